This is an optimization exercise on Yosys and OpenROAD, whose aim is small area and a short achievable clock period, not a production implementation.
RTL that was checked went through simulation tests only; none was proved equivalent to the original.
Runs are listed by start time; runs that overlapped did not see each other's results, and the first one shown may already differ from the original design.
The series may have gaps, and a smaller design here may also do less where the tests do not look.
The RTL of runs 2 to 6, 14 to 16, 26, 27 and 33 was laid out without a check of its function.

**design/flow/run.sh**
```bash
#!/bin/bash
# synth_recipe.tcl (not shown) runs the flow's synth.tcl, then flattens the netlist and writes it again
# the make line also repeats each setting of config.mk as NAME=value (left out here)
make -C /OpenROAD-flow-scripts/flow DESIGN_CONFIG=/design/flow/config.mk WORK_HOME=/design/flow/orfs CLKGATE_MAP_FILE= SYNTH_SCRIPT=/design/flow/synth_recipe.tcl finish
```
**design/flow/design.v**
```verilog
module	pwm #(parameter DATA_WIDTH = 32,
                        ADDR_WIDTH = 8)(
	input   logic	     clk_i,	 
	input   logic	     rst_ni, 
	input   logic	     w_en,rd_en,										
	input   logic [ADDR_WIDTH -1:0]  addr_i, 
	input   logic [DATA_WIDTH -1:0] wdata_i,
	output  logic [DATA_WIDTH -1:0] rdata_o,  
  	output  logic        o_pwm_1,  
 	output  logic        o_pwm_2,  
	output  logic     	 oe_pwm1,  
	output  logic     	 oe_pwm2  
);
localparam  adr_ctrl_1	 =	0,   
		   adr_divisor_1 =	4,
		   adr_period_1	 =	8,
		   adr_DC_1		 =	12;
localparam  adr_ctrl_2	 =	16,
		   adr_divisor_2 =	20,
		   adr_period_2	 =	24,
		   adr_DC_2		 =	28;
	reg [2:0] ctrl_1;    
	reg [2:0] ctrl_2;
	reg [DATA_WIDTH -1:0] period_1;
	reg [DATA_WIDTH -1:0] period_2;
	reg [DATA_WIDTH -1:0] DC_1;
	reg [DATA_WIDTH -1:0] DC_2;
	reg [DATA_WIDTH -1:0] divisor_1;
	reg [DATA_WIDTH -1:0] divisor_2;
	always @(posedge clk_i or negedge rst_ni) begin
		if (!rst_ni) begin
			ctrl_1    <= 3'd0;
			ctrl_2    <= 3'd0;
			period_1  <=  'd0;
			period_2  <=  'd0;
			divisor_1 <=  'd0;
			divisor_2 <=  'd0;
			DC_1      <=  'd0;
			DC_2      <=  'd0;
		end
		else if (w_en) begin
			case (addr_i)
				adr_ctrl_1: ctrl_1       <= wdata_i[2:0];
				adr_ctrl_2: ctrl_2       <= wdata_i[2:0];
				adr_divisor_1: divisor_1 <= wdata_i[DATA_WIDTH -1:0];
				adr_divisor_2: divisor_2 <= wdata_i[DATA_WIDTH -1:0];
				adr_period_1: period_1   <= wdata_i[DATA_WIDTH -1:0];
				adr_period_2: period_2   <= wdata_i[DATA_WIDTH -1:0];
				adr_DC_1: DC_1           <= wdata_i[DATA_WIDTH -1:0];
				adr_DC_2: DC_2           <= wdata_i[DATA_WIDTH -1:0];				
			endcase
		end
	end
	wire pwm_1,pwm_2;
	assign pwm_1   = ctrl_1[1];
	assign pwm_2   = ctrl_2[1];
	reg clock_p1;
	reg clock_p2;
	reg [DATA_WIDTH -1:0] counter_p1;
	reg [DATA_WIDTH -1:0] counter_p2;
	reg [DATA_WIDTH -1:0] period_counter1;
	reg [DATA_WIDTH -1:0] period_counter2;
	reg pts_1;
	reg pts_2;
	always @(posedge clk_i or negedge rst_ni) begin
			if (~rst_ni) begin
				clock_p1   <= 1'd0;
				clock_p2   <= 1'd0;
				counter_p1 <=  'd0;
				counter_p2 <=  'd0;
			end
			else begin
				if (pwm_1) begin
					counter_p1 <= counter_p1 + 'd1;
					if (counter_p1 == (divisor_1 - 1)) begin
						counter_p1 <=  'd0;
						clock_p1 <= ~clock_p1;
					end
				end
				if (pwm_2) begin
					counter_p2 <= counter_p2 + 'd1;
					if (counter_p2 == (divisor_2 - 1)) begin
						counter_p2 <= 'd0;
						clock_p2 <= ~clock_p2;
					end
			    end
	        end
	end	
	wire tick_1, tick_2;
	assign tick_1 = pwm_1 && (counter_p1 == (divisor_1 - 1)) && !clock_p1;
	assign tick_2 = pwm_2 && (counter_p2 == (divisor_2 - 1)) && !clock_p2;
	always @(posedge clk_i or negedge rst_ni) begin
			if (!rst_ni) begin
				pts_1           <= 1'b0;
				oe_pwm1         <= 1'b0;
				period_counter1 <=  'd0;
			end
			else if (tick_1 && ctrl_1[0]) begin
					if (pwm_1) begin
						oe_pwm1             <= 1'b1;
						if (period_counter1 >= period_1)
							period_counter1 <= 'd0;
						else
							period_counter1 <= period_counter1 + 'd1;
						if (period_counter1 < DC_1)
							pts_1 <= 1'b1;
						else
							pts_1 <= 1'b0;
					end
			end
    end
	always @(posedge clk_i or negedge rst_ni)
			if (!rst_ni) begin
				pts_2 <= 1'b0;
				oe_pwm2 <= 1'b0;
				period_counter2 <= 'd0;
			end
			else if (tick_2 && ctrl_2[0]) begin
				if (pwm_2) begin
					oe_pwm2 <= 1'b1;
					if (period_counter2 >= period_2)
						period_counter2 <= 'd0;
					else
						period_counter2 <= period_counter2 + 'd1;
					if (period_counter2 < DC_2)
						pts_2 <= 1'b1;
					else
						pts_2 <= 1'b0;
				end
			end 
	assign o_pwm_1 = (ctrl_1[2] ? pts_1 : 1'b0);
	assign o_pwm_2 = (ctrl_2[2] ? pts_2 : 1'b0);
	logic [DATA_WIDTH -1:0] rdata_d;
	always_comb
	if(rd_en ==1'b1) 
	rdata_d = (addr_i == adr_ctrl_1 ? {13'h0, ctrl_1} : (addr_i == adr_divisor_1 ? divisor_1 : (addr_i == adr_period_1 ? period_1 : (addr_i == adr_DC_1 ? DC_1 : (addr_i == adr_DC_2 ? DC_2 : (addr_i == adr_period_2 ? period_2 : (addr_i == adr_divisor_2 ? divisor_2 : (addr_i == adr_ctrl_2 ? {13'h0, ctrl_2} :32'd0))))))));
	else
	rdata_d = 'd0;
	always @(posedge clk_i or negedge rst_ni) begin
		if (!rst_ni)
			rdata_o <= 'd0;
		else
			rdata_o <= rdata_d;
	end
endmodule
module	apb_pwm #(parameter DATA_WIDTH = 32,
                        ADDR_WIDTH = 8)(
	input   logic	     PCLK_i,	 
	input   logic	     PRST_ni, 
	input   logic	     PWRITE_i,	 
	input   logic [ADDR_WIDTH -1:0]  PADDR_i, 
	input   logic [DATA_WIDTH -1:0] PWDATA_i,
	input   logic        PSEL_i,PENABLE_i, 
	output  logic [DATA_WIDTH -1:0] PRDATA_o,  
  	output  logic        o_pwm_1,  
 	output  logic        o_pwm_2,  
	output  logic     	 oe_pwm1,  
	output  logic     	 oe_pwm2,  
	output  logic        PSLVERR_o,PREADY_o  
);
logic [DATA_WIDTH -1 :0] wdata,rdata;
logic [ADDR_WIDTH -1 :0] addr;
logic write;
logic read;
pwm #(
.DATA_WIDTH(DATA_WIDTH),
.ADDR_WIDTH(ADDR_WIDTH) ) 
PWM_peripheral (
.clk_i(PCLK_i),
.rst_ni(PRST_ni),
.w_en(write),
.rd_en(read),
.wdata_i(wdata),
.addr_i(addr),
.rdata_o(rdata),
.o_pwm_1(o_pwm_1),
.o_pwm_2(o_pwm_2),
.oe_pwm1(oe_pwm1),
.oe_pwm2(oe_pwm2)
);
assign wdata = (PSEL_i && PENABLE_i)? PWDATA_i :'d0;
assign addr  = PSEL_i ? PADDR_i  :'d0;
assign write  = (PSEL_i && PENABLE_i)? PWRITE_i  :'d0;
assign read   = (PSEL_i && !PENABLE_i)? ~PWRITE_i :'d0;
assign PRDATA_o = rdata;
	assign PSLVERR_o = 1'b0;
	assign PREADY_o = 1'b1;
endmodule
```
**design/flow/constraint.sdc**
```tcl
create_clock -name core_clock -period 5.0 [get_ports {PCLK_i}]
set_input_delay 1.0000 -clock core_clock [delete_from_list [all_inputs] [get_ports {PCLK_i}]]
set_output_delay 1.0000 -clock core_clock [all_outputs]
set_load 0.01 [all_outputs]
```
**design/flow/config.mk**
```make
export PLATFORM = sky130hd
export DESIGN_NAME = apb_pwm
export DESIGN_NICKNAME = apb_pwm
export VERILOG_FILES = /design/flow/design.v
export SDC_FILE = /design/flow/constraint.sdc
export NUM_CORES = 4
export LEC_CHECK = 0
export CAP_MARGIN = 20
export CORE_MARGIN = 2
export CORE_UTILIZATION = 30
export SLEW_MARGIN = 20
```
==> summary.txt, run 1 <==
outcome complete, no violations; register area share after synthesis 41.24%; post-cts hold buffer count 0; r2r endpoint PWM_peripheral.period_counter2[29]; CTS Buf Count 41; xor/xnor share of the synthesized area 4.878%; layout cells sized above 1 9.320%; most frequent cells in the layout dfrtp_1, nand2_1, o21ai_0; vias in the first global route 17060; Async S/R FF share, synth 100.0%; DRC violations left 0; num rows 99; pins over their slew limit 0; Port-buffer cells 80; Sequential Area 0.009109 mm^2; Reg-to-Reg Start PWM_peripheral.divisor_2[21]; YS warnings 1; DIE WIDTH 275.3 um; multi-input logic area 0.01194 mm^2; Final TNS setup 0 ns; mux contribution to synthesized area 6.549%; max_slew headroom 33.05%; most common cell after layout, fill and taps aside dfrtp_1; Critical Path, Cell by Cell or4_1, nand4b_1, o31a_1, a2111oi_4, o2111ai_1, or4_1, or4_2, buf_12, or4_1, nand3_1; Worst Path Buf+Inv 1; Starting Density 30.27%; # setup viols final 0; Post-DP HPWL 52430 um; Worst Path Arrival 5.19 ns; depth of the most critical reg-to-reg path 10; worst slew pin tran 1.001 ns; Post-Syn Area 0.02209 mm^2; die area 0.07581 mm^2; Clock Latency Late Sink 0.58 ns; first-pass GRT wire length 108200 um; Synth Area per Inst 9.089 um^2; First-pass DRT Iterations 5; Syn Nets 2607; I/O pins 83; overall die height 275.3 um; Compound-Gate Fraction of Synth Area 16.13%; fillers 7436; Worst Skew 0.02686 ns; # clock sinks 364; Crit path max-delay family simple AND/OR/NAND/NOR gates; vias per cell 5.305; Worst EP required 5.49 ns; crit end category register; critical path type reg2reg; Remaining Overflow, GRT 0; Final min period 4.705 ns; GRT Resource Usage Total 18.75%; layout overhead on the synthesized area 14.54%; MaxCap Viol Count 0; largest net degree at the start of global routing 110; Routed WL 71040 um; via count 18350; Worst path most repeated cell or4_1; fmax 0.2125 GHz; RD Place Congestion 0.9440; Startpoint Class register; slowest stage delay, CP 0.73 ns; Slowest cell on crit path or4_1; CTS tree built; Hold Path Class in2async; Post-synth EDFFs 0; DRT antenna net count 0; RSZ-0062 raised after global routing false; # Post-CTS Setup Buffers 0; worst-path maximum fanout 61; Max clock buf depth 3; CORE AREA 0.07296 mm^2; simple logic cell fraction of the synthesized area 18.76%; most used flip-flop cell after synthesis dfrtp_1; Fin. Hold Viols 0; final net count 2650; drt wl/cell 20.53 um; root buf cell clkbuf_16; Tcrit/Tclk final 94.10%; initial antenna violation count 3; post_cts resized 0; Seq cells post-synth 364; largest family of logic cells by synthesized area simple AND/OR/NAND/NOR gates; CTS H-tree depth 2; Mapped Cells 2430; drt initial violations 1594; post-synthesis cell type count 76; Synth Area in Adders 7.478%; clk slew on worst S/H paths 0.06 ns; R2R setup slack 0.29 ns
per-layer routing:
| layer | vias up | routed length (um) | GRT usage, % |
|---|---|---|---|
| li1 | 8767 | - | - |
| met1 | 8868 | 33380 | 27.22 |
| met2 | 597 | 30120 | 27.52 |
| met3 | 118 | 4520 | 3.175 |
| met4 | 4 | 2988 | 7.568 |
| met5 | - | 27 | 0 |
cell usage after synthesis (all sizes together), types with 7 or more instances:
master  instances  area (um^2)
o41ai           7        61.31
ha            132         1652
a211o          12        105.1
nor2          179        671.9
or3            22        137.6
o22ai           7        43.79
nor3           61        305.3
nand2b         19        118.9
nor4           34        234.0
mux2          100         1126
nand4b          7        61.31
a21o           48        360.4
nand4          50        312.8
o21a            7        52.55
a211oi         16        125.1
nand3b          9        67.56
dfrtp         364         9109
and2           15        93.84
nand3          79        395.4
mux2i          32        320.3
nand2         244        915.9
or4            14        108.9
buf            26        146.4
and3           58        362.9
a221o          21        210.2
clkbuf         96        360.4
a31oi          12        75.07
xnor2          57        499.2
o21ai         212         1061
inv           155        581.8
nor2b          17        106.4
or2            10        62.56
o31ai          27        202.7
a22oi          31        232.7
xor2           66        578.1
a21oi         106        530.5
through the flow:
| step | cells | util (%) | hold WS [ns] | worst slack (ns) | area, um^2 |
|---|---|---|---|---|---|
| 3_3_place_gp | 3389 | 32.91 | 0.4573 | 0.4532 | 24010 |
| 5_1_grt | 3459 | 34.67 | 0.5023 | 0.1605 | 25290 |
| 4_1_cts | 3459 | 34.67 | 0.4706 | 0.3853 | 25290 |
| 6_report | 3460 | 34.67 | 0.4310 | 0.2950 | 25300 |
| 3_5_place_dp | 3389 | 32.91 | 0.4594 | 0.4256 | 24010 |
| 2_1_floorplan | 2430 | - | 0.4423 | 1.081 | 22090 |
flip-flops by register name, summed over array words and instances (netlist names), 3 cells and up:
| name | cells |
|---|---|
| PWM_peripheral.DC_1 | 32 |
| PWM_peripheral.DC_2 | 32 |
| PWM_peripheral.counter_p1 | 32 |
| PWM_peripheral.counter_p2 | 32 |
| PWM_peripheral.divisor_1 | 32 |
| PWM_peripheral.divisor_2 | 32 |
| PWM_peripheral.period_1 | 32 |
| PWM_peripheral.period_2 | 32 |
| PWM_peripheral.period_counter1 | 32 |
| PWM_peripheral.period_counter2 | 32 |
| PWM_peripheral.rdata_o | 32 |
| PWM_peripheral.ctrl_1 | 3 |
| PWM_peripheral.ctrl_2 | 3 |
logic make-up after synthesis:
| group | count (synthesis) |
|---|---|
| simple gates | 840 |
| compound gates | 560 |
| flops | 364 |
| buf+inv | 277 |
| fa+ha+maj | 132 |
| mux | 132 |
| xor+xnor | 123 |
| other cells | 2 |
worst register-to-register path, stage by stage, from the launching register on:
cell       delay (ns)
dfrtp_1          0.45
or4_1            0.73
nand4b_1         0.31
o31a_1           0.33
a2111oi_4        0.36
o2111ai_1        0.16
or4_1            0.63
or4_2            0.72
buf_12           0.20
or4_1            0.62
nand3_1          0.10
worst max path at each step:
stage          cells after the start                            endpoint                    startpoint
6_report                          10  PWM_peripheral.period_counter2[29]  PWM_peripheral.divisor_2[21]
5_1_grt                           10  PWM_peripheral.period_counter2[31]  PWM_peripheral.divisor_2[21]
4_1_cts                           10  PWM_peripheral.period_counter2[29]  PWM_peripheral.divisor_2[21]
2_1_floorplan                     12  PWM_peripheral.period_counter2[28]  PWM_peripheral.divisor_2[21]
3_5_place_dp                      10  PWM_peripheral.period_counter2[29]  PWM_peripheral.divisor_2[21]
3_3_place_gp                      10  PWM_peripheral.period_counter2[19]  PWM_peripheral.divisor_2[21]
final cells by class:
class | count | area share (%)
Antenna cell | 1 | 0.009892
Clock buffer | 66 | 4.902
Clock inverter | 4 | 0.1781
Inverter | 155 | 2.300
Multi-Input combinational cell | 1789 | 47.19
Sequential cell | 364 | 36.01
Tap cell | 959 | 4.743
Timing Repair Buffer | 122 | 4.669
Power of run 1 is not shown: the default activity estimate is doubtful for this run.
==> run 2, diff against run 1 <==
==> design/flow/design.v (replaced) <==
module pwm_ch (
	input  logic        clk_i,
	input  logic        rst_ni,
	input  logic [1:0]  ctrl_i,    
	input  logic [31:0] div_i,
	input  logic        div_v_i,
	input  logic [31:0] per_i,
	input  logic        per_v_i,
	input  logic [31:0] dc_i,
	input  logic        dc_v_i,
	output logic        pts_o,
	output logic        oe_o
);
	logic [31:0] c1;
	logic        ph;
	logic [31:0] pc;
	wire match = div_v_i ? (c1 == div_i) : (c1 == 32'd0);
	wire tick  = ctrl_i[1] & match & ~ph;
	wire wrap  = ~per_v_i | (pc >= per_i);
	wire below = dc_v_i & (pc < dc_i);
	always_ff @(posedge clk_i or negedge rst_ni)
		if (!rst_ni) begin
			c1 <= 32'd1;
			ph <= 1'b0;
		end else if (ctrl_i[1]) begin
			if (match) begin
				c1 <= 32'd1;
				ph <= ~ph;
			end else
				c1 <= c1 + 32'd1;
		end
	always_ff @(posedge clk_i or negedge rst_ni)
		if (!rst_ni) begin
			pc    <= 32'd0;
			pts_o <= 1'b0;
			oe_o  <= 1'b0;
		end else if (tick & ctrl_i[0]) begin
			oe_o  <= 1'b1;
			pc    <= wrap ? 32'd0 : pc + 32'd1;
			pts_o <= below;
		end
endmodule
module	apb_pwm #(parameter DATA_WIDTH = 32,
                        ADDR_WIDTH = 8)(
	input   logic                   PCLK_i,
	input   logic                   PRST_ni,
	input   logic                   PWRITE_i,
	input   logic [ADDR_WIDTH -1:0] PADDR_i,
	input   logic [DATA_WIDTH -1:0] PWDATA_i,
	input   logic                   PSEL_i,PENABLE_i,
	output  logic [DATA_WIDTH -1:0] PRDATA_o,
	output  logic                   o_pwm_1,
	output  logic                   o_pwm_2,
	output  logic                   oe_pwm1,
	output  logic                   oe_pwm2,
	output  logic                   PSLVERR_o,PREADY_o
);
	wire       hit = (PADDR_i[7:5] == 3'd0) && (PADDR_i[1:0] == 2'd0);
	wire [2:0] idx = PADDR_i[4:2];
	wire       wr  = PSEL_i & PENABLE_i & PWRITE_i & hit;
	wire       rs  = PSEL_i & ~PENABLE_i & ~PWRITE_i & hit;
	logic [7:0] we;
	always_comb begin
		we = 8'd0;
		we[idx] = wr;
	end
	logic [2:0] ctrl_1, ctrl_2;
	always_ff @(posedge PCLK_i or negedge PRST_ni)
		if (!PRST_ni) begin
			ctrl_1 <= 3'd0;
			ctrl_2 <= 3'd0;
		end else begin
			if (we[0]) ctrl_1 <= PWDATA_i[2:0];
			if (we[4]) ctrl_2 <= PWDATA_i[2:0];
		end
	logic [31:0] div_1, per_1, dc_1, div_2, per_2, dc_2;
	logic [7:0]  v;    
	always_ff @(posedge PCLK_i)
		begin
			if (we[1]) div_1 <= PWDATA_i;
			if (we[2]) per_1 <= PWDATA_i;
			if (we[3]) dc_1  <= PWDATA_i;
			if (we[5]) div_2 <= PWDATA_i;
			if (we[6]) per_2 <= PWDATA_i;
			if (we[7]) dc_2  <= PWDATA_i;
		end
	always_ff @(posedge PCLK_i or negedge PRST_ni)
		if (!PRST_ni)
			v <= 8'd0;
		else
			v <= v | {we[7:5], 1'b0, we[3:1], 1'b0};
	logic [31:0] rdata_d;
	always_comb begin
		rdata_d = 32'd0;
		if (rs)
			case (idx)
				3'd0: rdata_d = {29'd0, ctrl_1};
				3'd1: rdata_d = v[1] ? div_1 : 32'd0;
				3'd2: rdata_d = v[2] ? per_1 : 32'd0;
				3'd3: rdata_d = v[3] ? dc_1  : 32'd0;
				3'd4: rdata_d = {29'd0, ctrl_2};
				3'd5: rdata_d = v[5] ? div_2 : 32'd0;
				3'd6: rdata_d = v[6] ? per_2 : 32'd0;
				3'd7: rdata_d = v[7] ? dc_2  : 32'd0;
			endcase
	end
	always_ff @(posedge PCLK_i or negedge PRST_ni)
		if (!PRST_ni)
			PRDATA_o <= 32'd0;
		else
			PRDATA_o <= rdata_d;
	logic pts_1, pts_2;
	pwm_ch ch1 (.clk_i(PCLK_i), .rst_ni(PRST_ni), .ctrl_i(ctrl_1[1:0]),
		.div_i(div_1), .div_v_i(v[1]), .per_i(per_1), .per_v_i(v[2]),
		.dc_i(dc_1), .dc_v_i(v[3]), .pts_o(pts_1), .oe_o(oe_pwm1));
	pwm_ch ch2 (.clk_i(PCLK_i), .rst_ni(PRST_ni), .ctrl_i(ctrl_2[1:0]),
		.div_i(div_2), .div_v_i(v[5]), .per_i(per_2), .per_v_i(v[6]),
		.dc_i(dc_2), .dc_v_i(v[7]), .pts_o(pts_2), .oe_o(oe_pwm2));
	assign o_pwm_1   = ctrl_1[2] & pts_1;
	assign o_pwm_2   = ctrl_2[2] & pts_2;
	assign PSLVERR_o = 1'b0;
	assign PREADY_o  = 1'b1;
endmodule
==> run 2 against run 1 <==
  * Still clean
  * Clock-buffer cell count decreased by 11
  * Via count fell by 20%
  * Register-to-register slack improved by 1.3 ns
  * Core utilization up 0.49 points
  * Routed wire length is 15% lower
  * Critical path type is now in2reg
  * Largest cell class is now flip-flops and latches
==> summary.txt, run 2 <==
RSZ-0062 raised after global routing false; critical path type in2reg; first-pass GRT wire length 90010 um; final net count 2021; RD Place Congestion 0.9296; DIE WIDTH 258.6 um; Routed WL 60240 um; # Post-CTS Setup Buffers 0; Worst EP required 5.20 ns; fmax 0.2861 GHz; Port-buffer cells 80; vias in the first global route 14500; root buf cell clkbuf_16; DRC violations left 0; drt initial violations 1234; Synth Area per Inst 11.01 um^2; Starting Density 30.28%; worst-case hold path end point ch2.ph; CTS Buf Count 41; Final min period 3.495 ns; depth of the most critical reg-to-reg path 10; die area 0.06688 mm^2; Post-synth EDFFs 192; pins over their slew limit 0; I/O pins 83; Seq cells post-synth 370; CORE AREA 0.06423 mm^2; Critical Path, Cell by Cell clkdlybuf4s50_1, or4b_1, nor3_1, nand4_1, nor3b_2, buf_4; First-pass DRT Iterations 5; post-cts hold buffer count 0; MaxCap Viol Count 0; Hold Path Class reg2reg; Reg-to-Reg Start ch2.pc[15]; CTS tree built; max_slew headroom 31.87%; post_cts resized 0; post-synthesis cell type count 63; Slowest cell on crit path nor3_1; drt wl/cell 22.08 um; Worst Path Buf+Inv 2; CTS H-tree depth 2; Final TNS setup 0 ns; Post-Syn Area 0.01945 mm^2; Clock Latency Late Sink 0.56 ns; overall die height 258.6 um; layout cells sized above 1 7.532%; Crit path max-delay family simple AND/OR/NAND/NOR gates; most common cell after layout, fill and taps aside edfxtp_1; num rows 93; Fin. Hold Viols 0; post-synth top area cell edfxtp_1; number of cells on the critical path 6; Post-DP HPWL 44530 um; fillers 6360; # setup viols final 0; clk slew on worst S/H paths 0.06 ns; Syn Nets 1949; r2r endpoint ch2.pc[19]; GRT Resource Usage Total 17.79%; Max clock buf depth 3; Async S/R FF share, synth 48.11%; Worst Hold Path Cells 1; register area share after synthesis 52.56%; HP Start ch2.ph; Tcrit/Tclk final 69.89%; Startpoint Class input pin; YS warnings 2; largest net degree at the start of global routing 110; # clock sinks 370; slowest stage delay, CP 0.57 ns; layout overhead on the synthesized area 16.12%; most frequent cells in the layout edfxtp_1, dfrtp_1, inv_1; Remaining Overflow, GRT 0; R2R setup slack 1.59 ns; Final Core Density 35.16%; Worst Skew 0.01587 ns; crit end category register; Synth top area share 29.64%; most used flip-flop cell after synthesis edfxtp_1; worst slew pin tran 1.013 ns; initial antenna violation count 2; outcome complete, no violations; count leader, synth edfxtp_1; via count 14630; Worst Path Arrival 3.70 ns; worst-path maximum fanout 33; synth top area cells edfxtp_1, dfrtp_1, ha_1, a22oi_1, xnor2_1; commonest cells in the netlist edfxtp_1, dfrtp_1, inv_1; DRT antenna net count 0; Mapped Cells 1767; vias per cell 5.361
run 2: changes by cell type in the layout (fill, tap and decap cells not counted), sizes merged, moves of 41 or more:
| cell | before | now |
|---|---|---|
| dfrtp | 364 | 176 |
| a22oi | 31 | 105 |
| o21ai | 212 | 60 |
| nor3 | 61 | 20 |
| a21oi | 106 | 42 |
| edfxtp | 0 | 192 |
| nor2 | 179 | 101 |
| nand2 | 244 | 112 |
| mux2 | 100 | 6 |
run 2: cell type report:
class | count | area [um^2] | share of cell area [%]
flip-flops and latches | 370 | 10220 | 45.26
inverters | 145 | 544.3 | 2.410
clock inverters | 21 | 203.9 | 0.9030
diodes | 1 | 2.502 | 0.01108
repair buffers | 103 | 989.7 | 4.382
multi-input cells | 1178 | 8421 | 37.29
clock buffers | 55 | 1131 | 5.008
well taps | 855 | 1070 | 4.737
run 2: stage by stage:
step / hold slack, ns / area (um^2) / worst slack (ns) / std cells
6_report: 0.4659 / 22580 / 1.505 / 2728
5_1_grt: 0.4758 / 22580 / 1.361 / 2728
4_1_cts: 0.4681 / 22580 / 1.552 / 2727
3_5_place_dp: 0.4566 / 21250 / 0.9713 / 2651
3_3_place_gp: 0.4470 / 21240 / 0.9336 / 2651
2_1_floorplan: 0.4331 / 19450 / 0.1428 / 1767
run 2: cell families (layout without fill, tap and decap cells):
family | Yosys count | in the layout | share of synthesized area [%]
buffers and inverters | 219 | 324 | 4.490
AND/OR/NAND/NOR | 541 | 541 | 14.66
multiplexers | 6 | 6 | 0.3474
flip-flops | 370 | 370 | 52.56
adder cells (fa/ha/maj) | 137 | 137 | 8.814
other | 2 | 3 | 0.03861
XOR/XNOR | 123 | 123 | 5.539
AO/OA/AOI/OAI | 369 | 369 | 13.55
run 2: worst max path at each step:
| stage | startpoint | to | slack, ns |
|---|---|---|---|
| finish | PADDR_i[7] | dc_2[22] | 1.51 |
| global route | ch2.pc[15] | ch2.pc[2] | 1.36 |
| CTS | PADDR_i[7] | per_2[15] | 1.55 |
| detailed placement | PADDR_i[7] | per_2[19] | 0.97 |
| global placement | PADDR_i[7] | per_2[16] | 0.93 |
| floorplan | PADDR_i[7] | dc_2[0] | 0.14 |
run 2: metal layers:
metal,GRT usage (%),routed length [um]
met2,28.78,28260
met3,4.284,4389
met4,6.118,1860
met1,23.30,25730
met5,0,0
Power of run 2 is not shown: the default activity estimate is doubtful for this run.
==> run 3, diff against run 2 <==
--- a/design/flow/config.mk
+++ b/design/flow/config.mk
@@ -5,7 +5,9 @@
 export SDC_FILE = /design/flow/constraint.sdc
 export NUM_CORES = 4
 export LEC_CHECK = 0
+export ABC_AREA = 1
 export CAP_MARGIN = 20
 export CORE_MARGIN = 2
-export CORE_UTILIZATION = 30
+export CORE_UTILIZATION = 50
+export SETUP_SLACK_MARGIN = 2.5
 export SLEW_MARGIN = 20
==> run 3 against run 2 <==
  * Still clean on timing, DRC and antenna
  * Cell area is 14% higher
  * Via count is 33% higher
  * Die area is 32% lower
  * Critical path type is now reg2out
==> summary.txt, run 3 <==
most frequent cells in the layout nand2_1, inv_1, nor2_1; critical path type reg2out; Worst EP required 4.00 ns; CTS H-tree depth 2; largest net degree at the start of global routing 78; first-pass GRT wire length 117700 um; crit path from PRDATA_o[27]; register area share after synthesis 46.47%; # setup viols final 0; r2r endpoint ch2.pc[16]; post-synthesis cell type count 55; initial antenna violation count 3; R2R setup slack 2.65 ns; final net count 2940; Final TNS setup 0 ns; Synth top area share 26.21%; First-pass DRT Iterations 5; overall die height 213.7 um; via count 19450; CTS tree built; outcome complete, no violations; Slowest cell on crit path clkdlybuf4s50_1; depth of the most critical reg-to-reg path 10; Fin. Hold Viols 0; Startpoint Class register; vias in the first global route 18170; CP endpoint PRDATA_o[27]; worst-path maximum fanout 1; pins over their slew limit 0; fillers 3869; I/O pins 83; Syn Nets 2795; count leader, synth nand2_1; Reg-to-Reg Start ch2.pc[1]; num rows 76; Synth Area per Inst 8.418 um^2; MaxCap Viol Count 0; drt wl/cell 24.22 um; layout overhead on the synthesized area 17.30%; synth top area cells edfxtp_1, dfrtp_1, nand2_1, ha_1, inv_1; root buf cell clkbuf_16; Max clock buf depth 3; Crit path max-delay family buffers and inverters; post-synth top area cell edfxtp_1; number of cells on the critical path 1; Tcrit/Tclk final 49.48%; most used flip-flop cell after synthesis edfxtp_1; CORE AREA 0.04327 mm^2; Post-DP HPWL 59700 um; DIE WIDTH 213.7 um; Post-Syn Area 0.02200 mm^2; max_slew headroom 46.50%; # clock sinks 370; Mapped Cells 2613; slowest stage delay, CP 0.55 ns; crit end category primary output; clk slew on worst S/H paths 0.06 ns; DRC violations left 0; Critical Path, Cell by Cell clkdlybuf4s50_1; Hold Path Class in2async; Clock Latency Late Sink 0.58 ns; DRT antenna net count 0; YS warnings 2; vias per cell 5.759; fmax 0.4042 GHz; Remaining Overflow, GRT 0; GRT Resource Usage Total 35.85%; drt initial violations 2169; worst slew pin tran 0.7963 ns; Routed WL 81820 um; CTS Buf Count 43; most common cell after layout, fill and taps aside nand2_1; Worst Path Arrival 1.47 ns; Port-buffer cells 80; Post-synth EDFFs 192; commonest cells in the netlist nand2_1, inv_1, nor2_1; Worst Path Buf+Inv 1; Seq cells post-synth 370; RSZ-0062 raised after global routing true; Final min period 2.474 ns; Starting Density 50.84%; Worst Skew 0.01830 ns; die area 0.04569 mm^2; Async S/R FF share, synth 48.11%; layout cells sized above 1 9.423%; RD Place Congestion 0.9629
run 3: worst min-delay path by stage:
stage	startpoint	to	slack, ns
3_3_place_gp	ch1.oe_o	ch1.oe_o	0.45
4_1_cts	ch1.oe_o	ch1.oe_o	0.47
6_report	PRST_ni	ch2.pc[20]	0.45
5_1_grt	ch1.oe_o	ch1.oe_o	0.51
2_1_floorplan	ch2.pts_o	ch2.pts_o	0.44
3_5_place_dp	ch2.oe_o	ch2.oe_o	0.46
run 3: timing repair:
item,CTS,global route
gates cloned,9,2
setup buffers,39,21
resized for setup,62,39
hold buffers,0,0
endpoints found under the setup margin,322,195
pin swaps,14,11
run 3: kinds of logic (layout without fill, tap and decap cells):
group / Yosys count / in the layout / synth area share (%)
buffers and inverters: 416 / 585 / 7.656
AND/OR/NAND/NOR: 1242 / 1251 / 24.85
flip-flops: 370 / 370 / 46.47
AO/OA/AOI/OAI: 330 / 330 / 8.578
other: 2 / 4 / 0.03414
adder cells (fa/ha/maj): 137 / 137 / 7.793
XOR/XNOR: 116 / 116 / 4.619
run 3: layout make-up:
class / count / area [um^2] / share of cell area, %
clock inverter: 26 / 274.0 / 1.062
clock buffer: 52 / 1130 / 4.379
tap: 585 / 732.0 / 2.837
timing repair buffer: 151 / 1582 / 6.130
timing repair inverter: 2 / 15.01 / 0.05819
multi-input combinational: 1836 / 10470 / 40.59
sequential: 370 / 10230 / 39.65
antenna: 2 / 5.005 / 0.01940
inverter: 354 / 1360 / 5.271
run 3: layer usage:
metal  wire length (um)  global-route usage [%]  share of wire [%]
met1              34790                   51.13                 43
met2              35660                   54.99                 44
met3               8703                   7.528                 11
met4               2673                   10.94                3.3
met5                  0                       0                  0
run 3: per-stage QoR:
step	utilization [%]	setup WS [ns]	instance area, um^2	std cells	hold WS [ns]
3_5_place_dp	54.09	1.184	23400	3227	0.4587
2_1_floorplan	-	2.357	22130	2613	0.4422
4_1_cts	58.78	2.500	25430	3353	0.4743
3_3_place_gp	54.09	1.302	23400	3227	0.4459
6_report	59.63	2.526	25800	3378	0.4547
5_1_grt	59.62	2.454	25800	3376	0.5134
Power of run 3 is not shown: the default activity estimate is doubtful for this run.
==> run 4, diff against run 3 <==
--- a/design/flow/config.mk
+++ b/design/flow/config.mk
@@ -5,7 +5,7 @@
 export SDC_FILE = /design/flow/constraint.sdc
 export NUM_CORES = 4
 export LEC_CHECK = 0
-export ABC_AREA = 1
+export ABC_CLOCK_PERIOD_IN_PS = 2500
 export CAP_MARGIN = 20
 export CORE_MARGIN = 2
 export CORE_UTILIZATION = 50
==> run 4 against run 3 <==
  * Clock-buffer cell count shrank 8
  * Cell area decreased by 3.0%
  * Register-to-register slack got worse by 0.43 ns
  * First-iteration DRC count fell by 30%
  * Critical endpoint is now ch2.pc[31]
  * Highest routed layer unchanged
==> summary.txt, run 4 <==
most frequent cells in the layout edfxtp_1, dfrtp_1, inv_1; WL met3 6143 um; Post-Place Cells 2318; met1 WL 27290 um; First-pass DRT Iterations 6; Final TNS setup 0 ns; root buf cell clkbuf_16; RD Place Congestion 0.8974; Routed WL 67380 um; YS warnings 2; # clock sinks 370; Fin. Hold Viols 0; post-synthesis cell type count 63; Post-Syn Area 0.01945 mm^2; CTS Buf Count 42; post-cts hold buffer count 0; drt initial violations 1529; Slowest cell on crit path dfrtp_2; Synth Area per Inst 11.01 um^2; Worst Path Arrival 3.24 ns; mux contribution to synthesized area 0.3474%; Worst Path Buf+Inv 2; drt wl/cell 26.67 um; worst slew pin tran 0.9209 ns; Critical Path, Cell by Cell ha_1, a21oi_1, o21ai_0, a221oi_2, a31oi_4, or2_4, buf_12, or2_4, buf_12, o31ai_4; DRC violations left 0; vias in the first global route 15070; Hold Path Class reg2reg; Seq cells post-synth 370; Async S/R FF share, synth 48.11%; final net count 2156; fillers 3005; worst-path maximum fanout 8; Sequential Area 0.01027 mm^2; Clock Latency Late Sink 0.58 ns; final cell count without fillers 2526; Syn Nets 1949; most used flip-flop cell after synthesis edfxtp_1; uppermost layer routed met4; Tcrit/Tclk final 55.57%; outcome complete, no violations; Max clock buf depth 3; crit end category register; CTS tree built; register area share after synthesis 52.56%; GRT Resource Usage Total 32.07%; die area 0.04049 mm^2; Startpoint Class register; most common cell after layout, fill and taps aside edfxtp_1; I/O pins 83; overall die height 201.2 um; initial antenna violation count 2; pins over their slew limit 0; Synth Area in Adders 8.814%; Mapped Cells 1767; via count 15750; Starting Density 50.44%; Synth top area share 29.64%; Final Core Density 64.93%; Reg-to-Reg Start ch2.pc[11]; multi-input logic area 0.009614 mm^2; Final min period 2.779 ns; vias per cell 6.233; CTS H-tree depth 2; Post-synth EDFFs 192; Compound-Gate Fraction of Synth Area 13.55%; layout overhead on the synthesized area 28.73%; fmax 0.3599 GHz; HP Start ch2.oe_o; num rows 72; # setup viols final 0; crit path from ch2.pc[11]; Worst Skew 0.02583 ns; layout cells sized above 1 23.37%; Worst EP required 5.46 ns; Port-buffer cells 80; critical path type reg2reg; WL met2 30980 um; commonest cells in the netlist edfxtp_1, dfrtp_1, inv_1; largest family of logic cells by synthesized area simple AND/OR/NAND/NOR gates; first-pass GRT wire length 96020 um; Post-DP HPWL 44130 um; Remaining Overflow, GRT 0; slowest stage delay, CP 0.47 ns; synth top area cells edfxtp_1, dfrtp_1, ha_1, a22oi_1, xnor2_1; MaxCap Viol Count 0; count leader, synth edfxtp_1; largest net degree at the start of global routing 95; DRT antenna net count 0; max_slew headroom 38.61%; Crit path max-delay family compound AO/OA/AOI/OAI gates; RSZ-0062 raised after global routing true; clk slew on worst S/H paths 0.06 ns; post-synth top area cell edfxtp_1; xor/xnor share of the synthesized area 5.539%; simple logic cell fraction of the synthesized area 14.66%; CORE AREA 0.03856 mm^2; DIE WIDTH 201.2 um
## run 4: cell count changes after synthesis, sizes merged, moves of 35 or more
cell / before / now
a21oi: 127 / 42
a22oi: 26 / 105
and3: 3 / 38
clkbuf: 18 / 59
inv: 352 / 145
nand2: 604 / 112
nand3: 145 / 64
nor2: 300 / 101
nor3: 82 / 20
o22ai: 38 / 2
o31ai: 0 / 43
## run 4: worst paths after layout
check | slack [ns] | cells past startpoint | endpoint
setup / recovery | 2.22 | 10 | ch2.pc[31]
hold / removal | 0.47 | 1 | ch2.oe_o
setup reg to reg | 2.22 | 10 | ch2.pc[31]
hold reg to reg | 0.47 | 1 | ch2.oe_o
max in group asynchronous | 3.43 | 2 | ch2.c1[0]
min in group asynchronous | 0.49 | 1 | ch2.pc[5]
## run 4: routing by layer
| layer | up-vias | track usage, % |
|---|---|---|
| met2 | 730 | 50.28 |
| li1 | 6998 | - |
| met1 | 7853 | 43.66 |
| met5 | - | 0 |
| met4 | 0 | 13.00 |
| met3 | 164 | 6.819 |
## run 4: cell families (layout without fill, tap and decap cells)
family	count (synthesis)	after routing
fa+ha+maj	137	137
simple gates	541	544
other cells	2	3
xor+xnor	123	123
buf+inv	219	456
flops	370	370
mux	6	6
compound gates	369	369
## run 4: cell type report
type	instances	area share (%)
timing repair buffer	234	10.04
sequential	370	41.03
clock inverter	33	1.484
tap	518	2.589
clock buffer	44	4.268
antenna	1	0.009995
inverter	145	2.174
multi-input combinational	1181	38.40
## run 4: metrics by stage
| stage | hold slack [ns] | instance area, um^2 | setup WS (ns) |
|---|---|---|---|
| finish | 0.4697 | 25040 | 2.221 |
| global route | 0.5024 | 25030 | 2.159 |
| CTS | 0.4824 | 23780 | 2.203 |
| detailed placement | 0.4668 | 20960 | 1.149 |
| global placement | 0.4515 | 20960 | 1.202 |
| floorplan | 0.4331 | 19630 | 1.652 |
## run 4: what timing repair did
action                     4_1_cts  5_1_grt
cloned                          14        5
resized for setup              184      126
setup endpoints to repair      347      150
pin swaps                       29       39
setup buffers                   55       56
Power of run 4 is not shown: the default activity estimate is doubtful for this run.
==> run 5, diff against run 4 <==
--- a/design/flow/design.v
+++ b/design/flow/design.v
@@ -9,15 +9,40 @@
 	input  logic [31:0] dc_i,
 	input  logic        dc_v_i,
 	output logic        pts_o,
+	output logic        pts_d_o,   
 	output logic        oe_o
 );
 	logic [31:0] c1;
 	logic        ph;
 	logic [31:0] pc;
+	function automatic lt32;
+		input [31:0] a;
+		input [31:0] b;
+		integer i;
+		begin
+			lt32 = 1'b0;
+			for (i = 0; i < 32; i = i + 1)
+				lt32 = (~a[i] & b[i]) | (~(a[i] ^ b[i]) & lt32);
+		end
+	endfunction
+	function automatic [31:0] inc32;
+		input [31:0] a;
+		integer i;
+		reg c;
+		begin
+			c = 1'b1;
+			for (i = 0; i < 32; i = i + 1) begin
+				inc32[i] = a[i] ^ c;
+				c = c & a[i];
+			end
+		end
+	endfunction
 	wire match = div_v_i ? (c1 == div_i) : (c1 == 32'd0);
 	wire tick  = ctrl_i[1] & match & ~ph;
-	wire wrap  = ~per_v_i | (pc >= per_i);
-	wire below = dc_v_i & (pc < dc_i);
+	wire wrap  = ~per_v_i | ~lt32(pc, per_i);
+	wire below = dc_v_i & lt32(pc, dc_i);
+	wire load  = tick & ctrl_i[0];
+	assign pts_d_o = load ? below : pts_o;
 	always_ff @(posedge clk_i or negedge rst_ni)
 		if (!rst_ni) begin
 			c1 <= 32'd1;
@@ -27,16 +52,16 @@
 				c1 <= 32'd1;
 				ph <= ~ph;
 			end else
-				c1 <= c1 + 32'd1;
+				c1 <= inc32(c1);
 		end
 	always_ff @(posedge clk_i or negedge rst_ni)
 		if (!rst_ni) begin
 			pc    <= 32'd0;
 			pts_o <= 1'b0;
 			oe_o  <= 1'b0;
-		end else if (tick & ctrl_i[0]) begin
+		end else if (load) begin
 			oe_o  <= 1'b1;
-			pc    <= wrap ? 32'd0 : pc + 32'd1;
+			pc    <= wrap ? 32'd0 : inc32(pc);
 			pts_o <= below;
 		end
 endmodule
@@ -59,11 +84,7 @@
 	wire [2:0] idx = PADDR_i[4:2];
 	wire       wr  = PSEL_i & PENABLE_i & PWRITE_i & hit;
 	wire       rs  = PSEL_i & ~PENABLE_i & ~PWRITE_i & hit;
-	logic [7:0] we;
-	always_comb begin
-		we = 8'd0;
-		we[idx] = wr;
-	end
+	wire [7:0] we = {8{wr}} & (8'd1 << idx);
 	logic [2:0] ctrl_1, ctrl_2;
 	always_ff @(posedge PCLK_i or negedge PRST_ni)
 		if (!PRST_ni) begin
@@ -109,15 +130,23 @@
 			PRDATA_o <= 32'd0;
 		else
 			PRDATA_o <= rdata_d;
-	logic pts_1, pts_2;
+	logic pts_1, pts_2, pts_d_1, pts_d_2;
 	pwm_ch ch1 (.clk_i(PCLK_i), .rst_ni(PRST_ni), .ctrl_i(ctrl_1[1:0]),
 		.div_i(div_1), .div_v_i(v[1]), .per_i(per_1), .per_v_i(v[2]),
-		.dc_i(dc_1), .dc_v_i(v[3]), .pts_o(pts_1), .oe_o(oe_pwm1));
+		.dc_i(dc_1), .dc_v_i(v[3]), .pts_o(pts_1), .pts_d_o(pts_d_1), .oe_o(oe_pwm1));
 	pwm_ch ch2 (.clk_i(PCLK_i), .rst_ni(PRST_ni), .ctrl_i(ctrl_2[1:0]),
 		.div_i(div_2), .div_v_i(v[5]), .per_i(per_2), .per_v_i(v[6]),
-		.dc_i(dc_2), .dc_v_i(v[7]), .pts_o(pts_2), .oe_o(oe_pwm2));
-	assign o_pwm_1   = ctrl_1[2] & pts_1;
-	assign o_pwm_2   = ctrl_2[2] & pts_2;
+		.dc_i(dc_2), .dc_v_i(v[7]), .pts_o(pts_2), .pts_d_o(pts_d_2), .oe_o(oe_pwm2));
+	wire gate_d_1 = we[0] ? PWDATA_i[2] : ctrl_1[2];
+	wire gate_d_2 = we[4] ? PWDATA_i[2] : ctrl_2[2];
+	always_ff @(posedge PCLK_i or negedge PRST_ni)
+		if (!PRST_ni) begin
+			o_pwm_1 <= 1'b0;
+			o_pwm_2 <= 1'b0;
+		end else begin
+			o_pwm_1 <= gate_d_1 & pts_d_1;
+			o_pwm_2 <= gate_d_2 & pts_d_2;
+		end
 	assign PSLVERR_o = 1'b0;
 	assign PREADY_o  = 1'b1;
 endmodule
==> design/flow/flow/run.sh (new file) <==
#!/bin/bash
# Standard ORFS layout with two changes: Yosys keeps adders as plain logic
# for ABC (no half/full-adder cell extraction), and the ports get buf_1
# buffers (sized later by repair) instead of the default delay buffers.
set -euo pipefail
bash standard.sh ADDER_MAP_FILE= "BUFFER_PORTS_ARGS=-buffer_cell sky130_fd_sc_hd__buf_1" finish > standard.log 2>&1
==> design/flow/standard.sh (new file) <==
#!/bin/bash
# synth_recipe.tcl (not shown) runs the flow's synth.tcl, then flattens the netlist and writes it again
# the make line also repeats each setting of config.mk as NAME=value (left out here)
make -C /OpenROAD-flow-scripts/flow DESIGN_CONFIG=/design/flow/config.mk WORK_HOME=/design/flow/orfs CLKGATE_MAP_FILE= SYNTH_SCRIPT=/design/flow/synth_recipe.tcl "${@:-finish}"
--- a/design/flow/config.mk
+++ b/design/flow/config.mk
@@ -5,7 +5,6 @@
 export SDC_FILE = /design/flow/constraint.sdc
 export NUM_CORES = 4
 export LEC_CHECK = 0
-export ABC_CLOCK_PERIOD_IN_PS = 2500
 export CAP_MARGIN = 20
 export CORE_MARGIN = 2
 export CORE_UTILIZATION = 50
removed: design/flow/run.sh
==> run 5 against run 4 <==
  * Synthesized cell count is 9.5% lower
  * Final cell count decreased by 8.6%
  * Register-to-register slack worse by 0.25 ns
  * Flip-flop and latch count rose by 2
  * Sequential share of layout area rose by 4.1 points
  * Cell area down 8.8%
  * Via count fell by 10%
  * Area after synthesis is 8.5% lower
  * Highest routed layer is now met5
  * Non-clock buffer count fell by 2
  * Critical path depth grew 2
  * Still clean on timing, DRC and antenna
  * Critical endpoint is now ch2.pc[26]
  * Clock skew hardly changed
==> summary.txt, run 5 <==
outcome complete, no violations; CORE AREA 0.03531 mm^2; most used flip-flop cell after synthesis edfxtp_1; First-pass DRT Iterations 8; RD Place Congestion 0.9386; CP endpoint ch2.pc[26]; R2R setup slack 1.98 ns; largest net degree at the start of global routing 75; Max clock buf depth 3; Remaining Overflow, GRT 0; die area 0.03711 mm^2; Final TNS setup 0 ns; YS warnings 2; Worst EP required 5.46 ns; Final min period 3.025 ns; initial antenna violation count 1; worst-path maximum fanout 7; num rows 69; Critical Path, Cell by Cell xor2_1, nor4_2, nand3_1, or4_4, a211oi_4, buf_12, and3_4, and4_4, buf_4, nand2_4, xnor2_2, nor2_2; DRT antenna net count 0; Slowest cell on crit path or4_4; Syn Nets 1645; synth top area cells edfxtp_1, dfrtp_1, xor2_1, a22oi_1, xnor2_1; CTS Buf Count 41; Final Core Density 64.63%; Post-DP HPWL 39870 um; count leader, synth edfxtp_1; DIE WIDTH 192.6 um; register area share after synthesis 57.74%; RSZ-0062 raised after global routing true; Tcrit/Tclk final 60.50%; post-synthesis cell type count 69; root buf cell clkbuf_16; # clock sinks 372; Routed WL 59550 um; vias per cell 6.126; pins over their slew limit 0; ANT cells 0; slowest stage delay, CP 0.52 ns; drt initial violations 1454; Worst Path Arrival 3.48 ns; Async S/R FF share, synth 48.39%; Post-Syn Area 0.01779 mm^2; Reg-to-Reg Start div_2[7]; most frequent cells in the layout edfxtp_1, dfrtp_1, nor2_1; Post-synth EDFFs 192; GRT Resource Usage Total 31.93%; first-pass GRT wire length 85860 um; clk slew on worst S/H paths 0.06 ns; DRC violations left 0; via count 14140; commonest cells in the netlist edfxtp_1, dfrtp_1, nor2_1; Mapped Cells 1600; depth of the most critical reg-to-reg path 12; CTS H-tree depth 2; crit end category register; Worst Skew 0.02564 ns; fmax 0.3306 GHz; r2r endpoint ch2.pc[26]; I/O pins 83; Port-buffer cells 80; Hold Path Class reg2reg; vias in the first global route 13510; MaxCap Viol Count 0; Starting Density 50.38%; drt wl/cell 25.79 um; overall die height 192.6 um; critical path type reg2reg; CTS tree built; Synth Area per Inst 11.12 um^2; worst slew pin tran 0.8200 ns; Clock Latency Late Sink 0.58 ns; layout overhead on the synthesized area 28.28%; Fin. Hold Viols 0; Synth top area share 32.41%; # setup viols final 0; most common cell after layout, fill and taps aside edfxtp_1; final net count 1861; post-synth top area cell edfxtp_1; Seq cells post-synth 372; layout cells sized above 1 25.38%; crit path from div_2[7]; max_slew headroom 44.76%; post-cts hold buffer count 0; Startpoint Class register
run 5: worst max-delay path: cells and delay by family (launching register included):
kind,cells,cell delay [ns]
xor+xnor,2,0.39
simple gates,7,1.47
flops,1,0.48
buf+inv,2,0.29
compound gates,1,0.27
run 5: cell type report:
| class | instances | area, um^2 |
|---|---|---|
| clock buffer | 47 | 1080 |
| sequential | 372 | 10300 |
| inverter | 96 | 360.3 |
| fill | 2740 | 12490 |
| timing repair buffer | 232 | 1913 |
| clock inverter | 28 | 317.8 |
| tap | 461 | 576.8 |
| multi-input combinational | 1073 | 8275 |
run 5: worst min-delay path by stage:
| stage | from | endpoint | slack [ns] | cells past startpoint |
|---|---|---|---|---|
| global placement | ch2.oe_o | ch2.oe_o | 0.46 | 1 |
| detailed placement | ch1.oe_o | ch1.oe_o | 0.46 | 1 |
| floorplan | ch1.ph | ch1.ph | 0.44 | 1 |
| CTS | ch1.ph | ch1.ph | 0.47 | 1 |
| finish | ch2.oe_o | ch2.oe_o | 0.47 | 1 |
| global route | ch1.oe_o | ch1.oe_o | 0.49 | 1 |
run 5: cell families after synthesis:
kind of cell	synth area share [%]
multiplexers	0.3727
AND/OR/NAND/NOR	14.71
adder cells (fa/ha/maj)	2.588
flip-flops	57.74
AO/OA/AOI/OAI	13.22
XOR/XNOR	7.778
other	0.04221
buffers and inverters	3.552
run 5: metal layers:
| metal | share of wire [%] | track usage [%] |
|---|---|---|
| met1 | 42 | 45.35 |
| met5 | 0.022 | 0.9615 |
| met4 | 3.5 | 12.42 |
| met2 | 46 | 49.04 |
| met3 | 8.4 | 5.383 |
run 5: stage by stage:
step | instance area [um^2] | std cells | hold slack [ns] | worst slack (ns)
2_1_floorplan | 18180 | 1600 | 0.4423 | 1.645
3_3_place_gp | 18900 | 2099 | 0.4567 | 1.324
3_5_place_dp | 18900 | 2099 | 0.4607 | 1.282
4_1_cts | 21860 | 2266 | 0.4730 | 2.047
5_1_grt | 22820 | 2309 | 0.4915 | 1.877
6_report | 22820 | 2309 | 0.4689 | 1.975
run 5: what timing repair did:
action / CTS / global route
setup buffers: 83 / 40
resized for setup: 180 / 132
pin swaps: 87 / 78
gates cloned: 9 / 3
setup endpoints to repair: 288 / 215
Power of run 5 is not shown: the default activity estimate is doubtful for this run.
==> run 6, diff against run 5 <==
==> design/flow/run.sh (new file) <==
#!/bin/bash
# synth_recipe.tcl (not shown) runs the flow's synth.tcl, then flattens the netlist and writes it again
# the make line also repeats each setting of config.mk as NAME=value (left out here)
make -C /OpenROAD-flow-scripts/flow DESIGN_CONFIG=/design/flow/config.mk WORK_HOME=/design/flow/orfs CLKGATE_MAP_FILE= SYNTH_SCRIPT=/design/flow/synth_recipe.tcl finish
--- a/design/flow/config.mk
+++ b/design/flow/config.mk
@@ -5,6 +5,7 @@
 export SDC_FILE = /design/flow/constraint.sdc
 export NUM_CORES = 4
 export LEC_CHECK = 0
+export ABC_AREA = 1
 export CAP_MARGIN = 20
 export CORE_MARGIN = 2
 export CORE_UTILIZATION = 50
removed: design/flow/flow/run.sh
removed: design/flow/standard.sh
==> run 6 against run 5 <==
  * The layout now fails its checks (negative setup slack)
  * Clock skew shrank 0.0052 ns
  * Via count is 3.5% higher
  * Non-clock buffer count shrank 33
  * Fmax decreased by 45%
  * Clock-buffer cell count grew 9
  * Critical path type unchanged
==> summary.txt, run 6 <==
CORE AREA 0.03883 mm^2; Starting Density 50.98%; Violated Checks negative setup slack; most frequent cells in the layout nand2_1, inv_1, edfxtp_1; outcome failed layout checks; Syn Nets 2231; Post-DP HPWL 38630 um; RSZ-0062 raised after global routing true; most used flip-flop cell after synthesis edfxtp_1; GRT Resource Usage Total 28.33%; Clock Latency Late Sink 0.58 ns; worst slack, placed -0.4958 ns; slowest stage delay, CP 0.38 ns; # clock sinks 372; synth top area cells edfxtp_1, dfrtp_1, ha_1, nand2_1, inv_1; count leader, synth nand2_1; Worst EP required 5.42 ns; worst slew pin tran 0.8073 ns; drt wl/cell 22.03 um; post-cts hold buffer count 0; Seq cells post-synth 372; critical path type reg2reg; worst-path maximum fanout 2; Tcrit/Tclk final 110.6%; I/O pins 83; DIE WIDTH 203.0 um; CTS Buf Count 43; Max clock buf depth 3; pins over their slew limit 0; post-synthesis cell type count 43; MaxCap Viol Count 0; max_slew headroom 46.18%; clk slew on worst S/H paths 0.06 ns; most common cell after layout, fill and taps aside nand2_1; RD Place Congestion 0.8500; ANT cells 0; Routed WL 58990 um; final net count 2415; Slowest cell on crit path dfrtp_1; CTS tree built; YS warnings 2; DRT antenna net count 0; fmax 0.1808 GHz; commonest cells in the netlist nand2_1, inv_1, ha_1; Fin. Hold Viols 0; multi-input logic area 0.01043 mm^2; Remaining Overflow, GRT 0; vias per cell 5.471; num rows 72; Worst Skew 0.02046 ns; # setup viols final 46; First-pass DRT Iterations 5; DRC violations left 0; overall die height 203.0 um; vias in the first global route 14800; Port-buffer cells 80; first-pass GRT wire length 87190 um; Final min period 5.532 ns; Hold Path Class in2async; Async S/R FF share, synth 48.39%; layout cells sized above 1 26.17%; Worst path most repeated cell ha_4; register area share after synthesis 51.90%; fillers 2913; root buf cell clkbuf_16; Synth Area per Inst 10.20 um^2; initial antenna violation count 0; drt initial violations 920; final worst setup slack -0.5316 ns; layout overhead on the synthesized area 32.22%; Startpoint Class register; largest net degree at the start of global routing 78; Mapped Cells 1940; Post-Syn Area 0.01979 mm^2; post-synth top area cell edfxtp_1; crit end category register; via count 14650; Worst Path Arrival 5.95 ns; Synth top area share 29.13%; Sequential Area 0.01028 mm^2; Post-synth EDFFs 192; die area 0.04119 mm^2; CTS H-tree depth 2
==> run 6: cell types whose count changed in the layout (fill, tap and decap cells not counted), moves of 78 or more <==
cell     previous run  this run
xor2_1             87         3
inv_1              93       278
nand2_1            85       442
ha_4                0       120
ha_1                0       122
buf_1              78         0
==> run 6: final timing paths <==
path                                 from      endpoint  slack, ns  cells past startpoint
worst max-delay path            ch1.c1[1]    ch1.c1[31]      -0.53                     33
worst min-delay path              PRST_ni     ch2.pc[9]       0.45                      1
worst max register to register  ch1.c1[1]    ch1.c1[31]      -0.53                     33
worst min register to register   ch2.oe_o      ch2.oe_o       0.48                      1
max in group asynchronous         PRST_ni  PRDATA_o[28]       3.41                      2
min in group core_clock          ch2.oe_o      ch2.oe_o       0.48                      1
==> run 6: kinds of logic after synthesis <==
group,Yosys count,synth area share [%]
buf+inv,351,6.922
mux,32,1.618
other cells,2,0.03794
flops,372,51.90
compound gates,242,8.920
simple gates,670,13.95
xor+xnor,25,1.106
fa+ha+maj,246,15.55
==> run 6: metrics by stage <==
step | cell area [um^2] | TNS, ns | utilization, % | hold slack (ns) | std cells
after floorplan | 21390 | -3.027 | - | 0.4395 | 1940
after global placement | 23020 | -4.535 | 59.29 | 0.4530 | 2529
after detailed placement | 23020 | -6.040 | 59.29 | 0.4613 | 2529
after CTS | 25440 | -9.693 | 65.51 | 0.4753 | 2648
after global routing | 26170 | -41.68 | 67.40 | 0.4997 | 2677
final | 26170 | -9.391 | 67.40 | 0.4517 | 2677
==> run 6: metal layers <==
| metal | track usage, % | vias up | wire [um] |
|---|---|---|---|
| li1 | - | 6946 | - |
| met1 | 36.22 | 7188 | 24740 |
| met2 | 49.88 | 398 | 29160 |
| met3 | 3.146 | 113 | 2844 |
| met4 | 10.09 | 0 | 2236 |
| met5 | 0 | - | 0 |
==> run 6: layout make-up <==
cell class	count	share of cell area, %
clock buffer	56	4.336
timing repair buffer	199	9.194
tap	518	2.477
clock inverter	24	0.6789
inverter	289	4.188
sequential	372	39.29
multi-input combinational	1219	39.84
==> run 6: timing repair <==
item / CTS / global route
pin swaps: 48 / 59
setup buffers: 26 / 23
gates resized for setup: 113 / 111
hold endpoints to repair: 0 / 0
setup endpoints to repair: 282 / 265
gates cloned: 13 / 6
==> run 6: worst max-delay path, delay by kind of cell (launching register included) <==
kind | cells | cell delay, ns
simple gates | 1 | 0.05
flops | 1 | 0.38
compound gates | 1 | 0.06
xor+xnor | 1 | 0.16
fa+ha+maj | 30 | 4.71
Power of run 6 is not shown: the default activity estimate is doubtful for this run.
==> run 7, diff against run 6 <==
--- a/design/flow/design.v
+++ b/design/flow/design.v
@@ -18,51 +18,56 @@
 	function automatic lt32;
 		input [31:0] a;
 		input [31:0] b;
-		integer i;
+		reg [31:0] l, e;
+		integer i, s;
 		begin
-			lt32 = 1'b0;
-			for (i = 0; i < 32; i = i + 1)
-				lt32 = (~a[i] & b[i]) | (~(a[i] ^ b[i]) & lt32);
+			l = ~a & b;
+			e = ~(a ^ b);
+			for (s = 1; s < 32; s = s * 2)
+				for (i = 0; i < 32; i = i + 2 * s) begin
+					l[i] = l[i + s] | (e[i + s] & l[i]);
+					e[i] = e[i + s] & e[i];
+				end
+			lt32 = l[0];
 		end
 	endfunction
-	function automatic [31:0] inc32;
+	function automatic [31:0] pre32;
 		input [31:0] a;
-		integer i;
-		reg c;
+		reg [31:0] p;
+		integer i, s;
 		begin
-			c = 1'b1;
-			for (i = 0; i < 32; i = i + 1) begin
-				inc32[i] = a[i] ^ c;
-				c = c & a[i];
-			end
+			p = {a[30:0], 1'b1};
+			for (s = 1; s < 32; s = s * 2)
+				for (i = 0; i < 32; i = i + 1)
+					if ((i / s) % 2 == 1)
+						p[i] = p[i] & p[(i / s) * s - 1];
+			pre32 = p;
 		end
 	endfunction
+	wire en    = ctrl_i[1];
 	wire match = div_v_i ? (c1 == div_i) : (c1 == 32'd0);
-	wire tick  = ctrl_i[1] & match & ~ph;
+	wire tick  = en & match & ~ph;
 	wire wrap  = ~per_v_i | ~lt32(pc, per_i);
 	wire below = dc_v_i & lt32(pc, dc_i);
 	wire load  = tick & ctrl_i[0];
+	wire [31:0] c1_inc = c1 ^ pre32(c1);
+	wire [31:0] pc_inc = pc ^ pre32(pc);
 	assign pts_d_o = load ? below : pts_o;
 	always_ff @(posedge clk_i or negedge rst_ni)
 		if (!rst_ni) begin
-			c1 <= 32'd1;
-			ph <= 1'b0;
-		end else if (ctrl_i[1]) begin
-			if (match) begin
-				c1 <= 32'd1;
-				ph <= ~ph;
-			end else
-				c1 <= inc32(c1);
-		end
-	always_ff @(posedge clk_i or negedge rst_ni)
-		if (!rst_ni) begin
+			c1    <= 32'd1;
+			ph    <= 1'b0;
 			pc    <= 32'd0;
 			pts_o <= 1'b0;
 			oe_o  <= 1'b0;
-		end else if (load) begin
-			oe_o  <= 1'b1;
-			pc    <= wrap ? 32'd0 : inc32(pc);
-			pts_o <= below;
+		end else begin
+			if (en)
+				c1 <= match ? 32'd1 : c1_inc;
+			ph    <= ph ^ (en & match);
+			if (load)
+				pc <= wrap ? 32'd0 : pc_inc;
+			pts_o <= pts_d_o;
+			oe_o  <= oe_o | load;
 		end
 endmodule
 module	apb_pwm #(parameter DATA_WIDTH = 32,
==> design/flow/flow/run.sh (new file) <==
#!/bin/bash
# The standard layout (standard.sh) with these changes:
#  - synthesis keeps adders as plain logic for ABC (no adder-cell extraction)
#    and, when flow/abc.script exists, maps with that ABC script instead of
#    ORFS's; registers and their names are those of the standard synthesis
#  - ports get buf_1 buffers (sized later by repair) instead of delay cells
# make's full output goes to standard.log; ORFS's own logs are in orfs/logs.
set -euo pipefail
W=$PWD
args=(ADDER_MAP_FILE= "BUFFER_PORTS_ARGS=-buffer_cell sky130_fd_sc_hd__buf_1" "SYNTH_SCRIPT=$W/flow/my_synth.tcl")
if [[ -f flow/abc.script ]]; then args+=("MY_ABC_SCRIPT=$W/flow/abc.script"); fi
if [[ -f flow/extra.vars ]]; then while read -r l; do [[ -n "$l" ]] && args+=("$l"); done < flow/extra.vars; fi
bash standard.sh "${args[@]}" finish > standard.log 2>&1
==> design/flow/flow/abc.script (new file) <==
strash
&get -n
&st
&syn2
&dch
&nf
&put
==> design/flow/flow/my_synth.tcl (new file) <==
proc synth {args} { yosys synth -nofsm -noshare {*}$args }
proc abc {args} {
  set i [lsearch -exact $args -script]
  if {$i >= 0 && [info exists ::env(MY_ABC_SCRIPT)] && $::env(MY_ABC_SCRIPT) ne ""} {
    lset args [expr {$i + 1}] $::env(MY_ABC_SCRIPT)
  }
  yosys abc {*}$args
}
source $::env(SCRIPTS_DIR)/synth.tcl
# left out here: clear keep_hierarchy, flatten, clean up, hide names made inside functions, write 1_2_yosys.v
==> design/flow/standard.sh (new file) <==
#!/bin/bash
# synth_recipe.tcl (not shown) runs the flow's synth.tcl, then flattens the netlist and writes it again
# the make line also repeats each setting of config.mk as NAME=value (left out here)
make -C /OpenROAD-flow-scripts/flow DESIGN_CONFIG=/design/flow/config.mk WORK_HOME=/design/flow/orfs CLKGATE_MAP_FILE= SYNTH_SCRIPT=/design/flow/synth_recipe.tcl "${@:-finish}"
==> design/flow/config.mk (replaced) <==
export PLATFORM = sky130hd
export DESIGN_NAME = apb_pwm
export DESIGN_NICKNAME = apb_pwm
export VERILOG_FILES = /design/flow/design.v
export SDC_FILE = /design/flow/constraint.sdc
export NUM_CORES = 4
export LEC_CHECK = 0
export CAP_MARGIN = 20
export CORE_MARGIN = 2
export CORE_UTILIZATION = 50
export SETUP_SLACK_MARGIN = 2.6
export SLEW_MARGIN = 20
removed: design/flow/run.sh
==> run 7 against run 6 <==
  * Core utilization shrank 1.3 points
  * Via count shrank 3.3%
  * Die area shrank 13%
  * The run now finishes clean
  * Critical path depth shrank 23
  * First-iteration DRC count grew 63%
==> summary.txt, run 7 <==
outcome complete, no violations; Max clock buf depth 3; worst-path maximum fanout 8; Startpoint Class register; clk slew on worst S/H paths 0.06 ns; overall die height 189.3 um; largest net degree at the start of global routing 86; drt wl/cell 24.93 um; Post-synth EDFFs 192; met1 GRT Util 44.63%; met3 usage 7.359%; Synth Area per Inst 11.37 um^2; CTS Buf Count 41; # setup viols final 0; fmax 0.3470 GHz; I/O pins 83; Final Cell Area 0.02227 mm^2; RD Place Congestion 0.8778; simple logic cell fraction of the synthesized area 18.19%; CTS tree built; Worst Path Arrival 3.32 ns; GRT Resource Usage Total 31.15%; DRT antenna net count 0; # clock sinks 372; drt initial violations 1504; Fin. Hold Viols 0; Final min period 2.882 ns; count leader, synth edfxtp_1; Clock Latency Late Sink 0.56 ns; most used flip-flop cell after synthesis edfxtp_1; layout overhead on the synthesized area 29.71%; Worst EP required 5.44 ns; MaxCap Viol Count 0; first-pass GRT wire length 83300 um; Starting Density 50.96%; Worst Skew 0.02061 ns; crit end category register; Tcrit/Tclk final 57.63%; ANT cells 0; Port-buffer cells 80; pins over their slew limit 0; initial antenna violation count 0; busiest grt layer met2; layout cells sized above 1 24.38%; Critical Path, Cell by Cell nor4_1, nand4_1, nor3_1, a31oi_4, or4b_4, buf_12, nor3_4, and3_4, xnor2_2, nor2_1; Synth top area share 33.57%; commonest cells in the netlist edfxtp_1, dfrtp_1, nor2_1; YS warnings 2; Post-Syn Area 0.01717 mm^2; register area share after synthesis 59.82%; Seq cells post-synth 372; Async S/R FF share, synth 48.39%; final net count 1813; root buf cell clkbuf_16; largest family of logic cells by synthesized area simple AND/OR/NAND/NOR gates; Compound-Gate Fraction of Synth Area 13.03%; via count 14160; synth top area cells edfxtp_1, dfrtp_1, xnor2_1, nor3_1, nor2_1; DRC violations left 0; die area 0.03584 mm^2; most common cell after layout, fill and taps aside edfxtp_1; First-pass DRT Iterations 8; Post-DP HPWL 37190 um; vias per cell 6.294; placed cell areas 0.01850 mm^2; Synth Area in Adders 1.166%; vias in the first global route 13710; max_slew headroom 38.12%; mux contribution to synthesized area 0.3279%; slowest stage delay, CP 0.53 ns; num rows 67; RSZ-0062 raised after global routing true; Mapped Cells 1510; Hold Path Class reg2reg; worst slew pin tran 0.9282 ns; Final TNS setup 0 ns; CORE AREA 0.03370 mm^2; most frequent cells in the layout edfxtp_1, dfrtp_1, buf_4; Syn Nets 1555; Slowest cell on crit path or4b_4; Remaining Overflow, GRT 0; critical path type reg2reg; xor/xnor share of the synthesized area 5.559%; post-synth top area cell edfxtp_1; CTS H-tree depth 2; Routed WL 56070 um; post-synthesis cell type count 58; DIE WIDTH 189.3 um; Global Route met2 Usage 47.42%
[run 7: timing repair]
action | in CTS | in global routing
pin swaps | 64 | 51
buffers inserted | 77 | 31
gates resized for setup | 159 | 153
cloned | 7 | 0
hold buffers | 0 | 0
setup endpoints to repair | 282 | 218
hold endpoints to repair | 0 | 0
[run 7: logic make-up (layout without fill, tap and decap cells)]
kind of cell | Yosys count | count (layout)
flops | 372 | 372
buf+inv | 83 | 370
mux | 5 | 5
other cells | 2 | 2
fa+ha+maj | 20 | 20
xor+xnor | 109 | 109
compound gates | 321 | 323
simple gates | 598 | 600
[run 7: metal layers]
layer  wire [um]  part of all wire (%)
met5           0                     0
met3        5003                   8.9
met2       25440                    45
met4        1557                   2.8
met1       24060                    43
[run 7: cell type report]
| cell class | instances | area (um^2) |
|---|---|---|
| Tap cell | 448 | 560.5 |
| Timing Repair Buffer | 213 | 1617 |
| Fill cell | 2581 | 11430 |
| Multi-Input combinational cell | 1059 | 8120 |
| Clock inverter | 17 | 152.6 |
| Sequential cell | 372 | 10300 |
| Clock buffer | 59 | 1217 |
| Inverter | 81 | 310.3 |
[run 7: final timing paths]
check                           start     endpoint  slack, ns  cells after the start
max                        ch2.c1[23]   ch2.pc[17]       2.12                     10
min                          ch2.oe_o     ch2.oe_o       0.47                      1
max reg2reg                ch2.c1[23]   ch2.pc[17]       2.12                     10
min reg2reg                  ch2.oe_o     ch2.oe_o       0.47                      1
max in group asynchronous     PRST_ni   ch1.pc[25]       3.30                      2
min in group asynchronous     PRST_ni  PRDATA_o[4]       0.62                      1
[run 7: metrics by stage]
stage / util [%] / hold WS, ns / worst slack (ns) / instances
global route: 66.09 / 0.5058 / 2.010 / 2249
CTS: 63.50 / 0.4671 / 2.195 / 2218
detailed placement: 54.90 / 0.4530 / 1.299 / 2058
global placement: 54.90 / 0.4427 / 1.398 / 2058
floorplan: - / 0.4285 / 2.006 / 1510
finish: 66.09 / 0.4742 / 2.118 / 2249
[run 7: critical path: cells and delay by family (launching register included)]
kind	cells	cell delay, ns
xor+xnor	1	0.10
buf+inv	1	0.18
compound gates	1	0.06
simple gates	7	1.92
flops	1	0.50
Power of run 7 is not shown: the default activity estimate is doubtful for this run.
==> run 8, diff against run 7 <==
removed: design/flow/flow/abc.script
==> run 8 against run 7 <==
  * Still clean
  * Global-route usage down 0.66 points
  * Clock-buffer cell count unchanged
  * Routed wire length is 7.1% higher
  * Critical path depth did not move
  * Sequential share of layout area shrank 0.39 points
  * Register-to-register slack gained 0.33 ns
  * Final cell count grew 4.9%
  * Core utilization is 4.7 points lower
  * Synthesized cell count increased by 14%
  * Setup slack better by 0.33 ns
  * Die area grew 8.0%
  * Clock skew up 0.0025 ns
  * Critical path type unchanged
==> summary.txt, run 8 <==
Critical Path, Cell by Cell nor2b_4, maj3_2, and2_4, a2111oi_4, nor2_4, a211oi_4, buf_12, nor2_4, buf_6, a221o_1; RD Place Congestion 0.9185; Max clock buf depth 3; Synth top area share 31.02%; first-pass GRT wire length 87630 um; Post-synth EDFFs 192; via count 14890; Worst EP required 5.44 ns; ANT cells 0; critical path type reg2reg; Tcrit/Tclk final 51.09%; First-pass DRT Iterations 6; crit path from per_2[30]; outcome complete, no violations; final worst setup slack 2.446 ns; Worst Path Buf+Inv 2; Clock Latency Late Sink 0.57 ns; synth top area cells edfxtp_1, dfrtp_1, xor2_1, xnor2_1, a22oi_1; Worst path most repeated cell nor2_4; Post-Syn Area 0.01859 mm^2; layout overhead on the synthesized area 20.97%; Sequential Area 0.01031 mm^2; commonest cells in the netlist edfxtp_1, dfrtp_1, nand2_1; post-synthesis cell type count 78; worst slack, placed 1.449 ns; Reg-to-Reg Start per_2[30]; CORE AREA 0.03661 mm^2; Starting Density 50.77%; vias in the first global route 13710; Routed WL 60040 um; Slowest cell on crit path edfxtp_1; Fin. Hold Viols 0; final cell count without fillers 2359; DRC violations left 0; DRT antenna net count 0; RSZ-0062 raised after global routing true; post-synth top area cell edfxtp_1; # clock sinks 372; DIE WIDTH 196.8 um; GRT Resource Usage Total 30.49%; Synth Area per Inst 10.80 um^2; Port-buffer cells 80; num rows 70; Crit path max-delay family compound AO/OA/AOI/OAI gates; clk slew on worst S/H paths 0.06 ns; CTS H-tree depth 2; fillers 2966; Post-DP HPWL 41860 um; CTS tree built; HP Start ch1.oe_o; most common cell after layout, fill and taps aside edfxtp_1; register area share after synthesis 55.27%; MaxCap Viol Count 0; die area 0.03873 mm^2; initial antenna violation count 0; drt initial violations 1661; drt wl/cell 25.45 um; CTS Buf Count 41; count leader, synth edfxtp_1; worst-path maximum fanout 7; max_slew headroom 46.69%; root buf cell clkbuf_16; layout cells sized above 1 18.67%; I/O pins 83; multi-input logic area 0.008427 mm^2; most used flip-flop cell after synthesis edfxtp_1; Mapped Cells 1721; slowest stage delay, CP 0.44 ns; pins over their slew limit 0; Final min period 2.554 ns; Final TNS setup 0 ns; Hold Path Class reg2reg; Post-Place Cells 2187; vias per cell 6.312; worst slew pin tran 0.7997 ns; fmax 0.3915 GHz; Syn Nets 1766; Worst Skew 0.02312 ns; most frequent cells in the layout edfxtp_1, dfrtp_1, nand2_1; final net count 1903; Async S/R FF share, synth 48.39%; Min Hold Slack 0.4702 ns; # setup viols final 0; largest net degree at the start of global routing 60; overall die height 196.8 um; Remaining Overflow, GRT 0; crit end category register; Startpoint Class register; Worst Path Arrival 2.99 ns; post-cts hold buffer count 0; YS warnings 2; Seq cells post-synth 372
run 8: changes by cell type in the layout (fill, tap and decap cells not counted), sizes merged, moves of 14 or more:
cell    change
a21oi      -16
inv        +76
clkinv     -85
o21ai      +48
a22oi      +52
nand3      +17
maj3       +14
nor3       -51
and3       -29
a222oi     -27
xor2       +60
o211ai     +14
nand2      +29
buf        -30
run 8: worst paths after layout:
path                               to  slack, ns  cells past startpoint
hold reg to reg              ch1.oe_o       0.47                      1
setup reg to reg           ch2.pc[14]       2.45                     10
min in group asynchronous    ch2.oe_o       0.55                      1
hold / removal               ch1.oe_o       0.47                      1
max in group asynchronous   ch1.pc[1]       3.35                      2
setup / recovery           ch2.pc[14]       2.45                     10
run 8: per-stage QoR:
step	instance area, um^2	utilization (%)
6_report	22480	61.41
4_1_cts	21580	58.95
2_1_floorplan	18690	-
3_3_place_gp	19290	52.70
3_5_place_dp	19290	52.70
5_1_grt	22480	61.41
run 8: cell type report:
class	count	share of cell area, %
flip-flops and latches	372	45.84
multi-input cells	1182	37.48
repair buffers	184	6.077
clock buffers	59	5.415
well taps	468	2.604
clock inverters	17	1.297
inverters	77	1.286
run 8: cells by family after synthesis:
family          count (synthesis)  synth area share, %
compound gates                405                15.09
xor+xnor                      159                7.493
fa+ha+maj                      34                1.845
buf+inv                       175                3.810
flops                         372                55.27
mux                            10               0.5790
other cells                     2              0.04041
simple gates                  564                15.87
run 8: metal layers:
| layer | track usage (%) | vias up | wire length [um] |
|---|---|---|---|
| met5 | 0 | - | 0 |
| met2 | 47.85 | 642 | 27550 |
| met3 | 4.124 | 111 | 4574 |
| li1 | - | 6646 | - |
| met4 | 8.911 | 0 | 1885 |
| met1 | 44.44 | 7491 | 26030 |
run 8: what timing repair did:
action | CTS | global route
setup buffers | 44 | 39
setup endpoints to repair | 324 | 333
pin swaps | 34 | 55
gates cloned | 7 | 6
gates resized for setup | 92 | 115
run 8: worst reg2reg max path: cells and delay by family (launching register included):
family          cells  cell delay (ns)
fa+ha+maj           1             0.31
simple gates        4             0.49
compound gates      3             0.89
buf+inv             2             0.30
flops               1             0.44
Power of run 8 is not shown: the default activity estimate is doubtful for this run.
==> run 9, diff against run 8 <==
--- a/design/flow/config.mk
+++ b/design/flow/config.mk
@@ -8,5 +8,8 @@
 export CAP_MARGIN = 20
 export CORE_MARGIN = 2
 export CORE_UTILIZATION = 50
+export CTS_BUF_LIST = sky130_fd_sc_hd__clkbuf_8
+export CTS_CLUSTER_DIAMETER = 60
+export CTS_CLUSTER_SIZE = 20
 export SETUP_SLACK_MARGIN = 2.6
 export SLEW_MARGIN = 20
==> run 9 against run 8 <==
  * Area after synthesis did not move
  * Still clean
  * Fmax fell by 3.7%
  * Sequential share of layout area up 2.0 points
  * Cell area down 4.1%
  * Highest routed layer unchanged
==> summary.txt, run 9 <==
Critical Path, Cell by Cell nor2b_4, or4_1, or3_4, buf_4, a21oi_4, a211oi_4, buf_12, nand2b_4, o311ai_4; worst slew pin tran 0.8083 ns; Max clock buf depth 3; most used flip-flop cell after synthesis edfxtp_1; Worst Path Arrival 3.21 ns; Synth top area share 31.02%; YS warnings 2; drt initial violations 1582; RD Place Congestion 0.9185; Fin. Hold Viols 0; Hold Path Class in2async; layout cells sized above 1 18.28%; met1 GRT Util 44.15%; Clock Latency Late Sink 0.68 ns; CTS H-tree depth 1; Crit path max-delay family simple AND/OR/NAND/NOR gates; Global Route met2 Usage 48.34%; Final min period 2.652 ns; CTS tree built; worst-path maximum fanout 7; busiest grt layer met2; Slowest cell on crit path or4_1; clk slew on worst S/H paths 0.11 ns; num rows 70; ANT cells 0; Async S/R FF share, synth 48.39%; vias in the first global route 13630; CTS Buf Count 30; fmax 0.3771 GHz; DIE WIDTH 196.8 um; Starting Density 50.77%; synth top area cells edfxtp_1, dfrtp_1, xor2_1, xnor2_1, a22oi_1; Remaining Overflow, GRT 0; depth of the most critical reg-to-reg path 9; Post-Syn Area 0.01859 mm^2; max_slew headroom 46.11%; RSZ-0062 raised after global routing true; DRC violations left 0; die area 0.03873 mm^2; initial antenna violation count 0; Worst EP required 5.55 ns; Routed WL 59930 um; # setup viols final 0; most common cell after layout, fill and taps aside edfxtp_1; largest net degree at the start of global routing 60; via count 14700; Worst Path Buf+Inv 2; Final TNS setup 0 ns; MaxCap Viol Count 0; Syn Nets 1766; First-pass DRT Iterations 6; root buf cell clkbuf_8; slowest stage delay, CP 0.51 ns; final net count 1886; post-cts hold buffer count 0; Worst Skew 0.04183 ns; outcome complete, no violations; GRT Resource Usage Total 30.38%; register area share after synthesis 55.27%; Post-synth EDFFs 192; post-synthesis cell type count 78; commonest cells in the netlist edfxtp_1, dfrtp_1, nand2_1; Startpoint Class register; count leader, synth edfxtp_1; met3 usage 3.901%; Port-buffer cells 80; vias per cell 6.301; first-pass GRT wire length 87660 um; # clock sinks 372; Seq cells post-synth 372; number of cells on the critical path 9; DRT antenna net count 0; drt wl/cell 25.69 um; CORE AREA 0.03661 mm^2; critical path type reg2reg; Post-DP HPWL 41860 um; Tcrit/Tclk final 53.04%; Mapped Cells 1721; Synth Area per Inst 10.80 um^2; I/O pins 83; layout overhead on the synthesized area 16.07%; pins over their slew limit 0; crit end category register; post-synth top area cell edfxtp_1; most frequent cells in the layout edfxtp_1, dfrtp_1, nand2_1; overall die height 196.8 um
run 9: worst paths after layout:
path | slack [ns] | start | end
min | 0.44 | PRST_ni | ch2.oe_o
max reg2reg | 2.35 | per_2[29] | ch2.pc[26]
max in group asynchronous | 3.46 | PRST_ni | ch1.pc[10]
min in group core_clock | 0.48 | ch1.oe_o | ch1.oe_o
max | 2.35 | per_2[29] | ch2.pc[26]
min reg2reg | 0.48 | ch1.oe_o | ch1.oe_o
run 9: stage by stage:
stage | hold WS (ns) | cells | worst slack (ns) | instance area (um^2) | utilization [%]
final | 0.4414 | 2333 | 2.348 | 21570 | 58.92
after global placement | 0.4518 | 2187 | 1.450 | 19290 | 52.70
after detailed placement | 0.4569 | 2187 | 1.449 | 19290 | 52.70
after global routing | 0.4776 | 2333 | 2.263 | 21570 | 58.92
after CTS | 0.4284 | 2290 | 2.282 | 20730 | 56.61
after floorplan | 0.4423 | 1721 | 1.820 | 18690 | -
run 9: what timing repair did:
item,in CTS,in global routing
gates cloned,9,3
resized for setup,109,118
pin swaps,32,51
setup endpoints to repair,227,308
setup buffers,38,40
run 9: final cells by class:
type	instances	area, um^2
timing repair buffer	179	1276
clock inverter	25	247.7
multi-input combinational	1181	8429
fill	3088	15040
inverter	77	289.0
clock buffer	31	426.7
sequential	372	10320
tap	468	585.6
run 9: cell families after synthesis:
family / share of synthesized area [%]
xor+xnor: 7.493
mux: 0.5790
buf+inv: 3.810
flops: 55.27
compound gates: 15.09
fa+ha+maj: 1.845
other cells: 0.04041
simple gates: 15.87
run 9: layer usage:
metal	vias up	wire length, um
li1	6605	-
met4	0	2092
met1	7366	25980
met3	111	4213
met5	-	0
met2	619	27640
Power of run 9 is not shown: the default activity estimate is doubtful for this run.
==> run 10, diff against run 9 <==
--- a/design/flow/config.mk
+++ b/design/flow/config.mk
@@ -8,8 +8,8 @@
 export CAP_MARGIN = 20
 export CORE_MARGIN = 2
 export CORE_UTILIZATION = 50
-export CTS_BUF_LIST = sky130_fd_sc_hd__clkbuf_8
-export CTS_CLUSTER_DIAMETER = 60
-export CTS_CLUSTER_SIZE = 20
+export CTS_BUF_LIST = sky130_fd_sc_hd__clkbuf_16
+export CTS_CLUSTER_DIAMETER = 100
+export CTS_CLUSTER_SIZE = 30
 export SETUP_SLACK_MARGIN = 2.6
 export SLEW_MARGIN = 20
==> run 10 against run 9 <==
  * Still clean
  * Clock-buffer cell count down 12
  * Sequential share of layout area down 0.13 points
  * Fmax up 3.4%
  * Register-to-register slack better by 0.09 ns
  * Clock skew down 0.00053 ns
  * First-iteration DRC count up 11%
  * Via count up 0.49%
  * Area after synthesis unchanged
  * Core utilization up 0.13 points
  * Cell area up 0.23%
  * Flip-flop and latch count unchanged
  * Non-clock buffer count up 4
  * Highest routed layer unchanged
==> summary.txt, run 10 <==
# clock sinks 372; CTS tree built; Post-Syn Area 0.01859 mm^2; Remaining Overflow, GRT 0; Worst Path Buf+Inv 2; count leader, synth edfxtp_1; I/O pins 83; layout cells sized above 1 17.43%; first-pass GRT wire length 86820 um; final net count 1880; MaxCap Viol Count 0; RD Place Congestion 0.9185; DRT antenna net count 0; Seq cells post-synth 372; fillers 3045; pins over their slew limit 0; Post-synth EDFFs 192; CTS H-tree depth 1; Final min period 2.565 ns; # setup viols final 0; layout overhead on the synthesized area 16.33%; post-synth top area cell edfxtp_1; CTS Buf Count 18; max_slew headroom 47.57%; num rows 70; register area share after synthesis 55.27%; outcome complete, no violations; drt initial violations 1758; Port-buffer cells 80; vias in the first global route 13550; Max clock buf depth 3; Hold Path Class reg2reg; Worst EP required 5.48 ns; RSZ-0062 raised after global routing true; Final TNS setup 0 ns; largest net degree at the start of global routing 60; Fin. Hold Viols 0; Crit path max-delay family simple AND/OR/NAND/NOR gates; post-synthesis cell type count 78; Clock Latency Late Sink 0.56 ns; Synth Area per Inst 10.80 um^2; initial antenna violation count 0; Synth top area share 31.02%; Routed WL 60800 um; synth top area cells edfxtp_1, dfrtp_1, xor2_1, xnor2_1, a22oi_1; Critical Path, Cell by Cell nor2b_4, or4_1, or3_4, nor4_4, buf_4, buf_6, a211oi_4, nor4b_2, a21o_1; Syn Nets 1766; root buf cell clkbuf_16; Worst Skew 0.04130 ns; most frequent cells in the layout edfxtp_1, dfrtp_1, nand2_1; Tcrit/Tclk final 51.31%; Startpoint Class register; DRC violations left 0; crit end category register; DIE WIDTH 196.8 um; post-cts hold buffer count 0; worst slew pin tran 0.7864 ns; vias per cell 6.381; drt wl/cell 26.26 um; Slowest cell on crit path or4_1; Post-DP HPWL 41860 um; die area 0.03873 mm^2; commonest cells in the netlist edfxtp_1, dfrtp_1, nand2_1; final cell count without fillers 2315; critical path type reg2reg; via count 14770; First-pass DRT Iterations 6; most used flip-flop cell after synthesis edfxtp_1; fmax 0.3898 GHz; Post-Place Cells 2187; Starting Density 50.77%; slowest stage delay, CP 0.50 ns; ANT cells 0; Worst Path Arrival 3.04 ns; Async S/R FF share, synth 48.39%; CORE AREA 0.03661 mm^2; YS warnings 2; GRT Resource Usage Total 29.96%; most common cell after layout, fill and taps aside edfxtp_1; clk slew on worst S/H paths 0.11 ns; worst-path maximum fanout 6; Mapped Cells 1721; overall die height 196.8 um
-- run 10: cells by family after synthesis --
family	after synthesis	share of synthesized area, %
AND/OR/NAND/NOR	564	15.87
AO/OA/AOI/OAI	405	15.09
flip-flops	372	55.27
other	2	0.04041
XOR/XNOR	159	7.493
multiplexers	10	0.5790
buffers and inverters	175	3.810
adder cells (fa/ha/maj)	34	1.845
-- run 10: layer usage --
layer	vias up	track usage, %	wire length [um]
li1	6586	-	-
met1	7427	44.27	25920
met2	638	47.86	28360
met3	122	3.063	4310
met4	0	7.129	2209
met5	-	0	0
-- run 10: through the flow --
| step | worst slack [ns] | utilization, % | hold slack [ns] | instance area, um^2 |
|---|---|---|---|---|
| after global routing | 2.316 | 59.06 | 0.5081 | 21620 |
| after global placement | 1.450 | 52.70 | 0.4518 | 19290 |
| after floorplan | 1.820 | - | 0.4423 | 18690 |
| final | 2.435 | 59.06 | 0.4812 | 21620 |
| after CTS | 2.334 | 56.76 | 0.4839 | 20780 |
| after detailed placement | 1.449 | 52.70 | 0.4569 | 19290 |
-- run 10: final cells by class --
cell class	count	area [um^2]	share of cell area [%]
inverter	77	289.0	1.337
multi-input combinational	1183	8443	39.05
clock inverter	13	118.9	0.5498
timing repair buffer	183	1396	6.458
tap	468	585.6	2.708
clock buffer	19	475.5	2.199
sequential	372	10310	47.70
-- run 10: what timing repair did --
action / in CTS / in global routing
hold endpoints to repair: 0 / 0
pin swaps: 38 / 40
resized for setup: 108 / 131
setup buffers: 49 / 29
setup endpoints to repair: 324 / 239
gates cloned: 8 / 10
-- run 10: final timing paths --
check / slack [ns] / endpoint / start / cells after the start
min in group asynchronous: 0.56 / ch2.oe_o / PRST_ni / 1
max in group asynchronous: 3.34 / ch1.c1[8] / PRST_ni / 2
worst min register to register: 0.48 / ch1.oe_o / ch1.oe_o / 1
worst max register to register: 2.43 / ch2.pc[27] / per_2[25] / 9
worst max-delay path: 2.43 / ch2.pc[27] / per_2[25] / 9
worst min-delay path: 0.48 / ch1.oe_o / ch1.oe_o / 1
Power of run 10 is not shown: the default activity estimate is doubtful for this run.
==> run 11, diff against run 10 <==
--- a/design/flow/config.mk
+++ b/design/flow/config.mk
@@ -9,7 +9,7 @@
 export CORE_MARGIN = 2
 export CORE_UTILIZATION = 50
 export CTS_BUF_LIST = sky130_fd_sc_hd__clkbuf_16
-export CTS_CLUSTER_DIAMETER = 100
-export CTS_CLUSTER_SIZE = 30
+export CTS_CLUSTER_DIAMETER = 80
+export CTS_CLUSTER_SIZE = 24
 export SETUP_SLACK_MARGIN = 2.6
 export SLEW_MARGIN = 20
==> run 11 against run 10 <==
  * Core utilization increased by 0.72 points
  * Synthesized cell count unchanged
  * Sequential share of layout area decreased by 0.62 points
  * Final cell count increased by 0.48%
  * Critical endpoint is now ch2.pc[21]
==> summary.txt, run 11 <==
CTS H-tree depth 1; initial antenna violation count 0; Async S/R FF share, synth 48.39%; register area share after synthesis 55.27%; final net count 1885; post-synthesis cell type count 78; R2R setup slack 2.40 ns; YS warnings 2; Synth Area per Inst 10.80 um^2; GRT Resource Usage Total 30.48%; simple logic cell fraction of the synthesized area 15.87%; First-pass DRT Iterations 6; overall die height 196.8 um; Seq cells post-synth 372; mux contribution to synthesized area 0.5790%; worst slew pin tran 0.8031 ns; I/O pins 83; r2r endpoint ch2.pc[21]; Post-synth EDFFs 192; multi-input logic area 0.008506 mm^2; Remaining Overflow, GRT 0; max_slew headroom 46.46%; Routed WL 60340 um; most common cell after layout, fill and taps aside edfxtp_1; pins over their slew limit 0; RSZ-0062 raised after global routing true; worst-case hold path end point ch1.oe_o; Starting Density 50.77%; Post-Syn Area 0.01859 mm^2; fmax 0.3847 GHz; num rows 70; largest family of logic cells by synthesized area simple AND/OR/NAND/NOR gates; Tcrit/Tclk final 51.98%; layout cells sized above 1 17.71%; CTS tree built; Final min period 2.599 ns; Final TNS setup 0 ns; fillers 3025; # clock sinks 372; layout overhead on the synthesized area 17.75%; Syn Nets 1766; commonest cells in the netlist edfxtp_1, dfrtp_1, nand2_1; Worst Path Arrival 3.07 ns; ANT cells 0; Synth top area share 31.02%; met1 GRT Util 44.53%; largest net degree at the start of global routing 60; drt wl/cell 25.94 um; crit end category register; Synth Area in Adders 1.845%; worst-path maximum fanout 7; CORE AREA 0.03661 mm^2; DIE WIDTH 196.8 um; MaxCap Viol Count 0; Global Route met2 Usage 48.82%; post-synth top area cell edfxtp_1; outcome complete, no violations; first-pass GRT wire length 88080 um; Final Core Density 59.77%; RD Place Congestion 0.9185; Reg-to-Reg Start per_2[29]; count leader, synth edfxtp_1; Startpoint Class register; die area 0.03873 mm^2; clk slew on worst S/H paths 0.09 ns; post-cts hold buffer count 0; Worst Skew 0.03381 ns; Final Cell Area 0.02188 mm^2; Clock Latency Late Sink 0.59 ns; DRC violations left 0; met3 usage 3.662%; depth of the most critical reg-to-reg path 8; Worst EP required 5.47 ns; Hold Path Class reg2reg; HP Start ch1.oe_o; drt initial violations 1472; via count 14830; vias per cell 6.376; Sequential Area 0.01030 mm^2; most used flip-flop cell after synthesis edfxtp_1; Mapped Cells 1721; placed cell areas 0.01929 mm^2; Max clock buf depth 3; DRT antenna net count 0; root buf cell clkbuf_16; xor/xnor share of the synthesized area 7.493%; Compound-Gate Fraction of Synth Area 15.09%; synth top area cells edfxtp_1, dfrtp_1, xor2_1, xnor2_1, a22oi_1; CTS Buf Count 24; Fin. Hold Viols 0; vias in the first global route 13710; Port-buffer cells 80; Worst Hold Path Cells 1; most frequent cells in the layout edfxtp_1, dfrtp_1, nand2_1; busiest grt layer met2; # setup viols final 0; Post-DP HPWL 41860 um; critical path type reg2reg
-- run 11: changes by cell type in the layout (fill, tap and decap cells not counted), moves of 3 or more --
cell / change
dfrtp_1: +7
inv_8: +3
clkbuf_16: +3
clkinv_8: +5
dfrtp_2: -6
buf_8: +3
a211oi_1: -3
o21ai_2: -4
nor4_2: -3
o21ai_0: +6
a211oi_2: +3
-- run 11: final cells by class --
class / instances / area share, %
multi-input combinational: 1183 / 38.87
clock inverter: 20 / 1.098
clock buffer: 24 / 2.744
tap: 468 / 2.676
sequential: 372 / 47.07
timing repair buffer: 182 / 6.221
inverter: 77 / 1.321
-- run 11: routing by layer --
metal | wire length (um) | up-vias
met5 | 0 | -
met4 | 2091 | 0
met3 | 4435 | 117
met2 | 28100 | 650
met1 | 25720 | 7460
li1 | - | 6603
-- run 11: timing repair --
action	4_1_cts	5_1_grt
setup endpoints to repair	292	313
gates resized for setup	132	95
pin swaps	54	36
cloned	10	4
buffers inserted	43	38
-- run 11: kinds of logic (layout without fill, tap and decap cells) --
group                      after synthesis  after routing
and+or+nand+nor                        564            571
AOI/OAI and AO/OA                      405            407
DFF                                    372            372
buffers and inverters                  175            303
xor gates and xnor gates               159            159
adders and majority gates               34             34
muxes                                   10             10
other                                    2              2
-- run 11: critical path, cell delays in order (launching register included) --
cell	delay (ns)
edfxtp_1	0.42
nor2b_4	0.15
or4_1	0.51
or3_4	0.38
nor4_4	0.24
a211oi_4	0.12
buf_12	0.16
nand2b_4	0.23
o311ai_2	0.28
-- run 11: how the worst max path moves through the flow --
stage	startpoint	end	slack, ns	depth (start not counted)
after global placement	PADDR_i[6]	dc_2[21]	1.45	5
after CTS	per_2[29]	ch2.pc[21]	2.33	8
final	per_2[29]	ch2.pc[21]	2.40	8
after global routing	per_2[25]	ch2.pc[25]	2.32	8
after detailed placement	PADDR_i[6]	dc_2[17]	1.45	5
after floorplan	PADDR_i[6]	dc_1[0]	1.82	4
-- run 11: stage by stage --
step	instances	worst slack [ns]	hold slack [ns]
finish	2326	2.401	0.4734
global route	2326	2.318	0.5055
CTS	2284	2.335	0.4783
detailed placement	2187	1.449	0.4569
global placement	2187	1.450	0.4518
floorplan	1721	1.820	0.4423
Power of run 11 is not shown: the default activity estimate is doubtful for this run.
==> run 12, diff against run 11 <==
==> design/flow/flow/abc.script (new file) <==
&get -n
&st
&dch
&nf
&put
==> run 12 against run 11 <==
  * Still clean on timing, DRC and antenna
  * Register-to-register slack got worse by 0.19 ns
  * Core utilization rose by 4.5 points
  * Fmax fell by 6.8%
  * Sequential share of layout area fell by 1.7 points
  * Critical endpoint is now ch1.pc[26]
  * Largest cell class unchanged
==> summary.txt, run 12 <==
# setup viols final 0; Async S/R FF share, synth 48.39%; MaxCap Viol Count 0; RSZ-0062 raised after global routing true; First-pass DRT Iterations 5; Synth Area per Inst 11.28 um^2; largest family of logic cells by synthesized area simple AND/OR/NAND/NOR gates; most common cell after layout, fill and taps aside edfxtp_1; overall die height 192.9 um; crit end category register; number of cells on the critical path 12; Post-Syn Area 0.01784 mm^2; Worst Path Arrival 3.26 ns; GRT Resource Usage Total 29.99%; worst-path maximum fanout 6; DIE WIDTH 192.9 um; Reg-to-Reg Start div_1[14]; Crit path max-delay family simple AND/OR/NAND/NOR gates; Remaining Overflow, GRT 0; R2R setup slack 2.21 ns; placed cell areas 0.01916 mm^2; die area 0.03721 mm^2; largest net degree at the start of global routing 88; num rows 69; final cell count without fillers 2323; depth of the most critical reg-to-reg path 12; CORE AREA 0.03531 mm^2; initial antenna violation count 2; register area share after synthesis 57.58%; YS warnings 2; I/O pins 83; clk slew on worst S/H paths 0.10 ns; # clock sinks 372; xor/xnor share of the synthesized area 8.297%; Fin. Hold Viols 0; Final TNS setup 0 ns; drt wl/cell 24.76 um; critical path type reg2reg; layout overhead on the synthesized area 27.18%; CTS Buf Count 23; slowest stage delay, CP 0.49 ns; Seq cells post-synth 372; Synth top area share 32.32%; Worst EP required 5.47 ns; Worst Hold Path Cells 1; r2r endpoint ch1.pc[26]; most used flip-flop cell after synthesis edfxtp_1; post-cts hold buffer count 0; Slowest cell on crit path edfxtp_1; Routed WL 57530 um; fmax 0.3587 GHz; Max clock buf depth 3; synth top area cells edfxtp_1, dfrtp_1, xnor2_1, a21oi_1, nor3_1; layout cells sized above 1 21.92%; HP Start ch2.oe_o; DRC violations left 0; DRT antenna net count 0; vias per cell 6.222; Starting Density 50.53%; worst-case hold path end point ch2.oe_o; via count 14450; outcome complete, no violations; RD Place Congestion 0.8579; Synth Area in Adders 1.234%; Port-buffer cells 80; worst slew pin tran 0.8933 ns; Worst Path Buf+Inv 4; drt initial violations 1058; Mapped Cells 1582; fillers 2758; Post-synth EDFFs 192; Final Cell Area 0.02269 mm^2; pins over their slew limit 0; Syn Nets 1627; Clock Latency Late Sink 0.56 ns; max_slew headroom 40.45%; count leader, synth edfxtp_1; Hold Path Class reg2reg; final net count 1889; post-synth top area cell edfxtp_1; vias in the first global route 13650; Post-Place Cells 2141; Worst Skew 0.01950 ns; CTS tree built; most frequent cells in the layout edfxtp_1, dfrtp_1, xnor2_1; post-synthesis cell type count 63; root buf cell clkbuf_16; CTS H-tree depth 1; Worst path most repeated cell buf_6; Final min period 2.788 ns; Compound-Gate Fraction of Synth Area 14.26%; Post-DP HPWL 37010 um; commonest cells in the netlist edfxtp_1, dfrtp_1, xnor2_1; Startpoint Class register; simple logic cell fraction of the synthesized area 16.51%; mux contribution to synthesized area 0.4979%; Critical Path, Cell by Cell xnor2_1, nand4_1, nor4_4, a31oi_4, buf_6, nor4b_4, buf_6, buf_12, buf_16, and2_4, nor2_1, a211oi_1; first-pass GRT wire length 82940 um; Tcrit/Tclk final 55.75%
run 12: cell types whose count changed after synthesis, sizes merged, moves of 26 or more:
cell / previous run / this run
a22oi: 92 / 30
a211oi: 11 / 37
xor2: 80 / 42
o21ai: 85 / 33
xnor2: 79 / 127
clkbuf: 75 / 0
clkinv: 0 / 71
and3: 13 / 40
inv: 77 / 0
a21oi: 56 / 113
run 12: cell families (layout without fill, tap and decap cells):
kind of cell | count (synthesis) | after routing
mux | 8 | 8
xor+xnor | 169 | 169
other cells | 2 | 3
fa+ha+maj | 22 | 22
simple gates | 555 | 558
compound gates | 381 | 386
buf+inv | 73 | 344
flops | 372 | 372
run 12: through the flow:
stage / utilization, % / worst slack (ns) / hold WS, ns
floorplan: - / 1.858 / 0.4660
global placement: 54.25 / 1.747 / 0.4485
detailed placement: 54.25 / 1.736 / 0.4506
CTS: 60.90 / 2.193 / 0.4771
global route: 64.26 / 2.098 / 0.4998
finish: 64.26 / 2.212 / 0.4684
run 12: repair_timing:
action                     4_1_cts  5_1_grt
gates cloned                    16        3
resized for setup              169      124
pin swaps                       77       68
setup buffers                   56       64
setup endpoints to repair      346      241
run 12: per-layer routing:
metal	global-route usage, %	vias up	routed length, um
li1	-	6554	-
met1	43.69	7255	24960
met2	46.91	537	26440
met3	3.073	107	3754
met4	10.64	0	2374
met5	0	-	0
run 12: worst max-delay path by stage:
| stage | startpoint | endpoint | slack [ns] |
|---|---|---|---|
| 4_1_cts | per_2[31] | ch2.pc[2] | 2.19 |
| 3_5_place_dp | PADDR_i[6] | div_2[26] | 1.74 |
| 2_1_floorplan | PADDR_i[6] | dc_1[0] | 1.86 |
| 3_3_place_gp | PADDR_i[6] | div_2[26] | 1.75 |
| 6_report | div_1[14] | ch1.pc[26] | 2.21 |
| 5_1_grt | div_1[12] | ch1.pc[29] | 2.10 |
run 12: layout make-up:
type	count	area, um^2	area share (%)
Inverter	71	277.8	1.224
Timing Repair Buffer	231	2039	8.988
Clock inverter	19	205.2	0.9043
Clock buffer	23	575.6	2.537
Tap cell	461	576.8	2.542
Multi-Input combinational cell	1145	8711	38.39
Antenna cell	1	2.502	0.01103
Sequential cell	372	10300	45.40
Power of run 12 is not shown: the default activity estimate is doubtful for this run.
==> run 13, diff against run 12 <==
--- a/design/flow/config.mk
+++ b/design/flow/config.mk
@@ -7,7 +7,7 @@
 export LEC_CHECK = 0
 export CAP_MARGIN = 20
 export CORE_MARGIN = 2
-export CORE_UTILIZATION = 50
+export CORE_UTILIZATION = 65
 export CTS_BUF_LIST = sky130_fd_sc_hd__clkbuf_16
 export CTS_CLUSTER_DIAMETER = 80
 export CTS_CLUSTER_SIZE = 24
removed: design/flow/flow/abc.script
==> run 13 against run 12 <==
  * Still clean
  * Final cell count decreased by 2.8%
  * Global-route usage is 7.0 points higher
  * Fmax rose by 3.5%
  * Non-clock buffer count fell by 18
  * Synthesized cell count increased by 8.8%
  * Register-to-register slack improved by 0.095 ns
==> summary.txt, run 13 <==
critical path type reg2reg; register area share after synthesis 55.27%; fillers 1829; post-cts hold buffer count 0; pins over their slew limit 0; Syn Nets 1766; crit path from ch2.pc[28]; Max clock buf depth 3; Synth top area share 31.02%; Seq cells post-synth 372; Clock Latency Late Sink 0.55 ns; I/O pins 83; Worst Skew 0.01635 ns; depth of the most critical reg-to-reg path 10; Routed WL 58530 um; Starting Density 66.53%; r2r endpoint ch2.pc[7]; CTS tree built; R2R setup slack 2.31 ns; Reg-to-Reg Start ch2.pc[28]; initial antenna violation count 0; die area 0.02996 mm^2; Post-synth EDFFs 192; vias per cell 6.872; CORE AREA 0.02793 mm^2; # setup viols final 0; fmax 0.3714 GHz; post-synth top area cell edfxtp_1; layout overhead on the synthesized area 17.77%; most frequent cells in the layout edfxtp_1, dfrtp_1, nand2_1; DIE WIDTH 173.1 um; overall die height 173.1 um; RSZ-0062 raised after global routing true; CTS H-tree depth 1; RD Place Congestion 0.9995; drt wl/cell 25.91 um; Hold Path Class reg2reg; most used flip-flop cell after synthesis edfxtp_1; num rows 61; Post-DP HPWL 39020 um; MaxCap Viol Count 0; final net count 1912; Post-Place Cells 2095; DRC violations left 0; multi-input logic area 0.008567 mm^2; CP endpoint ch2.pc[7]; drt initial violations 2164; commonest cells in the netlist edfxtp_1, dfrtp_1, nand2_1; via count 15520; Worst EP required 5.49 ns; Sequential Area 0.01032 mm^2; Tcrit/Tclk final 53.85%; GRT Resource Usage Total 36.96%; ANT cells 0; Final TNS setup 0 ns; worst slew pin tran 0.8716 ns; Min Hold Slack 0.4734 ns; final cell count without fillers 2259; worst slack, placed 1.452 ns; First-pass DRT Iterations 8; Post-Syn Area 0.01859 mm^2; CTS Buf Count 20; final worst setup slack 2.308 ns; worst-path maximum fanout 13; Startpoint Class register; synth top area cells edfxtp_1, dfrtp_1, xor2_1, xnor2_1, a22oi_1; Final min period 2.692 ns; # clock sinks 372; layout cells sized above 1 20.26%; Worst Path Arrival 3.18 ns; Mapped Cells 1721; Async S/R FF share, synth 48.39%; largest net degree at the start of global routing 67; Fin. Hold Viols 0; clk slew on worst S/H paths 0.10 ns; YS warnings 2; Remaining Overflow, GRT 0; count leader, synth edfxtp_1; first-pass GRT wire length 84700 um; post-synthesis cell type count 78; Synth Area per Inst 10.80 um^2; crit end category register; max_slew headroom 41.90%; most common cell after layout, fill and taps aside edfxtp_1; DRT antenna net count 0; root buf cell clkbuf_16; Port-buffer cells 80; outcome complete, no violations; vias in the first global route 14010
[run 13: cell types whose count changed in the layout (fill, tap and decap cells not counted), sizes merged, moves of 18 or more]
cell / previous run / this run
xor2: 42 / 80
o21ai: 38 / 85
a211oi: 37 / 12
nor3: 75 / 55
a22oi: 30 / 92
buf: 227 / 208
xnor2: 127 / 79
and3: 40 / 15
nand2: 93 / 114
a21oi: 113 / 56
clkinv: 71 / 2
inv: 12 / 87
nand2b: 13 / 31
[run 13: cells by family after synthesis]
kind of cell / count (synthesis) / share of synthesized area (%)
flops: 372 / 55.27
xor+xnor: 159 / 7.493
simple gates: 564 / 15.87
fa+ha+maj: 34 / 1.845
mux: 10 / 0.5790
other cells: 2 / 0.04041
compound gates: 405 / 15.09
buf+inv: 175 / 3.810
[run 13: routing by layer]
metal  vias to the layer above  global-route usage, %  share of wire (%)  wire, um
li1                       6649                      -                  -         -
met1                      7665                  53.56                 38     22360
met2                      1029                  57.65                 46     27130
met3                       181                  4.705                 10      6058
met4                         0                  14.12                5.1      2977
met5                         -                      0                  0         0
[run 13: per-stage QoR]
| step | util [%] | area [um^2] |
|---|---|---|
| 2_1_floorplan | - | 18690 |
| 3_3_place_gp | 68.58 | 19160 |
| 3_5_place_dp | 68.66 | 19180 |
| 4_1_cts | 74.30 | 20750 |
| 5_1_grt | 78.36 | 21890 |
| 6_report | 78.36 | 21890 |
[run 13: worst min path at each step]
stage              from        to  depth (start not counted)
6_report       ch2.oe_o  ch2.oe_o                          1
5_1_grt        ch2.oe_o  ch2.oe_o                          1
4_1_cts        ch1.oe_o  ch1.oe_o                          1
3_5_place_dp   ch1.oe_o  ch1.oe_o                          1
3_3_place_gp   ch1.oe_o  ch1.oe_o                          1
2_1_floorplan    ch1.ph    ch1.ph                          1
[run 13: layout make-up]
class	count	share of cell area (%)
multi-input combinational	1183	39.14
clock buffer	22	2.515
timing repair buffer	213	7.242
inverter	77	1.332
clock inverter	14	0.4402
tap	378	2.161
sequential	372	47.17
[run 13: timing repair]
action / 4_1_cts / 5_1_grt
pin swaps: 35 / 47
gates resized for setup: 117 / 134
endpoints found under the setup margin: 290 / 220
setup buffers: 54 / 60
cloned: 9 / 5
[run 13: critical path: stages, from the launching register on]
cell      delay, ns
dfrtp_2        0.45
xor2_1         0.17
or4_1          0.49
or3_4          0.38
buf_4          0.16
a21oi_4        0.24
a211oi_4       0.12
buf_6          0.16
nor2_4         0.15
buf_12         0.17
a22o_1         0.16
Power of run 13 is not shown: the default activity estimate is doubtful for this run.
==> run 14, diff against run 13 <==
--- a/design/flow/design.v
+++ b/design/flow/design.v
@@ -12,9 +12,11 @@
 	output logic        pts_d_o,   
 	output logic        oe_o
 );
-	logic [31:0] c1;
+	logic [31:0] c1;    
+	logic        y;     
 	logic        ph;
-	logic [31:0] pc;
+	logic [31:0] pc;    
+	logic        z;     
 	function automatic lt32;
 		input [31:0] a;
 		input [31:0] b;
@@ -44,28 +46,35 @@
 			pre32 = p;
 		end
 	endfunction
-	wire en    = ctrl_i[1];
-	wire match = div_v_i ? (c1 == div_i) : (c1 == 32'd0);
-	wire tick  = en & match & ~ph;
-	wire wrap  = ~per_v_i | ~lt32(pc, per_i);
-	wire below = dc_v_i & lt32(pc, dc_i);
-	wire load  = tick & ctrl_i[0];
+	wire en     = ctrl_i[1];
+	wire eq     = div_v_i ? (c1 == div_i) : (c1 == 32'd0);
+	wire match  = y ? (div_v_i & (div_i == 32'd1)) : eq;
+	wire tick   = en & match & ~ph;
+	wire load   = tick & ctrl_i[0];
+	wire lt_per = z ? (per_v_i & (per_i != 32'd0)) : (per_v_i & lt32(pc, per_i));
+	wire lt_dc  = z ? (dc_v_i & (dc_i != 32'd0)) : (dc_v_i & lt32(pc, dc_i));
 	wire [31:0] c1_inc = c1 ^ pre32(c1);
 	wire [31:0] pc_inc = pc ^ pre32(pc);
-	assign pts_d_o = load ? below : pts_o;
+	assign pts_d_o = load ? lt_dc : pts_o;
+	always_ff @(posedge clk_i) begin
+		if (en)
+			c1 <= y ? 32'd2 : c1_inc;
+		if (load)
+			pc <= z ? 32'd1 : pc_inc;
+	end
 	always_ff @(posedge clk_i or negedge rst_ni)
 		if (!rst_ni) begin
-			c1    <= 32'd1;
+			y     <= 1'b1;
 			ph    <= 1'b0;
-			pc    <= 32'd0;
+			z     <= 1'b1;
 			pts_o <= 1'b0;
 			oe_o  <= 1'b0;
 		end else begin
 			if (en)
-				c1 <= match ? 32'd1 : c1_inc;
+				y <= match;
 			ph    <= ph ^ (en & match);
 			if (load)
-				pc <= wrap ? 32'd0 : pc_inc;
+				z <= ~lt_per;
 			pts_o <= pts_d_o;
 			oe_o  <= oe_o | load;
 		end
--- a/design/flow/config.mk
+++ b/design/flow/config.mk
@@ -7,7 +7,7 @@
 export LEC_CHECK = 0
 export CAP_MARGIN = 20
 export CORE_MARGIN = 2
-export CORE_UTILIZATION = 65
+export CORE_UTILIZATION = 50
 export CTS_BUF_LIST = sky130_fd_sc_hd__clkbuf_16
 export CTS_CLUSTER_DIAMETER = 80
 export CTS_CLUSTER_SIZE = 24
==> run 14 against run 13 <==
  * Synthesized cell count is 2.2% higher
  * Hold slack got worse by 0.063 ns
  * Sequential share of layout area up 0.47 points
==> summary.txt, run 14 <==
Async S/R FF share, synth 14.89%; Routed WL 66200 um; drt initial violations 1949; placed cell areas 0.02064 mm^2; initial antenna violation count 1; register area share after synthesis 55.76%; first-pass GRT wire length 94920 um; crit end category register; synth top area cells edfxtp_1, xnor2_1, dfrtp_1, xor2_1, a22oi_1; Seq cells post-synth 376; Post-synth EDFFs 320; Max clock buf depth 3; Slowest cell on crit path or4_1; Post-Syn Area 0.01976 mm^2; Worst Path Arrival 2.91 ns; fmax 0.3828 GHz; vias in the first global route 14540; vias per cell 6.274; Worst Skew 0.01799 ns; Post-DP HPWL 46040 um; worst slew pin tran 0.7587 ns; Remaining Overflow, GRT 0; Startpoint Class register; Synth Area per Inst 11.23 um^2; via count 15470; critical path type reg2reg; num rows 72; YS warnings 2; layout cells sized above 1 16.58%; First-pass DRT Iterations 7; overall die height 202.8 um; CTS Buf Count 22; count leader, synth edfxtp_1; outcome complete, no violations; RD Place Congestion 0.9501; DRT antenna net count 0; post-synth top area cell edfxtp_1; die area 0.04112 mm^2; Hold Path Class in2async; fillers 3226; RSZ-0062 raised after global routing true; slowest stage delay, CP 0.57 ns; Final min period 2.613 ns; drt wl/cell 26.85 um; I/O pins 83; CTS tree built; ANT cells 0; Clock Latency Late Sink 0.58 ns; Starting Density 50.88%; layout overhead on the synthesized area 17.23%; max_slew headroom 48.95%; # setup viols final 0; # clock sinks 376; Port-buffer cells 80; final net count 1977; DIE WIDTH 202.8 um; worst-path maximum fanout 16; most frequent cells in the layout edfxtp_1, nor2_1, xnor2_1; Worst EP required 5.29 ns; clk slew on worst S/H paths 0.10 ns; Synth top area share 48.64%; Critical Path, Cell by Cell or4_1, or4_4, nor2_4, a41oi_2, a21boi_4, nor2_4, buf_12; Min Hold Slack 0.4108 ns; largest net degree at the start of global routing 39; Final Cell Area 0.02316 mm^2; CTS H-tree depth 1; Final TNS setup 0 ns; Tcrit/Tclk final 52.25%; commonest cells in the netlist edfxtp_1, nor2_1, xnor2_1; GRT Resource Usage Total 31.35%; CORE AREA 0.03883 mm^2; root buf cell clkbuf_16; Fin. Hold Viols 0; MaxCap Viol Count 0; most common cell after layout, fill and taps aside edfxtp_1; pins over their slew limit 0; DRC violations left 0; Worst path most repeated cell nor2_4; post-synthesis cell type count 80; most used flip-flop cell after synthesis edfxtp_1; Syn Nets 1804; Mapped Cells 1759
-- run 14: changes by cell type in the layout (fill, tap and decap cells not counted), sizes merged, moves of 24 or more --
cell,before,now
nand2,114,90
edfxtp,192,320
a21oi,56,31
nor4,39,69
nor2,108,179
dfrtp,178,52
xnor2,79,155
o21ai,85,40
nor3,55,23
-- run 14: cells by family after synthesis --
family,synth area share [%]
and+or+nand+nor,17.44
AOI/OAI and AO/OA,10.79
xor gates and xnor gates,10.73
buffers and inverters,3.331
muxes,0.3990
other,0.03801
DFF,55.76
adders and majority gates,1.520
-- run 14: stage by stage --
step	utilization, %	cells	worst slack [ns]
after global placement	53.16	2282	1.362
after detailed placement	53.16	2282	1.307
after floorplan	-	1759	2.214
final	59.65	2466	2.387
after global routing	59.65	2466	2.335
after CTS	57.32	2402	2.423
-- run 14: layout make-up --
cell class	instances	area, um^2	share of cell area (%)
tap	518	648.1	2.798
multi-input combinational	1221	8780	37.91
timing repair buffer	231	1690	7.298
clock buffer	23	575.6	2.485
clock inverter	17	132.6	0.5726
inverter	80	300.3	1.297
sequential	376	11030	47.64
-- run 14: per-layer routing --
| metal | vias up | part of all wire, % | global-route usage [%] |
|---|---|---|---|
| met4 | 2 | 2.8 | 9.254 |
| met3 | 111 | 10 | 7.817 |
| met2 | 774 | 45 | 48.67 |
| li1 | 6882 | - | - |
| met5 | - | 0.020 | 0 |
| met1 | 7703 | 42 | 43.74 |
-- run 14: worst paths after layout --
check | from | end | slack [ns] | cells past startpoint
min reg2reg | ch1.oe_o | ch1.oe_o | 0.48 | 1
max | div_2[19] | ch2.pc[17] | 2.39 | 7
max in group asynchronous | PRST_ni | ctrl_2[1] | 3.65 | 2
min in group core_clock | ch1.oe_o | ch1.oe_o | 0.48 | 1
max reg2reg | div_2[19] | ch2.pc[17] | 2.39 | 7
min | PRST_ni | PRDATA_o[17] | 0.41 | 1
-- run 14: timing repair --
action                     CTS  global route
hold buffers                 0             0
setup buffers               75            58
gates resized for setup     50            65
setup endpoints to repair  241           128
pin swaps                   23            40
hold endpoints to repair     0             0
gates cloned                 5             6
-- run 14: worst max-delay path: cells and delay by family, from the launching register on --
family,cells,cell delay [ns]
buffers and inverters,1,0.17
flip-flops,1,0.51
AO/OA/AOI/OAI,2,0.35
AND/OR/NAND/NOR,4,1.28
Power of run 14 is not shown: the default activity estimate is doubtful for this run.
==> run 15, diff against run 14 <==
--- a/design/flow/config.mk
+++ b/design/flow/config.mk
@@ -11,5 +11,5 @@
 export CTS_BUF_LIST = sky130_fd_sc_hd__clkbuf_16
 export CTS_CLUSTER_DIAMETER = 80
 export CTS_CLUSTER_SIZE = 24
-export SETUP_SLACK_MARGIN = 2.6
+export SETUP_SLACK_MARGIN = 2.8
 export SLEW_MARGIN = 20
==> run 15 against run 14 <==
  * Core utilization is 1.0 points higher
  * Final cell count is 1.2% higher
  * Critical endpoint is now ch2.pc[22]
  * Sequential share of layout area is 0.83 points lower
  * Critical path type unchanged
==> summary.txt, run 15 <==
Remaining Overflow, GRT 0; YS warnings 2; r2r endpoint ch2.pc[22]; post-synth top area cell edfxtp_1; DIE WIDTH 202.8 um; worst slew pin tran 0.7567 ns; drt wl/cell 26.98 um; RSZ-0062 raised after global routing true; depth of the most critical reg-to-reg path 7; Synth Area per Inst 11.23 um^2; slowest stage delay, CP 0.56 ns; most used flip-flop cell after synthesis edfxtp_1; Post-DP HPWL 46990 um; # clock sinks 376; register area share after synthesis 55.76%; Startpoint Class register; overall die height 202.8 um; vias per cell 6.291; layout cells sized above 1 18.82%; GRT Resource Usage Total 32.41%; fmax 0.3775 GHz; crit end category register; final net count 2006; Tcrit/Tclk final 52.98%; Worst EP required 5.28 ns; Routed WL 67300 um; Syn Nets 1804; CTS Buf Count 22; Hold Path Class in2async; vias in the first global route 14940; Final min period 2.649 ns; drt initial violations 1775; final worst setup slack 2.351 ns; initial antenna violation count 0; Max clock buf depth 3; Worst Path Arrival 2.93 ns; Async S/R FF share, synth 14.89%; Seq cells post-synth 376; ANT cells 0; via count 15700; Port-buffer cells 80; commonest cells in the netlist edfxtp_1, nor2_1, xnor2_1; MaxCap Viol Count 0; RD Place Congestion 0.9501; max_slew headroom 49.55%; num rows 72; DRT antenna net count 0; clk slew on worst S/H paths 0.10 ns; root buf cell clkbuf_16; Worst Skew 0.01747 ns; layout overhead on the synthesized area 19.28%; DRC violations left 0; die area 0.04112 mm^2; CTS H-tree depth 1; largest net degree at the start of global routing 37; # setup viols final 0; outcome complete, no violations; Critical Path, Cell by Cell or4_4, or4_4, nor2_4, a41oi_4, a21boi_4, nor2_4, buf_12; first-pass GRT wire length 98560 um; worst-path maximum fanout 16; Post-Syn Area 0.01976 mm^2; post-cts hold buffer count 0; Mapped Cells 1759; most common cell after layout, fill and taps aside edfxtp_1; critical path type reg2reg; Synth top area share 48.64%; Final TNS setup 0 ns; post-synthesis cell type count 80; Slowest cell on crit path or4_4; R2R setup slack 2.35 ns; Post-synth EDFFs 320; pins over their slew limit 0; First-pass DRT Iterations 5; I/O pins 83; count leader, synth edfxtp_1; Reg-to-Reg Start div_2[18]; most frequent cells in the layout edfxtp_1, nor2_1, xnor2_1; worst slack, placed 1.623 ns; Fin. Hold Viols 0; Starting Density 50.88%; synth top area cells edfxtp_1, xnor2_1, dfrtp_1, xor2_1, a22oi_1; CORE AREA 0.03883 mm^2; fillers 3262; Clock Latency Late Sink 0.57 ns; CTS tree built
-- run 15: metal layers --
metal	routed length, um	track usage [%]	vias up
met4	1615	7.299	0
li1	-	-	6955
met5	0	0	-
met2	31090	51.68	802
met3	6581	5.923	100
met1	28020	46.41	7839
-- run 15: area by class of cell --
cell class / count / area [um^2] / share of cell area, %
clock inverters: 17 / 145.1 / 0.6159
flip-flops and latches: 376 / 11030 / 46.81
repair buffers: 260 / 1936 / 8.214
clock buffers: 23 / 575.6 / 2.442
multi-input cells: 1221 / 8929 / 37.89
well taps: 518 / 648.1 / 2.750
inverters: 80 / 300.3 / 1.274
-- run 15: kinds of logic after synthesis --
family | Yosys count | share of synthesized area (%)
XOR/XNOR | 242 | 10.73
AO/OA/AOI/OAI | 300 | 10.79
adder cells (fa/ha/maj) | 30 | 1.520
flip-flops | 376 | 55.76
buffers and inverters | 166 | 3.331
multiplexers | 7 | 0.3990
AND/OR/NAND/NOR | 636 | 17.44
other | 2 | 0.03801
-- run 15: what timing repair did --
item	CTS	global route
pin swaps	36	60
gates resized for setup	81	72
cloned	4	1
setup endpoints to repair	263	173
buffers inserted	109	56
-- run 15: worst max-delay path by stage --
stage	start	end	slack [ns]	cells past startpoint
floorplan	PADDR_i[5]	dc_1[0]	2.21	3
global placement	PADDR_i[5]	dc_2[17]	1.70	4
detailed placement	PADDR_i[5]	dc_2[21]	1.62	4
CTS	div_2[18]	ch2.pc[21]	2.43	7
global route	div_2[18]	ch2.pc[20]	2.33	7
finish	div_2[18]	ch2.pc[22]	2.35	7
-- run 15: through the flow --
| step | cells | area, um^2 | util (%) | hold WS, ns |
|---|---|---|---|---|
| finish | 2495 | 23570 | 60.69 | 0.4548 |
| floorplan | 1759 | 20110 | - | 0.4371 |
| CTS | 2438 | 22730 | 58.53 | 0.4559 |
| detailed placement | 2285 | 20750 | 53.43 | 0.4565 |
| global placement | 2285 | 20750 | 53.43 | 0.4528 |
| global route | 2495 | 23570 | 60.69 | 0.4771 |
-- run 15: critical path: cells and delay by family (launching register included) --
kind                   cells  cell delay, ns
and+or+nand+nor            4            1.30
DFF                        1            0.51
AOI/OAI and AO/OA          2            0.35
buffers and inverters      1            0.17
Power of run 15 is not shown: the default activity estimate is doubtful for this run.
==> run 16, diff against run 15 <==
--- a/design/flow/design.v
+++ b/design/flow/design.v
@@ -53,14 +53,12 @@
 	wire load   = tick & ctrl_i[0];
 	wire lt_per = z ? (per_v_i & (per_i != 32'd0)) : (per_v_i & lt32(pc, per_i));
 	wire lt_dc  = z ? (dc_v_i & (dc_i != 32'd0)) : (dc_v_i & lt32(pc, dc_i));
-	wire [31:0] c1_inc = c1 ^ pre32(c1);
-	wire [31:0] pc_inc = pc ^ pre32(pc);
+	wire [31:0] c1_inc = c1 ^ (pre32(c1) & {32{en}});
+	wire [31:0] pc_inc = pc ^ (pre32(pc) & {32{load}});
 	assign pts_d_o = load ? lt_dc : pts_o;
 	always_ff @(posedge clk_i) begin
-		if (en)
-			c1 <= y ? 32'd2 : c1_inc;
-		if (load)
-			pc <= z ? 32'd1 : pc_inc;
+		c1 <= y ? 32'd2 : c1_inc;
+		pc <= z ? 32'd1 : pc_inc;
 	end
 	always_ff @(posedge clk_i or negedge rst_ni)
 		if (!rst_ni) begin
--- a/design/flow/config.mk
+++ b/design/flow/config.mk
@@ -11,5 +11,5 @@
 export CTS_BUF_LIST = sky130_fd_sc_hd__clkbuf_16
 export CTS_CLUSTER_DIAMETER = 80
 export CTS_CLUSTER_SIZE = 24
-export SETUP_SLACK_MARGIN = 2.8
+export SETUP_SLACK_MARGIN = 2.6
 export SLEW_MARGIN = 20
==> run 16 against run 15 <==
  * Still clean
  * Critical path type unchanged
  * Final cell count shrank 5.0%
  * Register-to-register slack worse by 0.85 ns
  * Synthesized cell count shrank 0.74%
  * Area after synthesis is 8.0% lower
  * Via count fell by 1.5%
  * Highest routed layer unchanged
  * Critical path depth up 4
==> summary.txt, run 16 <==
outcome complete, no violations; Async S/R FF share, synth 14.89%; DIE WIDTH 194.7 um; Seq cells post-synth 376; slowest stage delay, CP 0.55 ns; via count 15450; initial antenna violation count 2; Final min period 3.496 ns; # setup viols final 0; Slowest cell on crit path or4_4; DRT antenna net count 0; worst-path maximum fanout 4; MaxCap Viol Count 0; vias in the first global route 14620; critical path type reg2reg; count leader, synth edfxtp_1; Post-Syn Area 0.01818 mm^2; clk slew on worst S/H paths 0.09 ns; YS warnings 2; Startpoint Class register; pins over their slew limit 0; Port-buffer cells 80; Synth top area share 31.71%; Final TNS setup 0 ns; CORE AREA 0.03566 mm^2; vias per cell 6.518; CTS H-tree depth 1; First-pass DRT Iterations 8; Worst Path Arrival 3.95 ns; overall die height 194.7 um; drt wl/cell 28.39 um; layout cells sized above 1 17.13%; CTS Buf Count 24; num rows 69; GRT Resource Usage Total 34.62%; Max clock buf depth 3; crit end category register; register area share after synthesis 53.54%; CTS tree built; most frequent cells in the layout edfxtp_1, nor2_1, dfxtp_1; Critical Path, Cell by Cell xor2_1, or3_1, or4b_1, or3_4, a2111oi_4, buf_6, buf_6, nand4_4, or4_4, xnor2_2, nor2_1; Clock Latency Late Sink 0.58 ns; Syn Nets 1791; final worst setup slack 1.504 ns; post-synthesis cell type count 73; Routed WL 67300 um; RSZ-0062 raised after global routing true; Starting Density 50.99%; Remaining Overflow, GRT 0; max_slew headroom 24.42%; Post-synth EDFFs 192; largest net degree at the start of global routing 57; RD Place Congestion 0.9560; post-synth top area cell edfxtp_1; fmax 0.2860 GHz; I/O pins 83; die area 0.03790 mm^2; layout overhead on the synthesized area 19.79%; # clock sinks 376; final net count 1936; Worst EP required 5.45 ns; post-cts hold buffer count 0; synth top area cells edfxtp_1, dfxtp_1, dfrtp_1, xnor2_1, xor2_1; DRC violations left 0; Hold Path Class reg2reg; Tcrit/Tclk final 69.92%; first-pass GRT wire length 97100 um; Fin. Hold Viols 0; root buf cell clkbuf_16; Final Core Density 61.08%; worst slack, placed 1.199 ns; most common cell after layout, fill and taps aside edfxtp_1; commonest cells in the netlist edfxtp_1, nor2_1, dfxtp_1; Post-DP HPWL 47030 um; Worst Skew 0.02518 ns; most used flip-flop cell after synthesis edfxtp_1; drt initial violations 2209; worst slew pin tran 1.118 ns; Mapped Cells 1746; Worst path most repeated cell buf_6; Synth Area per Inst 10.41 um^2
run 16: cell count changes after synthesis, moves of 35 or more:
| cell | before | now |
|---|---|---|
| edfxtp_1 | 320 | 192 |
| xnor2_1 | 155 | 116 |
| a31oi_1 | 37 | 2 |
| a21oi_1 | 31 | 83 |
| a222oi_1 | 5 | 65 |
| dfxtp_1 | 0 | 128 |
| a22oi_1 | 93 | 3 |
run 16: final cells by class:
type	count	area (um^2)
Timing Repair Buffer	198	1493
Multi-Input combinational cell	1202	8772
Clock buffer	25	625.6
Fill cell	2949	13880
Antenna cell	1	2.502
Clock inverter	19	224.0
Tap cell	461	576.8
Inverter	89	339.1
Sequential cell	376	9747
run 16: kinds of logic after synthesis:
kind of cell | synth area share, %
fa+ha+maj | 1.542
mux | 0.4955
buf+inv | 3.599
other cells | 0.04131
xor+xnor | 10.02
compound gates | 11.09
flops | 53.54
simple gates | 19.68
run 16: critical path: cells and delay by family (launching register included):
kind	cells	cell delay, ns
XOR/XNOR	2	0.35
AND/OR/NAND/NOR	6	1.94
AO/OA/AOI/OAI	1	0.32
flip-flops	1	0.46
buffers and inverters	2	0.28
run 16: through the flow:
stage	hold slack (ns)	area [um^2]	instances
finish	0.4711	21780	2371
global route	0.4921	21780	2370
CTS	0.4737	21020	2332
detailed placement	0.4527	19210	2217
global placement	0.4509	19170	2215
floorplan	0.4364	18550	1746
run 16: repair_timing:
action / 4_1_cts / 5_1_grt
pin swaps: 39 / 40
setup buffers: 66 / 35
resized for setup: 87 / 99
endpoints found under the setup margin: 252 / 214
gates cloned: 5 / 3
run 16: metal layers:
layer	vias to the layer above	GRT usage [%]	share of wire (%)
met5	-	0	0
met4	0	11.97	3.9
met3	170	6.889	11
met2	973	54.89	45
met1	7550	47.57	39
li1	6761	-	-
run 16: path summary, 6_finish.rpt:
check	startpoint	endpoint	slack, ns	depth (start not counted)
max	div_1[12]	ch1.pc[28]	1.50	11
min	ch1.oe_o	ch1.oe_o	0.47	1
max reg2reg	div_1[12]	ch1.pc[28]	1.50	11
min reg2reg	ch1.oe_o	ch1.oe_o	0.47	1
max in group asynchronous	PRST_ni	ctrl_1[1]	3.76	1
min in group asynchronous	PRST_ni	ch2.oe_o	0.55	1
Power of run 16 is not shown: the default activity estimate is doubtful for this run.
==> run 17, diff against run 16 <==
--- a/design/flow/design.v
+++ b/design/flow/design.v
@@ -12,11 +12,9 @@
 	output logic        pts_d_o,   
 	output logic        oe_o
 );
-	logic [31:0] c1;    
-	logic        y;     
+	logic [31:0] c1;
 	logic        ph;
-	logic [31:0] pc;    
-	logic        z;     
+	logic [31:0] pc;
 	function automatic lt32;
 		input [31:0] a;
 		input [31:0] b;
@@ -46,33 +44,28 @@
 			pre32 = p;
 		end
 	endfunction
-	wire en     = ctrl_i[1];
-	wire eq     = div_v_i ? (c1 == div_i) : (c1 == 32'd0);
-	wire match  = y ? (div_v_i & (div_i == 32'd1)) : eq;
-	wire tick   = en & match & ~ph;
-	wire load   = tick & ctrl_i[0];
-	wire lt_per = z ? (per_v_i & (per_i != 32'd0)) : (per_v_i & lt32(pc, per_i));
-	wire lt_dc  = z ? (dc_v_i & (dc_i != 32'd0)) : (dc_v_i & lt32(pc, dc_i));
-	wire [31:0] c1_inc = c1 ^ (pre32(c1) & {32{en}});
-	wire [31:0] pc_inc = pc ^ (pre32(pc) & {32{load}});
-	assign pts_d_o = load ? lt_dc : pts_o;
-	always_ff @(posedge clk_i) begin
-		c1 <= y ? 32'd2 : c1_inc;
-		pc <= z ? 32'd1 : pc_inc;
-	end
+	wire en    = ctrl_i[1];
+	wire match = div_v_i ? (c1 == div_i) : (c1 == 32'd0);
+	wire tick  = en & match & ~ph;
+	wire wrap  = ~per_v_i | ~lt32(pc, per_i);
+	wire below = dc_v_i & lt32(pc, dc_i);
+	wire load  = tick & ctrl_i[0];
+	wire [31:0] c1_inc = c1 ^ pre32(c1);
+	wire [31:0] pc_inc = pc ^ pre32(pc);
+	assign pts_d_o = load ? below : pts_o;
 	always_ff @(posedge clk_i or negedge rst_ni)
 		if (!rst_ni) begin
-			y     <= 1'b1;
+			c1    <= 32'd1;
 			ph    <= 1'b0;
-			z     <= 1'b1;
+			pc    <= 32'd0;
 			pts_o <= 1'b0;
 			oe_o  <= 1'b0;
 		end else begin
 			if (en)
-				y <= match;
+				c1 <= match ? 32'd1 : c1_inc;
 			ph    <= ph ^ (en & match);
 			if (load)
-				z <= ~lt_per;
+				pc <= wrap ? 32'd0 : pc_inc;
 			pts_o <= pts_d_o;
 			oe_o  <= oe_o | load;
 		end
--- a/design/flow/config.mk
+++ b/design/flow/config.mk
@@ -13,3 +13,5 @@
 export CTS_CLUSTER_SIZE = 24
 export SETUP_SLACK_MARGIN = 2.6
 export SLEW_MARGIN = 20
+export SYNTH_HIERARCHICAL = 1
+export SYNTH_MINIMUM_KEEP_SIZE = 0
==> run 17 against run 16 <==
  * Cell area up 11%
  * Hold slack better by 0.00060 ns
  * Global-route usage down 3.2 points
  * First-iteration DRC count down 27%
  * Critical path depth down 1
  * Final cell count up 8.2%
  * Highest routed layer unchanged
  * Sequential share of layout area down 1.9 points
  * Register-to-register slack better by 0.81 ns
  * Synthesized cell count up 7.2%
  * Still clean
==> summary.txt, run 17 <==
RSZ-0062 raised after global routing true; overall die height 204.4 um; Seq cells post-synth 372; RD Place Congestion 0.9266; Final TNS setup 0 ns; # clock sinks 372; Synth Area in Adders 1.509%; MaxCap Viol Count 0; outcome complete, no violations; initial antenna violation count 2; Worst EP required 5.46 ns; CTS tree built; layout cells sized above 1 22.91%; GRT Resource Usage Total 31.38%; DRT antenna net count 0; largest family of logic cells by synthesized area simple AND/OR/NAND/NOR gates; worst slew pin tran 0.9533 ns; commonest cells in the netlist edfxtp_1, dfrtp_1, nor2_1; Post-Place Cells 2390; Async S/R FF share, synth 48.39%; worst-path maximum fanout 6; Post-synth EDFFs 192; Max clock buf depth 3; Worst Skew 0.02162 ns; first-pass GRT wire length 96720 um; Starting Density 50.63%; I/O pins 83; num rows 73; vias per cell 6.158; # setup viols final 0; Final min period 2.691 ns; r2r endpoint ch2.pc[27]; Synth Area per Inst 10.72 um^2; Hold Path Class reg2reg; largest net degree at the start of global routing 120; Syn Nets 1917; final cell count without fillers 2565; die area 0.04176 mm^2; fmax 0.3717 GHz; root buf cell clkbuf_16; Post-DP HPWL 46150 um; DRC violations left 0; Fin. Hold Viols 0; post-synthesis cell type count 83; fillers 3322; Startpoint Class register; Final Cell Area 0.02412 mm^2; mux contribution to synthesized area 0.6047%; synth top area cells edfxtp_1, dfrtp_1, xnor2_1, and3b_1, and3_1; register area share after synthesis 51.18%; depth of the most critical reg-to-reg path 10; most frequent cells in the layout edfxtp_1, dfrtp_1, xnor2_1; critical path type reg2reg; CTS Buf Count 26; Reg-to-Reg Start div_2[16]; clk slew on worst S/H paths 0.09 ns; Port-buffer cells 80; most used flip-flop cell after synthesis edfxtp_1; final net count 2063; simple logic cell fraction of the synthesized area 22.32%; via count 15800; DIE WIDTH 204.4 um; Tcrit/Tclk final 53.81%; Remaining Overflow, GRT 0; crit end category register; Post-Syn Area 0.02007 mm^2; xor/xnor share of the synthesized area 9.688%; post-synth top area cell edfxtp_1; Min Hold Slack 0.4717 ns; First-pass DRT Iterations 5; count leader, synth edfxtp_1; pins over their slew limit 0; max_slew headroom 36.45%; CP endpoint ch2.pc[27]; vias in the first global route 15090; CTS H-tree depth 1; crit path from div_2[16]; Synth top area share 28.73%; Mapped Cells 1872; drt wl/cell 26.07 um; placed cell areas 0.02076 mm^2; Clock Latency Late Sink 0.59 ns; Worst Path Arrival 3.15 ns; layout overhead on the synthesized area 20.18%; Compound-Gate Fraction of Synth Area 10.35%; drt initial violations 1605; R2R setup slack 2.31 ns; most common cell after layout, fill and taps aside edfxtp_1; YS warnings 8; Routed WL 66870 um; CORE AREA 0.03964 mm^2
[run 17: what timing repair did]
item	4_1_cts	5_1_grt
resized for setup	151	174
hold endpoints to repair	0	0
pin swaps	70	85
gates cloned	6	4
setup buffers	77	38
endpoints found under the setup margin	223	151
hold buffers	0	0
[run 17: kinds of logic after synthesis]
kind of cell	count (synthesis)
AOI/OAI and AO/OA	311
xor gates and xnor gates	222
adders and majority gates	30
buffers and inverters	189
DFF	372
muxes	9
other	2
and+or+nand+nor	737
[run 17: cell type report]
cell class | instances | area (um^2) | area share (%)
diodes | 2 | 5.005 | 0.02075
multi-input cells | 1315 | 10190 | 42.23
clock buffers | 27 | 675.6 | 2.801
repair buffers | 222 | 1740 | 7.215
well taps | 525 | 656.9 | 2.723
flip-flops and latches | 372 | 10330 | 42.81
clock inverters | 21 | 225.2 | 0.9337
inverters | 81 | 304.0 | 1.261
[run 17: worst min path at each step]
stage | to | slack (ns) | from | depth (start not counted)
2_1_floorplan | ch1.ph | 0.43 | ch1.ph | 1
3_3_place_gp | v[3] | 0.44 | v[3] | 1
3_5_place_dp | v[3] | 0.45 | v[3] | 1
4_1_cts | v[3] | 0.47 | v[3] | 1
5_1_grt | v[3] | 0.49 | v[3] | 1
6_report | ch2.oe_o | 0.47 | ch2.oe_o | 1
[run 17: per-stage QoR]
| stage | setup WS, ns | utilization [%] |
|---|---|---|
| detailed placement | 1.332 | 52.38 |
| CTS | 2.287 | 58.01 |
| floorplan | 2.184 | - |
| global route | 2.200 | 60.85 |
| global placement | 1.359 | 52.38 |
| finish | 2.310 | 60.85 |
[run 17: metal layers]
layer  global-route usage [%]  wire length [um]  vias up
met2                    50.46             31370      641
met5                        0                 0        -
met3                    3.508              4599      129
li1                         -                 -     7074
met1                    44.37             28230     7951
met4                    10.61              2675        0
[run 17: per-module statistics from Yosys, one instance, submodules excluded]
| module | copies in the design | cells inside | flip-flops and latches |
|---|---|---|---|
| apb_pwm | 1 | 662 | 238 |
| pwm_ch | 2 | 605 | 67 |
[run 17: worst max-delay path, stage by stage (launching register included)]
cell       delay [ns]
edfxtp_1         0.49
xnor2_2          0.25
nand4_1          0.17
nor4_4           0.34
buf_4            0.18
nand3_4          0.07
a2111oi_4        0.46
buf_4            0.24
nand4_1          0.13
xnor2_1          0.17
nor2_1           0.06
Power of run 17 is not shown: the default activity estimate is doubtful for this run.
==> run 18, diff against run 17 <==
--- a/design/flow/config.mk
+++ b/design/flow/config.mk
@@ -13,5 +13,4 @@
 export CTS_CLUSTER_SIZE = 24
 export SETUP_SLACK_MARGIN = 2.6
 export SLEW_MARGIN = 20
-export SYNTH_HIERARCHICAL = 1
-export SYNTH_MINIMUM_KEEP_SIZE = 0
+export TNS_END_PERCENT = 0
==> run 18 against run 17 <==
  * Still clean on timing, DRC and antenna
  * Flip-flop and latch count unchanged
  * Die area shrank 7.3%
  * Non-clock buffer count is 101 lower
  * Critical path type unchanged
  * Highest routed layer unchanged
  * Clock-buffer cell count shrank 3
  * Critical endpoint is now o_pwm_2
  * Largest cell class unchanged
  * Via count decreased by 10%
  * Core utilization down 4.9 points
==> summary.txt, run 18 <==
outcome complete, no violations; clk slew on worst S/H paths 0.10 ns; die area 0.03873 mm^2; register area share after synthesis 55.27%; Post-synth EDFFs 192; DRC violations left 0; Worst Hold Path Cells 1; vias in the first global route 13490; drt initial violations 1330; final cell count without fillers 2257; Port-buffer cells 80; fillers 3193; Final TNS setup 0 ns; synth top area cells edfxtp_1, dfrtp_1, xor2_1, xnor2_1, a22oi_1; Clock Latency Late Sink 0.58 ns; drt wl/cell 25.46 um; r2r endpoint o_pwm_2; Remaining Overflow, GRT 0; Worst EP required 5.50 ns; crit end category register; # clock sinks 372; slowest stage delay, CP 0.59 ns; R2R setup slack 2.30 ns; num rows 70; Worst Skew 0.03192 ns; Post-Place Cells 2187; Final min period 2.698 ns; MaxCap Viol Count 0; Hold Path Class reg2reg; WL met2 26390 um; Tcrit/Tclk final 53.95%; Compound-Gate Fraction of Synth Area 15.09%; Fin. Hold Viols 0; Worst Path Buf+Inv 0; post-synth top area cell edfxtp_1; uppermost layer routed met4; CTS H-tree depth 1; Reg-to-Reg Start ch2.pc[31]; Critical Path, Cell by Cell xnor2_1, o211ai_1, or4b_4, or4_4, o21bai_1, nor3b_1, a31oi_4, and2_1; HP Start ch1.oe_o; Mapped Cells 1721; simple logic cell fraction of the synthesized area 15.87%; Synth Area per Inst 10.80 um^2; DRT antenna net count 0; WL met3 4230 um; layout overhead on the synthesized area 10.30%; most common cell after layout, fill and taps aside edfxtp_1; Max clock buf depth 3; fmax 0.3707 GHz; most used flip-flop cell after synthesis edfxtp_1; xor/xnor share of the synthesized area 7.493%; Startpoint Class register; worst-case hold path end point ch1.oe_o; most frequent cells in the layout edfxtp_1, dfrtp_1, nand2_1; Syn Nets 1766; Seq cells post-synth 372; commonest cells in the netlist edfxtp_1, dfrtp_1, nand2_1; ANT cells 0; Sequential Area 0.01028 mm^2; Routed WL 57470 um; largest net degree at the start of global routing 72; max_slew headroom 33.90%; First-pass DRT Iterations 6; layout cells sized above 1 9.167%; GRT Resource Usage Total 29.86%; worst slew pin tran 0.9915 ns; met1 WL 25390 um; first-pass GRT wire length 86520 um; depth of the most critical reg-to-reg path 8; CTS tree built; Slowest cell on crit path or4_4; final net count 1818; mux contribution to synthesized area 0.5790%; Min Hold Slack 0.4730 ns; pins over their slew limit 0; critical path type reg2reg; Starting Density 50.77%; post-cts hold buffer count 0; YS warnings 2; vias per cell 6.272; Worst Path Arrival 3.19 ns; Post-Syn Area 0.01859 mm^2; RSZ-0062 raised after global routing true; via count 14160; largest family of logic cells by synthesized area simple AND/OR/NAND/NOR gates; Async S/R FF share, synth 48.39%; Post-DP HPWL 41820 um; multi-input logic area 0.007930 mm^2; root buf cell clkbuf_16; CORE AREA 0.03661 mm^2; post-synthesis cell type count 78; DIE WIDTH 196.8 um; I/O pins 83; Synth Area in Adders 1.845%; # setup viols final 0; initial antenna violation count 1; overall die height 196.8 um; count leader, synth edfxtp_1; Synth top area share 31.02%; worst-path maximum fanout 4; CTS Buf Count 22; RD Place Congestion 0.9463; Crit path max-delay family simple AND/OR/NAND/NOR gates
[run 18: changes by cell type in the layout (fill, tap and decap cells not counted), sizes merged, moves of 33 or more]
| cell | previous run | this run |
|---|---|---|
| and3b | 88 | 1 |
| nand2 | 71 | 114 |
| a22oi | 2 | 92 |
| nor2 | 154 | 108 |
| buf | 216 | 121 |
| o21ai | 118 | 85 |
| and3 | 116 | 13 |
| xnor2 | 150 | 79 |
[run 18: worst max-delay path by stage]
stage,slack (ns),from,cells after the start,endpoint
6_report,2.30,ch2.pc[31],8,o_pwm_2
5_1_grt,2.22,per_2[24],9,ch2.pc[23]
4_1_cts,2.26,ch2.pc[24],9,ch2.pc[25]
3_5_place_dp,1.45,PADDR_i[6],5,dc_2[20]
3_3_place_gp,1.51,PADDR_i[4],5,PRDATA_o[16]
2_1_floorplan,1.82,PADDR_i[6],4,dc_1[0]
[run 18: kinds of logic (layout without fill, tap and decap cells)]
family	count (synthesis)	in the layout
AND/OR/NAND/NOR	564	568
buffers and inverters	175	238
multiplexers	10	10
AO/OA/AOI/OAI	405	406
other	2	2
flip-flops	372	372
adder cells (fa/ha/maj)	34	34
XOR/XNOR	159	159
[run 18: area by class of cell]
cell class | count | area share, %
clock buffer | 24 | 2.930
clock inverter | 16 | 0.8301
tap | 468 | 2.856
inverter | 77 | 1.410
multi-input combinational | 1179 | 38.68
timing repair buffer | 121 | 3.131
sequential | 372 | 50.16
[run 18: repair_timing]
| action | in CTS | in global routing |
|---|---|---|
| pin swaps | 17 | 4 |
| resized for setup | 31 | 19 |
| endpoints found under the setup margin | 350 | 353 |
| setup buffers | 18 | 6 |
| cloned | 6 | 0 |
[run 18: metrics by stage]
stage / instance area, um^2 / util [%] / setup slack, ns
finish: 20500 / 55.99 / 2.302
global route: 20500 / 55.99 / 2.221
CTS: 20360 / 55.62 / 2.257
detailed placement: 19300 / 52.71 / 1.451
global placement: 19300 / 52.71 / 1.507
floorplan: 18650 / - / 1.816
[run 18: routing by layer]
metal / up-vias / GRT usage (%)
li1: 6449 / -
met1: 7086 / 44.67
met2: 547 / 47.04
met3: 75 / 2.772
met4: 0 / 7.658
met5: - / 0
Power of run 18 is not shown: the default activity estimate is doubtful for this run.
==> run 19, diff against run 18 <==
==> design/flow/flow/abc.script (new file) <==
strash
dch -f
map
topo
stime -c
--- a/design/flow/config.mk
+++ b/design/flow/config.mk
@@ -13,4 +13,3 @@
 export CTS_CLUSTER_SIZE = 24
 export SETUP_SLACK_MARGIN = 2.6
 export SLEW_MARGIN = 20
-export TNS_END_PERCENT = 0
==> run 19 against run 18 <==
  * Flip-flop and latch count unchanged
  * Clock-buffer cell count up 1
  * First-iteration DRC count up 43%
  * Core utilization grew 4.0 points
  * Global-route usage up 3.6 points
  * Fmax rose by 14%
  * Register-to-register slack gained 0.33 ns
  * Die area rose by 3.4%
  * Sequential share of layout area shrank 4.7 points
  * Critical path depth grew 2
  * Setup slack gained 0.33 ns
  * Critical path type unchanged
  * Largest cell class unchanged
==> summary.txt, run 19 <==
Post-Syn Area 0.01924 mm^2; xor/xnor share of the synthesized area 2.732%; RD Place Congestion 0.9431; Worst Skew 0.01764 ns; max_slew headroom 30.76%; Worst path most repeated cell nand4_1; Compound-Gate Fraction of Synth Area 19.19%; slowest stage delay, CP 0.51 ns; Starting Density 50.95%; vias per cell 6.263; Hold Path Class in2async; MaxCap Viol Count 0; synth top area cells edfxtp_1, dfrtp_1, clkinv_1, nand2_1, nor2_1; post-synthesis cell type count 40; Final TNS setup 0 ns; Routed WL 69130 um; Seq cells post-synth 372; Clock Latency Late Sink 0.58 ns; # clock sinks 372; Crit path max-delay family simple AND/OR/NAND/NOR gates; first-pass GRT wire length 102500 um; CTS H-tree depth 1; DRC violations left 0; simple logic cell fraction of the synthesized area 18.45%; Synth Area per Inst 9.066 um^2; GRT Resource Usage Total 33.47%; vias in the first global route 16530; layout cells sized above 1 12.18%; Synth Area in Adders 0%; largest net degree at the start of global routing 111; drt initial violations 1908; Port-buffer cells 80; Worst Path Arrival 2.84 ns; Max clock buf depth 3; final net count 2359; overall die height 200.2 um; Worst Path Buf+Inv 3; Critical Path, Cell by Cell xnor2_2, nand4_1, nor3_1, nand4_1, buf_4, nand2_2, nand4_1, buf_4, clkbuf_16, o21ai_0; worst-path maximum fanout 16; Post-synth EDFFs 192; Fin. Hold Viols 0; most common cell after layout, fill and taps aside nand2_1; DRT antenna net count 0; Tcrit/Tclk final 47.30%; DIE WIDTH 200.2 um; I/O pins 83; mux contribution to synthesized area 0%; Mapped Cells 2122; fmax 0.4228 GHz; Startpoint Class register; count leader, synth clkinv_1; via count 17820; register area share after synthesis 53.40%; First-pass DRT Iterations 7; Syn Nets 2167; # setup viols final 0; num rows 71; Synth top area share 29.97%; CORE AREA 0.03776 mm^2; Slowest cell on crit path dfrtp_1; drt wl/cell 24.30 um; CTS Buf Count 24; critical path type reg2reg; worst slew pin tran 1.038 ns; post-synth top area cell edfxtp_1; Post-DP HPWL 48700 um; initial antenna violation count 2; CTS tree built; commonest cells in the netlist clkinv_1, nand2_1, nor2_1; most used flip-flop cell after synthesis edfxtp_1; crit end category register; Remaining Overflow, GRT 0; Final min period 2.365 ns; root buf cell clkbuf_16; die area 0.04006 mm^2; largest family of logic cells by synthesized area compound AO/OA/AOI/OAI gates; most frequent cells in the layout nand2_1, clkinv_1, edfxtp_1; outcome complete, no violations; layout overhead on the synthesized area 17.81%; pins over their slew limit 0; RSZ-0062 raised after global routing true; Worst EP required 5.48 ns; YS warnings 2; clk slew on worst S/H paths 0.10 ns; Async S/R FF share, synth 48.39%
==> run 19: layer usage <==
metal  GRT usage (%)  wire (um)  part of all wire [%]  up-vias
met2           53.55      31490                    46      899
met5               0          0                     0        -
met1           47.99      29540                    43     8668
met3           3.661       5651                   8.2      132
li1                -          -                     -     8119
met4           10.77       2456                   3.6        0
==> run 19: final timing paths <==
path / start / to / slack, ns / cells past startpoint
worst max-delay path: ch2.c1[5] / ch2.pc[13] / 2.63 / 10
worst min-delay path: PRST_ni / ch2.pc[2] / 0.34 / 1
worst max register to register: ch2.c1[5] / ch2.pc[13] / 2.63 / 10
worst min register to register: ch2.pts_o / ch2.pts_o / 0.48 / 2
max in group asynchronous: PRST_ni / ch2.pc[30] / 3.58 / 2
min in group core_clock: ch2.pts_o / ch2.pts_o / 0.48 / 2
==> run 19: stage by stage <==
step / instances / hold WS (ns) / instance area, um^2 / util (%) / setup slack (ns)
after floorplan: 2122 / 0.4364 / 19370 / - / 1.884
after global placement: 2733 / 0.4498 / 20520 / 54.36 / 1.457
after detailed placement: 2733 / 0.4510 / 20530 / 54.37 / 1.503
after CTS: 2804 / 0.3332 / 21910 / 58.03 / 2.543
after global routing: 2844 / 0.3325 / 22660 / 60.02 / 2.529
final: 2845 / 0.3363 / 22660 / 60.03 / 2.635
==> run 19: what timing repair did <==
item / 4_1_cts / 5_1_grt
pin swaps: 13 / 20
buffers inserted: 23 / 33
endpoints found under the setup margin: 185 / 170
resized for setup: 51 / 116
hold buffers: 0 / 0
cloned: 4 / 6
==> run 19: area by class of cell <==
type                            instances  area [um^2]
Clock buffer                           25        625.6
Fill cell                            3247        15090
Inverter                              313         1255
Sequential cell                       372        10300
Antenna cell                            2        5.005
Clock inverter                         19        222.7
Tap cell                              511        639.4
Multi-Input combinational cell       1441         8471
Timing Repair Buffer                  162         1147
==> run 19: kinds of logic after synthesis <==
family                    after synthesis
and+or+nand+nor                       800
AOI/OAI and AO/OA                     573
DFF                                   372
buffers and inverters                 315
xor gates and xnor gates               60
other                                   2
==> run 19: worst register-to-register path, cell delays in order, from the launching register on <==
cell and delay, ns:
dfrtp_1 0.51, xnor2_2 0.30, nand4_1 0.19, nor3_1 0.19, nand4_1 0.11, buf_4 0.17
nand2_2 0.09, nand4_1 0.11, buf_4 0.20, clkbuf_16 0.17, o21ai_0 0.21
Power of run 19 is not shown: the default activity estimate is doubtful for this run.
==> run 20, diff against run 19 <==
--- a/design/flow/config.mk
+++ b/design/flow/config.mk
@@ -11,5 +11,6 @@
 export CTS_BUF_LIST = sky130_fd_sc_hd__clkbuf_16
 export CTS_CLUSTER_DIAMETER = 80
 export CTS_CLUSTER_SIZE = 24
-export SETUP_SLACK_MARGIN = 2.6
+export SETUP_SLACK_MARGIN = 3.0
 export SLEW_MARGIN = 20
+export TNS_END_PERCENT = 0
removed: design/flow/flow/abc.script
==> run 20 against run 19 <==
  * Hold slack improved by 0.14 ns
  * Sequential share of layout area increased by 4.7 points
  * Synthesized cell count is 19% lower
  * Still clean
  * Area after synthesis down 3.4%
  * Routed wire length is 17% lower
  * Cell area down 9.6%
  * Flip-flop and latch count unchanged
  * Critical endpoint is now o_pwm_2
  * Critical path type unchanged
  * Register-to-register slack got worse by 0.33 ns
==> summary.txt, run 20 <==
ANT cells 0; Mapped Cells 1721; initial antenna violation count 1; depth of the most critical reg-to-reg path 8; DIE WIDTH 196.8 um; Post-Place Cells 2187; RSZ-0062 raised after global routing true; Hold Path Class reg2reg; Fin. Hold Viols 0; worst-case hold path end point ch1.oe_o; outcome complete, no violations; final net count 1818; via count 14160; Startpoint Class register; first-pass GRT wire length 86520 um; Syn Nets 1766; Post-synth EDFFs 192; # setup viols final 0; HP Start ch1.oe_o; CORE AREA 0.03661 mm^2; Clock Latency Late Sink 0.58 ns; R2R setup slack 2.30 ns; Worst Skew 0.03192 ns; commonest cells in the netlist edfxtp_1, dfrtp_1, nand2_1; CTS Buf Count 22; Seq cells post-synth 372; drt initial violations 1330; Remaining Overflow, GRT 0; Crit path max-delay family simple AND/OR/NAND/NOR gates; MaxCap Viol Count 0; drt wl/cell 25.46 um; DRT antenna net count 0; die area 0.03873 mm^2; layout overhead on the synthesized area 10.30%; Worst Path Buf+Inv 0; synth top area cells edfxtp_1, dfrtp_1, xor2_1, xnor2_1, a22oi_1; placed cell areas 0.01930 mm^2; slowest stage delay, CP 0.59 ns; CTS H-tree depth 1; post-synthesis cell type count 78; most common cell after layout, fill and taps aside edfxtp_1; count leader, synth edfxtp_1; Post-DP HPWL 41820 um; vias in the first global route 13490; clk slew on worst S/H paths 0.10 ns; worst-path maximum fanout 4; Max clock buf depth 3; GRT Resource Usage Total 29.86%; Synth Area per Inst 10.80 um^2; layout cells sized above 1 9.167%; most used flip-flop cell after synthesis edfxtp_1; fmax 0.3707 GHz; # clock sinks 372; largest net degree at the start of global routing 72; most frequent cells in the layout edfxtp_1, dfrtp_1, nand2_1; post-synth top area cell edfxtp_1; Post-Syn Area 0.01859 mm^2; Reg-to-Reg Start ch2.pc[31]; Routed WL 57470 um; I/O pins 83; Worst Path Arrival 3.19 ns; Async S/R FF share, synth 48.39%; root buf cell clkbuf_16; YS warnings 2; pins over their slew limit 0; final cell count without fillers 2257; CTS tree built; Slowest cell on crit path or4_4; First-pass DRT Iterations 6; critical path type reg2reg; Port-buffer cells 80; crit end category register; worst slew pin tran 0.9915 ns; Final min period 2.698 ns; overall die height 196.8 um; Synth top area share 31.02%; max_slew headroom 33.90%; Tcrit/Tclk final 53.95%; r2r endpoint o_pwm_2; num rows 70; register area share after synthesis 55.27%; Worst Hold Path Cells 1; Final Cell Area 0.02050 mm^2; Critical Path, Cell by Cell xnor2_1, o211ai_1, or4b_4, or4_4, o21bai_1, nor3b_1, a31oi_4, and2_1; Final TNS setup 0 ns; vias per cell 6.272; Starting Density 50.77%; RD Place Congestion 0.9463; DRC violations left 0; Worst EP required 5.50 ns; number of cells on the critical path 8
[run 20: how the worst max path moves through the flow]
stage	startpoint	endpoint	slack [ns]
5_1_grt	per_2[24]	ch2.pc[23]	2.22
4_1_cts	ch2.pc[24]	ch2.pc[25]	2.26
6_report	ch2.pc[31]	o_pwm_2	2.30
2_1_floorplan	PADDR_i[6]	dc_1[0]	1.82
3_3_place_gp	PADDR_i[4]	PRDATA_o[16]	1.51
3_5_place_dp	PADDR_i[6]	dc_2[20]	1.45
[run 20: cells by family (layout without fill, tap and decap cells)]
family / Yosys count / after routing / share of synthesized area, %
muxes: 10 / 10 / 0.5790
AOI/OAI and AO/OA: 405 / 406 / 15.09
and+or+nand+nor: 564 / 568 / 15.87
other: 2 / 2 / 0.04041
adders and majority gates: 34 / 34 / 1.845
buffers and inverters: 175 / 238 / 3.810
DFF: 372 / 372 / 55.27
xor gates and xnor gates: 159 / 159 / 7.493
[run 20: what timing repair did]
action	CTS	global route
setup buffers	18	6
hold buffers	0	0
cloned	6	0
pin swaps	17	4
resized for setup	31	19
setup endpoints to repair	407	408
hold endpoints to repair	0	0
[run 20: cell type report]
| type | instances | area (um^2) |
|---|---|---|
| Clock buffer | 24 | 600.6 |
| Clock inverter | 16 | 170.2 |
| Fill cell | 3193 | 16110 |
| Inverter | 77 | 289.0 |
| Multi-Input combinational cell | 1179 | 7930 |
| Sequential cell | 372 | 10280 |
| Tap cell | 468 | 585.6 |
| Timing Repair Buffer | 121 | 641.9 |
[run 20: through the flow]
| stage | hold slack (ns) | util, % | setup slack [ns] |
|---|---|---|---|
| finish | 0.4730 | 55.99 | 2.302 |
| global route | 0.4904 | 55.99 | 2.221 |
| CTS | 0.4770 | 55.62 | 2.257 |
| detailed placement | 0.4505 | 52.71 | 1.451 |
| global placement | 0.4533 | 52.71 | 1.507 |
| floorplan | 0.4423 | - | 1.816 |
[run 20: layer usage]
layer,track usage [%],share of wire [%],up-vias
met1,44.67,44,7086
met2,47.04,46,547
met4,7.658,2.5,0
met5,0,0,-
met3,2.772,7.4,75
li1,-,-,6449
[run 20: worst reg2reg max path, delay by kind of cell, from the launching register on]
family,cells,cell delay [ns]
and+or+nand+nor,4,1.44
AOI/OAI and AO/OA,3,0.55
DFF,1,0.45
xor gates and xnor gates,1,0.18
Power of run 20 is not shown: the default activity estimate is doubtful for this run.
==> run 21, diff against run 20 <==
==> design/flow/flow/abc.script (new file) <==
strash
dch -f
map
topo
stime -c
--- a/design/flow/config.mk
+++ b/design/flow/config.mk
@@ -11,6 +11,6 @@
 export CTS_BUF_LIST = sky130_fd_sc_hd__clkbuf_16
 export CTS_CLUSTER_DIAMETER = 80
 export CTS_CLUSTER_SIZE = 24
-export SETUP_SLACK_MARGIN = 3.0
+export SETUP_SLACK_MARGIN = 2.6
 export SLEW_MARGIN = 20
 export TNS_END_PERCENT = 0
==> run 21 against run 20 <==
  * Critical endpoint is now ch1.pc[31]
  * Die area rose by 3.4%
  * Highest routed layer is now met5
  * Clock skew fell by 0.0025 ns
  * First-iteration DRC count rose by 42%
==> summary.txt, run 21 <==
layout overhead on the synthesized area 14.43%; DIE WIDTH 200.2 um; Mapped Cells 2122; Final TNS setup 0 ns; final net count 2325; critical path type reg2reg; post-synthesis cell type count 40; commonest cells in the netlist clkinv_1, nand2_1, nor2_1; max_slew headroom 38.15%; num rows 71; Syn Nets 2167; RSZ-0062 raised after global routing true; Seq cells post-synth 372; register area share after synthesis 53.40%; CORE AREA 0.03776 mm^2; pins over their slew limit 0; CTS Buf Count 24; # clock sinks 372; most frequent cells in the layout nand2_1, clkinv_1, edfxtp_1; outcome complete, no violations; CTS H-tree depth 1; drt initial violations 1887; fmax 0.4163 GHz; Fin. Hold Viols 0; Worst Path Arrival 2.91 ns; RD Place Congestion 0.9693; die area 0.04006 mm^2; Post-synth EDFFs 192; post-cts hold buffer count 0; root buf cell clkbuf_16; Post-DP HPWL 48890 um; Post-Syn Area 0.01924 mm^2; Clock Latency Late Sink 0.59 ns; DRT antenna net count 0; initial antenna violation count 2; most common cell after layout, fill and taps aside nand2_1; via count 17550; Max clock buf depth 3; layout cells sized above 1 7.920%; overall die height 200.2 um; count leader, synth clkinv_1; Synth top area share 29.97%; Worst EP required 5.51 ns; clk slew on worst S/H paths 0.10 ns; Remaining Overflow, GRT 0; Routed WL 66780 um; # setup viols final 0; Final min period 2.402 ns; vias in the first global route 16580; Port-buffer cells 80; Startpoint Class register; largest net degree at the start of global routing 83; Tcrit/Tclk final 48.04%; MaxCap Viol Count 0; first-pass GRT wire length 102000 um; post-synth top area cell edfxtp_1; GRT Resource Usage Total 33.22%; depth of the most critical reg-to-reg path 10; YS warnings 2; Synth Area per Inst 9.066 um^2; crit end category register; drt wl/cell 23.76 um; Worst Skew 0.02942 ns; I/O pins 83; synth top area cells edfxtp_1, dfrtp_1, clkinv_1, nand2_1, nor2_1; most used flip-flop cell after synthesis edfxtp_1; Starting Density 50.95%; worst-path maximum fanout 6; DRC violations left 0; Async S/R FF share, synth 48.39%; CTS tree built; First-pass DRT Iterations 5; vias per cell 6.243; Hold Path Class in2async; worst slew pin tran 0.9193 ns
## run 21: cell types whose count changed after synthesis, sizes merged, moves of 34 or more
| cell | delta |
|---|---|
| nand2 | +196 |
| o211ai | +49 |
| maj3 | -34 |
| clkinv | +313 |
| a21oi | +51 |
| nand4 | +59 |
| nor2 | +97 |
| nor3 | +37 |
| clkbuf | -75 |
| o22ai | +55 |
| nor2b | -50 |
| inv | -77 |
| xnor2 | -67 |
## run 21: kinds of logic after synthesis
kind of cell | Yosys count | synth area share [%]
buffers and inverters | 315 | 6.185
flip-flops | 372 | 53.40
AND/OR/NAND/NOR | 800 | 18.45
XOR/XNOR | 60 | 2.732
AO/OA/AOI/OAI | 573 | 19.19
other | 2 | 0.03904
## run 21: final cells by class
type | count | area [um^2]
clock inverter | 18 | 210.2
timing repair buffer | 130 | 804.5
tap | 511 | 639.4
multi-input combinational | 1439 | 8213
sequential | 372 | 10280
inverter | 313 | 1209
fill | 3339 | 15740
clock buffer | 26 | 650.6
antenna | 2 | 5.005
## run 21: critical path: stages, from the launching register on
cell and delay [ns]:
dfrtp_1 0.42, clkinvlp_4 0.24, nand2_1 0.14, nand4_1 0.17, nor3_4 0.21, nand2_1 0.14
o21bai_2 0.32, a21oi_4 0.23, buf_4 0.20, o21ai_0 0.10, a22oi_2 0.15
## run 21: through the flow
stage          setup WS [ns]  util (%)  cell area (um^2)  hold WS, ns  std cells
2_1_floorplan          1.858         -             19300       0.4447       2122
3_3_place_gp           1.135     54.32             20510       0.4507       2738
3_5_place_dp           1.146     54.32             20510       0.4509       2738
4_1_cts                2.436     57.39             21670       0.4812       2804
5_1_grt                2.461     58.30             22010       0.4941       2810
6_report               2.598     58.30             22010       0.4748       2811
## run 21: final timing paths
kind / startpoint / end / slack [ns]
worst max-delay path: ch1.pc[14] / ch1.pc[31] / 2.60
worst min-delay path: PRST_ni / ch2.pc[1] / 0.47
worst max register to register: ch1.pc[14] / ch1.pc[31] / 2.60
worst min register to register: ch2.oe_o / ch2.oe_o / 0.48
max in group asynchronous: PRST_ni / ch1.c1[6] / 3.52
min in group core_clock: ch2.oe_o / ch2.oe_o / 0.48
## run 21: what timing repair did
action                                  4_1_cts  5_1_grt
buffers inserted                             18        4
gates cloned                                  4        0
pin swaps                                     8        7
endpoints found under the setup margin      167      140
resized for setup                            20       69
## run 21: metal layers
layer  share of wire (%)  GRT usage [%]
met5               0.024              0
met4                 3.0          9.355
met2                  47          54.03
met3                 7.1          3.840
met1                  43          47.27
Power of run 21 is not shown: the default activity estimate is doubtful for this run.
==> run 22, diff against run 21 <==
--- a/design/flow/config.mk
+++ b/design/flow/config.mk
@@ -11,6 +11,5 @@
 export CTS_BUF_LIST = sky130_fd_sc_hd__clkbuf_16
 export CTS_CLUSTER_DIAMETER = 80
 export CTS_CLUSTER_SIZE = 24
-export SETUP_SLACK_MARGIN = 2.6
+export SETUP_SLACK_MARGIN = 2.8
 export SLEW_MARGIN = 20
-export TNS_END_PERCENT = 0
==> run 22 against run 21 <==
  * Fmax down 1.1%
  * Sequential share of layout area down 4.0 points
  * Core utilization up 5.7 points
  * Register-to-register slack worse by 0.03 ns
  * Hold slack worse by 0.13 ns
  * Die area unchanged
  * Flip-flop and latch count unchanged
  * Critical path type unchanged
==> summary.txt, run 22 <==
outcome complete, no violations; Port-buffer cells 80; most frequent cells in the layout nand2_1, clkinv_1, edfxtp_1; # setup viols final 0; worst slew pin tran 0.7937 ns; ANT cells 0; post-synth top area cell edfxtp_1; DIE WIDTH 200.2 um; CTS Buf Count 23; GRT Resource Usage Total 34.28%; largest family of logic cells by synthesized area compound AO/OA/AOI/OAI gates; synth top area cells edfxtp_1, dfrtp_1, clkinv_1, nand2_1, nor2_1; Worst EP required 5.46 ns; critical path type reg2reg; Mapped Cells 2122; xor/xnor share of the synthesized area 2.732%; Final TNS setup 0 ns; Synth Area in Adders 0%; CORE AREA 0.03776 mm^2; clk slew on worst S/H paths 0.10 ns; overall die height 200.2 um; Async S/R FF share, synth 48.39%; Routed WL 73060 um; mux contribution to synthesized area 0%; num rows 71; Post-Syn Area 0.01924 mm^2; worst-path maximum fanout 8; Post-DP HPWL 49130 um; Synth top area share 29.97%; Post-synth EDFFs 192; register area share after synthesis 53.40%; DRC violations left 0; CTS H-tree depth 1; commonest cells in the netlist clkinv_1, nand2_1, nor2_1; r2r endpoint ch1.pc[16]; Syn Nets 2167; RD Place Congestion 0.9625; Final min period 2.429 ns; vias in the first global route 16680; R2R setup slack 2.57 ns; First-pass DRT Iterations 5; crit path from div_1[20]; Remaining Overflow, GRT 0; largest net degree at the start of global routing 110; max_slew headroom 46.60%; post-synthesis cell type count 40; first-pass GRT wire length 105200 um; drt initial violations 2172; Compound-Gate Fraction of Synth Area 19.19%; root buf cell clkbuf_16; Hold Path Class in2async; pins over their slew limit 0; crit end category register; fillers 3175; placed cell areas 0.02057 mm^2; initial antenna violation count 2; YS warnings 2; Reg-to-Reg Start div_1[20]; drt wl/cell 25.08 um; # clock sinks 372; layout overhead on the synthesized area 25.59%; fmax 0.4117 GHz; Starting Density 50.95%; CTS tree built; Worst Skew 0.03325 ns; most common cell after layout, fill and taps aside nand2_1; Tcrit/Tclk final 48.58%; Final Cell Area 0.02416 mm^2; die area 0.04006 mm^2; I/O pins 83; simple logic cell fraction of the synthesized area 18.45%; MaxCap Viol Count 0; Clock Latency Late Sink 0.59 ns; post-cts hold buffer count 0; Startpoint Class register; Seq cells post-synth 372; Worst Path Arrival 2.89 ns; Max clock buf depth 3; RSZ-0062 raised after global routing true; DRT antenna net count 0; vias per cell 6.338; count leader, synth clkinv_1; Fin. Hold Viols 0; most used flip-flop cell after synthesis edfxtp_1; layout cells sized above 1 20.52%; depth of the most critical reg-to-reg path 11; Synth Area per Inst 9.066 um^2; via count 18460; final net count 2430
==> run 22: cell counts after synthesis <==
Identical to the previous run, type by type.
==> run 22: worst max-delay path by stage <==
stage | to | slack (ns) | depth (start not counted)
after floorplan | per_1[0] | 1.88 | 5
after global placement | PRDATA_o[28] | 1.64 | 9
after detailed placement | PRDATA_o[28] | 1.64 | 8
after CTS | div_1[10] | 2.61 | 6
after global routing | ch1.pc[20] | 2.47 | 10
final | ch1.pc[16] | 2.57 | 11
==> run 22: area by class of cell <==
| class | count | area [um^2] | share of cell area (%) |
|---|---|---|---|
| clock buffers | 24 | 600.6 | 2.486 |
| clock inverters | 18 | 153.9 | 0.6370 |
| inverters | 313 | 1335 | 5.526 |
| multi-input cells | 1441 | 9026 | 37.36 |
| flip-flops and latches | 372 | 10320 | 42.71 |
| well taps | 511 | 639.4 | 2.646 |
| repair buffers | 234 | 2087 | 8.638 |
==> run 22: worst max-delay path, stage by stage (launching register included) <==
cell	delay, ns
edfxtp_1	0.57
clkinv_2	0.10
a22oi_2	0.15
nand4_1	0.15
nor3_1	0.17
nand4_1	0.17
buf_4	0.20
a21oi_4	0.18
buf_6	0.17
buf_12	0.15
a31oi_1	0.09
o21bai_1	0.20
==> run 22: cells by family after synthesis <==
logic type	Yosys count
and+or+nand+nor	800
AOI/OAI and AO/OA	573
DFF	372
xor gates and xnor gates	60
other	2
buffers and inverters	315
==> run 22: through the flow <==
step                instances  util [%]  setup slack (ns)  hold WS (ns)
global route             2913     63.99             2.473        0.3558
detailed placement       2732     54.49             1.638        0.4506
CTS                      2836     59.87             2.609        0.3421
global placement         2732     54.49             1.640        0.4519
finish                   2913     63.99             2.571        0.3448
floorplan                2122         -             1.884        0.4364
==> run 22: metal layers <==
metal,vias to the layer above,routed length [um],track usage (%)
met2,997,33850,55.17
met5,-,23,0
met4,4,1595,6.263
li1,8280,-,-
met3,120,7544,5.874
met1,9063,30050,49.39
==> run 22: repair_timing <==
action | CTS | global route
resized for setup | 171 | 247
setup endpoints to repair | 314 | 264
buffers inserted | 51 | 62
cloned | 11 | 13
pin swaps | 34 | 52
Power of run 22 is not shown: the default activity estimate is doubtful for this run.
==> run 23, diff against run 22 <==
==> design/flow/flow/abc.script (replaced) <==
strash
dc2
dch
map
topo
stime -c
--- a/design/flow/config.mk
+++ b/design/flow/config.mk
@@ -11,5 +11,6 @@
 export CTS_BUF_LIST = sky130_fd_sc_hd__clkbuf_16
 export CTS_CLUSTER_DIAMETER = 80
 export CTS_CLUSTER_SIZE = 24
-export SETUP_SLACK_MARGIN = 2.8
+export SETUP_SLACK_MARGIN = 2.6
 export SLEW_MARGIN = 20
+export TNS_END_PERCENT = 0
==> run 23 against run 22 <==
  * Non-clock buffer count fell by 113
  * Critical path depth rose by 6
  * Fmax fell by 38%
  * Critical path type unchanged
  * Core utilization fell by 7.1 points
  * Global-route usage fell by 4.5 points
  * Routed wire length fell by 27%
  * Area after synthesis fell by 9.9%
  * Still clean on timing, DRC and antenna
  * Via count fell by 23%
  * Hold slack improved by 0.13 ns
  * Cell area fell by 19%
  * Final cell count fell by 18%
==> summary.txt, run 23 <==
Remaining Overflow, GRT 0; synth top area cells edfxtp_1, dfrtp_1, nor2_1, clkinv_1, a22oi_1; commonest cells in the netlist nor2_1, clkinv_1, edfxtp_1; Post-Place Cells 2347; final net count 1975; vias in the first global route 13360; DIE WIDTH 190.2 um; Final TNS setup 0 ns; CORE AREA 0.03437 mm^2; layout overhead on the synthesized area 12.82%; pins over their slew limit 0; Hold Path Class reg2reg; Min Hold Slack 0.4744 ns; Crit path max-delay family simple AND/OR/NAND/NOR gates; number of cells on the critical path 17; max_slew headroom 30.89%; first-pass GRT wire length 81160 um; Async S/R FF share, synth 48.39%; most frequent cells in the layout nor2_1, clkinv_1, edfxtp_1; Routed WL 53220 um; overall die height 190.2 um; final cell count without fillers 2401; YS warnings 2; most common cell after layout, fill and taps aside nor2_1; via count 14240; num rows 68; depth of the most critical reg-to-reg path 17; Post-Syn Area 0.01733 mm^2; First-pass DRT Iterations 6; DRT antenna net count 0; critical path type reg2reg; Starting Density 50.42%; Worst path most repeated cell nand4_1; Synth top area share 33.27%; slowest stage delay, CP 0.44 ns; clk slew on worst S/H paths 0.09 ns; vias per cell 5.932; Startpoint Class register; multi-input logic area 0.006357 mm^2; Synth Area per Inst 9.699 um^2; Post-DP HPWL 39920 um; post-synth top area cell edfxtp_1; Tcrit/Tclk final 78.48%; fillers 3049; register area share after synthesis 59.27%; crit path from ch1.c1[30]; R2R setup slack 1.08 ns; Worst Skew 0.01867 ns; Sequential Area 0.01028 mm^2; most used flip-flop cell after synthesis edfxtp_1; worst slew pin tran 1.033 ns; Worst Path Buf+Inv 2; Syn Nets 1832; DRC violations left 0; # clock sinks 372; drt initial violations 1358; Final min period 3.924 ns; layout cells sized above 1 7.246%; post-cts hold buffer count 0; fmax 0.2549 GHz; CTS Buf Count 22; Final Core Density 56.89%; Fin. Hold Viols 0; I/O pins 83; ANT cells 0; Slowest cell on crit path dfrtp_2; CTS tree built; crit end category register; root buf cell clkbuf_16; Worst Path Arrival 4.37 ns; Post-synth EDFFs 192; Seq cells post-synth 372; r2r endpoint ch1.pc[24]; worst-path maximum fanout 5; initial antenna violation count 0; RSZ-0062 raised after global routing true; largest net degree at the start of global routing 104; outcome complete, no violations; Clock Latency Late Sink 0.56 ns; Max clock buf depth 3; # setup viols final 0; Mapped Cells 1787; die area 0.03617 mm^2; GRT Resource Usage Total 29.75%; drt wl/cell 22.16 um; Reg-to-Reg Start ch1.c1[30]; count leader, synth nor2_1; post-synthesis cell type count 43; CTS H-tree depth 1; MaxCap Viol Count 0; RD Place Congestion 0.9788; Worst EP required 5.44 ns; Port-buffer cells 80; Critical Path, Cell by Cell nor3_2, nand3_1, nor4_2, nand4_1, o41ai_4, buf_4, nand4_1, nor4_4, nand4_1, nor4_4, nand4_1, buf_6, nor4_4, nand2_2, nor3_4, nand3_1, and3_2; CP endpoint ch1.pc[24]
## run 23: cell count changes after synthesis, sizes merged, moves of 46 or more
cell	change
nand2	-152
nand4	-51
clkinv	-46
o211ai	-54
a21oi	-46
nor2	+87
## run 23: what timing repair did
item                                    in CTS  in global routing
endpoints found under the setup margin     264                271
gates resized for setup                     14                 21
buffers inserted                             6                  8
pin swaps                                    6                 16
## run 23: cell families after synthesis
family	synth area share, %
other cells	0.04333
xor+xnor	2.072
buf+inv	5.869
flops	59.27
simple gates	17.29
compound gates	15.46
## run 23: how the worst min path moves through the flow
stage | startpoint | slack, ns | cells after the start | endpoint
after floorplan | ch1.pts_o | 0.44 | 2 | ch1.pts_o
after global placement | ch1.oe_o | 0.45 | 1 | ch1.oe_o
after detailed placement | ch1.oe_o | 0.46 | 1 | ch1.oe_o
after CTS | ch1.oe_o | 0.48 | 1 | ch1.oe_o
after global routing | ch2.ph | 0.49 | 1 | ch2.ph
final | ch1.oe_o | 0.47 | 1 | ch1.oe_o
## run 23: layout make-up
class	count	share of cell area (%)
Multi-Input combinational cell	1146	32.51
Sequential cell	372	52.56
Clock buffer	23	2.943
Clock inverter	17	0.6527
Inverter	267	5.145
Timing Repair Buffer	121	3.276
Tap cell	455	2.911
## run 23: metal layers
metal	global-route usage [%]	vias up	share of wire, %
met2	48.34	481	47
met4	7.901	0	2.6
met3	3.173	67	6.0
li1	-	6698	-
met1	42.84	6997	44
met5	0	-	0
## run 23: per-stage QoR
stage               setup WS, ns  area (um^2)
floorplan                  1.530        17420
global placement          0.6159        18550
detailed placement        0.5070        18570
CTS                        1.072        19410
global route              0.7570        19550
finish                     1.076        19550
Power of run 23 is not shown: the default activity estimate is doubtful for this run.
==> run 24, diff against run 23 <==
==> design/flow/flow/abc.script (replaced) <==
strash
dch -f
map
topo
stime -c
--- a/design/flow/config.mk
+++ b/design/flow/config.mk
@@ -13,4 +13,4 @@
 export CTS_CLUSTER_SIZE = 24
 export SETUP_SLACK_MARGIN = 2.6
 export SLEW_MARGIN = 20
-export TNS_END_PERCENT = 0
+export TNS_END_PERCENT = 20
==> run 24 against run 23 <==
  * Cell area rose by 16%
  * Die area rose by 11%
  * Clock skew rose by 0.021 ns
  * Area after synthesis rose by 11%
  * Critical path type unchanged
  * Via count rose by 25%
  * Flip-flop and latch count did not move
  * First-iteration DRC count rose by 48%
  * Final cell count rose by 18%
  * Core utilization rose by 3.1 points
  * Global-route usage rose by 3.7 points
  * Highest routed layer is now met5
==> summary.txt, run 24 <==
DRT antenna net count 0; crit end category register; layout overhead on the synthesized area 17.64%; final cell count without fillers 2838; Seq cells post-synth 372; Synth Area in Adders 0%; Worst EP required 5.50 ns; outcome complete, no violations; CTS Buf Count 23; Port-buffer cells 80; fmax 0.4133 GHz; final net count 2354; Final TNS setup 0 ns; slowest stage delay, CP 0.57 ns; commonest cells in the netlist clkinv_1, nand2_1, nor2_1; Post-synth EDFFs 192; Slowest cell on crit path edfxtp_1; layout cells sized above 1 12.85%; Critical Path, Cell by Cell clkinv_1, a22oi_1, nand4_1, nor3_2, nand4_1, nand2_2, nand4_1, buf_6, clkbuf_16, o21ai_0; xor/xnor share of the synthesized area 2.732%; CTS tree built; DRC violations left 0; register area share after synthesis 53.40%; simple logic cell fraction of the synthesized area 18.45%; vias per cell 6.268; Worst path most repeated cell nand4_1; GRT Resource Usage Total 33.40%; count leader, synth clkinv_1; CORE AREA 0.03776 mm^2; Post-Place Cells 2739; DIE WIDTH 200.2 um; Synth top area share 29.97%; Async S/R FF share, synth 48.39%; Worst Path Buf+Inv 3; most common cell after layout, fill and taps aside nand2_1; die area 0.04006 mm^2; Mapped Cells 2122; clk slew on worst S/H paths 0.09 ns; largest family of logic cells by synthesized area compound AO/OA/AOI/OAI gates; num rows 71; YS warnings 2; overall die height 200.2 um; Final min period 2.419 ns; Worst Skew 0.03953 ns; mux contribution to synthesized area 0%; worst slew pin tran 1.078 ns; post-synth top area cell edfxtp_1; Tcrit/Tclk final 48.39%; synth top area cells edfxtp_1, dfrtp_1, clkinv_1, nand2_1, nor2_1; Post-DP HPWL 49780 um; Fin. Hold Viols 0; pins over their slew limit 0; drt wl/cell 24.58 um; RD Place Congestion 1.008; largest net degree at the start of global routing 79; Startpoint Class register; most frequent cells in the layout nand2_1, clkinv_1, edfxtp_1; Compound-Gate Fraction of Synth Area 19.19%; Syn Nets 2167; post-synthesis cell type count 40; Max clock buf depth 3; Routed WL 69760 um; Starting Density 50.95%; Worst Path Arrival 2.91 ns; vias in the first global route 16410; fillers 3321; critical path type reg2reg; MaxCap Viol Count 0; RSZ-0062 raised after global routing true; initial antenna violation count 2; first-pass GRT wire length 102100 um; via count 17790; Synth Area per Inst 9.066 um^2; CTS H-tree depth 1; # setup viols final 0; I/O pins 83; # clock sinks 372; max_slew headroom 27.93%; most used flip-flop cell after synthesis edfxtp_1; worst-path maximum fanout 15; Post-Syn Area 0.01924 mm^2; First-pass DRT Iterations 6; drt initial violations 2012; root buf cell clkbuf_16; Clock Latency Late Sink 0.60 ns; Crit path max-delay family simple AND/OR/NAND/NOR gates; Remaining Overflow, GRT 0; Hold Path Class in2async
[run 24: changes by cell type after synthesis, moves of 34 or more]
| cell | delta |
|---|---|
| o211ai_1 | +54 |
| nor2_1 | -87 |
| clkinv_1 | +46 |
| nand2_1 | +152 |
| nand4_1 | +51 |
| o21bai_1 | +34 |
| a21oi_1 | +46 |
| xor2_1 | +34 |
[run 24: worst reg2reg max path: stages, from the launching register on]
cell and delay, ns:
edfxtp_1 0.57, clkinv_1 0.14, a22oi_1 0.20, nand4_1 0.15, nor3_2 0.14, nand4_1 0.25
nand2_2 0.19, nand4_1 0.12, buf_6 0.21, clkbuf_16 0.19, o21ai_0 0.17
[run 24: metrics by stage]
| stage | worst slack [ns] | hold slack (ns) | area, um^2 | utilization [%] |
|---|---|---|---|---|
| detailed placement | 1.135 | 0.4581 | 20520 | 54.36 |
| finish | 2.581 | 0.4097 | 22630 | 59.94 |
| global route | 2.475 | 0.4273 | 22630 | 59.93 |
| global placement | 1.227 | 0.4484 | 20510 | 54.32 |
| CTS | 2.427 | 0.3950 | 21660 | 57.36 |
| floorplan | 1.884 | 0.4447 | 19310 | - |
[run 24: cells by family (layout without fill, tap and decap cells)]
logic type             count (synthesis)  after routing
XOR/XNOR                              60             60
flip-flops                           372            372
other                                  2              3
buffers and inverters                315            517
AND/OR/NAND/NOR                      800            800
AO/OA/AOI/OAI                        573            575
[run 24: worst paths after layout]
check                      slack [ns]  startpoint  cells past startpoint    endpoint
setup / recovery                 2.58   div_2[22]                     10   ch2.pc[4]
hold / removal                   0.41     PRST_ni                      1  ch2.c1[31]
setup reg to reg                 2.58   div_2[22]                     10   ch2.pc[4]
hold reg to reg                  0.47    ch1.oe_o                      1    ch1.oe_o
max in group asynchronous        3.68     PRST_ni                      2  ch2.pc[25]
min in group core_clock          0.47    ch1.oe_o                      1    ch1.oe_o
[run 24: cell type report]
| class | count | area [um^2] | share of cell area (%) |
|---|---|---|---|
| Multi-Input combinational cell | 1437 | 8417 | 37.19 |
| Clock inverter | 19 | 220.2 | 0.9731 |
| Inverter | 313 | 1240 | 5.479 |
| Sequential cell | 372 | 10300 | 45.50 |
| Timing Repair Buffer | 162 | 1239 | 5.474 |
| Tap cell | 511 | 639.4 | 2.825 |
| Antenna cell | 1 | 2.502 | 0.01106 |
| Clock buffer | 23 | 575.6 | 2.543 |
[run 24: metal layers]
metal	track usage, %	vias to the layer above	wire [um]	share of wire [%]
met1	47.71	8707	28980	42
li1	-	8095	-	-
met3	5.190	134	6458	9.3
met4	8.769	4	1820	2.6
met2	53.39	848	32470	47
met5	0	-	30	0.043
[run 24: timing repair]
action	4_1_cts	5_1_grt
buffers inserted	12	31
resized for setup	35	183
endpoints found under the setup margin	150	179
hold buffers	0	0
gates cloned	3	10
pin swaps	7	27
Power of run 24 is not shown: the default activity estimate is doubtful for this run.
==> run 25, diff against run 24 <==
==> design/flow/config.mk (replaced) <==
export PLATFORM = sky130hd
export DESIGN_NAME = apb_pwm
export DESIGN_NICKNAME = apb_pwm
export VERILOG_FILES = /design/flow/design.v
export SDC_FILE = /design/flow/constraint.sdc
export NUM_CORES = 4
export LEC_CHECK = 0
export CAP_MARGIN = 20
export CORE_MARGIN = 2
export CORE_UTILIZATION = 50
export CTS_BUF_LIST = sky130_fd_sc_hd__clkbuf_8
export CTS_CLUSTER_DIAMETER = 50
export CTS_CLUSTER_SIZE = 14
export SETUP_SLACK_MARGIN = 2.6
export SLEW_MARGIN = 20
export TNS_END_PERCENT = 0
==> run 25 against run 24 <==
  * Non-clock buffer count is 24 lower
  * Via count is 0.12% higher
  * Clock skew is 0.0015 ns higher
  * Critical path depth is 1 higher
  * Final cell count is 0.46% higher
  * Hold slack better by 0.031 ns
  * Critical path type unchanged
  * Global-route usage is 0.28 points higher
  * Flip-flop and latch count stayed put
  * Register-to-register slack worse by 0.02 ns
  * Setup slack worse by 0.022 ns
  * Routed wire length is 2.7% lower
  * Clock-buffer cell count is 22 higher
==> summary.txt, run 25 <==
drt initial violations 1905; Synth top area share 29.97%; Post-DP HPWL 48890 um; Async S/R FF share, synth 48.39%; clk slew on worst S/H paths 0.08 ns; first-pass GRT wire length 102700 um; num rows 71; Worst Skew 0.04105 ns; DIE WIDTH 200.2 um; # setup viols final 0; r2r endpoint ch1.pc[31]; First-pass DRT Iterations 6; Final min period 2.441 ns; Post-synth EDFFs 192; Syn Nets 2167; CP endpoint ch1.pc[31]; Critical Path, Cell by Cell clkinv_1, nor2_1, nand2_2, nor2_2, buf_4, nand4_1, nor2_4, nand2_1, nor2_1, nand4_1, a22oi_2; pins over their slew limit 0; overall die height 200.2 um; DRC violations left 0; drt wl/cell 23.80 um; register area share after synthesis 53.40%; outcome complete, no violations; Post-Syn Area 0.01924 mm^2; R2R setup slack 2.56 ns; commonest cells in the netlist clkinv_1, nand2_1, nor2_1; Routed WL 67870 um; GRT Resource Usage Total 33.68%; most frequent cells in the layout nand2_1, clkinv_1, nor2_1, edfxtp_1, dfrtp_1; largest net degree at the start of global routing 83; via count 17810; Mapped Cells 2122; post-synthesis cell type count 40; CORE AREA 0.03776 mm^2; final net count 2351; Remaining Overflow, GRT 0; post-synth top area cell edfxtp_1; Seq cells post-synth 372; Clock Latency Late Sink 0.63 ns; count leader, synth clkinv_1; root buf cell clkbuf_8; RD Place Congestion 0.9693; CTS tree built; RSZ-0062 raised after global routing true; # clock sinks 372; crit end category register; max_slew headroom 39.96%; I/O pins 83; Final TNS setup 0 ns; most used flip-flop cell after synthesis edfxtp_1; Hold Path Class in2async; Slowest cell on crit path dfrtp_1; most common cell after layout, fill and taps aside nand2_1; Tcrit/Tclk final 48.82%; worst-path maximum fanout 8; fillers 3343; vias in the first global route 16800; DRT antenna net count 0; Starting Density 50.95%; Max clock buf depth 3; MaxCap Viol Count 0; Fin. Hold Viols 0; crit path from ch1.pc[1]; synth top area cells edfxtp_1, dfrtp_1, clkinv_1, nand2_1, nor2_1; slowest stage delay, CP 0.43 ns; YS warnings 2; vias per cell 6.247; fmax 0.4097 GHz; layout overhead on the synthesized area 15.41%; critical path type reg2reg; CTS Buf Count 42; initial antenna violation count 2; CTS H-tree depth 2; worst slew pin tran 0.8923 ns; Worst EP required 5.55 ns; die area 0.04006 mm^2; Port-buffer cells 80; Startpoint Class register; Synth Area per Inst 9.066 um^2; Worst Path Arrival 2.99 ns; depth of the most critical reg-to-reg path 11; layout cells sized above 1 9.577%; Reg-to-Reg Start ch1.pc[1]
[run 25: cell counts after synthesis]
No cell type changed its count.
[run 25: critical path, delay by kind of cell (launching register included)]
family | cells | cell delay (ns)
buf+inv | 2 | 0.33
compound gates | 1 | 0.22
flops | 1 | 0.43
simple gates | 8 | 1.38
[run 25: what timing repair did]
action | 4_1_cts | 5_1_grt
hold buffers | 0 | 0
resized for setup | 19 | 71
setup buffers | 18 | 12
cloned | 4 | 0
pin swaps | 9 | 7
setup endpoints to repair | 133 | 138
[run 25: through the flow]
stage	hold WS, ns	cell area, um^2	cells	setup WS, ns	utilization (%)
3_5_place_dp	0.4509	20510	2738	1.146	54.32
6_report	0.4411	22200	2851	2.559	58.80
4_1_cts	0.4239	21810	2837	2.443	57.76
3_3_place_gp	0.4507	20510	2738	1.135	54.32
5_1_grt	0.4746	22200	2851	2.467	58.80
2_1_floorplan	0.4447	19300	2122	1.858	-
[run 25: kinds of logic after synthesis]
| group | count (synthesis) | share of synthesized area (%) |
|---|---|---|
| buffers and inverters | 315 | 6.185 |
| XOR/XNOR | 60 | 2.732 |
| AO/OA/AOI/OAI | 573 | 19.19 |
| other | 2 | 0.03904 |
| AND/OR/NAND/NOR | 800 | 18.45 |
| flip-flops | 372 | 53.40 |
[run 25: how the worst min path moves through the flow]
stage / slack [ns] / endpoint / startpoint
floorplan: 0.44 / ch1.pts_o / ch1.pts_o
global placement: 0.45 / ch1.oe_o / ch1.oe_o
detailed placement: 0.45 / ch1.oe_o / ch1.oe_o
CTS: 0.42 / ch2.c1[21] / PRST_ni
global route: 0.47 / ch2.pc[2] / PRST_ni
finish: 0.44 / ch2.pc[0] / PRST_ni
[run 25: per-layer routing]
layer | vias up | GRT usage [%] | wire, um
li1 | 8113 | - | -
met1 | 8688 | 47.40 | 28690
met2 | 862 | 53.72 | 31450
met3 | 145 | 4.556 | 5425
met4 | 2 | 11.97 | 2283
met5 | - | 0 | 16
[run 25: area by class of cell]
cell class	count	area, um^2	area share (%)
Antenna cell	1	2.502	0.01127
Clock buffer	45	619.3	2.790
Clock inverter	32	380.4	1.713
Inverter	313	1209	5.444
Multi-Input combinational cell	1439	8212	36.99
Sequential cell	372	10280	46.30
Tap cell	511	639.4	2.880
Timing Repair Buffer	138	859.6	3.872
Power of run 25 is not shown: the default activity estimate is doubtful for this run.
==> run 26, diff against run 25 <==
--- a/design/flow/design.v
+++ b/design/flow/design.v
@@ -9,7 +9,6 @@
 	input  logic [31:0] dc_i,
 	input  logic        dc_v_i,
 	output logic        pts_o,
-	output logic        pts_d_o,   
 	output logic        oe_o
 );
 	logic [31:0] c1;
@@ -52,7 +51,6 @@
 	wire load  = tick & ctrl_i[0];
 	wire [31:0] c1_inc = c1 ^ pre32(c1);
 	wire [31:0] pc_inc = pc ^ pre32(pc);
-	assign pts_d_o = load ? below : pts_o;
 	always_ff @(posedge clk_i or negedge rst_ni)
 		if (!rst_ni) begin
 			c1    <= 32'd1;
@@ -66,7 +64,8 @@
 			ph    <= ph ^ (en & match);
 			if (load)
 				pc <= wrap ? 32'd0 : pc_inc;
-			pts_o <= pts_d_o;
+			if (load)
+				pts_o <= below;
 			oe_o  <= oe_o | load;
 		end
 endmodule
@@ -135,23 +134,15 @@
 			PRDATA_o <= 32'd0;
 		else
 			PRDATA_o <= rdata_d;
-	logic pts_1, pts_2, pts_d_1, pts_d_2;
+	logic pts_1, pts_2;
 	pwm_ch ch1 (.clk_i(PCLK_i), .rst_ni(PRST_ni), .ctrl_i(ctrl_1[1:0]),
 		.div_i(div_1), .div_v_i(v[1]), .per_i(per_1), .per_v_i(v[2]),
-		.dc_i(dc_1), .dc_v_i(v[3]), .pts_o(pts_1), .pts_d_o(pts_d_1), .oe_o(oe_pwm1));
+		.dc_i(dc_1), .dc_v_i(v[3]), .pts_o(pts_1), .oe_o(oe_pwm1));
 	pwm_ch ch2 (.clk_i(PCLK_i), .rst_ni(PRST_ni), .ctrl_i(ctrl_2[1:0]),
 		.div_i(div_2), .div_v_i(v[5]), .per_i(per_2), .per_v_i(v[6]),
-		.dc_i(dc_2), .dc_v_i(v[7]), .pts_o(pts_2), .pts_d_o(pts_d_2), .oe_o(oe_pwm2));
-	wire gate_d_1 = we[0] ? PWDATA_i[2] : ctrl_1[2];
-	wire gate_d_2 = we[4] ? PWDATA_i[2] : ctrl_2[2];
-	always_ff @(posedge PCLK_i or negedge PRST_ni)
-		if (!PRST_ni) begin
-			o_pwm_1 <= 1'b0;
-			o_pwm_2 <= 1'b0;
-		end else begin
-			o_pwm_1 <= gate_d_1 & pts_d_1;
-			o_pwm_2 <= gate_d_2 & pts_d_2;
-		end
+		.dc_i(dc_2), .dc_v_i(v[7]), .pts_o(pts_2), .oe_o(oe_pwm2));
+	assign o_pwm_1   = ctrl_1[2] & pts_1;
+	assign o_pwm_2   = ctrl_2[2] & pts_2;
 	assign PSLVERR_o = 1'b0;
 	assign PREADY_o  = 1'b1;
 endmodule
--- a/design/flow/config.mk
+++ b/design/flow/config.mk
@@ -8,9 +8,9 @@
 export CAP_MARGIN = 20
 export CORE_MARGIN = 2
 export CORE_UTILIZATION = 50
-export CTS_BUF_LIST = sky130_fd_sc_hd__clkbuf_8
-export CTS_CLUSTER_DIAMETER = 50
-export CTS_CLUSTER_SIZE = 14
+export CTS_BUF_LIST = sky130_fd_sc_hd__clkbuf_16
+export CTS_CLUSTER_DIAMETER = 80
+export CTS_CLUSTER_SIZE = 24
 export SETUP_SLACK_MARGIN = 2.6
 export SLEW_MARGIN = 20
 export TNS_END_PERCENT = 0
==> run 26 against run 25 <==
  * Register-to-register slack got worse by 0.10 ns
  * Final cell count down 2.0%
  * Critical path depth down 4
  * Clock-buffer cell count down 21
  * Synthesized cell count is 0.99% lower
  * Routed wire length increased by 3.8%
  * Hold slack improved by 0.062 ns
  * First-iteration DRC count down 5.1%
  * Critical endpoint is now PRDATA_o[2]
==> summary.txt, run 26 <==
outcome complete, no violations; DRC violations left 0; Crit path max-delay family buffers and inverters; worst slew pin tran 1.117 ns; drt wl/cell 25.21 um; initial antenna violation count 0; Port-buffer cells 80; post-cts hold buffer count 0; RD Place Congestion 0.9734; GRT Resource Usage Total 34.21%; depth of the most critical reg-to-reg path 9; Synth Area per Inst 9.254 um^2; pins over their slew limit 0; met3 usage 4.778%; Max clock buf depth 3; Startpoint Class input pin; Hold Path Class reg2reg; Final Cell Area 0.02210 mm^2; CTS H-tree depth 1; commonest cells in the netlist clkinv_1, nand2_1, nor2_1; Synth top area share 29.65%; register area share after synthesis 52.58%; crit end category register; Global Route met2 Usage 55.73%; DIE WIDTH 201.2 um; Post-Syn Area 0.01944 mm^2; Routed WL 70420 um; Remaining Overflow, GRT 0; Final min period 2.544 ns; Worst Skew 0.02272 ns; worst-case hold path end point ch1.oe_o; vias per cell 6.388; MaxCap Viol Count 0; met1 GRT Util 47.69%; Final Core Density 57.31%; Worst Path Arrival 3.04 ns; clk slew on worst S/H paths 0.10 ns; # clock sinks 370; fmax 0.3931 GHz; Fin. Hold Viols 0; Worst EP required 5.50 ns; layout overhead on the synthesized area 13.66%; most frequent cells in the layout clkinv_1, nand2_1, nor2_1; post-synth top area cell edfxtp_1; First-pass DRT Iterations 6; fillers 3552; Starting Density 50.43%; post-synthesis cell type count 43; Mapped Cells 2101; busiest grt layer met2; critical path type in2reg; I/O pins 83; most common cell after layout, fill and taps aside clkinv_1; ANT cells 0; layout cells sized above 1 6.769%; Async S/R FF share, synth 48.11%; Final TNS setup 0 ns; CTS Buf Count 23; CTS tree built; most used flip-flop cell after synthesis edfxtp_1; first-pass GRT wire length 105500 um; drt initial violations 1808; Syn Nets 2146; final net count 2305; Clock Latency Late Sink 0.58 ns; Worst Path Buf+Inv 2; placed cell areas 0.02077 mm^2; Reg-to-Reg Start ch2.pc[27]; synth top area cells edfxtp_1, dfrtp_1, clkinv_1, nand2_1, nor2_1; Worst Hold Path Cells 2; Critical Path, Cell by Cell buf_1, nand3_1, nor2_1, clkinvlp_4, o221ai_1, nor3_1, a21oi_1; r2r endpoint ch2.pc[31]; CORE AREA 0.03856 mm^2; HP Start ch1.oe_o; max_slew headroom 25.34%; RSZ-0062 raised after global routing true; die area 0.04048 mm^2; Tcrit/Tclk final 50.88%; overall die height 201.2 um; root buf cell clkbuf_16; vias in the first global route 16940; R2R setup slack 2.46 ns; DRT antenna net count 0; worst-path maximum fanout 12; via count 17840; num rows 72; Slowest cell on crit path buf_1; slowest stage delay, CP 0.45 ns; # setup viols final 0; YS warnings 2; Post-synth EDFFs 192; largest net degree at the start of global routing 66; Post-DP HPWL 50090 um; count leader, synth clkinv_1; Seq cells post-synth 370
==> run 26: kinds of logic (layout without fill, tap and decap cells) <==
logic type,after synthesis,after routing,share of synthesized area [%]
buf+inv,302,470,5.869
flops,370,370,52.58
other cells,2,2,0.03863
xor+xnor,66,66,2.973
simple gates,773,777,17.73
compound gates,588,590,20.81
==> run 26: worst min-delay path, cell delays in order, from the launching register on <==
cell and delay [ns]:
dfrtp_1 0.36, clkinv_1 0.06, nand2_1 0.06
==> run 26: area by class of cell <==
class                           count  area (um^2)  area share (%)
Multi-Input combinational cell   1435         8456           38.27
Sequential cell                   370        10230           46.28
Timing Repair Buffer              130        837.1           3.788
Clock buffer                       24        600.6           2.718
Inverter                          300         1149           5.198
Tap cell                          518        648.1           2.933
Clock inverter                     16        180.2          0.8154
==> run 26: worst max-delay path by stage <==
stage / start / end / depth (start not counted) / slack [ns]
after floorplan: PADDR_i[7] / dc_1[0] / 5 / 1.85
after global placement: PADDR_i[4] / PRDATA_o[5] / 6 / 1.43
after detailed placement: PADDR_i[4] / PRDATA_o[5] / 6 / 1.41
after CTS: ch2.c1[28] / ch2.pc[7] / 8 / 2.33
after global routing: ch2.c1[0] / ch2.pc[31] / 9 / 2.30
final: PADDR_i[4] / PRDATA_o[2] / 7 / 2.46
==> run 26: metal layers <==
metal / share of wire [%] / wire length (um)
met1: 41 / 29090
met2: 46 / 32670
met3: 8.5 / 6015
met4: 3.8 / 2643
met5: 0 / 0
==> run 26: repair_timing <==
action	in CTS	in global routing
gates cloned	4	2
resized for setup	17	40
buffers inserted	12	11
pin swaps	7	9
endpoints found under the hold margin	0	0
endpoints found under the setup margin	250	258
==> run 26: through the flow <==
step	worst slack [ns]	hold slack (ns)	std cells
after floorplan	1.854	0.4455	2101
after CTS	2.334	0.5027	2780
after detailed placement	1.413	0.4779	2724
after global routing	2.297	0.5231	2793
final	2.456	0.5027	2793
after global placement	1.430	0.4734	2722
Power of run 26 is not shown: the default activity estimate is doubtful for this run.
==> run 27, diff against run 26 <==
removed: design/flow/flow/abc.script
==> run 27 against run 26 <==
  * Fmax decreased by 14%
  * Critical path depth decreased by 1
  * Synthesized cell count decreased by 19%
  * Global-route usage decreased by 3.2 points
  * Highest routed layer unchanged
  * Cell area decreased by 7.0%
  * Area after synthesis decreased by 5.0%
  * Via count decreased by 19%
  * Routed wire length decreased by 16%
  * Final cell count decreased by 19%
  * Still clean on timing, DRC and antenna
  * Register-to-register slack got worse by 0.36 ns
==> summary.txt, run 27 <==
outcome complete, no violations; Slowest cell on crit path clkdlybuf4s15_1; Post-Syn Area 0.01847 mm^2; Worst Path Arrival 3.40 ns; CTS Buf Count 24; I/O pins 83; MaxCap Viol Count 0; depth of the most critical reg-to-reg path 10; largest net degree at the start of global routing 98; Final TNS setup 0 ns; Mapped Cells 1710; GRT Resource Usage Total 30.98%; worst slack, placed 1.347 ns; Hold Path Class reg2reg; WL met3 4902 um; DRC violations left 0; layout cells sized above 1 9.217%; CTS H-tree depth 1; HP Start ch1.ph; Post-synth EDFFs 192; post-synth top area cell edfxtp_1; DRT antenna net count 0; vias per cell 6.338; layout overhead on the synthesized area 11.23%; uppermost layer routed met4; Routed WL 58860 um; First-pass DRT Iterations 5; Starting Density 50.58%; final net count 1828; Remaining Overflow, GRT 0; worst-path maximum fanout 17; Startpoint Class input pin; # setup viols final 0; r2r endpoint ch2.pc[18]; first-pass GRT wire length 89020 um; max_slew headroom 43.32%; Reg-to-Reg Start per_2[11]; final worst setup slack 2.033 ns; overall die height 196.2 um; commonest cells in the netlist edfxtp_1, dfrtp_1, nand2_1; RSZ-0062 raised after global routing true; Worst EP required 5.43 ns; Async S/R FF share, synth 48.11%; clk slew on worst S/H paths 0.09 ns; slowest stage delay, CP 0.68 ns; Worst Skew 0.02613 ns; Final min period 2.967 ns; Seq cells post-synth 370; most common cell after layout, fill and taps aside edfxtp_1; Synth Area per Inst 10.80 um^2; initial antenna violation count 1; Clock Latency Late Sink 0.57 ns; post-synthesis cell type count 77; Critical Path, Cell by Cell clkdlybuf4s15_1, nand2_1, nor2_2, buf_4, a22oi_1, a31oi_1; Worst Hold Path Cells 1; die area 0.03850 mm^2; CTS tree built; DIE WIDTH 196.2 um; RD Place Congestion 0.9558; pins over their slew limit 0; Synth top area share 31.21%; critical path type in2reg; crit end category register; fmax 0.3371 GHz; register area share after synthesis 55.34%; num rows 70; vias in the first global route 13800; Max clock buf depth 3; Fin. Hold Viols 0; R2R setup slack 2.10 ns; drt initial violations 1657; most used flip-flop cell after synthesis edfxtp_1; met1 WL 24130 um; via count 14380; worst-case hold path end point ch1.ph; ANT cells 0; Min Hold Slack 0.4766 ns; Post-DP HPWL 42810 um; YS warnings 2; Port-buffer cells 80; worst slew pin tran 0.8493 ns; count leader, synth edfxtp_1; CORE AREA 0.03652 mm^2; most frequent cells in the layout edfxtp_1, dfrtp_1, nand2_1; synth top area cells edfxtp_1, dfrtp_1, a22oi_1, xor2_1, xnor2_1; drt wl/cell 25.94 um; root buf cell clkbuf_16; WL met2 28120 um; Syn Nets 1755; Tcrit/Tclk final 59.34%; # clock sinks 370
## run 27: cell types whose count changed after synthesis, sizes merged, moves of 58 or more
cell    before  now
inv          0   78
nor2b        0   59
clkinv     300    2
nor3        93   27
nor2       216   97
a41oi       67    0
clkbuf       0   75
nand2      260  120
o21bai      64    6
o211ai      68    8
## run 27: through the flow
stage,util [%],cell area (um^2),cells
after CTS,55.95,20440,2259
final,56.26,20550,2269
after global placement,52.86,19310,2194
after floorplan,-,18560,1710
after global routing,56.26,20550,2269
after detailed placement,52.86,19310,2194
## run 27: final cells by class
class | instances | area, um^2
timing repair buffer | 137 | 787.0
inverter | 80 | 301.5
tap | 468 | 585.6
clock buffer | 26 | 650.6
clock inverter | 18 | 181.4
multi-input combinational | 1170 | 7812
fill | 3110 | 15980
sequential | 370 | 10230
## run 27: worst max path at each step
stage / startpoint / endpoint / slack (ns) / cells after the start
finish: PADDR_i[4] / PRDATA_o[21] / 2.03 / 6
global route: per_2[11] / ch2.pc[16] / 1.95 / 10
CTS: ch1.pc[0] / ch1.pc[30] / 2.12 / 8
detailed placement: PADDR_i[6] / dc_2[24] / 1.35 / 6
global placement: PADDR_i[6] / per_2[3] / 1.39 / 6
floorplan: PADDR_i[6] / dc_1[0] / 1.80 / 4
## run 27: kinds of logic after synthesis
kind of cell / synth area share, %
AOI/OAI and AO/OA: 16.30
buffers and inverters: 3.739
xor gates and xnor gates: 6.733
adders and majority gates: 2.113
other: 0.04066
DFF: 55.34
and+or+nand+nor: 15.32
muxes: 0.4199
## run 27: repair_timing
action / CTS / global route
setup buffers: 18 / 10
pin swaps: 13 / 9
hold buffers: 0 / 0
gates cloned: 3 / 0
resized for setup: 31 / 11
endpoints found under the setup margin: 364 / 335
## run 27: routing by layer
metal	GRT usage [%]	vias to the layer above
li1	-	6468
met1	43.18	7166
met2	51.65	664
met3	3.146	84
met4	9.231	0
met5	0	-
## run 27: critical path: cells and delay by family
kind	cells	cell delay, ns
AND/OR/NAND/NOR	2	0.85
AO/OA/AOI/OAI	2	0.46
buffers and inverters	2	1.07
Power of run 27 is not shown: the default activity estimate is doubtful for this run.
==> run 28, diff against run 27 <==
--- a/design/flow/design.v
+++ b/design/flow/design.v
@@ -9,6 +9,7 @@
 	input  logic [31:0] dc_i,
 	input  logic        dc_v_i,
 	output logic        pts_o,
+	output logic        pts_d_o,   
 	output logic        oe_o
 );
 	logic [31:0] c1;
@@ -51,6 +52,7 @@
 	wire load  = tick & ctrl_i[0];
 	wire [31:0] c1_inc = c1 ^ pre32(c1);
 	wire [31:0] pc_inc = pc ^ pre32(pc);
+	assign pts_d_o = load ? below : pts_o;
 	always_ff @(posedge clk_i or negedge rst_ni)
 		if (!rst_ni) begin
 			c1    <= 32'd1;
@@ -64,8 +66,7 @@
 			ph    <= ph ^ (en & match);
 			if (load)
 				pc <= wrap ? 32'd0 : pc_inc;
-			if (load)
-				pts_o <= below;
+			pts_o <= pts_d_o;
 			oe_o  <= oe_o | load;
 		end
 endmodule
@@ -134,15 +135,23 @@
 			PRDATA_o <= 32'd0;
 		else
 			PRDATA_o <= rdata_d;
-	logic pts_1, pts_2;
+	logic pts_1, pts_2, pts_d_1, pts_d_2;
 	pwm_ch ch1 (.clk_i(PCLK_i), .rst_ni(PRST_ni), .ctrl_i(ctrl_1[1:0]),
 		.div_i(div_1), .div_v_i(v[1]), .per_i(per_1), .per_v_i(v[2]),
-		.dc_i(dc_1), .dc_v_i(v[3]), .pts_o(pts_1), .oe_o(oe_pwm1));
+		.dc_i(dc_1), .dc_v_i(v[3]), .pts_o(pts_1), .pts_d_o(pts_d_1), .oe_o(oe_pwm1));
 	pwm_ch ch2 (.clk_i(PCLK_i), .rst_ni(PRST_ni), .ctrl_i(ctrl_2[1:0]),
 		.div_i(div_2), .div_v_i(v[5]), .per_i(per_2), .per_v_i(v[6]),
-		.dc_i(dc_2), .dc_v_i(v[7]), .pts_o(pts_2), .oe_o(oe_pwm2));
-	assign o_pwm_1   = ctrl_1[2] & pts_1;
-	assign o_pwm_2   = ctrl_2[2] & pts_2;
+		.dc_i(dc_2), .dc_v_i(v[7]), .pts_o(pts_2), .pts_d_o(pts_d_2), .oe_o(oe_pwm2));
+	wire gate_d_1 = we[0] ? PWDATA_i[2] : ctrl_1[2];
+	wire gate_d_2 = we[4] ? PWDATA_i[2] : ctrl_2[2];
+	always_ff @(posedge PCLK_i or negedge PRST_ni)
+		if (!PRST_ni) begin
+			o_pwm_1 <= 1'b0;
+			o_pwm_2 <= 1'b0;
+		end else begin
+			o_pwm_1 <= gate_d_1 & pts_d_1;
+			o_pwm_2 <= gate_d_2 & pts_d_2;
+		end
 	assign PSLVERR_o = 1'b0;
 	assign PREADY_o  = 1'b1;
 endmodule
==> design/flow/flow/run.sh (replaced) <==
#!/bin/bash
# The standard layout (standard.sh) with these changes:
#  - synthesis keeps adders as plain logic for ABC (no adder-cell extraction)
#    and, when flow/abc.script exists, maps with that ABC script instead of
#    ORFS's; registers and their names are those of the standard synthesis
#  - ports get buf_1 buffers (or the cell named in flow/port_buf), sized
#    later by repair, instead of delay cells
# make's full output goes to standard.log; ORFS's own logs are in orfs/logs.
#  - the delay cells are added to the platform's don't-use list
set -euo pipefail
W=$PWD
PORT_BUF=sky130_fd_sc_hd__buf_1
if [[ -f flow/port_buf ]]; then PORT_BUF=$(cat flow/port_buf); fi
DONT_USE="sky130_fd_sc_hd__probe_p_8 sky130_fd_sc_hd__probec_p_8 sky130_fd_sc_hd__lpflow_bleeder_1 sky130_fd_sc_hd__lpflow_clkbufkapwr_1 sky130_fd_sc_hd__lpflow_clkbufkapwr_16 sky130_fd_sc_hd__lpflow_clkbufkapwr_2 sky130_fd_sc_hd__lpflow_clkbufkapwr_4 sky130_fd_sc_hd__lpflow_clkbufkapwr_8 sky130_fd_sc_hd__lpflow_clkinvkapwr_1 sky130_fd_sc_hd__lpflow_clkinvkapwr_16 sky130_fd_sc_hd__lpflow_clkinvkapwr_2 sky130_fd_sc_hd__lpflow_clkinvkapwr_4 sky130_fd_sc_hd__lpflow_clkinvkapwr_8 sky130_fd_sc_hd__lpflow_decapkapwr_12 sky130_fd_sc_hd__lpflow_decapkapwr_3 sky130_fd_sc_hd__lpflow_decapkapwr_4 sky130_fd_sc_hd__lpflow_decapkapwr_6 sky130_fd_sc_hd__lpflow_decapkapwr_8 sky130_fd_sc_hd__lpflow_inputiso0n_1 sky130_fd_sc_hd__lpflow_inputiso0p_1 sky130_fd_sc_hd__lpflow_inputiso1n_1 sky130_fd_sc_hd__lpflow_inputiso1p_1 sky130_fd_sc_hd__lpflow_inputisolatch_1 sky130_fd_sc_hd__lpflow_isobufsrc_1 sky130_fd_sc_hd__lpflow_isobufsrc_16 sky130_fd_sc_hd__lpflow_isobufsrc_2 sky130_fd_sc_hd__lpflow_isobufsrc_4 sky130_fd_sc_hd__lpflow_isobufsrc_8 sky130_fd_sc_hd__lpflow_isobufsrckapwr_16 sky130_fd_sc_hd__lpflow_lsbuf_lh_hl_isowell_tap_1 sky130_fd_sc_hd__lpflow_lsbuf_lh_hl_isowell_tap_2 sky130_fd_sc_hd__lpflow_lsbuf_lh_hl_isowell_tap_4 sky130_fd_sc_hd__lpflow_lsbuf_lh_isowell_4 sky130_fd_sc_hd__lpflow_lsbuf_lh_isowell_tap_1 sky130_fd_sc_hd__lpflow_lsbuf_lh_isowell_tap_2 sky130_fd_sc_hd__lpflow_lsbuf_lh_isowell_tap_4"
DELAY_CELLS="sky130_fd_sc_hd__clkdlybuf4s15_1 sky130_fd_sc_hd__clkdlybuf4s15_2 sky130_fd_sc_hd__clkdlybuf4s18_1 sky130_fd_sc_hd__clkdlybuf4s18_2 sky130_fd_sc_hd__clkdlybuf4s25_1 sky130_fd_sc_hd__clkdlybuf4s25_2 sky130_fd_sc_hd__clkdlybuf4s50_1 sky130_fd_sc_hd__clkdlybuf4s50_2 sky130_fd_sc_hd__dlygate4sd1_1 sky130_fd_sc_hd__dlygate4sd2_1 sky130_fd_sc_hd__dlygate4sd3_1 sky130_fd_sc_hd__dlymetal6s2s_1 sky130_fd_sc_hd__dlymetal6s4s_1 sky130_fd_sc_hd__dlymetal6s6s_1"
args=(ADDER_MAP_FILE= "BUFFER_PORTS_ARGS=-buffer_cell $PORT_BUF" "SYNTH_SCRIPT=$W/flow/my_synth.tcl")
if [[ -f flow/no_delay_cells ]]; then args+=("DONT_USE_CELLS=$DONT_USE $DELAY_CELLS"); fi
if [[ -f flow/abc.script ]]; then args+=("MY_ABC_SCRIPT=$W/flow/abc.script"); fi
if [[ -f flow/extra.vars ]]; then while read -r l; do [[ -n "$l" ]] && args+=("$l"); done < flow/extra.vars; fi
bash standard.sh "${args[@]}" finish > standard.log 2>&1
==> design/flow/flow/abc.script (new file) <==
strash
dch -f
map
topo
stime -c
==> design/flow/flow/no_delay_cells (new file) <==
delay cells are on the don't-use list
==> design/flow/flow/port_buf (new file) <==
sky130_fd_sc_hd__buf_2
==> run 28 against run 27 <==
  * Routed wire length increased by 16%
  * Area after synthesis increased by 4.1%
  * Sequential share of layout area decreased by 3.0 points
  * Flip-flop and latch count increased by 2
  * Global-route usage increased by 2.4 points
  * Cell area increased by 7.0%
  * Register-to-register slack improved by 0.36 ns
==> summary.txt, run 28 <==
outcome complete, no violations; Seq cells post-synth 372; Critical Path, Cell by Cell clkinv_1, o2bb2ai_1, nor2_1, nand4_1, o21bai_1, a21oi_1, o2111ai_1, a21oi_1; Startpoint Class register; Post-Place Cells 2735; worst slew pin tran 0.9722 ns; fillers 3429; Synth top area share 29.97%; pins over their slew limit 0; critical path type reg2reg; # setup viols final 0; DRC violations left 0; vias in the first global route 16760; YS warnings 2; RSZ-0062 raised after global routing true; most used flip-flop cell after synthesis edfxtp_1; Tcrit/Tclk final 50.87%; MaxCap Viol Count 0; Synth Area per Inst 9.066 um^2; Routed WL 68090 um; Worst Path Arrival 3.05 ns; die area 0.04006 mm^2; Post-synth EDFFs 192; slowest stage delay, CP 0.51 ns; post-synthesis cell type count 40; Crit path max-delay family compound AO/OA/AOI/OAI gates; drt wl/cell 24.12 um; DRT antenna net count 0; Final TNS setup 0 ns; vias per cell 6.294; root buf cell clkbuf_16; Final min period 2.544 ns; CORE AREA 0.03776 mm^2; worst slack, placed 1.388 ns; Async S/R FF share, synth 48.39%; register area share after synthesis 53.40%; most frequent cells in the layout nand2_1, clkinv_1, nor2_1; Mapped Cells 2122; clk slew on worst S/H paths 0.10 ns; Port-buffer cells 80; CTS tree built; Fin. Hold Viols 0; Worst EP required 5.50 ns; Post-Syn Area 0.01924 mm^2; Clock Latency Late Sink 0.58 ns; CTS H-tree depth 1; layout overhead on the synthesized area 14.28%; overall die height 200.2 um; Remaining Overflow, GRT 0; count leader, synth clkinv_1; final worst setup slack 2.456 ns; Starting Density 50.95%; I/O pins 83; Post-DP HPWL 50100 um; Final Core Density 58.23%; Syn Nets 2167; worst-path maximum fanout 6; via count 17770; Worst Skew 0.02310 ns; CTS Buf Count 24; post-cts hold buffer count 0; final cell count without fillers 2823; GRT Resource Usage Total 33.34%; Slowest cell on crit path dfrtp_1; initial antenna violation count 0; final net count 2339; synth top area cells edfxtp_1, dfrtp_1, clkinv_1, nand2_1, nor2_1; Worst Path Buf+Inv 1; layout cells sized above 1 11.63%; Hold Path Class reg2reg; fmax 0.3931 GHz; largest net degree at the start of global routing 105; first-pass GRT wire length 103000 um; max_slew headroom 35.19%; Worst path most repeated cell a21oi_1; RD Place Congestion 0.9559; # clock sinks 372; First-pass DRT Iterations 6; most common cell after layout, fill and taps aside nand2_1; crit end category register; num rows 71; Max clock buf depth 3; post-synth top area cell edfxtp_1; DIE WIDTH 200.2 um; ANT cells 0; drt initial violations 1761; commonest cells in the netlist clkinv_1, nand2_1, nor2_1
-- run 28: worst register-to-register path, delay by kind of cell (launching register included) --
| family | cells | cell delay, ns |
|---|---|---|
| AO/OA/AOI/OAI | 5 | 1.30 |
| flip-flops | 1 | 0.51 |
| AND/OR/NAND/NOR | 2 | 0.39 |
| buffers and inverters | 1 | 0.27 |
-- run 28: area by class of cell --
cell class | count | area, um^2 | share of cell area [%]
timing repair buffer | 145 | 900.9 | 4.098
clock inverter | 19 | 172.7 | 0.7854
inverter | 313 | 1199 | 5.452
clock buffer | 25 | 625.6 | 2.846
tap | 511 | 639.4 | 2.908
sequential | 372 | 10280 | 46.77
multi-input combinational | 1438 | 8165 | 37.14
-- run 28: through the flow --
stage / hold slack [ns] / cell area, um^2
after floorplan: 0.4447 / 19300
after global placement: 0.4470 / 20510
after detailed placement: 0.4495 / 20530
after CTS: 0.4707 / 21610
after global routing: 0.4821 / 21980
final: 0.4666 / 21980
-- run 28: cell families (layout without fill, tap and decap cells) --
logic type,count (synthesis),in the layout,share of synthesized area (%)
AO/OA/AOI/OAI,573,576,19.19
XOR/XNOR,60,60,2.732
buffers and inverters,315,502,6.185
flip-flops,372,372,53.40
other,2,2,0.03904
AND/OR/NAND/NOR,800,800,18.45
-- run 28: final timing paths --
| check | start | end | slack (ns) | cells past startpoint |
|---|---|---|---|---|
| max | ch2.pc[9] | o_pwm_2 | 2.46 | 8 |
| min | ch1.oe_o | ch1.oe_o | 0.47 | 1 |
| max reg2reg | ch2.pc[9] | o_pwm_2 | 2.46 | 8 |
| min reg2reg | ch1.oe_o | ch1.oe_o | 0.47 | 1 |
| max in group asynchronous | PRST_ni | ch1.c1[4] | 3.42 | 2 |
| min in group asynchronous | PRST_ni | ch2.pc[3] | 0.52 | 1 |
-- run 28: layer usage --
metal	vias to the layer above	track usage, %	part of all wire, %
li1	8072	-	-
met1	8765	47.40	43
met2	807	53.63	46
met3	124	4.719	7.8
met4	0	9.275	3.2
met5	-	0	0
-- run 28: what timing repair did --
action / CTS / global route
setup buffers: 14 / 25
resized for setup: 36 / 62
pin swaps: 4 / 9
cloned: 3 / 1
endpoints found under the hold margin: 0 / 0
setup endpoints to repair: 230 / 251
Power of run 28 is not shown: the default activity estimate is doubtful for this run.
==> run 29, diff against run 28 <==
==> design/flow/flow/port_buf (replaced) <==
sky130_fd_sc_hd__buf_4
==> run 29 against run 28 <==
  * Fmax grew 1.3%
  * Clock skew grew 0.010 ns
  * Setup slack gained 0.033 ns
  * Core utilization grew 0.48 points
  * Die area is the same
  * Critical path type unchanged
  * Largest cell class unchanged
==> summary.txt, run 29 <==
Min Hold Slack 0.4782 ns; post-synthesis cell type count 40; via count 17720; Worst Skew 0.03315 ns; Worst Path Arrival 3.01 ns; RSZ-0062 raised after global routing true; post-synth top area cell edfxtp_1; synth top area cells edfxtp_1, dfrtp_1, clkinv_1, nand2_1, nor2_1; Mapped Cells 2122; Startpoint Class register; Post-DP HPWL 50620 um; initial antenna violation count 1; Starting Density 50.95%; worst-path maximum fanout 9; # clock sinks 372; Remaining Overflow, GRT 0; CTS tree built; die area 0.04006 mm^2; Post-Syn Area 0.01924 mm^2; post-cts hold buffer count 0; Syn Nets 2167; register area share after synthesis 53.40%; final net count 2334; Worst Path Buf+Inv 1; layout cells sized above 1 11.10%; CTS H-tree depth 1; Port-buffer cells 80; root buf cell clkbuf_16; layout overhead on the synthesized area 15.22%; drt initial violations 1905; RD Place Congestion 0.9531; first-pass GRT wire length 103900 um; most used flip-flop cell after synthesis edfxtp_1; number of cells on the critical path 8; clk slew on worst S/H paths 0.10 ns; Routed WL 68540 um; count leader, synth clkinv_1; Post-synth EDFFs 192; YS warnings 2; Synth top area share 29.97%; overall die height 200.2 um; pins over their slew limit 0; First-pass DRT Iterations 5; Final TNS setup 0 ns; DRC violations left 0; vias per cell 6.289; # setup viols final 0; Final min period 2.511 ns; depth of the most critical reg-to-reg path 8; num rows 71; largest net degree at the start of global routing 104; outcome complete, no violations; Critical Path, Cell by Cell clkinv_1, a22oi_1, nand4_1, a21oi_1, o21bai_1, a21oi_1, o2111ai_1, a21oi_1; commonest cells in the netlist clkinv_1, nand2_1, nor2_1; I/O pins 83; CORE AREA 0.03776 mm^2; DRT antenna net count 0; Crit path max-delay family compound AO/OA/AOI/OAI gates; fmax 0.3982 GHz; Synth Area per Inst 9.066 um^2; CTS Buf Count 23; critical path type reg2reg; Max clock buf depth 3; Async S/R FF share, synth 48.39%; Slowest cell on crit path dfrtp_2; Fin. Hold Viols 0; most frequent cells in the layout clkinv_1, nand2_1, nor2_1; Worst Hold Path Cells 1; Worst path most repeated cell a21oi_1; Hold Path Class reg2reg; worst slew pin tran 1.100 ns; vias in the first global route 16770; max_slew headroom 26.47%; Tcrit/Tclk final 50.22%; Clock Latency Late Sink 0.59 ns; DIE WIDTH 200.2 um; slowest stage delay, CP 0.54 ns; MaxCap Viol Count 0; GRT Resource Usage Total 33.80%; crit end category register; Seq cells post-synth 372; Worst EP required 5.50 ns; drt wl/cell 24.32 um
## run 29: cell counts after synthesis
No cell type changed its count.
## run 29: cell families after synthesis
logic type	share of synthesized area (%)
buf+inv	6.185
xor+xnor	2.732
other cells	0.03904
simple gates	18.45
flops	53.40
compound gates	19.19
## run 29: routing by layer
| metal | vias up | part of all wire (%) | wire (um) | global-route usage, % |
|---|---|---|---|---|
| met1 | 8628 | 43 | 29220 | 48.87 |
| met2 | 898 | 46 | 31270 | 53.78 |
| met3 | 126 | 8.8 | 6052 | 4.670 |
| met5 | - | 0 | 0 | 0 |
| met4 | 0 | 2.9 | 1998 | 8.875 |
| li1 | 8069 | - | - | - |
## run 29: what timing repair did
item / 4_1_cts / 5_1_grt
endpoints found under the setup margin: 215 / 296
cloned: 2 / 3
endpoints found under the hold margin: 0 / 0
resized for setup: 24 / 67
setup buffers: 7 / 27
pin swaps: 2 / 12
## run 29: worst paths after layout
| path | startpoint | to | slack [ns] |
|---|---|---|---|
| max | ch2.pc[7] | o_pwm_2 | 2.49 |
| min | ch2.oe_o | ch2.oe_o | 0.48 |
| max reg2reg | ch2.pc[7] | o_pwm_2 | 2.49 |
| min reg2reg | ch2.oe_o | ch2.oe_o | 0.48 |
| max in group asynchronous | PRST_ni | ch1.c1[0] | 3.35 |
| min in group asynchronous | PRST_ni | ch2.pts_o | 0.51 |
## run 29: per-stage QoR
step                setup WS, ns  cell area (um^2)  util, %  instances
finish                     2.489             22170    58.71       2818
CTS                        2.314             21670    57.41       2787
global route               2.376             22160    58.70       2817
floorplan                  1.858             19300        -       2122
detailed placement         1.366             20720    54.88       2736
global placement           1.459             20720    54.88       2736
## run 29: final cells by class
type | count | area [um^2]
Sequential cell | 372 | 10280
Clock inverter | 19 | 195.2
Multi-Input combinational cell | 1437 | 8179
Inverter | 313 | 1197
Timing Repair Buffer | 142 | 1092
Clock buffer | 23 | 575.6
Fill cell | 3360 | 15590
Tap cell | 511 | 639.4
Antenna cell | 1 | 2.502
Power of run 29 is not shown: the default activity estimate is doubtful for this run.
==> run 30, diff against run 29 <==
==> design/flow/flow/abc.script (replaced) <==
strash
dch
map -D 1500
topo
stime -c
removed: design/flow/flow/no_delay_cells
removed: design/flow/flow/port_buf
==> run 30 against run 29 <==
  * Clock-buffer cell count unchanged
  * Area after synthesis fell by 8.0%
  * Core utilization shrank 0.61 points
  * Via count decreased by 14%
  * Cell area fell by 9.0%
  * Setup slack got worse by 0.23 ns
  * Final cell count is 11% lower
  * Fmax down 8.2%
  * Flip-flop and latch count is the same
==> summary.txt, run 30 <==
outcome complete, no violations; xor/xnor share of the synthesized area 1.633%; Tcrit/Tclk final 54.73%; Mapped Cells 1869; # clock sinks 372; Final min period 2.737 ns; fmax 0.3654 GHz; vias in the first global route 14020; root buf cell clkbuf_16; drt wl/cell 23.46 um; slowest stage delay, CP 0.43 ns; post-synthesis cell type count 43; # setup viols final 0; Startpoint Class input pin; num rows 68; first-pass GRT wire length 87470 um; MaxCap Viol Count 0; Worst EP required 5.47 ns; final net count 2068; DRC violations left 0; Syn Nets 1914; CTS H-tree depth 1; Worst Path Buf+Inv 4; Routed WL 58510 um; via count 15200; initial antenna violation count 0; count leader, synth nor2_1; CP endpoint PRDATA_o[2]; clk slew on worst S/H paths 0.10 ns; Synth Area per Inst 9.471 um^2; CTS Buf Count 22; post-synth top area cell edfxtp_1; Critical Path, Cell by Cell buf_1, clkinv_1, nor2_1, clkinv_1, nor2_4, clkinv_1, o22ai_1, a221oi_1, a31oi_1; Fin. Hold Viols 0; Crit path max-delay family buffers and inverters; I/O pins 83; commonest cells in the netlist nor2_1, clkinv_1, edfxtp_1; Slowest cell on crit path clkinv_1; Seq cells post-synth 372; Remaining Overflow, GRT 0; R2R setup slack 2.33 ns; synth top area cells edfxtp_1, dfrtp_1, nor2_1, clkinv_1, nand2_1; Synth top area share 32.57%; die area 0.03693 mm^2; critical path type in2reg; Worst path most repeated cell clkinv_1; Final TNS setup 0 ns; Post-synth EDFFs 192; Compound-Gate Fraction of Synth Area 14.44%; layout overhead on the synthesized area 13.93%; Async S/R FF share, synth 48.39%; Reg-to-Reg Start ch2.c1[16]; Max clock buf depth 3; mux contribution to synthesized area 0.06361%; max_slew headroom 26.37%; r2r endpoint ch2.pc[26]; YS warnings 2; number of cells on the critical path 9; post-cts hold buffer count 0; layout cells sized above 1 9.269%; worst slew pin tran 1.102 ns; depth of the most critical reg-to-reg path 12; ANT cells 0; Post-Syn Area 0.01770 mm^2; Clock Latency Late Sink 0.57 ns; worst-path maximum fanout 11; most frequent cells in the layout nor2_1, clkinv_1, edfxtp_1; Worst Skew 0.02608 ns; drt initial violations 1474; Synth Area in Adders 0.05655%; Post-DP HPWL 42150 um; crit end category register; Worst Hold Path Cells 1; most common cell after layout, fill and taps aside nor2_1; overall die height 192.2 um; DIE WIDTH 192.2 um; CTS tree built; pins over their slew limit 0; vias per cell 6.093; CORE AREA 0.03471 mm^2; GRT Resource Usage Total 32.25%; Starting Density 50.99%; most used flip-flop cell after synthesis edfxtp_1; Port-buffer cells 80; RD Place Congestion 0.9935; largest net degree at the start of global routing 89; simple logic cell fraction of the synthesized area 19.99%; largest family of logic cells by synthesized area simple AND/OR/NAND/NOR gates; crit path from PADDR_i[4]; DRT antenna net count 0; RSZ-0062 raised after global routing true; Hold Path Class reg2reg; register area share after synthesis 58.03%; Worst Path Arrival 3.21 ns; First-pass DRT Iterations 5
==> run 30: changes by cell type in the layout (fill, tap and decap cells not counted), moves of 52 or more <==
cell / before / now
nor2_1: 194 / 321
clkinv_1: 304 / 251
nand2_1: 304 / 180
o211ai_1: 68 / 14
nand4_1: 98 / 36
buf_4: 85 / 33
buf_1: 9 / 79
==> run 30: worst min-delay path by stage <==
stage | from | endpoint
floorplan | ch1.pts_o | ch1.pts_o
global placement | ch1.pts_o | ch1.pts_o
detailed placement | ch1.pts_o | ch1.pts_o
CTS | ch2.ph | ch2.ph
global route | ch2.ph | ch2.ph
finish | ch2.ph | ch2.ph
==> run 30: layout make-up <==
type                       instances  area [um^2]
multi-input combinational       1240         6892
clock buffer                      23        575.6
inverter                         267         1035
timing repair buffer             120        691.9
clock inverter                    17        130.1
tap                              455        569.3
sequential                       372        10270
fill                            3081        14550
==> run 30: worst reg2reg max path, stage by stage, from the launching register on <==
cell and delay [ns]:
dfrtp_1 0.43, clkinvlp_4 0.15, buf_4 0.13, o221ai_1 0.12, nor4_1 0.34, nand4_1 0.15, and2_4 0.19, nor2_4 0.21
buf_12 0.15, nand3_2 0.16, nor4_1 0.30, nor2_1 0.07, nor3_1 0.17
==> run 30: cells by family (layout without fill, tap and decap cells) <==
family,after synthesis,count (layout)
other,2,2
flip-flops,372,372
XOR/XNOR,33,33
adder cells (fa/ha/maj),1,1
AND/OR/NAND/NOR,808,820
AO/OA/AOI/OAI,383,383
buffers and inverters,269,427
multiplexers,1,1
==> run 30: routing by layer <==
metal | share of wire (%) | wire length, um | track usage, %
met2 | 46 | 26830 | 50.71
met3 | 7.9 | 4640 | 4.860
met1 | 42 | 24830 | 46.04
met4 | 3.8 | 2205 | 10.54
met5 | 0 | 0 | 0
==> run 30: metrics by stage <==
stage          std cells  cell area, um^2  util (%)  hold WS, ns  worst slack (ns)
3_3_place_gp        2408            18800     54.15       0.4596             1.354
6_report            2494            20170     58.10       0.4838             2.263
2_1_floorplan       1869            17870         -       0.4443             2.373
5_1_grt             2494            20170     58.10       0.4895             2.118
3_5_place_dp        2408            18800     54.16       0.4630             1.297
4_1_cts             2475            19830     57.13       0.4843             2.267
==> run 30: timing repair <==
action,CTS,global route
pin swaps,13,11
endpoints found under the setup margin,305,333
setup buffers,15,19
gates resized for setup,19,48
gates cloned,12,0
Power of run 30 is not shown: the default activity estimate is doubtful for this run.
==> run 31, diff against run 30 <==
==> design/flow/flow/abc.script (replaced) <==
strash
dch
map -D 1000
topo
stime -c
==> run 31 against run 30 <==
  * Still clean on timing, DRC and antenna
  * Fmax is 11% higher
  * First-iteration DRC count increased by 15%
  * Core utilization decreased by 1.3 points
  * Setup slack better by 0.26 ns
  * Final cell count grew 6.9%
  * Synthesized cell count up 9.4%
  * Flip-flop and latch count unchanged
  * Clock skew is 0.013 ns higher
  * Clock-buffer cell count rose by 1
  * Non-clock buffer count down 11
  * Highest routed layer is now met5
==> summary.txt, run 31 <==
outcome complete, no violations; Tcrit/Tclk final 49.44%; CTS H-tree depth 1; post-cts hold buffer count 0; Synth Area per Inst 9.163 um^2; post-synth top area cell edfxtp_1; Final TNS setup 0 ns; Max clock buf depth 3; Fin. Hold Viols 0; slowest stage delay, CP 0.47 ns; first-pass GRT wire length 91190 um; max_slew headroom 35.39%; Slowest cell on crit path clkinv_2; overall die height 197.6 um; count leader, synth nand2_1; RD Place Congestion 0.9488; fmax 0.4045 GHz; Worst Skew 0.03891 ns; Post-Syn Area 0.01874 mm^2; Post-DP HPWL 45940 um; CTS Buf Count 22; Hold Path Class in2async; vias in the first global route 15460; First-pass DRT Iterations 6; MaxCap Viol Count 0; Remaining Overflow, GRT 0; DIE WIDTH 197.6 um; clk slew on worst S/H paths 0.10 ns; fillers 3380; critical path type in2reg; post-synthesis cell type count 43; ANT cells 0; worst-path maximum fanout 27; YS warnings 2; initial antenna violation count 2; CTS tree built; num rows 70; Worst Path Arrival 2.92 ns; Starting Density 50.94%; RSZ-0062 raised after global routing true; Mapped Cells 2045; Post-Place Cells 2607; final net count 2226; Startpoint Class input pin; most frequent cells in the layout nand2_1, clkinv_1, nor2_1; GRT Resource Usage Total 31.36%; Synth top area share 30.77%; crit end category register; final cell count without fillers 2665; Clock Latency Late Sink 0.58 ns; largest net degree at the start of global routing 99; final worst setup slack 2.528 ns; most common cell after layout, fill and taps aside nand2_1; layout overhead on the synthesized area 11.41%; via count 16320; Seq cells post-synth 372; Final min period 2.472 ns; register area share after synthesis 54.82%; # setup viols final 0; worst slack, placed 1.578 ns; Async S/R FF share, synth 48.39%; root buf cell clkbuf_16; vias per cell 6.125; die area 0.03904 mm^2; Port-buffer cells 80; commonest cells in the netlist nand2_1, clkinv_1, nor2_1; Critical Path, Cell by Cell buf_1, clkinv_1, nand4_1, clkinv_2, a221oi_1, a41oi_1; CORE AREA 0.03679 mm^2; drt initial violations 1691; drt wl/cell 23.25 um; # clock sinks 372; I/O pins 83; layout cells sized above 1 6.372%; R2R setup slack 2.59 ns; Post-synth EDFFs 192; Routed WL 61960 um; synth top area cells edfxtp_1, dfrtp_1, nand2_1, clkinv_1, nor2_1; Worst EP required 5.45 ns; Syn Nets 2090; Worst Path Buf+Inv 3; pins over their slew limit 0; Crit path max-delay family buffers and inverters; worst slew pin tran 0.9602 ns; DRC violations left 0; most used flip-flop cell after synthesis edfxtp_1; DRT antenna net count 0
run 31: worst reg2reg max path: cells and delay by family, from the launching register on:
family / cells / cell delay, ns
DFF: 1 / 0.47
buffers and inverters: 1 / 0.26
AOI/OAI and AO/OA: 3 / 0.71
and+or+nand+nor: 5 / 0.92
run 31: kinds of logic (layout without fill, tap and decap cells):
kind of cell	count (synthesis)	in the layout	synth area share, %
simple gates	896	901	21.28
compound gates	444	444	15.08
flops	372	372	54.82
buf+inv	252	399	5.088
xor+xnor	79	79	3.692
other cells	2	2	0.04008
run 31: area by class of cell:
| cell class | instances | area [um^2] | area share (%) |
|---|---|---|---|
| clock buffers | 24 | 600.6 | 2.877 |
| inverters | 250 | 963.4 | 4.615 |
| multi-input cells | 1426 | 7759 | 37.16 |
| repair buffers | 109 | 575.6 | 2.757 |
| well taps | 468 | 585.6 | 2.805 |
| flip-flops and latches | 372 | 10280 | 49.22 |
| clock inverters | 16 | 117.6 | 0.5633 |
run 31: layer usage:
metal  track usage, %  share of wire, %  vias to the layer above
li1                 -                 -                     7625
met1            41.78                40                     7887
met2            52.35                48                      674
met5                0             0.011                        -
met4            10.75               3.5                        2
met3            5.020               8.6                      134
run 31: path summary, 6_finish.rpt:
kind / cells past startpoint / from / end
max: 6 / PADDR_i[4] / PRDATA_o[0]
min: 1 / PRST_ni / ch2.pc[29]
max reg2reg: 9 / ch1.pc[19] / o_pwm_1
min reg2reg: 2 / ch1.pts_o / ch1.pts_o
max in group asynchronous: 2 / PRST_ni / ch1.c1[19]
min in group core_clock: 2 / ch1.pts_o / ch1.pts_o
run 31: through the flow:
step	utilization, %	area (um^2)	hold slack, ns
after floorplan	-	18760	0.4411
after global placement	53.86	19810	0.4578
after detailed placement	53.86	19810	0.4671
after CTS	56.06	20620	0.4729
after global routing	56.76	20880	0.5080
final	56.76	20880	0.4625
run 31: what timing repair did:
item                                    in CTS  in global routing
resized for setup                           18                 37
pin swaps                                    2                  6
buffers inserted                             4                  8
endpoints found under the setup margin     222                266
cloned                                       0                  6
Power of run 31 is not shown: the default activity estimate is doubtful for this run.
==> run 32, diff against run 31 <==
==> design/flow/flow/abc.script (replaced) <==
strash
dch
map -D 1200
topo
stime -c
==> run 32 against run 31 <==
  * Via count is 5.1% lower
  * Routed wire length fell by 4.7%
  * Cell area fell by 1.3%
  * Synthesized cell count fell by 7.6%
  * Setup slack got worse by 0.054 ns
  * Core utilization rose by 1.3 points
  * Clock skew down 0.021 ns
  * Die area down 3.9%
  * Critical path type unchanged
  * Largest cell class unchanged
==> summary.txt, run 32 <==
Synth Area in Adders 0%; simple logic cell fraction of the synthesized area 19.30%; synth top area cells edfxtp_1, dfrtp_1, nand2_1, clkinv_1, nor2_1; Final min period 2.526 ns; Post-synth EDFFs 192; # clock sinks 372; fmax 0.3958 GHz; post-synthesis cell type count 42; Critical Path, Cell by Cell buf_1, nand2_1, nor2_1, inv_2, nor2_4, buf_4, clkinv_1, o22ai_1, a21oi_1, a31oi_1; clk slew on worst S/H paths 0.09 ns; RSZ-0062 raised after global routing true; xor/xnor share of the synthesized area 3.017%; r2r endpoint ch2.pc[24]; HP Start ch2.oe_o; layout cells sized above 1 8.087%; DRT antenna net count 0; Synth top area share 32.04%; Post-Syn Area 0.01800 mm^2; critical path type in2reg; Mapped Cells 1889; Post-DP HPWL 42900 um; Tcrit/Tclk final 50.53%; Synth Area per Inst 9.527 um^2; CORE AREA 0.03548 mm^2; largest net degree at the start of global routing 69; Clock Latency Late Sink 0.57 ns; met1 GRT Util 44.60%; drt initial violations 1601; Seq cells post-synth 372; pins over their slew limit 0; CTS tree built; R2R setup slack 2.48 ns; I/O pins 83; Hold Path Class reg2reg; slowest stage delay, CP 0.34 ns; busiest grt layer met2; drt wl/cell 23.38 um; register area share after synthesis 57.08%; Worst EP required 5.48 ns; # setup viols final 0; initial antenna violation count 0; depth of the most critical reg-to-reg path 12; die area 0.03753 mm^2; RD Place Congestion 0.9250; Reg-to-Reg Start ch2.c1[14]; Min Hold Slack 0.4690 ns; CTS Buf Count 22; post-synth top area cell edfxtp_1; vias in the first global route 14250; largest family of logic cells by synthesized area simple AND/OR/NAND/NOR gates; via count 15490; vias per cell 6.132; fillers 3112; layout overhead on the synthesized area 14.52%; YS warnings 2; Max clock buf depth 3; outcome complete, no violations; First-pass DRT Iterations 5; CTS H-tree depth 1; root buf cell clkbuf_16; Post-Place Cells 2442; max_slew headroom 29.52%; Port-buffer cells 80; num rows 69; worst slew pin tran 1.048 ns; Routed WL 59050 um; Worst Skew 0.01753 ns; crit end category register; Compound-Gate Fraction of Synth Area 15.47%; Final TNS setup 0 ns; Remaining Overflow, GRT 0; Worst Path Arrival 3.01 ns; Worst Hold Path Cells 1; DIE WIDTH 193.7 um; ANT cells 0; count leader, synth nand2_1; MaxCap Viol Count 0; DRC violations left 0; Async S/R FF share, synth 48.39%; crit path from PADDR_i[3]; most common cell after layout, fill and taps aside nand2_1; met3 usage 4.888%; mux contribution to synthesized area 0%; most frequent cells in the layout nand2_1, clkinv_1, nor2_1; final net count 2094; Startpoint Class input pin; Fin. Hold Viols 0; GRT Resource Usage Total 30.42%; overall die height 193.7 um; most used flip-flop cell after synthesis edfxtp_1; Starting Density 50.72%; Syn Nets 1934; Slowest cell on crit path buf_4; final cell count without fillers 2526; commonest cells in the netlist nand2_1, clkinv_1, nor2_1; first-pass GRT wire length 87330 um; worst-case hold path end point ch2.oe_o; Global Route met2 Usage 46.51%; worst-path maximum fanout 22
run 32: worst max-delay path: cells and delay by family:
kind | cells | cell delay (ns)
AOI/OAI and AO/OA | 3 | 0.39
buffers and inverters | 4 | 0.84
and+or+nand+nor | 3 | 0.76
run 32: through the flow:
stage               worst slack (ns)  utilization [%]  instance area [um^2]
floorplan                      2.186                -                 18080
global placement               1.614            53.79                 19090
detailed placement             1.525            53.79                 19090
CTS                            2.386            56.53                 20060
global route                   2.332            58.08                 20610
finish                         2.474            58.08                 20610
run 32: kinds of logic (layout without fill, tap and decap cells):
logic type                after synthesis  after routing
xor gates and xnor gates               62             62
DFF                                   372            372
and+or+nand+nor                       777            783
other                                   2              2
AOI/OAI and AO/OA                     434            434
buffers and inverters                 242            412
run 32: what timing repair did:
item / CTS / global route
setup buffers: 7 / 30
resized for setup: 34 / 45
pin swaps: 4 / 21
setup endpoints to repair: 317 / 317
hold buffers: 0 / 0
cloned: 3 / 4
run 32: worst max-delay path by stage:
stage / slack (ns) / cells after the start / end
final: 2.47 / 10 / PRDATA_o[31]
after global routing: 2.33 / 11 / ch1.pc[19]
after CTS: 2.39 / 6 / div_1[20]
after detailed placement: 1.53 / 11 / ch2.pc[26]
after global placement: 1.61 / 11 / ch2.pc[7]
after floorplan: 2.19 / 10 / ch1.pc[19]
run 32: layer usage:
| layer | vias up | share of wire (%) |
|---|---|---|
| li1 | 7214 | - |
| met4 | 0 | 3.6 |
| met5 | - | 0 |
| met2 | 676 | 45 |
| met3 | 82 | 8.5 |
| met1 | 7518 | 43 |
run 32: layout make-up:
type                       instances  area, um^2  share of cell area [%]
timing repair buffer             132       915.9                   4.444
multi-input combinational       1281        7166                   34.77
tap                              461       576.8                   2.799
inverter                         240       935.9                   4.541
clock inverter                    17       157.7                  0.7650
sequential                       372       10280                   49.89
clock buffer                      23       575.6                   2.793
Power of run 32 is not shown: the default activity estimate is doubtful for this run.
==> run 33, diff against run 32 <==
--- a/design/flow/design.v
+++ b/design/flow/design.v
@@ -12,9 +12,11 @@
 	output logic        pts_d_o,   
 	output logic        oe_o
 );
-	logic [31:0] c1;
+	logic [31:0] c1;    
+	logic        y;     
 	logic        ph;
-	logic [31:0] pc;
+	logic [31:0] pc;    
+	logic        z;     
 	function automatic lt32;
 		input [31:0] a;
 		input [31:0] b;
@@ -44,28 +46,35 @@
 			pre32 = p;
 		end
 	endfunction
-	wire en    = ctrl_i[1];
-	wire match = div_v_i ? (c1 == div_i) : (c1 == 32'd0);
-	wire tick  = en & match & ~ph;
-	wire wrap  = ~per_v_i | ~lt32(pc, per_i);
-	wire below = dc_v_i & lt32(pc, dc_i);
-	wire load  = tick & ctrl_i[0];
+	wire en     = ctrl_i[1];
+	wire eq     = div_v_i ? (c1 == div_i) : (c1 == 32'd0);
+	wire match  = y ? (div_v_i & (div_i == 32'd1)) : eq;
+	wire tick   = en & match & ~ph;
+	wire load   = tick & ctrl_i[0];
+	wire lt_per = z ? (per_v_i & (per_i != 32'd0)) : (per_v_i & lt32(pc, per_i));
+	wire lt_dc  = z ? (dc_v_i & (dc_i != 32'd0)) : (dc_v_i & lt32(pc, dc_i));
 	wire [31:0] c1_inc = c1 ^ pre32(c1);
 	wire [31:0] pc_inc = pc ^ pre32(pc);
-	assign pts_d_o = load ? below : pts_o;
+	assign pts_d_o = load ? lt_dc : pts_o;
+	always_ff @(posedge clk_i) begin
+		if (en)
+			c1 <= y ? 32'd2 : c1_inc;
+		if (load)
+			pc <= z ? 32'd1 : pc_inc;
+	end
 	always_ff @(posedge clk_i or negedge rst_ni)
 		if (!rst_ni) begin
-			c1    <= 32'd1;
+			y     <= 1'b1;
 			ph    <= 1'b0;
-			pc    <= 32'd0;
+			z     <= 1'b1;
 			pts_o <= 1'b0;
 			oe_o  <= 1'b0;
 		end else begin
 			if (en)
-				c1 <= match ? 32'd1 : c1_inc;
+				y <= match;
 			ph    <= ph ^ (en & match);
 			if (load)
-				pc <= wrap ? 32'd0 : pc_inc;
+				z <= ~lt_per;
 			pts_o <= pts_d_o;
 			oe_o  <= oe_o | load;
 		end
==> design/flow/flow/abc.script (replaced) <==
strash
dch
map -D 1000
topo
stime -c
==> run 33 against run 32 <==
  * Register-to-register slack worse by 0.05 ns
  * Critical path depth decreased by 3
  * Global-route usage grew 2.8 points
  * Critical endpoint is now PRDATA_o[2]
  * Clock-buffer cell count grew 3
  * Cell area up 5.7%
  * Non-clock buffer count fell by 14
  * Via count up 8.0%
  * Die area is 6.2% higher
  * Area after synthesis up 6.4%
  * Core utilization is 0.27 points lower
  * Setup slack got worse by 0.090 ns
  * Still clean on timing, DRC and antenna
==> summary.txt, run 33 <==
num rows 71; most common cell after layout, fill and taps aside edfxtp_1; Remaining Overflow, GRT 0; Final min period 2.616 ns; multi-input logic area 0.007301 mm^2; RD Place Congestion 0.9452; most frequent cells in the layout edfxtp_1, clkinv_1, nand2_1; clk slew on worst S/H paths 0.10 ns; post-cts hold buffer count 0; critical path type in2reg; count leader, synth edfxtp_1; Routed WL 66070 um; root buf cell clkbuf_16; layout cells sized above 1 7.565%; fillers 3325; synth top area cells edfxtp_1, dfrtp_1, clkinv_1, nand2_1, a21oi_1; Post-Syn Area 0.01914 mm^2; Starting Density 50.82%; MaxCap Viol Count 0; Sequential Area 0.01102 mm^2; RSZ-0062 raised after global routing true; Mapped Cells 2011; outcome complete, no violations; most used flip-flop cell after synthesis edfxtp_1; DRT antenna net count 0; Synth top area share 50.20%; First-pass DRT Iterations 5; # clock sinks 376; YS warnings 2; I/O pins 83; Port-buffer cells 80; pins over their slew limit 0; drt initial violations 1611; Max clock buf depth 3; crit end category register; Seq cells post-synth 376; Async S/R FF share, synth 14.89%; CTS H-tree depth 1; register area share after synthesis 57.55%; DRC violations left 0; Post-DP HPWL 49200 um; Tcrit/Tclk final 52.33%; CTS Buf Count 26; drt wl/cell 24.53 um; commonest cells in the netlist edfxtp_1, clkinv_1, nand2_1; via count 16740; largest net degree at the start of global routing 38; post-synthesis cell type count 44; Clock Latency Late Sink 0.61 ns; layout overhead on the synthesized area 13.75%; Worst Skew 0.03144 ns; DIE WIDTH 199.7 um; first-pass GRT wire length 96890 um; Fin. Hold Viols 0; fmax 0.3822 GHz; final net count 2206; GRT Resource Usage Total 33.24%; post-synth top area cell edfxtp_1; CTS tree built; overall die height 199.7 um; vias in the first global route 15400; # setup viols final 0; Final TNS setup 0 ns; max_slew headroom 40.90%; vias per cell 6.212; initial antenna violation count 2; worst-path maximum fanout 20; die area 0.03987 mm^2; CORE AREA 0.03767 mm^2; Worst Path Arrival 3.12 ns; Worst EP required 5.50 ns; Hold Path Class in2async; Post-synth EDFFs 320; Syn Nets 2056; worst slew pin tran 0.8864 ns; Synth Area per Inst 9.519 um^2; Startpoint Class input pin
run 33: area by class of cell:
| class | count | share of cell area [%] |
|---|---|---|
| inverter | 309 | 5.442 |
| multi-input combinational | 1330 | 33.53 |
| antenna | 2 | 0.02299 |
| clock inverter | 22 | 1.069 |
| clock buffer | 26 | 2.988 |
| tap | 511 | 2.936 |
| sequential | 376 | 50.59 |
| timing repair buffer | 118 | 3.419 |
run 33: path summary, 6_finish.rpt:
path | startpoint | to | slack (ns) | cells after the start
worst max-delay path | PADDR_i[4] | PRDATA_o[2] | 2.38 | 7
worst min register to register | ch2.pts_o | ch2.pts_o | 0.48 | 2
worst min-delay path | PRST_ni | PRDATA_o[8] | 0.40 | 1
min in group core_clock | ch2.pts_o | ch2.pts_o | 0.48 | 2
worst max register to register | ch1.pc[1] | ch1.pc[20] | 2.43 | 10
max in group asynchronous | PRST_ni | ch2.y | 3.58 | 2
run 33: worst max-delay path, cell delays in order:
cell,delay [ns]
buf_1,0.24
nand3_1,0.33
nor2_1,0.27
clkinv_2,0.35
o22ai_1,0.56
a221oi_1,0.15
a31oi_1,0.22
run 33: through the flow:
step,std cells,hold WS [ns],area (um^2),utilization (%),worst slack [ns]
floorplan,2011,0.4444,19230,-,2.348
global placement,2610,0.4536,20230,53.71,1.628
detailed placement,2610,0.4623,20230,53.71,1.573
CTS,2673,0.4096,21420,56.86,2.313
global route,2693,0.4358,21770,57.80,2.248
finish,2694,0.4038,21770,57.81,2.384
run 33: logic make-up (layout without fill, tap and decap cells):
logic type,count (synthesis),after routing,share of synthesized area (%)
xor gates and xnor gates,48,48,2.196
AOI/OAI and AO/OA,508,508,15.90
buffers and inverters,311,475,6.138
DFF,376,376,57.55
other,2,4,0.03923
and+or+nand+nor,766,772,18.18
run 33: per-layer routing:
metal  share of wire (%)  up-vias  GRT usage, %
met5                   0        -             0
met4                 4.9        0         13.99
met3                 7.4      142         4.068
met2                  46      742         53.22
met1                  42     8156         45.90
li1                    -     7696             -
run 33: what timing repair did:
| action | 4_1_cts | 5_1_grt |
|---|---|---|
| setup buffers | 9 | 19 |
| resized for setup | 30 | 29 |
| setup endpoints to repair | 371 | 375 |
| cloned | 6 | 0 |
| pin swaps | 11 | 10 |
Power of run 33 is not shown: the default activity estimate is doubtful for this run.
==> run 34, diff against run 33 <==
--- a/design/flow/design.v
+++ b/design/flow/design.v
@@ -12,11 +12,9 @@
 	output logic        pts_d_o,   
 	output logic        oe_o
 );
-	logic [31:0] c1;    
-	logic        y;     
+	logic [31:0] c1;
 	logic        ph;
-	logic [31:0] pc;    
-	logic        z;     
+	logic [31:0] pc;
 	function automatic lt32;
 		input [31:0] a;
 		input [31:0] b;
@@ -46,35 +44,28 @@
 			pre32 = p;
 		end
 	endfunction
-	wire en     = ctrl_i[1];
-	wire eq     = div_v_i ? (c1 == div_i) : (c1 == 32'd0);
-	wire match  = y ? (div_v_i & (div_i == 32'd1)) : eq;
-	wire tick   = en & match & ~ph;
-	wire load   = tick & ctrl_i[0];
-	wire lt_per = z ? (per_v_i & (per_i != 32'd0)) : (per_v_i & lt32(pc, per_i));
-	wire lt_dc  = z ? (dc_v_i & (dc_i != 32'd0)) : (dc_v_i & lt32(pc, dc_i));
+	wire en    = ctrl_i[1];
+	wire match = div_v_i ? (c1 == div_i) : (c1 == 32'd0);
+	wire tick  = en & match & ~ph;
+	wire wrap  = ~per_v_i | ~lt32(pc, per_i);
+	wire below = dc_v_i & lt32(pc, dc_i);
+	wire load  = tick & ctrl_i[0];
 	wire [31:0] c1_inc = c1 ^ pre32(c1);
 	wire [31:0] pc_inc = pc ^ pre32(pc);
-	assign pts_d_o = load ? lt_dc : pts_o;
-	always_ff @(posedge clk_i) begin
-		if (en)
-			c1 <= y ? 32'd2 : c1_inc;
-		if (load)
-			pc <= z ? 32'd1 : pc_inc;
-	end
+	assign pts_d_o = load ? below : pts_o;
 	always_ff @(posedge clk_i or negedge rst_ni)
 		if (!rst_ni) begin
-			y     <= 1'b1;
+			c1    <= 32'd1;
 			ph    <= 1'b0;
-			z     <= 1'b1;
+			pc    <= 32'd0;
 			pts_o <= 1'b0;
 			oe_o  <= 1'b0;
 		end else begin
 			if (en)
-				y <= match;
+				c1 <= match ? 32'd1 : c1_inc;
 			ph    <= ph ^ (en & match);
 			if (load)
-				z <= ~lt_per;
+				pc <= wrap ? 32'd0 : pc_inc;
 			pts_o <= pts_d_o;
 			oe_o  <= oe_o | load;
 		end
--- a/design/flow/config.mk
+++ b/design/flow/config.mk
@@ -7,7 +7,7 @@
 export LEC_CHECK = 0
 export CAP_MARGIN = 20
 export CORE_MARGIN = 2
-export CORE_UTILIZATION = 50
+export CORE_UTILIZATION = 40
 export CTS_BUF_LIST = sky130_fd_sc_hd__clkbuf_16
 export CTS_CLUSTER_DIAMETER = 80
 export CTS_CLUSTER_SIZE = 24
==> run 34 against run 33 <==
  * Synthesized cell count is 1.7% higher
  * Flip-flop and latch count is 4 lower
  * Hold slack better by 0.036 ns
  * Non-clock buffer count is 16 lower
  * Register-to-register slack better by 0.10 ns
  * Final cell count is 3.9% higher
  * Clock-buffer cell count is 1 higher
  * Clock skew is 0.011 ns lower
  * Routed wire length is 8.0% lower
  * Critical endpoint is now dc_2[17]
==> summary.txt, run 34 <==
clk slew on worst S/H paths 0.09 ns; count leader, synth nand2_1; YS warnings 2; synth top area cells edfxtp_1, dfrtp_1, nand2_1, clkinv_1, nor2_1; Final TNS setup 0 ns; # clock sinks 372; most frequent cells in the layout nand2_1, clkinv_1, nor2_1; RSZ-0062 raised after global routing true; drt wl/cell 21.71 um; CORE AREA 0.04636 mm^2; Post-Syn Area 0.01874 mm^2; MaxCap Viol Count 0; pins over their slew limit 0; First-pass DRT Iterations 6; Hold Path Class in2async; Worst Path Arrival 2.72 ns; Worst Skew 0.02011 ns; Synth Area per Inst 9.163 um^2; Final min period 2.520 ns; via count 16150; fmax 0.3968 GHz; largest net degree at the start of global routing 104; register area share after synthesis 54.82%; crit end category register; Post-synth EDFFs 192; I/O pins 83; Tcrit/Tclk final 50.41%; first-pass GRT wire length 92180 um; R2R setup slack 2.53 ns; Starting Density 40.42%; CTS H-tree depth 1; ANT cells 0; vias per cell 5.767; outcome complete, no violations; Port-buffer cells 80; GRT Resource Usage Total 25.16%; final net count 2218; layout cells sized above 1 5.700%; Post-Place Cells 2749; Fin. Hold Viols 0; DRC violations left 0; Synth top area share 30.77%; Max clock buf depth 3; root buf cell clkbuf_16; Seq cells post-synth 372; critical path type in2reg; layout overhead on the synthesized area 12.53%; final cell count without fillers 2800; Routed WL 60800 um; num rows 79; commonest cells in the netlist nand2_1, clkinv_1, nor2_1; Post-DP HPWL 45490 um; Startpoint Class input pin; max_slew headroom 25.06%; RD Place Congestion 0.9235; Mapped Cells 2045; worst-path maximum fanout 33; DIE WIDTH 220.4 um; post-synthesis cell type count 43; CTS tree built; Async S/R FF share, synth 48.39%; vias in the first global route 15040; Remaining Overflow, GRT 0; Worst EP required 5.20 ns; most used flip-flop cell after synthesis edfxtp_1; worst slew pin tran 1.122 ns; # setup viols final 0; most common cell after layout, fill and taps aside nand2_1; overall die height 220.4 um; die area 0.04860 mm^2; Clock Latency Late Sink 0.59 ns; DRT antenna net count 0; post-synth top area cell edfxtp_1; initial antenna violation count 0; CTS Buf Count 26; drt initial violations 1642; Syn Nets 2090
## run 34: cell types whose count changed in the layout (fill, tap and decap cells not counted), sizes merged, moves of 34 or more
cell and delta:
nand2 +69, dfrtp +126, o22ai -48, edfxtp -128
xor2 +34, clkinv -54, a21oi -72, nand3 +66
nor4 -40
## run 34: worst paths after layout
kind,from,to,cells after the start
worst max register to register,ch1.pc[29],o_pwm_1,8
worst min register to register,ch1.pts_o,ch1.pts_o,2
max in group asynchronous,PRST_ni,ch1.pc[11],2
min in group core_clock,ch1.pts_o,ch1.pts_o,2
worst max-delay path,PADDR_i[7],dc_2[17],6
worst min-delay path,PRST_ni,PRDATA_o[24],1
## run 34: area by class of cell
type / instances / area (um^2)
sequential: 372 / 10270
timing repair buffer: 102 / 514.2
clock inverter: 21 / 262.8
fill: 4414 / 25270
multi-input combinational: 1421 / 7652
tap: 607 / 759.5
inverter: 250 / 948.4
clock buffer: 27 / 675.6
## run 34: timing repair
action | in CTS | in global routing
cloned | 0 | 0
gates resized for setup | 8 | 18
setup buffers | 1 | 0
hold buffers | 0 | 0
setup endpoints to repair | 212 | 230
## run 34: cells by family (layout without fill, tap and decap cells)
family / count (synthesis) / in the layout / share of synthesized area, %
xor+xnor: 79 / 79 / 3.692
flops: 372 / 372 / 54.82
simple gates: 896 / 896 / 21.28
compound gates: 444 / 444 / 15.08
other cells: 2 / 2 / 0.04008
buf+inv: 252 / 400 / 5.088
## run 34: per-layer routing
metal | track usage [%] | routed length, um
met5 | 0 | 0
met1 | 35.39 | 26320
met4 | 5.078 | 1393
met3 | 2.928 | 4235
met2 | 42.05 | 28850
## run 34: worst max-delay path, cell delays in order
cell	delay [ns]
buf_1	0.07
nor3_1	0.17
nand2_1	0.09
nor2_1	0.23
nand2_1	0.23
nor2_4	0.88
## run 34: stage by stage
stage	setup WS [ns]	utilization (%)	hold WS [ns]	cell area (um^2)
finish	2.480	45.49	0.4399	21090
global route	2.349	45.49	0.4695	21090
CTS	2.293	45.23	0.4437	20970
detailed placement	1.426	43.16	0.4653	20010
global placement	1.566	43.16	0.4591	20010
floorplan	2.005	-	0.4411	18760
Power of run 34 is not shown: the default activity estimate is doubtful for this run.
==> run 35, diff against run 34 <==
--- a/design/flow/config.mk
+++ b/design/flow/config.mk
@@ -7,10 +7,10 @@
 export LEC_CHECK = 0
 export CAP_MARGIN = 20
 export CORE_MARGIN = 2
-export CORE_UTILIZATION = 40
+export CORE_UTILIZATION = 50
 export CTS_BUF_LIST = sky130_fd_sc_hd__clkbuf_16
 export CTS_CLUSTER_DIAMETER = 80
 export CTS_CLUSTER_SIZE = 24
-export SETUP_SLACK_MARGIN = 2.6
+export SETUP_SLACK_MARGIN = 2.5
 export SLEW_MARGIN = 20
-export TNS_END_PERCENT = 0
+export TNS_END_PERCENT = 100
==> run 35 against run 34 <==
  * Still clean
  * Area after synthesis did not move
  * Register-to-register slack better by 0.19 ns
  * Clock-buffer cell count is 4 lower
==> summary.txt, run 35 <==
# setup viols final 0; Final TNS setup 0 ns; outcome complete, no violations; DIE WIDTH 197.6 um; max_slew headroom 29.70%; Startpoint Class input pin; layout overhead on the synthesized area 11.16%; final net count 2213; most common cell after layout, fill and taps aside nand2_1; GRT Resource Usage Total 31.09%; register area share after synthesis 54.82%; Post-DP HPWL 45480 um; vias in the first global route 15340; num rows 70; largest net degree at the start of global routing 98; root buf cell clkbuf_16; Worst EP required 5.19 ns; Fin. Hold Viols 0; initial antenna violation count 0; Remaining Overflow, GRT 0; Starting Density 50.94%; multi-input logic area 0.007775 mm^2; MaxCap Viol Count 0; First-pass DRT Iterations 7; YS warnings 2; Post-Syn Area 0.01874 mm^2; Mapped Cells 2045; Tcrit/Tclk final 49.99%; Routed WL 60580 um; CORE AREA 0.03679 mm^2; Synth top area share 30.77%; I/O pins 83; most frequent cells in the layout nand2_1, clkinv_1, nor2_1; fillers 3265; post-synth top area cell edfxtp_1; layout cells sized above 1 6.224%; Worst Skew 0.03321 ns; RSZ-0062 raised after global routing true; Min Hold Slack 0.4711 ns; ANT cells 0; DRC violations left 0; commonest cells in the netlist nand2_1, clkinv_1, nor2_1; Worst Path Arrival 2.69 ns; Sequential Area 0.01027 mm^2; count leader, synth nand2_1; Seq cells post-synth 372; RD Place Congestion 0.9446; Port-buffer cells 80; crit end category register; worst slew pin tran 1.052 ns; Syn Nets 2090; via count 16280; CTS tree built; Async S/R FF share, synth 48.39%; Hold Path Class reg2reg; Clock Latency Late Sink 0.58 ns; critical path type in2reg; # clock sinks 372; pins over their slew limit 0; CTS H-tree depth 1; Final min period 2.499 ns; die area 0.03904 mm^2; fmax 0.4001 GHz; overall die height 197.6 um; vias per cell 6.137; post-synthesis cell type count 43; Synth Area per Inst 9.163 um^2; synth top area cells edfxtp_1, dfrtp_1, nand2_1, clkinv_1, nor2_1; DRT antenna net count 0; drt wl/cell 22.83 um; clk slew on worst S/H paths 0.09 ns; worst-path maximum fanout 33; CTS Buf Count 23; Post-synth EDFFs 192; most used flip-flop cell after synthesis edfxtp_1; Max clock buf depth 3; first-pass GRT wire length 91230 um; drt initial violations 1567
==> run 35: changes by cell type in the layout (fill, tap and decap cells not counted), sizes merged, moves of 4 or more <==
cell / change
buf: -4
clkbuf: -4
clkinv: -8
inv: +7
==> run 35: routing by layer <==
metal  vias to the layer above  track usage, %  share of wire, %
met1                      7930           42.46                42
met4                         0           8.131               2.8
met5                         -               0                 0
met2                       656           52.67                48
met3                        99           3.893               7.7
li1                       7597               -                 -
==> run 35: area by class of cell <==
type | count | area share [%]
inverter | 250 | 4.631
clock buffer | 23 | 2.763
multi-input combinational | 1423 | 37.32
sequential | 372 | 49.32
tap | 468 | 2.811
timing repair buffer | 98 | 2.361
clock inverter | 19 | 0.7868
==> run 35: repair_timing <==
action / 4_1_cts / 5_1_grt
cloned: 0 / 2
hold buffers: 0 / 0
gates resized for setup: 18 / 45
pin swaps: 0 / 6
endpoints found under the setup margin: 91 / 245
setup buffers: 0 / 4
==> run 35: cells by family after synthesis <==
kind of cell           after synthesis  share of synthesized area [%]
other                                2                        0.04008
flip-flops                         372                          54.82
buffers and inverters              252                          5.088
AO/OA/AOI/OAI                      444                          15.08
XOR/XNOR                            79                          3.692
AND/OR/NAND/NOR                    896                          21.28
==> run 35: path summary, 6_finish.rpt <==
| kind | slack [ns] | cells past startpoint | endpoint | from |
|---|---|---|---|---|
| worst min-delay path | 0.47 | 2 | ch1.pts_o | ch1.pts_o |
| worst max-delay path | 2.50 | 6 | per_2[30] | PADDR_i[7] |
| worst max register to register | 2.72 | 9 | ch2.pc[15] | ch2.pc[11] |
| min in group asynchronous | 0.48 | 1 | ch2.pc[29] | PRST_ni |
| worst min register to register | 0.47 | 2 | ch1.pts_o | ch1.pts_o |
| max in group asynchronous | 3.45 | 2 | ch1.pc[27] | PRST_ni |
==> run 35: worst max-delay path, stage by stage <==
cell and delay [ns]:
buf_1 0.08, nor3_2 0.16, nand2_1 0.10, nor2_2 0.20
nand2_1 0.25, nor2_4 0.86
==> run 35: per-stage QoR <==
step	worst slack [ns]	std cells	instance area, um^2	utilization (%)
global route	2.393	2653	20830	56.63
floorplan	2.006	2045	18800	-
detailed placement	1.518	2605	19820	53.87
global placement	1.648	2605	19820	53.87
finish	2.501	2653	20830	56.63
CTS	2.508	2647	20610	56.02
Power of run 35 is not shown: the default activity estimate is doubtful for this run.
==> run 36, diff against run 35 <==
--- a/design/flow/config.mk
+++ b/design/flow/config.mk
@@ -11,6 +11,6 @@
 export CTS_BUF_LIST = sky130_fd_sc_hd__clkbuf_16
 export CTS_CLUSTER_DIAMETER = 80
 export CTS_CLUSTER_SIZE = 24
-export SETUP_SLACK_MARGIN = 2.5
+export SETUP_SLACK_MARGIN = 2.6
 export SLEW_MARGIN = 20
-export TNS_END_PERCENT = 100
+export TNS_END_PERCENT = 5
==> run 36 against run 35 <==
  * Synthesized cell count unchanged
  * Area after synthesis unchanged
  * Sequential share of layout area fell by 0.18 points
  * Global-route usage up 0.16 points
  * Flip-flop and latch count stayed put
  * Clock-buffer cell count is the same
  * Core utilization grew 0.20 points
  * Routed wire length grew 1.1%
  * Register-to-register slack lost 0.07 ns
  * Clock skew is 0.014 ns lower
==> summary.txt, run 36 <==
Mapped Cells 2045; First-pass DRT Iterations 5; Post-DP HPWL 45440 um; num rows 70; layout overhead on the synthesized area 11.56%; overall die height 197.6 um; Worst EP required 5.48 ns; YS warnings 2; Startpoint Class input pin; # clock sinks 372; final cell count without fillers 2665; initial antenna violation count 0; Crit path max-delay family simple AND/OR/NAND/NOR gates; most used flip-flop cell after synthesis edfxtp_1; Hold Path Class reg2reg; Worst Skew 0.01885 ns; Remaining Overflow, GRT 0; CORE AREA 0.03679 mm^2; crit end category register; root buf cell clkbuf_16; Final min period 2.409 ns; Slowest cell on crit path nor4_1; CTS Buf Count 23; Post-synth EDFFs 192; outcome complete, no violations; Worst Path Buf+Inv 1; Seq cells post-synth 372; RD Place Congestion 0.9343; Final Core Density 56.83%; Synth Area per Inst 9.163 um^2; die area 0.03904 mm^2; Starting Density 50.94%; layout cells sized above 1 6.691%; DIE WIDTH 197.6 um; Async S/R FF share, synth 48.39%; post-synth top area cell edfxtp_1; Synth top area share 30.77%; max_slew headroom 28.51%; pins over their slew limit 0; DRT antenna net count 0; critical path type in2reg; post-synthesis cell type count 43; Syn Nets 2090; vias per cell 6.074; worst-path maximum fanout 29; Tcrit/Tclk final 48.19%; CTS H-tree depth 1; Max clock buf depth 3; via count 16190; drt wl/cell 22.99 um; # setup viols final 0; register area share after synthesis 54.82%; most common cell after layout, fill and taps aside nand2_1; Min Hold Slack 0.4789 ns; Post-Place Cells 2607; most frequent cells in the layout nand2_1, clkinv_1, nor2_1; final net count 2226; Port-buffer cells 80; clk slew on worst S/H paths 0.10 ns; first-pass GRT wire length 91060 um; drt initial violations 1462; I/O pins 83; Critical Path, Cell by Cell buf_1, nor3_2, nand2_1, nor4_1, nand2_4, a41oi_1; Final TNS setup 0 ns; Fin. Hold Viols 0; synth top area cells edfxtp_1, dfrtp_1, nand2_1, clkinv_1, nor2_1; slowest stage delay, CP 0.77 ns; post-cts hold buffer count 0; GRT Resource Usage Total 31.24%; DRC violations left 0; RSZ-0062 raised after global routing true; commonest cells in the netlist nand2_1, clkinv_1, nor2_1; worst slew pin tran 1.070 ns; ANT cells 0; Worst Path Arrival 2.89 ns; largest net degree at the start of global routing 68; MaxCap Viol Count 0; count leader, synth nand2_1; fmax 0.4150 GHz; CTS tree built; vias in the first global route 15110; Routed WL 61270 um; Clock Latency Late Sink 0.57 ns; Post-Syn Area 0.01874 mm^2
run 36: worst reg2reg max path, delay by kind of cell (launching register included):
family          cells  cell delay, ns
compound gates      5            1.10
flops               1            0.44
simple gates        3            0.43
buf+inv             1            0.24
run 36: cell type report:
cell class | count | area, um^2
clock inverter | 18 | 148.9
tap | 468 | 585.6
inverter | 250 | 964.7
fill | 3260 | 15880
sequential | 372 | 10270
clock buffer | 23 | 575.6
multi-input combinational | 1424 | 7770
timing repair buffer | 110 | 586.8
run 36: kinds of logic (layout without fill, tap and decap cells):
| family | after synthesis | after routing | share of synthesized area (%) |
|---|---|---|---|
| flops | 372 | 372 | 54.82 |
| simple gates | 896 | 898 | 21.28 |
| xor+xnor | 79 | 79 | 3.692 |
| compound gates | 444 | 445 | 15.08 |
| buf+inv | 252 | 401 | 5.088 |
| other cells | 2 | 2 | 0.04008 |
run 36: metrics by stage:
stage,cell area [um^2],setup WS [ns]
floorplan,18770,2.005
global placement,19830,1.582
detailed placement,19840,1.514
CTS,20610,2.308
global route,20910,2.457
finish,20910,2.591
run 36: path summary, 6_finish.rpt:
kind	from	to	slack, ns	cells after the start
setup / recovery	PADDR_i[7]	PRDATA_o[24]	2.59	6
hold / removal	ch1.pts_o	ch1.pts_o	0.48	2
setup reg to reg	ch2.pc[11]	ch2.pc[17]	2.65	9
hold reg to reg	ch1.pts_o	ch1.pts_o	0.48	2
max in group asynchronous	PRST_ni	ch1.c1[0]	3.54	2
min in group asynchronous	PRST_ni	ch2.pc[25]	0.53	1
run 36: what timing repair did:
action                                  CTS  global route
gates cloned                              1             2
endpoints found under the setup margin  127           237
pin swaps                                 1             6
buffers inserted                          0            14
resized for setup                        13            43
run 36: metal layers:
metal	GRT usage (%)	vias to the layer above	share of wire [%]	routed length, um
li1	-	7622	-	-
met1	43.33	7874	43	26460
met2	52.45	599	48	29290
met3	3.329	93	6.2	3814
met4	8.577	0	2.8	1700
met5	0	-	0	0
Power of run 36 is not shown: the default activity estimate is doubtful for this run.
==> run 37, diff against run 36 <==
--- a/design/flow/config.mk
+++ b/design/flow/config.mk
@@ -13,4 +13,4 @@
 export CTS_CLUSTER_SIZE = 24
 export SETUP_SLACK_MARGIN = 2.6
 export SLEW_MARGIN = 20
-export TNS_END_PERCENT = 5
+export TNS_END_PERCENT = 10
==> run 37 against run 36 <==
  * Still clean on timing, DRC and antenna
  * First-iteration DRC count up 7.5%
  * Core utilization up 0.17 points
  * Via count down 0.30%
  * Largest cell class unchanged
  * Clock skew up 0.0024 ns
  * Die area unchanged
==> summary.txt, run 37 <==
final net count 2229; r2r endpoint ch2.pc[17]; num rows 70; Clock Latency Late Sink 0.57 ns; crit end category register; most common cell after layout, fill and taps aside nand2_1; CTS tree built; Post-Syn Area 0.01874 mm^2; Synth Area per Inst 9.163 um^2; fillers 3256; placed cell areas 0.01984 mm^2; register area share after synthesis 54.82%; Tcrit/Tclk final 48.80%; worst-case hold path end point ch1.pts_o; depth of the most critical reg-to-reg path 9; commonest cells in the netlist nand2_1, clkinv_1, nor2_1; Sequential Area 0.01027 mm^2; die area 0.03904 mm^2; initial antenna violation count 0; DIE WIDTH 197.6 um; worst-path maximum fanout 33; Async S/R FF share, synth 48.39%; Syn Nets 2090; MaxCap Viol Count 0; # clock sinks 372; post-cts hold buffer count 0; Max clock buf depth 3; layout cells sized above 1 7.045%; most frequent cells in the layout nand2_1, clkinv_1, nor2_1; Routed WL 61210 um; count leader, synth nand2_1; largest net degree at the start of global routing 68; RD Place Congestion 0.9343; Final min period 2.440 ns; GRT Resource Usage Total 31.24%; Remaining Overflow, GRT 0; drt initial violations 1572; R2R setup slack 2.67 ns; First-pass DRT Iterations 5; Final TNS setup 0 ns; Worst Path Arrival 2.63 ns; Hold Path Class reg2reg; layout overhead on the synthesized area 11.90%; Startpoint Class input pin; post-synth top area cell edfxtp_1; Post-DP HPWL 45440 um; YS warnings 2; post-synthesis cell type count 43; critical path type in2reg; root buf cell clkbuf_16; CTS Buf Count 23; Starting Density 50.94%; CORE AREA 0.03679 mm^2; pins over their slew limit 0; Synth top area share 30.77%; vias in the first global route 15110; RSZ-0062 raised after global routing true; outcome complete, no violations; Min Hold Slack 0.4770 ns; Final Cell Area 0.02097 mm^2; synth top area cells edfxtp_1, dfrtp_1, nand2_1, clkinv_1, nor2_1; via count 16140; overall die height 197.6 um; Reg-to-Reg Start ch2.pc[11]; vias per cell 6.049; multi-input logic area 0.007797 mm^2; max_slew headroom 28.03%; Mapped Cells 2045; Fin. Hold Viols 0; first-pass GRT wire length 91060 um; Port-buffer cells 80; DRT antenna net count 0; most used flip-flop cell after synthesis edfxtp_1; Worst EP required 5.19 ns; CTS H-tree depth 1; I/O pins 83; clk slew on worst S/H paths 0.09 ns; # setup viols final 0; ANT cells 0; drt wl/cell 22.94 um; Worst Hold Path Cells 2; Seq cells post-synth 372; Post-synth EDFFs 192; Worst Skew 0.02123 ns; worst slew pin tran 1.077 ns; DRC violations left 0; HP Start ch1.pts_o; fmax 0.4099 GHz
==> run 37: final cells by class <==
cell class / count / share of cell area (%)
sequential: 372 / 49.00
clock inverter: 18 / 0.7101
tap: 468 / 2.793
multi-input combinational: 1424 / 37.19
clock buffer: 23 / 2.745
inverter: 250 / 4.601
timing repair buffer: 113 / 2.966
==> run 37: kinds of logic (layout without fill, tap and decap cells) <==
family / Yosys count / in the layout / share of synthesized area [%]
compound gates: 444 / 445 / 15.08
buf+inv: 252 / 404 / 5.088
other cells: 2 / 2 / 0.04008
simple gates: 896 / 898 / 21.28
xor+xnor: 79 / 79 / 3.692
flops: 372 / 372 / 54.82
==> run 37: how the worst max path moves through the flow <==
stage | end | cells past startpoint | from
final | per_1[30] | 5 | PADDR_i[3]
after global routing | ch2.pc[22] | 10 | ch2.pc[12]
after CTS | ch2.c1[25] | 10 | ch2.c1[0]
after detailed placement | PRDATA_o[2] | 6 | PADDR_i[4]
after global placement | PRDATA_o[2] | 6 | PADDR_i[4]
after floorplan | o_pwm_1 | 9 | ch1.c1[0]
==> run 37: layer usage <==
| metal | track usage [%] | wire [um] | vias up |
|---|---|---|---|
| li1 | - | - | 7626 |
| met1 | 43.33 | 26220 | 7826 |
| met2 | 52.45 | 29370 | 589 |
| met3 | 3.329 | 3852 | 98 |
| met4 | 8.577 | 1769 | 0 |
| met5 | 0 | 0 | - |
==> run 37: what timing repair did <==
item                       4_1_cts  5_1_grt
resized for setup               13       51
cloned                           1        2
setup endpoints to repair      127      237
buffers inserted                 0       17
pin swaps                        1        7
==> run 37: through the flow <==
| step | instances | utilization [%] | setup WS, ns |
|---|---|---|---|
| finish | 2668 | 57.00 | 2.560 |
| global route | 2668 | 57.00 | 2.473 |
| CTS | 2649 | 56.03 | 2.308 |
| detailed placement | 2607 | 53.94 | 1.514 |
| global placement | 2607 | 53.92 | 1.582 |
| floorplan | 2045 | - | 2.005 |
==> run 37: critical path: stages <==
cell      delay, ns
buf_1          0.25
nand2_1        0.16
nor2_1         0.20
clkinv_1       0.14
nor2_4         0.83
Power of run 37 is not shown: the default activity estimate is doubtful for this run.
==> run 38, diff against run 37 <==
--- a/design/flow/config.mk
+++ b/design/flow/config.mk
@@ -11,6 +11,6 @@
 export CTS_BUF_LIST = sky130_fd_sc_hd__clkbuf_16
 export CTS_CLUSTER_DIAMETER = 80
 export CTS_CLUSTER_SIZE = 24
-export SETUP_SLACK_MARGIN = 2.6
+export SETUP_SLACK_MARGIN = 2.8
 export SLEW_MARGIN = 20
-export TNS_END_PERCENT = 10
+export TNS_END_PERCENT = 5
==> run 38 against run 37 <==
  * Still clean on timing, DRC and antenna
  * Final cell count rose by 1.1%
  * Area after synthesis did not move
  * Die area did not move
  * Non-clock buffer count rose by 27
  * Sequential share of layout area fell by 1.2 points
  * Setup slack improved by 0.095 ns
  * Synthesized cell count did not move
  * Register-to-register slack improved by 0.03 ns
  * First-iteration DRC count fell by 5.5%
  * Critical endpoint is now per_1[0]
  * Highest routed layer unchanged
==> summary.txt, run 38 <==
Final TNS setup 0 ns; critical path type in2reg; Min Hold Slack 0.4770 ns; num rows 70; post-synth top area cell edfxtp_1; layout overhead on the synthesized area 15.00%; met1 GRT Util 44.06%; RSZ-0062 raised after global routing true; CORE AREA 0.03679 mm^2; max_slew headroom 41.16%; Worst Path Arrival 2.55 ns; Routed WL 63870 um; worst slew pin tran 0.8745 ns; Final min period 2.345 ns; post-synthesis cell type count 43; outcome complete, no violations; CTS tree built; Startpoint Class input pin; Remaining Overflow, GRT 0; Synth Area per Inst 9.163 um^2; overall die height 197.6 um; layout cells sized above 1 11.12%; clk slew on worst S/H paths 0.08 ns; CTS Buf Count 23; GRT Resource Usage Total 31.51%; fmax 0.4264 GHz; post-cts hold buffer count 0; busiest grt layer met2; multi-input logic area 0.008001 mm^2; Global Route met2 Usage 52.76%; Post-synth EDFFs 192; register area share after synthesis 54.82%; final net count 2259; most frequent cells in the layout nand2_1, clkinv_1, nor2_1; ANT cells 0; Worst Skew 0.02121 ns; met3 usage 3.090%; Hold Path Class reg2reg; Worst EP required 5.20 ns; Final Cell Area 0.02155 mm^2; # setup viols final 0; commonest cells in the netlist nand2_1, clkinv_1, nor2_1; Max clock buf depth 3; drt initial violations 1485; Async S/R FF share, synth 48.39%; Tcrit/Tclk final 46.90%; synth top area cells edfxtp_1, dfrtp_1, nand2_1, clkinv_1, nor2_1; DRC violations left 0; Synth top area share 30.77%; vias per cell 6.135; drt wl/cell 23.67 um; RD Place Congestion 0.9343; root buf cell clkbuf_16; Starting Density 50.94%; vias in the first global route 15190; Post-Syn Area 0.01874 mm^2; Post-DP HPWL 45440 um; initial antenna violation count 0; Port-buffer cells 80; crit end category register; most used flip-flop cell after synthesis edfxtp_1; largest net degree at the start of global routing 68; CTS H-tree depth 1; Syn Nets 2090; I/O pins 83; Sequential Area 0.01030 mm^2; worst-path maximum fanout 16; YS warnings 2; DIE WIDTH 197.6 um; Fin. Hold Viols 0; fillers 3216; count leader, synth nand2_1; Mapped Cells 2045; via count 16550; MaxCap Viol Count 0; first-pass GRT wire length 91800 um; Seq cells post-synth 372; First-pass DRT Iterations 5; placed cell areas 0.01984 mm^2; Clock Latency Late Sink 0.58 ns; pins over their slew limit 0; # clock sinks 372; most common cell after layout, fill and taps aside nand2_1; die area 0.03904 mm^2; DRT antenna net count 0
## run 38: cell counts after synthesis
No cell type changed its count.
## run 38: final timing paths
path                             from  cells after the start          to  slack (ns)
setup / recovery           PADDR_i[3]                      5    per_1[0]        2.65
hold / removal              ch1.pts_o                      2   ch1.pts_o        0.48
setup reg to reg           ch1.pc[19]                      9     o_pwm_1        2.70
hold reg to reg             ch1.pts_o                      2   ch1.pts_o        0.48
max in group asynchronous     PRST_ni                      2   ch1.c1[0]        3.54
min in group asynchronous     PRST_ni                      1  ch2.pc[25]        0.52
## run 38: kinds of logic (layout without fill, tap and decap cells)
group	count (synthesis)	count (layout)	synth area share (%)
other cells	2	2	0.04008
xor+xnor	79	79	3.692
buf+inv	252	431	5.088
simple gates	896	901	21.28
flops	372	372	54.82
compound gates	444	445	15.08
## run 38: layer usage
| metal | vias up | share of wire, % |
|---|---|---|
| li1 | 7691 | - |
| met1 | 8138 | 43 |
| met2 | 625 | 48 |
| met3 | 99 | 6.9 |
| met4 | 0 | 2.9 |
| met5 | - | 0 |
## run 38: critical path, cell delays in order
cell and delay [ns]:
buf_1 0.23, nand2_1 0.26, nor2_1 0.25, clkinv_1 0.27, nor2_4 0.53
## run 38: final cells by class
cell class	instances	share of cell area, %
sequential	372	47.80
multi-input combinational	1427	37.13
inverter	250	4.593
timing repair buffer	140	4.395
tap	468	2.717
clock buffer	23	2.671
clock inverter	18	0.6909
## run 38: metrics by stage
stage          util, %  worst slack, ns  cells
2_1_floorplan        -            2.005   2045
3_3_place_gp     53.92            1.582   2607
3_5_place_dp     53.94            1.514   2607
4_1_cts          56.47            2.604   2655
5_1_grt          58.58            2.535   2698
6_report         58.58            2.655   2698
## run 38: what timing repair did
action,CTS,global route
resized for setup,38,132
pin swaps,3,25
setup buffers,4,33
cloned,3,10
endpoints found under the setup margin,237,295
Power of run 38 is not shown: the default activity estimate is doubtful for this run.
==> run 39, diff against run 38 <==
--- a/design/flow/config.mk
+++ b/design/flow/config.mk
@@ -11,6 +11,6 @@
 export CTS_BUF_LIST = sky130_fd_sc_hd__clkbuf_16
 export CTS_CLUSTER_DIAMETER = 80
 export CTS_CLUSTER_SIZE = 24
-export SETUP_SLACK_MARGIN = 2.8
+export SETUP_SLACK_MARGIN = 3.0
 export SLEW_MARGIN = 20
 export TNS_END_PERCENT = 5
==> run 39 against run 38 <==
  * Still clean on timing, DRC and antenna
  * First-iteration DRC count is 16% higher
  * Fmax up 0.70%
  * Sequential share of layout area decreased by 1.3 points
  * Routed wire length rose by 1.9%
  * Via count rose by 1.8%
  * Area after synthesis unchanged
  * Critical path type is now reg2reg
  * Critical endpoint is now ch2.pc[17]
==> summary.txt, run 39 <==
outcome complete, no violations; die area 0.03904 mm^2; met1 GRT Util 45.41%; Worst EP required 5.45 ns; Worst Path Arrival 2.78 ns; initial antenna violation count 0; Final Core Density 60.25%; busiest grt layer met2; ANT cells 0; first-pass GRT wire length 94590 um; critical path type reg2reg; slowest stage delay, CP 0.58 ns; Synth Area per Inst 9.163 um^2; post-synthesis cell type count 43; overall die height 197.6 um; Startpoint Class register; num rows 70; Synth top area share 30.77%; I/O pins 83; synth top area cells edfxtp_1, dfrtp_1, nand2_1, clkinv_1, nor2_1; DIE WIDTH 197.6 um; worst slew pin tran 0.8805 ns; post-cts hold buffer count 0; Seq cells post-synth 372; pins over their slew limit 0; Async S/R FF share, synth 48.39%; most frequent cells in the layout nand2_1, clkinv_1, nor2_1; Worst Skew 0.02112 ns; Syn Nets 2090; crit end category register; worst-case hold path end point ch1.pts_o; Max clock buf depth 3; RD Place Congestion 0.9343; Final TNS setup 0 ns; commonest cells in the netlist nand2_1, clkinv_1, nor2_1; Clock Latency Late Sink 0.57 ns; First-pass DRT Iterations 8; Starting Density 50.94%; most common cell after layout, fill and taps aside nand2_1; Hold Path Class reg2reg; Slowest cell on crit path edfxtp_1; fmax 0.4294 GHz; drt wl/cell 23.86 um; Routed WL 65050 um; DRC violations left 0; Remaining Overflow, GRT 0; # clock sinks 372; Final min period 2.329 ns; vias per cell 6.182; Reg-to-Reg Start div_2[27]; RSZ-0062 raised after global routing true; drt initial violations 1725; vias in the first global route 15570; Tcrit/Tclk final 46.58%; DRT antenna net count 0; Post-synth EDFFs 192; met3 usage 3.773%; Critical Path, Cell by Cell inv_2, a22oi_2, nand4_1, nor3_2, nand4_1, nand2_2, nand4_1, buf_4, clkbuf_16, buf_6, buf_16, nand2_1, o21ai_1; clk slew on worst S/H paths 0.10 ns; R2R setup slack 2.67 ns; register area share after synthesis 54.82%; layout cells sized above 1 13.73%; # setup viols final 0; largest net degree at the start of global routing 68; final net count 2287; MaxCap Viol Count 0; Worst Hold Path Cells 2; Mapped Cells 2045; max_slew headroom 41.30%; YS warnings 2; most used flip-flop cell after synthesis edfxtp_1; CTS H-tree depth 1; count leader, synth nand2_1; GRT Resource Usage Total 32.58%; Post-DP HPWL 45440 um; root buf cell clkbuf_16; worst-path maximum fanout 4; CTS tree built; Fin. Hold Viols 0; r2r endpoint ch2.pc[17]; HP Start ch1.pts_o; Post-Syn Area 0.01874 mm^2; via count 16850; Port-buffer cells 80; layout overhead on the synthesized area 18.27%; Worst path most repeated cell nand4_1; CORE AREA 0.03679 mm^2; CTS Buf Count 23; depth of the most critical reg-to-reg path 13; Global Route met2 Usage 53.98%; post-synth top area cell edfxtp_1
[run 39: changes by cell type in the layout (fill, tap and decap cells not counted), sizes merged]
cell and delta:
buf +27, clkinv +10, inv -8, clkinvlp -2
bufbuf +1
[run 39: per-layer routing]
layer  up-vias  wire [um]
met5         -          0
met4         0       1895
met3       104       4712
met2       705      30870
met1      8281      27570
li1       7762          -
[run 39: per-stage QoR]
stage,hold slack [ns],instances,cell area [um^2],setup WS [ns]
after CTS,0.4830,2684,21410,2.702
after detailed placement,0.4619,2607,19840,1.514
after global placement,0.4592,2607,19830,1.582
after floorplan,0.4411,2045,18770,2.005
final,0.4779,2726,22160,2.671
after global routing,0.5173,2726,22160,2.592
[run 39: worst max-delay path by stage]
stage                     from           end  slack [ns]
finish               div_2[27]    ch2.pc[17]        2.67
global route        ch2.c1[19]    ch2.pc[17]        2.59
CTS                 PADDR_i[7]  PRDATA_o[13]        2.70
detailed placement  PADDR_i[4]   PRDATA_o[2]        1.51
global placement    PADDR_i[4]   PRDATA_o[2]        1.58
floorplan            ch1.c1[0]       o_pwm_1        2.00
[run 39: critical path: cells and delay by family, from the launching register on]
kind                   cells  cell delay [ns]
buffers and inverters      5             0.66
DFF                        1             0.58
AOI/OAI and AO/OA          2             0.18
and+or+nand+nor            6             0.78
[run 39: area by class of cell]
class,count,area [um^2]
Fill cell,3170,14620
Sequential cell,372,10310
Multi-Input combinational cell,1427,8104
Timing Repair Buffer,168,1438
Inverter,250,1002
Tap cell,468,585.6
Clock buffer,23,575.6
Clock inverter,18,148.9
[run 39: cells by family after synthesis]
family | Yosys count | synth area share [%]
AO/OA/AOI/OAI | 444 | 15.08
flip-flops | 372 | 54.82
other | 2 | 0.04008
buffers and inverters | 252 | 5.088
AND/OR/NAND/NOR | 896 | 21.28
XOR/XNOR | 79 | 3.692
[run 39: repair_timing]
action / CTS / global route
gates resized for setup: 118 / 124
setup endpoints to repair: 373 / 398
setup buffers: 22 / 34
pin swaps: 16 / 32
cloned: 14 / 8
Power of run 39 is not shown: the default activity estimate is doubtful for this run.
==> run 40, diff against run 39 <==
--- a/design/flow/config.mk
+++ b/design/flow/config.mk
@@ -11,6 +11,6 @@
 export CTS_BUF_LIST = sky130_fd_sc_hd__clkbuf_16
 export CTS_CLUSTER_DIAMETER = 80
 export CTS_CLUSTER_SIZE = 24
-export SETUP_SLACK_MARGIN = 3.0
+export SETUP_SLACK_MARGIN = 2.8
 export SLEW_MARGIN = 20
-export TNS_END_PERCENT = 5
+export TNS_END_PERCENT = 2
==> run 40 against run 39 <==
  * Still clean on timing, DRC and antenna
  * Via count is 2.1% lower
  * Clock-buffer cell count stayed put
  * Critical path depth is 8 lower
  * Routed wire length is 3.0% lower
  * Critical path type is now in2reg
  * Critical endpoint is now per_1[0]
==> summary.txt, run 40 <==
Critical Path, Cell by Cell buf_1, nand2_1, nor2_1, clkinv_1, nor2_4; most frequent cells in the layout nand2_1, clkinv_1, nor2_1; root buf cell clkbuf_16; GRT Resource Usage Total 31.48%; RSZ-0062 raised after global routing true; Max clock buf depth 3; most common cell after layout, fill and taps aside nand2_1; simple logic cell fraction of the synthesized area 21.28%; DIE WIDTH 197.6 um; CTS tree built; first-pass GRT wire length 91720 um; Hold Path Class reg2reg; Final min period 2.359 ns; Worst Path Arrival 2.56 ns; Remaining Overflow, GRT 0; worst-path maximum fanout 16; Starting Density 50.94%; Slowest cell on crit path nor2_4; overall die height 197.6 um; Worst Skew 0.01902 ns; most used flip-flop cell after synthesis edfxtp_1; xor/xnor share of the synthesized area 3.692%; mux contribution to synthesized area 0%; clk slew on worst S/H paths 0.09 ns; First-pass DRT Iterations 6; Synth Area in Adders 0%; num rows 70; worst slack, placed 1.514 ns; largest net degree at the start of global routing 68; outcome complete, no violations; slowest stage delay, CP 0.54 ns; Synth top area share 30.77%; layout cells sized above 1 8.371%; initial antenna violation count 0; Worst Path Buf+Inv 2; Routed WL 63090 um; # setup viols final 0; Worst EP required 5.20 ns; Syn Nets 2090; Async S/R FF share, synth 48.39%; post-synthesis cell type count 43; post-synth top area cell edfxtp_1; Final TNS setup 0 ns; Clock Latency Late Sink 0.57 ns; Synth Area per Inst 9.163 um^2; DRC violations left 0; register area share after synthesis 54.82%; vias per cell 6.161; DRT antenna net count 0; Fin. Hold Viols 0; CTS H-tree depth 1; drt wl/cell 23.56 um; commonest cells in the netlist nand2_1, clkinv_1, nor2_1; ANT cells 0; pins over their slew limit 0; layout overhead on the synthesized area 13.37%; Mapped Cells 2045; Seq cells post-synth 372; drt initial violations 1512; RD Place Congestion 0.9343; MaxCap Viol Count 0; CORE AREA 0.03679 mm^2; Crit path max-delay family simple AND/OR/NAND/NOR gates; CTS Buf Count 23; Startpoint Class input pin; die area 0.03904 mm^2; worst slew pin tran 0.8774 ns; vias in the first global route 15180; YS warnings 2; Post-DP HPWL 45440 um; Tcrit/Tclk final 47.18%; crit end category register; max_slew headroom 40.96%; count leader, synth nand2_1; I/O pins 83; fmax 0.4239 GHz; final worst setup slack 2.641 ns; final net count 2239; Post-Syn Area 0.01874 mm^2; Port-buffer cells 80; Compound-Gate Fraction of Synth Area 15.08%; critical path type in2reg; synth top area cells edfxtp_1, dfrtp_1, nand2_1, clkinv_1, nor2_1; # clock sinks 372; via count 16500; Post-synth EDFFs 192; largest family of logic cells by synthesized area simple AND/OR/NAND/NOR gates
[run 40: cell type report]
class / count / area [um^2]
flip-flops and latches: 372 / 10280
well taps: 468 / 585.6
clock buffers: 23 / 575.6
clock inverters: 18 / 148.9
repair buffers: 119 / 747.0
fillers: 3234 / 15540
inverters: 250 / 973.4
multi-input cells: 1428 / 7936
[run 40: metrics by stage]
| stage | utilization (%) | hold WS (ns) | instances | instance area [um^2] |
|---|---|---|---|---|
| finish | 57.76 | 0.4781 | 2678 | 21250 |
| detailed placement | 53.94 | 0.4619 | 2607 | 19840 |
| global route | 57.76 | 0.5173 | 2678 | 21250 |
| global placement | 53.92 | 0.4592 | 2607 | 19830 |
| floorplan | - | 0.4411 | 2045 | 18770 |
| CTS | 56.36 | 0.4830 | 2654 | 20730 |
[run 40: worst register-to-register path: cells and delay by family, from the launching register on]
kind / cells / cell delay, ns
and+or+nand+nor: 5 / 0.84
AOI/OAI and AO/OA: 3 / 0.70
DFF: 1 / 0.46
buffers and inverters: 1 / 0.26
[run 40: kinds of logic after synthesis]
kind of cell / Yosys count
AOI/OAI and AO/OA: 444
xor gates and xnor gates: 79
buffers and inverters: 252
DFF: 372
other: 2
and+or+nand+nor: 896
[run 40: what timing repair did]
action                                  CTS  global route
gates resized for setup                  31            79
cloned                                    3             8
endpoints found under the setup margin  237           295
pin swaps                                 2            14
hold buffers                              0             0
setup buffers                             3            16
[run 40: routing by layer]
layer | share of wire [%] | up-vias | track usage [%]
li1 | - | 7665 | -
met1 | 42 | 8024 | 44.01
met2 | 47 | 706 | 52.80
met3 | 7.9 | 103 | 3.107
met4 | 2.9 | 0 | 8.271
met5 | 0 | - | 0
[run 40: worst paths after layout]
| check | start | end | slack [ns] | cells past startpoint |
|---|---|---|---|---|
| min in group asynchronous | PRST_ni | ch2.pc[25] | 0.53 | 1 |
| max in group asynchronous | PRST_ni | ch1.c1[0] | 3.54 | 2 |
| min | ch1.pts_o | ch1.pts_o | 0.48 | 2 |
| max reg2reg | ch1.pc[19] | o_pwm_1 | 2.67 | 9 |
| max | PADDR_i[3] | per_1[0] | 2.64 | 5 |
| min reg2reg | ch1.pts_o | ch1.pts_o | 0.48 | 2 |
Power of run 40 is not shown: the default activity estimate is doubtful for this run.
==> run 41, diff against run 40 <==
==> design/flow/flow/abc.script (replaced) <==
strash
dch
map -D 1200
topo
stime -c
--- a/design/flow/config.mk
+++ b/design/flow/config.mk
@@ -13,4 +13,4 @@
 export CTS_CLUSTER_SIZE = 24
 export SETUP_SLACK_MARGIN = 2.8
 export SLEW_MARGIN = 20
-export TNS_END_PERCENT = 2
+export TNS_END_PERCENT = 5
==> run 41 against run 40 <==
  * Cell area rose by 1.6%
  * Still clean
  * Highest routed layer unchanged
  * Hold slack got worse by 0.065 ns
  * Final cell count fell by 3.5%
==> summary.txt, run 41 <==
root buf cell clkbuf_16; GRT Resource Usage Total 32.00%; Fin. Hold Viols 0; post-cts hold buffer count 0; pins over their slew limit 0; count leader, synth nand2_1; RD Place Congestion 0.9742; Slowest cell on crit path nand2_1; Synth Area per Inst 9.527 um^2; most common cell after layout, fill and taps aside nand2_1; worst slew pin tran 1.000 ns; initial antenna violation count 0; YS warnings 2; # clock sinks 372; mux contribution to synthesized area 0%; CORE AREA 0.03548 mm^2; Synth Area in Adders 0%; CTS Buf Count 23; first-pass GRT wire length 91060 um; final net count 2153; worst-path maximum fanout 22; post-synthesis cell type count 42; crit end category register; layout cells sized above 1 14.64%; Syn Nets 1934; First-pass DRT Iterations 5; Max clock buf depth 3; Routed WL 61370 um; post-synth top area cell edfxtp_1; vias in the first global route 14660; Compound-Gate Fraction of Synth Area 15.47%; Worst Path Arrival 2.93 ns; Final TNS setup 0 ns; DIE WIDTH 193.7 um; Post-synth EDFFs 192; CTS H-tree depth 1; simple logic cell fraction of the synthesized area 19.30%; critical path type in2reg; Remaining Overflow, GRT 0; layout overhead on the synthesized area 19.93%; Async S/R FF share, synth 48.39%; Post-Syn Area 0.01800 mm^2; overall die height 193.7 um; outcome complete, no violations; Reg-to-Reg Start ch1.c1[7]; synth top area cells edfxtp_1, dfrtp_1, nand2_1, clkinv_1, nor2_1; largest net degree at the start of global routing 87; DRC violations left 0; largest family of logic cells by synthesized area simple AND/OR/NAND/NOR gates; Clock Latency Late Sink 0.57 ns; Tcrit/Tclk final 49.50%; max_slew headroom 32.69%; Seq cells post-synth 372; register area share after synthesis 57.08%; Starting Density 50.72%; most used flip-flop cell after synthesis edfxtp_1; Post-DP HPWL 42980 um; I/O pins 83; RSZ-0062 raised after global routing true; R2R setup slack 2.52 ns; Final min period 2.475 ns; Startpoint Class input pin; slowest stage delay, CP 0.35 ns; fmax 0.4040 GHz; die area 0.03753 mm^2; Synth top area share 32.04%; xor/xnor share of the synthesized area 3.017%; Hold Path Class in2async; clk slew on worst S/H paths 0.09 ns; # setup viols final 0; DRT antenna net count 0; ANT cells 0; vias per cell 6.185; CTS tree built; most frequent cells in the layout nand2_1, clkinv_1, nor2_1; Port-buffer cells 80; drt initial violations 1552; via count 15990; num rows 69; Worst Skew 0.02873 ns; Critical Path, Cell by Cell buf_1, clkinv_1, nor2_1, nand2_1, nor2_4, buf_4, a22oi_1, a41oi_1; Worst EP required 5.46 ns; commonest cells in the netlist nand2_1, clkinv_1, nor2_1; drt wl/cell 23.74 um; Mapped Cells 1889; crit path from PADDR_i[2]; MaxCap Viol Count 0
==> run 41: cell types whose count changed after synthesis, sizes merged, moves of 9 or more <==
cell / previous run / this run
a2bb2oi: 15 / 2
a31oi: 25 / 42
a41oi: 29 / 18
clkinv: 250 / 240
nand2: 339 / 271
nand3: 128 / 60
o2111ai: 1 / 10
o21ai: 133 / 118
o221ai: 2 / 14
xor2: 53 / 37
==> run 41: cells by family after synthesis <==
logic type / Yosys count
AOI/OAI and AO/OA: 434
xor gates and xnor gates: 62
buffers and inverters: 242
DFF: 372
other: 2
and+or+nand+nor: 777
==> run 41: layer usage <==
layer | global-route usage, % | vias to the layer above | share of wire [%]
met2 | 49.10 | 760 | 45
met1 | 47.02 | 7788 | 43
li1 | - | 7326 | -
met3 | 3.409 | 115 | 7.4
met5 | 0 | - | 0
met4 | 12.55 | 0 | 4.7
==> run 41: timing repair <==
action / CTS / global route
gates resized for setup: 80 / 117
gates cloned: 14 / 1
endpoints found under the setup margin: 339 / 364
setup buffers: 44 / 42
pin swaps: 34 / 34
hold endpoints to repair: 0 / 0
==> run 41: cell type report <==
| type | instances | area [um^2] |
|---|---|---|
| fill | 2997 | 13900 |
| sequential | 372 | 10310 |
| multi-input combinational | 1283 | 7493 |
| timing repair buffer | 188 | 1489 |
| inverter | 240 | 968.4 |
| tap | 461 | 576.8 |
| clock buffer | 23 | 575.6 |
| clock inverter | 18 | 173.9 |
==> run 41: worst paths after layout <==
check,endpoint,cells after the start
hold reg to reg,ch2.oe_o,1
min in group core_clock,ch2.oe_o,1
setup reg to reg,ch1.pc[6],12
setup / recovery,PRDATA_o[21],8
max in group asynchronous,ch1.pc[5],2
hold / removal,ch2.c1[9],1
==> run 41: metrics by stage <==
stage                     util [%]  hold WS [ns]  instance area, um^2  cells  setup WS (ns)
after global placement       53.83        0.4500                19100   2443          1.561
final                        60.83        0.4134                21580   2585          2.525
after detailed placement     53.83        0.4509                19100   2443          1.505
after global routing         60.83        0.4318                21580   2585          2.339
after CTS                    58.62        0.4069                20800   2542          2.552
after floorplan                  -        0.4443                18100   1889          2.236
==> run 41: worst max-delay path, delay by kind of cell <==
family	cells	cell delay, ns
buffers and inverters	3	0.54
and+or+nand+nor	3	0.93
AOI/OAI and AO/OA	2	0.43
Power of run 41 is not shown: the default activity estimate is doubtful for this run.
==> run 42, diff against run 41 <==
==> design/flow/flow/abc.script (replaced) <==
strash
dch
map -D 1000
topo
stime -c
--- a/design/flow/config.mk
+++ b/design/flow/config.mk
@@ -11,6 +11,7 @@
 export CTS_BUF_LIST = sky130_fd_sc_hd__clkbuf_16
 export CTS_CLUSTER_DIAMETER = 80
 export CTS_CLUSTER_SIZE = 24
+export PLACE_DENSITY = 0.75
 export SETUP_SLACK_MARGIN = 2.8
 export SLEW_MARGIN = 20
-export TNS_END_PERCENT = 5
+export TNS_END_PERCENT = 2
==> run 42 against run 41 <==
  * Still clean
  * Area after synthesis rose by 4.1%
  * Setup slack improved by 0.11 ns
  * Synthesized cell count rose by 8.3%
  * Clock skew down 0.0080 ns
  * Cell area decreased by 0.50%
  * Critical path depth decreased by 2
  * Final cell count grew 4.3%
  * Via count is 5.9% higher
  * Fmax is 4.7% higher
  * Critical path type unchanged
  * Critical endpoint is now dc_2[26]
  * Highest routed layer unchanged
==> summary.txt, run 42 <==
DRC violations left 0; post-synthesis cell type count 43; Port-buffer cells 80; I/O pins 83; CORE AREA 0.03679 mm^2; max_slew headroom 38.79%; Min Hold Slack 0.4857 ns; Post-Syn Area 0.01874 mm^2; worst slew pin tran 0.9181 ns; Async S/R FF share, synth 48.39%; CTS tree built; Mapped Cells 2045; synth top area cells edfxtp_1, dfrtp_1, nand2_1, clkinv_1, nor2_1; Reg-to-Reg Start div_1[16]; overall die height 197.6 um; R2R setup slack 2.68 ns; count leader, synth nand2_1; Post-synth EDFFs 192; HP Start ch1.pts_o; Clock Latency Late Sink 0.57 ns; # clock sinks 372; # setup viols final 0; layout cells sized above 1 10.77%; first-pass GRT wire length 89420 um; vias per cell 6.277; worst-case hold path end point ch1.pts_o; outcome complete, no violations; vias in the first global route 15530; YS warnings 2; fmax 0.4229 GHz; most frequent cells in the layout nand2_1, clkinv_1, nor2_1; commonest cells in the netlist nand2_1, clkinv_1, nor2_1; RD Place Congestion 0.9831; uppermost layer routed met4; Hold Path Class reg2reg; most common cell after layout, fill and taps aside nand2_1; root buf cell clkbuf_16; post-synth top area cell edfxtp_1; final net count 2259; Final TNS setup 0 ns; WL met3 6438 um; Post-DP HPWL 42450 um; clk slew on worst S/H paths 0.09 ns; Starting Density 50.94%; WL met2 27540 um; most used flip-flop cell after synthesis edfxtp_1; depth of the most critical reg-to-reg path 11; die area 0.03904 mm^2; pins over their slew limit 0; Tcrit/Tclk final 47.29%; drt wl/cell 22.16 um; num rows 70; Worst Hold Path Cells 2; Worst EP required 5.19 ns; Worst Skew 0.02077 ns; CTS H-tree depth 1; Final min period 2.365 ns; initial antenna violation count 1; Max clock buf depth 3; DRT antenna net count 0; via count 16930; crit end category register; Syn Nets 2090; Remaining Overflow, GRT 0; met1 WL 23180 um; Seq cells post-synth 372; Synth Area per Inst 9.163 um^2; worst-path maximum fanout 17; ANT cells 0; largest net degree at the start of global routing 66; drt initial violations 2021; Worst Path Arrival 2.56 ns; Routed WL 59760 um; First-pass DRT Iterations 7; Fin. Hold Viols 0; GRT Resource Usage Total 30.03%; critical path type in2reg; Startpoint Class input pin; CTS Buf Count 22; layout overhead on the synthesized area 14.60%; register area share after synthesis 54.82%; r2r endpoint ch1.pc[6]; RSZ-0062 raised after global routing true; MaxCap Viol Count 0; Synth top area share 30.77%; DIE WIDTH 197.6 um
## run 42: cell types whose count changed after synthesis, moves of 13 or more
cell	before	now
nand2_1	271	339
a31oi_1	42	25
o21ai_0	118	133
nand3_1	60	128
a2bb2oi_1	2	15
xor2_1	37	53
## run 42: how the worst max path moves through the flow
stage | slack, ns | cells past startpoint | endpoint | from
floorplan | 2.00 | 9 | o_pwm_1 | ch1.c1[0]
global placement | 1.59 | 6 | PRDATA_o[2] | PADDR_i[4]
detailed placement | 1.34 | 6 | PRDATA_o[2] | PADDR_i[4]
CTS | 2.67 | 10 | ch2.c1[13] | ctrl_2[1]
global route | 2.58 | 9 | ch2.pc[10] | ch2.pc[19]
finish | 2.64 | 6 | dc_2[26] | PADDR_i[7]
## run 42: layout make-up
type	count	area, um^2
clock buffer	23	575.6
clock inverter	16	132.6
fill	3141	15310
inverter	250	993.5
multi-input combinational	1426	8033
sequential	372	10290
tap	468	585.6
timing repair buffer	142	862.1
## run 42: metrics by stage
stage / std cells / util (%) / cell area [um^2] / setup slack (ns)
floorplan: 2045 / - / 18770 / 2.005
global placement: 2609 / 53.96 / 19850 / 1.588
detailed placement: 2609 / 53.98 / 19860 / 1.341
CTS: 2666 / 56.81 / 20900 / 2.669
global route: 2697 / 58.38 / 21480 / 2.584
finish: 2697 / 58.38 / 21480 / 2.635
## run 42: kinds of logic (layout without fill, tap and decap cells)
kind of cell	count (synthesis)	after routing	share of synthesized area [%]
compound gates	444	445	15.08
xor+xnor	79	79	3.692
buf+inv	252	431	5.088
flops	372	372	54.82
other cells	2	2	0.04008
simple gates	896	900	21.28
## run 42: worst max-delay path: stages
cell	delay, ns
buf_1	0.08
nor3_2	0.17
nand2_1	0.11
nor2_2	0.18
nand2_1	0.33
nor2_4	0.67
## run 42: repair_timing
| action | in CTS | in global routing |
|---|---|---|
| gates resized for setup | 46 | 100 |
| cloned | 5 | 2 |
| setup endpoints to repair | 243 | 334 |
| buffers inserted | 13 | 29 |
| pin swaps | 8 | 17 |
| hold buffers | 0 | 0 |
| hold endpoints to repair | 0 | 0 |
## run 42: routing by layer
metal	vias to the layer above	global-route usage [%]
li1	7685	-
met1	8113	41.14
met2	967	48.50
met3	163	4.815
met4	0	10.92
met5	-	0
Power of run 42 is not shown: the default activity estimate is doubtful for this run.
==> run 43, diff against run 42 <==
--- a/design/flow/config.mk
+++ b/design/flow/config.mk
@@ -11,7 +11,7 @@
 export CTS_BUF_LIST = sky130_fd_sc_hd__clkbuf_16
 export CTS_CLUSTER_DIAMETER = 80
 export CTS_CLUSTER_SIZE = 24
-export PLACE_DENSITY = 0.75
+export GPL_ROUTABILITY_DRIVEN = 0
 export SETUP_SLACK_MARGIN = 2.8
 export SLEW_MARGIN = 20
 export TNS_END_PERCENT = 2
==> run 43 against run 42 <==
  * Still clean on timing, DRC and antenna
  * Core utilization hardly changed
  * Setup slack lost 0.061 ns
  * Register-to-register slack better by 0.02 ns
  * First-iteration DRC count fell by 11%
  * Cell area about the same
  * Sequential share of layout area about the same
==> summary.txt, run 43 <==
crit end category register; num rows 70; DRC violations left 0; overall die height 197.6 um; clk slew on worst S/H paths 0.09 ns; Post-Syn Area 0.01874 mm^2; drt initial violations 1803; Remaining Overflow, GRT 0; Mapped Cells 2045; pins over their slew limit 0; Worst EP required 5.24 ns; CTS Buf Count 24; layout cells sized above 1 9.644%; first-pass GRT wire length 91920 um; Port-buffer cells 80; Routed WL 63390 um; worst slack, placed 1.519 ns; worst-path maximum fanout 27; First-pass DRT Iterations 6; layout overhead on the synthesized area 14.65%; Post-synth EDFFs 192; initial antenna violation count 0; DRT antenna net count 0; via count 16630; DIE WIDTH 197.6 um; synth top area cells edfxtp_1, dfrtp_1, nand2_1, clkinv_1, nor2_1; post-synthesis cell type count 43; Startpoint Class input pin; Hold Path Class in2async; fillers 3273; Syn Nets 2090; Slowest cell on crit path buf_4; root buf cell clkbuf_16; Async S/R FF share, synth 48.39%; # setup viols final 0; final net count 2246; largest net degree at the start of global routing 97; Crit path max-delay family simple AND/OR/NAND/NOR gates; register area share after synthesis 54.82%; Max clock buf depth 3; worst slew pin tran 0.7562 ns; Fin. Hold Viols 0; Worst Skew 0.02437 ns; critical path type in2reg; Tcrit/Tclk final 48.51%; Post-DP HPWL 45060 um; vias per cell 6.188; most used flip-flop cell after synthesis edfxtp_1; most frequent cells in the layout nand2_1, clkinv_1, nor2_1; Worst Path Buf+Inv 2; Worst path most repeated cell nand2_1; Final min period 2.425 ns; drt wl/cell 23.59 um; ANT cells 0; outcome complete, no violations; count leader, synth nand2_1; Worst Path Arrival 2.67 ns; Starting Density 50.94%; CTS tree built; RSZ-0062 raised after global routing true; Critical Path, Cell by Cell buf_1, nor3_2, nand2_1, nor2_2, nand2_1, nor2_4, buf_4; slowest stage delay, CP 0.40 ns; # clock sinks 372; commonest cells in the netlist nand2_1, clkinv_1, nor2_1; fmax 0.4123 GHz; vias in the first global route 15310; MaxCap Viol Count 0; Final TNS setup 0 ns; most common cell after layout, fill and taps aside nand2_1; Synth Area per Inst 9.163 um^2; max_slew headroom 49.43%; CTS H-tree depth 1; final worst setup slack 2.575 ns; post-synth top area cell edfxtp_1; die area 0.03904 mm^2; CORE AREA 0.03679 mm^2; I/O pins 83; post-cts hold buffer count 0; Post-Place Cells 2607; final cell count without fillers 2687; Seq cells post-synth 372; Clock Latency Late Sink 0.58 ns; Synth top area share 30.77%; GRT Resource Usage Total 31.40%; YS warnings 2
==> run 43: cell counts after synthesis <==
Identical to the previous run, type by type.
==> run 43: logic make-up (layout without fill, tap and decap cells) <==
family	after synthesis	count (layout)	share of synthesized area, %
and+or+nand+nor	896	902	21.28
DFF	372	372	54.82
other	2	2	0.04008
xor gates and xnor gates	79	79	3.692
buffers and inverters	252	420	5.088
AOI/OAI and AO/OA	444	444	15.08
==> run 43: area by class of cell <==
type | count | area, um^2 | share of cell area (%)
Clock buffer | 25 | 625.6 | 2.912
Timing Repair Buffer | 126 | 800.8 | 3.727
Sequential cell | 372 | 10290 | 47.89
Multi-Input combinational cell | 1427 | 7954 | 37.02
Tap cell | 468 | 585.6 | 2.726
Inverter | 250 | 980.9 | 4.566
Clock inverter | 19 | 247.7 | 1.153
==> run 43: final timing paths <==
| kind | from | cells past startpoint | end | slack (ns) |
|---|---|---|---|---|
| hold / removal | PRST_ni | 1 | ch2.pc[29] | 0.46 |
| setup reg to reg | ch1.pc[19] | 9 | o_pwm_1 | 2.70 |
| hold reg to reg | ch1.pts_o | 2 | ch1.pts_o | 0.48 |
| setup / recovery | PADDR_i[7] | 7 | div_2[28] | 2.57 |
| min in group core_clock | ch1.pts_o | 2 | ch1.pts_o | 0.48 |
| max in group asynchronous | PRST_ni | 2 | ch1.pc[15] | 3.34 |
==> run 43: through the flow <==
stage	hold slack (ns)	util, %	instance area (um^2)
CTS	0.4718	56.79	20890
floorplan	0.4411	-	18770
detailed placement	0.4631	53.88	19820
finish	0.4602	58.40	21480
global route	0.5089	58.40	21480
global placement	0.4619	53.88	19820
==> run 43: layer usage <==
metal,up-vias,part of all wire (%),wire length [um],GRT usage (%)
met3,145,8.9,5651,4.576
met2,785,47,29600,51.50
met5,-,0,0,0
met1,8028,41,25680,42.83
li1,7670,-,-,-
met4,0,3.9,2460,10.92
==> run 43: worst reg2reg max path, cell delays in order (launching register included) <==
cell and delay (ns):
dfrtp_1 0.46, clkinv_1 0.26, a22oi_1 0.28, nand2_1 0.07, nor3_1 0.23, nand4_1 0.21, o21bai_1 0.20, nand2_1 0.18
nand4_1 0.18, a21oi_1 0.17
==> run 43: what timing repair did <==
item / in CTS / in global routing
buffers inserted: 5 / 19
gates cloned: 2 / 10
pin swaps: 3 / 16
gates resized for setup: 41 / 91
endpoints found under the setup margin: 281 / 322
Power of run 43 is not shown: the default activity estimate is doubtful for this run.

[static timing again, ports no longer ideal]
How much do the figures lean on ideal ports? The routed layouts below were timed once more, with nothing changed but the port constraints. Step 1 sets driving cells, clkbuf_16 on the clock port and buf_2 on the other inputs (assumed; they add their load-dependent delay and slew). Step 2, shift: input delay + t, output delay - t, t = (earliest + latest rising clock arrival at the registers) / 2. This alone moves slack from input paths to output paths. Slacks: ideal ports / drivers / drivers and shift; pairs: ideal ports / drivers.
run	t (ns)	setup WS [ns]	hold WS [ns]
run 1	0.629	0.295 / 0.295 / 0.295	0.431 / 0.428 / 0.470
run 2	0.617	1.505 / 1.540 / 0.923	0.466 / 0.466 / 0.466
run 3	0.633	2.526 / 2.468 / 1.941	0.455 / 0.433 / 0.464
run 4	0.625	2.221 / 2.221 / 1.952	0.470 / 0.465 / 0.470
run 5	0.623	1.975 / 1.975 / 1.597	0.469 / 0.469 / 0.469
run 6	0.627	-0.532 / -0.532 / -0.532	0.452 / 0.431 / 0.482
run 7	0.601	2.118 / 2.118 / 2.118	0.474 / 0.474 / 0.474
run 8	0.615	2.446 / 2.446 / 1.969	0.470 / 0.470 / 0.470
run 9	0.711	2.348 / 2.348 / 1.884	0.441 / 0.412 / 0.480
run 10	0.597	2.435 / 2.435 / 1.938	0.481 / 0.481 / 0.481
run 11	0.631	2.401 / 2.401 / 1.980	0.473 / 0.473 / 0.473
run 12	0.605	2.212 / 2.212 / 2.116	0.468 / 0.468 / 0.468
run 13	0.595	2.308 / 2.308 / 1.974	0.473 / 0.473 / 0.473
run 14	0.629	2.387 / 2.387 / 2.046	0.411 / 0.380 / 0.476
run 15	0.621	2.351 / 2.351 / 2.064	0.455 / 0.423 / 0.473
run 16	0.629	1.504 / 1.504 / 1.504	0.471 / 0.471 / 0.471
run 17	0.633	2.309 / 2.309 / 2.070	0.472 / 0.472 / 0.472
run 18	0.613	2.302 / 2.302 / 1.859	0.473 / 0.473 / 0.473
run 19	0.630	2.635 / 2.635 / 2.103	0.336 / 0.311 / 0.478
run 20	0.613	2.302 / 2.302 / 1.859	0.473 / 0.473 / 0.473
run 21	0.629	2.598 / 2.598 / 2.048	0.475 / 0.451 / 0.482
run 22	0.627	2.571 / 2.571 / 2.228	0.345 / 0.312 / 0.475
run 23	0.601	1.076 / 1.076 / 1.076	0.474 / 0.455 / 0.474
run 24	0.637	2.581 / 2.581 / 2.007	0.410 / 0.377 / 0.474
run 25	0.665	2.559 / 2.559 / 2.032	0.441 / 0.422 / 0.479
run 26	0.627	2.456 / 2.440 / 1.868	0.503 / 0.503 / 0.503
run 27	0.615	2.033 / 2.071 / 1.456	0.477 / 0.463 / 0.477
run 28	0.625	2.456 / 2.456 / 1.906	0.467 / 0.467 / 0.467
run 29	0.629	2.489 / 2.489 / 1.968	0.478 / 0.478 / 0.478
run 30	0.611	2.263 / 2.291 / 1.680	0.484 / 0.468 / 0.484
run 31	0.615	2.528 / 2.536 / 1.921	0.462 / 0.435 / 0.485
run 32	0.618	2.474 / 2.476 / 1.878	0.469 / 0.469 / 0.469
run 33	0.649	2.384 / 2.341 / 1.692	0.404 / 0.390 / 0.481
run 34	0.636	2.480 / 2.519 / 1.883	0.440 / 0.407 / 0.480
run 35	0.619	2.501 / 2.534 / 1.914	0.471 / 0.455 / 0.471
run 36	0.623	2.591 / 2.611 / 1.989	0.479 / 0.479 / 0.479
run 37	0.621	2.560 / 2.584 / 1.963	0.477 / 0.477 / 0.477
run 38	0.625	2.655 / 2.678 / 2.053	0.477 / 0.477 / 0.477
run 39	0.623	2.671 / 2.671 / 2.151	0.478 / 0.478 / 0.478
run 40	0.623	2.641 / 2.664 / 2.041	0.478 / 0.478 / 0.478
run 41	0.608	2.525 / 2.529 / 1.950	0.413 / 0.382 / 0.469
run 42	0.615	2.635 / 2.669 / 2.054	0.486 / 0.486 / 0.486
run 43	0.623	2.575 / 2.607 / 1.984	0.460 / 0.429 / 0.480
The setup slack of run 33, which loses most, moves by -0.043 ns with the drivers and by -0.692 ns with both steps.
